Context: an optimization exercise on an open-source flow, tuned for small area and a short achievable clock period. The choices shown serve that exercise and are no tape-out recipe.
At most, simulation tests tie the RTL to the original design; equivalence was not proved.
Runs are listed by start time; runs that overlapped did not see each other's results, and the first one shown may already differ from the original design.
The series may have gaps, and a smaller design here may also do less where the tests do not look.
Function not checked in runs 3, 5, 7, 8, 15, 16, 18 and 19: the RTL went through the layout flow alone.
Power is estimated from default activity; no workload was simulated.

`design/flow/run.sh`:
```
#!/bin/bash
# synth_recipe.tcl (not shown) runs the flow's synth.tcl, then flattens the netlist and writes it again
# the make line also repeats each setting of config.mk as NAME=value (left out here)
make -C /OpenROAD-flow-scripts/flow DESIGN_CONFIG=/design/flow/config.mk WORK_HOME=/design/flow/orfs CLKGATE_MAP_FILE= SYNTH_SCRIPT=/design/flow/synth_recipe.tcl finish
```
`design/flow/config.mk`:
```
export PLATFORM = sky130hd
export DESIGN_NAME = CIRCUIT7
export DESIGN_NICKNAME = CIRCUIT7
export VERILOG_FILES = /design/flow/design.v
export SDC_FILE = /design/flow/constraint.sdc
export NUM_CORES = 4
export LEC_CHECK = 0
export CAP_MARGIN = 20
export CORE_MARGIN = 2
export CORE_UTILIZATION = 50
export CTS_CLUSTER_DIAMETER = 25
export CTS_CLUSTER_SIZE = 4
export SLEW_MARGIN = 20
```
`design/flow/constraint.sdc`:
```
create_clock -name core_clock -period 260.0 [get_ports {Clk}]
set_input_delay 52.0000 -clock core_clock [delete_from_list [all_inputs] [get_ports {Clk}]]
set_output_delay 52.0000 -clock core_clock [all_outputs]
set_load 0.01 [all_outputs]
```
`design/flow/design.v`:
```
`timescale 1ns / 1ps
module DIV(a, b, quot);
    parameter DATAWIDTH = 2;
    input [DATAWIDTH - 1:0] a, b;
    output reg [DATAWIDTH - 1:0] quot;
    always @(*) begin
        quot <= (b == 0) ? {DATAWIDTH{1'b1}} : a / b;
    end
endmodule
`timescale 1ns / 1ps
module MOD(a, b, rem);
    parameter DATAWIDTH = 64;
    input [DATAWIDTH - 1:0] a, b;
    output reg [DATAWIDTH - 1:0] rem;
    always @(*) begin
        rem <= (b == 0) ? a : a % b;
    end
endmodule
`timescale 1ns / 1ps
module COMP(a, b, gt, lt, eq);
    parameter DATAWIDTH = 64;
    input [DATAWIDTH - 1:0] a, b;
    output reg gt, lt, eq;
    always @(*) begin
        gt <= 0; lt <= 0; eq <= 0;
        if($signed(a) > $signed(b))
            gt <= 1;
        else if($signed(a) < $signed(b))
            lt <= 1;
        else
            eq <= 1;
    end
endmodule
`timescale 1ns / 1ps
module MUX2x1(a, b, sel, d);
    parameter DATAWIDTH = 64;
    input [DATAWIDTH - 1:0] a, b;
    input sel;
    output reg [DATAWIDTH - 1:0] d;
    always @(*) begin
        if(sel == 0)
            d <= a;
        else
            d <= b;
    end
endmodule
`timescale 1ns / 1ps
module REG(d, Clk, Rst, q);
    parameter DATAWIDTH = 8;
    input Clk, Rst;
    input [DATAWIDTH - 1:0] d;
    output reg [DATAWIDTH - 1:0] q;
    always @(posedge Clk) begin
        if(Rst)
            q <= 0;
        else
            q <= d;
    end
endmodule
`timescale 1ns / 1ps
module CIRCUIT7(a, b, c, d, zero, Clk, Rst, z);
    input Clk, Rst;
    input [31:0] a, b, c, d, zero;
    output [31:0] z;
    wire [31:0] e, f, g, zwire;
    wire gEQz, gLTz, gGTz;  
    DIV #(32) div1(a, b, e);
    DIV #(32) div2(c, d, f);
    MOD #(32) mod1(a, b, g);
    COMP #(32) comp1(g, zero, gGTz, gLTz, gEQz);
    MUX2x1 #(32) mux1(f, e, gEQz, zwire);
    REG #(32) reg1(zwire, Clk, Rst, z);
endmodule
```
==> impl_metrics.json, run 1 <==
{
  "end_kind": "flop",
  "stdcell_count": 10661,
  "firstDrtPassIters": 9,
  "die_w_um": 351.5,
  "grt_pass1_vias": 65925,
  "post-place-cells": 10647,
  "syn-num-nets": 10251,
  "cts.htree.levels": 2,
  "timing.critical_path.buf_inv": 25,
  "ys_top_cells_by_count": "ha_1, nor2_1, nand2_1, a21oi_1, o21ai_0",
  "cts_made_buffers": 5,
  "cts_resized": 0,
  "cpMaxStageDelayCell": "a221oi_1",
  "fin_ws_ps": 111410,
  "die_height_um": 351.5,
  "fmax_ghz": 0.006730,
  "seq_area_frac_synth_pct": 1.061,
  "drv_slew": 0,
  "cts_buffer_depth": 2,
  "drc": 0,
  "synth_seq_cells": 32,
  "antenna_found_initial": 9,
  "cts_hold_buf": 0,
  "p_leak_nw": 29.65,
  "avgSynthCellArea_um2": 6.711,
  "largest_register_ffs": 32,
  "nets": 10296,
  "cts_tree": "done",
  "grt_max_degree": 58,
  "initial_core_util_pct": 50.40,
  "power_mw": 0.2027,
  "crit_required_ps": 260140,
  "regMostFlops": "reg1.q",
  "hold_path.class": "input pin to flop",
  "detail-route-antenna-nets": 0,
  "hold_viol_final": 0,
  "grt.overflow.total": 0,
  "path_clk_slew_ps": 80,
  "synth_edf_count": 0,
  "clock-sinks": 32,
  "synth_top_area_share_pct": 22.58,
  "place_congestion": 1.096,
  "place_ws_ps": 114660,
  "reg_top3": "reg1.q x32",
  "nFillCells": 12270,
  "num_io_pins": 194,
  "yosysMostFrequentCell": "ha_1",
  "synth_area_leader_cell": "ha_1",
  "final-setup-viol-count": 0,
  "drt_iter0_drc": 8245,
  "ys_top_cells_by_area": "ha_1, a21oi_1, xnor2_1, nor2_1, nand2_1",
  "status": "finished clean",
  "grt_usage_pct": 41.96,
  "rows": 127,
  "slowest_delay_ps": 980,
  "ys_async_sr_fraction_pct": 0,
  "core_area_um2": 119800,
  "cp-start-kind": "input pin",
  "period_share_pct": 57.15,
  "finalCriticalPeriod_ps": 148590,
  "synth_cells": 8998,
  "syn2layout_area_growth_pct": 6.995,
  "hpwl_mm": 221.3,
  "maxCapViolations": 0,
  "crit_arrival_ps": 148730,
  "die-area_um2": 123600,
  "peakVddDrop_v": 0.000002440,
  "cts_setup_buffers": 0,
  "grt_first_pass_wirelength_mm": 402.3,
  "ys_warn_count": 5,
  "seqCellArea_um2": 640.6,
  "rsz0062_at_grt": "no",
  "cts_root_buf": "clkbuf_16",
  "viasPerCell": 6.765,
  "path_max_fanout": 57,
  "ys_types": 99,
  "vias": 72121,
  "drive_above_1_share_pct": 5.053,
  "critical_path_class": "input pin to flop",
  "slew_headroom_pct": 23.18,
  "ys.flop_type": "dfxtp_1",
  "wirelength_mm": 271.8,
  "syn_area_um2": 60390,
  "fin_setup_tns_ps": 0,
  "detail_route.wl_per_cell_um": 25.50,
  "p_per_area_nw_per_um2": 3.138,
  "max_slew.worst_pin.slew_ps": 1152,
  "multi_input_area_um2": 57260,
  "port_buffers": 193,
  "cp_top_family": "compound AO/OA/AOI/OAI gates"
}
[layout make-up]
| type | instances | share of cell area [%] |
|---|---|---|
| repair buffers | 332 | 4.609 |
| flip-flops and latches | 32 | 0.9915 |
| diodes | 5 | 0.01936 |
| clock buffers | 7 | 0.2362 |
| well taps | 1612 | 3.122 |
| clock inverters | 1 | 0.04647 |
| inverters | 405 | 2.353 |
| multi-input cells | 8267 | 88.62 |
[layer usage]
metal / track usage, % / part of all wire, %
met2: 64.15 / 42
met1: 56.22 / 41
met3: 6.519 / 11
met5: 0 / 0.0077
met4: 22.66 / 6.4
[final timing paths]
path,start,endpoint,slack [ps],depth (start not counted)
max,b[12],reg1.q[16],111410,304
min,Rst,reg1.q[11],52520,2
[cell families after synthesis]
| logic type | synth area share [%] |
|---|---|
| simple gates | 25.40 |
| compound gates | 33.73 |
| fa+ha+maj | 22.62 |
| buf+inv | 4.388 |
| xor+xnor | 9.587 |
| mux | 3.220 |
| flops | 1.061 |
[per-stage QoR]
stage	utilization [%]	area [um^2]	hold slack (ps)
floorplan	-	60390	52080
global placement	53.75	64400	52750
detailed placement	53.75	64400	52740
CTS	53.91	64590	52510
global route	53.92	64610	52520
finish	53.93	64610	52520
[where the power goes]
part / internal, mW / leakage, nW / total (mW) / switching, mW
clock: 0.00509 / 0.0902 / 0.00860 / 0.00351
sequential: 0.00496 / 0.258 / 0.00501 / 0.0000546
combinational: 0.0750 / 29.3 / 0.189 / 0.114
[layout by cell type (no fill, tap or decap), types with 256 or more instances in the layout]
cell type	Yosys	routed
a21oi_1	775	773
nor3_1	326	325
inv_1	403	389
o21ai_0	540	536
a21o_1	362	362
xor2_1	256	256
nand2_1	928	928
nor2_1	933	929
ha_1	1090	1090
xnor2_1	405	405
o21a_1	295	295
==> inputs of run 2 (changes only) <==
--- a/design/flow/config.mk
+++ b/design/flow/config.mk
@@ -6,4 +6,5 @@
 export NUM_CORES = 4
 export LEC_CHECK = 0
+export ABC_AREA = 1
 export CAP_MARGIN = 20
 export CORE_MARGIN = 2
==> run 2 against run 1 <==
Largest power group unchanged. Hold slack got worse by 19 ps. Sequential share of layout area barely moved. Largest cell class unchanged. Combinational power fell by 4%. Critical path type unchanged. Final area rose by 1.0%. Power fell by 4.3%. Clock-buffer cell count fell by 2. Die area rose by 3.1%. Cell count rose by 15%.
==> impl_metrics.json, run 2 <==
{
  "status": "finished clean",
  "period_share_pct": 55.32,
  "grt_usage_pct": 34.94,
  "drc": 0,
  "die_height_um": 356.9,
  "grt_first_pass_wirelength_mm": 354.5,
  "cpMaxStageDelayCell": "clkinv_1",
  "cts_buffer_depth": 2,
  "cts_made_buffers": 5,
  "die-area_um2": 127400,
  "synth_area_leader_cell": "ha_1",
  "maxCapViolations": 0,
  "viasPerCell": 5.610,
  "port_buffers": 193,
  "firstDrtPassIters": 6,
  "num_io_pins": 194,
  "synth_seq_cells": 32,
  "grt.overflow.total": 0,
  "switching_share_pct": 60.23,
  "max_slew.worst_pin.slew_ps": 1226,
  "ys_warn_count": 5,
  "wirelength_mm": 230.5,
  "seq_area_frac_synth_pct": 1.029,
  "seq_power_share_pct": 2.6,
  "grt_pass1_vias": 63454,
  "cts_setup_buffers": 0,
  "cpMostUsedCell": "nand2_1",
  "largest_register_ffs": 32,
  "power_switching_mw": 0.1168,
  "hpwl_mm": 187.8,
  "avgSynthCellArea_um2": 5.896,
  "slew_headroom_pct": 18.25,
  "syn_area_um2": 62260,
  "final_cell_mix": "nand2_1, inv_1, ha_1",
  "synth_cells": 10559,
  "final-setup-viol-count": 0,
  "fmax_ghz": 0.006953,
  "detail_route.wl_per_cell_um": 18.78,
  "crit_arrival_ps": 143960,
  "p_leak_nw": 36.34,
  "nets": 11885,
  "clock-sinks": 32,
  "crit_required_ps": 260130,
  "rows": 129,
  "rsz0062_at_grt": "no",
  "p_int_mw": 0.07710,
  "cts_tree": "done",
  "path_max_fanout": 32,
  "place_congestion": 1.023,
  "cts.htree.levels": 2,
  "p_comb_share_pct": 93.6,
  "drive_above_1_share_pct": 7.533,
  "syn-num-nets": 11812,
  "synth_edf_count": 0,
  "timing.critical_path.buf_inv": 81,
  "drt_iter0_drc": 5832,
  "fin_setup_tns_ps": 0,
  "p_clk_share_pct": 3.7,
  "reg_top3": "reg1.q x32",
  "finalCriticalPeriod_ps": 143830,
  "path_clk_slew_ps": 70,
  "ys_top_cells_by_count": "nand2_1, inv_1, ha_1, a21oi_1, nand3_1",
  "cts_resized": 0,
  "fin_ws_ps": 116170,
  "critical_path_class": "input pin to flop",
  "cts_root_buf": "clkbuf_16",
  "post-place-cells": 12262,
  "initial_core_util_pct": 50.36,
  "yosysMostFrequentCell": "nand2_1",
  "final_common_cell": "nand2_1",
  "synth_top_area_share_pct": 21.91,
  "syn2layout_area_growth_pct": 4.819,
  "hold_viol_final": 0,
  "drv_slew": 0,
  "slowest_delay_ps": 1250,
  "regMostFlops": "reg1.q",
  "ys_async_sr_fraction_pct": 0,
  "antenna_found_initial": 16,
  "cts_hold_buf": 0,
  "ys.flop_type": "dfxtp_1",
  "p_per_area_nw_per_um2": 2.972,
  "peakVddDrop_v": 0.000002793,
  "grt_max_degree": 39,
  "cp-start-kind": "input pin",
  "die_w_um": 356.9,
  "multi_input_area_um2": 53480,
  "ys_top_cells_by_area": "ha_1, nand2_1, inv_1, a21oi_1, xor2_1",
  "vias": 68854,
  "nFillCells": 13170,
  "stdcell_count": 12274,
  "ys_types": 103,
  "end_kind": "flop",
  "core_area_um2": 123600,
  "seqCellArea_um2": 640.6,
  "hold_path.class": "input pin to flop",
  "place_ws_ps": 117550,
  "detail-route-antenna-nets": 0,
  "cp_top_family": "simple AND/OR/NAND/NOR gates"
}
## run 2: area by class of cell
class / instances / share of cell area, %
clock buffer: 5 / 0.1917
multi-input combinational: 8619 / 81.95
timing repair buffer: 275 / 3.902
sequential: 32 / 0.9816
antenna: 4 / 0.01534
clock inverter: 3 / 0.02876
inverter: 1699 / 9.795
tap: 1637 / 3.139
## run 2: power groups by stage
stage          registers, mW  clock network (mW)  logic [mW]
2_1_floorplan        0.00512                   0       0.137
3_3_place_gp         0.00524                   0       0.177
3_5_place_dp         0.00522                   0       0.178
4_1_cts              0.00511             0.00743       0.179
5_1_grt              0.00512             0.00731       0.203
6_report             0.00511             0.00727       0.182
## run 2: metal layers
layer / routed length (um) / vias up / GRT usage (%)
li1: - / 34979 / -
met1: 105100 / 31271 / 47.44
met2: 100900 / 2203 / 57.30
met3: 15780 / 393 / 3.561
met4: 8592 / 8 / 11.99
met5: 49 / - / 0
## run 2: path summary, 6_finish.rpt
check	endpoint	slack [ps]	start	cells past startpoint
setup / recovery	reg1.q[26]	116170	b[31]	538
hold / removal	reg1.q[3]	52510	Rst	3
## run 2: per-stage QoR
| stage | util (%) | hold WS (ps) | power [mW] | instance area [um^2] |
|---|---|---|---|---|
| after floorplan | - | 52230 | 0.1426 | 62260 |
| after global placement | 52.62 | 52740 | 0.1818 | 65050 |
| after detailed placement | 52.65 | 52740 | 0.1833 | 65100 |
| after CTS | 52.77 | 52470 | 0.1917 | 65240 |
| after global routing | 52.78 | 52500 | 0.2158 | 65260 |
| final | 52.78 | 52510 | 0.1940 | 65260 |
## run 2: logic make-up (layout without fill, tap and decap cells)
family          after synthesis  in the layout  synth area share, %
flops                        32             32                1.029
compound gates             1977           1977                19.39
xor+xnor                    683            683                9.608
simple gates               4846           4846                34.50
other cells                   0              4                    0
fa+ha+maj                  1091           1091                21.94
buf+inv                    1908           1982                13.15
mux                          22             22               0.3859
## run 2: tightest hold or removal path, stage by stage
cell      delay, ps
buf_2           100
buf_4           320
a221oi_1        310
==> inputs of run 3 (changes only) <==
==> design/flow/design.v (replaced) <==
module DIV #(parameter W = 32) (a, b, quot, rem);
    input  [W-1:0] a, b;
    output [W-1:0] quot;
    output [W-1:0] rem;
    wire [W-1:0] r [0:W];    
    wire [W:0]   hz;         
    assign hz[W] = 1'b1;
    assign r[W] = {W{1'b0}};
    genvar i;
    generate
        for (i = W-1; i >= 0; i = i - 1) begin : row
            localparam integer w = W - i;
            assign hz[i] = hz[i+1] & ~b[i];
            wire [w-1:0] t;
            if (w == 1) begin : t1
                assign t = a[i];
            end else begin : tn
                assign t = {r[i+1][w-2:0], a[i]};
            end
            wire [w:0] diff = {1'b0, t} - {1'b0, b[w-1:0]};
            assign quot[i] = hz[w] & ~diff[w];
            wire [w-1:0] nr = quot[i] ? diff[w-1:0] : t;
            if (w == W) begin : full
                assign r[i] = nr;
            end else begin : part
                assign r[i] = {{(W-w){1'b0}}, nr};
            end
        end
    endgenerate
    assign rem = r[0];
endmodule
module COMP(a, b, eq);
    parameter DATAWIDTH = 32;
    input [DATAWIDTH - 1:0] a, b;
    output eq;
    assign eq = (a == b);
endmodule
`timescale 1ns / 1ps
module MUX2x1(a, b, sel, d);
    parameter DATAWIDTH = 64;
    input [DATAWIDTH - 1:0] a, b;
    input sel;
    output reg [DATAWIDTH - 1:0] d;
    always @(*) begin
        if(sel == 0)
            d <= a;
        else
            d <= b;
    end
endmodule
`timescale 1ns / 1ps
module REG(d, Clk, Rst, q);
    parameter DATAWIDTH = 8;
    input Clk, Rst;
    input [DATAWIDTH - 1:0] d;
    output reg [DATAWIDTH - 1:0] q;
    always @(posedge Clk) begin
        if(Rst)
            q <= 0;
        else
            q <= d;
    end
endmodule
module CIRCUIT7(a, b, c, d, zero, Clk, Rst, z);
    input Clk, Rst;
    input [31:0] a, b, c, d, zero;
    output [31:0] z;
    wire [31:0] e, f, g, fr, zwire;
    wire gEQz;
    DIV #(32) div1(a, b, e, g);      
    DIV #(32) div2(c, d, f, fr);     
    COMP #(32) comp1(g, zero, gEQz);
    MUX2x1 #(32) mux1(f, e, gEQz, zwire);
    REG #(32) reg1(zwire, Clk, Rst, z);
endmodule
==> run 3 against run 2 <==
Still clean. Fmax decreased by 1.4%. Core utilization increased by 0.22 points. First-iteration DRC count decreased by 57%. Combinational power decreased by 16%. Non-clock buffer count decreased by 1. Hold slack improved by 180 ps. Critical path depth increased by 80. Worst setup slack got worse by 2100 ps. Sequential power decreased by 2%. Die area decreased by 9.6%. Largest power group unchanged.
==> impl_metrics.json, run 3 <==
{
  "status": "finished clean",
  "crit_arrival_ps": 146110,
  "fmax_ghz": 0.006853,
  "cts_made_buffers": 5,
  "antenna_found_initial": 1,
  "post-place-cells": 10737,
  "synth_edf_count": 0,
  "seq_area_frac_synth_pct": 1.139,
  "pg_clk_mw": 0.00662,
  "grt_usage_pct": 26.83,
  "die_height_um": 339.4,
  "cts_root_buf": "clkbuf_16",
  "cp_top_family": "compound AO/OA/AOI/OAI gates",
  "syn2layout_area_growth_pct": 5.584,
  "antennaDiodeCount": 0,
  "synth_area_leader_cell": "ha_1",
  "core_area_um2": 112000,
  "worstHoldStart": "b[0]",
  "crit_required_ps": 260200,
  "seq_power_share_pct": 3.0,
  "power_mw": 0.1646,
  "ys_async_sr_fraction_pct": 0,
  "ys_top_cells_by_count": "nand2_1, inv_1, ha_1, a21oi_1, o21ai_0",
  "ys_warn_count": 3,
  "place_congestion": 0.8935,
  "largest_register_ffs": 32,
  "peakVddDrop_v": 0.000002442,
  "detail_route.wl_per_cell_um": 14.56,
  "synth_cells": 9143,
  "place_ws_ps": 114390,
  "fin_setup_tns_ps": 0,
  "cpMaxStageDelayCell": "o21ai_0",
  "endpoint": "reg1.q[0]",
  "power_switching_mw": 0.09380,
  "nFillCells": 11880,
  "top_power_group": "combinational cells",
  "clock-sinks": 32,
  "drt_iter0_drc": 2518,
  "rsz0062_at_grt": "no",
  "die-area_um2": 115200,
  "slew_headroom_pct": 31.44,
  "path_depth": 618,
  "slowest_delay_ps": 680,
  "end_kind": "flop",
  "switching_share_pct": 56.97,
  "port_buffers": 193,
  "cp-start-kind": "input pin",
  "fin_ws_ps": 114080,
  "regMostFlops": "reg1.q",
  "p_int_mw": 0.07081,
  "yosysMostFrequentCell": "nand2_1",
  "hold-path-endpoint": "reg1.q[31]",
  "multi_input_area_um2": 49530,
  "die_w_um": 339.4,
  "cts_buffer_depth": 2,
  "finalCriticalPeriod_ps": 145920,
  "powerSeq_mw": 0.00500,
  "path_clk_slew_ps": 60,
  "p_per_area_nw_per_um2": 2.773,
  "final_common_cell": "nand2_1",
  "avgSynthCellArea_um2": 6.151,
  "grt.overflow.total": 0,
  "synth_top_area_share_pct": 23.43,
  "cts.htree.levels": 2,
  "critical_path_class": "input pin to flop",
  "drc": 0,
  "cpMostUsedCell": "nand2_1",
  "initial_core_util_pct": 50.20,
  "path_max_fanout": 56,
  "final_cell_mix": "nand2_1, inv_1, ha_1",
  "cts_setup_buffers": 0,
  "synth_seq_cells": 32,
  "drv_slew": 0,
  "firstDrtPassIters": 5,
  "rows": 123,
  "vias": 57299,
  "nets": 10520,
  "reg_top3": "reg1.q x32",
  "startpoint": "d[31]",
  "wirelength_mm": 156.4,
  "stdcell_count": 10745,
  "cts_tree": "done",
  "grt_pass1_vias": 54235,
  "final-setup-viol-count": 0,
  "detail-route-antenna-nets": 0,
  "hpwl_mm": 130.1,
  "hold_viol_final": 0,
  "period_share_pct": 56.12,
  "pg_comb_mw": 0.153,
  "p_comb_share_pct": 92.9,
  "num_io_pins": 194,
  "hold_path.class": "input pin to flop",
  "p_leak_nw": 32.52,
  "syn_area_um2": 56240,
  "grt_max_degree": 61,
  "hold_path_depth": 7,
  "seqCellArea_um2": 640.6,
  "cts_hold_buf": 0,
  "cts_resized": 0,
  "ys_top_cells_by_area": "ha_1, nand2_1, a21oi_1, inv_1, xor2_1",
  "ys.flop_type": "dfxtp_1",
  "grt_first_pass_wirelength_mm": 263.0,
  "maxCapViolations": 0,
  "p_clk_share_pct": 4.0,
  "viasPerCell": 5.333,
  "drive_above_1_share_pct": 6.295,
  "max_slew.worst_pin.slew_ps": 1027,
  "ys_types": 63,
  "timing.critical_path.buf_inv": 50,
  "syn-num-nets": 10419
}
==> run 3: cell count changes after synthesis, moves of 65 or more <==
cell	change
nand3_1	-117
o21ai_0	+150
nand3_2	-68
xnor2_1	+80
a21oi_1	+92
o21ai_2	+106
inv_2	-65
o21bai_1	+103
nand2_1	-722
inv_1	-379
nor3_1	-87
nor2_1	-87
==> run 3: layer usage <==
layer | track usage, % | vias up | part of all wire [%]
met4 | 4.591 | 2 | 1.5
met3 | 0.6720 | 123 | 2.7
met2 | 48.91 | 736 | 48
met1 | 35.50 | 25688 | 48
li1 | - | 30750 | -
met5 | 0 | - | 0.0083
==> run 3: logic make-up after synthesis <==
group / Yosys count / synth area share [%]
flops: 32 / 1.139
buf+inv: 1423 / 10.82
fa+ha+maj: 1114 / 25.60
xor+xnor: 767 / 11.94
simple gates: 3648 / 28.44
compound gates: 2159 / 22.05
==> run 3: cell type report <==
type / instances / area share, %
clock buffer: 7 / 0.2402
timing repair buffer: 274 / 4.244
inverter: 1243 / 7.857
multi-input combinational: 7688 / 83.41
clock inverter: 1 / 0.01264
tap: 1500 / 3.161
sequential: 32 / 1.079
==> run 3: per-stage QoR <==
stage	area [um^2]	hold slack, ps	util [%]
global route	59380	52740	53.00
floorplan	56240	52180	-
CTS	59380	52680	53.00
detailed placement	59230	52740	52.87
finish	59380	52680	53.00
global placement	59230	52740	52.87
==> run 4: too many edits to list; what changed since run 3 <==
design/flow/design.v: 75 -> 3877 lines; modules unchanged: 3
  DIV: edited, 31 -> 3833 lines, shown in part
  CIRCUIT7: edited, 12 -> 12 lines
==> module DIV, changes in run 4, first 53 of 3864 lines <==
@@ -1,31 +1,3833 @@
-module DIV #(parameter W = 32) (a, b, quot, rem);
-    input  [W-1:0] a, b;
-    output [W-1:0] quot;
-    output [W-1:0] rem;
-    wire [W-1:0] r [0:W];    
-    wire [W:0]   hz;         
-    assign hz[W] = 1'b1;
-    assign r[W] = {W{1'b0}};
-    genvar i;
-    generate
-        for (i = W-1; i >= 0; i = i - 1) begin : row
-            localparam integer w = W - i;
-            assign hz[i] = hz[i+1] & ~b[i];
-            wire [w-1:0] t;
-            if (w == 1) begin : t1
-                assign t = a[i];
-            end else begin : tn
-                assign t = {r[i+1][w-2:0], a[i]};
-            end
-            wire [w:0] diff = {1'b0, t} - {1'b0, b[w-1:0]};
-            assign quot[i] = hz[w] & ~diff[w];
-            wire [w-1:0] nr = quot[i] ? diff[w-1:0] : t;
-            if (w == W) begin : full
-                assign r[i] = nr;
-            end else begin : part
-                assign r[i] = {{(W-w){1'b0}}, nr};
-            end
-        end
-    endgenerate
-    assign rem = r[0];
+module DIV(a, b, quot, rem);
+    input  [31:0] a, b;
+    output [31:0] quot;
+    output [31:0] rem;
+    wire [31:0] nb = ~b;
+    wire [32:0] hz;   
+    assign hz[32] = 1'b1;
+    assign hz[31] = hz[32] & nb[31];
+    assign hz[30] = hz[31] & nb[30];
+    assign hz[29] = hz[30] & nb[29];
+    assign hz[28] = hz[29] & nb[28];
+    assign hz[27] = hz[28] & nb[27];
+    assign hz[26] = hz[27] & nb[26];
+    assign hz[25] = hz[26] & nb[25];
+    assign hz[24] = hz[25] & nb[24];
+    assign hz[23] = hz[24] & nb[23];
+    assign hz[22] = hz[23] & nb[22];
+    assign hz[21] = hz[22] & nb[21];
+    assign hz[20] = hz[21] & nb[20];
+    assign hz[19] = hz[20] & nb[19];
+    assign hz[18] = hz[19] & nb[18];
+    assign hz[17] = hz[18] & nb[17];
==> module CIRCUIT7 as of run 4 <==
module CIRCUIT7(a, b, c, d, zero, Clk, Rst, z);
    input Clk, Rst;
    input [31:0] a, b, c, d, zero;
    output [31:0] z;
    wire [31:0] e, f, g, fr, zwire;
    wire gEQz;
    DIV div1(a, b, e, g);      
    DIV div2(c, d, f, fr);     
    COMP #(32) comp1(g, zero, gEQz);
    MUX2x1 #(32) mux1(f, e, gEQz, zwire);
    REG #(32) reg1(zwire, Clk, Rst, z);
endmodule
==> run 4 against run 3 <==
Cell count shrank 15%. Hold slack lost 470 ps. Combinational power shrank 17%. Largest power group unchanged. Clock-buffer cell count shrank 2.
==> impl_metrics.json, run 4 <==
{
  "status": "finished clean",
  "cp_top_family": "compound AO/OA/AOI/OAI gates",
  "final_common_cell": "nand2_1",
  "fmax_ghz": 0.006343,
  "final-setup-viol-count": 0,
  "cts_resized": 0,
  "clock-sinks": 32,
  "peakVddDrop_v": 0.000002197,
  "power_switching_mw": 0.07673,
  "power_mw": 0.1398,
  "design_area_um2": 53970,
  "initial_core_util_pct": 50.23,
  "num_io_pins": 194,
  "detail_route.wl_per_cell_um": 15.98,
  "fin_setup_tns_ps": 0,
  "wirelength_mm": 145.2,
  "drv_slew": 0,
  "drt_iter0_drc": 2775,
  "p_comb_share_pct": 91.1,
  "viasPerCell": 5.359,
  "p_per_area_nw_per_um2": 2.590,
  "crit_arrival_ps": 157860,
  "endpoint": "reg1.q[0]",
  "grt_pass1_vias": 46878,
  "cp-start-kind": "input pin",
  "yosysMostFrequentCell": "nand2_1",
  "grt_usage_pct": 28.06,
  "hpwl_mm": 120.2,
  "die_height_um": 323.0,
  "powerSeq_mw": 0.00500,
  "drc": 0,
  "synth_area_leader_cell": "ha_1",
  "cts.htree.levels": 2,
  "p_clk_share_pct": 5.3,
  "top_power_group": "combinational cells",
  "cts_setup_buffers": 0,
  "grt_first_pass_wirelength_mm": 241.0,
  "drive_above_1_share_pct": 8.965,
  "place_congestion": 0.8891,
  "cts_root_buf": "clkbuf_16",
  "path_max_fanout": 56,
  "ys_top_cells_by_area": "ha_1, nand2_1, fa_1, nand3_1, inv_1",
  "die-area_um2": 104300,
  "antenna_found_initial": 1,
  "rows": 117,
  "maxCapViolations": 0,
  "hold-path-endpoint": "reg1.q[31]",
  "slew_headroom_pct": 28.71,
  "end_kind": "flop",
  "final_cell_mix": "nand2_1, ha_1, inv_1",
  "nFillCells": 10332,
  "slowest_delay_ps": 680,
  "final_util_pct": 53.27,
  "cpMostUsedCell": "a21o_1",
  "die_w_um": 323.0,
  "p_leak_nw": 30.08,
  "synth_top_area_share_pct": 23.70,
  "largest_register_ffs": 32,
  "reg_top3": "reg1.q x32",
  "cts_buffer_depth": 2,
  "timing.hold.ws_ps": 52220,
  "rsz0062_at_grt": "no",
  "detail-route-antenna-nets": 0,
  "startpoint": "d[31]",
  "ys_top_cells_by_count": "nand2_1, ha_1, inv_1, nand3_1, xnor2_1",
  "grt.overflow.total": 0,
  "syn_area_um2": 50890,
  "ys_warn_count": 2,
  "regMostFlops": "reg1.q",
  "synth_cells": 7628,
  "ys.flop_type": "dfxtp_1",
  "finalCriticalPeriod_ps": 157660,
  "max_slew.worst_pin.slew_ps": 1069,
  "vias": 48701,
  "firstDrtPassIters": 5,
  "ys_async_sr_fraction_pct": 0,
  "port_buffers": 193,
  "syn2layout_area_growth_pct": 6.056,
  "synth_seq_cells": 32,
  "switching_share_pct": 54.90,
  "crit_required_ps": 260190,
  "hold_path_depth": 6,
  "path_clk_slew_ps": 60,
  "core_area_um2": 101300,
  "pg_clk_mw": 0.00741,
  "syn-num-nets": 9007,
  "p_int_mw": 0.06300,
  "worstHoldStart": "d[1]",
  "cts_made_buffers": 5,
  "place_area_um2": 53800,
  "path_depth": 615,
  "timing.critical_path.buf_inv": 49,
  "hold_path.class": "input pin to flop",
  "cts_tree": "done",
  "pg_comb_mw": 0.127,
  "critical_path_class": "input pin to flop",
  "nets": 9097,
  "seq_area_frac_synth_pct": 1.259,
  "ys_types": 73,
  "hold_viol_final": 0,
  "grt_max_degree": 57,
  "avgSynthCellArea_um2": 6.671,
  "synth_edf_count": 0,
  "period_share_pct": 60.64,
  "cts_hold_buf": 0,
  "cpMaxStageDelayCell": "nand2_2",
  "seq_power_share_pct": 3.6
}
run 4: cell count changes in the layout (fill, tap and decap cells not counted), moves of 192 or more:
| cell | before | now |
|---|---|---|
| a21o_1 | 44 | 253 |
| a21oi_1 | 933 | 308 |
| fa_1 | 61 | 253 |
| inv_1 | 1224 | 806 |
| nor2_1 | 448 | 232 |
| o21ai_0 | 530 | 207 |
| xor2_1 | 472 | 197 |
run 4: through the flow:
| step | instances | setup slack (ps) |
|---|---|---|
| 6_report | 9088 | 102340 |
| 5_1_grt | 9088 | 91730 |
| 4_1_cts | 9087 | 102510 |
| 3_5_place_dp | 9079 | 102520 |
| 3_3_place_gp | 9079 | 105290 |
| 2_1_floorplan | 7628 | 121460 |
run 4: cells by family after synthesis:
group | Yosys count | synth area share (%)
xor gates and xnor gates | 532 | 9.157
AOI/OAI and AO/OA | 1237 | 15.04
DFF | 32 | 1.259
muxes | 4 | 0.1033
and+or+nand+nor | 3575 | 32.05
adders and majority gates | 1217 | 33.66
buffers and inverters | 1031 | 8.741
run 4: cell type report:
cell class / count / area [um^2] / share of cell area, %
Sequential cell: 32 / 640.6 / 1.187
Tap cell: 1368 / 1712 / 3.172
Timing Repair Buffer: 263 / 2432 / 4.507
Inverter: 851 / 3198 / 5.926
Multi-Input combinational cell: 6565 / 45820 / 84.89
Clock inverter: 3 / 42.54 / 0.07883
Clock buffer: 5 / 125.1 / 0.2318
Antenna cell: 1 / 2.502 / 0.004637
run 4: metal layers:
layer | track usage [%] | up-vias | share of wire (%)
li1 | - | 25540 | -
met1 | 38.78 | 22329 | 49
met2 | 48.84 | 702 | 46
met3 | 0.6449 | 130 | 2.8
met4 | 5.695 | 0 | 1.9
met5 | 0 | - | 0
==> inputs of run 5 (changes only) <==
==> design/flow/design.v (replaced) <==
module DIV #(parameter W = 32) (a, b, quot, rem);
    input  [W-1:0] a, b;
    output [W-1:0] quot;
    output [W-1:0] rem;
    wire [W-1:0] r [0:W];    
    wire [W:0]   hz;         
    assign hz[W] = 1'b1;
    assign r[W] = {W{1'b0}};
    genvar i;
    generate
        for (i = W-1; i >= 0; i = i - 1) begin : row
            localparam integer w = W - i;
            assign hz[i] = hz[i+1] & ~b[i];
            wire [w-1:0] t;
            if (w == 1) begin : t1
                assign t = a[i];
            end else begin : tn
                assign t = {r[i+1][w-2:0], a[i]};
            end
            wire [w:0] diff = {1'b0, t} - {1'b0, b[w-1:0]};
            assign quot[i] = hz[w] & ~diff[w];
            wire [w-1:0] nr = quot[i] ? diff[w-1:0] : t;
            if (w == W) begin : full
                assign r[i] = nr;
            end else begin : part
                assign r[i] = {{(W-w){1'b0}}, nr};
            end
        end
    endgenerate
    assign rem = r[0];
endmodule
module COMP(a, b, eq);
    parameter DATAWIDTH = 32;
    input [DATAWIDTH - 1:0] a, b;
    output eq;
    assign eq = (a == b);
endmodule
`timescale 1ns / 1ps
module MUX2x1(a, b, sel, d);
    parameter DATAWIDTH = 64;
    input [DATAWIDTH - 1:0] a, b;
    input sel;
    output reg [DATAWIDTH - 1:0] d;
    always @(*) begin
        if(sel == 0)
            d <= a;
        else
            d <= b;
    end
endmodule
`timescale 1ns / 1ps
module REG(d, Clk, Rst, q);
    parameter DATAWIDTH = 8;
    input Clk, Rst;
    input [DATAWIDTH - 1:0] d;
    output reg [DATAWIDTH - 1:0] q;
    always @(posedge Clk) begin
        if(Rst)
            q <= 0;
        else
            q <= d;
    end
endmodule
module CIRCUIT7(a, b, c, d, zero, Clk, Rst, z);
    input Clk, Rst;
    input [31:0] a, b, c, d, zero;
    output [31:0] z;
    wire [31:0] e, f, g, fr, zwire;
    wire gEQz;
    DIV #(32) div1(a, b, e, g);      
    DIV #(32) div2(c, d, f, fr);     
    COMP #(32) comp1(g, zero, gEQz);
    MUX2x1 #(32) mux1(f, e, gEQz, zwire);
    REG #(32) reg1(zwire, Clk, Rst, z);
endmodule
--- a/design/flow/config.mk
+++ b/design/flow/config.mk
@@ -9,6 +9,7 @@
 export CAP_MARGIN = 20
 export CORE_MARGIN = 2
-export CORE_UTILIZATION = 50
+export CORE_UTILIZATION = 70
 export CTS_CLUSTER_DIAMETER = 25
 export CTS_CLUSTER_SIZE = 4
+export PLACE_DENSITY = 0.8
 export SLEW_MARGIN = 20
==> run 5 against run 4 <==
Flip-flop and latch count did not move. Non-clock buffer count is 4 higher. Hold slack gained 330 ps. Die area is 21% lower. Sequential power about the same. Critical endpoint unchanged. Sequential share of layout area decreased by 0.097 points. Worst setup slack improved by 9600 ps. Clock-buffer cell count unchanged. Global-route usage rose by 7.3 points. Cell count rose by 13%. Synthesized cell count grew 20%.
==> impl_metrics.json, run 5 <==
{
  "cts_hold_buf": 0,
  "die-area_um2": 82630,
  "drive_above_1_share_pct": 6.224,
  "vias": 58910,
  "regMostFlops": "reg1.q",
  "ys_warn_count": 3,
  "nFillCells": 7128,
  "drt_iter0_drc": 3506,
  "powerSeq_mw": 0.00500,
  "synth_top_area_share_pct": 23.43,
  "worstHoldStart": "d[1]",
  "final_common_cell": "nand2_1",
  "power_switching_mw": 0.09523,
  "nets": 10513,
  "die_w_um": 287.5,
  "startpoint": "d[31]",
  "synth_cells": 9143,
  "cts_buffer_depth": 2,
  "ys_top_cells_by_count": "nand2_1, inv_1, ha_1, a21oi_1, o21ai_0",
  "avgSynthCellArea_um2": 6.151,
  "switching_share_pct": 57.44,
  "period_share_pct": 56.95,
  "fin_setup_tns_ps": 0,
  "crit_arrival_ps": 148290,
  "syn_area_um2": 56240,
  "endpoint": "reg1.q[0]",
  "peakVddDrop_v": 0.000002577,
  "cts_tree": "done",
  "ys_top_cells_by_area": "ha_1, nand2_1, a21oi_1, inv_1, xor2_1",
  "fmax_ghz": 0.006754,
  "final_util_pct": 74.14,
  "path_clk_slew_ps": 80,
  "detail_route.wl_per_cell_um": 14.42,
  "grt_first_pass_wirelength_mm": 251.4,
  "grt_pass1_vias": 55411,
  "hold_path.class": "input pin to flop",
  "syn-num-nets": 10419,
  "cts_made_buffers": 5,
  "synth_area_leader_cell": "ha_1",
  "initial_core_util_pct": 70.96,
  "seq_area_frac_synth_pct": 1.139,
  "maxCapViolations": 0,
  "final_cell_mix": "nand2_1, inv_1, ha_1",
  "p_comb_share_pct": 92.8,
  "clock-sinks": 32,
  "cp_top_family": "compound AO/OA/AOI/OAI gates",
  "p_int_mw": 0.07052,
  "cpMostUsedCell": "nand2_1",
  "cts.htree.levels": 2,
  "p_per_area_nw_per_um2": 2.821,
  "hold_path_depth": 6,
  "hold-path-endpoint": "reg1.q[31]",
  "critical_path_class": "input pin to flop",
  "port_buffers": 193,
  "wirelength_mm": 148.4,
  "rows": 103,
  "path_max_fanout": 60,
  "num_io_pins": 194,
  "pg_clk_mw": 0.00700,
  "ys_types": 63,
  "place_congestion": 0.9692,
  "cp-start-kind": "input pin",
  "pg_comb_mw": 0.154,
  "die_height_um": 287.5,
  "drc": 0,
  "synth_seq_cells": 32,
  "p_leak_nw": 32.49,
  "largest_register_ffs": 32,
  "cpMaxStageDelayCell": "o21ai_2",
  "finalCriticalPeriod_ps": 148060,
  "top_power_group": "combinational cells",
  "viasPerCell": 5.725,
  "drv_slew": 0,
  "antenna_found_initial": 4,
  "end_kind": "flop",
  "syn2layout_area_growth_pct": 4.487,
  "crit_required_ps": 260230,
  "grt.overflow.total": 0,
  "max_slew.worst_pin.slew_ps": 1030,
  "yosysMostFrequentCell": "nand2_1",
  "hold_viol_final": 0,
  "slew_headroom_pct": 31.26,
  "detail-route-antenna-nets": 0,
  "status": "finished clean",
  "path_depth": 618,
  "cts_setup_buffers": 0,
  "cts_resized": 0,
  "cts_root_buf": "clkbuf_16",
  "grt_usage_pct": 35.39,
  "ys_async_sr_fraction_pct": 0,
  "seq_power_share_pct": 3.0,
  "synth_edf_count": 0,
  "reg_top3": "reg1.q x32",
  "p_clk_share_pct": 4.2,
  "final-setup-viol-count": 0,
  "timing.critical_path.buf_inv": 52,
  "firstDrtPassIters": 6,
  "core_area_um2": 79260,
  "hpwl_mm": 122.0,
  "slowest_delay_ps": 640,
  "grt_max_degree": 61,
  "ys.flop_type": "dfxtp_1",
  "rsz0062_at_grt": "no"
}
==> run 5: per-stage QoR <==
stage	worst slack [ps]	hold WS (ps)	cells	power [mW]	cell area (um^2)
after CTS	113290	52510	10288	0.1640	58760
after global routing	100860	52600	10290	0.1871	58770
after floorplan	128410	52180	9143	0.1280	56240
final	111940	52540	10290	0.1658	58770
after global placement	117050	52740	10280	0.1522	58620
after detailed placement	113050	52730	10280	0.1563	58620
==> run 5: cells by family (layout without fill, tap and decap cells) <==
logic type	after synthesis	count (layout)	share of synthesized area (%)
DFF	32	32	1.139
xor gates and xnor gates	767	767	11.94
adders and majority gates	1114	1114	25.60
other	0	2	0
and+or+nand+nor	3648	3648	28.44
buffers and inverters	1423	1518	10.82
AOI/OAI and AO/OA	2159	2159	22.05
==> run 5: layout make-up <==
type                            instances  area (um^2)  share of cell area (%)
Inverter                             1243         4666                   7.940
Tap cell                             1050         1314                   2.236
Timing Repair Buffer                  267         2467                   4.199
Multi-Input combinational cell       7688        49530                   84.28
Antenna cell                            2        5.005                0.008517
Clock buffer                            5        125.1                  0.2129
Sequential cell                        32        640.6                   1.090
Clock inverter                          3        18.77                 0.03194
==> run 5: layer usage <==
layer,GRT usage (%),vias to the layer above,wire (um)
met2,63.06,1382,69210
met3,2.987,291,8026
met5,0,-,13
li1,-,30715,-
met4,11.67,2,4505
met1,44.60,26520,66650
==> inputs of run 6 (changes only) <==
==> design/flow/design.v: back to that of run 4 <==
==> design/flow/flow/run.sh (new file) <==
#!/bin/bash
# Standard layout, with timing repair aiming for extra setup slack so that
# the resizer works on the critical paths although the clock is met.
set -e
cd "$(dirname "$0")/.."
echo "export SETUP_SLACK_MARGIN = 130" >> config.mk
bash standard.sh > standard.log 2>&1
==> design/flow/standard.sh (new file) <==
#!/bin/bash
# synth_recipe.tcl (not shown) runs the flow's synth.tcl, then flattens the netlist and writes it again
# the make line also repeats each setting of config.mk as NAME=value (left out here)
make -C /OpenROAD-flow-scripts/flow DESIGN_CONFIG=/design/flow/config.mk WORK_HOME=/design/flow/orfs CLKGATE_MAP_FILE= SYNTH_SCRIPT=/design/flow/synth_recipe.tcl "${@:-finish}"
--- a/design/flow/config.mk
+++ b/design/flow/config.mk
@@ -9,7 +9,7 @@
 export CAP_MARGIN = 20
 export CORE_MARGIN = 2
-export CORE_UTILIZATION = 70
+export CORE_UTILIZATION = 50
 export CTS_CLUSTER_DIAMETER = 25
 export CTS_CLUSTER_SIZE = 4
-export PLACE_DENSITY = 0.8
 export SLEW_MARGIN = 20
+export SETUP_SLACK_MARGIN = 130
removed: design/flow/run.sh
==> run 6 against run 5 <==
Still clean. Hold slack got worse by 280 ps. Final area grew 12%. Power is 5.2% higher. Sequential share of layout area is 0.11 points lower. Combinational power rose by 5%. First-iteration DRC count fell by 1.2%. Global-route usage is 4.5 points lower. Non-clock buffer count increased by 772. Cell count decreased by 3.6%. Via count fell by 7.1%. Largest power group unchanged.
==> impl_metrics.json, run 6 <==
{
  "stdcell_count": 9918,
  "syn_area_um2": 50890,
  "die-area_um2": 104300,
  "ys_warn_count": 2,
  "hold_path.class": "input pin to flop",
  "seq_area_frac_synth_pct": 1.259,
  "crit_required_ps": 260190,
  "fmax_ghz": 0.007254,
  "hold_viol_final": 0,
  "viasPerCell": 5.517,
  "synth_cells": 7628,
  "cts_root_buf": "clkbuf_16",
  "end_kind": "flop",
  "timing.hold.ws_ps": 52260,
  "crit_arrival_ps": 138040,
  "port_buffers": 193,
  "p_leak_nw": 35.12,
  "pg_clk_mw": 0.00747,
  "hpwl_mm": 122.4,
  "cpMaxStageDelayCell": "fa_1",
  "grt_first_pass_wirelength_mm": 262.2,
  "p_int_mw": 0.08239,
  "antenna_found_initial": 2,
  "synth_top_area_share_pct": 23.70,
  "power_switching_mw": 0.09198,
  "synth_seq_cells": 32,
  "grt_pass1_vias": 50406,
  "core_area_um2": 101300,
  "die_w_um": 323.0,
  "seq_power_share_pct": 2.9,
  "cp-start-kind": "input pin",
  "place_congestion": 0.9121,
  "status": "finished clean",
  "num_io_pins": 194,
  "synth_compound_gate_area_share_pct": 15.04,
  "cts_tree": "done",
  "endpoint": "reg1.q[0]",
  "synth_area_leader_cell": "ha_1",
  "grt_max_degree": 47,
  "synth-xor-area-share_pct": 9.157,
  "regMostFlops": "reg1.q",
  "cts_made_buffers": 5,
  "reg_top3": "reg1.q x32",
  "vias": 54715,
  "grt.overflow.total": 0,
  "final_cell_mix": "nand2_1, ha_1, buf_4",
  "period_share_pct": 53.02,
  "slew_headroom_pct": 26.51,
  "drt_iter0_drc": 3465,
  "drc": 0,
  "syn-num-nets": 9007,
  "nets": 9926,
  "hold_path_depth": 4,
  "synthAdderAreaFrac_pct": 33.66,
  "grt_usage_pct": 30.84,
  "nFillCells": 9273,
  "path_max_fanout": 13,
  "drive_above_1_share_pct": 26.60,
  "ys_top_cells_by_count": "nand2_1, ha_1, inv_1, nand3_1, xnor2_1",
  "pg_comb_mw": 0.162,
  "cts_buffer_depth": 2,
  "p_per_area_nw_per_um2": 2.656,
  "detail_route.wl_per_cell_um": 17.66,
  "muxShareOfSynthArea_pct": 0.1033,
  "slowest_delay_ps": 430,
  "syn2layout_area_growth_pct": 29.05,
  "peakVddDrop_v": 0.000002920,
  "ys_types": 73,
  "startpoint": "d[31]",
  "ys_async_sr_fraction_pct": 0,
  "wirelength_mm": 175.2,
  "power_mw": 0.1744,
  "hold-path-endpoint": "reg1.q[1]",
  "fin_setup_tns_ps": 0,
  "cts_hold_buf": 0,
  "top_power_group": "combinational cells",
  "rsz0062_at_grt": "yes",
  "rows": 117,
  "die_height_um": 323.0,
  "path_depth": 603,
  "avgSynthCellArea_um2": 6.671,
  "critical_path_class": "input pin to flop",
  "post-place-cells": 9076,
  "cp_top_family": "compound AO/OA/AOI/OAI gates",
  "path_clk_slew_ps": 50,
  "ys_top_cells_by_area": "ha_1, nand2_1, fa_1, nand3_1, inv_1",
  "largest_register_ffs": 32,
  "timing.critical_path.buf_inv": 48,
  "powerSeq_mw": 0.00499,
  "ys.flop_type": "dfxtp_1",
  "final_common_cell": "nand2_1",
  "cpMostUsedCell": "a21o_1",
  "p_clk_share_pct": 4.3,
  "yosysMostFrequentCell": "nand2_1",
  "finalCriticalPeriod_ps": 137850,
  "cts.htree.levels": 2,
  "maxCapViolations": 0,
  "switching_share_pct": 52.74,
  "max_slew.worst_pin.slew_ps": 1094,
  "firstDrtPassIters": 8,
  "synth_edf_count": 0,
  "drv_slew": 0,
  "detail-route-antenna-nets": 0,
  "yosys.area_share.simple_pct": 32.05,
  "worstHoldStart": "b[31]",
  "final-setup-viol-count": 0,
  "initial_core_util_pct": 50.23,
  "synth_top_family_by_area": "adder cells",
  "clock-sinks": 32,
  "p_comb_share_pct": 92.9
}
## run 6: layout make-up
type / count / area, um^2 / area share (%)
clock inverter: 3 / 42.54 / 0.06478
tap: 1368 / 1712 / 2.607
timing repair inverter: 2 / 10.01 / 0.01524
multi-input combinational: 6616 / 50560 / 77.00
clock buffer: 5 / 125.1 / 0.1905
timing repair buffer: 1039 / 9076 / 13.82
inverter: 851 / 3492 / 5.318
sequential: 32 / 640.6 / 0.9756
antenna: 2 / 5.005 / 0.007622
## run 6: cells by family (layout without fill, tap and decap cells)
group	after synthesis	after routing
compound gates	1237	1237
mux	4	4
fa+ha+maj	1217	1217
flops	32	32
xor+xnor	532	532
simple gates	3575	3626
other cells	0	2
buf+inv	1031	1900
## run 6: stage by stage
| stage | setup slack (ps) | instance area [um^2] | utilization (%) |
|---|---|---|---|
| after global placement | 109540 | 54220 | 53.52 |
| after global routing | 117690 | 65670 | 64.82 |
| after floorplan | 125700 | 51420 | - |
| final | 122150 | 65670 | 64.82 |
| after CTS | 123560 | 59220 | 58.46 |
| after detailed placement | 107000 | 54220 | 53.52 |
## run 6: timing repair
action	CTS	global route
cloned	44	30
pin swaps	231	588
setup endpoints to repair	32	32
resized for setup	439	653
setup buffers	330	427
## run 6: routing by layer
metal	wire length (um)	vias to the layer above	global-route usage (%)
li1	-	27293	-
met1	78080	25629	40.98
met2	81990	1433	53.43
met3	8418	360	1.797
met4	6707	0	9.468
met5	0	-	0
--- run 7: outline of the changes from run 6 ---
design/flow/design.v: 3877 -> 2229 lines; modules unchanged: 4
  DIV: edited, 3833 -> 2185 lines, shown in part
==> module DIV, changes in run 7, first 43 of 3895 lines <==
@@ -51,6 +51,5 @@
     wire s30_0 = p30_0;
     wire r30_0 = quot[30] ? s30_0 : a[30];
-    wire s30_1 = p30_1 ^ g30_0;
-    wire r30_1 = quot[30] ? s30_1 : r31_0;
+    wire r30_1 = (quot[30] & g30_0) ? ~p30_1 : ((quot[30] & ~g30_0) ? p30_1 : r31_0);
     wire g29_0 = a[29] | nb[0];
     wire p29_0 = ~(a[29] ^ nb[0]);
@@ -64,8 +63,6 @@
     wire s29_0 = p29_0;
     wire r29_0 = quot[29] ? s29_0 : a[29];
-    wire s29_1 = p29_1 ^ g29_0;
-    wire r29_1 = quot[29] ? s29_1 : r30_0;
-    wire s29_2 = p29_2 ^ G2;
-    wire r29_2 = quot[29] ? s29_2 : r30_1;
+    wire r29_1 = (quot[29] & g29_0) ? ~p29_1 : ((quot[29] & ~g29_0) ? p29_1 : r30_0);
+    wire r29_2 = (quot[29] & G2) ? ~p29_2 : ((quot[29] & ~G2) ? p29_2 : r30_1);
     wire g28_0 = a[28] | nb[0];
     wire p28_0 = ~(a[28] ^ nb[0]);
@@ -77,17 +74,12 @@
     wire p28_3 = r29_2 ^ nb[3];
     wire G4 = g28_1 | (p28_1 & g28_0);
-    wire G5 = g28_3 | (p28_3 & g28_2);
-    wire P6 = p28_3 & p28_2;
-    wire G7 = g28_2 | (p28_2 & G4);
-    wire G8 = G5 | (P6 & G4);
-    assign quot[28] = hz[4] & G8;
+    wire G5 = g28_2 | (p28_2 & G4);
+    wire G6 = g28_3 | (p28_3 & G5);
+    assign quot[28] = hz[4] & G6;
     wire s28_0 = p28_0;
     wire r28_0 = quot[28] ? s28_0 : a[28];
-    wire s28_1 = p28_1 ^ g28_0;
-    wire r28_1 = quot[28] ? s28_1 : r29_0;
-    wire s28_2 = p28_2 ^ G4;
-    wire r28_2 = quot[28] ? s28_2 : r29_1;
-    wire s28_3 = p28_3 ^ G7;
-    wire r28_3 = quot[28] ? s28_3 : r29_2;
+    wire r28_1 = (quot[28] & g28_0) ? ~p28_1 : ((quot[28] & ~g28_0) ? p28_1 : r29_0);
+    wire r28_2 = (quot[28] & G4) ? ~p28_2 : ((quot[28] & ~G4) ? p28_2 : r29_1);
+    wire r28_3 = (quot[28] & G5) ? ~p28_3 : ((quot[28] & ~G5) ? p28_3 : r29_2);
     wire g27_0 = a[27] | nb[0];
     wire p27_0 = ~(a[27] ^ nb[0]);
--- a/design/flow/flow/run.sh
+++ b/design/flow/flow/run.sh
@@ -4,4 +4,4 @@
 set -e
 cd "$(dirname "$0")/.."
-echo "export SETUP_SLACK_MARGIN = 130" >> config.mk
+echo "export SETUP_SLACK_MARGIN = 110" >> config.mk
 bash standard.sh > standard.log 2>&1
--- a/design/flow/config.mk
+++ b/design/flow/config.mk
@@ -13,3 +13,3 @@
 export CTS_CLUSTER_SIZE = 4
 export SLEW_MARGIN = 20
-export SETUP_SLACK_MARGIN = 130
+export SETUP_SLACK_MARGIN = 110
==> run 7 against run 6 <==
Global-route usage decreased by 1.1 points. Sequential share of layout area hardly changed. Cell count rose by 0.87%. Worst setup slack lost 22000 ps. Combinational power hardly changed. Power down 0.78%. Clock power increased by 18%. Via count down 4.5%. Synthesized cell count grew 2.7%. Flip-flop and latch count is the same. Clock-buffer cell count did not move. Hold slack improved by 160 ps. Critical endpoint unchanged. Largest cell class unchanged.
==> impl_metrics.json, run 7 <==
{
  "status": "finished clean",
  "cpMaxStageDelayCell": "ha_1",
  "regMostFlops": "reg1.q",
  "startpoint": "d[29]",
  "nFillCells": 8634,
  "worstHoldStart": "d[31]",
  "rsz0062_at_grt": "yes",
  "seq_area_frac_synth_pct": 1.335,
  "die-area_um2": 98470,
  "drc": 0,
  "ys_async_sr_fraction_pct": 0,
  "cts_tree": "done",
  "seq_power_share_pct": 2.9,
  "synth_edf_count": 0,
  "p_leak_nw": 35.51,
  "path_max_fanout": 14,
  "detail_route.wl_per_cell_um": 16.00,
  "ys_types": 53,
  "syn2layout_area_growth_pct": 32.66,
  "top_power_group": "combinational cells",
  "ys.flop_type": "dfxtp_1",
  "rows": 113,
  "hpwl_mm": 106.9,
  "drv_slew": 0,
  "p_int_mw": 0.08490,
  "synth_cells": 7831,
  "synth_seq_cells": 32,
  "p_comb_share_pct": 92.0,
  "port_buffers": 193,
  "post-place-cells": 9177,
  "vias": 52237,
  "cpMostUsedCell": "a21o_1",
  "critical_path_class": "input pin to flop",
  "hold_path.class": "input pin to flop",
  "cts_made_buffers": 5,
  "p_clk_share_pct": 5.1,
  "wirelength_mm": 160.0,
  "clock-sinks": 32,
  "path_depth": 1160,
  "avgSynthCellArea_um2": 6.128,
  "fin_setup_tns_ps": 0,
  "hold_viol_final": 0,
  "place_congestion": 0.8836,
  "max_slew.worst_pin.slew_ps": 1069,
  "firstDrtPassIters": 5,
  "crit_arrival_ps": 160350,
  "fmax_ghz": 0.006245,
  "peakVddDrop_v": 0.000002557,
  "ys_top_cells_by_area": "ha_1, nand2_1, inv_1, xnor2_1, or2_2",
  "p_per_area_nw_per_um2": 2.718,
  "stdcell_count": 10004,
  "drive_above_1_share_pct": 35.58,
  "powerSeq_mw": 0.00498,
  "power_switching_mw": 0.08812,
  "pg_comb_mw": 0.159,
  "maxCapViolations": 0,
  "path_clk_slew_ps": 70,
  "end_kind": "flop",
  "grt_usage_pct": 29.73,
  "die_height_um": 313.8,
  "antenna_found_initial": 2,
  "pg_clk_mw": 0.00878,
  "syn_area_um2": 47990,
  "final_common_cell": "nand2_1",
  "finalCriticalPeriod_ps": 160130,
  "viasPerCell": 5.222,
  "largest_register_ffs": 32,
  "initial_core_util_pct": 50.51,
  "yosysMostFrequentCell": "nand2_1",
  "detail-route-antenna-nets": 0,
  "place_ws_ps": 90690,
  "num_io_pins": 194,
  "cp-start-kind": "input pin",
  "crit_required_ps": 260220,
  "die_w_um": 313.8,
  "final_cell_mix": "nand2_1, nand2_2, ha_1",
  "cts_buffer_depth": 2,
  "core_area_um2": 95010,
  "endpoint": "reg1.q[0]",
  "nets": 9952,
  "grt_pass1_vias": 46941,
  "period_share_pct": 61.59,
  "synth_top_area_share_pct": 27.51,
  "timing.critical_path.buf_inv": 194,
  "hold-path-endpoint": "reg1.q[0]",
  "slowest_delay_ps": 290,
  "synth_area_leader_cell": "ha_1",
  "slew_headroom_pct": 28.72,
  "switching_share_pct": 50.92,
  "grt_first_pass_wirelength_mm": 240.1,
  "grt_max_degree": 35,
  "ys_warn_count": 2,
  "reg_top3": "reg1.q x32",
  "cp_top_family": "compound AO/OA/AOI/OAI gates",
  "timing.hold.ws_ps": 52420,
  "grt.overflow.total": 0,
  "syn-num-nets": 9048,
  "fin_ws_ps": 99870,
  "drt_iter0_drc": 2672,
  "cts_root_buf": "clkbuf_16",
  "ys_top_cells_by_count": "nand2_1, inv_1, ha_1, xnor2_1, nand3_1",
  "cts.htree.levels": 2,
  "final-setup-viol-count": 0,
  "hold_path_depth": 6
}
-- run 7: cell type report --
cell class	instances	area, um^2	share of cell area, %
inverter	1130	4579	7.194
timing repair inverter	38	301.5	0.4737
antenna	3	7.507	0.01179
tap	1265	1583	2.486
multi-input combinational	6503	47170	74.09
sequential	32	640.6	1.006
clock buffer	5	125.1	0.1965
timing repair buffer	1025	9210	14.47
clock inverter	3	46.29	0.07272
-- run 7: cells by family after synthesis --
| logic type | synth area share (%) |
|---|---|
| buffers and inverters | 11.88 |
| muxes | 0.02086 |
| and+or+nand+nor | 35.16 |
| adders and majority gates | 27.51 |
| AOI/OAI and AO/OA | 14.97 |
| xor gates and xnor gates | 9.126 |
| DFF | 1.335 |
-- run 7: stage by stage --
stage	cell area [um^2]	power, mW	utilization [%]
final	63660	0.1731	67.00
after global routing	63650	0.1912	67.00
after CTS	56150	0.1459	59.10
after detailed placement	50900	0.1251	53.58
after global placement	50900	0.1224	53.58
after floorplan	48590	0.1026	-
-- run 7: routing by layer --
metal / GRT usage [%] / wire, um / vias up / share of wire (%)
met5: 0 / 0 / - / 0
met4: 7.101 / 5146 / 0 / 3.2
met3: 0.9236 / 5838 / 246 / 3.6
met2: 52.08 / 75660 / 1004 / 47
met1: 40.16 / 73400 / 23971 / 46
li1: - / - / 27016 / -
-- run 7: what timing repair did --
action | 4_1_cts | 5_1_grt
setup buffers | 357 | 393
pin swaps | 220 | 841
hold endpoints to repair | 0 | 0
gates cloned | 58 | 7
gates resized for setup | 438 | 1354
hold buffers | 0 | 0
endpoints found under the setup margin | 32 | 32
--- run 8: outline of the changes from run 7 ---
design/flow/design.v: 2229 -> 3748 lines; modules unchanged: 4
  DIV: edited, 2185 -> 3704 lines, shown in part
==> module DIV, changes in run 8, first 41 of 3720 lines <==
@@ -74,12 +74,15 @@
     wire p28_3 = r29_2 ^ nb[3];
     wire G4 = g28_1 | (p28_1 & g28_0);
-    wire G5 = g28_2 | (p28_2 & G4);
-    wire G6 = g28_3 | (p28_3 & G5);
-    assign quot[28] = hz[4] & G6;
+    wire G5 = g28_3 | (p28_3 & g28_2);
+    wire P6 = p28_3 & p28_2;
+    wire G7 = g28_2 | (p28_2 & G4);
+    wire G8 = G5 | (P6 & G4);
+    assign quot[28] = hz[4] & G8;
     wire s28_0 = p28_0;
     wire r28_0 = quot[28] ? s28_0 : a[28];
     wire r28_1 = (quot[28] & g28_0) ? ~p28_1 : ((quot[28] & ~g28_0) ? p28_1 : r29_0);
     wire r28_2 = (quot[28] & G4) ? ~p28_2 : ((quot[28] & ~G4) ? p28_2 : r29_1);
-    wire r28_3 = (quot[28] & G5) ? ~p28_3 : ((quot[28] & ~G5) ? p28_3 : r29_2);
+    wire s28_3 = p28_3 ^ G7;
+    wire r28_3 = quot[28] ? s28_3 : r29_2;
     wire g27_0 = a[27] | nb[0];
     wire p27_0 = ~(a[27] ^ nb[0]);
@@ -92,15 +95,18 @@
     wire g27_4 = r28_3 & nb[4];
     wire p27_4 = r28_3 ^ nb[4];
-    wire G7 = g27_1 | (p27_1 & g27_0);
-    wire G8 = g27_2 | (p27_2 & G7);
-    wire G9 = g27_3 | (p27_3 & G8);
-    wire G10 = g27_4 | (p27_4 & G9);
-    assign quot[27] = hz[5] & G10;
+    wire G9 = g27_1 | (p27_1 & g27_0);
+    wire G10 = g27_2 | (p27_2 & G9);
+    wire G11 = g27_4 | (p27_4 & g27_3);
+    wire P12 = p27_4 & p27_3;
+    wire G13 = g27_3 | (p27_3 & G10);
+    wire G14 = G11 | (P12 & G10);
+    assign quot[27] = hz[5] & G14;
     wire s27_0 = p27_0;
     wire r27_0 = quot[27] ? s27_0 : a[27];
     wire r27_1 = (quot[27] & g27_0) ? ~p27_1 : ((quot[27] & ~g27_0) ? p27_1 : r28_0);
-    wire r27_2 = (quot[27] & G7) ? ~p27_2 : ((quot[27] & ~G7) ? p27_2 : r28_1);
-    wire r27_3 = (quot[27] & G8) ? ~p27_3 : ((quot[27] & ~G8) ? p27_3 : r28_2);
-    wire r27_4 = (quot[27] & G9) ? ~p27_4 : ((quot[27] & ~G9) ? p27_4 : r28_3);
==> run 8 against run 7 <==
Power down 12%. Core utilization down 9.2 points. Via count down 1.5%. Sequential share of layout area up 0.098 points. Hold slack better by 87 ps. Global-route usage down 2.1 points. Fmax up 9.6%. Sequential power about the same. First-iteration DRC count about the same.
==> impl_metrics.json, run 8 <==
{
  "cp_top_family": "compound AO/OA/AOI/OAI gates",
  "cts_root_buf": "clkbuf_16",
  "detail_route.wl_per_cell_um": 15.49,
  "vias": 51445,
  "worstHoldStart": "d[30]",
  "largest_register_ffs": 32,
  "p_leak_nw": 33.04,
  "ys_top_cells_by_area": "ha_1, nand2_1, xnor2_1, nand3_1, inv_1",
  "hold_path.class": "input pin to flop",
  "die_w_um": 322.5,
  "critical_path_class": "input pin to flop",
  "grt_pass1_vias": 47559,
  "startpoint": "d[29]",
  "top_power_group": "combinational cells",
  "cpMaxStageDelayCell": "ha_1",
  "end_kind": "flop",
  "fin_ws_ps": 113940,
  "final-setup-viol-count": 0,
  "syn-num-nets": 9178,
  "avgSynthCellArea_um2": 6.444,
  "maxCapViolations": 0,
  "cts_buffer_depth": 2,
  "period_share_pct": 56.18,
  "initial_core_util_pct": 50.56,
  "cpMostUsedCell": "a21o_1",
  "synth_edf_count": 0,
  "regMostFlops": "reg1.q",
  "synth_area_leader_cell": "ha_1",
  "syn_area_um2": 50710,
  "synth_cells": 7869,
  "detail-route-antenna-nets": 0,
  "power_switching_mw": 0.08101,
  "timing.hold.ws_ps": 52510,
  "firstDrtPassIters": 5,
  "powerSeq_mw": 0.00499,
  "path_clk_slew_ps": 60,
  "seq_area_frac_synth_pct": 1.263,
  "timing.critical_path.buf_inv": 42,
  "final_cell_mix": "nand2_1, ha_1, inv_1",
  "nets": 9591,
  "syn2layout_area_growth_pct": 14.39,
  "viasPerCell": 5.336,
  "status": "finished clean",
  "final_common_cell": "nand2_1",
  "ys_top_cells_by_count": "nand2_1, ha_1, inv_1, nand3_1, xnor2_1",
  "hold-path-endpoint": "reg1.q[0]",
  "switching_share_pct": 53.29,
  "cts_tree": "done",
  "drt_iter0_drc": 2671,
  "cts_hold_buf": 0,
  "cp-start-kind": "input pin",
  "path_depth": 692,
  "p_per_area_nw_per_um2": 2.621,
  "crit_required_ps": 260190,
  "ys_types": 69,
  "core_area_um2": 100300,
  "max_slew.worst_pin.slew_ps": 987.9,
  "grt_first_pass_wirelength_mm": 238.1,
  "seq_power_share_pct": 3.3,
  "ys_async_sr_fraction_pct": 0,
  "reg_top3": "reg1.q x32",
  "path_max_fanout": 11,
  "grt.overflow.total": 0,
  "slew_headroom_pct": 34.14,
  "p_int_mw": 0.07098,
  "peakVddDrop_v": 0.000002260,
  "port_buffers": 193,
  "drive_above_1_share_pct": 15.22,
  "ys_warn_count": 2,
  "drc": 0,
  "antenna_found_initial": 1,
  "rsz0062_at_grt": "yes",
  "crit_arrival_ps": 146250,
  "hpwl_mm": 115.8,
  "pg_comb_mw": 0.140,
  "die-area_um2": 104000,
  "p_clk_share_pct": 4.9,
  "cts.htree.levels": 2,
  "pg_clk_mw": 0.00738,
  "fmax_ghz": 0.006847,
  "hold_path_depth": 9,
  "endpoint": "reg1.q[0]",
  "drv_slew": 0,
  "synth_seq_cells": 32,
  "ys.flop_type": "dfxtp_1",
  "num_io_pins": 194,
  "die_height_um": 322.5,
  "yosysMostFrequentCell": "nand2_1",
  "synth_top_area_share_pct": 26.03,
  "rows": 116,
  "nFillCells": 10004,
  "clock-sinks": 32,
  "place_ws_ps": 100830,
  "hold_viol_final": 0,
  "wirelength_mm": 149.3,
  "grt_usage_pct": 27.68,
  "grt_max_degree": 53,
  "cts_made_buffers": 5,
  "fin_setup_tns_ps": 0,
  "slowest_delay_ps": 360,
  "place_congestion": 0.8857,
  "finalCriticalPeriod_ps": 146060,
  "p_comb_share_pct": 91.9
}
run 8: changes by cell type after synthesis, moves of 139 or more:
cell     change
a21oi_1    +139
inv_1      -179
nand2_1    -374
nand3_1    +333
o21ai_0    -150
or2_2      -197
xor2_1     +146
run 8: final cells by class:
class / count / area [um^2] / area share [%]
multi-input combinational: 6722 / 46640 / 80.41
inverter: 958 / 3657 / 6.305
clock buffer: 5 / 125.1 / 0.2157
clock inverter: 3 / 42.54 / 0.07334
tap: 1357 / 1698 / 2.927
antenna: 2 / 5.005 / 0.008628
timing repair inverter: 1 / 5.005 / 0.008628
sequential: 32 / 640.6 / 1.104
timing repair buffer: 562 / 5192 / 8.952
run 8: cell families after synthesis:
group | after synthesis | synth area share [%]
buffers and inverters | 1132 | 9.754
xor gates and xnor gates | 613 | 10.59
and+or+nand+nor | 3685 | 32.92
adders and majority gates | 1147 | 29.66
AOI/OAI and AO/OA | 1260 | 15.81
DFF | 32 | 1.263
run 8: through the flow:
step	total power, mW	cells	utilization [%]	cell area, um^2
2_1_floorplan	0.1080	7869	-	50710
3_3_place_gp	0.1312	9311	53.32	53480
3_5_place_dp	0.1335	9311	53.32	53480
4_1_cts	0.1431	9351	54.32	54480
5_1_grt	0.1715	9641	57.83	58000
6_report	0.1520	9642	57.84	58000
run 8: repair_timing:
action                     CTS  global route
cloned                      18            17
resized for setup           80           313
pin swaps                   18           294
setup endpoints to repair    3            32
hold endpoints to repair     0             0
setup buffers               14           272
run 8: layer usage:
metal,global-route usage (%),routed length [um]
met3,1.143,5820
met1,38.06,71320
met5,0,0
met4,6.781,3840
met2,47.35,68350
==> inputs of run 9 (changes only) <==
==> design/flow/design.v: back to that of run 4 <==
==> run 9 against run 8 <==
Synthesized cell count decreased by 3.1%. Global-route usage increased by 0.63 points. Worst setup slack improved by 2800 ps. Flip-flop and latch count unchanged. Core utilization decreased by 2.9 points. Fmax increased by 1.9%. Combinational power decreased by 6%. Final area decreased by 4.0%. Power decreased by 5.7%. Die area increased by 0.35%.
==> impl_metrics.json, run 9 <==
{
  "status": "finished clean",
  "cts.htree.levels": 2,
  "hold-path-endpoint": "reg1.q[31]",
  "vias": 49504,
  "final_cell_mix": "nand2_1, ha_1, inv_1",
  "pg_clk_mw": 0.00743,
  "power_switching_mw": 0.07884,
  "cts_tree": "done",
  "hold_viol_final": 0,
  "drv_slew": 0,
  "ys_types": 73,
  "top_power_group": "combinational cells",
  "peakVddDrop_v": 0.000002194,
  "detail_route.wl_per_cell_um": 16.24,
  "die_w_um": 323.0,
  "startpoint": "d[30]",
  "critical_path_class": "input pin to flop",
  "grt_usage_pct": 28.30,
  "synth_area_leader_cell": "ha_1",
  "clock-sinks": 32,
  "synth_cells": 7628,
  "drc": 0,
  "seq_area_frac_synth_pct": 1.259,
  "initial_core_util_pct": 50.23,
  "slowest_delay_ps": 480,
  "largest_register_ffs": 32,
  "cp_top_family": "compound AO/OA/AOI/OAI gates",
  "pg_comb_mw": 0.131,
  "fmax_ghz": 0.006980,
  "synth_seq_cells": 32,
  "path_depth": 622,
  "wirelength_mm": 149.2,
  "seq_power_share_pct": 3.5,
  "period_share_pct": 55.11,
  "reg_top3": "reg1.q x32",
  "avgSynthCellArea_um2": 6.671,
  "hold_path.class": "input pin to flop",
  "core_area_um2": 101300,
  "fin_setup_tns_ps": 0,
  "grt_pass1_vias": 47146,
  "hpwl_mm": 120.2,
  "regMostFlops": "reg1.q",
  "die_height_um": 323.0,
  "cpMostUsedCell": "a21o_1",
  "syn2layout_area_growth_pct": 9.454,
  "p_int_mw": 0.06454,
  "p_per_area_nw_per_um2": 2.575,
  "timing.critical_path.buf_inv": 44,
  "worstHoldStart": "d[1]",
  "ys_warn_count": 2,
  "slew_headroom_pct": 29.00,
  "syn_area_um2": 50890,
  "drive_above_1_share_pct": 11.57,
  "place_congestion": 0.8891,
  "ys.flop_type": "dfxtp_1",
  "cp-start-kind": "input pin",
  "crit_arrival_ps": 143470,
  "port_buffers": 193,
  "cts_hold_buf": 0,
  "finalCriticalPeriod_ps": 143280,
  "p_comb_share_pct": 91.3,
  "hold_path_depth": 6,
  "maxCapViolations": 0,
  "cts_buffer_depth": 2,
  "syn-num-nets": 9007,
  "ys_top_cells_by_count": "nand2_1, ha_1, inv_1, nand3_1, xnor2_1",
  "antenna_found_initial": 1,
  "num_io_pins": 194,
  "end_kind": "flop",
  "die-area_um2": 104300,
  "viasPerCell": 5.390,
  "power_mw": 0.1434,
  "cts_root_buf": "clkbuf_16",
  "p_clk_share_pct": 5.2,
  "final_common_cell": "nand2_1",
  "p_leak_nw": 30.77,
  "yosysMostFrequentCell": "nand2_1",
  "nets": 9194,
  "endpoint": "reg1.q[0]",
  "switching_share_pct": 54.97,
  "powerSeq_mw": 0.00500,
  "cts_made_buffers": 5,
  "ys_top_cells_by_area": "ha_1, nand2_1, fa_1, nand3_1, inv_1",
  "synth_top_area_share_pct": 23.70,
  "final-setup-viol-count": 0,
  "grt.overflow.total": 0,
  "max_slew.worst_pin.slew_ps": 1065,
  "grt_first_pass_wirelength_mm": 242.8,
  "drt_iter0_drc": 2741,
  "final_util_pct": 54.98,
  "rows": 117,
  "grt_max_degree": 57,
  "crit_required_ps": 260190,
  "path_max_fanout": 39,
  "path_clk_slew_ps": 60,
  "cpMaxStageDelayCell": "clkdlybuf4s50_1",
  "rsz0062_at_grt": "yes",
  "ys_async_sr_fraction_pct": 0,
  "firstDrtPassIters": 5,
  "synth_edf_count": 0,
  "detail-route-antenna-nets": 0
}
==> run 9: changes by cell type in the layout (fill, tap and decap cells not counted), sizes merged, moves of 43 or more <==
cell    before   now
fa          92   253
ha        1055   964
nand2     2298  2124
a21o       303   260
inv        934   832
buf        355   150
nor2       201   248
o21bai      57     7
xnor2      435   335
==> run 9: cell type report <==
| cell class | instances | area (um^2) |
|---|---|---|
| Sequential cell | 32 | 640.6 |
| Inverter | 851 | 3269 |
| Timing Repair Buffer | 345 | 3273 |
| Fill cell | 10177 | 45610 |
| Clock inverter | 3 | 42.54 |
| Antenna cell | 1 | 2.502 |
| Tap cell | 1368 | 1712 |
| Multi-Input combinational cell | 6580 | 46630 |
| Clock buffer | 5 | 125.1 |
==> run 9: what timing repair did <==
| action | CTS | global route |
|---|---|---|
| endpoints found under the hold margin | 0 | 0 |
| endpoints found under the setup margin | 3 | 32 |
| buffers inserted | 16 | 59 |
| cloned | 5 | 17 |
| pin swaps | 4 | 41 |
| resized for setup | 64 | 191 |
==> run 9: metrics by stage <==
stage | hold WS, ps | instances | instance area, um^2 | worst slack (ps)
CTS | 52190 | 9108 | 54370 | 110020
floorplan | 52180 | 7628 | 50890 | 121460
finish | 52200 | 9185 | 55700 | 116730
detailed placement | 52520 | 9079 | 53800 | 102520
global placement | 52520 | 9079 | 53800 | 105290
global route | 52260 | 9185 | 55700 | 109550
==> run 9: logic make-up (layout without fill, tap and decap cells) <==
| group | Yosys count | in the layout | share of synthesized area (%) |
|---|---|---|---|
| xor+xnor | 532 | 532 | 9.157 |
| simple gates | 3575 | 3590 | 32.05 |
| compound gates | 1237 | 1237 | 15.04 |
| buf+inv | 1031 | 1204 | 8.741 |
| flops | 32 | 32 | 1.259 |
| other cells | 0 | 1 | 0 |
| mux | 4 | 4 | 0.1033 |
| fa+ha+maj | 1217 | 1217 | 33.66 |
==> run 9: per-layer routing <==
| layer | part of all wire, % | routed length, um | vias to the layer above | track usage [%] |
|---|---|---|---|---|
| li1 | - | - | 25769 | - |
| met3 | 2.9 | 4364 | 138 | 0.7263 |
| met4 | 2.0 | 3019 | 0 | 5.757 |
| met5 | 0 | 0 | - | 0 |
| met1 | 49 | 72610 | 22811 | 38.92 |
| met2 | 46 | 69160 | 786 | 49.44 |
==> inputs of run 10 (changes only) <==
--- a/design/flow/flow/run.sh
+++ b/design/flow/flow/run.sh
@@ -4,4 +4,4 @@
 set -e
 cd "$(dirname "$0")/.."
-echo "export SETUP_SLACK_MARGIN = 110" >> config.mk
+echo "export SETUP_SLACK_MARGIN = 100" >> config.mk
 bash standard.sh > standard.log 2>&1
--- a/design/flow/config.mk
+++ b/design/flow/config.mk
@@ -13,3 +13,3 @@
 export CTS_CLUSTER_SIZE = 4
 export SLEW_MARGIN = 20
-export SETUP_SLACK_MARGIN = 110
+export SETUP_SLACK_MARGIN = 100
==> run 10 against run 9 <==
Flip-flop and latch count is the same. Sequential power is essentially flat. Worst setup slack lost 7800 ps. Highest routed layer unchanged. Critical endpoint unchanged. Combinational power is essentially flat.
==> impl_metrics.json, run 10 <==
{
  "status": "finished clean",
  "cp_top_family": "compound AO/OA/AOI/OAI gates",
  "grt.overflow.total": 0,
  "die-area_um2": 104300,
  "cts_buffer_depth": 2,
  "synth_cells": 7628,
  "pg_clk_mw": 0.00740,
  "stdcell_count": 9108,
  "path_depth": 619,
  "p_per_area_nw_per_um2": 2.585,
  "maxCapViolations": 0,
  "muxShareOfSynthArea_pct": 0.1033,
  "synth_area_leader_cell": "ha_1",
  "rows": 117,
  "cts_root_buf": "clkbuf_16",
  "wirelength_mm": 146.2,
  "core_area_um2": 101300,
  "worstHoldStart": "d[1]",
  "syn_area_um2": 50890,
  "max_slew.worst_pin.slew_ps": 1057,
  "cts.htree.levels": 2,
  "yosysMostFrequentCell": "nand2_1",
  "path_max_fanout": 56,
  "ys_async_sr_fraction_pct": 0,
  "synth-xor-area-share_pct": 9.157,
  "timing.critical_path.buf_inv": 46,
  "final_util_pct": 53.64,
  "synth_compound_gate_area_share_pct": 15.04,
  "synth_edf_count": 0,
  "period_share_pct": 58.09,
  "cts_made_buffers": 5,
  "cp-start-kind": "input pin",
  "synth_seq_cells": 32,
  "clock-sinks": 32,
  "crit_required_ps": 260190,
  "ys_types": 73,
  "drv_slew": 0,
  "cpMaxStageDelayCell": "clkdlybuf4s50_1",
  "grt_max_degree": 57,
  "nFillCells": 10319,
  "final-setup-viol-count": 0,
  "ys_top_cells_by_area": "ha_1, nand2_1, fa_1, nand3_1, inv_1",
  "grt_usage_pct": 28.06,
  "die_height_um": 323.0,
  "pg_comb_mw": 0.128,
  "seq_area_frac_synth_pct": 1.259,
  "hold_path.class": "input pin to flop",
  "p_leak_nw": 30.17,
  "fin_setup_tns_ps": 0,
  "num_io_pins": 194,
  "peakVddDrop_v": 0.000002167,
  "grt_first_pass_wirelength_mm": 241.0,
  "avgSynthCellArea_um2": 6.671,
  "slowest_delay_ps": 480,
  "p_clk_share_pct": 5.3,
  "finalCriticalPeriod_ps": 151050,
  "largest_register_ffs": 32,
  "switching_share_pct": 54.97,
  "yosys.area_share.simple_pct": 32.05,
  "final_cell_mix": "nand2_1, ha_1, inv_1",
  "p_comb_share_pct": 91.2,
  "ys.flop_type": "dfxtp_1",
  "drt_iter0_drc": 2745,
  "viasPerCell": 5.364,
  "synthAdderAreaFrac_pct": 33.66,
  "powerSeq_mw": 0.00500,
  "vias": 48859,
  "rsz0062_at_grt": "no",
  "antenna_found_initial": 1,
  "hold_viol_final": 0,
  "seq_power_share_pct": 3.6,
  "cts_tree": "done",
  "hold-path-endpoint": "reg1.q[31]",
  "reg_top3": "reg1.q x32",
  "firstDrtPassIters": 5,
  "initial_core_util_pct": 50.23,
  "cts_hold_buf": 0,
  "ys_warn_count": 2,
  "drc": 0,
  "place_congestion": 0.8891,
  "power_switching_mw": 0.07719,
  "ys_top_cells_by_count": "nand2_1, ha_1, inv_1, nand3_1, xnor2_1",
  "cpMostUsedCell": "a21o_1",
  "port_buffers": 193,
  "post-place-cells": 9079,
  "detail_route.wl_per_cell_um": 16.05,
  "end_kind": "flop",
  "die_w_um": 323.0,
  "drive_above_1_share_pct": 9.472,
  "hold_path_depth": 6,
  "top_power_group": "combinational cells",
  "hpwl_mm": 120.2,
  "crit_arrival_ps": 151240,
  "syn-num-nets": 9007,
  "endpoint": "reg1.q[0]",
  "fmax_ghz": 0.006621,
  "p_int_mw": 0.06321,
  "syn2layout_area_growth_pct": 6.776,
  "detail-route-antenna-nets": 0,
  "slew_headroom_pct": 29.54,
  "grt_pass1_vias": 46878,
  "synth_top_family_by_area": "adder cells",
  "startpoint": "d[30]",
  "final_common_cell": "nand2_1",
  "nets": 9117,
  "path_clk_slew_ps": 60,
  "critical_path_class": "input pin to flop",
  "synth_top_area_share_pct": 23.70,
  "regMostFlops": "reg1.q"
}
==> run 10: per-layer routing <==
layer	vias to the layer above	GRT usage, %	routed length (um)
met5	-	0	0
met4	0	5.695	2894
met3	135	0.6449	4066
met2	706	48.84	67480
met1	22421	38.78	71770
li1	25597	-	-
==> run 10: area by class of cell <==
class / count / area (um^2) / share of cell area [%]
Clock inverter: 3 / 42.54 / 0.07829
Tap cell: 1368 / 1712 / 3.150
Antenna cell: 1 / 2.502 / 0.004606
Timing Repair Buffer: 279 / 2574 / 4.737
Clock buffer: 5 / 125.1 / 0.2303
Sequential cell: 32 / 640.6 / 1.179
Inverter: 851 / 3239 / 5.962
Multi-Input combinational cell: 6569 / 46000 / 84.66
==> run 10: kinds of logic (layout without fill, tap and decap cells) <==
group	after synthesis	after routing
muxes	4	4
buffers and inverters	1031	1138
and+or+nand+nor	3575	3579
other	0	1
AOI/OAI and AO/OA	1237	1237
DFF	32	32
adders and majority gates	1217	1217
xor gates and xnor gates	532	532
==> run 10: timing repair <==
item	4_1_cts	5_1_grt
endpoints found under the setup margin	0	3
resized for setup	0	64
setup buffers	0	16
==> run 10: metrics by stage <==
stage / power, mW / hold slack [ps] / cell area [um^2] / worst slack, ps
after floorplan: 0.1041 / 52180 / 50890 / 121460
after global placement: 0.1298 / 52520 / 53800 / 105290
after detailed placement: 0.1318 / 52520 / 53800 / 102520
after CTS: 0.1402 / 52190 / 53970 / 102510
after global routing: 0.1596 / 52260 / 54330 / 99930
final: 0.1404 / 52220 / 54330 / 108950
==> inputs of run 11 (changes only) <==
--- a/design/flow/flow/run.sh
+++ b/design/flow/flow/run.sh
@@ -4,4 +4,4 @@
 set -e
 cd "$(dirname "$0")/.."
-echo "export SETUP_SLACK_MARGIN = 100" >> config.mk
+echo "export SETUP_SLACK_MARGIN = 120" >> config.mk
 bash standard.sh > standard.log 2>&1
--- a/design/flow/config.mk
+++ b/design/flow/config.mk
@@ -13,3 +13,3 @@
 export CTS_CLUSTER_SIZE = 4
 export SLEW_MARGIN = 20
-export SETUP_SLACK_MARGIN = 100
+export SETUP_SLACK_MARGIN = 120
==> run 11 against run 10 <==
Via count increased by 6.6%. Clock power increased by 1%. Worst setup slack improved by 12000 ps. Flip-flop and latch count unchanged. Die area unchanged. Cell count increased by 4.9%. Critical path type unchanged. Power increased by 13%. Still clean on timing, DRC and antenna. Fmax increased by 8.7%. Synthesized area unchanged. Sequential power about the same. Core utilization increased by 7.1 points.
==> impl_metrics.json, run 11 <==
{
  "p_comb_share_pct": 92.2,
  "hold_viol_final": 0,
  "place_congestion": 0.8891,
  "maxCapViolations": 0,
  "p_clk_share_pct": 4.7,
  "clock-sinks": 32,
  "power_switching_mw": 0.08527,
  "syn2layout_area_growth_pct": 20.95,
  "ys_warn_count": 2,
  "p_per_area_nw_per_um2": 2.585,
  "power_mw": 0.1591,
  "worstHoldStart": "d[1]",
  "place_ws_ps": 102520,
  "ys_types": 73,
  "hpwl_mm": 120.2,
  "final_common_cell": "nand2_1",
  "pg_clk_mw": 0.00748,
  "die_height_um": 323.0,
  "hold_path.class": "input pin to flop",
  "startpoint": "d[26]",
  "path_clk_slew_ps": 60,
  "final-setup-viol-count": 0,
  "final_util_pct": 60.76,
  "slew_headroom_pct": 24.10,
  "synth_cells": 7628,
  "path_max_fanout": 12,
  "avgSynthCellArea_um2": 6.671,
  "ys_async_sr_fraction_pct": 0,
  "ys_top_cells_by_area": "ha_1, nand2_1, fa_1, nand3_1, inv_1",
  "status": "finished clean",
  "period_share_pct": 53.46,
  "synth_edf_count": 0,
  "rows": 117,
  "ys.flop_type": "dfxtp_1",
  "crit_required_ps": 260190,
  "place_area_um2": 53800,
  "cts_buffer_depth": 2,
  "drc": 0,
  "viasPerCell": 5.451,
  "grt_max_degree": 49,
  "synth_area_leader_cell": "ha_1",
  "wirelength_mm": 160.1,
  "peakVddDrop_v": 0.000002202,
  "slowest_delay_ps": 440,
  "use_met2_pct": 51.06,
  "synth_seq_cells": 32,
  "die-area_um2": 104300,
  "nets": 9560,
  "die_w_um": 323.0,
  "critical_path_class": "input pin to flop",
  "finalCriticalPeriod_ps": 138990,
  "detail-route-antenna-nets": 0,
  "crit_arrival_ps": 139180,
  "cts.htree.levels": 2,
  "port_buffers": 193,
  "fmax_ghz": 0.007195,
  "num_io_pins": 194,
  "end_kind": "flop",
  "top_power_group": "combinational cells",
  "pg_comb_mw": 0.147,
  "vias": 52061,
  "met1_usage_pct": 39.72,
  "cpMostUsedCell": "a21o_1",
  "cts_made_buffers": 5,
  "largest_register_ffs": 32,
  "rsz0062_at_grt": "yes",
  "design_area_um2": 61550,
  "post-place-cells": 9079,
  "antenna_found_initial": 1,
  "hold-path-endpoint": "reg1.q[31]",
  "cp_top_family": "compound AO/OA/AOI/OAI gates",
  "grt.overflow.total": 0,
  "cts_hold_buf": 0,
  "grt_usage_pct": 29.21,
  "syn-num-nets": 9007,
  "grt_first_pass_wirelength_mm": 250.4,
  "fin_ws_ps": 121010,
  "grt-busiest-layer": "met2",
  "cts_root_buf": "clkbuf_16",
  "stdcell_count": 9551,
  "seq_power_share_pct": 3.1,
  "path_depth": 623,
  "drive_above_1_share_pct": 20.78,
  "powerSeq_mw": 0.00500,
  "timing.hold.ws_ps": 52230,
  "core_area_um2": 101300,
  "max_slew.worst_pin.slew_ps": 1138,
  "cts_tree": "done",
  "seq_area_frac_synth_pct": 1.259,
  "fin_setup_tns_ps": 0,
  "timing.critical_path.buf_inv": 55,
  "final_cell_mix": "nand2_1, ha_1, inv_1",
  "use_met3_pct": 0.9830,
  "switching_share_pct": 53.59,
  "drt_iter0_drc": 2783,
  "grt_pass1_vias": 48661,
  "firstDrtPassIters": 8,
  "synth_top_area_share_pct": 23.70,
  "regMostFlops": "reg1.q",
  "hold_path_depth": 6,
  "cp-start-kind": "input pin",
  "cpMaxStageDelayCell": "clkdlybuf4s50_1",
  "drv_slew": 0,
  "p_int_mw": 0.07382,
  "endpoint": "reg1.q[0]",
  "reg_top3": "reg1.q x32",
  "yosysMostFrequentCell": "nand2_1",
  "syn_area_um2": 50890,
  "detail_route.wl_per_cell_um": 16.76,
  "p_leak_nw": 33.25,
  "ys_top_cells_by_count": "nand2_1, ha_1, inv_1, nand3_1, xnor2_1",
  "initial_core_util_pct": 50.23
}
-- run 11: cell counts after synthesis --
Identical to the previous run, type by type.
-- run 11: logic make-up (layout without fill, tap and decap cells) --
| kind of cell | Yosys count | count (layout) | synth area share [%] |
|---|---|---|---|
| compound gates | 1237 | 1237 | 15.04 |
| xor+xnor | 532 | 532 | 9.157 |
| fa+ha+maj | 1217 | 1217 | 33.66 |
| buf+inv | 1031 | 1560 | 8.741 |
| flops | 32 | 32 | 1.259 |
| mux | 4 | 4 | 0.1033 |
| other cells | 0 | 1 | 0 |
| simple gates | 3575 | 3600 | 32.05 |
-- run 11: repair_timing --
item | 4_1_cts | 5_1_grt
endpoints found under the setup margin | 32 | 32
pin swaps | 103 | 479
gates resized for setup | 324 | 608
setup buffers | 108 | 314
cloned | 29 | 12
-- run 11: layout make-up --
| class | instances | area, um^2 |
|---|---|---|
| fill | 9531 | 39750 |
| clock buffer | 5 | 125.1 |
| tap | 1368 | 1712 |
| timing repair inverter | 1 | 8.758 |
| multi-input combinational | 6590 | 49180 |
| clock inverter | 3 | 42.54 |
| sequential | 32 | 640.6 |
| inverter | 851 | 3392 |
| timing repair buffer | 700 | 6444 |
| antenna | 1 | 2.502 |
-- run 11: routing by layer --
| layer | vias to the layer above | share of wire, % |
|---|---|---|
| li1 | 26531 | - |
| met1 | 24281 | 47 |
| met2 | 1016 | 47 |
| met3 | 233 | 3.4 |
| met4 | 0 | 2.8 |
| met5 | - | 0 |
==> inputs of run 12 (changes only) <==
==> design/flow/flow/run.sh (replaced) <==
#!/bin/bash
# Standard layout (standard.sh), with timing repair aiming for extra
# setup slack so that the resizer works on the critical paths although the
# clock is met. Pin swapping is left out of the repair moves.
set -e
cd "$(dirname "$0")/.."
cat >> config.mk <<'EOC'
export SETUP_SLACK_MARGIN = 110
export SKIP_PIN_SWAP = 1
EOC
bash standard.sh > standard.log 2>&1
--- a/design/flow/config.mk
+++ b/design/flow/config.mk
@@ -13,3 +13,4 @@
 export CTS_CLUSTER_SIZE = 4
 export SLEW_MARGIN = 20
-export SETUP_SLACK_MARGIN = 120
+export SETUP_SLACK_MARGIN = 110
+export SKIP_PIN_SWAP = 1
==> run 12 against run 11 <==
Still clean on timing, DRC and antenna. Non-clock buffer count down 353. Critical path type unchanged. Cell count shrank 3.8%. Global-route usage down 0.91 points. Sequential share of layout area grew 0.11 points. Sequential power barely moved. Final area down 9.6%. Synthesized cell count unchanged. First-iteration DRC count is 0.40% lower. Critical path depth down 1. Combinational power down 11%. Core utilization shrank 5.8 points.
==> impl_metrics.json, run 12 <==
{
  "regMostFlops": "reg1.q",
  "fmax_ghz": 0.006981,
  "firstDrtPassIters": 8,
  "hold-path-endpoint": "reg1.q[31]",
  "pg_clk_mw": 0.00744,
  "place_ws_ps": 102520,
  "die-area_um2": 104300,
  "hold_path.class": "input pin to flop",
  "path_clk_slew_ps": 60,
  "hpwl_mm": 120.2,
  "grt_pass1_vias": 47139,
  "reg_top3": "reg1.q x32",
  "cts_tree": "done",
  "design_area_um2": 55670,
  "cp_top_family": "compound AO/OA/AOI/OAI gates",
  "slew_headroom_pct": 28.72,
  "timing.critical_path.buf_inv": 46,
  "cts_root_buf": "clkbuf_16",
  "maxCapViolations": 0,
  "finalCriticalPeriod_ps": 143250,
  "antenna_found_initial": 1,
  "hold_viol_final": 0,
  "worstHoldStart": "d[1]",
  "path_depth": 622,
  "cts_made_buffers": 5,
  "ys.flop_type": "dfxtp_1",
  "ys_warn_count": 2,
  "synth_edf_count": 0,
  "p_per_area_nw_per_um2": 2.575,
  "detail_route.wl_per_cell_um": 16.24,
  "nets": 9197,
  "fin_ws_ps": 116750,
  "final-setup-viol-count": 0,
  "rsz0062_at_grt": "yes",
  "ys_types": 73,
  "crit_required_ps": 260190,
  "avgSynthCellArea_um2": 6.671,
  "die_w_um": 323.0,
  "grt_usage_pct": 28.30,
  "synth_top_area_share_pct": 23.70,
  "clock-sinks": 32,
  "ys_top_cells_by_area": "ha_1, nand2_1, fa_1, nand3_1, inv_1",
  "num_io_pins": 194,
  "p_int_mw": 0.06457,
  "seq_power_share_pct": 3.5,
  "startpoint": "d[31]",
  "cts.htree.levels": 2,
  "place_area_um2": 53800,
  "final_common_cell": "nand2_1",
  "power_mw": 0.1433,
  "port_buffers": 193,
  "grt.overflow.total": 0,
  "drive_above_1_share_pct": 11.52,
  "final_cell_mix": "nand2_1, ha_1, inv_1",
  "vias": 49534,
  "critical_path_class": "input pin to flop",
  "grt_first_pass_wirelength_mm": 242.8,
  "p_clk_share_pct": 5.2,
  "nFillCells": 10185,
  "path_max_fanout": 39,
  "cts_buffer_depth": 2,
  "peakVddDrop_v": 0.000002194,
  "drv_slew": 0,
  "initial_core_util_pct": 50.23,
  "synth_area_leader_cell": "ha_1",
  "largest_register_ffs": 32,
  "pg_comb_mw": 0.131,
  "syn2layout_area_growth_pct": 9.398,
  "switching_share_pct": 54.93,
  "fin_setup_tns_ps": 0,
  "syn_area_um2": 50890,
  "core_area_um2": 101300,
  "cpMaxStageDelayCell": "clkdlybuf4s50_1",
  "period_share_pct": 55.10,
  "p_leak_nw": 30.75,
  "drc": 0,
  "status": "finished clean",
  "wirelength_mm": 149.2,
  "rows": 117,
  "cts_hold_buf": 0,
  "detail-route-antenna-nets": 0,
  "max_slew.worst_pin.slew_ps": 1069,
  "hold_path_depth": 6,
  "grt_max_degree": 57,
  "syn-num-nets": 9007,
  "ys_async_sr_fraction_pct": 0,
  "seq_area_frac_synth_pct": 1.259,
  "top_power_group": "combinational cells",
  "cp-start-kind": "input pin",
  "synth_cells": 7628,
  "drt_iter0_drc": 2772,
  "die_height_um": 323.0,
  "end_kind": "flop",
  "power_switching_mw": 0.07874,
  "place_congestion": 0.8891,
  "endpoint": "reg1.q[0]",
  "powerSeq_mw": 0.00500,
  "crit_arrival_ps": 143440,
  "cpMostUsedCell": "a21o_1",
  "slowest_delay_ps": 470,
  "p_comb_share_pct": 91.3,
  "viasPerCell": 5.391,
  "ys_top_cells_by_count": "nand2_1, ha_1, inv_1, nand3_1, xnor2_1",
  "yosysMostFrequentCell": "nand2_1",
  "synth_seq_cells": 32
}
run 12: cell counts after synthesis:
No cell type changed its count.
run 12: layer usage:
| metal | wire length (um) | part of all wire (%) | global-route usage, % | up-vias |
|---|---|---|---|---|
| li1 | - | - | - | 25778 |
| met1 | 72540 | 49 | 38.91 | 22812 |
| met2 | 69090 | 46 | 49.45 | 793 |
| met3 | 4440 | 3.0 | 0.7263 | 151 |
| met4 | 3101 | 2.1 | 5.757 | 0 |
| met5 | 0 | 0 | 0 | - |
run 12: through the flow:
step / instances / hold slack, ps / utilization, %
floorplan: 7628 / 52180 / -
global route: 9188 / 52260 / 54.95
global placement: 9079 / 52520 / 53.11
finish: 9188 / 52220 / 54.95
CTS: 9106 / 52190 / 53.66
detailed placement: 9079 / 52520 / 53.11
run 12: logic make-up after synthesis:
family	Yosys count	share of synthesized area [%]
XOR/XNOR	532	9.157
flip-flops	32	1.259
buffers and inverters	1031	8.741
AND/OR/NAND/NOR	3575	32.05
adder cells (fa/ha/maj)	1217	33.66
multiplexers	4	0.1033
AO/OA/AOI/OAI	1237	15.04
run 12: what timing repair did:
| action | 4_1_cts | 5_1_grt |
|---|---|---|
| endpoints found under the setup margin | 3 | 32 |
| gates resized for setup | 65 | 179 |
| buffers inserted | 14 | 64 |
| gates cloned | 5 | 17 |
run 12: cell type report:
type	instances	area, um^2	share of cell area, %
Timing Repair inverter	1	5.005	0.008990
Sequential cell	32	640.6	1.151
Clock inverter	3	42.54	0.07642
Tap cell	1368	1712	3.075
Timing Repair Buffer	347	3271	5.875
Clock buffer	5	125.1	0.2248
Inverter	851	3272	5.877
Multi-Input combinational cell	6580	46600	83.71
Antenna cell	1	2.502	0.004495
==> inputs of run 13 (changes only) <==
--- a/design/flow/flow/run.sh
+++ b/design/flow/flow/run.sh
@@ -6,5 +6,5 @@
 cd "$(dirname "$0")/.."
 cat >> config.mk <<'EOC'
-export SETUP_SLACK_MARGIN = 110
+export SETUP_SLACK_MARGIN = 105
 export SKIP_PIN_SWAP = 1
 EOC
--- a/design/flow/config.mk
+++ b/design/flow/config.mk
@@ -13,4 +13,4 @@
 export CTS_CLUSTER_SIZE = 4
 export SLEW_MARGIN = 20
-export SETUP_SLACK_MARGIN = 110
+export SETUP_SLACK_MARGIN = 105
 export SKIP_PIN_SWAP = 1
==> run 13 against run 12 <==
Still clean. Die area unchanged. Clock-buffer cell count stayed put. Final area decreased by 1.4%. Via count is 0.81% lower. Cell count decreased by 0.48%. Power fell by 1.5%. Global-route usage decreased by 0.24 points. Synthesized area unchanged. Synthesized cell count did not move. Core utilization down 0.80 points. Fmax shrank 2.5%. Combinational power about the same. Critical path type unchanged. Critical endpoint unchanged. Largest cell class unchanged.
==> impl_metrics.json, run 13 <==
{
  "peakVddDrop_v": 0.000002195,
  "cp-start-kind": "input pin",
  "ys_top_cells_by_area": "ha_1, nand2_1, fa_1, nand3_1, inv_1",
  "yosysMostFrequentCell": "nand2_1",
  "post-place-cells": 9079,
  "synth_edf_count": 0,
  "hpwl_mm": 120.2,
  "p_clk_share_pct": 5.2,
  "nFillCells": 10244,
  "synthAdderAreaFrac_pct": 33.66,
  "detail_route.wl_per_cell_um": 16.12,
  "synth_compound_gate_area_share_pct": 15.04,
  "synth_cells": 7628,
  "largest_register_ffs": 32,
  "grt_usage_pct": 28.06,
  "seq_power_share_pct": 3.5,
  "detail-route-antenna-nets": 0,
  "final_common_cell": "nand2_1",
  "drive_above_1_share_pct": 10.24,
  "path_depth": 617,
  "syn2layout_area_growth_pct": 7.814,
  "avgSynthCellArea_um2": 6.671,
  "startpoint": "d[31]",
  "fin_ws_ps": 113010,
  "die_height_um": 323.0,
  "switching_share_pct": 55.02,
  "end_kind": "flop",
  "syn-num-nets": 9007,
  "grt.overflow.total": 0,
  "rows": 117,
  "final_cell_mix": "nand2_1, ha_1, inv_1",
  "die-area_um2": 104300,
  "synth_area_leader_cell": "ha_1",
  "hold-path-endpoint": "reg1.q[31]",
  "wirelength_mm": 147.4,
  "hold_path.class": "input pin to flop",
  "worstHoldStart": "d[1]",
  "hold_viol_final": 0,
  "endpoint": "reg1.q[0]",
  "p_leak_nw": 30.39,
  "synth-xor-area-share_pct": 9.157,
  "design_area_um2": 54860,
  "p_int_mw": 0.06350,
  "synth_top_area_share_pct": 23.70,
  "clock-sinks": 32,
  "finalCriticalPeriod_ps": 146990,
  "critical_path_class": "input pin to flop",
  "ys_top_cells_by_count": "nand2_1, ha_1, inv_1, nand3_1, xnor2_1",
  "timing.critical_path.buf_inv": 48,
  "cts_buffer_depth": 2,
  "top_power_group": "combinational cells",
  "cts_tree": "done",
  "ys_types": 73,
  "port_buffers": 193,
  "drv_slew": 0,
  "p_per_area_nw_per_um2": 2.574,
  "cts_root_buf": "clkbuf_16",
  "p_comb_share_pct": 91.2,
  "ys_warn_count": 2,
  "muxShareOfSynthArea_pct": 0.1033,
  "drc": 0,
  "firstDrtPassIters": 8,
  "slowest_delay_ps": 490,
  "regMostFlops": "reg1.q",
  "die_w_um": 323.0,
  "grt_pass1_vias": 46887,
  "stdcell_count": 9144,
  "pg_clk_mw": 0.00740,
  "place_area_um2": 53800,
  "period_share_pct": 56.53,
  "initial_core_util_pct": 50.23,
  "place_congestion": 0.8891,
  "cp_top_family": "compound AO/OA/AOI/OAI gates",
  "path_max_fanout": 56,
  "cpMostUsedCell": "a21o_1",
  "antenna_found_initial": 1,
  "cts_made_buffers": 5,
  "yosys.area_share.simple_pct": 32.05,
  "grt_first_pass_wirelength_mm": 241.0,
  "rsz0062_at_grt": "no",
  "fmax_ghz": 0.006803,
  "synth_top_family_by_area": "adder cells",
  "final_util_pct": 54.16,
  "cpMaxStageDelayCell": "fa_1",
  "slew_headroom_pct": 29.74,
  "pg_comb_mw": 0.129,
  "drt_iter0_drc": 2770,
  "syn_area_um2": 50890,
  "num_io_pins": 194,
  "power_switching_mw": 0.07770,
  "nets": 9153,
  "powerSeq_mw": 0.00500,
  "reg_top3": "reg1.q x32",
  "hold_path_depth": 6,
  "status": "finished clean",
  "crit_required_ps": 260190,
  "path_clk_slew_ps": 60,
  "crit_arrival_ps": 147180,
  "fin_setup_tns_ps": 0,
  "max_slew.worst_pin.slew_ps": 1054,
  "cts.htree.levels": 2,
  "maxCapViolations": 0,
  "grt_max_degree": 57,
  "seq_area_frac_synth_pct": 1.259,
  "vias": 49133,
  "final-setup-viol-count": 0,
  "ys_async_sr_fraction_pct": 0,
  "viasPerCell": 5.373,
  "synth_seq_cells": 32,
  "ys.flop_type": "dfxtp_1",
  "core_area_um2": 101300,
  "place_ws_ps": 102520
}
-- run 13: per-layer routing --
| metal | part of all wire, % | vias to the layer above | track usage (%) |
|---|---|---|---|
| li1 | - | 25669 | - |
| met1 | 49 | 22559 | 38.79 |
| met2 | 46 | 766 | 48.87 |
| met3 | 3.1 | 139 | 0.6511 |
| met4 | 1.9 | 0 | 5.643 |
| met5 | 0 | - | 0 |
-- run 13: through the flow --
stage                     hold WS [ps]  power, mW
final                            52220     0.1412
after global routing             52260     0.1604
after global placement           52520     0.1298
after detailed placement         52520     0.1318
after floorplan                  52180     0.1041
after CTS                        52190     0.1403
-- run 13: repair_timing --
| item | in CTS | in global routing |
|---|---|---|
| setup endpoints to repair | 2 | 3 |
| gates resized for setup | 9 | 124 |
| buffers inserted | 0 | 44 |
| gates cloned | 0 | 12 |
| hold buffers | 0 | 0 |
-- run 13: kinds of logic after synthesis --
family / count (synthesis)
buffers and inverters: 1031
adder cells (fa/ha/maj): 1217
AO/OA/AOI/OAI: 1237
multiplexers: 4
AND/OR/NAND/NOR: 3575
flip-flops: 32
XOR/XNOR: 532
-- run 13: cell type report --
type / instances / area (um^2) / area share (%)
well taps: 1368 / 1712 / 3.120
diodes: 1 / 2.502 / 0.004561
clock inverters: 3 / 42.54 / 0.07754
clock buffers: 5 / 125.1 / 0.2281
repair inverters: 2 / 10.01 / 0.01824
repair buffers: 308 / 2863 / 5.218
inverters: 851 / 3254 / 5.932
multi-input cells: 6574 / 46210 / 84.23
flip-flops and latches: 32 / 640.6 / 1.168
==> inputs of run 14 (changes only) <==
--- a/design/flow/flow/run.sh
+++ b/design/flow/flow/run.sh
@@ -6,5 +6,5 @@
 cd "$(dirname "$0")/.."
 cat >> config.mk <<'EOC'
-export SETUP_SLACK_MARGIN = 105
+export SETUP_SLACK_MARGIN = 110
 export SKIP_PIN_SWAP = 1
 EOC
--- a/design/flow/config.mk
+++ b/design/flow/config.mk
@@ -6,5 +6,4 @@
 export NUM_CORES = 4
 export LEC_CHECK = 0
-export ABC_AREA = 1
 export CAP_MARGIN = 20
 export CORE_MARGIN = 2
@@ -13,4 +12,4 @@
 export CTS_CLUSTER_SIZE = 4
 export SLEW_MARGIN = 20
-export SETUP_SLACK_MARGIN = 105
+export SETUP_SLACK_MARGIN = 110
 export SKIP_PIN_SWAP = 1
==> run 14 against run 13 <==
Power rose by 33%. Synthesized area rose by 16%. Cell count rose by 8.4%. First-iteration DRC count rose by 92%. Sequential power barely moved. Worst setup slack improved by 4000 ps. Global-route usage rose by 9.1 points. Final area rose by 16%. Critical path type unchanged. Highest routed layer is now met5.
==> impl_metrics.json, run 14 <==
{
  "clock-sinks": 32,
  "drive_above_1_share_pct": 5.625,
  "muxShareOfSynthArea_pct": 3.716,
  "grt_pass1_vias": 61056,
  "die-area_um2": 121200,
  "hold_path.class": "input pin to flop",
  "timing.hold.ws_ps": 52240,
  "final_cell_mix": "ha_1, nand2_1, nor2_1",
  "finalCriticalPeriod_ps": 143000,
  "grt_max_degree": 48,
  "grt.overflow.total": 0,
  "synth_cells": 8265,
  "synth_top_area_share_pct": 20.37,
  "vias": 63819,
  "synthAdderAreaFrac_pct": 28.93,
  "cts_tree": "done",
  "yosys.area_share.simple_pct": 22.50,
  "syn2layout_area_growth_pct": 7.313,
  "fmax_ghz": 0.006993,
  "antenna_found_initial": 4,
  "syn_area_um2": 59200,
  "num_io_pins": 194,
  "seq_area_frac_synth_pct": 1.082,
  "detail_route.wl_per_cell_um": 23.41,
  "regMostFlops": "reg1.q",
  "cpMaxStageDelayCell": "a2111oi_1",
  "rows": 126,
  "viasPerCell": 6.438,
  "p_leak_nw": 29.29,
  "fin_setup_tns_ps": 0,
  "path_max_fanout": 38,
  "period_share_pct": 55.00,
  "slew_headroom_pct": 19.12,
  "final-setup-viol-count": 0,
  "seqCellArea_um2": 640.6,
  "path_clk_slew_ps": 70,
  "nets": 9752,
  "cts_made_buffers": 5,
  "p_per_area_nw_per_um2": 2.954,
  "synth_top_family_by_area": "compound AO/OA/AOI/OAI gates",
  "hpwl_mm": 191.4,
  "core_area_um2": 117800,
  "yosysMostFrequentCell": "ha_1",
  "port_buffers": 193,
  "peakVddDrop_v": 0.000005445,
  "synth-xor-area-share_pct": 9.166,
  "ys_async_sr_fraction_pct": 0,
  "drc": 0,
  "max_slew.worst_pin.slew_ps": 1203,
  "cpMostUsedCell": "o21ai_0",
  "rsz0062_at_grt": "no",
  "ys.flop_type": "dfxtp_1",
  "ys_top_cells_by_count": "ha_1, nand2_1, nor2_1, a21oi_1, o21ai_0",
  "critical_path_class": "input pin to flop",
  "cts_hold_buf": 0,
  "firstDrtPassIters": 6,
  "end_kind": "flop",
  "hold_viol_final": 0,
  "detail-route-antenna-nets": 0,
  "cts_buffer_depth": 2,
  "largest_register_ffs": 32,
  "maxCapViolations": 0,
  "ys_warn_count": 2,
  "crit_arrival_ps": 143170,
  "reg_top3": "reg1.q x32",
  "drt_iter0_drc": 5306,
  "grt_usage_pct": 37.16,
  "ys_types": 100,
  "crit_required_ps": 260170,
  "grt_first_pass_wirelength_mm": 357.9,
  "synth_area_leader_cell": "ha_1",
  "avgSynthCellArea_um2": 7.163,
  "cts_root_buf": "clkbuf_16",
  "initial_core_util_pct": 50.27,
  "final_common_cell": "ha_1",
  "die_height_um": 348.1,
  "die_w_um": 348.1,
  "drv_slew": 0,
  "slowest_delay_ps": 760,
  "cp-start-kind": "input pin",
  "syn-num-nets": 9644,
  "place_congestion": 1.008,
  "status": "finished clean",
  "nFillCells": 11822,
  "ys_top_cells_by_area": "ha_1, fa_1, nand2_1, xnor2_1, nor2_1",
  "cts.htree.levels": 2,
  "hold_path_depth": 3,
  "synth_seq_cells": 32,
  "multi_input_area_um2": 56110,
  "synth_compound_gate_area_share_pct": 30.16,
  "synth_edf_count": 0,
  "wirelength_mm": 232.0
}
run 14: cell types whose count changed after synthesis, moves of 159 or more:
cell      delta
a21oi_1    +265
clkbuf_1   +159
inv_1      -353
nand2_1   -1112
nand3_1    -533
nor2_1     +559
nor3_1     +198
o21a_1     +260
o21ai_0    +282
o21ai_1    -195
or2_2      -163
run 14: path summary, 6_finish.rpt:
path,start,endpoint,slack (ps)
setup / recovery,d[20],reg1.q[0],117000
hold / removal,d[1],reg1.q[31],52240
run 14: logic make-up after synthesis:
kind of cell / after synthesis
and+or+nand+nor: 2838
AOI/OAI and AO/OA: 2659
adders and majority gates: 1217
buffers and inverters: 696
xor gates and xnor gates: 618
muxes: 205
DFF: 32
run 14: worst max-delay path: cells and delay by family:
kind                       cells  cell delay [ps]
AOI/OAI and AO/OA            201            50550
and+or+nand+nor               77            17540
adders and majority gates     41            15050
muxes                         11             4290
buffers and inverters         17             3530
run 14: repair_timing:
action | 4_1_cts | 5_1_grt
setup endpoints to repair | 0 | 1
setup buffers | 0 | 0
gates resized for setup | 0 | 7
run 14: cell type report:
cell class	instances	area share (%)
clock buffer	5	0.1969
timing repair buffer	339	4.695
clock inverter	3	0.03742
sequential	32	1.008
multi-input combinational	7537	88.32
antenna	3	0.01182
inverter	458	2.706
tap	1536	3.025
run 14: where the power goes:
group | internal (mW) | switching, mW
combinational | 0.0702 | 0.106
clock | 0.00359 | 0.00329
sequential | 0.00496 | 0.0000230
run 14: routing by layer:
metal | vias to the layer above | global-route usage, % | share of wire, %
li1 | 30628 | - | -
met1 | 30409 | 50.21 | 44
met2 | 2370 | 60.44 | 44
met3 | 410 | 5.489 | 7.5
met4 | 2 | 12.10 | 3.9
met5 | - | 0 | 0.0056
run 14: stage by stage:
| stage | cells | total power, mW | area, um^2 | setup slack, ps | utilization, % |
|---|---|---|---|---|---|
| after global routing | 9910 | 0.2057 | 63520 | 110240 | 53.94 |
| after CTS | 9910 | 0.1847 | 63500 | 116610 | 53.92 |
| after floorplan | 8265 | 0.1300 | 59200 | 128930 | - |
| final | 9913 | 0.1877 | 63530 | 117000 | 53.95 |
| after detailed placement | 9902 | 0.1768 | 63350 | 116570 | 53.79 |
| after global placement | 9901 | 0.1753 | 63340 | 118370 | 53.79 |
==> run 15: too many edits to list; what changed since run 14 <==
design/flow/design.v: 3877 -> 7405 lines; modules unchanged: 3
  DIV: edited, 3833 -> 3704 lines, not shown
  DIVEQ: new, 3658 lines, shown in part
  CIRCUIT7: edited, 12 -> 11 lines
==> module DIVEQ as of run 15, first 52 of 3658 lines <==
module DIVEQ(a, b, zero, quot, eq);
    input  [31:0] a, b;
    output [31:0] quot;
    input  [31:0] zero;
    output eq;        
    wire [31:0] nb = ~b;
    wire [32:0] hz;   
    assign hz[32] = 1'b1;
    assign hz[31] = hz[32] & nb[31];
    assign hz[30] = hz[31] & nb[30];
    assign hz[29] = hz[30] & nb[29];
    assign hz[28] = hz[29] & nb[28];
    assign hz[27] = hz[28] & nb[27];
    assign hz[26] = hz[27] & nb[26];
    assign hz[25] = hz[26] & nb[25];
    assign hz[24] = hz[25] & nb[24];
    assign hz[23] = hz[24] & nb[23];
    assign hz[22] = hz[23] & nb[22];
    assign hz[21] = hz[22] & nb[21];
    assign hz[20] = hz[21] & nb[20];
    assign hz[19] = hz[20] & nb[19];
    assign hz[18] = hz[19] & nb[18];
    assign hz[17] = hz[18] & nb[17];
    assign hz[16] = hz[17] & nb[16];
    assign hz[15] = hz[16] & nb[15];
    assign hz[14] = hz[15] & nb[14];
    assign hz[13] = hz[14] & nb[13];
    assign hz[12] = hz[13] & nb[12];
    assign hz[11] = hz[12] & nb[11];
    assign hz[10] = hz[11] & nb[10];
    assign hz[9] = hz[10] & nb[9];
    assign hz[8] = hz[9] & nb[8];
    assign hz[7] = hz[8] & nb[7];
    assign hz[6] = hz[7] & nb[6];
    assign hz[5] = hz[6] & nb[5];
    assign hz[4] = hz[5] & nb[4];
    assign hz[3] = hz[4] & nb[3];
    assign hz[2] = hz[3] & nb[2];
    assign hz[1] = hz[2] & nb[1];
    assign hz[0] = hz[1] & nb[0];
    wire g31_0 = a[31] | nb[0];
    wire p31_0 = ~(a[31] ^ nb[0]);
    assign quot[31] = hz[1] & g31_0;
    wire s31_0 = p31_0;
    wire r31_0 = quot[31] ? s31_0 : a[31];
    wire g30_0 = a[30] | nb[0];
    wire p30_0 = ~(a[30] ^ nb[0]);
    wire g30_1 = r31_0 & nb[1];
    wire p30_1 = r31_0 ^ nb[1];
    wire G1 = g30_1 | (p30_1 & g30_0);
    assign quot[30] = hz[2] & G1;
    wire s30_0 = p30_0;
==> module CIRCUIT7 as of run 15 <==
module CIRCUIT7(a, b, c, d, zero, Clk, Rst, z);
    input Clk, Rst;
    input [31:0] a, b, c, d, zero;
    output [31:0] z;
    wire [31:0] e, f, fr, zwire;
    wire gEQz;
    DIVEQ div1(a, b, zero, e, gEQz);   
    DIV   div2(c, d, f, fr);           
    MUX2x1 #(32) mux1(f, e, gEQz, zwire);
    REG #(32) reg1(zwire, Clk, Rst, z);
endmodule
--- a/design/flow/config.mk
+++ b/design/flow/config.mk
@@ -6,4 +6,5 @@
 export NUM_CORES = 4
 export LEC_CHECK = 0
+export ABC_AREA = 1
 export CAP_MARGIN = 20
 export CORE_MARGIN = 2
==> run 15 against run 14 <==
Still clean on timing, DRC and antenna. Power decreased by 22%. Clock power up 29%. Via count down 19%. Highest routed layer unchanged.
==> impl_metrics.json, run 15 <==
{
  "cpMostUsedCell": "a21o_1",
  "grt_max_degree": 50,
  "synth_cells": 8174,
  "multi_input_area_um2": 47750,
  "end_kind": "flop",
  "cp-start-kind": "input pin",
  "yosysMostFrequentCell": "nand2_1",
  "final_common_cell": "nand2_1",
  "startpoint": "d[28]",
  "detail-route-antenna-nets": 0,
  "timing.critical_path.buf_inv": 41,
  "final_util_pct": 55.34,
  "peakVddDrop_v": 0.000002442,
  "cts_root_buf": "clkbuf_16",
  "ys.flop_type": "dfxtp_1",
  "drv_slew": 0,
  "slowest_delay_ps": 410,
  "regMostFlops": "reg1.q",
  "critical_path_class": "input pin to flop",
  "hold-path-endpoint": "reg1.q[0]",
  "max_slew.worst_pin.slew_ps": 1047,
  "hold_viol_final": 0,
  "slew_headroom_pct": 30.23,
  "num_io_pins": 194,
  "port_buffers": 193,
  "drt_iter0_drc": 2976,
  "seq_area_frac_synth_pct": 1.199,
  "status": "finished clean",
  "cts_hold_buf": 0,
  "crit_required_ps": 260220,
  "reg_top3": "reg1.q x32",
  "final_cell_mix": "nand2_1, inv_1, ha_1",
  "cts_tree": "done",
  "wirelength_mm": 154.8,
  "grt_pass1_vias": 47310,
  "antenna_found_initial": 15,
  "pg_clk_mw": 0.00885,
  "grt.overflow.total": 0,
  "largest_register_ffs": 32,
  "hpwl_mm": 125.3,
  "p_clk_share_pct": 6.1,
  "crit_arrival_ps": 143830,
  "grt_usage_pct": 27.46,
  "endpoint": "reg1.q[0]",
  "p_per_area_nw_per_um2": 2.502,
  "final-setup-viol-count": 0,
  "die_height_um": 330.8,
  "vias": 51650,
  "cts.htree.levels": 2,
  "firstDrtPassIters": 6,
  "path_max_fanout": 18,
  "maxCapViolations": 0,
  "rows": 119,
  "cpMaxStageDelayCell": "clkdlybuf4s50_1",
  "fmax_ghz": 0.006963,
  "clock-sinks": 32,
  "path_depth": 681,
  "ys_warn_count": 2,
  "drive_above_1_share_pct": 14.47,
  "die-area_um2": 109500,
  "seqCellArea_um2": 640.6,
  "seq_power_share_pct": 3.5,
  "top_power_group": "combinational cells",
  "ys_types": 77,
  "hold_path.class": "input pin to flop",
  "p_int_mw": 0.06572,
  "power_mw": 0.1462,
  "finalCriticalPeriod_ps": 143610,
  "cts_buffer_depth": 2,
  "syn_area_um2": 53410,
  "synth_edf_count": 0,
  "detail_route.wl_per_cell_um": 15.73,
  "synth_area_leader_cell": "ha_1",
  "ys_top_cells_by_area": "ha_1, nand2_1, inv_1, nand3_1, xnor2_1",
  "powerSeq_mw": 0.00516,
  "switching_share_pct": 55.02,
  "nets": 9783,
  "drc": 0,
  "path_clk_slew_ps": 90,
  "initial_core_util_pct": 50.60,
  "nFillCells": 10662,
  "ys_async_sr_fraction_pct": 0,
  "cts_made_buffers": 5,
  "syn2layout_area_growth_pct": 9.377,
  "worstHoldStart": "Rst",
  "avgSynthCellArea_um2": 6.534,
  "period_share_pct": 55.24,
  "synth_top_area_share_pct": 24.71,
  "p_comb_share_pct": 90.4,
  "core_area_um2": 105600,
  "cp_top_family": "compound AO/OA/AOI/OAI gates",
  "pg_comb_mw": 0.132,
  "synth_seq_cells": 32,
  "ys_top_cells_by_count": "nand2_1, inv_1, ha_1, nand3_1, xnor2_1",
  "place_congestion": 0.9453,
  "hold_path_depth": 2,
  "die_w_um": 330.8,
  "power_switching_mw": 0.08043,
  "syn-num-nets": 9514,
  "rsz0062_at_grt": "no",
  "viasPerCell": 5.249,
  "p_leak_nw": 33.24,
  "fin_setup_tns_ps": 0,
  "grt_first_pass_wirelength_mm": 246.0
}
[run 15: cell types whose count changed after synthesis, sizes merged, moves of 114 or more]
cell    before   now
a21oi      579   350
a31oi      144    15
fa         253   123
inv        457  1081
mux2       118     0
nand2      909  2446
nand2b     121     0
nand3      173   789
nor2       792   237
nor2b      114     0
nor3       224    32
o21a       265     5
or2         65   249
[run 15: kinds of logic (layout without fill, tap and decap cells)]
| family | count (synthesis) | after routing | synth area share (%) |
|---|---|---|---|
| xor+xnor | 557 | 557 | 9.134 |
| other cells | 0 | 5 | 0 |
| buf+inv | 1265 | 1519 | 11.38 |
| compound gates | 1258 | 1258 | 15.17 |
| simple gates | 3883 | 3899 | 33.77 |
| mux | 1 | 1 | 0.01874 |
| flops | 32 | 32 | 1.199 |
| fa+ha+maj | 1178 | 1178 | 29.32 |
[run 15: routing by layer]
layer | global-route usage, % | vias up | part of all wire (%)
li1 | - | 27480 | -
met1 | 39.62 | 23139 | 50
met2 | 43.83 | 856 | 43
met3 | 3.773 | 153 | 5.7
met4 | 4.269 | 22 | 2.0
met5 | 0 | - | 0.090
[run 15: metrics by stage]
| stage | setup slack (ps) | area [um^2] | instances | hold slack, ps |
|---|---|---|---|---|
| 2_1_floorplan | 117460 | 53410 | 8174 | 52070 |
| 3_3_place_gp | 104650 | 55660 | 9660 | 52740 |
| 3_5_place_dp | 101520 | 55660 | 9660 | 52740 |
| 4_1_cts | 110030 | 56430 | 9693 | 52440 |
| 5_1_grt | 108970 | 58410 | 9835 | 52450 |
| 6_report | 116390 | 58420 | 9840 | 52460 |
[run 15: timing repair]
action / CTS / global route
setup endpoints to repair: 3 / 3
gates cloned: 12 / 17
resized for setup: 70 / 186
buffers inserted: 13 / 125
[run 15: final cells by class]
type	instances	area share, %
sequential	32	1.097
clock inverter	3	0.07924
tap	1391	2.979
inverter	1097	7.083
antenna	5	0.02142
timing repair buffer	414	6.785
multi-input combinational	6893	81.74
clock buffer	5	0.2142
--- run 16: outline of the changes from run 15 ---
design/flow/design.v: 7405 -> 3877 lines; modules unchanged: 3
  DIV: edited, 3704 -> 3833 lines, shown in part
  CIRCUIT7: edited, 11 -> 12 lines
  removed: DIVEQ
==> module DIV, changes in run 16, first 42 of 914 lines <==
@@ -51,5 +51,6 @@
     wire s30_0 = p30_0;
     wire r30_0 = quot[30] ? s30_0 : a[30];
-    wire r30_1 = (quot[30] & g30_0) ? ~p30_1 : ((quot[30] & ~g30_0) ? p30_1 : r31_0);
+    wire s30_1 = p30_1 ^ g30_0;
+    wire r30_1 = quot[30] ? s30_1 : r31_0;
     wire g29_0 = a[29] | nb[0];
     wire p29_0 = ~(a[29] ^ nb[0]);
@@ -60,9 +61,11 @@
     wire G2 = g29_1 | (p29_1 & g29_0);
     wire G3 = g29_2 | (p29_2 & G2);
-    assign quot[29] = hz[3] & G3;
+    assign quot[29] = (hz[3] & g29_2) | ((hz[3] & p29_2) & G2);
     wire s29_0 = p29_0;
     wire r29_0 = quot[29] ? s29_0 : a[29];
-    wire r29_1 = (quot[29] & g29_0) ? ~p29_1 : ((quot[29] & ~g29_0) ? p29_1 : r30_0);
-    wire r29_2 = (quot[29] & G2) ? ~p29_2 : ((quot[29] & ~G2) ? p29_2 : r30_1);
+    wire s29_1 = p29_1 ^ g29_0;
+    wire r29_1 = quot[29] ? s29_1 : r30_0;
+    wire s29_2 = p29_2 ^ G2;
+    wire r29_2 = quot[29] ? s29_2 : r30_1;
     wire g28_0 = a[28] | nb[0];
     wire p28_0 = ~(a[28] ^ nb[0]);
@@ -78,9 +81,11 @@
     wire G7 = g28_2 | (p28_2 & G4);
     wire G8 = G5 | (P6 & G4);
-    assign quot[28] = hz[4] & G8;
+    assign quot[28] = (hz[4] & G5) | ((hz[4] & P6) & G4);
     wire s28_0 = p28_0;
     wire r28_0 = quot[28] ? s28_0 : a[28];
-    wire r28_1 = (quot[28] & g28_0) ? ~p28_1 : ((quot[28] & ~g28_0) ? p28_1 : r29_0);
-    wire r28_2 = (quot[28] & G4) ? ~p28_2 : ((quot[28] & ~G4) ? p28_2 : r29_1);
+    wire s28_1 = p28_1 ^ g28_0;
+    wire r28_1 = quot[28] ? s28_1 : r29_0;
+    wire s28_2 = p28_2 ^ G4;
+    wire r28_2 = quot[28] ? s28_2 : r29_1;
     wire s28_3 = p28_3 ^ G7;
     wire r28_3 = quot[28] ? s28_3 : r29_2;
@@ -101,12 +106,15 @@
     wire G13 = g27_3 | (p27_3 & G10);
     wire G14 = G11 | (P12 & G10);
-    assign quot[27] = hz[5] & G14;
==> module CIRCUIT7 as of run 16 <==
module CIRCUIT7(a, b, c, d, zero, Clk, Rst, z);
    input Clk, Rst;
    input [31:0] a, b, c, d, zero;
    output [31:0] z;
    wire [31:0] e, f, g, fr, zwire;
    wire gEQz;
    DIV div1(a, b, e, g);      
    DIV div2(c, d, f, fr);     
    COMP #(32) comp1(g, zero, gEQz);
    MUX2x1 #(32) mux1(f, e, gEQz, zwire);
    REG #(32) reg1(zwire, Clk, Rst, z);
endmodule
==> run 16 against run 15 <==
Critical endpoint unchanged. Sequential power shrank 3%. Synthesized cell count grew 2.2%. Wire length is 6.2% higher. Largest power group unchanged.
==> impl_metrics.json, run 16 <==
{
  "nets": 9860,
  "num_io_pins": 194,
  "ys_async_sr_fraction_pct": 0,
  "end_kind": "flop",
  "cp_top_family": "compound AO/OA/AOI/OAI gates",
  "muxShareOfSynthArea_pct": 0.05566,
  "critical_path_class": "input pin to flop",
  "drive_above_1_share_pct": 8.866,
  "p_per_area_nw_per_um2": 2.556,
  "ys_top_cells_by_area": "ha_1, nand2_1, fa_1, inv_1, nand3_1",
  "synth_edf_count": 0,
  "multi_input_area_um2": 47820,
  "grt.overflow.total": 0,
  "hold-path-endpoint": "reg1.q[31]",
  "seq_area_frac_synth_pct": 1.187,
  "syn_area_um2": 53950,
  "yosysMostFrequentCell": "nand2_1",
  "final_common_cell": "nand2_1",
  "antenna_found_initial": 3,
  "die_height_um": 332.5,
  "p_leak_nw": 32.05,
  "status": "finished clean",
  "worstHoldStart": "b[1]",
  "rsz0062_at_grt": "no",
  "core_area_um2": 107100,
  "peakVddDrop_v": 0.000003949,
  "largest_register_ffs": 32,
  "syn-num-nets": 9735,
  "ys_warn_count": 2,
  "rows": 120,
  "synth_cells": 8356,
  "detail-route-antenna-nets": 0,
  "grt_pass1_vias": 50770,
  "yosys.area_share.simple_pct": 34.27,
  "synth_area_leader_cell": "ha_1",
  "power_mw": 0.1464,
  "grt_usage_pct": 29.57,
  "cts_root_buf": "clkbuf_16",
  "timing.hold.ws_ps": 52300,
  "reg_top3": "reg1.q x32",
  "avgSynthCellArea_um2": 6.456,
  "seqCellArea_um2": 640.6,
  "synth_compound_gate_area_share_pct": 14.51,
  "syn2layout_area_growth_pct": 6.153,
  "final-setup-viol-count": 0,
  "nFillCells": 10932,
  "viasPerCell": 5.431,
  "path_max_fanout": 45,
  "slew_headroom_pct": 22.46,
  "synth-xor-area-share_pct": 7.971,
  "grt_max_degree": 46,
  "cts_buffer_depth": 2,
  "drv_slew": 0,
  "cp-start-kind": "input pin",
  "drt_iter0_drc": 3189,
  "cts_hold_buf": 0,
  "cts_tree": "done",
  "wirelength_mm": 164.4,
  "fin_setup_tns_ps": 0,
  "cts.htree.levels": 2,
  "detail_route.wl_per_cell_um": 16.63,
  "hold_path_depth": 6,
  "period_share_pct": 54.25,
  "ys.flop_type": "dfxtp_1",
  "initial_core_util_pct": 50.39,
  "regMostFlops": "reg1.q",
  "final_cell_mix": "nand2_1, inv_1, ha_1",
  "finalCriticalPeriod_ps": 141050,
  "max_slew.worst_pin.slew_ps": 1162,
  "path_clk_slew_ps": 80,
  "cpMostUsedCell": "nand2_1",
  "synth_seq_cells": 32,
  "drc": 0,
  "fmax_ghz": 0.007089,
  "ys_top_cells_by_count": "nand2_1, inv_1, ha_1, nand3_1, a21oi_1",
  "clock-sinks": 32,
  "vias": 53696,
  "timing.critical_path.buf_inv": 57,
  "die-area_um2": 110500,
  "port_buffers": 193,
  "synth_top_area_share_pct": 22.40,
  "hold_path.class": "input pin to flop",
  "synth_top_family_by_area": "simple AND/OR/NAND/NOR gates",
  "synthAdderAreaFrac_pct": 31.72,
  "ys_types": 79,
  "crit_required_ps": 260210,
  "firstDrtPassIters": 7,
  "maxCapViolations": 0,
  "slowest_delay_ps": 650,
  "grt_first_pass_wirelength_mm": 268.8,
  "place_congestion": 0.9431,
  "hold_viol_final": 0,
  "crit_arrival_ps": 141270,
  "cpMaxStageDelayCell": "o21ai_0",
  "cts_made_buffers": 5,
  "die_w_um": 332.5,
  "hpwl_mm": 135.0
}
==> run 16: cell types whose count changed after synthesis, moves of 61 or more <==
cell | previous run | this run
and2_1 | 38 | 99
ha_1 | 1055 | 966
o21ai_0 | 154 | 333
nand3_1 | 663 | 780
o21ai_2 | 173 | 71
a21o_1 | 246 | 179
nor2_1 | 192 | 267
fa_1 | 123 | 251
xnor2_1 | 378 | 292
==> run 16: per-layer routing <==
metal  global-route usage, %  part of all wire (%)  vias up  wire length, um
met5                       0                     0        -                0
met4                   7.186                   2.6        0             4320
met3                   1.312                   4.3      179             7032
met2                   49.58                    45     1061            73590
met1                   41.54                    48    24694            79460
li1                        -                     -    27762                -
==> run 16: area by class of cell <==
class / count / area share, %
inverters: 1141 / 7.562
repair buffers: 277 / 4.444
clock inverters: 3 / 0.07428
clock buffers: 5 / 0.2185
flip-flops and latches: 32 / 1.119
multi-input cells: 7024 / 83.51
diodes: 2 / 0.008739
well taps: 1403 / 3.065
==> run 16: where the power goes <==
group	internal [mW]	total (mW)	switching [mW]
registers	0.00496	0.00500	0.0000421
clock network	0.00454	0.00796	0.00343
logic	0.0541	0.133	0.0793
==> run 16: kinds of logic after synthesis <==
family | count (synthesis)
AND/OR/NAND/NOR | 4010
AO/OA/AOI/OAI | 1303
buffers and inverters | 1300
adder cells (fa/ha/maj) | 1217
XOR/XNOR | 491
flip-flops | 32
multiplexers | 3
==> run 16: how the worst max path moves through the flow <==
stage / start / endpoint / depth (start not counted)
final: d[31] / reg1.q[0] / 551
after global routing: d[31] / reg1.q[0] / 557
after CTS: d[31] / reg1.q[0] / 549
after detailed placement: d[31] / reg1.q[0] / 549
after global placement: d[31] / reg1.q[0] / 552
after floorplan: d[31] / reg1.q[0] / 547
==> run 16: repair_timing <==
| action | 4_1_cts | 5_1_grt |
|---|---|---|
| endpoints found under the setup margin | 0 | 2 |
| buffers inserted | 0 | 3 |
| resized for setup | 0 | 34 |
==> run 16: metrics by stage <==
step	util (%)	cell area, um^2	std cells	setup slack [ps]
after floorplan	-	53950	8356	133610
after global placement	53.22	56970	9874	114730
after detailed placement	53.22	56970	9874	114200
after CTS	53.38	57140	9882	114230
after global routing	53.49	57270	9887	109970
final	53.49	57270	9887	118950
==> inputs of run 17 (changes only) <==
==> design/flow/design.v: back to that of run 4 <==
--- a/design/flow/config.mk
+++ b/design/flow/config.mk
@@ -9,5 +9,5 @@
 export CAP_MARGIN = 20
 export CORE_MARGIN = 2
-export CORE_UTILIZATION = 50
+export CORE_UTILIZATION = 65
 export CTS_CLUSTER_DIAMETER = 25
 export CTS_CLUSTER_SIZE = 4
==> run 17 against run 16 <==
Fmax is 1.8% lower. Largest cell class unchanged. Final area is 3.6% lower. Sequential share of layout area hardly changed. Sequential power hardly changed. Hold slack worse by 91 ps. Highest routed layer unchanged. Core utilization is 18 points higher. Global-route usage is 5.9 points higher. Clock power is 8.5% lower. Critical path depth is 72 higher.
==> impl_metrics.json, run 17 <==
{
  "status": "finished clean",
  "power_switching_mw": 0.07990,
  "synth_top_area_share_pct": 23.70,
  "startpoint": "d[29]",
  "drc": 0,
  "syn_area_um2": 50890,
  "peakVddDrop_v": 0.000003632,
  "switching_share_pct": 55.28,
  "rsz0062_at_grt": "no",
  "antenna_found_initial": 2,
  "ys.flop_type": "dfxtp_1",
  "syn2layout_area_growth_pct": 8.473,
  "largest_register_ffs": 32,
  "powerSeq_mw": 0.00501,
  "hold-path-endpoint": "reg1.q[31]",
  "timing.hold.ws_ps": 52210,
  "p_clk_share_pct": 5.0,
  "vias": 50933,
  "worstHoldStart": "d[1]",
  "die_height_um": 283.8,
  "path_max_fanout": 39,
  "cpMaxStageDelayCell": "clkdlybuf4s50_1",
  "synth_area_leader_cell": "ha_1",
  "p_int_mw": 0.06460,
  "ys_types": 73,
  "seq_area_frac_synth_pct": 1.259,
  "drv_slew": 0,
  "crit_required_ps": 260180,
  "grt_pass1_vias": 48578,
  "detail_route.wl_per_cell_um": 16.54,
  "cts_hold_buf": 0,
  "firstDrtPassIters": 6,
  "post-place-cells": 8749,
  "regMostFlops": "reg1.q",
  "top_power_group": "combinational cells",
  "path_clk_slew_ps": 60,
  "p_leak_nw": 30.65,
  "drive_above_1_share_pct": 11.46,
  "core_area_um2": 77470,
  "drt_iter0_drc": 3213,
  "slew_headroom_pct": 24.21,
  "max_slew.worst_pin.slew_ps": 1130,
  "yosys.area_share.simple_pct": 32.05,
  "p_per_area_nw_per_um2": 2.618,
  "hold_path_depth": 6,
  "die_w_um": 283.8,
  "ys_warn_count": 2,
  "pg_comb_mw": 0.132,
  "grt.overflow.total": 0,
  "wl_met1_mm": 64.59,
  "end_kind": "flop",
  "cts.htree.levels": 2,
  "final-setup-viol-count": 0,
  "critical_path_class": "input pin to flop",
  "synthAdderAreaFrac_pct": 33.66,
  "grt_first_pass_wirelength_mm": 239.6,
  "timing.critical_path.buf_inv": 44,
  "place_congestion": 0.9589,
  "path_depth": 623,
  "detail-route-antenna-nets": 0,
  "cts_made_buffers": 5,
  "wirelength_mm": 146.3,
  "port_buffers": 193,
  "ys_top_cells_by_count": "nand2_1, ha_1, inv_1, nand3_1, xnor2_1",
  "seq_power_share_pct": 3.5,
  "fin_setup_tns_ps": 0,
  "yosysMostFrequentCell": "nand2_1",
  "cpMostUsedCell": "a21o_1",
  "rows": 102,
  "cts_root_buf": "clkbuf_16",
  "finalCriticalPeriod_ps": 143610,
  "syn-num-nets": 9007,
  "ys_async_sr_fraction_pct": 0,
  "hold_path.class": "input pin to flop",
  "initial_core_util_pct": 65.69,
  "num_io_pins": 194,
  "synth-xor-area-share_pct": 9.157,
  "synth_edf_count": 0,
  "grt_usage_pct": 35.45,
  "cts_tree": "done",
  "final_cell_mix": "nand2_1, ha_1, inv_1",
  "hpwl_mm": 116.0,
  "viasPerCell": 5.755,
  "synth_compound_gate_area_share_pct": 15.04,
  "synth_seq_cells": 32,
  "die-area_um2": 80540,
  "fmax_ghz": 0.006963,
  "maxCapViolations": 0,
  "cts_buffer_depth": 2,
  "endpoint": "reg1.q[0]",
  "wl_met2_mm": 68.18,
  "period_share_pct": 55.24,
  "muxShareOfSynthArea_pct": 0.1033,
  "slowest_delay_ps": 460,
  "nets": 9185,
  "cp-start-kind": "input pin",
  "final_common_cell": "nand2_1",
  "hold_viol_final": 0,
  "met3WireLength_mm": 8.387,
  "avgSynthCellArea_um2": 6.671,
  "pg_clk_mw": 0.00728,
  "reg_top3": "reg1.q x32",
  "crit_arrival_ps": 143800,
  "route.top_layer_used": "met4",
  "synth_cells": 7628,
  "ys_top_cells_by_area": "ha_1, nand2_1, fa_1, nand3_1, inv_1",
  "stdcell_count": 8850,
  "p_comb_share_pct": 91.5,
  "synth_top_family_by_area": "adder cells",
  "clock-sinks": 32,
  "grt_max_degree": 57,
  "cp_top_family": "compound AO/OA/AOI/OAI gates"
}
## run 17: through the flow
stage,instance area (um^2),utilization [%],worst slack [ps],power (mW)
after floorplan,50890,-,121460,0.1041
after global placement,53380,68.90,106130,0.1280
after detailed placement,53380,68.90,102400,0.1318
after CTS,53890,69.56,110150,0.1407
after global routing,55190,71.25,109280,0.1623
final,55200,71.25,116390,0.1445
## run 17: routing by layer
| layer | vias up | GRT usage [%] |
|---|---|---|
| li1 | 25742 | - |
| met2 | 1348 | 61.17 |
| met1 | 23553 | 46.05 |
| met3 | 290 | 3.103 |
| met4 | 0 | 12.62 |
| met5 | - | 0 |
## run 17: final cells by class
class / instances / area (um^2)
Antenna cell: 3 / 7.507
Clock buffer: 5 / 125.1
Clock inverter: 3 / 42.54
Fill cell: 6882 / 22270
Inverter: 851 / 3278
Multi-Input combinational cell: 6585 / 46760
Sequential cell: 32 / 640.6
Tap cell: 1040 / 1301
Timing Repair Buffer: 330 / 3037
Timing Repair inverter: 1 / 5.005
## run 17: kinds of logic (layout without fill, tap and decap cells)
kind of cell | Yosys count | in the layout
AOI/OAI and AO/OA | 1237 | 1237
buffers and inverters | 1031 | 1190
other | 0 | 3
muxes | 4 | 4
DFF | 32 | 32
xor gates and xnor gates | 532 | 532
and+or+nand+nor | 3575 | 3595
adders and majority gates | 1217 | 1217
## run 17: timing repair
item	in CTS	in global routing
gates resized for setup	60	199
setup buffers	8	59
setup endpoints to repair	3	32
gates cloned	6	17
==> inputs of run 18 (changes only) <==
--- a/design/flow/design.v
+++ b/design/flow/design.v
@@ -6,36 +6,116 @@
     wire [32:0] hz;   
     assign hz[32] = 1'b1;
-    assign hz[31] = hz[32] & nb[31];
-    assign hz[30] = hz[31] & nb[30];
-    assign hz[29] = hz[30] & nb[29];
-    assign hz[28] = hz[29] & nb[28];
-    assign hz[27] = hz[28] & nb[27];
-    assign hz[26] = hz[27] & nb[26];
-    assign hz[25] = hz[26] & nb[25];
-    assign hz[24] = hz[25] & nb[24];
-    assign hz[23] = hz[24] & nb[23];
-    assign hz[22] = hz[23] & nb[22];
-    assign hz[21] = hz[22] & nb[21];
-    assign hz[20] = hz[21] & nb[20];
-    assign hz[19] = hz[20] & nb[19];
-    assign hz[18] = hz[19] & nb[18];
-    assign hz[17] = hz[18] & nb[17];
-    assign hz[16] = hz[17] & nb[16];
-    assign hz[15] = hz[16] & nb[15];
-    assign hz[14] = hz[15] & nb[14];
-    assign hz[13] = hz[14] & nb[13];
-    assign hz[12] = hz[13] & nb[12];
-    assign hz[11] = hz[12] & nb[11];
-    assign hz[10] = hz[11] & nb[10];
-    assign hz[9] = hz[10] & nb[9];
-    assign hz[8] = hz[9] & nb[8];
-    assign hz[7] = hz[8] & nb[7];
-    assign hz[6] = hz[7] & nb[6];
-    assign hz[5] = hz[6] & nb[5];
-    assign hz[4] = hz[5] & nb[4];
-    assign hz[3] = hz[4] & nb[3];
-    assign hz[2] = hz[3] & nb[2];
-    assign hz[1] = hz[2] & nb[1];
-    assign hz[0] = hz[1] & nb[0];
+    wire hzs30_31 = nb[30] & nb[31];
+    wire hzs28_29 = nb[28] & nb[29];
+    wire hzs29_31 = nb[29] & hzs30_31;
+    wire hzs28_31 = hzs28_29 & hzs30_31;
+    wire hzs26_27 = nb[26] & nb[27];
+    wire hzs24_25 = nb[24] & nb[25];
+    wire hzs25_27 = nb[25] & hzs26_27;
+    wire hzs24_27 = hzs24_25 & hzs26_27;
+    wire hzs27_31 = nb[27] & hzs28_31;
+    wire hzs26_31 = hzs26_27 & hzs28_31;
+    wire hzs25_31 = hzs25_27 & hzs28_31;
+    wire hzs24_31 = hzs24_27 & hzs28_31;
+    wire hzs22_23 = nb[22] & nb[23];
+    wire hzs20_21 = nb[20] & nb[21];
+    wire hzs21_23 = nb[21] & hzs22_23;
+    wire hzs20_23 = hzs20_21 & hzs22_23;
+    wire hzs18_19 = nb[18] & nb[19];
+    wire hzs16_17 = nb[16] & nb[17];
+    wire hzs17_19 = nb[17] & hzs18_19;
+    wire hzs16_19 = hzs16_17 & hzs18_19;
+    wire hzs19_23 = nb[19] & hzs20_23;
+    wire hzs18_23 = hzs18_19 & hzs20_23;
+    wire hzs17_23 = hzs17_19 & hzs20_23;
+    wire hzs16_23 = hzs16_19 & hzs20_23;
+    wire hzs23_31 = nb[23] & hzs24_31;
+    wire hzs22_31 = hzs22_23 & hzs24_31;
+    wire hzs21_31 = hzs21_23 & hzs24_31;
+    wire hzs20_31 = hzs20_23 & hzs24_31;
+    wire hzs19_31 = hzs19_23 & hzs24_31;
+    wire hzs18_31 = hzs18_23 & hzs24_31;
+    wire hzs17_31 = hzs17_23 & hzs24_31;
+    wire hzs16_31 = hzs16_23 & hzs24_31;
+    wire hzs14_15 = nb[14] & nb[15];
+    wire hzs12_13 = nb[12] & nb[13];
+    wire hzs13_15 = nb[13] & hzs14_15;
+    wire hzs12_15 = hzs12_13 & hzs14_15;
+    wire hzs10_11 = nb[10] & nb[11];
+    wire hzs8_9 = nb[8] & nb[9];
+    wire hzs9_11 = nb[9] & hzs10_11;
+    wire hzs8_11 = hzs8_9 & hzs10_11;
+    wire hzs11_15 = nb[11] & hzs12_15;
+    wire hzs10_15 = hzs10_11 & hzs12_15;
+    wire hzs9_15 = hzs9_11 & hzs12_15;
+    wire hzs8_15 = hzs8_11 & hzs12_15;
+    wire hzs6_7 = nb[6] & nb[7];
+    wire hzs4_5 = nb[4] & nb[5];
+    wire hzs5_7 = nb[5] & hzs6_7;
+    wire hzs4_7 = hzs4_5 & hzs6_7;
+    wire hzs2_3 = nb[2] & nb[3];
+    wire hzs0_1 = nb[0] & nb[1];
+    wire hzs1_3 = nb[1] & hzs2_3;
+    wire hzs0_3 = hzs0_1 & hzs2_3;
+    wire hzs3_7 = nb[3] & hzs4_7;
+    wire hzs2_7 = hzs2_3 & hzs4_7;
+    wire hzs1_7 = hzs1_3 & hzs4_7;
+    wire hzs0_7 = hzs0_3 & hzs4_7;
+    wire hzs7_15 = nb[7] & hzs8_15;
+    wire hzs6_15 = hzs6_7 & hzs8_15;
+    wire hzs5_15 = hzs5_7 & hzs8_15;
+    wire hzs4_15 = hzs4_7 & hzs8_15;
+    wire hzs3_15 = hzs3_7 & hzs8_15;
+    wire hzs2_15 = hzs2_7 & hzs8_15;
+    wire hzs1_15 = hzs1_7 & hzs8_15;
+    wire hzs0_15 = hzs0_7 & hzs8_15;
+    wire hzs15_31 = nb[15] & hzs16_31;
+    wire hzs14_31 = hzs14_15 & hzs16_31;
+    wire hzs13_31 = hzs13_15 & hzs16_31;
+    wire hzs12_31 = hzs12_15 & hzs16_31;
+    wire hzs11_31 = hzs11_15 & hzs16_31;
+    wire hzs10_31 = hzs10_15 & hzs16_31;
+    wire hzs9_31 = hzs9_15 & hzs16_31;
+    wire hzs8_31 = hzs8_15 & hzs16_31;
+    wire hzs7_31 = hzs7_15 & hzs16_31;
+    wire hzs6_31 = hzs6_15 & hzs16_31;
+    wire hzs5_31 = hzs5_15 & hzs16_31;
+    wire hzs4_31 = hzs4_15 & hzs16_31;
+    wire hzs3_31 = hzs3_15 & hzs16_31;
+    wire hzs2_31 = hzs2_15 & hzs16_31;
+    wire hzs1_31 = hzs1_15 & hzs16_31;
+    wire hzs0_31 = hzs0_15 & hzs16_31;
+    assign hz[31] = nb[31];
+    assign hz[30] = hzs30_31;
+    assign hz[29] = hzs29_31;
+    assign hz[28] = hzs28_31;
+    assign hz[27] = hzs27_31;
+    assign hz[26] = hzs26_31;
+    assign hz[25] = hzs25_31;
+    assign hz[24] = hzs24_31;
+    assign hz[23] = hzs23_31;
+    assign hz[22] = hzs22_31;
+    assign hz[21] = hzs21_31;
+    assign hz[20] = hzs20_31;
+    assign hz[19] = hzs19_31;
+    assign hz[18] = hzs18_31;
+    assign hz[17] = hzs17_31;
+    assign hz[16] = hzs16_31;
+    assign hz[15] = hzs15_31;
+    assign hz[14] = hzs14_31;
+    assign hz[13] = hzs13_31;
+    assign hz[12] = hzs12_31;
+    assign hz[11] = hzs11_31;
+    assign hz[10] = hzs10_31;
+    assign hz[9] = hzs9_31;
+    assign hz[8] = hzs8_31;
+    assign hz[7] = hzs7_31;
+    assign hz[6] = hzs6_31;
+    assign hz[5] = hzs5_31;
+    assign hz[4] = hzs4_31;
+    assign hz[3] = hzs3_31;
+    assign hz[2] = hzs2_31;
+    assign hz[1] = hzs1_31;
+    assign hz[0] = hzs0_31;
     wire g31_0 = a[31] | nb[0];
     wire p31_0 = ~(a[31] ^ nb[0]);
@@ -51,6 +131,5 @@
     wire s30_0 = p30_0;
     wire r30_0 = quot[30] ? s30_0 : a[30];
-    wire s30_1 = p30_1 ^ g30_0;
-    wire r30_1 = quot[30] ? s30_1 : r31_0;
+    wire r30_1 = (quot[30] & g30_0) ? ~p30_1 : ((quot[30] & ~g30_0) ? p30_1 : r31_0);
     wire g29_0 = a[29] | nb[0];
     wire p29_0 = ~(a[29] ^ nb[0]);
@@ -64,8 +143,6 @@
     wire s29_0 = p29_0;
     wire r29_0 = quot[29] ? s29_0 : a[29];
-    wire s29_1 = p29_1 ^ g29_0;
-    wire r29_1 = quot[29] ? s29_1 : r30_0;
-    wire s29_2 = p29_2 ^ G2;
-    wire r29_2 = quot[29] ? s29_2 : r30_1;
+    wire r29_1 = (quot[29] & g29_0) ? ~p29_1 : ((quot[29] & ~g29_0) ? p29_1 : r30_0);
+    wire r29_2 = (quot[29] & G2) ? ~p29_2 : ((quot[29] & ~G2) ? p29_2 : r30_1);
     wire g28_0 = a[28] | nb[0];
     wire p28_0 = ~(a[28] ^ nb[0]);
@@ -84,8 +161,6 @@
     wire s28_0 = p28_0;
     wire r28_0 = quot[28] ? s28_0 : a[28];
-    wire s28_1 = p28_1 ^ g28_0;
-    wire r28_1 = quot[28] ? s28_1 : r29_0;
-    wire s28_2 = p28_2 ^ G4;
-    wire r28_2 = quot[28] ? s28_2 : r29_1;
+    wire r28_1 = (quot[28] & g28_0) ? ~p28_1 : ((quot[28] & ~g28_0) ? p28_1 : r29_0);
+    wire r28_2 = (quot[28] & G4) ? ~p28_2 : ((quot[28] & ~G4) ? p28_2 : r29_1);
     wire s28_3 = p28_3 ^ G7;
     wire r28_3 = quot[28] ? s28_3 : r29_2;
@@ -109,12 +184,9 @@
     wire s27_0 = p27_0;
     wire r27_0 = quot[27] ? s27_0 : a[27];
-    wire s27_1 = p27_1 ^ g27_0;
-    wire r27_1 = quot[27] ? s27_1 : r28_0;
-    wire s27_2 = p27_2 ^ G9;
-    wire r27_2 = quot[27] ? s27_2 : r28_1;
+    wire r27_1 = (quot[27] & g27_0) ? ~p27_1 : ((quot[27] & ~g27_0) ? p27_1 : r28_0);
+    wire r27_2 = (quot[27] & G9) ? ~p27_2 : ((quot[27] & ~G9) ? p27_2 : r28_1);
     wire s27_3 = p27_3 ^ G10;
     wire r27_3 = quot[27] ? s27_3 : r28_2;
-    wire s27_4 = p27_4 ^ G13;
-    wire r27_4 = quot[27] ? s27_4 : r28_3;
+    wire r27_4 = (quot[27] & G13) ? ~p27_4 : ((quot[27] & ~G13) ? p27_4 : r28_3);
     wire g26_0 = a[26] | nb[0];
     wire p26_0 = ~(a[26] ^ nb[0]);
@@ -141,12 +213,9 @@
     wire s26_0 = p26_0;
     wire r26_0 = quot[26] ? s26_0 : a[26];
-    wire s26_1 = p26_1 ^ g26_0;
-    wire r26_1 = quot[26] ? s26_1 : r27_0;
-    wire s26_2 = p26_2 ^ G15;
-    wire r26_2 = quot[26] ? s26_2 : r27_1;
+    wire r26_1 = (quot[26] & g26_0) ? ~p26_1 : ((quot[26] & ~g26_0) ? p26_1 : r27_0);
+    wire r26_2 = (quot[26] & G15) ? ~p26_2 : ((quot[26] & ~G15) ? p26_2 : r27_1);
     wire s26_3 = p26_3 ^ G16;
     wire r26_3 = quot[26] ? s26_3 : r27_2;
-    wire s26_4 = p26_4 ^ G21;
-    wire r26_4 = quot[26] ? s26_4 : r27_3;
+    wire r26_4 = (quot[26] & G21) ? ~p26_4 : ((quot[26] & ~G21) ? p26_4 : r27_3);
     wire s26_5 = p26_5 ^ G22;
     wire r26_5 = quot[26] ? s26_5 : r27_4;
@@ -180,12 +249,9 @@
     wire s25_0 = p25_0;
     wire r25_0 = quot[25] ? s25_0 : a[25];
-    wire s25_1 = p25_1 ^ g25_0;
-    wire r25_1 = quot[25] ? s25_1 : r26_0;
-    wire s25_2 = p25_2 ^ G24;
-    wire r25_2 = quot[25] ? s25_2 : r26_1;
+    wire r25_1 = (quot[25] & g25_0) ? ~p25_1 : ((quot[25] & ~g25_0) ? p25_1 : r26_0);
+    wire r25_2 = (quot[25] & G24) ? ~p25_2 : ((quot[25] & ~G24) ? p25_2 : r26_1);
     wire s25_3 = p25_3 ^ G27;
     wire r25_3 = quot[25] ? s25_3 : r26_2;
-    wire s25_4 = p25_4 ^ G28;
-    wire r25_4 = quot[25] ? s25_4 : r26_3;
+    wire r25_4 = (quot[25] & G28) ? ~p25_4 : ((quot[25] & ~G28) ? p25_4 : r26_3);
     wire s25_5 = p25_5 ^ G33;
     wire r25_5 = quot[25] ? s25_5 : r26_4;
@@ -228,12 +294,9 @@
     wire s24_0 = p24_0;
     wire r24_0 = quot[24] ? s24_0 : a[24];
-    wire s24_1 = p24_1 ^ g24_0;
-    wire r24_1 = quot[24] ? s24_1 : r25_0;
-    wire s24_2 = p24_2 ^ G36;
-    wire r24_2 = quot[24] ? s24_2 : r25_1;
+    wire r24_1 = (quot[24] & g24_0) ? ~p24_1 : ((quot[24] & ~g24_0) ? p24_1 : r25_0);
+    wire r24_2 = (quot[24] & G36) ? ~p24_2 : ((quot[24] & ~G36) ? p24_2 : r25_1);
     wire s24_3 = p24_3 ^ G39;
     wire r24_3 = quot[24] ? s24_3 : r25_2;
-    wire s24_4 = p24_4 ^ G40;
-    wire r24_4 = quot[24] ? s24_4 : r25_3;
+    wire r24_4 = (quot[24] & G40) ? ~p24_4 : ((quot[24] & ~G40) ? p24_4 : r25_3);
     wire s24_5 = p24_5 ^ G49;
     wire r24_5 = quot[24] ? s24_5 : r25_4;
@@ -281,12 +344,9 @@
     wire s23_0 = p23_0;
     wire r23_0 = quot[23] ? s23_0 : a[23];
-    wire s23_1 = p23_1 ^ g23_0;
-    wire r23_1 = quot[23] ? s23_1 : r24_0;
-    wire s23_2 = p23_2 ^ G53;
-    wire r23_2 = quot[23] ? s23_2 : r24_1;
+    wire r23_1 = (quot[23] & g23_0) ? ~p23_1 : ((quot[23] & ~g23_0) ? p23_1 : r24_0);
+    wire r23_2 = (quot[23] & G53) ? ~p23_2 : ((quot[23] & ~G53) ? p23_2 : r24_1);
     wire s23_3 = p23_3 ^ G54;
     wire r23_3 = quot[23] ? s23_3 : r24_2;
-    wire s23_4 = p23_4 ^ G57;
-    wire r23_4 = quot[23] ? s23_4 : r24_3;
+    wire r23_4 = (quot[23] & G57) ? ~p23_4 : ((quot[23] & ~G57) ? p23_4 : r24_3);
     wire s23_5 = p23_5 ^ G58;
     wire r23_5 = quot[23] ? s23_5 : r24_4;
@@ -295,6 +355,5 @@
     wire s23_7 = p23_7 ^ G68;
     wire r23_7 = quot[23] ? s23_7 : r24_6;
-    wire s23_8 = p23_8 ^ G69;
-    wire r23_8 = quot[23] ? s23_8 : r24_7;
+    wire r23_8 = (quot[23] & G69) ? ~p23_8 : ((quot[23] & ~G69) ? p23_8 : r24_7);
     wire g22_0 = a[22] | nb[0];
     wire p22_0 = ~(a[22] ^ nb[0]);
@@ -341,12 +400,9 @@
     wire s22_0 = p22_0;
     wire r22_0 = quot[22] ? s22_0 : a[22];
-    wire s22_1 = p22_1 ^ g22_0;
-    wire r22_1 = quot[22] ? s22_1 : r23_0;
-    wire s22_2 = p22_2 ^ G71;
-    wire r22_2 = quot[22] ? s22_2 : r23_1;
+    wire r22_1 = (quot[22] & g22_0) ? ~p22_1 : ((quot[22] & ~g22_0) ? p22_1 : r23_0);
+    wire r22_2 = (quot[22] & G71) ? ~p22_2 : ((quot[22] & ~G71) ? p22_2 : r23_1);
     wire s22_3 = p22_3 ^ G72;
     wire r22_3 = quot[22] ? s22_3 : r23_2;
-    wire s22_4 = p22_4 ^ G75;
-    wire r22_4 = quot[22] ? s22_4 : r23_3;
+    wire r22_4 = (quot[22] & G75) ? ~p22_4 : ((quot[22] & ~G75) ? p22_4 : r23_3);
     wire s22_5 = p22_5 ^ G76;
     wire r22_5 = quot[22] ? s22_5 : r23_4;
@@ -355,6 +411,5 @@
     wire s22_7 = p22_7 ^ G88;
     wire r22_7 = quot[22] ? s22_7 : r23_6;
-    wire s22_8 = p22_8 ^ G89;
-    wire r22_8 = quot[22] ? s22_8 : r23_7;
+    wire r22_8 = (quot[22] & G89) ? ~p22_8 : ((quot[22] & ~G89) ? p22_8 : r23_7);
     wire s22_9 = p22_9 ^ G90;
     wire r22_9 = quot[22] ? s22_9 : r23_8;
@@ -408,12 +463,9 @@
     wire s21_0 = p21_0;
     wire r21_0 = quot[21] ? s21_0 : a[21];
-    wire s21_1 = p21_1 ^ g21_0;
-    wire r21_1 = quot[21] ? s21_1 : r22_0;
-    wire s21_2 = p21_2 ^ G92;
-    wire r21_2 = quot[21] ? s21_2 : r22_1;
+    wire r21_1 = (quot[21] & g21_0) ? ~p21_1 : ((quot[21] & ~g21_0) ? p21_1 : r22_0);
+    wire r21_2 = (quot[21] & G92) ? ~p21_2 : ((quot[21] & ~G92) ? p21_2 : r22_1);
     wire s21_3 = p21_3 ^ G93;
     wire r21_3 = quot[21] ? s21_3 : r22_2;
-    wire s21_4 = p21_4 ^ G98;
-    wire r21_4 = quot[21] ? s21_4 : r22_3;
+    wire r21_4 = (quot[21] & G98) ? ~p21_4 : ((quot[21] & ~G98) ? p21_4 : r22_3);
     wire s21_5 = p21_5 ^ G99;
     wire r21_5 = quot[21] ? s21_5 : r22_4;
@@ -422,6 +474,5 @@
     wire s21_7 = p21_7 ^ G111;
     wire r21_7 = quot[21] ? s21_7 : r22_6;
-    wire s21_8 = p21_8 ^ G112;
-    wire r21_8 = quot[21] ? s21_8 : r22_7;
+    wire r21_8 = (quot[21] & G112) ? ~p21_8 : ((quot[21] & ~G112) ? p21_8 : r22_7);
     wire s21_9 = p21_9 ^ G113;
     wire r21_9 = quot[21] ? s21_9 : r22_8;
@@ -484,12 +535,9 @@
     wire s20_0 = p20_0;
     wire r20_0 = quot[20] ? s20_0 : a[20];
-    wire s20_1 = p20_1 ^ g20_0;
-    wire r20_1 = quot[20] ? s20_1 : r21_0;
-    wire s20_2 = p20_2 ^ G116;
-    wire r20_2 = quot[20] ? s20_2 : r21_1;
+    wire r20_1 = (quot[20] & g20_0) ? ~p20_1 : ((quot[20] & ~g20_0) ? p20_1 : r21_0);
+    wire r20_2 = (quot[20] & G116) ? ~p20_2 : ((quot[20] & ~G116) ? p20_2 : r21_1);
     wire s20_3 = p20_3 ^ G117;
     wire r20_3 = quot[20] ? s20_3 : r21_2;
-    wire s20_4 = p20_4 ^ G122;
-    wire r20_4 = quot[20] ? s20_4 : r21_3;
+    wire r20_4 = (quot[20] & G122) ? ~p20_4 : ((quot[20] & ~G122) ? p20_4 : r21_3);
     wire s20_5 = p20_5 ^ G123;
     wire r20_5 = quot[20] ? s20_5 : r21_4;
@@ -498,6 +546,5 @@
     wire s20_7 = p20_7 ^ G139;
     wire r20_7 = quot[20] ? s20_7 : r21_6;
-    wire s20_8 = p20_8 ^ G140;
-    wire r20_8 = quot[20] ? s20_8 : r21_7;
+    wire r20_8 = (quot[20] & G140) ? ~p20_8 : ((quot[20] & ~G140) ? p20_8 : r21_7);
     wire s20_9 = p20_9 ^ G141;
     wire r20_9 = quot[20] ? s20_9 : r21_8;
@@ -567,12 +614,9 @@
     wire s19_0 = p19_0;
     wire r19_0 = quot[19] ? s19_0 : a[19];
-    wire s19_1 = p19_1 ^ g19_0;
-    wire r19_1 = quot[19] ? s19_1 : r20_0;
-    wire s19_2 = p19_2 ^ G145;
-    wire r19_2 = quot[19] ? s19_2 : r20_1;
+    wire r19_1 = (quot[19] & g19_0) ? ~p19_1 : ((quot[19] & ~g19_0) ? p19_1 : r20_0);
+    wire r19_2 = (quot[19] & G145) ? ~p19_2 : ((quot[19] & ~G145) ? p19_2 : r20_1);
     wire s19_3 = p19_3 ^ G148;
     wire r19_3 = quot[19] ? s19_3 : r20_2;
-    wire s19_4 = p19_4 ^ G149;
-    wire r19_4 = quot[19] ? s19_4 : r20_3;
+    wire r19_4 = (quot[19] & G149) ? ~p19_4 : ((quot[19] & ~G149) ? p19_4 : r20_3);
     wire s19_5 = p19_5 ^ G154;
     wire r19_5 = quot[19] ? s19_5 : r20_4;
@@ -581,6 +625,5 @@
     wire s19_7 = p19_7 ^ G156;
     wire r19_7 = quot[19] ? s19_7 : r20_6;
-    wire s19_8 = p19_8 ^ G171;
-    wire r19_8 = quot[19] ? s19_8 : r20_7;
+    wire r19_8 = (quot[19] & G171) ? ~p19_8 : ((quot[19] & ~G171) ? p19_8 : r20_7);
     wire s19_9 = p19_9 ^ G172;
     wire r19_9 = quot[19] ? s19_9 : r20_8;
@@ -659,12 +702,9 @@
     wire s18_0 = p18_0;
     wire r18_0 = quot[18] ? s18_0 : a[18];
-    wire s18_1 = p18_1 ^ g18_0;
-    wire r18_1 = quot[18] ? s18_1 : r19_0;
-    wire s18_2 = p18_2 ^ G177;
-    wire r18_2 = quot[18] ? s18_2 : r19_1;
+    wire r18_1 = (quot[18] & g18_0) ? ~p18_1 : ((quot[18] & ~g18_0) ? p18_1 : r19_0);
+    wire r18_2 = (quot[18] & G177) ? ~p18_2 : ((quot[18] & ~G177) ? p18_2 : r19_1);
     wire s18_3 = p18_3 ^ G180;
     wire r18_3 = quot[18] ? s18_3 : r19_2;
-    wire s18_4 = p18_4 ^ G181;
-    wire r18_4 = quot[18] ? s18_4 : r19_3;
+    wire r18_4 = (quot[18] & G181) ? ~p18_4 : ((quot[18] & ~G181) ? p18_4 : r19_3);
     wire s18_5 = p18_5 ^ G186;
     wire r18_5 = quot[18] ? s18_5 : r19_4;
@@ -673,6 +713,5 @@
     wire s18_7 = p18_7 ^ G188;
     wire r18_7 = quot[18] ? s18_7 : r19_6;
-    wire s18_8 = p18_8 ^ G207;
-    wire r18_8 = quot[18] ? s18_8 : r19_7;
+    wire r18_8 = (quot[18] & G207) ? ~p18_8 : ((quot[18] & ~G207) ? p18_8 : r19_7);
     wire s18_9 = p18_9 ^ G208;
     wire r18_9 = quot[18] ? s18_9 : r19_8;
@@ -760,12 +799,9 @@
     wire s17_0 = p17_0;
     wire r17_0 = quot[17] ? s17_0 : a[17];
-    wire s17_1 = p17_1 ^ g17_0;
-    wire r17_1 = quot[17] ? s17_1 : r18_0;
-    wire s17_2 = p17_2 ^ G214;
-    wire r17_2 = quot[17] ? s17_2 : r18_1;
+    wire r17_1 = (quot[17] & g17_0) ? ~p17_1 : ((quot[17] & ~g17_0) ? p17_1 : r18_0);
+    wire r17_2 = (quot[17] & G214) ? ~p17_2 : ((quot[17] & ~G214) ? p17_2 : r18_1);
     wire s17_3 = p17_3 ^ G217;
     wire r17_3 = quot[17] ? s17_3 : r18_2;
-    wire s17_4 = p17_4 ^ G218;
-    wire r17_4 = quot[17] ? s17_4 : r18_3;
+    wire r17_4 = (quot[17] & G218) ? ~p17_4 : ((quot[17] & ~G218) ? p17_4 : r18_3);
     wire s17_5 = p17_5 ^ G227;
     wire r17_5 = quot[17] ? s17_5 : r18_4;
@@ -774,6 +810,5 @@
     wire s17_7 = p17_7 ^ G229;
     wire r17_7 = quot[17] ? s17_7 : r18_6;
-    wire s17_8 = p17_8 ^ G230;
-    wire r17_8 = quot[17] ? s17_8 : r18_7;
+    wire r17_8 = (quot[17] & G230) ? ~p17_8 : ((quot[17] & ~G230) ? p17_8 : r18_7);
     wire s17_9 = p17_9 ^ G249;
     wire r17_9 = quot[17] ? s17_9 : r18_8;
@@ -872,12 +907,9 @@
     wire s16_0 = p16_0;
     wire r16_0 = quot[16] ? s16_0 : a[16];
-    wire s16_1 = p16_1 ^ g16_0;
-    wire r16_1 = quot[16] ? s16_1 : r17_0;
-    wire s16_2 = p16_2 ^ G256;
-    wire r16_2 = quot[16] ? s16_2 : r17_1;
+    wire r16_1 = (quot[16] & g16_0) ? ~p16_1 : ((quot[16] & ~g16_0) ? p16_1 : r17_0);
+    wire r16_2 = (quot[16] & G256) ? ~p16_2 : ((quot[16] & ~G256) ? p16_2 : r17_1);
     wire s16_3 = p16_3 ^ G259;
     wire r16_3 = quot[16] ? s16_3 : r17_2;
-    wire s16_4 = p16_4 ^ G260;
-    wire r16_4 = quot[16] ? s16_4 : r17_3;
+    wire r16_4 = (quot[16] & G260) ? ~p16_4 : ((quot[16] & ~G260) ? p16_4 : r17_3);
     wire s16_5 = p16_5 ^ G269;
     wire r16_5 = quot[16] ? s16_5 : r17_4;
@@ -886,6 +918,5 @@
     wire s16_7 = p16_7 ^ G271;
     wire r16_7 = quot[16] ? s16_7 : r17_6;
-    wire s16_8 = p16_8 ^ G272;
-    wire r16_8 = quot[16] ? s16_8 : r17_7;
+    wire r16_8 = (quot[16] & G272) ? ~p16_8 : ((quot[16] & ~G272) ? p16_8 : r17_7);
     wire s16_9 = p16_9 ^ G297;
     wire r16_9 = quot[16] ? s16_9 : r17_8;
@@ -989,12 +1020,9 @@
     wire s15_0 = p15_0;
     wire r15_0 = quot[15] ? s15_0 : a[15];
-    wire s15_1 = p15_1 ^ g15_0;
-    wire r15_1 = quot[15] ? s15_1 : r16_0;
-    wire s15_2 = p15_2 ^ G305;
-    wire r15_2 = quot[15] ? s15_2 : r16_1;
+    wire r15_1 = (quot[15] & g15_0) ? ~p15_1 : ((quot[15] & ~g15_0) ? p15_1 : r16_0);
+    wire r15_2 = (quot[15] & G305) ? ~p15_2 : ((quot[15] & ~G305) ? p15_2 : r16_1);
     wire s15_3 = p15_3 ^ G306;
     wire r15_3 = quot[15] ? s15_3 : r16_2;
-    wire s15_4 = p15_4 ^ G309;
-    wire r15_4 = quot[15] ? s15_4 : r16_3;
+    wire r15_4 = (quot[15] & G309) ? ~p15_4 : ((quot[15] & ~G309) ? p15_4 : r16_3);
     wire s15_5 = p15_5 ^ G310;
     wire r15_5 = quot[15] ? s15_5 : r16_4;
@@ -1003,6 +1031,5 @@
     wire s15_7 = p15_7 ^ G320;
     wire r15_7 = quot[15] ? s15_7 : r16_6;
-    wire s15_8 = p15_8 ^ G321;
-    wire r15_8 = quot[15] ? s15_8 : r16_7;
+    wire r15_8 = (quot[15] & G321) ? ~p15_8 : ((quot[15] & ~G321) ? p15_8 : r16_7);
     wire s15_9 = p15_9 ^ G322;
     wire r15_9 = quot[15] ? s15_9 : r16_8;
@@ -1019,6 +1046,5 @@
     wire s15_15 = p15_15 ^ G352;
     wire r15_15 = quot[15] ? s15_15 : r16_14;
-    wire s15_16 = p15_16 ^ G353;
-    wire r15_16 = quot[15] ? s15_16 : r16_15;
+    wire r15_16 = (quot[15] & G353) ? ~p15_16 : ((quot[15] & ~G353) ? p15_16 : r16_15);
     wire g14_0 = a[14] | nb[0];
     wire p14_0 = ~(a[14] ^ nb[0]);
@@ -1113,12 +1139,9 @@
     wire s14_0 = p14_0;
     wire r14_0 = quot[14] ? s14_0 : a[14];
-    wire s14_1 = p14_1 ^ g14_0;
-    wire r14_1 = quot[14] ? s14_1 : r15_0;
-    wire s14_2 = p14_2 ^ G355;
-    wire r14_2 = quot[14] ? s14_2 : r15_1;
+    wire r14_1 = (quot[14] & g14_0) ? ~p14_1 : ((quot[14] & ~g14_0) ? p14_1 : r15_0);
+    wire r14_2 = (quot[14] & G355) ? ~p14_2 : ((quot[14] & ~G355) ? p14_2 : r15_1);
     wire s14_3 = p14_3 ^ G356;
     wire r14_3 = quot[14] ? s14_3 : r15_2;
-    wire s14_4 = p14_4 ^ G359;
-    wire r14_4 = quot[14] ? s14_4 : r15_3;
+    wire r14_4 = (quot[14] & G359) ? ~p14_4 : ((quot[14] & ~G359) ? p14_4 : r15_3);
     wire s14_5 = p14_5 ^ G360;
     wire r14_5 = quot[14] ? s14_5 : r15_4;
@@ -1127,6 +1150,5 @@
     wire s14_7 = p14_7 ^ G370;
     wire r14_7 = quot[14] ? s14_7 : r15_6;
-    wire s14_8 = p14_8 ^ G371;
-    wire r14_8 = quot[14] ? s14_8 : r15_7;
+    wire r14_8 = (quot[14] & G371) ? ~p14_8 : ((quot[14] & ~G371) ? p14_8 : r15_7);
     wire s14_9 = p14_9 ^ G372;
     wire r14_9 = quot[14] ? s14_9 : r15_8;
@@ -1143,6 +1165,5 @@
     wire s14_15 = p14_15 ^ G404;
     wire r14_15 = quot[14] ? s14_15 : r15_14;
-    wire s14_16 = p14_16 ^ G405;
-    wire r14_16 = quot[14] ? s14_16 : r15_15;
+    wire r14_16 = (quot[14] & G405) ? ~p14_16 : ((quot[14] & ~G405) ? p14_16 : r15_15);
     wire s14_17 = p14_17 ^ G406;
     wire r14_17 = quot[14] ? s14_17 : r15_16;
@@ -1244,12 +1265,9 @@
     wire s13_0 = p13_0;
     wire r13_0 = quot[13] ? s13_0 : a[13];
-    wire s13_1 = p13_1 ^ g13_0;
-    wire r13_1 = quot[13] ? s13_1 : r14_0;
-    wire s13_2 = p13_2 ^ G408;
-    wire r13_2 = quot[13] ? s13_2 : r14_1;
+    wire r13_1 = (quot[13] & g13_0) ? ~p13_1 : ((quot[13] & ~g13_0) ? p13_1 : r14_0);
+    wire r13_2 = (quot[13] & G408) ? ~p13_2 : ((quot[13] & ~G408) ? p13_2 : r14_1);
     wire s13_3 = p13_3 ^ G409;
     wire r13_3 = quot[13] ? s13_3 : r14_2;
-    wire s13_4 = p13_4 ^ G412;
-    wire r13_4 = quot[13] ? s13_4 : r14_3;
+    wire r13_4 = (quot[13] & G412) ? ~p13_4 : ((quot[13] & ~G412) ? p13_4 : r14_3);
     wire s13_5 = p13_5 ^ G413;
     wire r13_5 = quot[13] ? s13_5 : r14_4;
@@ -1258,6 +1276,5 @@
     wire s13_7 = p13_7 ^ G425;
     wire r13_7 = quot[13] ? s13_7 : r14_6;
-    wire s13_8 = p13_8 ^ G426;
-    wire r13_8 = quot[13] ? s13_8 : r14_7;
+    wire r13_8 = (quot[13] & G426) ? ~p13_8 : ((quot[13] & ~G426) ? p13_8 : r14_7);
     wire s13_9 = p13_9 ^ G427;
     wire r13_9 = quot[13] ? s13_9 : r14_8;
@@ -1274,6 +1291,5 @@
     wire s13_15 = p13_15 ^ G459;
     wire r13_15 = quot[13] ? s13_15 : r14_14;
-    wire s13_16 = p13_16 ^ G460;
-    wire r13_16 = quot[13] ? s13_16 : r14_15;
+    wire r13_16 = (quot[13] & G460) ? ~p13_16 : ((quot[13] & ~G460) ? p13_16 : r14_15);
     wire s13_17 = p13_17 ^ G461;
     wire r13_17 = quot[13] ? s13_17 : r14_16;
@@ -1384,12 +1400,9 @@
     wire s12_0 = p12_0;
     wire r12_0 = quot[12] ? s12_0 : a[12];
-    wire s12_1 = p12_1 ^ g12_0;
-    wire r12_1 = quot[12] ? s12_1 : r13_0;
-    wire s12_2 = p12_2 ^ G464;
-    wire r12_2 = quot[12] ? s12_2 : r13_1;
+    wire r12_1 = (quot[12] & g12_0) ? ~p12_1 : ((quot[12] & ~g12_0) ? p12_1 : r13_0);
+    wire r12_2 = (quot[12] & G464) ? ~p12_2 : ((quot[12] & ~G464) ? p12_2 : r13_1);
     wire s12_3 = p12_3 ^ G465;
     wire r12_3 = quot[12] ? s12_3 : r13_2;
-    wire s12_4 = p12_4 ^ G468;
-    wire r12_4 = quot[12] ? s12_4 : r13_3;
+    wire r12_4 = (quot[12] & G468) ? ~p12_4 : ((quot[12] & ~G468) ? p12_4 : r13_3);
     wire s12_5 = p12_5 ^ G469;
     wire r12_5 = quot[12] ? s12_5 : r13_4;
@@ -1398,6 +1411,5 @@
     wire s12_7 = p12_7 ^ G481;
     wire r12_7 = quot[12] ? s12_7 : r13_6;
-    wire s12_8 = p12_8 ^ G482;
-    wire r12_8 = quot[12] ? s12_8 : r13_7;
+    wire r12_8 = (quot[12] & G482) ? ~p12_8 : ((quot[12] & ~G482) ? p12_8 : r13_7);
     wire s12_9 = p12_9 ^ G483;
     wire r12_9 = quot[12] ? s12_9 : r13_8;
@@ -1414,6 +1426,5 @@
     wire s12_15 = p12_15 ^ G519;
     wire r12_15 = quot[12] ? s12_15 : r13_14;
-    wire s12_16 = p12_16 ^ G520;
-    wire r12_16 = quot[12] ? s12_16 : r13_15;
+    wire r12_16 = (quot[12] & G520) ? ~p12_16 : ((quot[12] & ~G520) ? p12_16 : r13_15);
     wire s12_17 = p12_17 ^ G521;
     wire r12_17 = quot[12] ? s12_17 : r13_16;
@@ -1531,12 +1542,9 @@
     wire s11_0 = p11_0;
     wire r11_0 = quot[11] ? s11_0 : a[11];
-    wire s11_1 = p11_1 ^ g11_0;
-    wire r11_1 = quot[11] ? s11_1 : r12_0;
-    wire s11_2 = p11_2 ^ G525;
-    wire r11_2 = quot[11] ? s11_2 : r12_1;
+    wire r11_1 = (quot[11] & g11_0) ? ~p11_1 : ((quot[11] & ~g11_0) ? p11_1 : r12_0);
+    wire r11_2 = (quot[11] & G525) ? ~p11_2 : ((quot[11] & ~G525) ? p11_2 : r12_1);
     wire s11_3 = p11_3 ^ G526;
     wire r11_3 = quot[11] ? s11_3 : r12_2;
-    wire s11_4 = p11_4 ^ G531;
-    wire r11_4 = quot[11] ? s11_4 : r12_3;
+    wire r11_4 = (quot[11] & G531) ? ~p11_4 : ((quot[11] & ~G531) ? p11_4 : r12_3);
     wire s11_5 = p11_5 ^ G532;
     wire r11_5 = quot[11] ? s11_5 : r12_4;
@@ -1545,6 +1553,5 @@
     wire s11_7 = p11_7 ^ G544;
     wire r11_7 = quot[11] ? s11_7 : r12_6;
-    wire s11_8 = p11_8 ^ G545;
-    wire r11_8 = quot[11] ? s11_8 : r12_7;
+    wire r11_8 = (quot[11] & G545) ? ~p11_8 : ((quot[11] & ~G545) ? p11_8 : r12_7);
     wire s11_9 = p11_9 ^ G546;
     wire r11_9 = quot[11] ? s11_9 : r12_8;
@@ -1561,6 +1568,5 @@
     wire s11_15 = p11_15 ^ G582;
     wire r11_15 = quot[11] ? s11_15 : r12_14;
-    wire s11_16 = p11_16 ^ G583;
-    wire r11_16 = quot[11] ? s11_16 : r12_15;
+    wire r11_16 = (quot[11] & G583) ? ~p11_16 : ((quot[11] & ~G583) ? p11_16 : r12_15);
     wire s11_17 = p11_17 ^ G584;
     wire r11_17 = quot[11] ? s11_17 : r12_16;
@@ -1687,12 +1693,9 @@
     wire s10_0 = p10_0;
     wire r10_0 = quot[10] ? s10_0 : a[10];
-    wire s10_1 = p10_1 ^ g10_0;
-    wire r10_1 = quot[10] ? s10_1 : r11_0;
-    wire s10_2 = p10_2 ^ G589;
-    wire r10_2 = quot[10] ? s10_2 : r11_1;
+    wire r10_1 = (quot[10] & g10_0) ? ~p10_1 : ((quot[10] & ~g10_0) ? p10_1 : r11_0);
+    wire r10_2 = (quot[10] & G589) ? ~p10_2 : ((quot[10] & ~G589) ? p10_2 : r11_1);
     wire s10_3 = p10_3 ^ G590;
     wire r10_3 = quot[10] ? s10_3 : r11_2;
-    wire s10_4 = p10_4 ^ G595;
-    wire r10_4 = quot[10] ? s10_4 : r11_3;
+    wire r10_4 = (quot[10] & G595) ? ~p10_4 : ((quot[10] & ~G595) ? p10_4 : r11_3);
     wire s10_5 = p10_5 ^ G596;
     wire r10_5 = quot[10] ? s10_5 : r11_4;
@@ -1701,6 +1704,5 @@
     wire s10_7 = p10_7 ^ G608;
     wire r10_7 = quot[10] ? s10_7 : r11_6;
-    wire s10_8 = p10_8 ^ G609;
-    wire r10_8 = quot[10] ? s10_8 : r11_7;
+    wire r10_8 = (quot[10] & G609) ? ~p10_8 : ((quot[10] & ~G609) ? p10_8 : r11_7);
     wire s10_9 = p10_9 ^ G610;
     wire r10_9 = quot[10] ? s10_9 : r11_8;
@@ -1717,6 +1719,5 @@
     wire s10_15 = p10_15 ^ G650;
     wire r10_15 = quot[10] ? s10_15 : r11_14;
-    wire s10_16 = p10_16 ^ G651;
-    wire r10_16 = quot[10] ? s10_16 : r11_15;
+    wire r10_16 = (quot[10] & G651) ? ~p10_16 : ((quot[10] & ~G651) ? p10_16 : r11_15);
     wire s10_17 = p10_17 ^ G652;
     wire r10_17 = quot[10] ? s10_17 : r11_16;
@@ -1852,12 +1853,9 @@
     wire s9_0 = p9_0;
     wire r9_0 = quot[9] ? s9_0 : a[9];
-    wire s9_1 = p9_1 ^ g9_0;
-    wire r9_1 = quot[9] ? s9_1 : r10_0;
-    wire s9_2 = p9_2 ^ G658;
-    wire r9_2 = quot[9] ? s9_2 : r10_1;
+    wire r9_1 = (quot[9] & g9_0) ? ~p9_1 : ((quot[9] & ~g9_0) ? p9_1 : r10_0);
+    wire r9_2 = (quot[9] & G658) ? ~p9_2 : ((quot[9] & ~G658) ? p9_2 : r10_1);
     wire s9_3 = p9_3 ^ G659;
     wire r9_3 = quot[9] ? s9_3 : r10_2;
-    wire s9_4 = p9_4 ^ G664;
-    wire r9_4 = quot[9] ? s9_4 : r10_3;
+    wire r9_4 = (quot[9] & G664) ? ~p9_4 : ((quot[9] & ~G664) ? p9_4 : r10_3);
     wire s9_5 = p9_5 ^ G665;
     wire r9_5 = quot[9] ? s9_5 : r10_4;
@@ -1866,6 +1864,5 @@
     wire s9_7 = p9_7 ^ G681;
     wire r9_7 = quot[9] ? s9_7 : r10_6;
-    wire s9_8 = p9_8 ^ G682;
-    wire r9_8 = quot[9] ? s9_8 : r10_7;
+    wire r9_8 = (quot[9] & G682) ? ~p9_8 : ((quot[9] & ~G682) ? p9_8 : r10_7);
     wire s9_9 = p9_9 ^ G683;
     wire r9_9 = quot[9] ? s9_9 : r10_8;
@@ -1882,6 +1879,5 @@
     wire s9_15 = p9_15 ^ G723;
     wire r9_15 = quot[9] ? s9_15 : r10_14;
-    wire s9_16 = p9_16 ^ G724;
-    wire r9_16 = quot[9] ? s9_16 : r10_15;
+    wire r9_16 = (quot[9] & G724) ? ~p9_16 : ((quot[9] & ~G724) ? p9_16 : r10_15);
     wire s9_17 = p9_17 ^ G725;
     wire r9_17 = quot[9] ? s9_17 : r10_16;
@@ -2028,12 +2024,9 @@
     wire s8_0 = p8_0;
     wire r8_0 = quot[8] ? s8_0 : a[8];
-    wire s8_1 = p8_1 ^ g8_0;
-    wire r8_1 = quot[8] ? s8_1 : r9_0;
-    wire s8_2 = p8_2 ^ G732;
-    wire r8_2 = quot[8] ? s8_2 : r9_1;
+    wire r8_1 = (quot[8] & g8_0) ? ~p8_1 : ((quot[8] & ~g8_0) ? p8_1 : r9_0);
+    wire r8_2 = (quot[8] & G732) ? ~p8_2 : ((quot[8] & ~G732) ? p8_2 : r9_1);
     wire s8_3 = p8_3 ^ G733;
     wire r8_3 = quot[8] ? s8_3 : r9_2;
-    wire s8_4 = p8_4 ^ G738;
-    wire r8_4 = quot[8] ? s8_4 : r9_3;
+    wire r8_4 = (quot[8] & G738) ? ~p8_4 : ((quot[8] & ~G738) ? p8_4 : r9_3);
     wire s8_5 = p8_5 ^ G739;
     wire r8_5 = quot[8] ? s8_5 : r9_4;
@@ -2042,6 +2035,5 @@
     wire s8_7 = p8_7 ^ G755;
     wire r8_7 = quot[8] ? s8_7 : r9_6;
-    wire s8_8 = p8_8 ^ G756;
-    wire r8_8 = quot[8] ? s8_8 : r9_7;
+    wire r8_8 = (quot[8] & G756) ? ~p8_8 : ((quot[8] & ~G756) ? p8_8 : r9_7);
     wire s8_9 = p8_9 ^ G757;
     wire r8_9 = quot[8] ? s8_9 : r9_8;
@@ -2058,6 +2050,5 @@
     wire s8_15 = p8_15 ^ G803;
     wire r8_15 = quot[8] ? s8_15 : r9_14;
-    wire s8_16 = p8_16 ^ G804;
-    wire r8_16 = quot[8] ? s8_16 : r9_15;
+    wire r8_16 = (quot[8] & G804) ? ~p8_16 : ((quot[8] & ~G804) ? p8_16 : r9_15);
     wire s8_17 = p8_17 ^ G805;
     wire r8_17 = quot[8] ? s8_17 : r9_16;
@@ -2211,12 +2202,9 @@
     wire s7_0 = p7_0;
     wire r7_0 = quot[7] ? s7_0 : a[7];
-    wire s7_1 = p7_1 ^ g7_0;
-    wire r7_1 = quot[7] ? s7_1 : r8_0;
-    wire s7_2 = p7_2 ^ G813;
-    wire r7_2 = quot[7] ? s7_2 : r8_1;
+    wire r7_1 = (quot[7] & g7_0) ? ~p7_1 : ((quot[7] & ~g7_0) ? p7_1 : r8_0);
+    wire r7_2 = (quot[7] & G813) ? ~p7_2 : ((quot[7] & ~G813) ? p7_2 : r8_1);
     wire s7_3 = p7_3 ^ G816;
     wire r7_3 = quot[7] ? s7_3 : r8_2;
-    wire s7_4 = p7_4 ^ G817;
-    wire r7_4 = quot[7] ? s7_4 : r8_3;
+    wire r7_4 = (quot[7] & G817) ? ~p7_4 : ((quot[7] & ~G817) ? p7_4 : r8_3);
     wire s7_5 = p7_5 ^ G822;
     wire r7_5 = quot[7] ? s7_5 : r8_4;
@@ -2225,6 +2213,5 @@
     wire s7_7 = p7_7 ^ G824;
     wire r7_7 = quot[7] ? s7_7 : r8_6;
-    wire s7_8 = p7_8 ^ G839;
-    wire r7_8 = quot[7] ? s7_8 : r8_7;
+    wire r7_8 = (quot[7] & G839) ? ~p7_8 : ((quot[7] & ~G839) ? p7_8 : r8_7);
     wire s7_9 = p7_9 ^ G840;
     wire r7_9 = quot[7] ? s7_9 : r8_8;
@@ -2241,6 +2228,5 @@
     wire s7_15 = p7_15 ^ G886;
     wire r7_15 = quot[7] ? s7_15 : r8_14;
-    wire s7_16 = p7_16 ^ G887;
-    wire r7_16 = quot[7] ? s7_16 : r8_15;
+    wire r7_16 = (quot[7] & G887) ? ~p7_16 : ((quot[7] & ~G887) ? p7_16 : r8_15);
     wire s7_17 = p7_17 ^ G888;
     wire r7_17 = quot[7] ? s7_17 : r8_16;
@@ -2403,12 +2389,9 @@
     wire s6_0 = p6_0;
     wire r6_0 = quot[6] ? s6_0 : a[6];
-    wire s6_1 = p6_1 ^ g6_0;
-    wire r6_1 = quot[6] ? s6_1 : r7_0;
-    wire s6_2 = p6_2 ^ G897;
-    wire r6_2 = quot[6] ? s6_2 : r7_1;
+    wire r6_1 = (quot[6] & g6_0) ? ~p6_1 : ((quot[6] & ~g6_0) ? p6_1 : r7_0);
+    wire r6_2 = (quot[6] & G897) ? ~p6_2 : ((quot[6] & ~G897) ? p6_2 : r7_1);
     wire s6_3 = p6_3 ^ G900;
     wire r6_3 = quot[6] ? s6_3 : r7_2;
-    wire s6_4 = p6_4 ^ G901;
-    wire r6_4 = quot[6] ? s6_4 : r7_3;
+    wire r6_4 = (quot[6] & G901) ? ~p6_4 : ((quot[6] & ~G901) ? p6_4 : r7_3);
     wire s6_5 = p6_5 ^ G906;
     wire r6_5 = quot[6] ? s6_5 : r7_4;
@@ -2417,6 +2400,5 @@
     wire s6_7 = p6_7 ^ G908;
     wire r6_7 = quot[6] ? s6_7 : r7_6;
-    wire s6_8 = p6_8 ^ G923;
-    wire r6_8 = quot[6] ? s6_8 : r7_7;
+    wire r6_8 = (quot[6] & G923) ? ~p6_8 : ((quot[6] & ~G923) ? p6_8 : r7_7);
     wire s6_9 = p6_9 ^ G924;
     wire r6_9 = quot[6] ? s6_9 : r7_8;
@@ -2433,6 +2415,5 @@
     wire s6_15 = p6_15 ^ G974;
     wire r6_15 = quot[6] ? s6_15 : r7_14;
-    wire s6_16 = p6_16 ^ G975;
-    wire r6_16 = quot[6] ? s6_16 : r7_15;
+    wire r6_16 = (quot[6] & G975) ? ~p6_16 : ((quot[6] & ~G975) ? p6_16 : r7_15);
     wire s6_17 = p6_17 ^ G976;
     wire r6_17 = quot[6] ? s6_17 : r7_16;
@@ -2604,12 +2585,9 @@
     wire s5_0 = p5_0;
     wire r5_0 = quot[5] ? s5_0 : a[5];
-    wire s5_1 = p5_1 ^ g5_0;
-    wire r5_1 = quot[5] ? s5_1 : r6_0;
-    wire s5_2 = p5_2 ^ G986;
-    wire r5_2 = quot[5] ? s5_2 : r6_1;
+    wire r5_1 = (quot[5] & g5_0) ? ~p5_1 : ((quot[5] & ~g5_0) ? p5_1 : r6_0);
+    wire r5_2 = (quot[5] & G986) ? ~p5_2 : ((quot[5] & ~G986) ? p5_2 : r6_1);
     wire s5_3 = p5_3 ^ G989;
     wire r5_3 = quot[5] ? s5_3 : r6_2;
-    wire s5_4 = p5_4 ^ G990;
-    wire r5_4 = quot[5] ? s5_4 : r6_3;
+    wire r5_4 = (quot[5] & G990) ? ~p5_4 : ((quot[5] & ~G990) ? p5_4 : r6_3);
     wire s5_5 = p5_5 ^ G995;
     wire r5_5 = quot[5] ? s5_5 : r6_4;
@@ -2618,6 +2596,5 @@
     wire s5_7 = p5_7 ^ G997;
     wire r5_7 = quot[5] ? s5_7 : r6_6;
-    wire s5_8 = p5_8 ^ G1016;
-    wire r5_8 = quot[5] ? s5_8 : r6_7;
+    wire r5_8 = (quot[5] & G1016) ? ~p5_8 : ((quot[5] & ~G1016) ? p5_8 : r6_7);
     wire s5_9 = p5_9 ^ G1017;
     wire r5_9 = quot[5] ? s5_9 : r6_8;
@@ -2634,6 +2611,5 @@
     wire s5_15 = p5_15 ^ G1067;
     wire r5_15 = quot[5] ? s5_15 : r6_14;
-    wire s5_16 = p5_16 ^ G1068;
-    wire r5_16 = quot[5] ? s5_16 : r6_15;
+    wire r5_16 = (quot[5] & G1068) ? ~p5_16 : ((quot[5] & ~G1068) ? p5_16 : r6_15);
     wire s5_17 = p5_17 ^ G1069;
     wire r5_17 = quot[5] ? s5_17 : r6_16;
@@ -2816,12 +2792,9 @@
     wire s4_0 = p4_0;
     wire r4_0 = quot[4] ? s4_0 : a[4];
-    wire s4_1 = p4_1 ^ g4_0;
-    wire r4_1 = quot[4] ? s4_1 : r5_0;
-    wire s4_2 = p4_2 ^ G1080;
-    wire r4_2 = quot[4] ? s4_2 : r5_1;
+    wire r4_1 = (quot[4] & g4_0) ? ~p4_1 : ((quot[4] & ~g4_0) ? p4_1 : r5_0);
+    wire r4_2 = (quot[4] & G1080) ? ~p4_2 : ((quot[4] & ~G1080) ? p4_2 : r5_1);
     wire s4_3 = p4_3 ^ G1083;
     wire r4_3 = quot[4] ? s4_3 : r5_2;
-    wire s4_4 = p4_4 ^ G1084;
-    wire r4_4 = quot[4] ? s4_4 : r5_3;
+    wire r4_4 = (quot[4] & G1084) ? ~p4_4 : ((quot[4] & ~G1084) ? p4_4 : r5_3);
     wire s4_5 = p4_5 ^ G1089;
     wire r4_5 = quot[4] ? s4_5 : r5_4;
@@ -2830,6 +2803,5 @@
     wire s4_7 = p4_7 ^ G1091;
     wire r4_7 = quot[4] ? s4_7 : r5_6;
-    wire s4_8 = p4_8 ^ G1110;
-    wire r4_8 = quot[4] ? s4_8 : r5_7;
+    wire r4_8 = (quot[4] & G1110) ? ~p4_8 : ((quot[4] & ~G1110) ? p4_8 : r5_7);
     wire s4_9 = p4_9 ^ G1111;
     wire r4_9 = quot[4] ? s4_9 : r5_8;
@@ -2846,6 +2818,5 @@
     wire s4_15 = p4_15 ^ G1167;
     wire r4_15 = quot[4] ? s4_15 : r5_14;
-    wire s4_16 = p4_16 ^ G1168;
-    wire r4_16 = quot[4] ? s4_16 : r5_15;
+    wire r4_16 = (quot[4] & G1168) ? ~p4_16 : ((quot[4] & ~G1168) ? p4_16 : r5_15);
     wire s4_17 = p4_17 ^ G1169;
     wire r4_17 = quot[4] ? s4_17 : r5_16;
@@ -3037,12 +3008,9 @@
     wire s3_0 = p3_0;
     wire r3_0 = quot[3] ? s3_0 : a[3];
-    wire s3_1 = p3_1 ^ g3_0;
-    wire r3_1 = quot[3] ? s3_1 : r4_0;
-    wire s3_2 = p3_2 ^ G1181;
-    wire r3_2 = quot[3] ? s3_2 : r4_1;
+    wire r3_1 = (quot[3] & g3_0) ? ~p3_1 : ((quot[3] & ~g3_0) ? p3_1 : r4_0);
+    wire r3_2 = (quot[3] & G1181) ? ~p3_2 : ((quot[3] & ~G1181) ? p3_2 : r4_1);
     wire s3_3 = p3_3 ^ G1184;
     wire r3_3 = quot[3] ? s3_3 : r4_2;
-    wire s3_4 = p3_4 ^ G1185;
-    wire r3_4 = quot[3] ? s3_4 : r4_3;
+    wire r3_4 = (quot[3] & G1185) ? ~p3_4 : ((quot[3] & ~G1185) ? p3_4 : r4_3);
     wire s3_5 = p3_5 ^ G1194;
     wire r3_5 = quot[3] ? s3_5 : r4_4;
@@ -3051,6 +3019,5 @@
     wire s3_7 = p3_7 ^ G1196;
     wire r3_7 = quot[3] ? s3_7 : r4_6;
-    wire s3_8 = p3_8 ^ G1197;
-    wire r3_8 = quot[3] ? s3_8 : r4_7;
+    wire r3_8 = (quot[3] & G1197) ? ~p3_8 : ((quot[3] & ~G1197) ? p3_8 : r4_7);
     wire s3_9 = p3_9 ^ G1216;
     wire r3_9 = quot[3] ? s3_9 : r4_8;
@@ -3067,6 +3034,5 @@
     wire s3_15 = p3_15 ^ G1222;
     wire r3_15 = quot[3] ? s3_15 : r4_14;
-    wire s3_16 = p3_16 ^ G1273;
-    wire r3_16 = quot[3] ? s3_16 : r4_15;
+    wire r3_16 = (quot[3] & G1273) ? ~p3_16 : ((quot[3] & ~G1273) ? p3_16 : r4_15);
     wire s3_17 = p3_17 ^ G1274;
     wire r3_17 = quot[3] ? s3_17 : r4_16;
@@ -3269,12 +3235,9 @@
     wire s2_0 = p2_0;
     wire r2_0 = quot[2] ? s2_0 : a[2];
-    wire s2_1 = p2_1 ^ g2_0;
-    wire r2_1 = quot[2] ? s2_1 : r3_0;
-    wire s2_2 = p2_2 ^ G1287;
-    wire r2_2 = quot[2] ? s2_2 : r3_1;
+    wire r2_1 = (quot[2] & g2_0) ? ~p2_1 : ((quot[2] & ~g2_0) ? p2_1 : r3_0);
+    wire r2_2 = (quot[2] & G1287) ? ~p2_2 : ((quot[2] & ~G1287) ? p2_2 : r3_1);
     wire s2_3 = p2_3 ^ G1290;
     wire r2_3 = quot[2] ? s2_3 : r3_2;
-    wire s2_4 = p2_4 ^ G1291;
-    wire r2_4 = quot[2] ? s2_4 : r3_3;
+    wire r2_4 = (quot[2] & G1291) ? ~p2_4 : ((quot[2] & ~G1291) ? p2_4 : r3_3);
     wire s2_5 = p2_5 ^ G1300;
     wire r2_5 = quot[2] ? s2_5 : r3_4;
@@ -3283,6 +3246,5 @@
     wire s2_7 = p2_7 ^ G1302;
     wire r2_7 = quot[2] ? s2_7 : r3_6;
-    wire s2_8 = p2_8 ^ G1303;
-    wire r2_8 = quot[2] ? s2_8 : r3_7;
+    wire r2_8 = (quot[2] & G1303) ? ~p2_8 : ((quot[2] & ~G1303) ? p2_8 : r3_7);
     wire s2_9 = p2_9 ^ G1322;
     wire r2_9 = quot[2] ? s2_9 : r3_8;
@@ -3299,6 +3261,5 @@
     wire s2_15 = p2_15 ^ G1328;
     wire r2_15 = quot[2] ? s2_15 : r3_14;
-    wire s2_16 = p2_16 ^ G1385;
-    wire r2_16 = quot[2] ? s2_16 : r3_15;
+    wire r2_16 = (quot[2] & G1385) ? ~p2_16 : ((quot[2] & ~G1385) ? p2_16 : r3_15);
     wire s2_17 = p2_17 ^ G1386;
     wire r2_17 = quot[2] ? s2_17 : r3_16;
@@ -3512,12 +3473,9 @@
     wire s1_0 = p1_0;
     wire r1_0 = quot[1] ? s1_0 : a[1];
-    wire s1_1 = p1_1 ^ g1_0;
-    wire r1_1 = quot[1] ? s1_1 : r2_0;
-    wire s1_2 = p1_2 ^ G1400;
-    wire r1_2 = quot[1] ? s1_2 : r2_1;
+    wire r1_1 = (quot[1] & g1_0) ? ~p1_1 : ((quot[1] & ~g1_0) ? p1_1 : r2_0);
+    wire r1_2 = (quot[1] & G1400) ? ~p1_2 : ((quot[1] & ~G1400) ? p1_2 : r2_1);
     wire s1_3 = p1_3 ^ G1403;
     wire r1_3 = quot[1] ? s1_3 : r2_2;
-    wire s1_4 = p1_4 ^ G1404;
-    wire r1_4 = quot[1] ? s1_4 : r2_3;
+    wire r1_4 = (quot[1] & G1404) ? ~p1_4 : ((quot[1] & ~G1404) ? p1_4 : r2_3);
     wire s1_5 = p1_5 ^ G1413;
     wire r1_5 = quot[1] ? s1_5 : r2_4;
@@ -3526,6 +3484,5 @@
     wire s1_7 = p1_7 ^ G1415;
     wire r1_7 = quot[1] ? s1_7 : r2_6;
-    wire s1_8 = p1_8 ^ G1416;
-    wire r1_8 = quot[1] ? s1_8 : r2_7;
+    wire r1_8 = (quot[1] & G1416) ? ~p1_8 : ((quot[1] & ~G1416) ? p1_8 : r2_7);
     wire s1_9 = p1_9 ^ G1441;
     wire r1_9 = quot[1] ? s1_9 : r2_8;
@@ -3542,6 +3499,5 @@
     wire s1_15 = p1_15 ^ G1447;
     wire r1_15 = quot[1] ? s1_15 : r2_14;
-    wire s1_16 = p1_16 ^ G1448;
-    wire r1_16 = quot[1] ? s1_16 : r2_15;
+    wire r1_16 = (quot[1] & G1448) ? ~p1_16 : ((quot[1] & ~G1448) ? p1_16 : r2_15);
     wire s1_17 = p1_17 ^ G1505;
     wire r1_17 = quot[1] ? s1_17 : r2_16;
@@ -3768,12 +3724,9 @@
     wire s0_0 = p0_0;
     wire r0_0 = quot[0] ? s0_0 : a[0];
-    wire s0_1 = p0_1 ^ g0_0;
-    wire r0_1 = quot[0] ? s0_1 : r1_0;
-    wire s0_2 = p0_2 ^ G1520;
-    wire r0_2 = quot[0] ? s0_2 : r1_1;
+    wire r0_1 = (quot[0] & g0_0) ? ~p0_1 : ((quot[0] & ~g0_0) ? p0_1 : r1_0);
+    wire r0_2 = (quot[0] & G1520) ? ~p0_2 : ((quot[0] & ~G1520) ? p0_2 : r1_1);
     wire s0_3 = p0_3 ^ G1523;
     wire r0_3 = quot[0] ? s0_3 : r1_2;
-    wire s0_4 = p0_4 ^ G1524;
-    wire r0_4 = quot[0] ? s0_4 : r1_3;
+    wire r0_4 = (quot[0] & G1524) ? ~p0_4 : ((quot[0] & ~G1524) ? p0_4 : r1_3);
     wire s0_5 = p0_5 ^ G1533;
     wire r0_5 = quot[0] ? s0_5 : r1_4;
@@ -3782,6 +3735,5 @@
     wire s0_7 = p0_7 ^ G1535;
     wire r0_7 = quot[0] ? s0_7 : r1_6;
-    wire s0_8 = p0_8 ^ G1536;
-    wire r0_8 = quot[0] ? s0_8 : r1_7;
+    wire r0_8 = (quot[0] & G1536) ? ~p0_8 : ((quot[0] & ~G1536) ? p0_8 : r1_7);
     wire s0_9 = p0_9 ^ G1561;
     wire r0_9 = quot[0] ? s0_9 : r1_8;
@@ -3798,6 +3750,5 @@
     wire s0_15 = p0_15 ^ G1567;
     wire r0_15 = quot[0] ? s0_15 : r1_14;
-    wire s0_16 = p0_16 ^ G1568;
-    wire r0_16 = quot[0] ? s0_16 : r1_15;
+    wire r0_16 = (quot[0] & G1568) ? ~p0_16 : ((quot[0] & ~G1568) ? p0_16 : r1_15);
     wire s0_17 = p0_17 ^ G1633;
     wire r0_17 = quot[0] ? s0_17 : r1_16;
--- a/design/flow/config.mk
+++ b/design/flow/config.mk
@@ -9,5 +9,5 @@
 export CAP_MARGIN = 20
 export CORE_MARGIN = 2
-export CORE_UTILIZATION = 65
+export CORE_UTILIZATION = 50
 export CTS_CLUSTER_DIAMETER = 25
 export CTS_CLUSTER_SIZE = 4
==> run 18 against run 17 <==
Clock-buffer cell count increased by 1. Final area up 6.1%. Die area grew 40%. Power is 6.4% higher. Worst setup slack gained 4500 ps. Clock power about the same. Combinational power rose by 8%. Global-route usage fell by 5.3 points. Critical path depth up 533. Wire length is 18% higher. Sequential share of layout area down 0.067 points. Hold slack improved by 370 ps. Critical endpoint unchanged.
==> impl_metrics.json, run 18 <==
{
  "status": "finished clean",
  "hold_viol_final": 0,
  "avgSynthCellArea_um2": 6.123,
  "ys_async_sr_fraction_pct": 0,
  "vias": 56043,
  "ys_types": 72,
  "wirelength_mm": 172.6,
  "p_clk_share_pct": 4.7,
  "reg_top3": "reg1.q x32",
  "synth_edf_count": 0,
  "drive_above_1_share_pct": 9.334,
  "final_cell_mix": "nand2_1, inv_1, nand3_1",
  "cpMaxStageDelayCell": "clkdlybuf4s50_1",
  "timing.critical_path.buf_inv": 57,
  "nFillCells": 11337,
  "period_share_pct": 53.51,
  "grt_first_pass_wirelength_mm": 275.7,
  "cts_tree": "done",
  "place_congestion": 0.9717,
  "cp_top_family": "simple AND/OR/NAND/NOR gates",
  "stdcell_count": 10510,
  "power_switching_mw": 0.08696,
  "place_area_um2": 57710,
  "clock-sinks": 32,
  "hpwl_mm": 140.6,
  "grt_max_degree": 54,
  "pg_clk_mw": 0.00725,
  "end_kind": "flop",
  "die_w_um": 335.3,
  "antennaDiodeCount": 0,
  "hold_path.class": "input pin to flop",
  "detail-route-antenna-nets": 0,
  "ys.flop_type": "dfxtp_1",
  "cts_made_buffers": 5,
  "nets": 10404,
  "startpoint": "d[31]",
  "crit_arrival_ps": 139370,
  "ys_top_cells_by_area": "ha_1, nand2_1, nand3_1, inv_1, xnor2_1",
  "path_clk_slew_ps": 60,
  "cts_buffer_depth": 2,
  "p_comb_share_pct": 92.0,
  "firstDrtPassIters": 8,
  "cpMostUsedCell": "nand2_1",
  "num_io_pins": 194,
  "drc": 0,
  "switching_share_pct": 56.56,
  "ys_top_cells_by_count": "nand2_1, inv_1, nand3_1, ha_1, a21oi_1",
  "path_depth": 1156,
  "synth_top_area_share_pct": 24.06,
  "viasPerCell": 5.332,
  "seq_area_frac_synth_pct": 1.167,
  "endpoint": "reg1.q[0]",
  "fmax_ghz": 0.007187,
  "critical_path_class": "input pin to flop",
  "max_slew.worst_pin.slew_ps": 1376,
  "drv_slew": 0,
  "p_leak_nw": 33.75,
  "synth_area_leader_cell": "ha_1",
  "rows": 121,
  "worstHoldStart": "d[6]",
  "cts_root_buf": "clkbuf_16",
  "die_height_um": 335.3,
  "syn-num-nets": 10270,
  "cp-start-kind": "input pin",
  "hold-path-endpoint": "reg1.q[26]",
  "power_mw": 0.1537,
  "port_buffers": 193,
  "p_per_area_nw_per_um2": 2.624,
  "cts.htree.levels": 2,
  "final_common_cell": "nand2_1",
  "powerSeq_mw": 0.00500,
  "grt.overflow.total": 0,
  "path_max_fanout": 34,
  "synth_cells": 8961,
  "syn2layout_area_growth_pct": 6.781,
  "hold_path_depth": 6,
  "peakVddDrop_v": 0.000002868,
  "grt_pass1_vias": 52423,
  "die-area_um2": 112400,
  "regMostFlops": "reg1.q",
  "maxCapViolations": 0,
  "synth_seq_cells": 32,
  "p_int_mw": 0.06676,
  "yosysMostFrequentCell": "nand2_1",
  "core_area_um2": 108900,
  "detail_route.wl_per_cell_um": 16.43,
  "post-place-cells": 10471,
  "ys_warn_count": 2,
  "top_power_group": "combinational cells",
  "crit_required_ps": 260240,
  "slew_headroom_pct": 7.580,
  "finalCriticalPeriod_ps": 139140,
  "drt_iter0_drc": 3660,
  "pg_comb_mw": 0.142,
  "initial_core_util_pct": 50.41,
  "slowest_delay_ps": 450,
  "antenna_found_initial": 2,
  "design_area_um2": 58590,
  "grt_usage_pct": 30.14,
  "fin_setup_tns_ps": 0,
  "seq_power_share_pct": 3.3,
  "rsz0062_at_grt": "no",
  "final-setup-viol-count": 0,
  "syn_area_um2": 54870,
  "largest_register_ffs": 32
}
run 18: changes by cell type after synthesis, sizes merged, moves of 146 or more:
cell | before | now
a21o | 260 | 114
fa | 253 | 92
inv | 837 | 1249
nand2 | 2112 | 2803
nand3 | 789 | 1142
o21ai | 539 | 366
run 18: what timing repair did:
item,in CTS,in global routing
endpoints found under the setup margin,0,2
resized for setup,0,98
buffers inserted,0,20
hold buffers,0,0
endpoints found under the hold margin,0,0
run 18: cell families after synthesis:
| family | share of synthesized area [%] |
|---|---|
| fa+ha+maj | 27.41 |
| compound gates | 12.22 |
| xor+xnor | 9.050 |
| buf+inv | 11.07 |
| simple gates | 39.08 |
| flops | 1.167 |
run 18: final cells by class:
class | instances | area, um^2 | area share [%]
Multi-Input combinational cell | 7515 | 48500 | 82.77
Inverter | 1258 | 4768 | 8.138
Timing Repair Buffer | 283 | 2754 | 4.700
Tap cell | 1414 | 1769 | 3.020
Sequential cell | 32 | 640.6 | 1.093
Clock buffer | 6 | 128.9 | 0.2200
Clock inverter | 2 | 35.03 | 0.05979
run 18: routing by layer:
layer	part of all wire [%]	vias up	wire length, um	track usage (%)
met2	44	1144	76780	50.83
met4	2.0	2	3434	6.049
met1	49	25167	84180	42.31
met3	4.8	161	8246	1.559
met5	0.0041	-	7	0
li1	-	29569	-	-
run 18: metrics by stage:
step / hold slack [ps] / setup slack, ps / util (%)
after floorplan: 52190 / 130930 / -
after global placement: 52740 / 117880 / 53.02
after detailed placement: 52740 / 114780 / 53.02
after CTS: 52590 / 114770 / 53.17
after global routing: 52660 / 109850 / 53.83
final: 52580 / 120870 / 53.83
==> inputs of run 19 (changes only) <==
--- a/design/flow/design.v
+++ b/design/flow/design.v
@@ -131,5 +131,6 @@
     wire s30_0 = p30_0;
     wire r30_0 = quot[30] ? s30_0 : a[30];
-    wire r30_1 = (quot[30] & g30_0) ? ~p30_1 : ((quot[30] & ~g30_0) ? p30_1 : r31_0);
+    wire s30_1 = p30_1 ^ g30_0;
+    wire r30_1 = quot[30] ? s30_1 : r31_0;
     wire g29_0 = a[29] | nb[0];
     wire p29_0 = ~(a[29] ^ nb[0]);
@@ -143,6 +144,8 @@
     wire s29_0 = p29_0;
     wire r29_0 = quot[29] ? s29_0 : a[29];
-    wire r29_1 = (quot[29] & g29_0) ? ~p29_1 : ((quot[29] & ~g29_0) ? p29_1 : r30_0);
-    wire r29_2 = (quot[29] & G2) ? ~p29_2 : ((quot[29] & ~G2) ? p29_2 : r30_1);
+    wire s29_1 = p29_1 ^ g29_0;
+    wire r29_1 = quot[29] ? s29_1 : r30_0;
+    wire s29_2 = p29_2 ^ G2;
+    wire r29_2 = quot[29] ? s29_2 : r30_1;
     wire g28_0 = a[28] | nb[0];
     wire p28_0 = ~(a[28] ^ nb[0]);
@@ -161,6 +164,8 @@
     wire s28_0 = p28_0;
     wire r28_0 = quot[28] ? s28_0 : a[28];
-    wire r28_1 = (quot[28] & g28_0) ? ~p28_1 : ((quot[28] & ~g28_0) ? p28_1 : r29_0);
-    wire r28_2 = (quot[28] & G4) ? ~p28_2 : ((quot[28] & ~G4) ? p28_2 : r29_1);
+    wire s28_1 = p28_1 ^ g28_0;
+    wire r28_1 = quot[28] ? s28_1 : r29_0;
+    wire s28_2 = p28_2 ^ G4;
+    wire r28_2 = quot[28] ? s28_2 : r29_1;
     wire s28_3 = p28_3 ^ G7;
     wire r28_3 = quot[28] ? s28_3 : r29_2;
@@ -184,9 +189,12 @@
     wire s27_0 = p27_0;
     wire r27_0 = quot[27] ? s27_0 : a[27];
-    wire r27_1 = (quot[27] & g27_0) ? ~p27_1 : ((quot[27] & ~g27_0) ? p27_1 : r28_0);
-    wire r27_2 = (quot[27] & G9) ? ~p27_2 : ((quot[27] & ~G9) ? p27_2 : r28_1);
+    wire s27_1 = p27_1 ^ g27_0;
+    wire r27_1 = quot[27] ? s27_1 : r28_0;
+    wire s27_2 = p27_2 ^ G9;
+    wire r27_2 = quot[27] ? s27_2 : r28_1;
     wire s27_3 = p27_3 ^ G10;
     wire r27_3 = quot[27] ? s27_3 : r28_2;
-    wire r27_4 = (quot[27] & G13) ? ~p27_4 : ((quot[27] & ~G13) ? p27_4 : r28_3);
+    wire s27_4 = p27_4 ^ G13;
+    wire r27_4 = quot[27] ? s27_4 : r28_3;
     wire g26_0 = a[26] | nb[0];
     wire p26_0 = ~(a[26] ^ nb[0]);
@@ -213,9 +221,12 @@
     wire s26_0 = p26_0;
     wire r26_0 = quot[26] ? s26_0 : a[26];
-    wire r26_1 = (quot[26] & g26_0) ? ~p26_1 : ((quot[26] & ~g26_0) ? p26_1 : r27_0);
-    wire r26_2 = (quot[26] & G15) ? ~p26_2 : ((quot[26] & ~G15) ? p26_2 : r27_1);
+    wire s26_1 = p26_1 ^ g26_0;
+    wire r26_1 = quot[26] ? s26_1 : r27_0;
+    wire s26_2 = p26_2 ^ G15;
+    wire r26_2 = quot[26] ? s26_2 : r27_1;
     wire s26_3 = p26_3 ^ G16;
     wire r26_3 = quot[26] ? s26_3 : r27_2;
-    wire r26_4 = (quot[26] & G21) ? ~p26_4 : ((quot[26] & ~G21) ? p26_4 : r27_3);
+    wire s26_4 = p26_4 ^ G21;
+    wire r26_4 = quot[26] ? s26_4 : r27_3;
     wire s26_5 = p26_5 ^ G22;
     wire r26_5 = quot[26] ? s26_5 : r27_4;
@@ -249,9 +260,12 @@
     wire s25_0 = p25_0;
     wire r25_0 = quot[25] ? s25_0 : a[25];
-    wire r25_1 = (quot[25] & g25_0) ? ~p25_1 : ((quot[25] & ~g25_0) ? p25_1 : r26_0);
-    wire r25_2 = (quot[25] & G24) ? ~p25_2 : ((quot[25] & ~G24) ? p25_2 : r26_1);
+    wire s25_1 = p25_1 ^ g25_0;
+    wire r25_1 = quot[25] ? s25_1 : r26_0;
+    wire s25_2 = p25_2 ^ G24;
+    wire r25_2 = quot[25] ? s25_2 : r26_1;
     wire s25_3 = p25_3 ^ G27;
     wire r25_3 = quot[25] ? s25_3 : r26_2;
-    wire r25_4 = (quot[25] & G28) ? ~p25_4 : ((quot[25] & ~G28) ? p25_4 : r26_3);
+    wire s25_4 = p25_4 ^ G28;
+    wire r25_4 = quot[25] ? s25_4 : r26_3;
     wire s25_5 = p25_5 ^ G33;
     wire r25_5 = quot[25] ? s25_5 : r26_4;
@@ -294,9 +308,12 @@
     wire s24_0 = p24_0;
     wire r24_0 = quot[24] ? s24_0 : a[24];
-    wire r24_1 = (quot[24] & g24_0) ? ~p24_1 : ((quot[24] & ~g24_0) ? p24_1 : r25_0);
-    wire r24_2 = (quot[24] & G36) ? ~p24_2 : ((quot[24] & ~G36) ? p24_2 : r25_1);
+    wire s24_1 = p24_1 ^ g24_0;
+    wire r24_1 = quot[24] ? s24_1 : r25_0;
+    wire s24_2 = p24_2 ^ G36;
+    wire r24_2 = quot[24] ? s24_2 : r25_1;
     wire s24_3 = p24_3 ^ G39;
     wire r24_3 = quot[24] ? s24_3 : r25_2;
-    wire r24_4 = (quot[24] & G40) ? ~p24_4 : ((quot[24] & ~G40) ? p24_4 : r25_3);
+    wire s24_4 = p24_4 ^ G40;
+    wire r24_4 = quot[24] ? s24_4 : r25_3;
     wire s24_5 = p24_5 ^ G49;
     wire r24_5 = quot[24] ? s24_5 : r25_4;
@@ -344,9 +361,12 @@
     wire s23_0 = p23_0;
     wire r23_0 = quot[23] ? s23_0 : a[23];
-    wire r23_1 = (quot[23] & g23_0) ? ~p23_1 : ((quot[23] & ~g23_0) ? p23_1 : r24_0);
-    wire r23_2 = (quot[23] & G53) ? ~p23_2 : ((quot[23] & ~G53) ? p23_2 : r24_1);
+    wire s23_1 = p23_1 ^ g23_0;
+    wire r23_1 = quot[23] ? s23_1 : r24_0;
+    wire s23_2 = p23_2 ^ G53;
+    wire r23_2 = quot[23] ? s23_2 : r24_1;
     wire s23_3 = p23_3 ^ G54;
     wire r23_3 = quot[23] ? s23_3 : r24_2;
-    wire r23_4 = (quot[23] & G57) ? ~p23_4 : ((quot[23] & ~G57) ? p23_4 : r24_3);
+    wire s23_4 = p23_4 ^ G57;
+    wire r23_4 = quot[23] ? s23_4 : r24_3;
     wire s23_5 = p23_5 ^ G58;
     wire r23_5 = quot[23] ? s23_5 : r24_4;
@@ -355,5 +375,6 @@
     wire s23_7 = p23_7 ^ G68;
     wire r23_7 = quot[23] ? s23_7 : r24_6;
-    wire r23_8 = (quot[23] & G69) ? ~p23_8 : ((quot[23] & ~G69) ? p23_8 : r24_7);
+    wire s23_8 = p23_8 ^ G69;
+    wire r23_8 = quot[23] ? s23_8 : r24_7;
     wire g22_0 = a[22] | nb[0];
     wire p22_0 = ~(a[22] ^ nb[0]);
@@ -400,9 +421,12 @@
     wire s22_0 = p22_0;
     wire r22_0 = quot[22] ? s22_0 : a[22];
-    wire r22_1 = (quot[22] & g22_0) ? ~p22_1 : ((quot[22] & ~g22_0) ? p22_1 : r23_0);
-    wire r22_2 = (quot[22] & G71) ? ~p22_2 : ((quot[22] & ~G71) ? p22_2 : r23_1);
+    wire s22_1 = p22_1 ^ g22_0;
+    wire r22_1 = quot[22] ? s22_1 : r23_0;
+    wire s22_2 = p22_2 ^ G71;
+    wire r22_2 = quot[22] ? s22_2 : r23_1;
     wire s22_3 = p22_3 ^ G72;
     wire r22_3 = quot[22] ? s22_3 : r23_2;
-    wire r22_4 = (quot[22] & G75) ? ~p22_4 : ((quot[22] & ~G75) ? p22_4 : r23_3);
+    wire s22_4 = p22_4 ^ G75;
+    wire r22_4 = quot[22] ? s22_4 : r23_3;
     wire s22_5 = p22_5 ^ G76;
     wire r22_5 = quot[22] ? s22_5 : r23_4;
@@ -411,5 +435,6 @@
     wire s22_7 = p22_7 ^ G88;
     wire r22_7 = quot[22] ? s22_7 : r23_6;
-    wire r22_8 = (quot[22] & G89) ? ~p22_8 : ((quot[22] & ~G89) ? p22_8 : r23_7);
+    wire s22_8 = p22_8 ^ G89;
+    wire r22_8 = quot[22] ? s22_8 : r23_7;
     wire s22_9 = p22_9 ^ G90;
     wire r22_9 = quot[22] ? s22_9 : r23_8;
@@ -463,9 +488,12 @@
     wire s21_0 = p21_0;
     wire r21_0 = quot[21] ? s21_0 : a[21];
-    wire r21_1 = (quot[21] & g21_0) ? ~p21_1 : ((quot[21] & ~g21_0) ? p21_1 : r22_0);
-    wire r21_2 = (quot[21] & G92) ? ~p21_2 : ((quot[21] & ~G92) ? p21_2 : r22_1);
+    wire s21_1 = p21_1 ^ g21_0;
+    wire r21_1 = quot[21] ? s21_1 : r22_0;
+    wire s21_2 = p21_2 ^ G92;
+    wire r21_2 = quot[21] ? s21_2 : r22_1;
     wire s21_3 = p21_3 ^ G93;
     wire r21_3 = quot[21] ? s21_3 : r22_2;
-    wire r21_4 = (quot[21] & G98) ? ~p21_4 : ((quot[21] & ~G98) ? p21_4 : r22_3);
+    wire s21_4 = p21_4 ^ G98;
+    wire r21_4 = quot[21] ? s21_4 : r22_3;
     wire s21_5 = p21_5 ^ G99;
     wire r21_5 = quot[21] ? s21_5 : r22_4;
@@ -474,5 +502,6 @@
     wire s21_7 = p21_7 ^ G111;
     wire r21_7 = quot[21] ? s21_7 : r22_6;
-    wire r21_8 = (quot[21] & G112) ? ~p21_8 : ((quot[21] & ~G112) ? p21_8 : r22_7);
+    wire s21_8 = p21_8 ^ G112;
+    wire r21_8 = quot[21] ? s21_8 : r22_7;
     wire s21_9 = p21_9 ^ G113;
     wire r21_9 = quot[21] ? s21_9 : r22_8;
@@ -535,9 +564,12 @@
     wire s20_0 = p20_0;
     wire r20_0 = quot[20] ? s20_0 : a[20];
-    wire r20_1 = (quot[20] & g20_0) ? ~p20_1 : ((quot[20] & ~g20_0) ? p20_1 : r21_0);
-    wire r20_2 = (quot[20] & G116) ? ~p20_2 : ((quot[20] & ~G116) ? p20_2 : r21_1);
+    wire s20_1 = p20_1 ^ g20_0;
+    wire r20_1 = quot[20] ? s20_1 : r21_0;
+    wire s20_2 = p20_2 ^ G116;
+    wire r20_2 = quot[20] ? s20_2 : r21_1;
     wire s20_3 = p20_3 ^ G117;
     wire r20_3 = quot[20] ? s20_3 : r21_2;
-    wire r20_4 = (quot[20] & G122) ? ~p20_4 : ((quot[20] & ~G122) ? p20_4 : r21_3);
+    wire s20_4 = p20_4 ^ G122;
+    wire r20_4 = quot[20] ? s20_4 : r21_3;
     wire s20_5 = p20_5 ^ G123;
     wire r20_5 = quot[20] ? s20_5 : r21_4;
@@ -546,5 +578,6 @@
     wire s20_7 = p20_7 ^ G139;
     wire r20_7 = quot[20] ? s20_7 : r21_6;
-    wire r20_8 = (quot[20] & G140) ? ~p20_8 : ((quot[20] & ~G140) ? p20_8 : r21_7);
+    wire s20_8 = p20_8 ^ G140;
+    wire r20_8 = quot[20] ? s20_8 : r21_7;
     wire s20_9 = p20_9 ^ G141;
     wire r20_9 = quot[20] ? s20_9 : r21_8;
@@ -614,9 +647,12 @@
     wire s19_0 = p19_0;
     wire r19_0 = quot[19] ? s19_0 : a[19];
-    wire r19_1 = (quot[19] & g19_0) ? ~p19_1 : ((quot[19] & ~g19_0) ? p19_1 : r20_0);
-    wire r19_2 = (quot[19] & G145) ? ~p19_2 : ((quot[19] & ~G145) ? p19_2 : r20_1);
+    wire s19_1 = p19_1 ^ g19_0;
+    wire r19_1 = quot[19] ? s19_1 : r20_0;
+    wire s19_2 = p19_2 ^ G145;
+    wire r19_2 = quot[19] ? s19_2 : r20_1;
     wire s19_3 = p19_3 ^ G148;
     wire r19_3 = quot[19] ? s19_3 : r20_2;
-    wire r19_4 = (quot[19] & G149) ? ~p19_4 : ((quot[19] & ~G149) ? p19_4 : r20_3);
+    wire s19_4 = p19_4 ^ G149;
+    wire r19_4 = quot[19] ? s19_4 : r20_3;
     wire s19_5 = p19_5 ^ G154;
     wire r19_5 = quot[19] ? s19_5 : r20_4;
@@ -625,5 +661,6 @@
     wire s19_7 = p19_7 ^ G156;
     wire r19_7 = quot[19] ? s19_7 : r20_6;
-    wire r19_8 = (quot[19] & G171) ? ~p19_8 : ((quot[19] & ~G171) ? p19_8 : r20_7);
+    wire s19_8 = p19_8 ^ G171;
+    wire r19_8 = quot[19] ? s19_8 : r20_7;
     wire s19_9 = p19_9 ^ G172;
     wire r19_9 = quot[19] ? s19_9 : r20_8;
@@ -702,9 +739,12 @@
     wire s18_0 = p18_0;
     wire r18_0 = quot[18] ? s18_0 : a[18];
-    wire r18_1 = (quot[18] & g18_0) ? ~p18_1 : ((quot[18] & ~g18_0) ? p18_1 : r19_0);
-    wire r18_2 = (quot[18] & G177) ? ~p18_2 : ((quot[18] & ~G177) ? p18_2 : r19_1);
+    wire s18_1 = p18_1 ^ g18_0;
+    wire r18_1 = quot[18] ? s18_1 : r19_0;
+    wire s18_2 = p18_2 ^ G177;
+    wire r18_2 = quot[18] ? s18_2 : r19_1;
     wire s18_3 = p18_3 ^ G180;
     wire r18_3 = quot[18] ? s18_3 : r19_2;
-    wire r18_4 = (quot[18] & G181) ? ~p18_4 : ((quot[18] & ~G181) ? p18_4 : r19_3);
+    wire s18_4 = p18_4 ^ G181;
+    wire r18_4 = quot[18] ? s18_4 : r19_3;
     wire s18_5 = p18_5 ^ G186;
     wire r18_5 = quot[18] ? s18_5 : r19_4;
@@ -713,5 +753,6 @@
     wire s18_7 = p18_7 ^ G188;
     wire r18_7 = quot[18] ? s18_7 : r19_6;
-    wire r18_8 = (quot[18] & G207) ? ~p18_8 : ((quot[18] & ~G207) ? p18_8 : r19_7);
+    wire s18_8 = p18_8 ^ G207;
+    wire r18_8 = quot[18] ? s18_8 : r19_7;
     wire s18_9 = p18_9 ^ G208;
     wire r18_9 = quot[18] ? s18_9 : r19_8;
@@ -799,9 +840,12 @@
     wire s17_0 = p17_0;
     wire r17_0 = quot[17] ? s17_0 : a[17];
-    wire r17_1 = (quot[17] & g17_0) ? ~p17_1 : ((quot[17] & ~g17_0) ? p17_1 : r18_0);
-    wire r17_2 = (quot[17] & G214) ? ~p17_2 : ((quot[17] & ~G214) ? p17_2 : r18_1);
+    wire s17_1 = p17_1 ^ g17_0;
+    wire r17_1 = quot[17] ? s17_1 : r18_0;
+    wire s17_2 = p17_2 ^ G214;
+    wire r17_2 = quot[17] ? s17_2 : r18_1;
     wire s17_3 = p17_3 ^ G217;
     wire r17_3 = quot[17] ? s17_3 : r18_2;
-    wire r17_4 = (quot[17] & G218) ? ~p17_4 : ((quot[17] & ~G218) ? p17_4 : r18_3);
+    wire s17_4 = p17_4 ^ G218;
+    wire r17_4 = quot[17] ? s17_4 : r18_3;
     wire s17_5 = p17_5 ^ G227;
     wire r17_5 = quot[17] ? s17_5 : r18_4;
@@ -810,5 +854,6 @@
     wire s17_7 = p17_7 ^ G229;
     wire r17_7 = quot[17] ? s17_7 : r18_6;
-    wire r17_8 = (quot[17] & G230) ? ~p17_8 : ((quot[17] & ~G230) ? p17_8 : r18_7);
+    wire s17_8 = p17_8 ^ G230;
+    wire r17_8 = quot[17] ? s17_8 : r18_7;
     wire s17_9 = p17_9 ^ G249;
     wire r17_9 = quot[17] ? s17_9 : r18_8;
@@ -907,9 +952,12 @@
     wire s16_0 = p16_0;
     wire r16_0 = quot[16] ? s16_0 : a[16];
-    wire r16_1 = (quot[16] & g16_0) ? ~p16_1 : ((quot[16] & ~g16_0) ? p16_1 : r17_0);
-    wire r16_2 = (quot[16] & G256) ? ~p16_2 : ((quot[16] & ~G256) ? p16_2 : r17_1);
+    wire s16_1 = p16_1 ^ g16_0;
+    wire r16_1 = quot[16] ? s16_1 : r17_0;
+    wire s16_2 = p16_2 ^ G256;
+    wire r16_2 = quot[16] ? s16_2 : r17_1;
     wire s16_3 = p16_3 ^ G259;
     wire r16_3 = quot[16] ? s16_3 : r17_2;
-    wire r16_4 = (quot[16] & G260) ? ~p16_4 : ((quot[16] & ~G260) ? p16_4 : r17_3);
+    wire s16_4 = p16_4 ^ G260;
+    wire r16_4 = quot[16] ? s16_4 : r17_3;
     wire s16_5 = p16_5 ^ G269;
     wire r16_5 = quot[16] ? s16_5 : r17_4;
@@ -918,5 +966,6 @@
     wire s16_7 = p16_7 ^ G271;
     wire r16_7 = quot[16] ? s16_7 : r17_6;
-    wire r16_8 = (quot[16] & G272) ? ~p16_8 : ((quot[16] & ~G272) ? p16_8 : r17_7);
+    wire s16_8 = p16_8 ^ G272;
+    wire r16_8 = quot[16] ? s16_8 : r17_7;
     wire s16_9 = p16_9 ^ G297;
     wire r16_9 = quot[16] ? s16_9 : r17_8;
@@ -1020,9 +1069,12 @@
     wire s15_0 = p15_0;
     wire r15_0 = quot[15] ? s15_0 : a[15];
-    wire r15_1 = (quot[15] & g15_0) ? ~p15_1 : ((quot[15] & ~g15_0) ? p15_1 : r16_0);
-    wire r15_2 = (quot[15] & G305) ? ~p15_2 : ((quot[15] & ~G305) ? p15_2 : r16_1);
+    wire s15_1 = p15_1 ^ g15_0;
+    wire r15_1 = quot[15] ? s15_1 : r16_0;
+    wire s15_2 = p15_2 ^ G305;
+    wire r15_2 = quot[15] ? s15_2 : r16_1;
     wire s15_3 = p15_3 ^ G306;
     wire r15_3 = quot[15] ? s15_3 : r16_2;
-    wire r15_4 = (quot[15] & G309) ? ~p15_4 : ((quot[15] & ~G309) ? p15_4 : r16_3);
+    wire s15_4 = p15_4 ^ G309;
+    wire r15_4 = quot[15] ? s15_4 : r16_3;
     wire s15_5 = p15_5 ^ G310;
     wire r15_5 = quot[15] ? s15_5 : r16_4;
@@ -1031,5 +1083,6 @@
     wire s15_7 = p15_7 ^ G320;
     wire r15_7 = quot[15] ? s15_7 : r16_6;
-    wire r15_8 = (quot[15] & G321) ? ~p15_8 : ((quot[15] & ~G321) ? p15_8 : r16_7);
+    wire s15_8 = p15_8 ^ G321;
+    wire r15_8 = quot[15] ? s15_8 : r16_7;
     wire s15_9 = p15_9 ^ G322;
     wire r15_9 = quot[15] ? s15_9 : r16_8;
@@ -1046,5 +1099,6 @@
     wire s15_15 = p15_15 ^ G352;
     wire r15_15 = quot[15] ? s15_15 : r16_14;
-    wire r15_16 = (quot[15] & G353) ? ~p15_16 : ((quot[15] & ~G353) ? p15_16 : r16_15);
+    wire s15_16 = p15_16 ^ G353;
+    wire r15_16 = quot[15] ? s15_16 : r16_15;
     wire g14_0 = a[14] | nb[0];
     wire p14_0 = ~(a[14] ^ nb[0]);
@@ -1139,9 +1193,12 @@
     wire s14_0 = p14_0;
     wire r14_0 = quot[14] ? s14_0 : a[14];
-    wire r14_1 = (quot[14] & g14_0) ? ~p14_1 : ((quot[14] & ~g14_0) ? p14_1 : r15_0);
-    wire r14_2 = (quot[14] & G355) ? ~p14_2 : ((quot[14] & ~G355) ? p14_2 : r15_1);
+    wire s14_1 = p14_1 ^ g14_0;
+    wire r14_1 = quot[14] ? s14_1 : r15_0;
+    wire s14_2 = p14_2 ^ G355;
+    wire r14_2 = quot[14] ? s14_2 : r15_1;
     wire s14_3 = p14_3 ^ G356;
     wire r14_3 = quot[14] ? s14_3 : r15_2;
-    wire r14_4 = (quot[14] & G359) ? ~p14_4 : ((quot[14] & ~G359) ? p14_4 : r15_3);
+    wire s14_4 = p14_4 ^ G359;
+    wire r14_4 = quot[14] ? s14_4 : r15_3;
     wire s14_5 = p14_5 ^ G360;
     wire r14_5 = quot[14] ? s14_5 : r15_4;
@@ -1150,5 +1207,6 @@
     wire s14_7 = p14_7 ^ G370;
     wire r14_7 = quot[14] ? s14_7 : r15_6;
-    wire r14_8 = (quot[14] & G371) ? ~p14_8 : ((quot[14] & ~G371) ? p14_8 : r15_7);
+    wire s14_8 = p14_8 ^ G371;
+    wire r14_8 = quot[14] ? s14_8 : r15_7;
     wire s14_9 = p14_9 ^ G372;
     wire r14_9 = quot[14] ? s14_9 : r15_8;
@@ -1165,5 +1223,6 @@
     wire s14_15 = p14_15 ^ G404;
     wire r14_15 = quot[14] ? s14_15 : r15_14;
-    wire r14_16 = (quot[14] & G405) ? ~p14_16 : ((quot[14] & ~G405) ? p14_16 : r15_15);
+    wire s14_16 = p14_16 ^ G405;
+    wire r14_16 = quot[14] ? s14_16 : r15_15;
     wire s14_17 = p14_17 ^ G406;
     wire r14_17 = quot[14] ? s14_17 : r15_16;
@@ -1265,9 +1324,12 @@
     wire s13_0 = p13_0;
     wire r13_0 = quot[13] ? s13_0 : a[13];
-    wire r13_1 = (quot[13] & g13_0) ? ~p13_1 : ((quot[13] & ~g13_0) ? p13_1 : r14_0);
-    wire r13_2 = (quot[13] & G408) ? ~p13_2 : ((quot[13] & ~G408) ? p13_2 : r14_1);
+    wire s13_1 = p13_1 ^ g13_0;
+    wire r13_1 = quot[13] ? s13_1 : r14_0;
+    wire s13_2 = p13_2 ^ G408;
+    wire r13_2 = quot[13] ? s13_2 : r14_1;
     wire s13_3 = p13_3 ^ G409;
     wire r13_3 = quot[13] ? s13_3 : r14_2;
-    wire r13_4 = (quot[13] & G412) ? ~p13_4 : ((quot[13] & ~G412) ? p13_4 : r14_3);
+    wire s13_4 = p13_4 ^ G412;
+    wire r13_4 = quot[13] ? s13_4 : r14_3;
     wire s13_5 = p13_5 ^ G413;
     wire r13_5 = quot[13] ? s13_5 : r14_4;
@@ -1276,5 +1338,6 @@
     wire s13_7 = p13_7 ^ G425;
     wire r13_7 = quot[13] ? s13_7 : r14_6;
-    wire r13_8 = (quot[13] & G426) ? ~p13_8 : ((quot[13] & ~G426) ? p13_8 : r14_7);
+    wire s13_8 = p13_8 ^ G426;
+    wire r13_8 = quot[13] ? s13_8 : r14_7;
     wire s13_9 = p13_9 ^ G427;
     wire r13_9 = quot[13] ? s13_9 : r14_8;
@@ -1291,5 +1354,6 @@
     wire s13_15 = p13_15 ^ G459;
     wire r13_15 = quot[13] ? s13_15 : r14_14;
-    wire r13_16 = (quot[13] & G460) ? ~p13_16 : ((quot[13] & ~G460) ? p13_16 : r14_15);
+    wire s13_16 = p13_16 ^ G460;
+    wire r13_16 = quot[13] ? s13_16 : r14_15;
     wire s13_17 = p13_17 ^ G461;
     wire r13_17 = quot[13] ? s13_17 : r14_16;
@@ -1400,9 +1464,12 @@
     wire s12_0 = p12_0;
     wire r12_0 = quot[12] ? s12_0 : a[12];
-    wire r12_1 = (quot[12] & g12_0) ? ~p12_1 : ((quot[12] & ~g12_0) ? p12_1 : r13_0);
-    wire r12_2 = (quot[12] & G464) ? ~p12_2 : ((quot[12] & ~G464) ? p12_2 : r13_1);
+    wire s12_1 = p12_1 ^ g12_0;
+    wire r12_1 = quot[12] ? s12_1 : r13_0;
+    wire s12_2 = p12_2 ^ G464;
+    wire r12_2 = quot[12] ? s12_2 : r13_1;
     wire s12_3 = p12_3 ^ G465;
     wire r12_3 = quot[12] ? s12_3 : r13_2;
-    wire r12_4 = (quot[12] & G468) ? ~p12_4 : ((quot[12] & ~G468) ? p12_4 : r13_3);
+    wire s12_4 = p12_4 ^ G468;
+    wire r12_4 = quot[12] ? s12_4 : r13_3;
     wire s12_5 = p12_5 ^ G469;
     wire r12_5 = quot[12] ? s12_5 : r13_4;
@@ -1411,5 +1478,6 @@
     wire s12_7 = p12_7 ^ G481;
     wire r12_7 = quot[12] ? s12_7 : r13_6;
-    wire r12_8 = (quot[12] & G482) ? ~p12_8 : ((quot[12] & ~G482) ? p12_8 : r13_7);
+    wire s12_8 = p12_8 ^ G482;
+    wire r12_8 = quot[12] ? s12_8 : r13_7;
     wire s12_9 = p12_9 ^ G483;
     wire r12_9 = quot[12] ? s12_9 : r13_8;
@@ -1426,5 +1494,6 @@
     wire s12_15 = p12_15 ^ G519;
     wire r12_15 = quot[12] ? s12_15 : r13_14;
-    wire r12_16 = (quot[12] & G520) ? ~p12_16 : ((quot[12] & ~G520) ? p12_16 : r13_15);
+    wire s12_16 = p12_16 ^ G520;
+    wire r12_16 = quot[12] ? s12_16 : r13_15;
     wire s12_17 = p12_17 ^ G521;
     wire r12_17 = quot[12] ? s12_17 : r13_16;
@@ -1542,9 +1611,12 @@
     wire s11_0 = p11_0;
     wire r11_0 = quot[11] ? s11_0 : a[11];
-    wire r11_1 = (quot[11] & g11_0) ? ~p11_1 : ((quot[11] & ~g11_0) ? p11_1 : r12_0);
-    wire r11_2 = (quot[11] & G525) ? ~p11_2 : ((quot[11] & ~G525) ? p11_2 : r12_1);
+    wire s11_1 = p11_1 ^ g11_0;
+    wire r11_1 = quot[11] ? s11_1 : r12_0;
+    wire s11_2 = p11_2 ^ G525;
+    wire r11_2 = quot[11] ? s11_2 : r12_1;
     wire s11_3 = p11_3 ^ G526;
     wire r11_3 = quot[11] ? s11_3 : r12_2;
-    wire r11_4 = (quot[11] & G531) ? ~p11_4 : ((quot[11] & ~G531) ? p11_4 : r12_3);
+    wire s11_4 = p11_4 ^ G531;
+    wire r11_4 = quot[11] ? s11_4 : r12_3;
     wire s11_5 = p11_5 ^ G532;
     wire r11_5 = quot[11] ? s11_5 : r12_4;
@@ -1553,5 +1625,6 @@
     wire s11_7 = p11_7 ^ G544;
     wire r11_7 = quot[11] ? s11_7 : r12_6;
-    wire r11_8 = (quot[11] & G545) ? ~p11_8 : ((quot[11] & ~G545) ? p11_8 : r12_7);
+    wire s11_8 = p11_8 ^ G545;
+    wire r11_8 = quot[11] ? s11_8 : r12_7;
     wire s11_9 = p11_9 ^ G546;
     wire r11_9 = quot[11] ? s11_9 : r12_8;
@@ -1568,5 +1641,6 @@
     wire s11_15 = p11_15 ^ G582;
     wire r11_15 = quot[11] ? s11_15 : r12_14;
-    wire r11_16 = (quot[11] & G583) ? ~p11_16 : ((quot[11] & ~G583) ? p11_16 : r12_15);
+    wire s11_16 = p11_16 ^ G583;
+    wire r11_16 = quot[11] ? s11_16 : r12_15;
     wire s11_17 = p11_17 ^ G584;
     wire r11_17 = quot[11] ? s11_17 : r12_16;
@@ -1693,9 +1767,12 @@
     wire s10_0 = p10_0;
     wire r10_0 = quot[10] ? s10_0 : a[10];
-    wire r10_1 = (quot[10] & g10_0) ? ~p10_1 : ((quot[10] & ~g10_0) ? p10_1 : r11_0);
-    wire r10_2 = (quot[10] & G589) ? ~p10_2 : ((quot[10] & ~G589) ? p10_2 : r11_1);
+    wire s10_1 = p10_1 ^ g10_0;
+    wire r10_1 = quot[10] ? s10_1 : r11_0;
+    wire s10_2 = p10_2 ^ G589;
+    wire r10_2 = quot[10] ? s10_2 : r11_1;
     wire s10_3 = p10_3 ^ G590;
     wire r10_3 = quot[10] ? s10_3 : r11_2;
-    wire r10_4 = (quot[10] & G595) ? ~p10_4 : ((quot[10] & ~G595) ? p10_4 : r11_3);
+    wire s10_4 = p10_4 ^ G595;
+    wire r10_4 = quot[10] ? s10_4 : r11_3;
     wire s10_5 = p10_5 ^ G596;
     wire r10_5 = quot[10] ? s10_5 : r11_4;
@@ -1704,5 +1781,6 @@
     wire s10_7 = p10_7 ^ G608;
     wire r10_7 = quot[10] ? s10_7 : r11_6;
-    wire r10_8 = (quot[10] & G609) ? ~p10_8 : ((quot[10] & ~G609) ? p10_8 : r11_7);
+    wire s10_8 = p10_8 ^ G609;
+    wire r10_8 = quot[10] ? s10_8 : r11_7;
     wire s10_9 = p10_9 ^ G610;
     wire r10_9 = quot[10] ? s10_9 : r11_8;
@@ -1719,5 +1797,6 @@
     wire s10_15 = p10_15 ^ G650;
     wire r10_15 = quot[10] ? s10_15 : r11_14;
-    wire r10_16 = (quot[10] & G651) ? ~p10_16 : ((quot[10] & ~G651) ? p10_16 : r11_15);
+    wire s10_16 = p10_16 ^ G651;
+    wire r10_16 = quot[10] ? s10_16 : r11_15;
     wire s10_17 = p10_17 ^ G652;
     wire r10_17 = quot[10] ? s10_17 : r11_16;
@@ -1853,9 +1932,12 @@
     wire s9_0 = p9_0;
     wire r9_0 = quot[9] ? s9_0 : a[9];
-    wire r9_1 = (quot[9] & g9_0) ? ~p9_1 : ((quot[9] & ~g9_0) ? p9_1 : r10_0);
-    wire r9_2 = (quot[9] & G658) ? ~p9_2 : ((quot[9] & ~G658) ? p9_2 : r10_1);
+    wire s9_1 = p9_1 ^ g9_0;
+    wire r9_1 = quot[9] ? s9_1 : r10_0;
+    wire s9_2 = p9_2 ^ G658;
+    wire r9_2 = quot[9] ? s9_2 : r10_1;
     wire s9_3 = p9_3 ^ G659;
     wire r9_3 = quot[9] ? s9_3 : r10_2;
-    wire r9_4 = (quot[9] & G664) ? ~p9_4 : ((quot[9] & ~G664) ? p9_4 : r10_3);
+    wire s9_4 = p9_4 ^ G664;
+    wire r9_4 = quot[9] ? s9_4 : r10_3;
     wire s9_5 = p9_5 ^ G665;
     wire r9_5 = quot[9] ? s9_5 : r10_4;
@@ -1864,5 +1946,6 @@
     wire s9_7 = p9_7 ^ G681;
     wire r9_7 = quot[9] ? s9_7 : r10_6;
-    wire r9_8 = (quot[9] & G682) ? ~p9_8 : ((quot[9] & ~G682) ? p9_8 : r10_7);
+    wire s9_8 = p9_8 ^ G682;
+    wire r9_8 = quot[9] ? s9_8 : r10_7;
     wire s9_9 = p9_9 ^ G683;
     wire r9_9 = quot[9] ? s9_9 : r10_8;
@@ -1879,5 +1962,6 @@
     wire s9_15 = p9_15 ^ G723;
     wire r9_15 = quot[9] ? s9_15 : r10_14;
-    wire r9_16 = (quot[9] & G724) ? ~p9_16 : ((quot[9] & ~G724) ? p9_16 : r10_15);
+    wire s9_16 = p9_16 ^ G724;
+    wire r9_16 = quot[9] ? s9_16 : r10_15;
     wire s9_17 = p9_17 ^ G725;
     wire r9_17 = quot[9] ? s9_17 : r10_16;
@@ -2024,9 +2108,12 @@
     wire s8_0 = p8_0;
     wire r8_0 = quot[8] ? s8_0 : a[8];
-    wire r8_1 = (quot[8] & g8_0) ? ~p8_1 : ((quot[8] & ~g8_0) ? p8_1 : r9_0);
-    wire r8_2 = (quot[8] & G732) ? ~p8_2 : ((quot[8] & ~G732) ? p8_2 : r9_1);
+    wire s8_1 = p8_1 ^ g8_0;
+    wire r8_1 = quot[8] ? s8_1 : r9_0;
+    wire s8_2 = p8_2 ^ G732;
+    wire r8_2 = quot[8] ? s8_2 : r9_1;
     wire s8_3 = p8_3 ^ G733;
     wire r8_3 = quot[8] ? s8_3 : r9_2;
-    wire r8_4 = (quot[8] & G738) ? ~p8_4 : ((quot[8] & ~G738) ? p8_4 : r9_3);
+    wire s8_4 = p8_4 ^ G738;
+    wire r8_4 = quot[8] ? s8_4 : r9_3;
     wire s8_5 = p8_5 ^ G739;
     wire r8_5 = quot[8] ? s8_5 : r9_4;
@@ -2035,5 +2122,6 @@
     wire s8_7 = p8_7 ^ G755;
     wire r8_7 = quot[8] ? s8_7 : r9_6;
-    wire r8_8 = (quot[8] & G756) ? ~p8_8 : ((quot[8] & ~G756) ? p8_8 : r9_7);
+    wire s8_8 = p8_8 ^ G756;
+    wire r8_8 = quot[8] ? s8_8 : r9_7;
     wire s8_9 = p8_9 ^ G757;
     wire r8_9 = quot[8] ? s8_9 : r9_8;
@@ -2050,5 +2138,6 @@
     wire s8_15 = p8_15 ^ G803;
     wire r8_15 = quot[8] ? s8_15 : r9_14;
-    wire r8_16 = (quot[8] & G804) ? ~p8_16 : ((quot[8] & ~G804) ? p8_16 : r9_15);
+    wire s8_16 = p8_16 ^ G804;
+    wire r8_16 = quot[8] ? s8_16 : r9_15;
     wire s8_17 = p8_17 ^ G805;
     wire r8_17 = quot[8] ? s8_17 : r9_16;
@@ -2202,9 +2291,12 @@
     wire s7_0 = p7_0;
     wire r7_0 = quot[7] ? s7_0 : a[7];
-    wire r7_1 = (quot[7] & g7_0) ? ~p7_1 : ((quot[7] & ~g7_0) ? p7_1 : r8_0);
-    wire r7_2 = (quot[7] & G813) ? ~p7_2 : ((quot[7] & ~G813) ? p7_2 : r8_1);
+    wire s7_1 = p7_1 ^ g7_0;
+    wire r7_1 = quot[7] ? s7_1 : r8_0;
+    wire s7_2 = p7_2 ^ G813;
+    wire r7_2 = quot[7] ? s7_2 : r8_1;
     wire s7_3 = p7_3 ^ G816;
     wire r7_3 = quot[7] ? s7_3 : r8_2;
-    wire r7_4 = (quot[7] & G817) ? ~p7_4 : ((quot[7] & ~G817) ? p7_4 : r8_3);
+    wire s7_4 = p7_4 ^ G817;
+    wire r7_4 = quot[7] ? s7_4 : r8_3;
     wire s7_5 = p7_5 ^ G822;
     wire r7_5 = quot[7] ? s7_5 : r8_4;
@@ -2213,5 +2305,6 @@
     wire s7_7 = p7_7 ^ G824;
     wire r7_7 = quot[7] ? s7_7 : r8_6;
-    wire r7_8 = (quot[7] & G839) ? ~p7_8 : ((quot[7] & ~G839) ? p7_8 : r8_7);
+    wire s7_8 = p7_8 ^ G839;
+    wire r7_8 = quot[7] ? s7_8 : r8_7;
     wire s7_9 = p7_9 ^ G840;
     wire r7_9 = quot[7] ? s7_9 : r8_8;
@@ -2228,5 +2321,6 @@
     wire s7_15 = p7_15 ^ G886;
     wire r7_15 = quot[7] ? s7_15 : r8_14;
-    wire r7_16 = (quot[7] & G887) ? ~p7_16 : ((quot[7] & ~G887) ? p7_16 : r8_15);
+    wire s7_16 = p7_16 ^ G887;
+    wire r7_16 = quot[7] ? s7_16 : r8_15;
     wire s7_17 = p7_17 ^ G888;
     wire r7_17 = quot[7] ? s7_17 : r8_16;
@@ -2389,9 +2483,12 @@
     wire s6_0 = p6_0;
     wire r6_0 = quot[6] ? s6_0 : a[6];
-    wire r6_1 = (quot[6] & g6_0) ? ~p6_1 : ((quot[6] & ~g6_0) ? p6_1 : r7_0);
-    wire r6_2 = (quot[6] & G897) ? ~p6_2 : ((quot[6] & ~G897) ? p6_2 : r7_1);
+    wire s6_1 = p6_1 ^ g6_0;
+    wire r6_1 = quot[6] ? s6_1 : r7_0;
+    wire s6_2 = p6_2 ^ G897;
+    wire r6_2 = quot[6] ? s6_2 : r7_1;
     wire s6_3 = p6_3 ^ G900;
     wire r6_3 = quot[6] ? s6_3 : r7_2;
-    wire r6_4 = (quot[6] & G901) ? ~p6_4 : ((quot[6] & ~G901) ? p6_4 : r7_3);
+    wire s6_4 = p6_4 ^ G901;
+    wire r6_4 = quot[6] ? s6_4 : r7_3;
     wire s6_5 = p6_5 ^ G906;
     wire r6_5 = quot[6] ? s6_5 : r7_4;
@@ -2400,5 +2497,6 @@
     wire s6_7 = p6_7 ^ G908;
     wire r6_7 = quot[6] ? s6_7 : r7_6;
-    wire r6_8 = (quot[6] & G923) ? ~p6_8 : ((quot[6] & ~G923) ? p6_8 : r7_7);
+    wire s6_8 = p6_8 ^ G923;
+    wire r6_8 = quot[6] ? s6_8 : r7_7;
     wire s6_9 = p6_9 ^ G924;
     wire r6_9 = quot[6] ? s6_9 : r7_8;
@@ -2415,5 +2513,6 @@
     wire s6_15 = p6_15 ^ G974;
     wire r6_15 = quot[6] ? s6_15 : r7_14;
-    wire r6_16 = (quot[6] & G975) ? ~p6_16 : ((quot[6] & ~G975) ? p6_16 : r7_15);
+    wire s6_16 = p6_16 ^ G975;
+    wire r6_16 = quot[6] ? s6_16 : r7_15;
     wire s6_17 = p6_17 ^ G976;
     wire r6_17 = quot[6] ? s6_17 : r7_16;
@@ -2585,9 +2684,12 @@
     wire s5_0 = p5_0;
     wire r5_0 = quot[5] ? s5_0 : a[5];
-    wire r5_1 = (quot[5] & g5_0) ? ~p5_1 : ((quot[5] & ~g5_0) ? p5_1 : r6_0);
-    wire r5_2 = (quot[5] & G986) ? ~p5_2 : ((quot[5] & ~G986) ? p5_2 : r6_1);
+    wire s5_1 = p5_1 ^ g5_0;
+    wire r5_1 = quot[5] ? s5_1 : r6_0;
+    wire s5_2 = p5_2 ^ G986;
+    wire r5_2 = quot[5] ? s5_2 : r6_1;
     wire s5_3 = p5_3 ^ G989;
     wire r5_3 = quot[5] ? s5_3 : r6_2;
-    wire r5_4 = (quot[5] & G990) ? ~p5_4 : ((quot[5] & ~G990) ? p5_4 : r6_3);
+    wire s5_4 = p5_4 ^ G990;
+    wire r5_4 = quot[5] ? s5_4 : r6_3;
     wire s5_5 = p5_5 ^ G995;
     wire r5_5 = quot[5] ? s5_5 : r6_4;
@@ -2596,5 +2698,6 @@
     wire s5_7 = p5_7 ^ G997;
     wire r5_7 = quot[5] ? s5_7 : r6_6;
-    wire r5_8 = (quot[5] & G1016) ? ~p5_8 : ((quot[5] & ~G1016) ? p5_8 : r6_7);
+    wire s5_8 = p5_8 ^ G1016;
+    wire r5_8 = quot[5] ? s5_8 : r6_7;
     wire s5_9 = p5_9 ^ G1017;
     wire r5_9 = quot[5] ? s5_9 : r6_8;
@@ -2611,5 +2714,6 @@
     wire s5_15 = p5_15 ^ G1067;
     wire r5_15 = quot[5] ? s5_15 : r6_14;
-    wire r5_16 = (quot[5] & G1068) ? ~p5_16 : ((quot[5] & ~G1068) ? p5_16 : r6_15);
+    wire s5_16 = p5_16 ^ G1068;
+    wire r5_16 = quot[5] ? s5_16 : r6_15;
     wire s5_17 = p5_17 ^ G1069;
     wire r5_17 = quot[5] ? s5_17 : r6_16;
@@ -2792,9 +2896,12 @@
     wire s4_0 = p4_0;
     wire r4_0 = quot[4] ? s4_0 : a[4];
-    wire r4_1 = (quot[4] & g4_0) ? ~p4_1 : ((quot[4] & ~g4_0) ? p4_1 : r5_0);
-    wire r4_2 = (quot[4] & G1080) ? ~p4_2 : ((quot[4] & ~G1080) ? p4_2 : r5_1);
+    wire s4_1 = p4_1 ^ g4_0;
+    wire r4_1 = quot[4] ? s4_1 : r5_0;
+    wire s4_2 = p4_2 ^ G1080;
+    wire r4_2 = quot[4] ? s4_2 : r5_1;
     wire s4_3 = p4_3 ^ G1083;
     wire r4_3 = quot[4] ? s4_3 : r5_2;
-    wire r4_4 = (quot[4] & G1084) ? ~p4_4 : ((quot[4] & ~G1084) ? p4_4 : r5_3);
+    wire s4_4 = p4_4 ^ G1084;
+    wire r4_4 = quot[4] ? s4_4 : r5_3;
     wire s4_5 = p4_5 ^ G1089;
     wire r4_5 = quot[4] ? s4_5 : r5_4;
@@ -2803,5 +2910,6 @@
     wire s4_7 = p4_7 ^ G1091;
     wire r4_7 = quot[4] ? s4_7 : r5_6;
-    wire r4_8 = (quot[4] & G1110) ? ~p4_8 : ((quot[4] & ~G1110) ? p4_8 : r5_7);
+    wire s4_8 = p4_8 ^ G1110;
+    wire r4_8 = quot[4] ? s4_8 : r5_7;
     wire s4_9 = p4_9 ^ G1111;
     wire r4_9 = quot[4] ? s4_9 : r5_8;
@@ -2818,5 +2926,6 @@
     wire s4_15 = p4_15 ^ G1167;
     wire r4_15 = quot[4] ? s4_15 : r5_14;
-    wire r4_16 = (quot[4] & G1168) ? ~p4_16 : ((quot[4] & ~G1168) ? p4_16 : r5_15);
+    wire s4_16 = p4_16 ^ G1168;
+    wire r4_16 = quot[4] ? s4_16 : r5_15;
     wire s4_17 = p4_17 ^ G1169;
     wire r4_17 = quot[4] ? s4_17 : r5_16;
@@ -3008,9 +3117,12 @@
     wire s3_0 = p3_0;
     wire r3_0 = quot[3] ? s3_0 : a[3];
-    wire r3_1 = (quot[3] & g3_0) ? ~p3_1 : ((quot[3] & ~g3_0) ? p3_1 : r4_0);
-    wire r3_2 = (quot[3] & G1181) ? ~p3_2 : ((quot[3] & ~G1181) ? p3_2 : r4_1);
+    wire s3_1 = p3_1 ^ g3_0;
+    wire r3_1 = quot[3] ? s3_1 : r4_0;
+    wire s3_2 = p3_2 ^ G1181;
+    wire r3_2 = quot[3] ? s3_2 : r4_1;
     wire s3_3 = p3_3 ^ G1184;
     wire r3_3 = quot[3] ? s3_3 : r4_2;
-    wire r3_4 = (quot[3] & G1185) ? ~p3_4 : ((quot[3] & ~G1185) ? p3_4 : r4_3);
+    wire s3_4 = p3_4 ^ G1185;
+    wire r3_4 = quot[3] ? s3_4 : r4_3;
     wire s3_5 = p3_5 ^ G1194;
     wire r3_5 = quot[3] ? s3_5 : r4_4;
@@ -3019,5 +3131,6 @@
     wire s3_7 = p3_7 ^ G1196;
     wire r3_7 = quot[3] ? s3_7 : r4_6;
-    wire r3_8 = (quot[3] & G1197) ? ~p3_8 : ((quot[3] & ~G1197) ? p3_8 : r4_7);
+    wire s3_8 = p3_8 ^ G1197;
+    wire r3_8 = quot[3] ? s3_8 : r4_7;
     wire s3_9 = p3_9 ^ G1216;
     wire r3_9 = quot[3] ? s3_9 : r4_8;
@@ -3034,5 +3147,6 @@
     wire s3_15 = p3_15 ^ G1222;
     wire r3_15 = quot[3] ? s3_15 : r4_14;
-    wire r3_16 = (quot[3] & G1273) ? ~p3_16 : ((quot[3] & ~G1273) ? p3_16 : r4_15);
+    wire s3_16 = p3_16 ^ G1273;
+    wire r3_16 = quot[3] ? s3_16 : r4_15;
     wire s3_17 = p3_17 ^ G1274;
     wire r3_17 = quot[3] ? s3_17 : r4_16;
@@ -3235,9 +3349,12 @@
     wire s2_0 = p2_0;
     wire r2_0 = quot[2] ? s2_0 : a[2];
-    wire r2_1 = (quot[2] & g2_0) ? ~p2_1 : ((quot[2] & ~g2_0) ? p2_1 : r3_0);
-    wire r2_2 = (quot[2] & G1287) ? ~p2_2 : ((quot[2] & ~G1287) ? p2_2 : r3_1);
+    wire s2_1 = p2_1 ^ g2_0;
+    wire r2_1 = quot[2] ? s2_1 : r3_0;
+    wire s2_2 = p2_2 ^ G1287;
+    wire r2_2 = quot[2] ? s2_2 : r3_1;
     wire s2_3 = p2_3 ^ G1290;
     wire r2_3 = quot[2] ? s2_3 : r3_2;
-    wire r2_4 = (quot[2] & G1291) ? ~p2_4 : ((quot[2] & ~G1291) ? p2_4 : r3_3);
+    wire s2_4 = p2_4 ^ G1291;
+    wire r2_4 = quot[2] ? s2_4 : r3_3;
     wire s2_5 = p2_5 ^ G1300;
     wire r2_5 = quot[2] ? s2_5 : r3_4;
@@ -3246,5 +3363,6 @@
     wire s2_7 = p2_7 ^ G1302;
     wire r2_7 = quot[2] ? s2_7 : r3_6;
-    wire r2_8 = (quot[2] & G1303) ? ~p2_8 : ((quot[2] & ~G1303) ? p2_8 : r3_7);
+    wire s2_8 = p2_8 ^ G1303;
+    wire r2_8 = quot[2] ? s2_8 : r3_7;
     wire s2_9 = p2_9 ^ G1322;
     wire r2_9 = quot[2] ? s2_9 : r3_8;
@@ -3261,5 +3379,6 @@
     wire s2_15 = p2_15 ^ G1328;
     wire r2_15 = quot[2] ? s2_15 : r3_14;
-    wire r2_16 = (quot[2] & G1385) ? ~p2_16 : ((quot[2] & ~G1385) ? p2_16 : r3_15);
+    wire s2_16 = p2_16 ^ G1385;
+    wire r2_16 = quot[2] ? s2_16 : r3_15;
     wire s2_17 = p2_17 ^ G1386;
     wire r2_17 = quot[2] ? s2_17 : r3_16;
@@ -3473,9 +3592,12 @@
     wire s1_0 = p1_0;
     wire r1_0 = quot[1] ? s1_0 : a[1];
-    wire r1_1 = (quot[1] & g1_0) ? ~p1_1 : ((quot[1] & ~g1_0) ? p1_1 : r2_0);
-    wire r1_2 = (quot[1] & G1400) ? ~p1_2 : ((quot[1] & ~G1400) ? p1_2 : r2_1);
+    wire s1_1 = p1_1 ^ g1_0;
+    wire r1_1 = quot[1] ? s1_1 : r2_0;
+    wire s1_2 = p1_2 ^ G1400;
+    wire r1_2 = quot[1] ? s1_2 : r2_1;
     wire s1_3 = p1_3 ^ G1403;
     wire r1_3 = quot[1] ? s1_3 : r2_2;
-    wire r1_4 = (quot[1] & G1404) ? ~p1_4 : ((quot[1] & ~G1404) ? p1_4 : r2_3);
+    wire s1_4 = p1_4 ^ G1404;
+    wire r1_4 = quot[1] ? s1_4 : r2_3;
     wire s1_5 = p1_5 ^ G1413;
     wire r1_5 = quot[1] ? s1_5 : r2_4;
@@ -3484,5 +3606,6 @@
     wire s1_7 = p1_7 ^ G1415;
     wire r1_7 = quot[1] ? s1_7 : r2_6;
-    wire r1_8 = (quot[1] & G1416) ? ~p1_8 : ((quot[1] & ~G1416) ? p1_8 : r2_7);
+    wire s1_8 = p1_8 ^ G1416;
+    wire r1_8 = quot[1] ? s1_8 : r2_7;
     wire s1_9 = p1_9 ^ G1441;
     wire r1_9 = quot[1] ? s1_9 : r2_8;
@@ -3499,5 +3622,6 @@
     wire s1_15 = p1_15 ^ G1447;
     wire r1_15 = quot[1] ? s1_15 : r2_14;
-    wire r1_16 = (quot[1] & G1448) ? ~p1_16 : ((quot[1] & ~G1448) ? p1_16 : r2_15);
+    wire s1_16 = p1_16 ^ G1448;
+    wire r1_16 = quot[1] ? s1_16 : r2_15;
     wire s1_17 = p1_17 ^ G1505;
     wire r1_17 = quot[1] ? s1_17 : r2_16;
@@ -3724,9 +3848,12 @@
     wire s0_0 = p0_0;
     wire r0_0 = quot[0] ? s0_0 : a[0];
-    wire r0_1 = (quot[0] & g0_0) ? ~p0_1 : ((quot[0] & ~g0_0) ? p0_1 : r1_0);
-    wire r0_2 = (quot[0] & G1520) ? ~p0_2 : ((quot[0] & ~G1520) ? p0_2 : r1_1);
+    wire s0_1 = p0_1 ^ g0_0;
+    wire r0_1 = quot[0] ? s0_1 : r1_0;
+    wire s0_2 = p0_2 ^ G1520;
+    wire r0_2 = quot[0] ? s0_2 : r1_1;
     wire s0_3 = p0_3 ^ G1523;
     wire r0_3 = quot[0] ? s0_3 : r1_2;
-    wire r0_4 = (quot[0] & G1524) ? ~p0_4 : ((quot[0] & ~G1524) ? p0_4 : r1_3);
+    wire s0_4 = p0_4 ^ G1524;
+    wire r0_4 = quot[0] ? s0_4 : r1_3;
     wire s0_5 = p0_5 ^ G1533;
     wire r0_5 = quot[0] ? s0_5 : r1_4;
@@ -3735,5 +3862,6 @@
     wire s0_7 = p0_7 ^ G1535;
     wire r0_7 = quot[0] ? s0_7 : r1_6;
-    wire r0_8 = (quot[0] & G1536) ? ~p0_8 : ((quot[0] & ~G1536) ? p0_8 : r1_7);
+    wire s0_8 = p0_8 ^ G1536;
+    wire r0_8 = quot[0] ? s0_8 : r1_7;
     wire s0_9 = p0_9 ^ G1561;
     wire r0_9 = quot[0] ? s0_9 : r1_8;
@@ -3750,5 +3878,6 @@
     wire s0_15 = p0_15 ^ G1567;
     wire r0_15 = quot[0] ? s0_15 : r1_14;
-    wire r0_16 = (quot[0] & G1568) ? ~p0_16 : ((quot[0] & ~G1568) ? p0_16 : r1_15);
+    wire s0_16 = p0_16 ^ G1568;
+    wire r0_16 = quot[0] ? s0_16 : r1_15;
     wire s0_17 = p0_17 ^ G1633;
     wire r0_17 = quot[0] ? s0_17 : r1_16;
==> run 19 against run 18 <==
Synthesized cell count fell by 4.4%. Core utilization barely moved. Die area shrank 0.28%. Worst setup slack worse by 2000 ps. Largest power group unchanged. Sequential share of layout area is essentially flat. Critical endpoint unchanged. Global-route usage rose by 0.46 points.
==> impl_metrics.json, run 19 <==
{
  "status": "finished clean",
  "cts_tree": "done",
  "slew_headroom_pct": 33.92,
  "nets": 10077,
  "fin_setup_tns_ps": 0,
  "viasPerCell": 5.425,
  "final_common_cell": "nand2_1",
  "pg_clk_mw": 0.00732,
  "die_w_um": 334.8,
  "syn_area_um2": 54720,
  "cp_top_family": "compound AO/OA/AOI/OAI gates",
  "grt_usage_pct": 30.61,
  "reg_top3": "reg1.q x32",
  "crit_arrival_ps": 141330,
  "ys_top_cells_by_area": "ha_1, nand2_1, nand3_1, fa_1, inv_1",
  "seq_area_frac_synth_pct": 1.171,
  "core_area_um2": 108700,
  "initial_core_util_pct": 50.34,
  "power_mw": 0.1519,
  "crit_required_ps": 260240,
  "final_cell_mix": "nand2_1, nand3_1, inv_1",
  "synth_cells": 8570,
  "hold-path-endpoint": "reg1.q[31]",
  "die-area_um2": 112100,
  "cpMostUsedCell": "nand2_1",
  "syn2layout_area_growth_pct": 6.958,
  "cpMaxStageDelayCell": "fa_1",
  "place_area_um2": 57760,
  "switching_share_pct": 56.85,
  "timing.critical_path.buf_inv": 39,
  "hold_path.class": "input pin to flop",
  "wirelength_mm": 173.6,
  "p_clk_share_pct": 4.8,
  "fin_ws_ps": 118910,
  "peakVddDrop_v": 0.000002278,
  "synth_compound_gate_area_share_pct": 12.76,
  "final-setup-viol-count": 0,
  "yosysMostFrequentCell": "nand2_1",
  "detail-route-antenna-nets": 0,
  "grt_first_pass_wirelength_mm": 277.3,
  "synth_edf_count": 0,
  "place_congestion": 0.9415,
  "wl_met1_mm": 82.25,
  "ys_top_cells_by_count": "nand2_1, nand3_1, inv_1, ha_1, a21oi_1",
  "detail_route.wl_per_cell_um": 17.17,
  "finalCriticalPeriod_ps": 141090,
  "grt_pass1_vias": 51845,
  "cts_buffer_depth": 2,
  "wl_met2_mm": 77.87,
  "clock-sinks": 32,
  "vias": 54859,
  "cts_made_buffers": 5,
  "drc": 0,
  "final_util_pct": 53.84,
  "rows": 121,
  "hold_path_depth": 6,
  "pg_comb_mw": 0.140,
  "drt_iter0_drc": 3455,
  "antenna_found_initial": 0,
  "place_ws_ps": 113180,
  "top_power_group": "combinational cells",
  "cts_hold_buf": 0,
  "route.top_layer_used": "met4",
  "p_comb_share_pct": 91.9,
  "die_height_um": 334.8,
  "startpoint": "d[30]",
  "regMostFlops": "reg1.q",
  "grt_max_degree": 55,
  "fmax_ghz": 0.007088,
  "grt.overflow.total": 0,
  "maxCapViolations": 0,
  "rsz0062_at_grt": "no",
  "synth_area_leader_cell": "ha_1",
  "largest_register_ffs": 32,
  "met3WireLength_mm": 8.560,
  "ys.flop_type": "dfxtp_1",
  "critical_path_class": "input pin to flop",
  "endpoint": "reg1.q[0]",
  "muxShareOfSynthArea_pct": 0.03659,
  "cts.htree.levels": 2,
  "ys_types": 77,
  "end_kind": "flop",
  "cp-start-kind": "input pin",
  "path_clk_slew_ps": 60,
  "synth_top_family_by_area": "simple AND/OR/NAND/NOR gates",
  "p_per_area_nw_per_um2": 2.596,
  "period_share_pct": 54.27,
  "synth_top_area_share_pct": 22.04,
  "path_max_fanout": 48,
  "avgSynthCellArea_um2": 6.385,
  "yosys.area_share.simple_pct": 37.41,
  "slowest_delay_ps": 460,
  "drive_above_1_share_pct": 9.518,
  "design_area_um2": 58520,
  "ys_async_sr_fraction_pct": 0,
  "num_io_pins": 194,
  "firstDrtPassIters": 6,
  "seq_power_share_pct": 3.3,
  "p_leak_nw": 32.80,
  "synth-xor-area-share_pct": 7.715,
  "powerSeq_mw": 0.00502,
  "syn-num-nets": 9949,
  "max_slew.worst_pin.slew_ps": 990.0,
  "drv_slew": 0,
  "ys_warn_count": 2,
  "worstHoldStart": "b[1]",
  "hpwl_mm": 140.6,
  "synthAdderAreaFrac_pct": 31.30,
  "synth_seq_cells": 32,
  "port_buffers": 193,
  "cts_root_buf": "clkbuf_16",
  "hold_viol_final": 0,
  "antennaDiodeCount": 0,
  "power_switching_mw": 0.08636,
  "path_depth": 656,
  "p_int_mw": 0.06551
}
run 19: changes by cell type in the layout (fill, tap and decap cells not counted), moves of 30 or more:
cell,change
inv_1,-195
a21o_1,+54
o21ai_1,+47
fa_1,+161
or2_2,+30
nand2_1,-277
nand2_2,-61
a21oi_1,+45
xnor2_1,-94
ha_1,-91
o21bai_1,-45
run 19: final cells by class:
type	count	area, um^2
clock inverters	3	42.54
repair inverters	1	8.758
inverters	1078	4131
repair buffers	291	2671
fillers	11177	50180
clock buffers	5	125.1
multi-input cells	7289	49140
flip-flops and latches	32	640.6
well taps	1414	1769
run 19: stage by stage:
stage | hold slack, ps | instances
CTS | 52370 | 10079
finish | 52380 | 10113
floorplan | 52200 | 8570
global placement | 52700 | 10071
global route | 52460 | 10113
detailed placement | 52690 | 10071
run 19: repair_timing:
action                     4_1_cts  5_1_grt
setup buffers                    0       25
setup endpoints to repair        0        3
resized for setup                0       84
run 19: logic make-up after synthesis:
logic type,after synthesis
muxes,2
AOI/OAI and AO/OA,1111
buffers and inverters,1257
xor gates and xnor gates,482
DFF,32
and+or+nand+nor,4469
adders and majority gates,1217
run 19: layer usage:
metal | global-route usage (%) | vias up
met5 | 0 | -
met4 | 8.091 | 0
met3 | 2.313 | 199
met2 | 51.07 | 1228
met1 | 42.37 | 24908
li1 | - | 28524
==> inputs of run 20 (changes only) <==
==> design/flow/design.v: back to that of run 4 <==
==> design/flow/run.sh (new file) <==
#!/bin/bash
# synth_recipe.tcl (not shown) runs the flow's synth.tcl, then flattens the netlist and writes it again
# the make line also repeats each setting of config.mk as NAME=value (left out here)
make -C /OpenROAD-flow-scripts/flow DESIGN_CONFIG=/design/flow/config.mk WORK_HOME=/design/flow/orfs CLKGATE_MAP_FILE= SYNTH_SCRIPT=/design/flow/synth_recipe.tcl finish
--- a/design/flow/config.mk
+++ b/design/flow/config.mk
@@ -7,10 +7,8 @@
 export LEC_CHECK = 0
 export ABC_AREA = 1
-export CAP_MARGIN = 20
+export CAP_MARGIN = 70
 export CORE_MARGIN = 2
 export CORE_UTILIZATION = 50
 export CTS_CLUSTER_DIAMETER = 25
 export CTS_CLUSTER_SIZE = 4
-export SLEW_MARGIN = 20
-export SETUP_SLACK_MARGIN = 110
-export SKIP_PIN_SWAP = 1
+export SLEW_MARGIN = 70
removed: design/flow/flow/run.sh
removed: design/flow/standard.sh
==> run 20 against run 19 <==
Combinational power decreased by 8%. Fmax decreased by 7.7%. Highest routed layer unchanged. Flip-flop and latch count unchanged. Sequential share of layout area increased by 0.076 points. Hold slack got worse by 130 ps. Die area decreased by 6.9%. Sequential power about the same. Via count decreased by 10%. Global-route usage decreased by 2.6 points. Critical path type unchanged.
==> impl_metrics.json, run 20 <==
{
  "initial_core_util_pct": 50.23,
  "worstHoldStart": "d[1]",
  "finalCriticalPeriod_ps": 152830,
  "path_depth": 616,
  "synth_area_leader_cell": "ha_1",
  "detail-route-antenna-nets": 0,
  "synth_seq_cells": 32,
  "crit_arrival_ps": 153080,
  "nFillCells": 10295,
  "rows": 117,
  "seq_area_frac_synth_pct": 1.259,
  "syn2layout_area_growth_pct": 7.586,
  "cp-start-kind": "input pin",
  "place_congestion": 0.8891,
  "clock-sinks": 32,
  "cp_top_family": "compound AO/OA/AOI/OAI gates",
  "peakVddDrop_v": 0.000002149,
  "startpoint": "d[31]",
  "synth_cells": 7628,
  "cts_tree": "done",
  "max_slew.worst_pin.slew_ps": 450.7,
  "grt_usage_pct": 28.05,
  "hpwl_mm": 121.4,
  "ys.flop_type": "dfxtp_1",
  "critical_path_class": "input pin to flop",
  "stdcell_count": 9100,
  "cts_resized": 0,
  "avgSynthCellArea_um2": 6.671,
  "final_common_cell": "nand2_1",
  "ys_async_sr_fraction_pct": 0,
  "final_cell_mix": "nand2_1, ha_1, inv_1",
  "seq_power_share_pct": 3.5,
  "seqCellArea_um2": 640.6,
  "final_util_pct": 54.04,
  "grt_pass1_vias": 47232,
  "core_area_um2": 101300,
  "grt_first_pass_wirelength_mm": 241.1,
  "slowest_delay_ps": 480,
  "drc": 0,
  "p_per_area_nw_per_um2": 2.586,
  "largest_register_ffs": 32,
  "p_leak_nw": 30.34,
  "die_w_um": 323.0,
  "multi_input_area_um2": 46170,
  "hold-path-endpoint": "reg1.q[31]",
  "cts_hold_buf": 0,
  "p_int_mw": 0.06397,
  "detail_route.wl_per_cell_um": 16.01,
  "hold_path.class": "input pin to flop",
  "drive_above_1_share_pct": 10.08,
  "viasPerCell": 5.397,
  "cts_root_buf": "clkbuf_16",
  "pg_comb_mw": 0.129,
  "slew_headroom_pct": 69.72,
  "cts_buffer_depth": 2,
  "post-place-cells": 9089,
  "drt_iter0_drc": 2544,
  "syn-num-nets": 9007,
  "drv_slew": 0,
  "crit_required_ps": 260240,
  "powerSeq_mw": 0.00500,
  "period_share_pct": 58.78,
  "synth_edf_count": 0,
  "timing.critical_path.buf_inv": 49,
  "maxCapViolations": 0,
  "cts_made_buffers": 5,
  "switching_share_pct": 54.79,
  "grt_max_degree": 57,
  "syn_area_um2": 50890,
  "antenna_found_initial": 3,
  "rsz0062_at_grt": "no",
  "path_max_fanout": 56,
  "port_buffers": 193,
  "final-setup-viol-count": 0,
  "cts.htree.levels": 2,
  "top_power_group": "combinational cells",
  "pg_clk_mw": 0.00734,
  "firstDrtPassIters": 7,
  "grt.overflow.total": 0,
  "fmax_ghz": 0.006543,
  "num_io_pins": 194,
  "ys_top_cells_by_area": "ha_1, nand2_1, fa_1, nand3_1, inv_1",
  "wirelength_mm": 145.7,
  "regMostFlops": "reg1.q",
  "p_clk_share_pct": 5.2,
  "endpoint": "reg1.q[0]",
  "die-area_um2": 104300,
  "yosysMostFrequentCell": "nand2_1",
  "power_mw": 0.1416,
  "synth_top_area_share_pct": 23.70,
  "hold_viol_final": 0,
  "fin_setup_tns_ps": 0,
  "power_switching_mw": 0.07756,
  "vias": 49110,
  "ys_warn_count": 2,
  "cpMostUsedCell": "a21o_1",
  "p_comb_share_pct": 91.3,
  "cts_setup_buffers": 0,
  "cpMaxStageDelayCell": "clkdlybuf4s50_1",
  "path_clk_slew_ps": 60,
  "status": "finished clean",
  "reg_top3": "reg1.q x32",
  "die_height_um": 323.0,
  "nets": 9109,
  "end_kind": "flop",
  "ys_types": 73,
  "ys_top_cells_by_count": "nand2_1, ha_1, inv_1, nand3_1, xnor2_1",
  "hold_path_depth": 6
}
run 20: layer usage:
metal	vias up	track usage [%]	routed length [um]
met4	0	6.408	3351
met1	22624	38.42	70960
met5	-	0	0
met3	149	1.008	4592
met2	792	48.66	66790
li1	25545	-	-
run 20: cells by family after synthesis:
logic type	Yosys count	share of synthesized area [%]
xor gates and xnor gates	532	9.157
and+or+nand+nor	3575	32.05
muxes	4	0.1033
buffers and inverters	1031	8.741
adders and majority gates	1217	33.66
DFF	32	1.259
AOI/OAI and AO/OA	1237	15.04
run 20: cell type report:
type	count	area share (%)
Clock buffer	5	0.2285
Clock inverter	3	0.07771
Tap cell	1368	3.126
Multi-Input combinational cell	6565	84.33
Sequential cell	32	1.170
Timing Repair Buffer	275	5.147
Inverter	851	5.912
Antenna cell	1	0.004571
run 20: stage by stage:
| step | hold WS [ps] | setup WS [ps] | area [um^2] |
|---|---|---|---|
| global route | 52300 | 97570 | 54750 |
| finish | 52240 | 107170 | 54750 |
| floorplan | 52180 | 121460 | 50890 |
| detailed placement | 52550 | 107010 | 54390 |
| CTS | 52230 | 106950 | 54560 |
| global placement | 52520 | 105290 | 53800 |
==> inputs of run 21 (changes only) <==
--- a/design/flow/config.mk
+++ b/design/flow/config.mk
@@ -7,8 +7,8 @@
 export LEC_CHECK = 0
 export ABC_AREA = 1
-export CAP_MARGIN = 70
+export CAP_MARGIN = 90
 export CORE_MARGIN = 2
 export CORE_UTILIZATION = 50
 export CTS_CLUSTER_DIAMETER = 25
 export CTS_CLUSTER_SIZE = 4
-export SLEW_MARGIN = 70
+export SLEW_MARGIN = 90
==> run 21 against run 20 <==
The flow now stops in 5_1_grt. Synthesized cell count is the same. Synthesized area unchanged.
==> impl_metrics.json, run 21 <==
{
  "cts_root_buf": "clkbuf_16",
  "synth_area_leader_cell": "ha_1",
  "grt_max_degree": 17,
  "rows": 117,
  "hpwl_mm": 195.9,
  "ys_types": 73,
  "place_congestion": 0.8891,
  "synth_edf_count": 0,
  "yosysMostFrequentCell": "nand2_1",
  "cts_buffer_depth": 2,
  "cts_hold_buf": 0,
  "error": "[ERROR GRT-0232] Routing congestion too high. Check the congestion heatmap in the GUI.",
  "cts_resized": 0,
  "cts_setup_buffers": 0,
  "clock-sinks": 32,
  "avgSynthCellArea_um2": 6.671,
  "syn_area_um2": 50890,
  "synth_top_area_share_pct": 23.70,
  "syn-num-nets": 9007,
  "ys_async_sr_fraction_pct": 0,
  "status": "aborted with a tool error",
  "failing_step": "5_1_grt",
  "synth_cells": 7628,
  "ys_top_cells_by_area": "ha_1, nand2_1, fa_1, nand3_1, inv_1",
  "ys_top_cells_by_count": "nand2_1, ha_1, inv_1, nand3_1, xnor2_1",
  "ys_warn_count": 2,
  "initial_core_util_pct": 50.23,
  "port_buffers": 193,
  "num_io_pins": 194,
  "post-place-cells": 10492,
  "synth_seq_cells": 32,
  "place_ws_ps": 83120,
  "seq_area_frac_synth_pct": 1.259,
  "ys.flop_type": "dfxtp_1",
  "cts.htree.levels": 2,
  "die_height_um": 323.0,
  "die_w_um": 323.0,
  "cts_made_buffers": 5
}
-- run 21: cell counts after synthesis --
No cell type changed its count.
-- run 21: logic make-up after synthesis --
logic type | Yosys count | synth area share (%)
flip-flops | 32 | 1.259
multiplexers | 4 | 0.1033
buffers and inverters | 1031 | 8.741
AO/OA/AOI/OAI | 1237 | 15.04
XOR/XNOR | 532 | 9.157
AND/OR/NAND/NOR | 3575 | 32.05
adder cells (fa/ha/maj) | 1217 | 33.66
-- run 21: metrics by stage --
step / area, um^2 / power (mW) / utilization [%]
after floorplan: 50890 / 0.1041 / -
after global placement: 53800 / 0.1298 / 53.11
after detailed placement: 86880 / 0.2393 / 85.76
after CTS: 87050 / 0.2483 / 85.93
==> inputs of run 22 (changes only) <==
==> design/flow/flow/run.sh (new file) <==
#!/bin/bash
# Standard layout (standard.sh), with timing repair aiming for extra
# setup slack so that the resizer works on the critical paths although the
# clock is met. Pin swapping is left out of the repair moves.
set -e
cd "$(dirname "$0")/.."
cat >> config.mk <<'EOC'
export SETUP_SLACK_MARGIN = 110
export SKIP_PIN_SWAP = 1
EOC
bash standard.sh > standard.log 2>&1
==> design/flow/standard.sh (new file) <==
#!/bin/bash
# synth_recipe.tcl (not shown) runs the flow's synth.tcl, then flattens the netlist and writes it again
# the make line also repeats each setting of config.mk as NAME=value (left out here)
make -C /OpenROAD-flow-scripts/flow DESIGN_CONFIG=/design/flow/config.mk WORK_HOME=/design/flow/orfs CLKGATE_MAP_FILE= SYNTH_SCRIPT=/design/flow/synth_recipe.tcl "${@:-finish}"
--- a/design/flow/config.mk
+++ b/design/flow/config.mk
@@ -7,8 +7,10 @@
 export LEC_CHECK = 0
 export ABC_AREA = 1
-export CAP_MARGIN = 90
+export CAP_MARGIN = 70
 export CORE_MARGIN = 2
 export CORE_UTILIZATION = 50
 export CTS_CLUSTER_DIAMETER = 25
 export CTS_CLUSTER_SIZE = 4
-export SLEW_MARGIN = 90
+export SLEW_MARGIN = 70
+export SETUP_SLACK_MARGIN = 110
+export SKIP_PIN_SWAP = 1
removed: design/flow/run.sh
==> run 22 against run 21 <==
The run now finishes clean. Synthesized area did not move. Synthesized cell count is the same.
==> impl_metrics.json, run 22 <==
{
  "stdcell_count": 9203,
  "hold_viol_final": 0,
  "max_slew.worst_pin.slew_ps": 588.4,
  "ys_top_cells_by_area": "ha_1, nand2_1, fa_1, nand3_1, inv_1",
  "rows": 117,
  "cts_tree": "done",
  "place_area_um2": 54390,
  "grt.overflow.total": 0,
  "path_clk_slew_ps": 60,
  "syn2layout_area_growth_pct": 10.71,
  "crit_arrival_ps": 143440,
  "firstDrtPassIters": 6,
  "grt_pass1_vias": 47424,
  "grt_usage_pct": 28.21,
  "p_comb_share_pct": 91.4,
  "detail_route.wl_per_cell_um": 16.24,
  "viasPerCell": 5.414,
  "vias": 49823,
  "hold_path.class": "input pin to flop",
  "switching_share_pct": 54.84,
  "die-area_um2": 104300,
  "place_congestion": 0.8891,
  "ys_warn_count": 2,
  "timing.critical_path.buf_inv": 49,
  "cp-start-kind": "input pin",
  "drc": 0,
  "p_leak_nw": 31.02,
  "ys.flop_type": "dfxtp_1",
  "maxCapViolations": 0,
  "wirelength_mm": 149.4,
  "endpoint": "reg1.q[0]",
  "reg_top3": "reg1.q x32",
  "critical_path_class": "input pin to flop",
  "synth_top_area_share_pct": 23.70,
  "cp_top_family": "compound AO/OA/AOI/OAI gates",
  "regMostFlops": "reg1.q",
  "die_w_um": 323.0,
  "cts_buffer_depth": 2,
  "detail-route-antenna-nets": 0,
  "port_buffers": 193,
  "nFillCells": 10161,
  "hpwl_mm": 121.4,
  "seq_power_share_pct": 3.5,
  "antenna_found_initial": 3,
  "post-place-cells": 9089,
  "pg_comb_mw": 0.133,
  "crit_required_ps": 260200,
  "largest_register_ffs": 32,
  "hold_path_depth": 6,
  "initial_core_util_pct": 50.23,
  "finalCriticalPeriod_ps": 143240,
  "avgSynthCellArea_um2": 6.671,
  "route.top_layer_used": "met4",
  "synth_area_leader_cell": "ha_1",
  "die_height_um": 323.0,
  "design_area_um2": 56330,
  "drive_above_1_share_pct": 12.52,
  "startpoint": "d[31]",
  "yosysMostFrequentCell": "nand2_1",
  "wl_met1_mm": 71.88,
  "slowest_delay_ps": 490,
  "ys_async_sr_fraction_pct": 0,
  "syn_area_um2": 50890,
  "final_cell_mix": "nand2_1, ha_1, inv_1",
  "clock-sinks": 32,
  "synth_cells": 7628,
  "slew_headroom_pct": 60.73,
  "p_per_area_nw_per_um2": 2.573,
  "ys_types": 73,
  "drv_slew": 0,
  "pg_clk_mw": 0.00742,
  "place_ws_ps": 107010,
  "path_depth": 620,
  "cts_made_buffers": 5,
  "fmax_ghz": 0.006981,
  "final_common_cell": "nand2_1",
  "status": "finished clean",
  "path_max_fanout": 32,
  "rsz0062_at_grt": "no",
  "worstHoldStart": "d[1]",
  "hold-path-endpoint": "reg1.q[31]",
  "syn-num-nets": 9007,
  "cts_root_buf": "clkbuf_16",
  "cpMostUsedCell": "a21o_1",
  "seq_area_frac_synth_pct": 1.259,
  "peakVddDrop_v": 0.000002196,
  "cts_hold_buf": 0,
  "powerSeq_mw": 0.00500,
  "num_io_pins": 194,
  "synth_seq_cells": 32,
  "core_area_um2": 101300,
  "nets": 9212,
  "p_clk_share_pct": 5.1,
  "ys_top_cells_by_count": "nand2_1, ha_1, inv_1, nand3_1, xnor2_1",
  "power_mw": 0.1449,
  "period_share_pct": 55.09,
  "fin_ws_ps": 116760,
  "p_int_mw": 0.06542,
  "met3WireLength_mm": 5.009,
  "drt_iter0_drc": 2608,
  "top_power_group": "combinational cells",
  "power_switching_mw": 0.07949,
  "end_kind": "flop",
  "final-setup-viol-count": 0,
  "synth_edf_count": 0,
  "fin_setup_tns_ps": 0,
  "cpMaxStageDelayCell": "clkdlybuf4s50_1",
  "grt_first_pass_wirelength_mm": 242.3,
  "wl_met2_mm": 68.71,
  "grt_max_degree": 57,
  "cts.htree.levels": 2
}
-- run 22: cell counts after synthesis --
No cell type changed its count.
-- run 22: timing repair --
| action | in CTS | in global routing |
|---|---|---|
| gates cloned | 4 | 18 |
| endpoints found under the setup margin | 2 | 3 |
| resized for setup | 39 | 163 |
| setup buffers | 9 | 72 |
-- run 22: logic make-up (layout without fill, tap and decap cells) --
kind of cell	count (synthesis)	after routing	share of synthesized area [%]
AOI/OAI and AO/OA	1237	1237	15.04
DFF	32	32	1.259
xor gates and xnor gates	532	532	9.157
other	0	1	0
adders and majority gates	1217	1217	33.66
and+or+nand+nor	3575	3590	32.05
buffers and inverters	1031	1222	8.741
muxes	4	4	0.1033
-- run 22: per-stage QoR --
stage,hold WS (ps),utilization (%)
after floorplan,52180,-
after global placement,52520,53.11
after detailed placement,52550,53.69
after CTS,52230,54.04
after global routing,52300,55.61
final,52250,55.61
-- run 22: area by class of cell --
type	instances	area, um^2	share of cell area (%)
sequential	32	640.6	1.137
multi-input combinational	6580	46820	83.11
inverter	851	3297	5.852
tap	1368	1712	3.038
timing repair buffer	363	3694	6.557
clock buffer	5	125.1	0.2221
antenna	1	2.502	0.004442
clock inverter	3	42.54	0.07552
-- run 22: per-layer routing --
layer | up-vias | global-route usage (%)
li1 | 25772 | -
met1 | 22983 | 38.45
met2 | 899 | 49.02
met3 | 169 | 1.121
met4 | 0 | 6.584
met5 | - | 0
==> inputs of run 23 (changes only) <==
--- a/design/flow/flow/run.sh
+++ b/design/flow/flow/run.sh
@@ -6,5 +6,5 @@
 cd "$(dirname "$0")/.."
 cat >> config.mk <<'EOC'
-export SETUP_SLACK_MARGIN = 110
+export SETUP_SLACK_MARGIN = 118
 export SKIP_PIN_SWAP = 1
 EOC
--- a/design/flow/config.mk
+++ b/design/flow/config.mk
@@ -7,10 +7,10 @@
 export LEC_CHECK = 0
 export ABC_AREA = 1
-export CAP_MARGIN = 70
+export CAP_MARGIN = 20
 export CORE_MARGIN = 2
 export CORE_UTILIZATION = 50
 export CTS_CLUSTER_DIAMETER = 25
 export CTS_CLUSTER_SIZE = 4
-export SLEW_MARGIN = 70
-export SETUP_SLACK_MARGIN = 110
+export SLEW_MARGIN = 20
+export SETUP_SLACK_MARGIN = 118
 export SKIP_PIN_SWAP = 1
==> run 23 against run 22 <==
Hold slack worse by 53 ps. Flip-flop and latch count did not move. Global-route usage grew 0.70 points. Die area is the same. Core utilization is 2.4 points higher. Power rose by 4.4%. Critical path depth is 7 lower. Clock-buffer cell count unchanged. First-iteration DRC count grew 5.4%. Sequential power barely moved. Cell count grew 1.9%. Non-clock buffer count increased by 166. Critical path type unchanged. Largest cell class unchanged.
==> impl_metrics.json, run 23 <==
{
  "yosysMostFrequentCell": "nand2_1",
  "critical_path_class": "input pin to flop",
  "endpoint": "reg1.q[0]",
  "port_buffers": 193,
  "detail-route-antenna-nets": 0,
  "cts_made_buffers": 5,
  "synth_edf_count": 0,
  "status": "finished clean",
  "vias": 50966,
  "die_height_um": 323.0,
  "end_kind": "flop",
  "detail_route.wl_per_cell_um": 16.55,
  "nFillCells": 9890,
  "ys.flop_type": "dfxtp_1",
  "pg_comb_mw": 0.139,
  "grt-busiest-layer": "met2",
  "die-area_um2": 104300,
  "reg_top3": "reg1.q x32",
  "slew_headroom_pct": 29.74,
  "crit_arrival_ps": 137780,
  "grt_pass1_vias": 48047,
  "power_switching_mw": 0.08195,
  "power_mw": 0.1513,
  "grt.overflow.total": 0,
  "slowest_delay_ps": 490,
  "switching_share_pct": 54.18,
  "synth_area_leader_cell": "ha_1",
  "drv_slew": 0,
  "worstHoldStart": "d[1]",
  "use_met2_pct": 50.57,
  "path_max_fanout": 13,
  "cpMostUsedCell": "a21o_1",
  "max_slew.worst_pin.slew_ps": 1054,
  "hold-path-endpoint": "reg1.q[31]",
  "grt_usage_pct": 28.90,
  "cts_hold_buf": 0,
  "rows": 117,
  "period_share_pct": 52.92,
  "p_int_mw": 0.06928,
  "synth_cells": 7628,
  "core_area_um2": 101300,
  "firstDrtPassIters": 6,
  "synth_seq_cells": 32,
  "ys_top_cells_by_count": "nand2_1, ha_1, inv_1, nand3_1, xnor2_1",
  "ys_types": 73,
  "path_clk_slew_ps": 60,
  "ys_warn_count": 2,
  "regMostFlops": "reg1.q",
  "hold_path.class": "input pin to flop",
  "num_io_pins": 194,
  "cts_buffer_depth": 2,
  "rsz0062_at_grt": "no",
  "final_cell_mix": "nand2_1, ha_1, inv_1",
  "powerSeq_mw": 0.00500,
  "post-place-cells": 9079,
  "cp_top_family": "compound AO/OA/AOI/OAI gates",
  "nets": 9390,
  "p_clk_share_pct": 4.9,
  "final-setup-viol-count": 0,
  "finalCriticalPeriod_ps": 137590,
  "fmax_ghz": 0.007268,
  "cts_root_buf": "clkbuf_16",
  "viasPerCell": 5.433,
  "stdcell_count": 9381,
  "startpoint": "d[24]",
  "fin_setup_tns_ps": 0,
  "syn2layout_area_growth_pct": 15.51,
  "top_power_group": "combinational cells",
  "clock-sinks": 32,
  "path_depth": 613,
  "drive_above_1_share_pct": 16.54,
  "cts.htree.levels": 2,
  "drc": 0,
  "seq_area_frac_synth_pct": 1.259,
  "final_common_cell": "nand2_1",
  "p_per_area_nw_per_um2": 2.573,
  "p_comb_share_pct": 91.8,
  "met1_usage_pct": 39.53,
  "wirelength_mm": 155.3,
  "cpMaxStageDelayCell": "fa_1",
  "hold_path_depth": 6,
  "p_leak_nw": 32.08,
  "maxCapViolations": 0,
  "cp-start-kind": "input pin",
  "pg_clk_mw": 0.00746,
  "cts_tree": "done",
  "peakVddDrop_v": 0.000002215,
  "crit_required_ps": 260190,
  "timing.critical_path.buf_inv": 52,
  "hpwl_mm": 120.2,
  "timing.hold.ws_ps": 52190,
  "use_met3_pct": 0.7701,
  "synth_top_area_share_pct": 23.70,
  "ys_async_sr_fraction_pct": 0,
  "ys_top_cells_by_area": "ha_1, nand2_1, fa_1, nand3_1, inv_1",
  "syn_area_um2": 50890,
  "largest_register_ffs": 32,
  "grt_max_degree": 49,
  "die_w_um": 323.0,
  "initial_core_util_pct": 50.23,
  "seq_power_share_pct": 3.3,
  "grt_first_pass_wirelength_mm": 247.8,
  "antenna_found_initial": 1,
  "drt_iter0_drc": 2749,
  "hold_viol_final": 0,
  "syn-num-nets": 9007,
  "avgSynthCellArea_um2": 6.671,
  "place_congestion": 0.8891
}
[run 23: cell counts after synthesis]
No cell type changed its count.
[run 23: final cells by class]
class / instances / area, um^2 / area share (%)
timing repair buffer: 529 / 4979 / 8.470
multi-input combinational: 6592 / 47930 / 81.54
inverter: 851 / 3348 / 5.696
tap: 1368 / 1712 / 2.912
clock inverter: 3 / 42.54 / 0.07237
sequential: 32 / 640.6 / 1.090
antenna: 1 / 2.502 / 0.004257
clock buffer: 5 / 125.1 / 0.2129
[run 23: repair_timing]
action	4_1_cts	5_1_grt
cloned	26	16
endpoints found under the setup margin	28	32
resized for setup	219	376
setup buffers	54	197
[run 23: stage by stage]
| step | setup slack (ps) | area [um^2] | utilization (%) |
|---|---|---|---|
| finish | 122410 | 58780 | 58.02 |
| floorplan | 121460 | 50890 | - |
| CTS | 118000 | 55550 | 54.84 |
| global route | 116930 | 58780 | 58.02 |
| global placement | 105290 | 53800 | 53.11 |
| detailed placement | 102520 | 53800 | 53.11 |
[run 23: per-layer routing]
layer	up-vias	share of wire, %
li1	26197	-
met3	211	3.4
met1	23651	48
met2	907	46
met5	-	0
met4	0	2.6
[run 23: kinds of logic (layout without fill, tap and decap cells)]
| family | after synthesis | after routing | synth area share, % |
|---|---|---|---|
| buf+inv | 1031 | 1388 | 8.741 |
| xor+xnor | 532 | 532 | 9.157 |
| compound gates | 1237 | 1237 | 15.04 |
| fa+ha+maj | 1217 | 1217 | 33.66 |
| simple gates | 3575 | 3602 | 32.05 |
| mux | 4 | 4 | 0.1033 |
| flops | 32 | 32 | 1.259 |
| other cells | 0 | 1 | 0 |
==> inputs of run 24 (changes only) <==
--- a/design/flow/flow/run.sh
+++ b/design/flow/flow/run.sh
@@ -6,5 +6,5 @@
 cd "$(dirname "$0")/.."
 cat >> config.mk <<'EOC'
-export SETUP_SLACK_MARGIN = 118
+export SETUP_SLACK_MARGIN = 114
 export SKIP_PIN_SWAP = 1
 EOC
--- a/design/flow/config.mk
+++ b/design/flow/config.mk
@@ -13,4 +13,4 @@
 export CTS_CLUSTER_SIZE = 4
 export SLEW_MARGIN = 20
-export SETUP_SLACK_MARGIN = 118
+export SETUP_SLACK_MARGIN = 114
 export SKIP_PIN_SWAP = 1
==> run 24 against run 23 <==
Still clean. Critical path depth up 5. Cell count fell by 1.5%. Die area unchanged. Global-route usage decreased by 0.37 points. Largest cell class unchanged. Highest routed layer unchanged.
==> impl_metrics.json, run 24 <==
{
  "detail_route.wl_per_cell_um": 16.37,
  "cts_hold_buf": 0,
  "period_share_pct": 53.86,
  "slowest_delay_ps": 450,
  "syn-num-nets": 9007,
  "synth_edf_count": 0,
  "grt.overflow.total": 0,
  "crit_required_ps": 260190,
  "pg_comb_mw": 0.134,
  "reg_top3": "reg1.q x32",
  "path_max_fanout": 21,
  "p_clk_share_pct": 5.1,
  "ys_top_cells_by_count": "nand2_1, ha_1, inv_1, nand3_1, xnor2_1",
  "ys_async_sr_fraction_pct": 0,
  "cts_root_buf": "clkbuf_16",
  "drv_slew": 0,
  "cpMaxStageDelayCell": "fa_1",
  "detail-route-antenna-nets": 0,
  "hold_path_depth": 6,
  "final_cell_mix": "nand2_1, ha_1, inv_1",
  "grt_pass1_vias": 47437,
  "peakVddDrop_v": 0.000002233,
  "ys.flop_type": "dfxtp_1",
  "pg_clk_mw": 0.00742,
  "powerSeq_mw": 0.00500,
  "cts_buffer_depth": 2,
  "avgSynthCellArea_um2": 6.671,
  "ys_types": 73,
  "p_comb_share_pct": 91.5,
  "grt_first_pass_wirelength_mm": 244.6,
  "synth_area_leader_cell": "ha_1",
  "fin_ws_ps": 119970,
  "crit_arrival_ps": 140220,
  "drt_iter0_drc": 2757,
  "switching_share_pct": 54.71,
  "endpoint": "reg1.q[0]",
  "place_congestion": 0.8891,
  "finalCriticalPeriod_ps": 140030,
  "die_height_um": 323.0,
  "maxCapViolations": 0,
  "hold-path-endpoint": "reg1.q[31]",
  "ys_top_cells_by_area": "ha_1, nand2_1, fa_1, nand3_1, inv_1",
  "max_slew.worst_pin.slew_ps": 1049,
  "synth_seq_cells": 32,
  "firstDrtPassIters": 6,
  "nets": 9244,
  "p_int_mw": 0.06610,
  "power_switching_mw": 0.07988,
  "critical_path_class": "input pin to flop",
  "place_ws_ps": 102520,
  "grt_usage_pct": 28.53,
  "timing.hold.ws_ps": 52210,
  "worstHoldStart": "d[1]",
  "num_io_pins": 194,
  "vias": 49966,
  "wirelength_mm": 151.2,
  "final_common_cell": "nand2_1",
  "rows": 117,
  "hold_path.class": "input pin to flop",
  "syn2layout_area_growth_pct": 11.55,
  "cp-start-kind": "input pin",
  "die-area_um2": 104300,
  "synth_top_area_share_pct": 23.70,
  "hold_viol_final": 0,
  "startpoint": "d[26]",
  "drc": 0,
  "final-setup-viol-count": 0,
  "ys_warn_count": 2,
  "p_leak_nw": 31.15,
  "initial_core_util_pct": 50.23,
  "top_power_group": "combinational cells",
  "path_clk_slew_ps": 60,
  "path_depth": 618,
  "viasPerCell": 5.410,
  "cts_made_buffers": 5,
  "timing.critical_path.buf_inv": 50,
  "synth_cells": 7628,
  "slew_headroom_pct": 30.10,
  "seq_area_frac_synth_pct": 1.259,
  "seq_power_share_pct": 3.4,
  "fin_setup_tns_ps": 0,
  "yosysMostFrequentCell": "nand2_1",
  "die_w_um": 323.0,
  "port_buffers": 193,
  "regMostFlops": "reg1.q",
  "antenna_found_initial": 2,
  "power_mw": 0.1460,
  "p_per_area_nw_per_um2": 2.572,
  "hpwl_mm": 120.2,
  "cp_top_family": "compound AO/OA/AOI/OAI gates",
  "cpMostUsedCell": "a21o_1",
  "core_area_um2": 101300,
  "grt_max_degree": 49,
  "fmax_ghz": 0.007141,
  "clock-sinks": 32,
  "cts.htree.levels": 2,
  "status": "finished clean",
  "largest_register_ffs": 32,
  "drive_above_1_share_pct": 13.22,
  "end_kind": "flop",
  "rsz0062_at_grt": "yes",
  "syn_area_um2": 50890,
  "cts_tree": "done"
}
run 24: cell counts after synthesis:
No cell type changed its count.
run 24: logic make-up (layout without fill, tap and decap cells):
logic type,Yosys count,count (layout),share of synthesized area [%]
XOR/XNOR,532,532,9.157
adder cells (fa/ha/maj),1217,1217,33.66
AND/OR/NAND/NOR,3575,3593,32.05
buffers and inverters,1031,1251,8.741
other,0,2,0
flip-flops,32,32,1.259
AO/OA/AOI/OAI,1237,1237,15.04
multiplexers,4,4,0.1033
run 24: area by class of cell:
class | instances | area (um^2)
Multi-Input combinational cell | 6583 | 47200
Fill cell | 10114 | 44540
Timing Repair Buffer | 392 | 3737
Inverter | 851 | 3302
Tap cell | 1368 | 1712
Sequential cell | 32 | 640.6
Clock buffer | 5 | 125.1
Clock inverter | 3 | 42.54
Antenna cell | 2 | 5.005
run 24: timing repair:
item                                    CTS  global route
setup buffers                            27            92
resized for setup                       128           263
cloned                                   13            15
endpoints found under the setup margin    3            32
run 24: per-stage QoR:
step           instance area (um^2)  utilization [%]  instances
2_1_floorplan                 50890                -       7628
3_3_place_gp                  53800            53.11       9079
3_5_place_dp                  53800            53.11       9079
4_1_cts                       54790            54.09       9127
5_1_grt                       56760            56.03       9236
6_report                      56760            56.03       9236
run 24: routing by layer:
| layer | wire [um] | track usage (%) | up-vias |
|---|---|---|---|
| li1 | - | - | 25884 |
| met2 | 70180 | 49.79 | 824 |
| met4 | 3374 | 6.129 | 0 |
| met1 | 72870 | 39.08 | 23095 |
| met5 | 0 | 0 | - |
| met3 | 4738 | 0.8515 | 163 |
==> inputs of run 25 (changes only) <==
--- a/design/flow/config.mk
+++ b/design/flow/config.mk
@@ -13,4 +13,5 @@
 export CTS_CLUSTER_SIZE = 4
 export SLEW_MARGIN = 20
+export TNS_END_PERCENT = 10
 export SETUP_SLACK_MARGIN = 114
 export SKIP_PIN_SWAP = 1
==> run 25 against run 24 <==
Power unchanged. Final area unchanged. Sequential share of layout area unchanged. Sequential power about the same. Clock power about the same. Non-clock buffer count unchanged. Core utilization unchanged. Global-route usage unchanged. Critical path type unchanged. Critical endpoint unchanged. Largest cell class unchanged. Highest routed layer unchanged.
==> impl_metrics.json, run 25 <==
{
  "syn2layout_area_growth_pct": 11.55,
  "grt_pass1_vias": 47437,
  "rsz0062_at_grt": "yes",
  "ys_top_cells_by_count": "nand2_1, ha_1, inv_1, nand3_1, xnor2_1",
  "synth-xor-area-share_pct": 9.157,
  "worstHoldStart": "d[1]",
  "p_per_area_nw_per_um2": 2.572,
  "detail_route.wl_per_cell_um": 16.37,
  "place_area_um2": 53800,
  "ys_async_sr_fraction_pct": 0,
  "grt.overflow.total": 0,
  "cp_top_family": "compound AO/OA/AOI/OAI gates",
  "seqCellArea_um2": 640.6,
  "startpoint": "d[26]",
  "avgSynthCellArea_um2": 6.671,
  "regMostFlops": "reg1.q",
  "grt_usage_pct": 28.53,
  "cts.htree.levels": 2,
  "antenna_found_initial": 2,
  "final_util_pct": 56.03,
  "clock-sinks": 32,
  "ys_top_cells_by_area": "ha_1, nand2_1, fa_1, nand3_1, inv_1",
  "drv_slew": 0,
  "design_area_um2": 56760,
  "fin_ws_ps": 119970,
  "path_max_fanout": 21,
  "p_int_mw": 0.06610,
  "detail-route-antenna-nets": 0,
  "crit_required_ps": 260190,
  "path_clk_slew_ps": 60,
  "die_w_um": 323.0,
  "grt_max_degree": 49,
  "p_comb_share_pct": 91.5,
  "core_area_um2": 101300,
  "nets": 9244,
  "power_switching_mw": 0.07988,
  "hpwl_mm": 120.2,
  "timing.hold.ws_ps": 52210,
  "path_depth": 618,
  "synth_top_area_share_pct": 23.70,
  "seq_area_frac_synth_pct": 1.259,
  "p_clk_share_pct": 5.1,
  "max_slew.worst_pin.slew_ps": 1049,
  "drive_above_1_share_pct": 13.22,
  "synth_compound_gate_area_share_pct": 15.04,
  "critical_path_class": "input pin to flop",
  "multi_input_area_um2": 47200,
  "fin_setup_tns_ps": 0,
  "power_mw": 0.1460,
  "ys.flop_type": "dfxtp_1",
  "yosysMostFrequentCell": "nand2_1",
  "final_cell_mix": "nand2_1, ha_1, inv_1",
  "hold-path-endpoint": "reg1.q[31]",
  "wirelength_mm": 151.2,
  "vias": 49966,
  "largest_register_ffs": 32,
  "fmax_ghz": 0.007141,
  "cts_root_buf": "clkbuf_16",
  "finalCriticalPeriod_ps": 140030,
  "drc": 0,
  "cpMostUsedCell": "a21o_1",
  "ys_warn_count": 2,
  "slew_headroom_pct": 30.10,
  "crit_arrival_ps": 140220,
  "pg_clk_mw": 0.00742,
  "end_kind": "flop",
  "synth_top_family_by_area": "adder cells",
  "endpoint": "reg1.q[0]",
  "firstDrtPassIters": 6,
  "initial_core_util_pct": 50.23,
  "rows": 117,
  "slowest_delay_ps": 450,
  "final-setup-viol-count": 0,
  "nFillCells": 10114,
  "maxCapViolations": 0,
  "yosys.area_share.simple_pct": 32.05,
  "timing.critical_path.buf_inv": 50,
  "viasPerCell": 5.410,
  "synth_area_leader_cell": "ha_1",
  "synth_edf_count": 0,
  "num_io_pins": 194,
  "synth_cells": 7628,
  "switching_share_pct": 54.71,
  "stdcell_count": 9236,
  "port_buffers": 193,
  "peakVddDrop_v": 0.000002233,
  "ys_types": 73,
  "synth_seq_cells": 32,
  "cts_tree": "done",
  "hold_viol_final": 0,
  "place_congestion": 0.8891,
  "hold_path.class": "input pin to flop",
  "syn-num-nets": 9007,
  "die_height_um": 323.0,
  "hold_path_depth": 6,
  "period_share_pct": 53.86,
  "grt_first_pass_wirelength_mm": 244.6,
  "drt_iter0_drc": 2757,
  "p_leak_nw": 31.15,
  "cp-start-kind": "input pin",
  "synthAdderAreaFrac_pct": 33.66,
  "top_power_group": "combinational cells",
  "place_ws_ps": 102520,
  "cts_buffer_depth": 2,
  "die-area_um2": 104300,
  "seq_power_share_pct": 3.4,
  "muxShareOfSynthArea_pct": 0.1033,
  "cpMaxStageDelayCell": "fa_1",
  "pg_comb_mw": 0.134,
  "syn_area_um2": 50890,
  "cts_made_buffers": 5,
  "final_common_cell": "nand2_1",
  "status": "finished clean",
  "reg_top3": "reg1.q x32",
  "post-place-cells": 9079,
  "powerSeq_mw": 0.00500
}
## run 25: cell counts after synthesis
Identical to the previous run, type by type.
## run 25: metal layers
| layer | global-route usage [%] | vias to the layer above | wire length [um] |
|---|---|---|---|
| met2 | 49.79 | 824 | 70180 |
| met3 | 0.8515 | 163 | 4738 |
| li1 | - | 25884 | - |
| met1 | 39.08 | 23095 | 72870 |
| met4 | 6.129 | 0 | 3374 |
| met5 | 0 | - | 0 |
## run 25: logic make-up after synthesis
family,count (synthesis)
AOI/OAI and AO/OA,1237
xor gates and xnor gates,532
adders and majority gates,1217
buffers and inverters,1031
DFF,32
muxes,4
and+or+nand+nor,3575
## run 25: final cells by class
cell class              instances  share of cell area [%]
diodes                          2                0.008817
clock buffers                   5                  0.2204
clock inverters                 3                 0.07495
inverters                     851                   5.817
multi-input cells            6583                   83.15
flip-flops and latches         32                   1.129
well taps                    1368                   3.015
repair buffers                392                   6.584
## run 25: timing repair
action | in CTS | in global routing
gates resized for setup | 128 | 263
setup endpoints to repair | 3 | 32
hold endpoints to repair | 0 | 0
cloned | 13 | 15
buffers inserted | 27 | 92
hold buffers | 0 | 0

static timing again, ports no longer ideal:
Ports are ideal in the flow. The routed layouts listed here were re-timed in OpenROAD. Step 1 assumes that a clkbuf_16 drives the clock port and a buf_2 every other input. Step 2, shift: input delay + t, output delay - t, t = (earliest + latest rising clock arrival at the registers) / 2. This alone moves slack from input paths to output paths. Three values: no drivers, after step 1, after step 2; two values: the first two.
run	shift t [ns]	slack for setup (ns)	worst hold slack (ns)
run 1	0.386	111.410 / 111.447 / 111.061	52.524 / 52.479 / 52.760
run 2	0.399	116.169 / 116.053 / 115.654	52.505 / 52.467 / 52.755
run 3	0.353	114.083 / 114.109 / 113.756	52.681 / 52.667 / 52.757
run 4	0.354	102.337 / 102.358 / 102.004	52.215 / 52.203 / 52.557
run 5	0.372	111.938 / 111.953 / 111.581	52.540 / 52.509 / 52.746
run 6	0.360	122.147 / 122.167 / 121.807	52.259 / 52.228 / 52.588
run 7	0.390	99.871 / 99.906 / 99.516	52.419 / 52.389 / 52.747
run 8	0.351	113.944 / 113.977 / 113.626	52.506 / 52.472 / 52.761
run 9	0.354	116.725 / 116.754 / 116.399	52.202 / 52.192 / 52.546
run 10	0.352	108.954 / 108.983 / 108.631	52.217 / 52.207 / 52.559
run 11	0.356	121.010 / 121.034 / 120.677	52.226 / 52.225 / 52.582
run 12	0.354	116.753 / 116.773 / 116.419	52.216 / 52.206 / 52.560
run 13	0.353	113.010 / 113.030 / 112.677	52.218 / 52.208 / 52.561
run 14	0.375	117.000 / 117.037 / 116.662	52.238 / 52.210 / 52.585
run 15	0.383	116.387 / 116.416 / 116.033	52.456 / 52.483 / 52.758
run 16	0.365	118.946 / 118.971 / 118.606	52.303 / 52.294 / 52.659
run 17	0.353	116.387 / 116.412 / 116.059	52.212 / 52.190 / 52.543
run 18	0.353	120.865 / 120.894 / 120.541	52.584 / 52.558 / 52.761
run 19	0.356	118.910 / 118.941 / 118.585	52.376 / 52.360 / 52.716
run 20	0.354	107.165 / 107.197 / 106.843	52.244 / 52.230 / 52.584
run 22	0.356	116.759 / 116.791 / 116.434	52.247 / 52.233 / 52.589
run 23	0.356	122.410 / 122.439 / 122.083	52.193 / 52.182 / 52.538
run 24	0.356	119.972 / 119.999 / 119.643	52.206 / 52.195 / 52.552
run 25	0.356	119.972 / 119.999 / 119.643	52.206 / 52.195 / 52.552
After both steps setup and hold are still met in every run listed. For run 2, which loses most, drivers alone change the setup slack by -0.116 ns; drivers and shift together by -0.515 ns.
